This design comes from an exercise in tuning for small area, a short achievable clock period and few clock cycles per item on the open sky130 flow, not from production work. Only simulation tests tie the RTL to the original design; equivalence was not proved. Runs are listed by start time; runs that overlapped did not see each other's results, and the first one shown may already differ from the original design. The series may have gaps, and a smaller design here may also do less where the tests do not look.

==> flow/run.sh <==
#!/bin/bash
# synth_recipe.tcl (not shown) runs the flow's synth.tcl, then flattens the netlist and writes it again
# the make line also repeats each setting of config.mk as NAME=value (left out here)
make -C /OpenROAD-flow-scripts/flow DESIGN_CONFIG=/design/flow/config.mk WORK_HOME=/design/flow/orfs CLKGATE_MAP_FILE= SYNTH_SCRIPT=/design/flow/synth_recipe.tcl finish
==> flow/config.mk <==
export PLATFORM = sky130hd
export DESIGN_NAME = linear
export DESIGN_NICKNAME = linear
export VERILOG_FILES = /design/flow/design.v
export SDC_FILE = /design/flow/constraint.sdc
export NUM_CORES = 4
export LEC_CHECK = 0
export CAP_MARGIN = 30
export CORE_AREA = 5 5 615 615
export DIE_AREA = 0 0 620 620
export PLACE_DENSITY = 0.5
export SLEW_MARGIN = 30
==> flow/constraint.sdc <==
create_clock -name core_clock -period 8.0 [get_ports {clk}]
set_input_delay 1.6000 -clock core_clock [delete_from_list [all_inputs] [get_ports {clk}]]
set_output_delay 1.6000 -clock core_clock [all_outputs]
set_load 0.01 [all_outputs]
==> flow/design.v <==
module intadder_11_f300_uid1333
  (input wire clk,
   input wire [10:0] x,
   input wire [10:0] y,
   input wire cin,
   output wire [10:0] r);
  wire [10:0] rtmp;
  wire [10:0] y_d1;
  wire [10:0] y_d2;
  wire [10:0] n443_o;
  wire [10:0] n444_o;
  wire [10:0] n445_o;
  reg [10:0] n446_q;
  reg [10:0] n447_q;
  assign r = rtmp;
  assign rtmp = n445_o;  
  assign y_d1 = n446_q;  
  assign y_d2 = n447_q;  
  assign n443_o = x + y_d2;
  assign n444_o = {10'b0, cin};   
  assign n445_o = n443_o + n444_o;
  always @(posedge clk)
    n446_q <= y;
  always @(posedge clk)
    n447_q <= y_d1;
endmodule
module intadder_8_f300_uid10
  (input wire clk,
   input wire [7:0] x,
   input wire [7:0] y,
   input wire cin,
   output wire [7:0] r);
  wire [7:0] rtmp;
  wire [7:0] x_d1;
  wire [7:0] x_d2;
  wire [7:0] y_d1;
  wire [7:0] y_d2;
  wire [7:0] n429_o;
  wire [7:0] n430_o;
  wire [7:0] n431_o;
  reg [7:0] n432_q;
  reg [7:0] n433_q;
  reg [7:0] n434_q;
  reg [7:0] n435_q;
  assign r = rtmp;
  assign rtmp = n431_o;  
  assign x_d1 = n432_q;  
  assign x_d2 = n433_q;  
  assign y_d1 = n434_q;  
  assign y_d2 = n435_q;  
  assign n429_o = x_d2 + y_d2;
  assign n430_o = {7'b0, cin};   
  assign n431_o = n429_o + n430_o;
  always @(posedge clk)
    n432_q <= x;
  always @(posedge clk)
    n433_q <= x_d1;
  always @(posedge clk)
    n434_q <= y;
  always @(posedge clk)
    n435_q <= y_d1;
endmodule
module rightshiftersticky5_by_max_7_f300_uid8
  (input wire clk,
   input wire [4:0] x,
   input wire [2:0] s,
   output wire [6:0] r,
   output wire sticky);
  wire [2:0] ps;
  wire [2:0] ps_d1;
  wire [2:0] ps_d2;
  wire [6:0] xpadded;
  wire [6:0] level3;
  wire [6:0] level3_d1;
  wire stk2;
  wire [6:0] level2;
  wire [6:0] level2_d1;
  wire stk1;
  wire stk1_d1;
  wire [6:0] level1;
  wire [6:0] level1_d1;
  wire [6:0] level1_d2;
  wire stk0;
  wire [6:0] level0;
  wire [6:0] n368_o;
  wire [3:0] n370_o;
  wire n372_o;
  wire n373_o;
  wire n374_o;
  wire n375_o;
  wire n377_o;
  wire n378_o;
  wire [6:0] n379_o;
  wire [2:0] n380_o;
  wire [6:0] n382_o;
  wire [1:0] n384_o;
  wire n386_o;
  wire n387_o;
  wire n388_o;
  wire n389_o;
  wire n390_o;
  wire n392_o;
  wire n393_o;
  wire [6:0] n394_o;
  wire [4:0] n395_o;
  wire [6:0] n397_o;
  wire n399_o;
  wire n401_o;
  wire n402_o;
  wire n403_o;
  wire n404_o;
  wire n405_o;
  wire n407_o;
  wire n408_o;
  wire [6:0] n409_o;
  wire [5:0] n410_o;
  wire [6:0] n412_o;
  reg [2:0] n413_q;
  reg [2:0] n414_q;
  reg [6:0] n415_q;
  reg [6:0] n416_q;
  reg n417_q;
  reg [6:0] n418_q;
  reg [6:0] n419_q;
  assign r = level0;
  assign sticky = stk0;
  assign ps = s;  
  assign ps_d1 = n413_q;  
  assign ps_d2 = n414_q;  
  assign xpadded = n368_o;  
  assign level3 = xpadded;  
  assign level3_d1 = n415_q;  
  assign stk2 = n375_o;  
  assign level2 = n379_o;  
  assign level2_d1 = n416_q;  
  assign stk1 = n390_o;  
  assign stk1_d1 = n417_q;  
  assign level1 = n394_o;  
  assign level1_d1 = n418_q;  
  assign level1_d2 = n419_q;  
  assign stk0 = n405_o;  
  assign level0 = n409_o;  
  assign n368_o = {x, 2'b00};
  assign n370_o = level3_d1[3:0];
  assign n372_o = n370_o != 4'b0000;
  assign n373_o = ps_d1[2];
  assign n374_o = n372_o & n373_o;
  assign n375_o = n374_o ? 1'b1 : 1'b0;
  assign n377_o = ps[2];
  assign n378_o = ~n377_o;
  assign n379_o = n378_o ? level3 : n382_o;
  assign n380_o = level3[6:4];
  assign n382_o = {4'b0000, n380_o};
  assign n384_o = level2_d1[1:0];
  assign n386_o = n384_o != 2'b00;
  assign n387_o = ps_d1[1];
  assign n388_o = n386_o & n387_o;
  assign n389_o = n388_o | stk2;
  assign n390_o = n389_o ? 1'b1 : 1'b0;
  assign n392_o = ps[1];
  assign n393_o = ~n392_o;
  assign n394_o = n393_o ? level2 : n397_o;
  assign n395_o = level2[6:2];
  assign n397_o = {2'b00, n395_o};
  assign n399_o = level1_d2[0];
  assign n401_o = n399_o != 1'b0;
  assign n402_o = ps_d2[0];
  assign n403_o = n401_o & n402_o;
  assign n404_o = n403_o | stk1_d1;
  assign n405_o = n404_o ? 1'b1 : 1'b0;
  assign n407_o = ps[0];
  assign n408_o = ~n407_o;
  assign n409_o = n408_o ? level1 : n412_o;
  assign n410_o = level1[6:1];
  assign n412_o = {1'b0, n410_o};
  always @(posedge clk)
    n413_q <= ps;
  always @(posedge clk)
    n414_q <= ps_d1;
  always @(posedge clk)
    n415_q <= level3;
  always @(posedge clk)
    n416_q <= level2;
  always @(posedge clk)
    n417_q <= stk1;
  always @(posedge clk)
    n418_q <= level1;
  always @(posedge clk)
    n419_q <= level1_d1;
endmodule
module normalizer_z_6_6_6_f300_uid6
  (input wire clk,
   input wire [5:0] x,
   output wire [2:0] count,
   output wire [5:0] r);
  wire [5:0] level3;
  wire [5:0] level3_d1;
  wire count2;
  wire [5:0] level2;
  wire count1;
  wire [5:0] level1;
  wire [5:0] level1_d1;
  wire count0;
  wire count0_d1;
  wire [5:0] level0;
  wire [2:0] scount;
  wire [3:0] n317_o;
  wire n319_o;
  wire n320_o;
  wire n322_o;
  wire [5:0] n323_o;
  wire [1:0] n324_o;
  wire [5:0] n326_o;
  wire [1:0] n328_o;
  wire n330_o;
  wire n331_o;
  wire n333_o;
  wire [5:0] n334_o;
  wire [3:0] n335_o;
  wire [5:0] n337_o;
  wire n339_o;
  wire n341_o;
  wire n342_o;
  wire n344_o;
  wire [5:0] n345_o;
  wire [4:0] n346_o;
  wire [5:0] n348_o;
  wire [1:0] n349_o;
  wire [2:0] n350_o;
  reg [5:0] n351_q;
  reg [5:0] n352_q;
  reg n353_q;
  assign count = scount;
  assign r = level0;
  assign level3 = x;  
  assign level3_d1 = n351_q;  
  assign count2 = n320_o;  
  assign level2 = n323_o;  
  assign count1 = n331_o;  
  assign level1 = n334_o;  
  assign level1_d1 = n352_q;  
  assign count0 = n342_o;  
  assign count0_d1 = n353_q;  
  assign level0 = n345_o;  
  assign scount = n350_o;  
  assign n317_o = level3_d1[5:2];
  assign n319_o = n317_o == 4'b0000;
  assign n320_o = n319_o ? 1'b1 : 1'b0;
  assign n322_o = ~count2;
  assign n323_o = n322_o ? level3_d1 : n326_o;
  assign n324_o = level3_d1[1:0];
  assign n326_o = {n324_o, 4'b0000};
  assign n328_o = level2[5:4];
  assign n330_o = n328_o == 2'b00;
  assign n331_o = n330_o ? 1'b1 : 1'b0;
  assign n333_o = ~count1;
  assign n334_o = n333_o ? level2 : n337_o;
  assign n335_o = level2[3:0];
  assign n337_o = {n335_o, 2'b00};
  assign n339_o = level1[5];
  assign n341_o = n339_o == 1'b0;
  assign n342_o = n341_o ? 1'b1 : 1'b0;
  assign n344_o = ~count0_d1;
  assign n345_o = n344_o ? level1_d1 : n348_o;
  assign n346_o = level1_d1[4:0];
  assign n348_o = {n346_o, 1'b0};
  assign n349_o = {count2, count1};
  assign n350_o = {n349_o, count0};
  always @(posedge clk)
    n351_q <= level3;
  always @(posedge clk)
    n352_q <= level1;
  always @(posedge clk)
    n353_q <= count0;
endmodule
module intdualsub_7_f300_uid4
  (input wire clk,
   input wire [6:0] x,
   input wire [6:0] y,
   output wire [6:0] xmy,
   output wire [6:0] ymx);
  wire [6:0] temprxmy;
  wire [6:0] temprymx;
  wire [6:0] n297_o;
  wire [6:0] n298_o;
  wire [6:0] n301_o;
  wire [6:0] n302_o;
  wire [6:0] n303_o;
  wire [6:0] n306_o;
  assign xmy = temprxmy;
  assign ymx = temprymx;
  assign temprxmy = n301_o;  
  assign temprymx = n306_o;  
  assign n297_o = ~y;
  assign n298_o = x + n297_o;
  assign n301_o = n298_o + 7'b0000001;
  assign n302_o = ~x;
  assign n303_o = y + n302_o;
  assign n306_o = n303_o + 7'b0000001;
endmodule
module fadd #(parameter ID=1)
  (input wire clk,
   input wire [11:0] X,
   input wire [11:0] Y,
   output wire [11:0] R);
  wire [11:0] inx;
  wire [11:0] iny;
  wire exceptionxsuperiory;
  wire exceptionxequaly;
  wire [5:0] signedexponentx;
  wire [5:0] signedexponenty;
  wire [5:0] exponentdifferencexy;
  wire [4:0] exponentdifferenceyx;
  wire swap;
  wire [11:0] newx;
  wire [11:0] newx_d1;
  wire [11:0] newy;
  wire [4:0] exponentdifference;
  wire shiftedout;
  wire [2:0] shiftval;
  wire effsub;
  wire effsub_d1;
  wire effsub_d2;
  wire selectclosepath;
  wire selectclosepath_d1;
  wire selectclosepath_d2;
  wire [3:0] sdexnxy;
  wire pipesigny;
  wire [6:0] fracxclose1;
  wire [6:0] fracyclose1;
  wire [6:0] fracrclosexmy;
  wire [6:0] fracrcloseymx;
  wire fracsignclose;
  wire [5:0] fracrclose1;
  wire ressign;
  wire [2:0] nzerosnew;
  wire [5:0] shiftedfrac;
  wire roundclose0;
  wire resultcloseiszero0;
  wire [6:0] exponentresultclose;
  wire [6:0] exponentresultclose_d1;
  wire [10:0] resultbeforeroundclose;
  wire roundclose;
  wire resultcloseiszero;
  wire [4:0] fracnewy;
  wire [6:0] shiftedfracy;
  wire sticky;
  wire [7:0] fracyfar;
  wire [7:0] effsubvector;
  wire [7:0] fracyfarxorop;
  wire [7:0] fracxfar;
  wire cinaddfar;
  wire [7:0] fracresultfar0;
  wire [7:0] fracresultfarnormstage;
  wire [1:0] fracleadingbits;
  wire [3:0] fracresultfar1;
  wire fracresultroundbit;
  wire fracresultstickybit;
  wire roundfar1;
  wire [1:0] expoperationsel;
  wire [6:0] exponentupdate;
  wire [6:0] exponentresultfar0;
  wire [6:0] exponentresultfar0_d1;
  wire [6:0] exponentresultfar0_d2;
  wire [6:0] exponentresultfar1;
  wire [10:0] resultbeforeroundfar;
  wire roundfar;
  wire [10:0] resultbeforeround;
  wire round;
  wire zerofromclose;
  wire zerofromclose_d1;
  wire [10:0] resultrounded;
  wire synceffsub;
  wire synceffsub_d1;
  wire synceffsub_d2;
  wire [11:0] syncx;
  wire [11:0] syncx_d1;
  wire [11:0] syncx_d2;
  wire syncsigny;
  wire syncsigny_d1;
  wire syncsigny_d2;
  wire syncressign;
  wire syncressign_d1;
  wire syncressign_d2;
  wire [1:0] underflowoverflow;
  wire [11:0] resultnoexn;
  wire [3:0] syncexnxy;
  wire [3:0] syncexnxy_d1;
  wire [3:0] syncexnxy_d2;
  wire [1:0] exnr;
  wire sgnr;
  wire [8:0] expsigr;
  wire [1:0] n25_o;
  wire [1:0] n26_o;
  wire n27_o;
  wire n28_o;
  wire [1:0] n31_o;
  wire [1:0] n32_o;
  wire n33_o;
  wire n34_o;
  wire [4:0] n36_o;
  wire [5:0] n38_o;
  wire [4:0] n39_o;
  wire [5:0] n41_o;
  wire [5:0] n42_o;
  wire [4:0] n43_o;
  wire [4:0] n44_o;
  wire [4:0] n45_o;
  wire n46_o;
  wire n47_o;
  wire n48_o;
  wire n49_o;
  wire [11:0] n50_o;
  wire [11:0] n51_o;
  wire [4:0] n52_o;
  wire [4:0] n53_o;
  wire n54_o;
  wire n55_o;
  wire n56_o;
  wire [2:0] n57_o;
  wire n58_o;
  wire [2:0] n59_o;
  wire n61_o;
  wire n62_o;
  wire n63_o;
  wire [3:0] n64_o;
  wire n66_o;
  wire n67_o;
  wire [1:0] n69_o;
  wire [1:0] n70_o;
  wire [3:0] n71_o;
  wire n72_o;
  wire [3:0] n73_o;
  wire [5:0] n75_o;
  wire [6:0] n77_o;
  wire n78_o;
  wire [3:0] n79_o;
  wire [5:0] n81_o;
  wire [6:0] n83_o;
  wire n85_o;
  wire [3:0] n86_o;
  wire [6:0] n88_o;
  reg [6:0] n89_o;
  wire [6:0] fpadd_5_4_f300_uid2_dualsubclose_n90;
  wire [6:0] fpadd_5_4_f300_uid2_dualsubclose_n91;
  wire [6:0] fpadd_5_4_f300_uid2_dualsubclose_xmy;
  wire [6:0] fpadd_5_4_f300_uid2_dualsubclose_ymx;
  wire n96_o;
  wire [5:0] n97_o;
  wire n98_o;
  wire [5:0] n99_o;
  wire [5:0] n100_o;
  wire n103_o;
  wire n104_o;
  wire n105_o;
  wire n106_o;
  wire n107_o;
  wire n108_o;
  wire [2:0] norm_n109;
  wire [5:0] norm_n110;
  wire [2:0] norm_count;
  wire [5:0] norm_r;
  wire n115_o;
  wire n116_o;
  wire n117_o;
  wire n120_o;
  wire n121_o;
  wire [4:0] n123_o;
  wire [6:0] n125_o;
  wire [6:0] n127_o;
  wire [6:0] n128_o;
  wire [3:0] n129_o;
  wire [10:0] n130_o;
  wire [3:0] n131_o;
  wire [4:0] n133_o;
  wire [6:0] rightshiftercomponent_n134;
  wire rightshiftercomponent_n135;
  wire [6:0] rightshiftercomponent_r;
  wire rightshiftercomponent_sticky;
  wire [7:0] n141_o;
  wire [3:0] n142_o;
  wire [3:0] n143_o;
  wire [7:0] n144_o;
  wire [7:0] n145_o;
  wire [3:0] n146_o;
  wire [5:0] n148_o;
  wire [7:0] n150_o;
  wire n151_o;
  wire n152_o;
  wire [7:0] fpadd_5_4_f300_uid2_fracaddfar_n153;
  wire [7:0] fpadd_5_4_f300_uid2_fracaddfar_r;
  wire [1:0] n156_o;
  wire [3:0] n157_o;
  wire n159_o;
  wire [3:0] n160_o;
  wire [3:0] n161_o;
  wire n163_o;
  wire [3:0] n164_o;
  wire [3:0] n165_o;
  wire n166_o;
  wire n168_o;
  wire n169_o;
  wire n170_o;
  wire n172_o;
  wire n173_o;
  wire n174_o;
  wire n176_o;
  wire n177_o;
  wire n178_o;
  wire n179_o;
  wire n181_o;
  wire n182_o;
  wire n183_o;
  wire n184_o;
  wire n185_o;
  wire n186_o;
  wire n187_o;
  wire n188_o;
  wire n189_o;
  wire n192_o;
  wire [1:0] n193_o;
  wire n196_o;
  wire [1:0] n197_o;
  wire n199_o;
  wire n200_o;
  wire n201_o;
  wire n202_o;
  wire n203_o;
  wire n204_o;
  wire [3:0] n205_o;
  wire [1:0] n206_o;
  wire [5:0] n207_o;
  wire n208_o;
  wire [6:0] n209_o;
  wire [4:0] n210_o;
  wire [6:0] n212_o;
  wire [6:0] n213_o;
  wire [10:0] n214_o;
  wire n216_o;
  reg [10:0] n217_o;
  wire n219_o;
  reg n220_o;
  wire n221_o;
  localparam [10:0] n222_o = 11'b00000000000;
  wire [10:0] fpadd_5_4_f300_uid2_finalroundadd_n223;
  wire [10:0] fpadd_5_4_f300_uid2_finalroundadd_r;
  wire [1:0] n226_o;
  wire n227_o;
  wire [1:0] n229_o;
  wire n231_o;
  wire n234_o;
  wire n236_o;
  wire n237_o;
  wire n238_o;
  wire [1:0] n240_o;
  wire [1:0] n241_o;
  reg [1:0] n242_o;
  wire [8:0] n243_o;
  wire [9:0] n244_o;
  wire [1:0] n245_o;
  wire n247_o;
  wire [1:0] n249_o;
  wire n251_o;
  wire n254_o;
  wire [1:0] n255_o;
  wire [2:0] n256_o;
  reg [1:0] n257_o;
  wire n258_o;
  wire n260_o;
  wire n261_o;
  wire n262_o;
  wire n264_o;
  wire n265_o;
  wire [1:0] n266_o;
  reg n267_o;
  wire [8:0] n268_o;
  wire n270_o;
  wire [8:0] n271_o;
  reg [8:0] n272_o;
  wire [2:0] n273_o;
  wire [11:0] n274_o;
  reg [11:0] n275_q;
  reg n276_q;
  reg n277_q;
  reg n278_q;
  reg n279_q;
  reg [6:0] n280_q;
  reg [6:0] n281_q;
  reg [6:0] n282_q;
  reg n283_q;
  reg n284_q;
  reg n285_q;
  reg [11:0] n286_q;
  reg [11:0] n287_q;
  reg n288_q;
  reg n289_q;
  reg n290_q;
  reg n291_q;
  wire [11:0] n292_o;
  reg [3:0] n293_q;
  reg [3:0] n294_q;
  assign R = n274_o;
  assign inx = X;  
  assign iny = Y;  
  assign exceptionxsuperiory = n28_o;  
  assign exceptionxequaly = n34_o;  
  assign signedexponentx = n38_o;  
  assign signedexponenty = n41_o;  
  assign exponentdifferencexy = n42_o;  
  assign exponentdifferenceyx = n45_o;  
  assign swap = n49_o;  
  assign newx = n50_o;  
  assign newx_d1 = n275_q;  
  assign newy = n51_o;  
  assign exponentdifference = n52_o;  
  assign shiftedout = n56_o;  
  assign shiftval = n59_o;  
  assign effsub = n63_o;  
  assign effsub_d1 = n276_q;  
  assign effsub_d2 = n277_q;  
  assign selectclosepath = n67_o;  
  assign selectclosepath_d1 = n278_q;  
  assign selectclosepath_d2 = n279_q;  
  assign sdexnxy = n71_o;  
  assign pipesigny = n72_o;  
  assign fracxclose1 = n77_o;  
  assign fracyclose1 = n89_o;  
  assign fracrclosexmy = fpadd_5_4_f300_uid2_dualsubclose_n90;  
  assign fracrcloseymx = fpadd_5_4_f300_uid2_dualsubclose_n91;  
  assign fracsignclose = n96_o;  
  assign fracrclose1 = n99_o;  
  assign ressign = n105_o;  
  assign nzerosnew = norm_n109;  
  assign shiftedfrac = norm_n110;  
  assign roundclose0 = n117_o;  
  assign resultcloseiszero0 = n121_o;  
  assign exponentresultclose = n128_o;  
  assign exponentresultclose_d1 = n280_q;  
  assign resultbeforeroundclose = n130_o;  
  assign roundclose = roundclose0;  
  assign resultcloseiszero = resultcloseiszero0;  
  assign fracnewy = n133_o;  
  assign shiftedfracy = rightshiftercomponent_n134;  
  assign sticky = rightshiftercomponent_n135;  
  assign fracyfar = n141_o;  
  assign effsubvector = n144_o;  
  assign fracyfarxorop = n145_o;  
  assign fracxfar = n150_o;  
  assign cinaddfar = n152_o;  
  assign fracresultfar0 = fpadd_5_4_f300_uid2_fracaddfar_n153;  
  assign fracresultfarnormstage = fracresultfar0;  
  assign fracleadingbits = n156_o;  
  assign fracresultfar1 = n160_o;  
  assign fracresultroundbit = n169_o;  
  assign fracresultstickybit = n177_o;  
  assign roundfar1 = n189_o;  
  assign expoperationsel = n193_o;  
  assign exponentupdate = n209_o;  
  assign exponentresultfar0 = n212_o;  
  assign exponentresultfar0_d1 = n281_q;  
  assign exponentresultfar0_d2 = n282_q;  
  assign exponentresultfar1 = n213_o;  
  assign resultbeforeroundfar = n214_o;  
  assign roundfar = roundfar1;  
  assign resultbeforeround = n217_o;  
  assign round = n220_o;  
  assign zerofromclose = n221_o;  
  assign zerofromclose_d1 = n283_q;  
  assign resultrounded = fpadd_5_4_f300_uid2_finalroundadd_n223;  
  assign synceffsub = effsub;  
  assign synceffsub_d1 = n284_q;  
  assign synceffsub_d2 = n285_q;  
  assign syncx = newx;  
  assign syncx_d1 = n286_q;  
  assign syncx_d2 = n287_q;  
  assign syncsigny = pipesigny;  
  assign syncsigny_d1 = n288_q;  
  assign syncsigny_d2 = n289_q;  
  assign syncressign = ressign;  
  assign syncressign_d1 = n290_q;  
  assign syncressign_d2 = n291_q;  
  assign underflowoverflow = n226_o;  
  assign resultnoexn = n292_o;  
  assign syncexnxy = sdexnxy;  
  assign syncexnxy_d1 = n293_q;  
  assign syncexnxy_d2 = n294_q;  
  assign exnr = n257_o;  
  assign sgnr = n267_o;  
  assign expsigr = n272_o;  
  assign n25_o = inx[11:10];
  assign n26_o = iny[11:10];
  assign n27_o = $unsigned(n25_o) >= $unsigned(n26_o);
  assign n28_o = n27_o ? 1'b1 : 1'b0;
  assign n31_o = inx[11:10];
  assign n32_o = iny[11:10];
  assign n33_o = n31_o == n32_o;
  assign n34_o = n33_o ? 1'b1 : 1'b0;
  assign n36_o = inx[8:4];
  assign n38_o = {1'b0, n36_o};
  assign n39_o = iny[8:4];
  assign n41_o = {1'b0, n39_o};
  assign n42_o = signedexponentx - signedexponenty;
  assign n43_o = signedexponenty[4:0];
  assign n44_o = signedexponentx[4:0];
  assign n45_o = n43_o - n44_o;
  assign n46_o = exponentdifferencexy[5];
  assign n47_o = exceptionxequaly & n46_o;
  assign n48_o = ~exceptionxsuperiory;
  assign n49_o = n47_o | n48_o;
  assign n50_o = swap ? iny : inx;
  assign n51_o = swap ? inx : iny;
  assign n52_o = swap ? exponentdifferenceyx : n53_o;
  assign n53_o = exponentdifferencexy[4:0];
  assign n54_o = exponentdifference[4];
  assign n55_o = exponentdifference[3];
  assign n56_o = n54_o | n55_o;
  assign n57_o = exponentdifference[2:0];
  assign n58_o = ~shiftedout;
  assign n59_o = n58_o ? n57_o : 3'b111;
  assign n61_o = newx[9];
  assign n62_o = newy[9];
  assign n63_o = n61_o ^ n62_o;
  assign n64_o = exponentdifference[4:1];
  assign n66_o = n64_o == 4'b0000;
  assign n67_o = n66_o ? effsub : 1'b0;
  assign n69_o = newx[11:10];
  assign n70_o = newy[11:10];
  assign n71_o = {n69_o, n70_o};
  assign n72_o = newy[9];
  assign n73_o = newx[3:0];
  assign n75_o = {2'b01, n73_o};
  assign n77_o = {n75_o, 1'b0};
  assign n78_o = exponentdifference[0];
  assign n79_o = newy[3:0];
  assign n81_o = {2'b01, n79_o};
  assign n83_o = {n81_o, 1'b0};
  assign n85_o = n78_o == 1'b0;
  assign n86_o = newy[3:0];
  assign n88_o = {3'b001, n86_o};
  always @*
    case (n85_o)
      1'b1: n89_o = n83_o;
      default: n89_o = n88_o;
    endcase
  assign fpadd_5_4_f300_uid2_dualsubclose_n90 = fpadd_5_4_f300_uid2_dualsubclose_xmy;  
  assign fpadd_5_4_f300_uid2_dualsubclose_n91 = fpadd_5_4_f300_uid2_dualsubclose_ymx;  
  intdualsub_7_f300_uid4 fpadd_5_4_f300_uid2_dualsubclose (
    .clk(clk),
    .x(fracxclose1),
    .y(fracyclose1),
    .xmy(fpadd_5_4_f300_uid2_dualsubclose_xmy),
    .ymx(fpadd_5_4_f300_uid2_dualsubclose_ymx));
  assign n96_o = fracrclosexmy[6];
  assign n97_o = fracrclosexmy[5:0];
  assign n98_o = ~fracsignclose;
  assign n99_o = n98_o ? n97_o : n100_o;
  assign n100_o = fracrcloseymx[5:0];
  assign n103_o = fracrclose1 == 6'b000000;
  assign n104_o = selectclosepath & n103_o;
  assign n105_o = n104_o ? 1'b0 : n108_o;
  assign n106_o = newx[9];
  assign n107_o = selectclosepath & fracsignclose;
  assign n108_o = n106_o ^ n107_o;
  assign norm_n109 = norm_count;  
  assign norm_n110 = norm_r;  
  normalizer_z_6_6_6_f300_uid6 norm (
    .clk(clk),
    .x(fracrclose1),
    .count(norm_count),
    .r(norm_r));
  assign n115_o = shiftedfrac[0];
  assign n116_o = shiftedfrac[1];
  assign n117_o = n115_o & n116_o;
  assign n120_o = nzerosnew == 3'b111;
  assign n121_o = n120_o ? 1'b1 : 1'b0;
  assign n123_o = newx_d1[8:4];
  assign n125_o = {2'b00, n123_o};
  assign n127_o = {4'b0000, nzerosnew};
  assign n128_o = n125_o - n127_o;
  assign n129_o = shiftedfrac[4:1];
  assign n130_o = {exponentresultclose_d1, n129_o};
  assign n131_o = newy[3:0];
  assign n133_o = {1'b1, n131_o};
  assign rightshiftercomponent_n134 = rightshiftercomponent_r;  
  assign rightshiftercomponent_n135 = rightshiftercomponent_sticky;  
  rightshiftersticky5_by_max_7_f300_uid8 rightshiftercomponent (
    .clk(clk),
    .x(fracnewy),
    .s(shiftval),
    .r(rightshiftercomponent_r),
    .sticky(rightshiftercomponent_sticky));
  assign n141_o = {1'b0, shiftedfracy};
  assign n142_o = {effsub, effsub, effsub, effsub};
  assign n143_o = {effsub, effsub, effsub, effsub};
  assign n144_o = {n142_o, n143_o};
  assign n145_o = fracyfar ^ effsubvector;
  assign n146_o = newx[3:0];
  assign n148_o = {2'b01, n146_o};
  assign n150_o = {n148_o, 2'b00};
  assign n151_o = ~sticky;
  assign n152_o = effsub_d2 & n151_o;
  assign fpadd_5_4_f300_uid2_fracaddfar_n153 = fpadd_5_4_f300_uid2_fracaddfar_r;  
  intadder_8_f300_uid10 fpadd_5_4_f300_uid2_fracaddfar (
    .clk(clk),
    .x(fracxfar),
    .y(fracyfarxorop),
    .cin(cinaddfar),
    .r(fpadd_5_4_f300_uid2_fracaddfar_r));
  assign n156_o = fracresultfarnormstage[7:6];
  assign n157_o = fracresultfarnormstage[4:1];
  assign n159_o = fracleadingbits == 2'b00;
  assign n160_o = n159_o ? n157_o : n164_o;
  assign n161_o = fracresultfarnormstage[5:2];
  assign n163_o = fracleadingbits == 2'b01;
  assign n164_o = n163_o ? n161_o : n165_o;
  assign n165_o = fracresultfarnormstage[6:3];
  assign n166_o = fracresultfarnormstage[0];
  assign n168_o = fracleadingbits == 2'b00;
  assign n169_o = n168_o ? n166_o : n173_o;
  assign n170_o = fracresultfarnormstage[1];
  assign n172_o = fracleadingbits == 2'b01;
  assign n173_o = n172_o ? n170_o : n174_o;
  assign n174_o = fracresultfarnormstage[2];
  assign n176_o = fracleadingbits == 2'b00;
  assign n177_o = n176_o ? sticky : n182_o;
  assign n178_o = fracresultfarnormstage[0];
  assign n179_o = n178_o | sticky;
  assign n181_o = fracleadingbits == 2'b01;
  assign n182_o = n181_o ? n179_o : n186_o;
  assign n183_o = fracresultfarnormstage[1];
  assign n184_o = fracresultfarnormstage[0];
  assign n185_o = n183_o | n184_o;
  assign n186_o = n185_o | sticky;
  assign n187_o = fracresultfar1[0];
  assign n188_o = fracresultstickybit | n187_o;
  assign n189_o = fracresultroundbit & n188_o;
  assign n192_o = fracleadingbits == 2'b00;
  assign n193_o = n192_o ? 2'b11 : n197_o;
  assign n196_o = fracleadingbits == 2'b01;
  assign n197_o = n196_o ? 2'b00 : 2'b01;
  assign n199_o = expoperationsel[1];
  assign n200_o = expoperationsel[1];
  assign n201_o = expoperationsel[1];
  assign n202_o = expoperationsel[1];
  assign n203_o = expoperationsel[1];
  assign n204_o = expoperationsel[1];
  assign n205_o = {n204_o, n203_o, n202_o, n201_o};
  assign n206_o = {n200_o, n199_o};
  assign n207_o = {n205_o, n206_o};
  assign n208_o = expoperationsel[0];
  assign n209_o = {n207_o, n208_o};
  assign n210_o = newx[8:4];
  assign n212_o = {2'b00, n210_o};
  assign n213_o = exponentresultfar0_d2 + exponentupdate;
  assign n214_o = {exponentresultfar1, fracresultfar1};
  assign n216_o = selectclosepath_d2 == 1'b1;
  always @*
    case (n216_o)
      1'b1: n217_o = resultbeforeroundclose;
      default: n217_o = resultbeforeroundfar;
    endcase
  assign n219_o = selectclosepath_d2 == 1'b1;
  always @*
    case (n219_o)
      1'b1: n220_o = roundclose;
      default: n220_o = roundfar;
    endcase
  assign n221_o = selectclosepath_d1 & resultcloseiszero;
  assign fpadd_5_4_f300_uid2_finalroundadd_n223 = fpadd_5_4_f300_uid2_finalroundadd_r;  
  intadder_11_f300_uid1333 fpadd_5_4_f300_uid2_finalroundadd (
    .clk(clk),
    .x(resultbeforeround),
    .y(n222_o),
    .cin(round),
    .r(fpadd_5_4_f300_uid2_finalroundadd_r));
  assign n226_o = resultrounded[10:9];
  assign n227_o = ~zerofromclose_d1;
  assign n229_o = {n227_o, 1'b0};
  assign n231_o = underflowoverflow == 2'b01;
  assign n234_o = underflowoverflow == 2'b10;
  assign n236_o = underflowoverflow == 2'b11;
  assign n237_o = n234_o | n236_o;
  assign n238_o = ~zerofromclose_d1;
  assign n240_o = {1'b0, n238_o};
  assign n241_o = {n237_o, n231_o};
  always @*
    case (n241_o)
      2'b10: n242_o = 2'b00;
      2'b01: n242_o = n229_o;
      default: n242_o = n240_o;
    endcase
  assign n243_o = resultrounded[8:0];
  assign n244_o = {syncressign_d2, n243_o};
  assign n245_o = resultnoexn[11:10];
  assign n247_o = syncexnxy_d2 == 4'b0101;
  assign n249_o = {1'b1, synceffsub_d2};
  assign n251_o = syncexnxy_d2 == 4'b1010;
  assign n254_o = syncexnxy_d2 == 4'b1110;
  assign n255_o = syncexnxy_d2[3:2];
  assign n256_o = {n254_o, n251_o, n247_o};
  always @*
    case (n256_o)
      3'b100: n257_o = 2'b11;
      3'b010: n257_o = n249_o;
      3'b001: n257_o = n245_o;
      default: n257_o = n255_o;
    endcase
  assign n258_o = resultnoexn[9];
  assign n260_o = syncexnxy_d2 == 4'b0101;
  assign n261_o = syncx_d2[9];
  assign n262_o = n261_o & syncsigny_d2;
  assign n264_o = syncexnxy_d2 == 4'b0000;
  assign n265_o = syncx_d2[9];
  assign n266_o = {n264_o, n260_o};
  always @*
    case (n266_o)
      2'b10: n267_o = n262_o;
      2'b01: n267_o = n258_o;
      default: n267_o = n265_o;
    endcase
  assign n268_o = resultnoexn[8:0];
  assign n270_o = syncexnxy_d2 == 4'b0101;
  assign n271_o = syncx_d2[8:0];
  always @*
    case (n270_o)
      1'b1: n272_o = n268_o;
      default: n272_o = n271_o;
    endcase
  assign n273_o = {exnr, sgnr};
  assign n274_o = {n273_o, expsigr};
  always @(posedge clk)
    n275_q <= newx;
  always @(posedge clk)
    n276_q <= effsub;
  always @(posedge clk)
    n277_q <= effsub_d1;
  always @(posedge clk)
    n278_q <= selectclosepath;
  always @(posedge clk)
    n279_q <= selectclosepath_d1;
  always @(posedge clk)
    n280_q <= exponentresultclose;
  always @(posedge clk)
    n281_q <= exponentresultfar0;
  always @(posedge clk)
    n282_q <= exponentresultfar0_d1;
  always @(posedge clk)
    n283_q <= zerofromclose;
  always @(posedge clk)
    n284_q <= synceffsub;
  always @(posedge clk)
    n285_q <= synceffsub_d1;
  always @(posedge clk)
    n286_q <= syncx;
  always @(posedge clk)
    n287_q <= syncx_d1;
  always @(posedge clk)
    n288_q <= syncsigny;
  always @(posedge clk)
    n289_q <= syncsigny_d1;
  always @(posedge clk)
    n290_q <= syncressign;
  always @(posedge clk)
    n291_q <= syncressign_d1;
  assign n292_o = {n242_o, n244_o};
  always @(posedge clk)
    n293_q <= syncexnxy;
  always @(posedge clk)
    n294_q <= syncexnxy_d1;
endmodule
module dspblock_5x5_f300_uid9
  (input wire clk,
   input wire [4:0] x,
   input wire [4:0] y,
   output wire [9:0] r);
  wire [9:0] mint;
  wire [9:0] m;
  wire [9:0] rtmp;
  wire [9:0] n158_o;
  wire [9:0] n159_o;
  wire [9:0] n160_o;
  assign r = rtmp;
  assign mint = n160_o;  
  assign m = mint;  
  assign rtmp = m;  
  assign n158_o = {5'b0, x};   
  assign n159_o = {5'b0, y};   
  assign n160_o = n158_o * n159_o;  
endmodule
module intadder_11_f300_uid13
  (input wire clk,
   input wire [10:0] x,
   input wire [10:0] y,
   input wire cin,
   output wire [10:0] r);
  wire cin_1;
  wire cin_1_d1;
  wire [11:0] x_1;
  wire [11:0] x_1_d1;
  wire [11:0] y_1;
  wire [11:0] y_1_d1;
  wire [11:0] s_1;
  wire [10:0] r_1;
  wire [11:0] n147_o;
  wire [11:0] n149_o;
  wire [11:0] n150_o;
  wire [11:0] n151_o;
  wire [11:0] n152_o;
  wire [10:0] n153_o;
  reg n154_q;
  reg [11:0] n155_q;
  reg [11:0] n156_q;
  assign r = r_1;
  assign cin_1 = cin;  
  assign cin_1_d1 = n154_q;  
  assign x_1 = n147_o;  
  assign x_1_d1 = n155_q;  
  assign y_1 = n149_o;  
  assign y_1_d1 = n156_q;  
  assign s_1 = n152_o;  
  assign r_1 = n153_o;  
  assign n147_o = {1'b0, x};
  assign n149_o = {1'b0, y};
  assign n150_o = x_1_d1 + y_1_d1;
  assign n151_o = {11'b0, cin_1_d1};   
  assign n152_o = n150_o + n151_o;
  assign n153_o = s_1[10:0];
  always @(posedge clk)
    n154_q <= cin_1;
  always @(posedge clk)
    n155_q <= x_1;
  always @(posedge clk)
    n156_q <= y_1;
endmodule
module intmultiplier_f300_uid5
  (input wire clk,
   input wire [4:0] x,
   input wire [4:0] y,
   output wire [9:0] r);
  wire [4:0] tile_0_x;
  wire [4:0] tile_0_y;
  wire [9:0] tile_0_output;
  wire [9:0] tile_0_filtered_output;
  wire bh7_w0_0;
  wire bh7_w1_0;
  wire bh7_w2_0;
  wire bh7_w3_0;
  wire bh7_w4_0;
  wire bh7_w5_0;
  wire bh7_w6_0;
  wire bh7_w7_0;
  wire bh7_w8_0;
  wire bh7_w9_0;
  wire [9:0] tmp_bitheapresult_bh7_9;
  wire [9:0] bitheapresult_bh7;
  wire [9:0] tile_0_mult_n116;
  wire [9:0] tile_0_mult_r;
  wire n119_o;
  wire n120_o;
  wire n121_o;
  wire n122_o;
  wire n123_o;
  wire n124_o;
  wire n125_o;
  wire n126_o;
  wire n127_o;
  wire n128_o;
  wire [1:0] n129_o;
  wire [2:0] n130_o;
  wire [3:0] n131_o;
  wire [4:0] n132_o;
  wire [5:0] n133_o;
  wire [6:0] n134_o;
  wire [7:0] n135_o;
  wire [8:0] n136_o;
  wire [9:0] n137_o;
  assign r = bitheapresult_bh7;
  assign tile_0_x = x;  
  assign tile_0_y = y;  
  assign tile_0_output = tile_0_mult_n116;  
  assign tile_0_filtered_output = tile_0_output;  
  assign bh7_w0_0 = n119_o;  
  assign bh7_w1_0 = n120_o;  
  assign bh7_w2_0 = n121_o;  
  assign bh7_w3_0 = n122_o;  
  assign bh7_w4_0 = n123_o;  
  assign bh7_w5_0 = n124_o;  
  assign bh7_w6_0 = n125_o;  
  assign bh7_w7_0 = n126_o;  
  assign bh7_w8_0 = n127_o;  
  assign bh7_w9_0 = n128_o;  
  assign tmp_bitheapresult_bh7_9 = n137_o;  
  assign bitheapresult_bh7 = tmp_bitheapresult_bh7_9;  
  assign tile_0_mult_n116 = tile_0_mult_r;  
  dspblock_5x5_f300_uid9 tile_0_mult (
    .clk(clk),
    .x(tile_0_x),
    .y(tile_0_y),
    .r(tile_0_mult_r));
  assign n119_o = tile_0_filtered_output[0];
  assign n120_o = tile_0_filtered_output[1];
  assign n121_o = tile_0_filtered_output[2];
  assign n122_o = tile_0_filtered_output[3];
  assign n123_o = tile_0_filtered_output[4];
  assign n124_o = tile_0_filtered_output[5];
  assign n125_o = tile_0_filtered_output[6];
  assign n126_o = tile_0_filtered_output[7];
  assign n127_o = tile_0_filtered_output[8];
  assign n128_o = tile_0_filtered_output[9];
  assign n129_o = {bh7_w9_0, bh7_w8_0};
  assign n130_o = {n129_o, bh7_w7_0};
  assign n131_o = {n130_o, bh7_w6_0};
  assign n132_o = {n131_o, bh7_w5_0};
  assign n133_o = {n132_o, bh7_w4_0};
  assign n134_o = {n133_o, bh7_w3_0};
  assign n135_o = {n134_o, bh7_w2_0};
  assign n136_o = {n135_o, bh7_w1_0};
  assign n137_o = {n136_o, bh7_w0_0};
endmodule
module fmul #(parameter ID=1)
  (input wire clk,
   input wire [11:0] X,
   input wire [11:0] Y,
   output wire [11:0] R);
  wire sign;
  wire sign_d1;
  wire [4:0] expx;
  wire [4:0] expy;
  wire [6:0] expsumpresub;
  wire [6:0] bias;
  wire [6:0] expsum;
  wire [4:0] sigx;
  wire [4:0] sigy;
  wire [9:0] sigprod;
  wire [3:0] excsel;
  wire [1:0] exc;
  wire [1:0] exc_d1;
  wire norm;
  wire [6:0] exppostnorm;
  wire [9:0] sigprodext;
  wire [10:0] expsig;
  wire sticky;
  wire guard;
  wire round;
  wire [10:0] expsigpostround;
  wire [1:0] excpostnorm;
  wire [1:0] finalexc;
  wire n7_o;
  wire n8_o;
  wire n9_o;
  wire [4:0] n10_o;
  wire [4:0] n11_o;
  wire [6:0] n13_o;
  wire [6:0] n15_o;
  wire [6:0] n16_o;
  wire [6:0] n18_o;
  wire [3:0] n19_o;
  wire [4:0] n21_o;
  wire [3:0] n22_o;
  wire [4:0] n24_o;
  wire [9:0] significandmultiplication_n25;
  wire [9:0] significandmultiplication_r;
  wire [1:0] n28_o;
  wire [1:0] n29_o;
  wire [3:0] n30_o;
  wire n33_o;
  wire n35_o;
  wire n36_o;
  wire n38_o;
  wire n39_o;
  wire n42_o;
  wire n45_o;
  wire n47_o;
  wire n48_o;
  wire n50_o;
  wire n51_o;
  wire [2:0] n53_o;
  reg [1:0] n54_o;
  wire n55_o;
  wire [6:0] n57_o;
  wire [6:0] n58_o;
  wire [8:0] n59_o;
  wire [9:0] n61_o;
  wire [9:0] n62_o;
  wire [7:0] n63_o;
  wire [9:0] n65_o;
  wire [3:0] n66_o;
  wire [10:0] n67_o;
  wire n68_o;
  wire [4:0] n70_o;
  wire n72_o;
  wire n73_o;
  wire n75_o;
  wire n76_o;
  wire n77_o;
  wire n78_o;
  wire n79_o;
  wire n80_o;
  localparam [10:0] n81_o = 11'b00000000000;
  wire [10:0] roundingadder_n82;
  wire [10:0] roundingadder_r;
  wire [1:0] n85_o;
  wire n88_o;
  wire n91_o;
  wire n94_o;
  wire n96_o;
  wire n97_o;
  wire [2:0] n99_o;
  reg [1:0] n100_o;
  wire n102_o;
  wire n104_o;
  wire n105_o;
  wire n107_o;
  wire n108_o;
  reg [1:0] n109_o;
  wire [2:0] n110_o;
  wire [8:0] n111_o;
  wire [11:0] n112_o;
  reg n113_q;
  reg [1:0] n114_q;
  assign R = n112_o;
  assign sign = n9_o;  
  assign sign_d1 = n113_q;  
  assign expx = n10_o;  
  assign expy = n11_o;  
  assign expsumpresub = n16_o;  
  assign bias = 7'b0001111;  
  assign expsum = n18_o;  
  assign sigx = n21_o;  
  assign sigy = n24_o;  
  assign sigprod = significandmultiplication_n25;  
  assign excsel = n30_o;  
  assign exc = n54_o;  
  assign exc_d1 = n114_q;  
  assign norm = n55_o;  
  assign exppostnorm = n58_o;  
  assign sigprodext = n62_o;  
  assign expsig = n67_o;  
  assign sticky = n68_o;  
  assign guard = n73_o;  
  assign round = n80_o;  
  assign expsigpostround = roundingadder_n82;  
  assign excpostnorm = n100_o;  
  assign finalexc = n109_o;  
  assign n7_o = X[9];
  assign n8_o = Y[9];
  assign n9_o = n7_o ^ n8_o;
  assign n10_o = X[8:4];
  assign n11_o = Y[8:4];
  assign n13_o = {2'b00, expx};
  assign n15_o = {2'b00, expy};
  assign n16_o = n13_o + n15_o;
  assign n18_o = expsumpresub - bias;
  assign n19_o = X[3:0];
  assign n21_o = {1'b1, n19_o};
  assign n22_o = Y[3:0];
  assign n24_o = {1'b1, n22_o};
  assign significandmultiplication_n25 = significandmultiplication_r;  
  intmultiplier_f300_uid5 significandmultiplication (
    .clk(clk),
    .x(sigx),
    .y(sigy),
    .r(significandmultiplication_r));
  assign n28_o = X[11:10];
  assign n29_o = Y[11:10];
  assign n30_o = {n28_o, n29_o};
  assign n33_o = excsel == 4'b0000;
  assign n35_o = excsel == 4'b0001;
  assign n36_o = n33_o | n35_o;
  assign n38_o = excsel == 4'b0100;
  assign n39_o = n36_o | n38_o;
  assign n42_o = excsel == 4'b0101;
  assign n45_o = excsel == 4'b0110;
  assign n47_o = excsel == 4'b1001;
  assign n48_o = n45_o | n47_o;
  assign n50_o = excsel == 4'b1010;
  assign n51_o = n48_o | n50_o;
  assign n53_o = {n51_o, n42_o, n39_o};
  always @*
    case (n53_o)
      3'b100: n54_o = 2'b10;
      3'b010: n54_o = 2'b01;
      3'b001: n54_o = 2'b00;
      default: n54_o = 2'b11;
    endcase
  assign n55_o = sigprod[9];
  assign n57_o = {6'b000000, norm};
  assign n58_o = expsum + n57_o;
  assign n59_o = sigprod[8:0];
  assign n61_o = {n59_o, 1'b0};
  assign n62_o = norm ? n61_o : n65_o;
  assign n63_o = sigprod[7:0];
  assign n65_o = {n63_o, 2'b00};
  assign n66_o = sigprodext[9:6];
  assign n67_o = {exppostnorm, n66_o};
  assign n68_o = sigprodext[5];
  assign n70_o = sigprodext[4:0];
  assign n72_o = n70_o == 5'b00000;
  assign n73_o = n72_o ? 1'b0 : 1'b1;
  assign n75_o = sigprodext[6];
  assign n76_o = ~n75_o;
  assign n77_o = guard & n76_o;
  assign n78_o = sigprodext[6];
  assign n79_o = n77_o | n78_o;
  assign n80_o = sticky & n79_o;
  assign roundingadder_n82 = roundingadder_r;  
  intadder_11_f300_uid13 roundingadder (
    .clk(clk),
    .x(expsig),
    .y(n81_o),
    .cin(round),
    .r(roundingadder_r));
  assign n85_o = expsigpostround[10:9];
  assign n88_o = n85_o == 2'b00;
  assign n91_o = n85_o == 2'b01;
  assign n94_o = n85_o == 2'b11;
  assign n96_o = n85_o == 2'b10;
  assign n97_o = n94_o | n96_o;
  assign n99_o = {n97_o, n91_o, n88_o};
  always @*
    case (n99_o)
      3'b100: n100_o = 2'b00;
      3'b010: n100_o = 2'b10;
      3'b001: n100_o = 2'b01;
      default: n100_o = 2'b11;
    endcase
  assign n102_o = exc_d1 == 2'b11;
  assign n104_o = exc_d1 == 2'b10;
  assign n105_o = n102_o | n104_o;
  assign n107_o = exc_d1 == 2'b00;
  assign n108_o = n105_o | n107_o;
  always @*
    case (n108_o)
      1'b1: n109_o = exc_d1;
      default: n109_o = excpostnorm;
    endcase
  assign n110_o = {finalexc, sign_d1};
  assign n111_o = expsigpostround[8:0];
  assign n112_o = {n110_o, n111_o};
  always @(posedge clk)
    n113_q <= sign;
  always @(posedge clk)
    n114_q <= exc;
endmodule
`default_nettype none
module linear (
	clk,
	rst,
	start,
	ready,
	done,
	p__arg0_0_0,
	p__arg0_0_1,
	p__arg0_0_10,
	p__arg0_0_2,
	p__arg0_0_3,
	p__arg0_0_4,
	p__arg0_0_5,
	p__arg0_0_6,
	p__arg0_0_7,
	p__arg0_0_8,
	p__arg0_0_9,
	p___constant_11x11xf32_0_0,
	p___constant_11x11xf32_0_1,
	p___constant_11x11xf32_0_10,
	p___constant_11x11xf32_0_2,
	p___constant_11x11xf32_0_3,
	p___constant_11x11xf32_0_4,
	p___constant_11x11xf32_0_5,
	p___constant_11x11xf32_0_6,
	p___constant_11x11xf32_0_7,
	p___constant_11x11xf32_0_8,
	p___constant_11x11xf32_0_9,
	p___constant_11x11xf32_10_0,
	p___constant_11x11xf32_10_1,
	p___constant_11x11xf32_10_10,
	p___constant_11x11xf32_10_2,
	p___constant_11x11xf32_10_3,
	p___constant_11x11xf32_10_4,
	p___constant_11x11xf32_10_5,
	p___constant_11x11xf32_10_6,
	p___constant_11x11xf32_10_7,
	p___constant_11x11xf32_10_8,
	p___constant_11x11xf32_10_9,
	p___constant_11x11xf32_1_0,
	p___constant_11x11xf32_1_1,
	p___constant_11x11xf32_1_10,
	p___constant_11x11xf32_1_2,
	p___constant_11x11xf32_1_3,
	p___constant_11x11xf32_1_4,
	p___constant_11x11xf32_1_5,
	p___constant_11x11xf32_1_6,
	p___constant_11x11xf32_1_7,
	p___constant_11x11xf32_1_8,
	p___constant_11x11xf32_1_9,
	p___constant_11x11xf32_2_0,
	p___constant_11x11xf32_2_1,
	p___constant_11x11xf32_2_10,
	p___constant_11x11xf32_2_2,
	p___constant_11x11xf32_2_3,
	p___constant_11x11xf32_2_4,
	p___constant_11x11xf32_2_5,
	p___constant_11x11xf32_2_6,
	p___constant_11x11xf32_2_7,
	p___constant_11x11xf32_2_8,
	p___constant_11x11xf32_2_9,
	p___constant_11x11xf32_3_0,
	p___constant_11x11xf32_3_1,
	p___constant_11x11xf32_3_10,
	p___constant_11x11xf32_3_2,
	p___constant_11x11xf32_3_3,
	p___constant_11x11xf32_3_4,
	p___constant_11x11xf32_3_5,
	p___constant_11x11xf32_3_6,
	p___constant_11x11xf32_3_7,
	p___constant_11x11xf32_3_8,
	p___constant_11x11xf32_3_9,
	p___constant_11x11xf32_4_0,
	p___constant_11x11xf32_4_1,
	p___constant_11x11xf32_4_10,
	p___constant_11x11xf32_4_2,
	p___constant_11x11xf32_4_3,
	p___constant_11x11xf32_4_4,
	p___constant_11x11xf32_4_5,
	p___constant_11x11xf32_4_6,
	p___constant_11x11xf32_4_7,
	p___constant_11x11xf32_4_8,
	p___constant_11x11xf32_4_9,
	p___constant_11x11xf32_5_0,
	p___constant_11x11xf32_5_1,
	p___constant_11x11xf32_5_10,
	p___constant_11x11xf32_5_2,
	p___constant_11x11xf32_5_3,
	p___constant_11x11xf32_5_4,
	p___constant_11x11xf32_5_5,
	p___constant_11x11xf32_5_6,
	p___constant_11x11xf32_5_7,
	p___constant_11x11xf32_5_8,
	p___constant_11x11xf32_5_9,
	p___constant_11x11xf32_6_0,
	p___constant_11x11xf32_6_1,
	p___constant_11x11xf32_6_10,
	p___constant_11x11xf32_6_2,
	p___constant_11x11xf32_6_3,
	p___constant_11x11xf32_6_4,
	p___constant_11x11xf32_6_5,
	p___constant_11x11xf32_6_6,
	p___constant_11x11xf32_6_7,
	p___constant_11x11xf32_6_8,
	p___constant_11x11xf32_6_9,
	p___constant_11x11xf32_7_0,
	p___constant_11x11xf32_7_1,
	p___constant_11x11xf32_7_10,
	p___constant_11x11xf32_7_2,
	p___constant_11x11xf32_7_3,
	p___constant_11x11xf32_7_4,
	p___constant_11x11xf32_7_5,
	p___constant_11x11xf32_7_6,
	p___constant_11x11xf32_7_7,
	p___constant_11x11xf32_7_8,
	p___constant_11x11xf32_7_9,
	p___constant_11x11xf32_8_0,
	p___constant_11x11xf32_8_1,
	p___constant_11x11xf32_8_10,
	p___constant_11x11xf32_8_2,
	p___constant_11x11xf32_8_3,
	p___constant_11x11xf32_8_4,
	p___constant_11x11xf32_8_5,
	p___constant_11x11xf32_8_6,
	p___constant_11x11xf32_8_7,
	p___constant_11x11xf32_8_8,
	p___constant_11x11xf32_8_9,
	p___constant_11x11xf32_9_0,
	p___constant_11x11xf32_9_1,
	p___constant_11x11xf32_9_10,
	p___constant_11x11xf32_9_2,
	p___constant_11x11xf32_9_3,
	p___constant_11x11xf32_9_4,
	p___constant_11x11xf32_9_5,
	p___constant_11x11xf32_9_6,
	p___constant_11x11xf32_9_7,
	p___constant_11x11xf32_9_8,
	p___constant_11x11xf32_9_9,
	p___constant_11xf32_0,
	p___constant_11xf32_1,
	p___constant_11xf32_10,
	p___constant_11xf32_2,
	p___constant_11xf32_3,
	p___constant_11xf32_4,
	p___constant_11xf32_5,
	p___constant_11xf32_6,
	p___constant_11xf32_7,
	p___constant_11xf32_8,
	p___constant_11xf32_9,
	output_p_val_313
);
	input wire clk;
	input wire rst;
	input wire start;
	output wire ready;
	output wire done;
	input wire [11:0] p__arg0_0_0;
	input wire [11:0] p__arg0_0_1;
	input wire [11:0] p__arg0_0_10;
	input wire [11:0] p__arg0_0_2;
	input wire [11:0] p__arg0_0_3;
	input wire [11:0] p__arg0_0_4;
	input wire [11:0] p__arg0_0_5;
	input wire [11:0] p__arg0_0_6;
	input wire [11:0] p__arg0_0_7;
	input wire [11:0] p__arg0_0_8;
	input wire [11:0] p__arg0_0_9;
	input wire [11:0] p___constant_11x11xf32_0_0;
	input wire [11:0] p___constant_11x11xf32_0_1;
	input wire [11:0] p___constant_11x11xf32_0_10;
	input wire [11:0] p___constant_11x11xf32_0_2;
	input wire [11:0] p___constant_11x11xf32_0_3;
	input wire [11:0] p___constant_11x11xf32_0_4;
	input wire [11:0] p___constant_11x11xf32_0_5;
	input wire [11:0] p___constant_11x11xf32_0_6;
	input wire [11:0] p___constant_11x11xf32_0_7;
	input wire [11:0] p___constant_11x11xf32_0_8;
	input wire [11:0] p___constant_11x11xf32_0_9;
	input wire [11:0] p___constant_11x11xf32_10_0;
	input wire [11:0] p___constant_11x11xf32_10_1;
	input wire [11:0] p___constant_11x11xf32_10_10;
	input wire [11:0] p___constant_11x11xf32_10_2;
	input wire [11:0] p___constant_11x11xf32_10_3;
	input wire [11:0] p___constant_11x11xf32_10_4;
	input wire [11:0] p___constant_11x11xf32_10_5;
	input wire [11:0] p___constant_11x11xf32_10_6;
	input wire [11:0] p___constant_11x11xf32_10_7;
	input wire [11:0] p___constant_11x11xf32_10_8;
	input wire [11:0] p___constant_11x11xf32_10_9;
	input wire [11:0] p___constant_11x11xf32_1_0;
	input wire [11:0] p___constant_11x11xf32_1_1;
	input wire [11:0] p___constant_11x11xf32_1_10;
	input wire [11:0] p___constant_11x11xf32_1_2;
	input wire [11:0] p___constant_11x11xf32_1_3;
	input wire [11:0] p___constant_11x11xf32_1_4;
	input wire [11:0] p___constant_11x11xf32_1_5;
	input wire [11:0] p___constant_11x11xf32_1_6;
	input wire [11:0] p___constant_11x11xf32_1_7;
	input wire [11:0] p___constant_11x11xf32_1_8;
	input wire [11:0] p___constant_11x11xf32_1_9;
	input wire [11:0] p___constant_11x11xf32_2_0;
	input wire [11:0] p___constant_11x11xf32_2_1;
	input wire [11:0] p___constant_11x11xf32_2_10;
	input wire [11:0] p___constant_11x11xf32_2_2;
	input wire [11:0] p___constant_11x11xf32_2_3;
	input wire [11:0] p___constant_11x11xf32_2_4;
	input wire [11:0] p___constant_11x11xf32_2_5;
	input wire [11:0] p___constant_11x11xf32_2_6;
	input wire [11:0] p___constant_11x11xf32_2_7;
	input wire [11:0] p___constant_11x11xf32_2_8;
	input wire [11:0] p___constant_11x11xf32_2_9;
	input wire [11:0] p___constant_11x11xf32_3_0;
	input wire [11:0] p___constant_11x11xf32_3_1;
	input wire [11:0] p___constant_11x11xf32_3_10;
	input wire [11:0] p___constant_11x11xf32_3_2;
	input wire [11:0] p___constant_11x11xf32_3_3;
	input wire [11:0] p___constant_11x11xf32_3_4;
	input wire [11:0] p___constant_11x11xf32_3_5;
	input wire [11:0] p___constant_11x11xf32_3_6;
	input wire [11:0] p___constant_11x11xf32_3_7;
	input wire [11:0] p___constant_11x11xf32_3_8;
	input wire [11:0] p___constant_11x11xf32_3_9;
	input wire [11:0] p___constant_11x11xf32_4_0;
	input wire [11:0] p___constant_11x11xf32_4_1;
	input wire [11:0] p___constant_11x11xf32_4_10;
	input wire [11:0] p___constant_11x11xf32_4_2;
	input wire [11:0] p___constant_11x11xf32_4_3;
	input wire [11:0] p___constant_11x11xf32_4_4;
	input wire [11:0] p___constant_11x11xf32_4_5;
	input wire [11:0] p___constant_11x11xf32_4_6;
	input wire [11:0] p___constant_11x11xf32_4_7;
	input wire [11:0] p___constant_11x11xf32_4_8;
	input wire [11:0] p___constant_11x11xf32_4_9;
	input wire [11:0] p___constant_11x11xf32_5_0;
	input wire [11:0] p___constant_11x11xf32_5_1;
	input wire [11:0] p___constant_11x11xf32_5_10;
	input wire [11:0] p___constant_11x11xf32_5_2;
	input wire [11:0] p___constant_11x11xf32_5_3;
	input wire [11:0] p___constant_11x11xf32_5_4;
	input wire [11:0] p___constant_11x11xf32_5_5;
	input wire [11:0] p___constant_11x11xf32_5_6;
	input wire [11:0] p___constant_11x11xf32_5_7;
	input wire [11:0] p___constant_11x11xf32_5_8;
	input wire [11:0] p___constant_11x11xf32_5_9;
	input wire [11:0] p___constant_11x11xf32_6_0;
	input wire [11:0] p___constant_11x11xf32_6_1;
	input wire [11:0] p___constant_11x11xf32_6_10;
	input wire [11:0] p___constant_11x11xf32_6_2;
	input wire [11:0] p___constant_11x11xf32_6_3;
	input wire [11:0] p___constant_11x11xf32_6_4;
	input wire [11:0] p___constant_11x11xf32_6_5;
	input wire [11:0] p___constant_11x11xf32_6_6;
	input wire [11:0] p___constant_11x11xf32_6_7;
	input wire [11:0] p___constant_11x11xf32_6_8;
	input wire [11:0] p___constant_11x11xf32_6_9;
	input wire [11:0] p___constant_11x11xf32_7_0;
	input wire [11:0] p___constant_11x11xf32_7_1;
	input wire [11:0] p___constant_11x11xf32_7_10;
	input wire [11:0] p___constant_11x11xf32_7_2;
	input wire [11:0] p___constant_11x11xf32_7_3;
	input wire [11:0] p___constant_11x11xf32_7_4;
	input wire [11:0] p___constant_11x11xf32_7_5;
	input wire [11:0] p___constant_11x11xf32_7_6;
	input wire [11:0] p___constant_11x11xf32_7_7;
	input wire [11:0] p___constant_11x11xf32_7_8;
	input wire [11:0] p___constant_11x11xf32_7_9;
	input wire [11:0] p___constant_11x11xf32_8_0;
	input wire [11:0] p___constant_11x11xf32_8_1;
	input wire [11:0] p___constant_11x11xf32_8_10;
	input wire [11:0] p___constant_11x11xf32_8_2;
	input wire [11:0] p___constant_11x11xf32_8_3;
	input wire [11:0] p___constant_11x11xf32_8_4;
	input wire [11:0] p___constant_11x11xf32_8_5;
	input wire [11:0] p___constant_11x11xf32_8_6;
	input wire [11:0] p___constant_11x11xf32_8_7;
	input wire [11:0] p___constant_11x11xf32_8_8;
	input wire [11:0] p___constant_11x11xf32_8_9;
	input wire [11:0] p___constant_11x11xf32_9_0;
	input wire [11:0] p___constant_11x11xf32_9_1;
	input wire [11:0] p___constant_11x11xf32_9_10;
	input wire [11:0] p___constant_11x11xf32_9_2;
	input wire [11:0] p___constant_11x11xf32_9_3;
	input wire [11:0] p___constant_11x11xf32_9_4;
	input wire [11:0] p___constant_11x11xf32_9_5;
	input wire [11:0] p___constant_11x11xf32_9_6;
	input wire [11:0] p___constant_11x11xf32_9_7;
	input wire [11:0] p___constant_11x11xf32_9_8;
	input wire [11:0] p___constant_11x11xf32_9_9;
	input wire [11:0] p___constant_11xf32_0;
	input wire [11:0] p___constant_11xf32_1;
	input wire [11:0] p___constant_11xf32_10;
	input wire [11:0] p___constant_11xf32_2;
	input wire [11:0] p___constant_11xf32_3;
	input wire [11:0] p___constant_11xf32_4;
	input wire [11:0] p___constant_11xf32_5;
	input wire [11:0] p___constant_11xf32_6;
	input wire [11:0] p___constant_11xf32_7;
	input wire [11:0] p___constant_11xf32_8;
	input wire [11:0] p___constant_11xf32_9;
	output wire [11:0] output_p_val_313;
reg [11:0] p_val_106;
reg [11:0] p_val_107;
reg [11:0] p_val_130;
reg [11:0] p_val_131;
reg [11:0] p_val_154;
reg [11:0] p_val_155;
reg [11:0] p_val_178;
reg [11:0] p_val_179;
reg [11:0] p_val_202;
reg [11:0] p_val_203;
reg [11:0] p_val_226;
reg [11:0] p_val_227;
reg [11:0] p_val_250;
reg [11:0] p_val_251;
reg [11:0] p_val_274;
reg [11:0] p_val_275;
reg [11:0] p_val_276;
reg [11:0] p_val_277;
reg [11:0] p_val_278;
reg [11:0] p_val_279;
reg [11:0] p_val_280;
reg [11:0] p_val_281;
reg [11:0] p_val_282;
reg [11:0] p_val_283;
reg [11:0] p_val_284;
reg [11:0] p_val_285;
reg [11:0] p_val_286;
reg [11:0] p_val_287;
reg [11:0] p_val_288;
reg [11:0] p_val_289;
reg [11:0] p_val_290;
reg [11:0] p_val_291;
reg [11:0] p_val_292;
reg [11:0] p_val_293;
reg [11:0] p_val_294;
reg [11:0] p_val_295;
reg [11:0] p_val_296;
reg [11:0] p_val_297;
reg [11:0] p_val_299;
reg [11:0] p_val_300;
reg [11:0] p_val_301;
reg [11:0] p_val_302;
reg [11:0] p_val_303;
reg [11:0] p_val_304;
reg [11:0] p_val_305;
reg [11:0] p_val_306;
reg [11:0] p_val_307;
reg [11:0] p_val_308;
reg [11:0] p_val_309;
reg [11:0] p_val_310;
reg [11:0] p_val_311;
reg [11:0] p_val_312;
reg [11:0] p_val_313;
reg [11:0] p_val_34;
reg [11:0] p_val_35;
reg [11:0] p_val_58;
reg [11:0] p_val_59;
reg [11:0] p_val_82;
reg [11:0] p_val_83;
wire [11:0] p_val_cst_0_point_0000000000000000000000000 = 12'b000000000000;  
parameter fsm_state01 = 56'd1;
parameter fsm_state02 = 56'd2;
parameter fsm_state03 = 56'd4;
parameter fsm_state04 = 56'd8;
parameter fsm_state05 = 56'd16;
parameter fsm_state06 = 56'd32;
parameter fsm_state07 = 56'd64;
parameter fsm_state08 = 56'd128;
parameter fsm_state09 = 56'd256;
parameter fsm_state10 = 56'd512;
parameter fsm_state11 = 56'd1024;
parameter fsm_state12 = 56'd2048;
parameter fsm_state13 = 56'd4096;
parameter fsm_state14 = 56'd8192;
parameter fsm_state15 = 56'd16384;
parameter fsm_state16 = 56'd32768;
parameter fsm_state17 = 56'd65536;
parameter fsm_state18 = 56'd131072;
parameter fsm_state19 = 56'd262144;
parameter fsm_state20 = 56'd524288;
parameter fsm_state21 = 56'd1048576;
parameter fsm_state22 = 56'd2097152;
parameter fsm_state23 = 56'd4194304;
parameter fsm_state24 = 56'd8388608;
parameter fsm_state25 = 56'd16777216;
parameter fsm_state26 = 56'd33554432;
parameter fsm_state27 = 56'd67108864;
parameter fsm_state28 = 56'd134217728;
parameter fsm_state29 = 56'd268435456;
parameter fsm_state30 = 56'd536870912;
parameter fsm_state31 = 56'd1073741824;
parameter fsm_state32 = 56'd2147483648;
parameter fsm_state33 = 56'd4294967296;
parameter fsm_state34 = 56'd8589934592;
parameter fsm_state35 = 56'd17179869184;
parameter fsm_state36 = 56'd34359738368;
parameter fsm_state37 = 56'd68719476736;
parameter fsm_state38 = 56'd137438953472;
parameter fsm_state39 = 56'd274877906944;
parameter fsm_state40 = 56'd549755813888;
parameter fsm_state41 = 56'd1099511627776;
parameter fsm_state42 = 56'd2199023255552;
parameter fsm_state43 = 56'd4398046511104;
parameter fsm_state44 = 56'd8796093022208;
parameter fsm_state45 = 56'd17592186044416;
parameter fsm_state46 = 56'd35184372088832;
parameter fsm_state47 = 56'd70368744177664;
parameter fsm_state48 = 56'd140737488355328;
parameter fsm_state49 = 56'd281474976710656;
parameter fsm_state50 = 56'd562949953421312;
parameter fsm_state51 = 56'd1125899906842624;
parameter fsm_state52 = 56'd2251799813685248;
parameter fsm_state53 = 56'd4503599627370496;
parameter fsm_state54 = 56'd9007199254740992;
parameter fsm_state55 = 56'd18014398509481984;
(* max_fanout = 50, fsm_encoding = "none" *) reg [55:0] current_fsm;
reg [55:0] next_state_fsm;
wire current_fsm_state01;
wire current_fsm_state02;
wire current_fsm_state03;
wire current_fsm_state04;
wire current_fsm_state05;
wire current_fsm_state06;
wire current_fsm_state07;
wire current_fsm_state08;
wire current_fsm_state09;
wire current_fsm_state10;
wire current_fsm_state11;
wire current_fsm_state12;
wire current_fsm_state13;
wire current_fsm_state14;
wire current_fsm_state15;
wire current_fsm_state16;
wire current_fsm_state17;
wire current_fsm_state18;
wire current_fsm_state19;
wire current_fsm_state20;
wire current_fsm_state21;
wire current_fsm_state22;
wire current_fsm_state23;
wire current_fsm_state24;
wire current_fsm_state25;
wire current_fsm_state26;
wire current_fsm_state27;
wire current_fsm_state28;
wire current_fsm_state29;
wire current_fsm_state30;
wire current_fsm_state31;
wire current_fsm_state32;
wire current_fsm_state33;
wire current_fsm_state34;
wire current_fsm_state35;
wire current_fsm_state36;
wire current_fsm_state37;
wire current_fsm_state38;
wire current_fsm_state39;
wire current_fsm_state40;
wire current_fsm_state41;
wire current_fsm_state42;
wire current_fsm_state43;
wire current_fsm_state44;
wire current_fsm_state45;
wire current_fsm_state46;
wire current_fsm_state47;
wire current_fsm_state48;
wire current_fsm_state49;
wire current_fsm_state50;
wire current_fsm_state51;
wire current_fsm_state52;
wire current_fsm_state53;
wire current_fsm_state54;
wire current_fsm_state55;
reg [11:0] fadd_0_0_0_0_0_x;
reg [11:0] fadd_0_0_0_0_0_y;
wire [11:0] fadd_0_0_0_0_0_r;
fadd #(1) fadd_0_0_0_0_0(
    .clk(clk),
    .X(fadd_0_0_0_0_0_x),
    .Y(fadd_0_0_0_0_0_y),
    .R(fadd_0_0_0_0_0_r)
);
reg [11:0] fmul_0_0_0_0_0_x;
reg [11:0] fmul_0_0_0_0_0_y;
wire [11:0] fmul_0_0_0_0_0_r;
fmul #(1) fmul_0_0_0_0_0(
    .clk(clk),
    .X(fmul_0_0_0_0_0_x),
    .Y(fmul_0_0_0_0_0_y),
    .R(fmul_0_0_0_0_0_r)
);
reg [11:0] fadd_0_0_0_0_1_x;
reg [11:0] fadd_0_0_0_0_1_y;
wire [11:0] fadd_0_0_0_0_1_r;
fadd #(1) fadd_0_0_0_0_1(
    .clk(clk),
    .X(fadd_0_0_0_0_1_x),
    .Y(fadd_0_0_0_0_1_y),
    .R(fadd_0_0_0_0_1_r)
);
reg [11:0] fmul_0_0_0_0_1_x;
reg [11:0] fmul_0_0_0_0_1_y;
wire [11:0] fmul_0_0_0_0_1_r;
fmul #(1) fmul_0_0_0_0_1(
    .clk(clk),
    .X(fmul_0_0_0_0_1_x),
    .Y(fmul_0_0_0_0_1_y),
    .R(fmul_0_0_0_0_1_r)
);
reg [11:0] fadd_0_0_0_0_2_x;
reg [11:0] fadd_0_0_0_0_2_y;
wire [11:0] fadd_0_0_0_0_2_r;
fadd #(1) fadd_0_0_0_0_2(
    .clk(clk),
    .X(fadd_0_0_0_0_2_x),
    .Y(fadd_0_0_0_0_2_y),
    .R(fadd_0_0_0_0_2_r)
);
reg [11:0] fmul_0_0_0_0_2_x;
reg [11:0] fmul_0_0_0_0_2_y;
wire [11:0] fmul_0_0_0_0_2_r;
fmul #(1) fmul_0_0_0_0_2(
    .clk(clk),
    .X(fmul_0_0_0_0_2_x),
    .Y(fmul_0_0_0_0_2_y),
    .R(fmul_0_0_0_0_2_r)
);
reg [11:0] fadd_0_0_0_0_3_x;
reg [11:0] fadd_0_0_0_0_3_y;
wire [11:0] fadd_0_0_0_0_3_r;
fadd #(1) fadd_0_0_0_0_3(
    .clk(clk),
    .X(fadd_0_0_0_0_3_x),
    .Y(fadd_0_0_0_0_3_y),
    .R(fadd_0_0_0_0_3_r)
);
reg [11:0] fmul_0_0_0_0_3_x;
reg [11:0] fmul_0_0_0_0_3_y;
wire [11:0] fmul_0_0_0_0_3_r;
fmul #(1) fmul_0_0_0_0_3(
    .clk(clk),
    .X(fmul_0_0_0_0_3_x),
    .Y(fmul_0_0_0_0_3_y),
    .R(fmul_0_0_0_0_3_r)
);
reg [11:0] fadd_0_0_0_0_4_x;
reg [11:0] fadd_0_0_0_0_4_y;
wire [11:0] fadd_0_0_0_0_4_r;
fadd #(1) fadd_0_0_0_0_4(
    .clk(clk),
    .X(fadd_0_0_0_0_4_x),
    .Y(fadd_0_0_0_0_4_y),
    .R(fadd_0_0_0_0_4_r)
);
reg [11:0] fmul_0_0_0_0_4_x;
reg [11:0] fmul_0_0_0_0_4_y;
wire [11:0] fmul_0_0_0_0_4_r;
fmul #(1) fmul_0_0_0_0_4(
    .clk(clk),
    .X(fmul_0_0_0_0_4_x),
    .Y(fmul_0_0_0_0_4_y),
    .R(fmul_0_0_0_0_4_r)
);
reg [11:0] fadd_0_0_0_0_5_x;
reg [11:0] fadd_0_0_0_0_5_y;
wire [11:0] fadd_0_0_0_0_5_r;
fadd #(1) fadd_0_0_0_0_5(
    .clk(clk),
    .X(fadd_0_0_0_0_5_x),
    .Y(fadd_0_0_0_0_5_y),
    .R(fadd_0_0_0_0_5_r)
);
reg [11:0] fmul_0_0_0_0_5_x;
reg [11:0] fmul_0_0_0_0_5_y;
wire [11:0] fmul_0_0_0_0_5_r;
fmul #(1) fmul_0_0_0_0_5(
    .clk(clk),
    .X(fmul_0_0_0_0_5_x),
    .Y(fmul_0_0_0_0_5_y),
    .R(fmul_0_0_0_0_5_r)
);
reg [11:0] fadd_0_0_0_0_6_x;
reg [11:0] fadd_0_0_0_0_6_y;
wire [11:0] fadd_0_0_0_0_6_r;
fadd #(1) fadd_0_0_0_0_6(
    .clk(clk),
    .X(fadd_0_0_0_0_6_x),
    .Y(fadd_0_0_0_0_6_y),
    .R(fadd_0_0_0_0_6_r)
);
reg [11:0] fmul_0_0_0_0_6_x;
reg [11:0] fmul_0_0_0_0_6_y;
wire [11:0] fmul_0_0_0_0_6_r;
fmul #(1) fmul_0_0_0_0_6(
    .clk(clk),
    .X(fmul_0_0_0_0_6_x),
    .Y(fmul_0_0_0_0_6_y),
    .R(fmul_0_0_0_0_6_r)
);
reg [11:0] fadd_0_0_0_0_7_x;
reg [11:0] fadd_0_0_0_0_7_y;
wire [11:0] fadd_0_0_0_0_7_r;
fadd #(1) fadd_0_0_0_0_7(
    .clk(clk),
    .X(fadd_0_0_0_0_7_x),
    .Y(fadd_0_0_0_0_7_y),
    .R(fadd_0_0_0_0_7_r)
);
reg [11:0] fmul_0_0_0_0_7_x;
reg [11:0] fmul_0_0_0_0_7_y;
wire [11:0] fmul_0_0_0_0_7_r;
fmul #(1) fmul_0_0_0_0_7(
    .clk(clk),
    .X(fmul_0_0_0_0_7_x),
    .Y(fmul_0_0_0_0_7_y),
    .R(fmul_0_0_0_0_7_r)
);
reg [11:0] fadd_0_0_0_0_8_x;
reg [11:0] fadd_0_0_0_0_8_y;
wire [11:0] fadd_0_0_0_0_8_r;
fadd #(1) fadd_0_0_0_0_8(
    .clk(clk),
    .X(fadd_0_0_0_0_8_x),
    .Y(fadd_0_0_0_0_8_y),
    .R(fadd_0_0_0_0_8_r)
);
reg [11:0] fmul_0_0_0_0_8_x;
reg [11:0] fmul_0_0_0_0_8_y;
wire [11:0] fmul_0_0_0_0_8_r;
fmul #(1) fmul_0_0_0_0_8(
    .clk(clk),
    .X(fmul_0_0_0_0_8_x),
    .Y(fmul_0_0_0_0_8_y),
    .R(fmul_0_0_0_0_8_r)
);
reg [11:0] fadd_0_0_0_0_9_x;
reg [11:0] fadd_0_0_0_0_9_y;
wire [11:0] fadd_0_0_0_0_9_r;
fadd #(1) fadd_0_0_0_0_9(
    .clk(clk),
    .X(fadd_0_0_0_0_9_x),
    .Y(fadd_0_0_0_0_9_y),
    .R(fadd_0_0_0_0_9_r)
);
reg [11:0] fmul_0_0_0_0_9_x;
reg [11:0] fmul_0_0_0_0_9_y;
wire [11:0] fmul_0_0_0_0_9_r;
fmul #(1) fmul_0_0_0_0_9(
    .clk(clk),
    .X(fmul_0_0_0_0_9_x),
    .Y(fmul_0_0_0_0_9_y),
    .R(fmul_0_0_0_0_9_r)
);
reg [11:0] fadd_0_0_0_0_10_x;
reg [11:0] fadd_0_0_0_0_10_y;
wire [11:0] fadd_0_0_0_0_10_r;
fadd #(1) fadd_0_0_0_0_10(
    .clk(clk),
    .X(fadd_0_0_0_0_10_x),
    .Y(fadd_0_0_0_0_10_y),
    .R(fadd_0_0_0_0_10_r)
);
reg [11:0] fmul_0_0_0_0_10_x;
reg [11:0] fmul_0_0_0_0_10_y;
wire [11:0] fmul_0_0_0_0_10_r;
fmul #(1) fmul_0_0_0_0_10(
    .clk(clk),
    .X(fmul_0_0_0_0_10_x),
    .Y(fmul_0_0_0_0_10_y),
    .R(fmul_0_0_0_0_10_r)
);
always @ (posedge clk) begin
	if (1'b1 == current_fsm_state01) begin
	    fmul_0_0_0_0_0_x <= p__arg0_0_0;
	    fmul_0_0_0_0_0_y <= p___constant_11x11xf32_0_0;
	end
	if (1'b1 == current_fsm_state03) begin
	    fadd_0_0_0_0_0_x <= p_val_cst_0_point_0000000000000000000000000;
	    fadd_0_0_0_0_0_y <= fmul_0_0_0_0_0_r;
	end
	if (1'b1 == current_fsm_state04) begin
	    fmul_0_0_0_0_0_x <= p__arg0_0_1;
	    fmul_0_0_0_0_0_y <= p___constant_11x11xf32_0_1;
	end
	if (1'b1 == current_fsm_state06) begin
	    fadd_0_0_0_0_0_x <= fadd_0_0_0_0_0_r;
	    fadd_0_0_0_0_0_y <= fmul_0_0_0_0_0_r;
	end
	if (1'b1 == current_fsm_state07) begin
	    fmul_0_0_0_0_0_x <= p__arg0_0_2;
	    fmul_0_0_0_0_0_y <= p___constant_11x11xf32_0_2;
	end
	if (1'b1 == current_fsm_state09) begin
	    fadd_0_0_0_0_0_x <= fadd_0_0_0_0_0_r;
	    fadd_0_0_0_0_0_y <= fmul_0_0_0_0_0_r;
	end
	if (1'b1 == current_fsm_state10) begin
	    fmul_0_0_0_0_0_x <= p__arg0_0_3;
	    fmul_0_0_0_0_0_y <= p___constant_11x11xf32_0_3;
	end
	if (1'b1 == current_fsm_state12) begin
	    fadd_0_0_0_0_0_x <= fadd_0_0_0_0_0_r;
	    fadd_0_0_0_0_0_y <= fmul_0_0_0_0_0_r;
	end
	if (1'b1 == current_fsm_state13) begin
	    fmul_0_0_0_0_0_x <= p__arg0_0_4;
	    fmul_0_0_0_0_0_y <= p___constant_11x11xf32_0_4;
	end
	if (1'b1 == current_fsm_state15) begin
	    fadd_0_0_0_0_0_x <= fadd_0_0_0_0_0_r;
	    fadd_0_0_0_0_0_y <= fmul_0_0_0_0_0_r;
	end
	if (1'b1 == current_fsm_state16) begin
	    fmul_0_0_0_0_0_x <= p__arg0_0_5;
	    fmul_0_0_0_0_0_y <= p___constant_11x11xf32_0_5;
	end
	if (1'b1 == current_fsm_state18) begin
	    fadd_0_0_0_0_0_x <= fadd_0_0_0_0_0_r;
	    fadd_0_0_0_0_0_y <= fmul_0_0_0_0_0_r;
	end
	if (1'b1 == current_fsm_state19) begin
	    fmul_0_0_0_0_0_x <= p__arg0_0_6;
	    fmul_0_0_0_0_0_y <= p___constant_11x11xf32_0_6;
	end
	if (1'b1 == current_fsm_state21) begin
	    fadd_0_0_0_0_0_x <= fadd_0_0_0_0_0_r;
	    fadd_0_0_0_0_0_y <= fmul_0_0_0_0_0_r;
	end
	if (1'b1 == current_fsm_state22) begin
	    fmul_0_0_0_0_0_x <= p__arg0_0_7;
	    fmul_0_0_0_0_0_y <= p___constant_11x11xf32_0_7;
	end
	if (1'b1 == current_fsm_state24) begin
	    fadd_0_0_0_0_0_x <= fadd_0_0_0_0_0_r;
	    fadd_0_0_0_0_0_y <= fmul_0_0_0_0_0_r;
	end
	if (1'b1 == current_fsm_state25) begin
	    fmul_0_0_0_0_0_x <= p__arg0_0_8;
	    fmul_0_0_0_0_0_y <= p___constant_11x11xf32_0_8;
	end
	if (1'b1 == current_fsm_state27) begin
	    fadd_0_0_0_0_0_x <= fadd_0_0_0_0_0_r;
	    fadd_0_0_0_0_0_y <= fmul_0_0_0_0_0_r;
	end
	if (1'b1 == current_fsm_state28) begin
	    fmul_0_0_0_0_0_x <= p__arg0_0_9;
	    fmul_0_0_0_0_0_y <= p___constant_11x11xf32_0_9;
	end
	if (1'b1 == current_fsm_state30) begin
	    fadd_0_0_0_0_0_x <= fadd_0_0_0_0_0_r;
	    fadd_0_0_0_0_0_y <= fmul_0_0_0_0_0_r;
	end
	if (1'b1 == current_fsm_state31) begin
	    fmul_0_0_0_0_0_x <= p__arg0_0_10;
	    fmul_0_0_0_0_0_y <= p___constant_11x11xf32_0_10;
	end
	if (1'b1 == current_fsm_state33) begin
	    fadd_0_0_0_0_0_x <= fadd_0_0_0_0_0_r;
	    fadd_0_0_0_0_0_y <= fmul_0_0_0_0_0_r;
	end
	if (1'b1 == current_fsm_state36) begin
	    p_val_35 <= fadd_0_0_0_0_0_r;
	end
	if (1'b1 == current_fsm_state37) begin
	    fadd_0_0_0_0_0_x <= p_val_35;
	    fadd_0_0_0_0_0_y <= p___constant_11xf32_0;
	end
	if (1'b1 == current_fsm_state40) begin
	    p_val_287 <= fadd_0_0_0_0_0_r;
	end
	if (1'b1 == current_fsm_state41) begin
	    fadd_0_0_0_0_0_x <= p_val_287;
	    fadd_0_0_0_0_0_y <= p_val_288;
	end
	if (1'b1 == current_fsm_state44) begin
	    fadd_0_0_0_0_0_x <= fadd_0_0_0_0_0_r;
	    fadd_0_0_0_0_0_y <= fadd_0_0_0_0_2_r;
	end
	if (1'b1 == current_fsm_state47) begin
	    fadd_0_0_0_0_0_x <= fadd_0_0_0_0_0_r;
	    fadd_0_0_0_0_0_y <= fadd_0_0_0_0_4_r;
	end
end
always @ (posedge clk) begin
	if (1'b1 == current_fsm_state01) begin
	    fmul_0_0_0_0_1_x <= p__arg0_0_0;
	    fmul_0_0_0_0_1_y <= p___constant_11x11xf32_1_0;
	end
	if (1'b1 == current_fsm_state03) begin
	    fadd_0_0_0_0_1_x <= p_val_cst_0_point_0000000000000000000000000;
	    fadd_0_0_0_0_1_y <= fmul_0_0_0_0_1_r;
	end
	if (1'b1 == current_fsm_state04) begin
	    fmul_0_0_0_0_1_x <= p__arg0_0_1;
	    fmul_0_0_0_0_1_y <= p___constant_11x11xf32_1_1;
	end
	if (1'b1 == current_fsm_state06) begin
	    fadd_0_0_0_0_1_x <= fadd_0_0_0_0_1_r;
	    fadd_0_0_0_0_1_y <= fmul_0_0_0_0_1_r;
	end
	if (1'b1 == current_fsm_state07) begin
	    fmul_0_0_0_0_1_x <= p__arg0_0_2;
	    fmul_0_0_0_0_1_y <= p___constant_11x11xf32_1_2;
	end
	if (1'b1 == current_fsm_state09) begin
	    fadd_0_0_0_0_1_x <= fadd_0_0_0_0_1_r;
	    fadd_0_0_0_0_1_y <= fmul_0_0_0_0_1_r;
	end
	if (1'b1 == current_fsm_state10) begin
	    fmul_0_0_0_0_1_x <= p__arg0_0_3;
	    fmul_0_0_0_0_1_y <= p___constant_11x11xf32_1_3;
	end
	if (1'b1 == current_fsm_state12) begin
	    fadd_0_0_0_0_1_x <= fadd_0_0_0_0_1_r;
	    fadd_0_0_0_0_1_y <= fmul_0_0_0_0_1_r;
	end
	if (1'b1 == current_fsm_state13) begin
	    fmul_0_0_0_0_1_x <= p__arg0_0_4;
	    fmul_0_0_0_0_1_y <= p___constant_11x11xf32_1_4;
	end
	if (1'b1 == current_fsm_state15) begin
	    fadd_0_0_0_0_1_x <= fadd_0_0_0_0_1_r;
	    fadd_0_0_0_0_1_y <= fmul_0_0_0_0_1_r;
	end
	if (1'b1 == current_fsm_state16) begin
	    fmul_0_0_0_0_1_x <= p__arg0_0_5;
	    fmul_0_0_0_0_1_y <= p___constant_11x11xf32_1_5;
	end
	if (1'b1 == current_fsm_state18) begin
	    fadd_0_0_0_0_1_x <= fadd_0_0_0_0_1_r;
	    fadd_0_0_0_0_1_y <= fmul_0_0_0_0_1_r;
	end
	if (1'b1 == current_fsm_state19) begin
	    fmul_0_0_0_0_1_x <= p__arg0_0_6;
	    fmul_0_0_0_0_1_y <= p___constant_11x11xf32_1_6;
	end
	if (1'b1 == current_fsm_state21) begin
	    fadd_0_0_0_0_1_x <= fadd_0_0_0_0_1_r;
	    fadd_0_0_0_0_1_y <= fmul_0_0_0_0_1_r;
	end
	if (1'b1 == current_fsm_state22) begin
	    fmul_0_0_0_0_1_x <= p__arg0_0_7;
	    fmul_0_0_0_0_1_y <= p___constant_11x11xf32_1_7;
	end
	if (1'b1 == current_fsm_state24) begin
	    fadd_0_0_0_0_1_x <= fadd_0_0_0_0_1_r;
	    fadd_0_0_0_0_1_y <= fmul_0_0_0_0_1_r;
	end
	if (1'b1 == current_fsm_state25) begin
	    fmul_0_0_0_0_1_x <= p__arg0_0_8;
	    fmul_0_0_0_0_1_y <= p___constant_11x11xf32_1_8;
	end
	if (1'b1 == current_fsm_state27) begin
	    fadd_0_0_0_0_1_x <= fadd_0_0_0_0_1_r;
	    fadd_0_0_0_0_1_y <= fmul_0_0_0_0_1_r;
	end
	if (1'b1 == current_fsm_state28) begin
	    fmul_0_0_0_0_1_x <= p__arg0_0_9;
	    fmul_0_0_0_0_1_y <= p___constant_11x11xf32_1_9;
	end
	if (1'b1 == current_fsm_state30) begin
	    fadd_0_0_0_0_1_x <= fadd_0_0_0_0_1_r;
	    fadd_0_0_0_0_1_y <= fmul_0_0_0_0_1_r;
	end
	if (1'b1 == current_fsm_state31) begin
	    fmul_0_0_0_0_1_x <= p__arg0_0_10;
	    fmul_0_0_0_0_1_y <= p___constant_11x11xf32_1_10;
	end
	if (1'b1 == current_fsm_state33) begin
	    fadd_0_0_0_0_1_x <= fadd_0_0_0_0_1_r;
	    fadd_0_0_0_0_1_y <= fmul_0_0_0_0_1_r;
	end
	if (1'b1 == current_fsm_state36) begin
	    p_val_59 <= fadd_0_0_0_0_1_r;
	end
	if (1'b1 == current_fsm_state37) begin
	    fadd_0_0_0_0_1_x <= p_val_59;
	    fadd_0_0_0_0_1_y <= p___constant_11xf32_1;
	end
	if (1'b1 == current_fsm_state40) begin
	    p_val_288 <= fadd_0_0_0_0_1_r;
	end
end
always @ (posedge clk) begin
	if (1'b1 == current_fsm_state01) begin
	    fmul_0_0_0_0_2_x <= p__arg0_0_0;
	    fmul_0_0_0_0_2_y <= p___constant_11x11xf32_2_0;
	end
	if (1'b1 == current_fsm_state03) begin
	    fadd_0_0_0_0_2_x <= p_val_cst_0_point_0000000000000000000000000;
	    fadd_0_0_0_0_2_y <= fmul_0_0_0_0_2_r;
	end
	if (1'b1 == current_fsm_state04) begin
	    fmul_0_0_0_0_2_x <= p__arg0_0_1;
	    fmul_0_0_0_0_2_y <= p___constant_11x11xf32_2_1;
	end
	if (1'b1 == current_fsm_state06) begin
	    fadd_0_0_0_0_2_x <= fadd_0_0_0_0_2_r;
	    fadd_0_0_0_0_2_y <= fmul_0_0_0_0_2_r;
	end
	if (1'b1 == current_fsm_state07) begin
	    fmul_0_0_0_0_2_x <= p__arg0_0_2;
	    fmul_0_0_0_0_2_y <= p___constant_11x11xf32_2_2;
	end
	if (1'b1 == current_fsm_state09) begin
	    fadd_0_0_0_0_2_x <= fadd_0_0_0_0_2_r;
	    fadd_0_0_0_0_2_y <= fmul_0_0_0_0_2_r;
	end
	if (1'b1 == current_fsm_state10) begin
	    fmul_0_0_0_0_2_x <= p__arg0_0_3;
	    fmul_0_0_0_0_2_y <= p___constant_11x11xf32_2_3;
	end
	if (1'b1 == current_fsm_state12) begin
	    fadd_0_0_0_0_2_x <= fadd_0_0_0_0_2_r;
	    fadd_0_0_0_0_2_y <= fmul_0_0_0_0_2_r;
	end
	if (1'b1 == current_fsm_state13) begin
	    fmul_0_0_0_0_2_x <= p__arg0_0_4;
	    fmul_0_0_0_0_2_y <= p___constant_11x11xf32_2_4;
	end
	if (1'b1 == current_fsm_state15) begin
	    fadd_0_0_0_0_2_x <= fadd_0_0_0_0_2_r;
	    fadd_0_0_0_0_2_y <= fmul_0_0_0_0_2_r;
	end
	if (1'b1 == current_fsm_state16) begin
	    fmul_0_0_0_0_2_x <= p__arg0_0_5;
	    fmul_0_0_0_0_2_y <= p___constant_11x11xf32_2_5;
	end
	if (1'b1 == current_fsm_state18) begin
	    fadd_0_0_0_0_2_x <= fadd_0_0_0_0_2_r;
	    fadd_0_0_0_0_2_y <= fmul_0_0_0_0_2_r;
	end
	if (1'b1 == current_fsm_state19) begin
	    fmul_0_0_0_0_2_x <= p__arg0_0_6;
	    fmul_0_0_0_0_2_y <= p___constant_11x11xf32_2_6;
	end
	if (1'b1 == current_fsm_state21) begin
	    fadd_0_0_0_0_2_x <= fadd_0_0_0_0_2_r;
	    fadd_0_0_0_0_2_y <= fmul_0_0_0_0_2_r;
	end
	if (1'b1 == current_fsm_state22) begin
	    fmul_0_0_0_0_2_x <= p__arg0_0_7;
	    fmul_0_0_0_0_2_y <= p___constant_11x11xf32_2_7;
	end
	if (1'b1 == current_fsm_state24) begin
	    fadd_0_0_0_0_2_x <= fadd_0_0_0_0_2_r;
	    fadd_0_0_0_0_2_y <= fmul_0_0_0_0_2_r;
	end
	if (1'b1 == current_fsm_state25) begin
	    fmul_0_0_0_0_2_x <= p__arg0_0_8;
	    fmul_0_0_0_0_2_y <= p___constant_11x11xf32_2_8;
	end
	if (1'b1 == current_fsm_state27) begin
	    fadd_0_0_0_0_2_x <= fadd_0_0_0_0_2_r;
	    fadd_0_0_0_0_2_y <= fmul_0_0_0_0_2_r;
	end
	if (1'b1 == current_fsm_state28) begin
	    fmul_0_0_0_0_2_x <= p__arg0_0_9;
	    fmul_0_0_0_0_2_y <= p___constant_11x11xf32_2_9;
	end
	if (1'b1 == current_fsm_state30) begin
	    fadd_0_0_0_0_2_x <= fadd_0_0_0_0_2_r;
	    fadd_0_0_0_0_2_y <= fmul_0_0_0_0_2_r;
	end
	if (1'b1 == current_fsm_state31) begin
	    fmul_0_0_0_0_2_x <= p__arg0_0_10;
	    fmul_0_0_0_0_2_y <= p___constant_11x11xf32_2_10;
	end
	if (1'b1 == current_fsm_state33) begin
	    fadd_0_0_0_0_2_x <= fadd_0_0_0_0_2_r;
	    fadd_0_0_0_0_2_y <= fmul_0_0_0_0_2_r;
	end
	if (1'b1 == current_fsm_state36) begin
	    p_val_83 <= fadd_0_0_0_0_2_r;
	end
	if (1'b1 == current_fsm_state37) begin
	    fadd_0_0_0_0_2_x <= p_val_83;
	    fadd_0_0_0_0_2_y <= p___constant_11xf32_2;
	end
	if (1'b1 == current_fsm_state40) begin
	    p_val_289 <= fadd_0_0_0_0_2_r;
	end
	if (1'b1 == current_fsm_state41) begin
	    fadd_0_0_0_0_2_x <= p_val_289;
	    fadd_0_0_0_0_2_y <= p_val_290;
	end
end
always @ (posedge clk) begin
	if (1'b1 == current_fsm_state01) begin
	    fmul_0_0_0_0_3_x <= p__arg0_0_0;
	    fmul_0_0_0_0_3_y <= p___constant_11x11xf32_3_0;
	end
	if (1'b1 == current_fsm_state03) begin
	    fadd_0_0_0_0_3_x <= p_val_cst_0_point_0000000000000000000000000;
	    fadd_0_0_0_0_3_y <= fmul_0_0_0_0_3_r;
	end
	if (1'b1 == current_fsm_state04) begin
	    fmul_0_0_0_0_3_x <= p__arg0_0_1;
	    fmul_0_0_0_0_3_y <= p___constant_11x11xf32_3_1;
	end
	if (1'b1 == current_fsm_state06) begin
	    fadd_0_0_0_0_3_x <= fadd_0_0_0_0_3_r;
	    fadd_0_0_0_0_3_y <= fmul_0_0_0_0_3_r;
	end
	if (1'b1 == current_fsm_state07) begin
	    fmul_0_0_0_0_3_x <= p__arg0_0_2;
	    fmul_0_0_0_0_3_y <= p___constant_11x11xf32_3_2;
	end
	if (1'b1 == current_fsm_state09) begin
	    fadd_0_0_0_0_3_x <= fadd_0_0_0_0_3_r;
	    fadd_0_0_0_0_3_y <= fmul_0_0_0_0_3_r;
	end
	if (1'b1 == current_fsm_state10) begin
	    fmul_0_0_0_0_3_x <= p__arg0_0_3;
	    fmul_0_0_0_0_3_y <= p___constant_11x11xf32_3_3;
	end
	if (1'b1 == current_fsm_state12) begin
	    fadd_0_0_0_0_3_x <= fadd_0_0_0_0_3_r;
	    fadd_0_0_0_0_3_y <= fmul_0_0_0_0_3_r;
	end
	if (1'b1 == current_fsm_state13) begin
	    fmul_0_0_0_0_3_x <= p__arg0_0_4;
	    fmul_0_0_0_0_3_y <= p___constant_11x11xf32_3_4;
	end
	if (1'b1 == current_fsm_state15) begin
	    fadd_0_0_0_0_3_x <= fadd_0_0_0_0_3_r;
	    fadd_0_0_0_0_3_y <= fmul_0_0_0_0_3_r;
	end
	if (1'b1 == current_fsm_state16) begin
	    fmul_0_0_0_0_3_x <= p__arg0_0_5;
	    fmul_0_0_0_0_3_y <= p___constant_11x11xf32_3_5;
	end
	if (1'b1 == current_fsm_state18) begin
	    fadd_0_0_0_0_3_x <= fadd_0_0_0_0_3_r;
	    fadd_0_0_0_0_3_y <= fmul_0_0_0_0_3_r;
	end
	if (1'b1 == current_fsm_state19) begin
	    fmul_0_0_0_0_3_x <= p__arg0_0_6;
	    fmul_0_0_0_0_3_y <= p___constant_11x11xf32_3_6;
	end
	if (1'b1 == current_fsm_state21) begin
	    fadd_0_0_0_0_3_x <= fadd_0_0_0_0_3_r;
	    fadd_0_0_0_0_3_y <= fmul_0_0_0_0_3_r;
	end
	if (1'b1 == current_fsm_state22) begin
	    fmul_0_0_0_0_3_x <= p__arg0_0_7;
	    fmul_0_0_0_0_3_y <= p___constant_11x11xf32_3_7;
	end
	if (1'b1 == current_fsm_state24) begin
	    fadd_0_0_0_0_3_x <= fadd_0_0_0_0_3_r;
	    fadd_0_0_0_0_3_y <= fmul_0_0_0_0_3_r;
	end
	if (1'b1 == current_fsm_state25) begin
	    fmul_0_0_0_0_3_x <= p__arg0_0_8;
	    fmul_0_0_0_0_3_y <= p___constant_11x11xf32_3_8;
	end
	if (1'b1 == current_fsm_state27) begin
	    fadd_0_0_0_0_3_x <= fadd_0_0_0_0_3_r;
	    fadd_0_0_0_0_3_y <= fmul_0_0_0_0_3_r;
	end
	if (1'b1 == current_fsm_state28) begin
	    fmul_0_0_0_0_3_x <= p__arg0_0_9;
	    fmul_0_0_0_0_3_y <= p___constant_11x11xf32_3_9;
	end
	if (1'b1 == current_fsm_state30) begin
	    fadd_0_0_0_0_3_x <= fadd_0_0_0_0_3_r;
	    fadd_0_0_0_0_3_y <= fmul_0_0_0_0_3_r;
	end
	if (1'b1 == current_fsm_state31) begin
	    fmul_0_0_0_0_3_x <= p__arg0_0_10;
	    fmul_0_0_0_0_3_y <= p___constant_11x11xf32_3_10;
	end
	if (1'b1 == current_fsm_state33) begin
	    fadd_0_0_0_0_3_x <= fadd_0_0_0_0_3_r;
	    fadd_0_0_0_0_3_y <= fmul_0_0_0_0_3_r;
	end
	if (1'b1 == current_fsm_state36) begin
	    p_val_107 <= fadd_0_0_0_0_3_r;
	end
	if (1'b1 == current_fsm_state37) begin
	    fadd_0_0_0_0_3_x <= p_val_107;
	    fadd_0_0_0_0_3_y <= p___constant_11xf32_3;
	end
	if (1'b1 == current_fsm_state40) begin
	    p_val_290 <= fadd_0_0_0_0_3_r;
	end
end
always @ (posedge clk) begin
	if (1'b1 == current_fsm_state01) begin
	    fmul_0_0_0_0_4_x <= p__arg0_0_0;
	    fmul_0_0_0_0_4_y <= p___constant_11x11xf32_4_0;
	end
	if (1'b1 == current_fsm_state03) begin
	    fadd_0_0_0_0_4_x <= p_val_cst_0_point_0000000000000000000000000;
	    fadd_0_0_0_0_4_y <= fmul_0_0_0_0_4_r;
	end
	if (1'b1 == current_fsm_state04) begin
	    fmul_0_0_0_0_4_x <= p__arg0_0_1;
	    fmul_0_0_0_0_4_y <= p___constant_11x11xf32_4_1;
	end
	if (1'b1 == current_fsm_state06) begin
	    fadd_0_0_0_0_4_x <= fadd_0_0_0_0_4_r;
	    fadd_0_0_0_0_4_y <= fmul_0_0_0_0_4_r;
	end
	if (1'b1 == current_fsm_state07) begin
	    fmul_0_0_0_0_4_x <= p__arg0_0_2;
	    fmul_0_0_0_0_4_y <= p___constant_11x11xf32_4_2;
	end
	if (1'b1 == current_fsm_state09) begin
	    fadd_0_0_0_0_4_x <= fadd_0_0_0_0_4_r;
	    fadd_0_0_0_0_4_y <= fmul_0_0_0_0_4_r;
	end
	if (1'b1 == current_fsm_state10) begin
	    fmul_0_0_0_0_4_x <= p__arg0_0_3;
	    fmul_0_0_0_0_4_y <= p___constant_11x11xf32_4_3;
	end
	if (1'b1 == current_fsm_state12) begin
	    fadd_0_0_0_0_4_x <= fadd_0_0_0_0_4_r;
	    fadd_0_0_0_0_4_y <= fmul_0_0_0_0_4_r;
	end
	if (1'b1 == current_fsm_state13) begin
	    fmul_0_0_0_0_4_x <= p__arg0_0_4;
	    fmul_0_0_0_0_4_y <= p___constant_11x11xf32_4_4;
	end
	if (1'b1 == current_fsm_state15) begin
	    fadd_0_0_0_0_4_x <= fadd_0_0_0_0_4_r;
	    fadd_0_0_0_0_4_y <= fmul_0_0_0_0_4_r;
	end
	if (1'b1 == current_fsm_state16) begin
	    fmul_0_0_0_0_4_x <= p__arg0_0_5;
	    fmul_0_0_0_0_4_y <= p___constant_11x11xf32_4_5;
	end
	if (1'b1 == current_fsm_state18) begin
	    fadd_0_0_0_0_4_x <= fadd_0_0_0_0_4_r;
	    fadd_0_0_0_0_4_y <= fmul_0_0_0_0_4_r;
	end
	if (1'b1 == current_fsm_state19) begin
	    fmul_0_0_0_0_4_x <= p__arg0_0_6;
	    fmul_0_0_0_0_4_y <= p___constant_11x11xf32_4_6;
	end
	if (1'b1 == current_fsm_state21) begin
	    fadd_0_0_0_0_4_x <= fadd_0_0_0_0_4_r;
	    fadd_0_0_0_0_4_y <= fmul_0_0_0_0_4_r;
	end
	if (1'b1 == current_fsm_state22) begin
	    fmul_0_0_0_0_4_x <= p__arg0_0_7;
	    fmul_0_0_0_0_4_y <= p___constant_11x11xf32_4_7;
	end
	if (1'b1 == current_fsm_state24) begin
	    fadd_0_0_0_0_4_x <= fadd_0_0_0_0_4_r;
	    fadd_0_0_0_0_4_y <= fmul_0_0_0_0_4_r;
	end
	if (1'b1 == current_fsm_state25) begin
	    fmul_0_0_0_0_4_x <= p__arg0_0_8;
	    fmul_0_0_0_0_4_y <= p___constant_11x11xf32_4_8;
	end
	if (1'b1 == current_fsm_state27) begin
	    fadd_0_0_0_0_4_x <= fadd_0_0_0_0_4_r;
	    fadd_0_0_0_0_4_y <= fmul_0_0_0_0_4_r;
	end
	if (1'b1 == current_fsm_state28) begin
	    fmul_0_0_0_0_4_x <= p__arg0_0_9;
	    fmul_0_0_0_0_4_y <= p___constant_11x11xf32_4_9;
	end
	if (1'b1 == current_fsm_state30) begin
	    fadd_0_0_0_0_4_x <= fadd_0_0_0_0_4_r;
	    fadd_0_0_0_0_4_y <= fmul_0_0_0_0_4_r;
	end
	if (1'b1 == current_fsm_state31) begin
	    fmul_0_0_0_0_4_x <= p__arg0_0_10;
	    fmul_0_0_0_0_4_y <= p___constant_11x11xf32_4_10;
	end
	if (1'b1 == current_fsm_state33) begin
	    fadd_0_0_0_0_4_x <= fadd_0_0_0_0_4_r;
	    fadd_0_0_0_0_4_y <= fmul_0_0_0_0_4_r;
	end
	if (1'b1 == current_fsm_state36) begin
	    p_val_131 <= fadd_0_0_0_0_4_r;
	end
	if (1'b1 == current_fsm_state37) begin
	    fadd_0_0_0_0_4_x <= p_val_131;
	    fadd_0_0_0_0_4_y <= p___constant_11xf32_4;
	end
	if (1'b1 == current_fsm_state40) begin
	    p_val_291 <= fadd_0_0_0_0_4_r;
	end
	if (1'b1 == current_fsm_state41) begin
	    fadd_0_0_0_0_4_x <= p_val_291;
	    fadd_0_0_0_0_4_y <= p_val_292;
	end
	if (1'b1 == current_fsm_state44) begin
	    fadd_0_0_0_0_4_x <= fadd_0_0_0_0_4_r;
	    fadd_0_0_0_0_4_y <= fadd_0_0_0_0_6_r;
	end
end
always @ (posedge clk) begin
	if (1'b1 == current_fsm_state01) begin
	    fmul_0_0_0_0_5_x <= p__arg0_0_0;
	    fmul_0_0_0_0_5_y <= p___constant_11x11xf32_5_0;
	end
	if (1'b1 == current_fsm_state03) begin
	    fadd_0_0_0_0_5_x <= p_val_cst_0_point_0000000000000000000000000;
	    fadd_0_0_0_0_5_y <= fmul_0_0_0_0_5_r;
	end
	if (1'b1 == current_fsm_state04) begin
	    fmul_0_0_0_0_5_x <= p__arg0_0_1;
	    fmul_0_0_0_0_5_y <= p___constant_11x11xf32_5_1;
	end
	if (1'b1 == current_fsm_state06) begin
	    fadd_0_0_0_0_5_x <= fadd_0_0_0_0_5_r;
	    fadd_0_0_0_0_5_y <= fmul_0_0_0_0_5_r;
	end
	if (1'b1 == current_fsm_state07) begin
	    fmul_0_0_0_0_5_x <= p__arg0_0_2;
	    fmul_0_0_0_0_5_y <= p___constant_11x11xf32_5_2;
	end
	if (1'b1 == current_fsm_state09) begin
	    fadd_0_0_0_0_5_x <= fadd_0_0_0_0_5_r;
	    fadd_0_0_0_0_5_y <= fmul_0_0_0_0_5_r;
	end
	if (1'b1 == current_fsm_state10) begin
	    fmul_0_0_0_0_5_x <= p__arg0_0_3;
	    fmul_0_0_0_0_5_y <= p___constant_11x11xf32_5_3;
	end
	if (1'b1 == current_fsm_state12) begin
	    fadd_0_0_0_0_5_x <= fadd_0_0_0_0_5_r;
	    fadd_0_0_0_0_5_y <= fmul_0_0_0_0_5_r;
	end
	if (1'b1 == current_fsm_state13) begin
	    fmul_0_0_0_0_5_x <= p__arg0_0_4;
	    fmul_0_0_0_0_5_y <= p___constant_11x11xf32_5_4;
	end
	if (1'b1 == current_fsm_state15) begin
	    fadd_0_0_0_0_5_x <= fadd_0_0_0_0_5_r;
	    fadd_0_0_0_0_5_y <= fmul_0_0_0_0_5_r;
	end
	if (1'b1 == current_fsm_state16) begin
	    fmul_0_0_0_0_5_x <= p__arg0_0_5;
	    fmul_0_0_0_0_5_y <= p___constant_11x11xf32_5_5;
	end
	if (1'b1 == current_fsm_state18) begin
	    fadd_0_0_0_0_5_x <= fadd_0_0_0_0_5_r;
	    fadd_0_0_0_0_5_y <= fmul_0_0_0_0_5_r;
	end
	if (1'b1 == current_fsm_state19) begin
	    fmul_0_0_0_0_5_x <= p__arg0_0_6;
	    fmul_0_0_0_0_5_y <= p___constant_11x11xf32_5_6;
	end
	if (1'b1 == current_fsm_state21) begin
	    fadd_0_0_0_0_5_x <= fadd_0_0_0_0_5_r;
	    fadd_0_0_0_0_5_y <= fmul_0_0_0_0_5_r;
	end
	if (1'b1 == current_fsm_state22) begin
	    fmul_0_0_0_0_5_x <= p__arg0_0_7;
	    fmul_0_0_0_0_5_y <= p___constant_11x11xf32_5_7;
	end
	if (1'b1 == current_fsm_state24) begin
	    fadd_0_0_0_0_5_x <= fadd_0_0_0_0_5_r;
	    fadd_0_0_0_0_5_y <= fmul_0_0_0_0_5_r;
	end
	if (1'b1 == current_fsm_state25) begin
	    fmul_0_0_0_0_5_x <= p__arg0_0_8;
	    fmul_0_0_0_0_5_y <= p___constant_11x11xf32_5_8;
	end
	if (1'b1 == current_fsm_state27) begin
	    fadd_0_0_0_0_5_x <= fadd_0_0_0_0_5_r;
	    fadd_0_0_0_0_5_y <= fmul_0_0_0_0_5_r;
	end
	if (1'b1 == current_fsm_state28) begin
	    fmul_0_0_0_0_5_x <= p__arg0_0_9;
	    fmul_0_0_0_0_5_y <= p___constant_11x11xf32_5_9;
	end
	if (1'b1 == current_fsm_state30) begin
	    fadd_0_0_0_0_5_x <= fadd_0_0_0_0_5_r;
	    fadd_0_0_0_0_5_y <= fmul_0_0_0_0_5_r;
	end
	if (1'b1 == current_fsm_state31) begin
	    fmul_0_0_0_0_5_x <= p__arg0_0_10;
	    fmul_0_0_0_0_5_y <= p___constant_11x11xf32_5_10;
	end
	if (1'b1 == current_fsm_state33) begin
	    fadd_0_0_0_0_5_x <= fadd_0_0_0_0_5_r;
	    fadd_0_0_0_0_5_y <= fmul_0_0_0_0_5_r;
	end
	if (1'b1 == current_fsm_state36) begin
	    p_val_155 <= fadd_0_0_0_0_5_r;
	end
	if (1'b1 == current_fsm_state37) begin
	    fadd_0_0_0_0_5_x <= p_val_155;
	    fadd_0_0_0_0_5_y <= p___constant_11xf32_5;
	end
	if (1'b1 == current_fsm_state40) begin
	    p_val_292 <= fadd_0_0_0_0_5_r;
	end
end
always @ (posedge clk) begin
	if (1'b1 == current_fsm_state01) begin
	    fmul_0_0_0_0_6_x <= p__arg0_0_0;
	    fmul_0_0_0_0_6_y <= p___constant_11x11xf32_6_0;
	end
	if (1'b1 == current_fsm_state03) begin
	    fadd_0_0_0_0_6_x <= p_val_cst_0_point_0000000000000000000000000;
	    fadd_0_0_0_0_6_y <= fmul_0_0_0_0_6_r;
	end
	if (1'b1 == current_fsm_state04) begin
	    fmul_0_0_0_0_6_x <= p__arg0_0_1;
	    fmul_0_0_0_0_6_y <= p___constant_11x11xf32_6_1;
	end
	if (1'b1 == current_fsm_state06) begin
	    fadd_0_0_0_0_6_x <= fadd_0_0_0_0_6_r;
	    fadd_0_0_0_0_6_y <= fmul_0_0_0_0_6_r;
	end
	if (1'b1 == current_fsm_state07) begin
	    fmul_0_0_0_0_6_x <= p__arg0_0_2;
	    fmul_0_0_0_0_6_y <= p___constant_11x11xf32_6_2;
	end
	if (1'b1 == current_fsm_state09) begin
	    fadd_0_0_0_0_6_x <= fadd_0_0_0_0_6_r;
	    fadd_0_0_0_0_6_y <= fmul_0_0_0_0_6_r;
	end
	if (1'b1 == current_fsm_state10) begin
	    fmul_0_0_0_0_6_x <= p__arg0_0_3;
	    fmul_0_0_0_0_6_y <= p___constant_11x11xf32_6_3;
	end
	if (1'b1 == current_fsm_state12) begin
	    fadd_0_0_0_0_6_x <= fadd_0_0_0_0_6_r;
	    fadd_0_0_0_0_6_y <= fmul_0_0_0_0_6_r;
	end
	if (1'b1 == current_fsm_state13) begin
	    fmul_0_0_0_0_6_x <= p__arg0_0_4;
	    fmul_0_0_0_0_6_y <= p___constant_11x11xf32_6_4;
	end
	if (1'b1 == current_fsm_state15) begin
	    fadd_0_0_0_0_6_x <= fadd_0_0_0_0_6_r;
	    fadd_0_0_0_0_6_y <= fmul_0_0_0_0_6_r;
	end
	if (1'b1 == current_fsm_state16) begin
	    fmul_0_0_0_0_6_x <= p__arg0_0_5;
	    fmul_0_0_0_0_6_y <= p___constant_11x11xf32_6_5;
	end
	if (1'b1 == current_fsm_state18) begin
	    fadd_0_0_0_0_6_x <= fadd_0_0_0_0_6_r;
	    fadd_0_0_0_0_6_y <= fmul_0_0_0_0_6_r;
	end
	if (1'b1 == current_fsm_state19) begin
	    fmul_0_0_0_0_6_x <= p__arg0_0_6;
	    fmul_0_0_0_0_6_y <= p___constant_11x11xf32_6_6;
	end
	if (1'b1 == current_fsm_state21) begin
	    fadd_0_0_0_0_6_x <= fadd_0_0_0_0_6_r;
	    fadd_0_0_0_0_6_y <= fmul_0_0_0_0_6_r;
	end
	if (1'b1 == current_fsm_state22) begin
	    fmul_0_0_0_0_6_x <= p__arg0_0_7;
	    fmul_0_0_0_0_6_y <= p___constant_11x11xf32_6_7;
	end
	if (1'b1 == current_fsm_state24) begin
	    fadd_0_0_0_0_6_x <= fadd_0_0_0_0_6_r;
	    fadd_0_0_0_0_6_y <= fmul_0_0_0_0_6_r;
	end
	if (1'b1 == current_fsm_state25) begin
	    fmul_0_0_0_0_6_x <= p__arg0_0_8;
	    fmul_0_0_0_0_6_y <= p___constant_11x11xf32_6_8;
	end
	if (1'b1 == current_fsm_state27) begin
	    fadd_0_0_0_0_6_x <= fadd_0_0_0_0_6_r;
	    fadd_0_0_0_0_6_y <= fmul_0_0_0_0_6_r;
	end
	if (1'b1 == current_fsm_state28) begin
	    fmul_0_0_0_0_6_x <= p__arg0_0_9;
	    fmul_0_0_0_0_6_y <= p___constant_11x11xf32_6_9;
	end
	if (1'b1 == current_fsm_state30) begin
	    fadd_0_0_0_0_6_x <= fadd_0_0_0_0_6_r;
	    fadd_0_0_0_0_6_y <= fmul_0_0_0_0_6_r;
	end
	if (1'b1 == current_fsm_state31) begin
	    fmul_0_0_0_0_6_x <= p__arg0_0_10;
	    fmul_0_0_0_0_6_y <= p___constant_11x11xf32_6_10;
	end
	if (1'b1 == current_fsm_state33) begin
	    fadd_0_0_0_0_6_x <= fadd_0_0_0_0_6_r;
	    fadd_0_0_0_0_6_y <= fmul_0_0_0_0_6_r;
	end
	if (1'b1 == current_fsm_state36) begin
	    p_val_179 <= fadd_0_0_0_0_6_r;
	end
	if (1'b1 == current_fsm_state37) begin
	    fadd_0_0_0_0_6_x <= p_val_179;
	    fadd_0_0_0_0_6_y <= p___constant_11xf32_6;
	end
	if (1'b1 == current_fsm_state40) begin
	    p_val_293 <= fadd_0_0_0_0_6_r;
	end
	if (1'b1 == current_fsm_state41) begin
	    fadd_0_0_0_0_6_x <= p_val_293;
	    fadd_0_0_0_0_6_y <= p_val_294;
	end
end
always @ (posedge clk) begin
	if (1'b1 == current_fsm_state01) begin
	    fmul_0_0_0_0_7_x <= p__arg0_0_0;
	    fmul_0_0_0_0_7_y <= p___constant_11x11xf32_7_0;
	end
	if (1'b1 == current_fsm_state03) begin
	    fadd_0_0_0_0_7_x <= p_val_cst_0_point_0000000000000000000000000;
	    fadd_0_0_0_0_7_y <= fmul_0_0_0_0_7_r;
	end
	if (1'b1 == current_fsm_state04) begin
	    fmul_0_0_0_0_7_x <= p__arg0_0_1;
	    fmul_0_0_0_0_7_y <= p___constant_11x11xf32_7_1;
	end
	if (1'b1 == current_fsm_state06) begin
	    fadd_0_0_0_0_7_x <= fadd_0_0_0_0_7_r;
	    fadd_0_0_0_0_7_y <= fmul_0_0_0_0_7_r;
	end
	if (1'b1 == current_fsm_state07) begin
	    fmul_0_0_0_0_7_x <= p__arg0_0_2;
	    fmul_0_0_0_0_7_y <= p___constant_11x11xf32_7_2;
	end
	if (1'b1 == current_fsm_state09) begin
	    fadd_0_0_0_0_7_x <= fadd_0_0_0_0_7_r;
	    fadd_0_0_0_0_7_y <= fmul_0_0_0_0_7_r;
	end
	if (1'b1 == current_fsm_state10) begin
	    fmul_0_0_0_0_7_x <= p__arg0_0_3;
	    fmul_0_0_0_0_7_y <= p___constant_11x11xf32_7_3;
	end
	if (1'b1 == current_fsm_state12) begin
	    fadd_0_0_0_0_7_x <= fadd_0_0_0_0_7_r;
	    fadd_0_0_0_0_7_y <= fmul_0_0_0_0_7_r;
	end
	if (1'b1 == current_fsm_state13) begin
	    fmul_0_0_0_0_7_x <= p__arg0_0_4;
	    fmul_0_0_0_0_7_y <= p___constant_11x11xf32_7_4;
	end
	if (1'b1 == current_fsm_state15) begin
	    fadd_0_0_0_0_7_x <= fadd_0_0_0_0_7_r;
	    fadd_0_0_0_0_7_y <= fmul_0_0_0_0_7_r;
	end
	if (1'b1 == current_fsm_state16) begin
	    fmul_0_0_0_0_7_x <= p__arg0_0_5;
	    fmul_0_0_0_0_7_y <= p___constant_11x11xf32_7_5;
	end
	if (1'b1 == current_fsm_state18) begin
	    fadd_0_0_0_0_7_x <= fadd_0_0_0_0_7_r;
	    fadd_0_0_0_0_7_y <= fmul_0_0_0_0_7_r;
	end
	if (1'b1 == current_fsm_state19) begin
	    fmul_0_0_0_0_7_x <= p__arg0_0_6;
	    fmul_0_0_0_0_7_y <= p___constant_11x11xf32_7_6;
	end
	if (1'b1 == current_fsm_state21) begin
	    fadd_0_0_0_0_7_x <= fadd_0_0_0_0_7_r;
	    fadd_0_0_0_0_7_y <= fmul_0_0_0_0_7_r;
	end
	if (1'b1 == current_fsm_state22) begin
	    fmul_0_0_0_0_7_x <= p__arg0_0_7;
	    fmul_0_0_0_0_7_y <= p___constant_11x11xf32_7_7;
	end
	if (1'b1 == current_fsm_state24) begin
	    fadd_0_0_0_0_7_x <= fadd_0_0_0_0_7_r;
	    fadd_0_0_0_0_7_y <= fmul_0_0_0_0_7_r;
	end
	if (1'b1 == current_fsm_state25) begin
	    fmul_0_0_0_0_7_x <= p__arg0_0_8;
	    fmul_0_0_0_0_7_y <= p___constant_11x11xf32_7_8;
	end
	if (1'b1 == current_fsm_state27) begin
	    fadd_0_0_0_0_7_x <= fadd_0_0_0_0_7_r;
	    fadd_0_0_0_0_7_y <= fmul_0_0_0_0_7_r;
	end
	if (1'b1 == current_fsm_state28) begin
	    fmul_0_0_0_0_7_x <= p__arg0_0_9;
	    fmul_0_0_0_0_7_y <= p___constant_11x11xf32_7_9;
	end
	if (1'b1 == current_fsm_state30) begin
	    fadd_0_0_0_0_7_x <= fadd_0_0_0_0_7_r;
	    fadd_0_0_0_0_7_y <= fmul_0_0_0_0_7_r;
	end
	if (1'b1 == current_fsm_state31) begin
	    fmul_0_0_0_0_7_x <= p__arg0_0_10;
	    fmul_0_0_0_0_7_y <= p___constant_11x11xf32_7_10;
	end
	if (1'b1 == current_fsm_state33) begin
	    fadd_0_0_0_0_7_x <= fadd_0_0_0_0_7_r;
	    fadd_0_0_0_0_7_y <= fmul_0_0_0_0_7_r;
	end
	if (1'b1 == current_fsm_state36) begin
	    p_val_203 <= fadd_0_0_0_0_7_r;
	end
	if (1'b1 == current_fsm_state37) begin
	    fadd_0_0_0_0_7_x <= p_val_203;
	    fadd_0_0_0_0_7_y <= p___constant_11xf32_7;
	end
	if (1'b1 == current_fsm_state40) begin
	    p_val_294 <= fadd_0_0_0_0_7_r;
	end
end
always @ (posedge clk) begin
	if (1'b1 == current_fsm_state01) begin
	    fmul_0_0_0_0_8_x <= p__arg0_0_0;
	    fmul_0_0_0_0_8_y <= p___constant_11x11xf32_8_0;
	end
	if (1'b1 == current_fsm_state03) begin
	    fadd_0_0_0_0_8_x <= p_val_cst_0_point_0000000000000000000000000;
	    fadd_0_0_0_0_8_y <= fmul_0_0_0_0_8_r;
	end
	if (1'b1 == current_fsm_state04) begin
	    fmul_0_0_0_0_8_x <= p__arg0_0_1;
	    fmul_0_0_0_0_8_y <= p___constant_11x11xf32_8_1;
	end
	if (1'b1 == current_fsm_state06) begin
	    fadd_0_0_0_0_8_x <= fadd_0_0_0_0_8_r;
	    fadd_0_0_0_0_8_y <= fmul_0_0_0_0_8_r;
	end
	if (1'b1 == current_fsm_state07) begin
	    fmul_0_0_0_0_8_x <= p__arg0_0_2;
	    fmul_0_0_0_0_8_y <= p___constant_11x11xf32_8_2;
	end
	if (1'b1 == current_fsm_state09) begin
	    fadd_0_0_0_0_8_x <= fadd_0_0_0_0_8_r;
	    fadd_0_0_0_0_8_y <= fmul_0_0_0_0_8_r;
	end
	if (1'b1 == current_fsm_state10) begin
	    fmul_0_0_0_0_8_x <= p__arg0_0_3;
	    fmul_0_0_0_0_8_y <= p___constant_11x11xf32_8_3;
	end
	if (1'b1 == current_fsm_state12) begin
	    fadd_0_0_0_0_8_x <= fadd_0_0_0_0_8_r;
	    fadd_0_0_0_0_8_y <= fmul_0_0_0_0_8_r;
	end
	if (1'b1 == current_fsm_state13) begin
	    fmul_0_0_0_0_8_x <= p__arg0_0_4;
	    fmul_0_0_0_0_8_y <= p___constant_11x11xf32_8_4;
	end
	if (1'b1 == current_fsm_state15) begin
	    fadd_0_0_0_0_8_x <= fadd_0_0_0_0_8_r;
	    fadd_0_0_0_0_8_y <= fmul_0_0_0_0_8_r;
	end
	if (1'b1 == current_fsm_state16) begin
	    fmul_0_0_0_0_8_x <= p__arg0_0_5;
	    fmul_0_0_0_0_8_y <= p___constant_11x11xf32_8_5;
	end
	if (1'b1 == current_fsm_state18) begin
	    fadd_0_0_0_0_8_x <= fadd_0_0_0_0_8_r;
	    fadd_0_0_0_0_8_y <= fmul_0_0_0_0_8_r;
	end
	if (1'b1 == current_fsm_state19) begin
	    fmul_0_0_0_0_8_x <= p__arg0_0_6;
	    fmul_0_0_0_0_8_y <= p___constant_11x11xf32_8_6;
	end
	if (1'b1 == current_fsm_state21) begin
	    fadd_0_0_0_0_8_x <= fadd_0_0_0_0_8_r;
	    fadd_0_0_0_0_8_y <= fmul_0_0_0_0_8_r;
	end
	if (1'b1 == current_fsm_state22) begin
	    fmul_0_0_0_0_8_x <= p__arg0_0_7;
	    fmul_0_0_0_0_8_y <= p___constant_11x11xf32_8_7;
	end
	if (1'b1 == current_fsm_state24) begin
	    fadd_0_0_0_0_8_x <= fadd_0_0_0_0_8_r;
	    fadd_0_0_0_0_8_y <= fmul_0_0_0_0_8_r;
	end
	if (1'b1 == current_fsm_state25) begin
	    fmul_0_0_0_0_8_x <= p__arg0_0_8;
	    fmul_0_0_0_0_8_y <= p___constant_11x11xf32_8_8;
	end
	if (1'b1 == current_fsm_state27) begin
	    fadd_0_0_0_0_8_x <= fadd_0_0_0_0_8_r;
	    fadd_0_0_0_0_8_y <= fmul_0_0_0_0_8_r;
	end
	if (1'b1 == current_fsm_state28) begin
	    fmul_0_0_0_0_8_x <= p__arg0_0_9;
	    fmul_0_0_0_0_8_y <= p___constant_11x11xf32_8_9;
	end
	if (1'b1 == current_fsm_state30) begin
	    fadd_0_0_0_0_8_x <= fadd_0_0_0_0_8_r;
	    fadd_0_0_0_0_8_y <= fmul_0_0_0_0_8_r;
	end
	if (1'b1 == current_fsm_state31) begin
	    fmul_0_0_0_0_8_x <= p__arg0_0_10;
	    fmul_0_0_0_0_8_y <= p___constant_11x11xf32_8_10;
	end
	if (1'b1 == current_fsm_state33) begin
	    fadd_0_0_0_0_8_x <= fadd_0_0_0_0_8_r;
	    fadd_0_0_0_0_8_y <= fmul_0_0_0_0_8_r;
	end
	if (1'b1 == current_fsm_state36) begin
	    p_val_227 <= fadd_0_0_0_0_8_r;
	end
	if (1'b1 == current_fsm_state37) begin
	    fadd_0_0_0_0_8_x <= p_val_227;
	    fadd_0_0_0_0_8_y <= p___constant_11xf32_8;
	end
	if (1'b1 == current_fsm_state40) begin
	    p_val_295 <= fadd_0_0_0_0_8_r;
	end
	if (1'b1 == current_fsm_state41) begin
	    fadd_0_0_0_0_8_x <= p_val_295;
	    fadd_0_0_0_0_8_y <= p_val_296;
	end
	if (1'b1 == current_fsm_state41) begin
	    p_val_307 <= p_val_297;
	end
	if (1'b1 == current_fsm_state44) begin
	    p_val_308 <= fadd_0_0_0_0_8_r;
	end
	if (1'b1 == current_fsm_state46) begin
	    fadd_0_0_0_0_8_x <= p_val_308;
	    fadd_0_0_0_0_8_y <= p_val_307;
	end
	if (1'b1 == current_fsm_state49) begin
	    p_val_310 <= fadd_0_0_0_0_8_r;
	end
	if (1'b1 == current_fsm_state50) begin
	    p_val_311 <= fadd_0_0_0_0_0_r;
	end
	if (1'b1 == current_fsm_state51) begin
	    fadd_0_0_0_0_8_x <= p_val_311;
	    fadd_0_0_0_0_8_y <= p_val_310;
	end
	if (1'b1 == current_fsm_state54) begin
	    p_val_313 <= fadd_0_0_0_0_8_r;
	end
end
always @ (posedge clk) begin
	if (1'b1 == current_fsm_state01) begin
	    fmul_0_0_0_0_9_x <= p__arg0_0_0;
	    fmul_0_0_0_0_9_y <= p___constant_11x11xf32_9_0;
	end
	if (1'b1 == current_fsm_state03) begin
	    fadd_0_0_0_0_9_x <= p_val_cst_0_point_0000000000000000000000000;
	    fadd_0_0_0_0_9_y <= fmul_0_0_0_0_9_r;
	end
	if (1'b1 == current_fsm_state04) begin
	    fmul_0_0_0_0_9_x <= p__arg0_0_1;
	    fmul_0_0_0_0_9_y <= p___constant_11x11xf32_9_1;
	end
	if (1'b1 == current_fsm_state06) begin
	    fadd_0_0_0_0_9_x <= fadd_0_0_0_0_9_r;
	    fadd_0_0_0_0_9_y <= fmul_0_0_0_0_9_r;
	end
	if (1'b1 == current_fsm_state07) begin
	    fmul_0_0_0_0_9_x <= p__arg0_0_2;
	    fmul_0_0_0_0_9_y <= p___constant_11x11xf32_9_2;
	end
	if (1'b1 == current_fsm_state09) begin
	    fadd_0_0_0_0_9_x <= fadd_0_0_0_0_9_r;
	    fadd_0_0_0_0_9_y <= fmul_0_0_0_0_9_r;
	end
	if (1'b1 == current_fsm_state10) begin
	    fmul_0_0_0_0_9_x <= p__arg0_0_3;
	    fmul_0_0_0_0_9_y <= p___constant_11x11xf32_9_3;
	end
	if (1'b1 == current_fsm_state12) begin
	    fadd_0_0_0_0_9_x <= fadd_0_0_0_0_9_r;
	    fadd_0_0_0_0_9_y <= fmul_0_0_0_0_9_r;
	end
	if (1'b1 == current_fsm_state13) begin
	    fmul_0_0_0_0_9_x <= p__arg0_0_4;
	    fmul_0_0_0_0_9_y <= p___constant_11x11xf32_9_4;
	end
	if (1'b1 == current_fsm_state15) begin
	    fadd_0_0_0_0_9_x <= fadd_0_0_0_0_9_r;
	    fadd_0_0_0_0_9_y <= fmul_0_0_0_0_9_r;
	end
	if (1'b1 == current_fsm_state16) begin
	    fmul_0_0_0_0_9_x <= p__arg0_0_5;
	    fmul_0_0_0_0_9_y <= p___constant_11x11xf32_9_5;
	end
	if (1'b1 == current_fsm_state18) begin
	    fadd_0_0_0_0_9_x <= fadd_0_0_0_0_9_r;
	    fadd_0_0_0_0_9_y <= fmul_0_0_0_0_9_r;
	end
	if (1'b1 == current_fsm_state19) begin
	    fmul_0_0_0_0_9_x <= p__arg0_0_6;
	    fmul_0_0_0_0_9_y <= p___constant_11x11xf32_9_6;
	end
	if (1'b1 == current_fsm_state21) begin
	    fadd_0_0_0_0_9_x <= fadd_0_0_0_0_9_r;
	    fadd_0_0_0_0_9_y <= fmul_0_0_0_0_9_r;
	end
	if (1'b1 == current_fsm_state22) begin
	    fmul_0_0_0_0_9_x <= p__arg0_0_7;
	    fmul_0_0_0_0_9_y <= p___constant_11x11xf32_9_7;
	end
	if (1'b1 == current_fsm_state24) begin
	    fadd_0_0_0_0_9_x <= fadd_0_0_0_0_9_r;
	    fadd_0_0_0_0_9_y <= fmul_0_0_0_0_9_r;
	end
	if (1'b1 == current_fsm_state25) begin
	    fmul_0_0_0_0_9_x <= p__arg0_0_8;
	    fmul_0_0_0_0_9_y <= p___constant_11x11xf32_9_8;
	end
	if (1'b1 == current_fsm_state27) begin
	    fadd_0_0_0_0_9_x <= fadd_0_0_0_0_9_r;
	    fadd_0_0_0_0_9_y <= fmul_0_0_0_0_9_r;
	end
	if (1'b1 == current_fsm_state28) begin
	    fmul_0_0_0_0_9_x <= p__arg0_0_9;
	    fmul_0_0_0_0_9_y <= p___constant_11x11xf32_9_9;
	end
	if (1'b1 == current_fsm_state30) begin
	    fadd_0_0_0_0_9_x <= fadd_0_0_0_0_9_r;
	    fadd_0_0_0_0_9_y <= fmul_0_0_0_0_9_r;
	end
	if (1'b1 == current_fsm_state31) begin
	    fmul_0_0_0_0_9_x <= p__arg0_0_10;
	    fmul_0_0_0_0_9_y <= p___constant_11x11xf32_9_10;
	end
	if (1'b1 == current_fsm_state33) begin
	    fadd_0_0_0_0_9_x <= fadd_0_0_0_0_9_r;
	    fadd_0_0_0_0_9_y <= fmul_0_0_0_0_9_r;
	end
	if (1'b1 == current_fsm_state36) begin
	    p_val_251 <= fadd_0_0_0_0_9_r;
	end
	if (1'b1 == current_fsm_state37) begin
	    fadd_0_0_0_0_9_x <= p_val_251;
	    fadd_0_0_0_0_9_y <= p___constant_11xf32_9;
	end
	if (1'b1 == current_fsm_state40) begin
	    p_val_296 <= fadd_0_0_0_0_9_r;
	end
end
always @ (posedge clk) begin
	if (1'b1 == current_fsm_state01) begin
	    fmul_0_0_0_0_10_x <= p__arg0_0_0;
	    fmul_0_0_0_0_10_y <= p___constant_11x11xf32_10_0;
	end
	if (1'b1 == current_fsm_state03) begin
	    fadd_0_0_0_0_10_x <= p_val_cst_0_point_0000000000000000000000000;
	    fadd_0_0_0_0_10_y <= fmul_0_0_0_0_10_r;
	end
	if (1'b1 == current_fsm_state04) begin
	    fmul_0_0_0_0_10_x <= p__arg0_0_1;
	    fmul_0_0_0_0_10_y <= p___constant_11x11xf32_10_1;
	end
	if (1'b1 == current_fsm_state06) begin
	    fadd_0_0_0_0_10_x <= fadd_0_0_0_0_10_r;
	    fadd_0_0_0_0_10_y <= fmul_0_0_0_0_10_r;
	end
	if (1'b1 == current_fsm_state07) begin
	    fmul_0_0_0_0_10_x <= p__arg0_0_2;
	    fmul_0_0_0_0_10_y <= p___constant_11x11xf32_10_2;
	end
	if (1'b1 == current_fsm_state09) begin
	    fadd_0_0_0_0_10_x <= fadd_0_0_0_0_10_r;
	    fadd_0_0_0_0_10_y <= fmul_0_0_0_0_10_r;
	end
	if (1'b1 == current_fsm_state10) begin
	    fmul_0_0_0_0_10_x <= p__arg0_0_3;
	    fmul_0_0_0_0_10_y <= p___constant_11x11xf32_10_3;
	end
	if (1'b1 == current_fsm_state12) begin
	    fadd_0_0_0_0_10_x <= fadd_0_0_0_0_10_r;
	    fadd_0_0_0_0_10_y <= fmul_0_0_0_0_10_r;
	end
	if (1'b1 == current_fsm_state13) begin
	    fmul_0_0_0_0_10_x <= p__arg0_0_4;
	    fmul_0_0_0_0_10_y <= p___constant_11x11xf32_10_4;
	end
	if (1'b1 == current_fsm_state15) begin
	    fadd_0_0_0_0_10_x <= fadd_0_0_0_0_10_r;
	    fadd_0_0_0_0_10_y <= fmul_0_0_0_0_10_r;
	end
	if (1'b1 == current_fsm_state16) begin
	    fmul_0_0_0_0_10_x <= p__arg0_0_5;
	    fmul_0_0_0_0_10_y <= p___constant_11x11xf32_10_5;
	end
	if (1'b1 == current_fsm_state18) begin
	    fadd_0_0_0_0_10_x <= fadd_0_0_0_0_10_r;
	    fadd_0_0_0_0_10_y <= fmul_0_0_0_0_10_r;
	end
	if (1'b1 == current_fsm_state19) begin
	    fmul_0_0_0_0_10_x <= p__arg0_0_6;
	    fmul_0_0_0_0_10_y <= p___constant_11x11xf32_10_6;
	end
	if (1'b1 == current_fsm_state21) begin
	    fadd_0_0_0_0_10_x <= fadd_0_0_0_0_10_r;
	    fadd_0_0_0_0_10_y <= fmul_0_0_0_0_10_r;
	end
	if (1'b1 == current_fsm_state22) begin
	    fmul_0_0_0_0_10_x <= p__arg0_0_7;
	    fmul_0_0_0_0_10_y <= p___constant_11x11xf32_10_7;
	end
	if (1'b1 == current_fsm_state24) begin
	    fadd_0_0_0_0_10_x <= fadd_0_0_0_0_10_r;
	    fadd_0_0_0_0_10_y <= fmul_0_0_0_0_10_r;
	end
	if (1'b1 == current_fsm_state25) begin
	    fmul_0_0_0_0_10_x <= p__arg0_0_8;
	    fmul_0_0_0_0_10_y <= p___constant_11x11xf32_10_8;
	end
	if (1'b1 == current_fsm_state27) begin
	    fadd_0_0_0_0_10_x <= fadd_0_0_0_0_10_r;
	    fadd_0_0_0_0_10_y <= fmul_0_0_0_0_10_r;
	end
	if (1'b1 == current_fsm_state28) begin
	    fmul_0_0_0_0_10_x <= p__arg0_0_9;
	    fmul_0_0_0_0_10_y <= p___constant_11x11xf32_10_9;
	end
	if (1'b1 == current_fsm_state30) begin
	    fadd_0_0_0_0_10_x <= fadd_0_0_0_0_10_r;
	    fadd_0_0_0_0_10_y <= fmul_0_0_0_0_10_r;
	end
	if (1'b1 == current_fsm_state31) begin
	    fmul_0_0_0_0_10_x <= p__arg0_0_10;
	    fmul_0_0_0_0_10_y <= p___constant_11x11xf32_10_10;
	end
	if (1'b1 == current_fsm_state33) begin
	    fadd_0_0_0_0_10_x <= fadd_0_0_0_0_10_r;
	    fadd_0_0_0_0_10_y <= fmul_0_0_0_0_10_r;
	end
	if (1'b1 == current_fsm_state36) begin
	    p_val_275 <= fadd_0_0_0_0_10_r;
	end
	if (1'b1 == current_fsm_state37) begin
	    fadd_0_0_0_0_10_x <= p_val_275;
	    fadd_0_0_0_0_10_y <= p___constant_11xf32_10;
	end
	if (1'b1 == current_fsm_state40) begin
	    p_val_297 <= fadd_0_0_0_0_10_r;
	end
end
always @ (posedge clk) begin
    if (rst == 1'b1) begin
        current_fsm <= fsm_state01;
    end else begin
        current_fsm <= next_state_fsm;
    end
end
always @ (*) begin
    case (current_fsm)
		fsm_state01 : begin
		    if (start == 1'b1)
		        next_state_fsm = fsm_state02;
		    else
		        next_state_fsm = fsm_state01;
		end
		fsm_state02 : begin
		    next_state_fsm = fsm_state03;
		end
		fsm_state03 : begin
		    next_state_fsm = fsm_state04;
		end
		fsm_state04 : begin
		    next_state_fsm = fsm_state05;
		end
		fsm_state05 : begin
		    next_state_fsm = fsm_state06;
		end
		fsm_state06 : begin
		    next_state_fsm = fsm_state07;
		end
		fsm_state07 : begin
		    next_state_fsm = fsm_state08;
		end
		fsm_state08 : begin
		    next_state_fsm = fsm_state09;
		end
		fsm_state09 : begin
		    next_state_fsm = fsm_state10;
		end
		fsm_state10 : begin
		    next_state_fsm = fsm_state11;
		end
		fsm_state11 : begin
		    next_state_fsm = fsm_state12;
		end
		fsm_state12 : begin
		    next_state_fsm = fsm_state13;
		end
		fsm_state13 : begin
		    next_state_fsm = fsm_state14;
		end
		fsm_state14 : begin
		    next_state_fsm = fsm_state15;
		end
		fsm_state15 : begin
		    next_state_fsm = fsm_state16;
		end
		fsm_state16 : begin
		    next_state_fsm = fsm_state17;
		end
		fsm_state17 : begin
		    next_state_fsm = fsm_state18;
		end
		fsm_state18 : begin
		    next_state_fsm = fsm_state19;
		end
		fsm_state19 : begin
		    next_state_fsm = fsm_state20;
		end
		fsm_state20 : begin
		    next_state_fsm = fsm_state21;
		end
		fsm_state21 : begin
		    next_state_fsm = fsm_state22;
		end
		fsm_state22 : begin
		    next_state_fsm = fsm_state23;
		end
		fsm_state23 : begin
		    next_state_fsm = fsm_state24;
		end
		fsm_state24 : begin
		    next_state_fsm = fsm_state25;
		end
		fsm_state25 : begin
		    next_state_fsm = fsm_state26;
		end
		fsm_state26 : begin
		    next_state_fsm = fsm_state27;
		end
		fsm_state27 : begin
		    next_state_fsm = fsm_state28;
		end
		fsm_state28 : begin
		    next_state_fsm = fsm_state29;
		end
		fsm_state29 : begin
		    next_state_fsm = fsm_state30;
		end
		fsm_state30 : begin
		    next_state_fsm = fsm_state31;
		end
		fsm_state31 : begin
		    next_state_fsm = fsm_state32;
		end
		fsm_state32 : begin
		    next_state_fsm = fsm_state33;
		end
		fsm_state33 : begin
		    next_state_fsm = fsm_state34;
		end
		fsm_state34 : begin
		    next_state_fsm = fsm_state35;
		end
		fsm_state35 : begin
		    next_state_fsm = fsm_state36;
		end
		fsm_state36 : begin
		    next_state_fsm = fsm_state37;
		end
		fsm_state37 : begin
		    next_state_fsm = fsm_state38;
		end
		fsm_state38 : begin
		    next_state_fsm = fsm_state39;
		end
		fsm_state39 : begin
		    next_state_fsm = fsm_state40;
		end
		fsm_state40 : begin
		    next_state_fsm = fsm_state41;
		end
		fsm_state41 : begin
		    next_state_fsm = fsm_state42;
		end
		fsm_state42 : begin
		    next_state_fsm = fsm_state43;
		end
		fsm_state43 : begin
		    next_state_fsm = fsm_state44;
		end
		fsm_state44 : begin
		    next_state_fsm = fsm_state45;
		end
		fsm_state45 : begin
		    next_state_fsm = fsm_state46;
		end
		fsm_state46 : begin
		    next_state_fsm = fsm_state47;
		end
		fsm_state47 : begin
		    next_state_fsm = fsm_state48;
		end
		fsm_state48 : begin
		    next_state_fsm = fsm_state49;
		end
		fsm_state49 : begin
		    next_state_fsm = fsm_state50;
		end
		fsm_state50 : begin
		    next_state_fsm = fsm_state51;
		end
		fsm_state51 : begin
		    next_state_fsm = fsm_state52;
		end
		fsm_state52 : begin
		    next_state_fsm = fsm_state53;
		end
		fsm_state53 : begin
		    next_state_fsm = fsm_state54;
		end
		fsm_state54 : begin
		    next_state_fsm = fsm_state55;
		end
		fsm_state55 : begin
		    next_state_fsm = fsm_state01;
		end
		default : begin
		    next_state_fsm = 'bx;
		end
    endcase
end
assign current_fsm_state01 = current_fsm[6'd0];
assign current_fsm_state02 = current_fsm[6'd1];
assign current_fsm_state03 = current_fsm[6'd2];
assign current_fsm_state04 = current_fsm[6'd3];
assign current_fsm_state05 = current_fsm[6'd4];
assign current_fsm_state06 = current_fsm[6'd5];
assign current_fsm_state07 = current_fsm[6'd6];
assign current_fsm_state08 = current_fsm[6'd7];
assign current_fsm_state09 = current_fsm[6'd8];
assign current_fsm_state10 = current_fsm[6'd9];
assign current_fsm_state11 = current_fsm[6'd10];
assign current_fsm_state12 = current_fsm[6'd11];
assign current_fsm_state13 = current_fsm[6'd12];
assign current_fsm_state14 = current_fsm[6'd13];
assign current_fsm_state15 = current_fsm[6'd14];
assign current_fsm_state16 = current_fsm[6'd15];
assign current_fsm_state17 = current_fsm[6'd16];
assign current_fsm_state18 = current_fsm[6'd17];
assign current_fsm_state19 = current_fsm[6'd18];
assign current_fsm_state20 = current_fsm[6'd19];
assign current_fsm_state21 = current_fsm[6'd20];
assign current_fsm_state22 = current_fsm[6'd21];
assign current_fsm_state23 = current_fsm[6'd22];
assign current_fsm_state24 = current_fsm[6'd23];
assign current_fsm_state25 = current_fsm[6'd24];
assign current_fsm_state26 = current_fsm[6'd25];
assign current_fsm_state27 = current_fsm[6'd26];
assign current_fsm_state28 = current_fsm[6'd27];
assign current_fsm_state29 = current_fsm[6'd28];
assign current_fsm_state30 = current_fsm[6'd29];
assign current_fsm_state31 = current_fsm[6'd30];
assign current_fsm_state32 = current_fsm[6'd31];
assign current_fsm_state33 = current_fsm[6'd32];
assign current_fsm_state34 = current_fsm[6'd33];
assign current_fsm_state35 = current_fsm[6'd34];
assign current_fsm_state36 = current_fsm[6'd35];
assign current_fsm_state37 = current_fsm[6'd36];
assign current_fsm_state38 = current_fsm[6'd37];
assign current_fsm_state39 = current_fsm[6'd38];
assign current_fsm_state40 = current_fsm[6'd39];
assign current_fsm_state41 = current_fsm[6'd40];
assign current_fsm_state42 = current_fsm[6'd41];
assign current_fsm_state43 = current_fsm[6'd42];
assign current_fsm_state44 = current_fsm[6'd43];
assign current_fsm_state45 = current_fsm[6'd44];
assign current_fsm_state46 = current_fsm[6'd45];
assign current_fsm_state47 = current_fsm[6'd46];
assign current_fsm_state48 = current_fsm[6'd47];
assign current_fsm_state49 = current_fsm[6'd48];
assign current_fsm_state50 = current_fsm[6'd49];
assign current_fsm_state51 = current_fsm[6'd50];
assign current_fsm_state52 = current_fsm[6'd51];
assign current_fsm_state53 = current_fsm[6'd52];
assign current_fsm_state54 = current_fsm[6'd53];
assign current_fsm_state55 = current_fsm[6'd54];
assign output_p_val_313 = p_val_313;
assign ready = current_fsm_state01;
assign done = current_fsm_state55;
endmodule
==> results of run 1 <==
## routing by layer
| layer | vias to the layer above | share of wire | global-route usage |
|---|---|---|---|
| met1 | 44404 | 0.43 | 0.323 |
| met4 | 54 | 0.041 | 0.0936 |
| met3 | 581 | 0.064 | 0.0438 |
| met2 | 3061 | 0.46 | 0.396 |
| li1 | 45025 | - | - |
| met5 | - | 0.00070 | 0 |
## worst min-delay path by stage
stage                                                 start                                 to
after floorplan                                        flop                               flop
after global placement    fadd_0_0_0_0_10.n293_q[3]$_DFF_P_  fadd_0_0_0_0_10.n294_q[3]$_DFF_P_
after detailed placement                               flop                               flop
after CTS                                              flop                               flop
after global routing                                   flop                               flop
final                                                  flop                               flop
## synth_stat cells, types with 186 or more instances
| cell type | instances |
|---|---|
| sky130_fd_sc_hd__a21oi_1 | 716 |
| sky130_fd_sc_hd__and2_1 | 186 |
| sky130_fd_sc_hd__clkbuf_1 | 434 |
| sky130_fd_sc_hd__dfxtp_1 | 1100 |
| sky130_fd_sc_hd__edfxtp_1 | 732 |
| sky130_fd_sc_hd__ha_1 | 715 |
| sky130_fd_sc_hd__inv_1 | 776 |
| sky130_fd_sc_hd__mux2i_1 | 807 |
| sky130_fd_sc_hd__nand2_1 | 1258 |
| sky130_fd_sc_hd__nand3_1 | 187 |
| sky130_fd_sc_hd__nor2_1 | 712 |
| sky130_fd_sc_hd__nor3_1 | 186 |
| sky130_fd_sc_hd__o21ai_0 | 1161 |
| sky130_fd_sc_hd__xnor2_1 | 379 |
| sky130_fd_sc_hd__xor2_1 | 230 |
## through the flow
step,instance area (um^2),utilization
after floorplan,110000,-
after global placement,133000,0.358
after detailed placement,133000,0.358
after CTS,140000,0.377
after global routing,140000,0.377
final,140000,0.378
## area by class of cell
| cell class | count | area [um^2] |
|---|---|---|
| Sequential cell | 1832 | 44100 |
| Inverter | 788 | 2960 |
| Clock inverter | 92 | 801 |
| Tap cell | 4972 | 6220 |
| Clock buffer | 284 | 6050 |
| Timing Repair Buffer | 1889 | 18800 |
| Fill cell | 37554 | 231000 |
| Multi-Input combinational cell | 8670 | 61100 |
| Antenna cell | 115 | 288 |
## cells by family (layout without fill, tap and decap cells)
family,count (synthesis),count (layout),synth area share
simple gates,3295,3295,0.142
compound gates,2896,2896,0.158
flops,1832,1832,0.401
buf+inv,1330,3053,0.0455
mux,979,979,0.0912
fa+ha+maj,891,891,0.114
xor+xnor,609,609,0.0486
other cells,0,115,0
## critical path: cells and delay by family, from the launching register on
kind | cells | cell delay (ns)
muxes | 2 | 0.55
DFF | 1 | 0.43
and+or+nand+nor | 6 | 1.61
xor gates and xnor gates | 1 | 0.13
adders and majority gates | 3 | 0.65
buffers and inverters | 1 | 0.05
AOI/OAI and AO/OA | 7 | 2.20
==> flow_summary.html, run 1 <==
<table>
<tr><th>Metric</th><th>Value</th></tr>
<tr><th colspan="2">Synth</th></tr>
<tr><td>Total standard cell area after synthesis</td><td>110000 um^2</td></tr>
<tr><td>Share of the yosys chip area belonging to registers</td><td>0.401</td></tr>
<tr><td>Most used flip-flop cell after synthesis</td><td>sky130_fd_sc_hd__dfxtp_1</td></tr>
<tr><td>Number of synthesized flops with an enable pin</td><td>732</td></tr>
<tr><td>Post-synthesis async set-or-reset flop share</td><td>0</td></tr>
<tr><td>Area leader, netlist</td><td>sky130_fd_sc_hd__dfxtp_1</td></tr>
<tr><td>Cell count after synthesis</td><td>11.8k</td></tr>
<tr><td>Synth top area share</td><td>0.201</td></tr>
<tr><td>Distinct cells, synth</td><td>94</td></tr>
<tr><td>Flops &amp; latches, synth</td><td>about 1.8k</td></tr>
<tr><td>Number of nets in the synthesized netlist</td><td>14.4k</td></tr>
<tr><td>Biggest area contributors in the synthesized netlist</td><td>sky130_fd_sc_hd__dfxtp_1 (20%), sky130_fd_sc_hd__edfxtp_1 (20%), sky130_fd_sc_hd__ha_1 (8.2%)</td></tr>
<tr><td>Warning count from the yosys run</td><td>8</td></tr>
<tr><td>Avg Inst Size Synth</td><td>9.28 um^2</td></tr>
<tr><th colspan="2">Min path</th></tr>
<tr><td>Number of instances on the worst hold path</td><td>0</td></tr>
<tr><td>Hold WC Path Type</td><td>flop to flop</td></tr>
<tr><th colspan="2">Final layout</th></tr>
<tr><td>Most common library cell in the layout ignoring fill and taps</td><td>sky130_fd_sc_hd__clkdlybuf4s50_1</td></tr>
<tr><td>Biggest register</td><td>current_fsm</td></tr>
<tr><td>Final nets</td><td>16.0k</td></tr>
<tr><td>Flip-flop count of the largest register, all copies and words added</td><td>55</td></tr>
<tr><td>Area growth syn-to-layout</td><td>27.7%</td></tr>
<tr><td>Final instance count without filler cells</td><td>approximately 19k</td></tr>
<tr><td>Most frequent cells in the layout</td><td>sky130_fd_sc_hd__clkdlybuf4s50_1 (1731), sky130_fd_sc_hd__nand2_1 (1257), sky130_fd_sc_hd__o21ai_0 (1128)</td></tr>
<tr><td>Share of final-layout standard cells stronger than drive strength 1</td><td>0.0601</td></tr>
<tr><th colspan="2">Route</th></tr>
<tr><td>Vias/cell</td><td>5.00</td></tr>
<tr><td>ANT nets after route</td><td>0</td></tr>
<tr><td>Total wire length after detailed routing</td><td>493 mm</td></tr>
<tr><td>Vias post-DR</td><td>a little over 90k</td></tr>
<tr><td>Drt first-iter violations</td><td>7602</td></tr>
<tr><td>Detailed-routing iteration count for the pre-antenna-repair pass</td><td>8</td></tr>
<tr><td>Number of DRC violations after detailed routing</td><td>0</td></tr>
<tr><td>Routed length per instance</td><td>about 26 um</td></tr>
<tr><th colspan="2">Floorplanning</th></tr>
<tr><td>DIE WIDTH</td><td>620 um</td></tr>
<tr><td>Boundary Pins</td><td>1733</td></tr>
<tr><td>Chip height</td><td>620 um</td></tr>
<tr><td>Area enclosed by the die boundary</td><td>384000 um^2</td></tr>
<tr><td>Initial core utilization</td><td>0.296</td></tr>
<tr><td>Core region area</td><td>371000 um^2</td></tr>
<tr><td>Std-Cell Rows</td><td>224</td></tr>
<tr><th colspan="2">Place</th></tr>
<tr><td>Final estimated routing congestion in global placement</td><td>0.927</td></tr>
<tr><td>Dpl hpwl</td><td>402 mm</td></tr>
<tr><td>Placed Cells</td><td>around 18k</td></tr>
<tr><td>Count of buffers inserted at the top-level ports</td><td>~1.7k</td></tr>
<tr><td>Pre-CTS setup slack</td><td>2.14 ns</td></tr>
<tr><th colspan="2">Timing</th></tr>
<tr><td>Relative slew margins</td><td>0.216</td></tr>
<tr><td>Count of endpoints failing hold in the final timing report</td><td>0</td></tr>
<tr><td>Final worst hold slack</td><td>0.309 ns</td></tr>
<tr><td>Final critical path time including I/O delays and setup</td><td>5.87 ns</td></tr>
<tr><td>Setup slack of the critical path after layout</td><td>~2.1 ns</td></tr>
<tr><td>Period Utilization, post-route</td><td>0.734</td></tr>
<tr><td>Clock Skew</td><td>0.0494 ns</td></tr>
<tr><td>Achievable clock frequency</td><td>about 170 MHz</td></tr>
<tr><td>Final Max Tran Viols</td><td>0</td></tr>
<tr><td>Unrepaired setup endpoints after global routing</td><td>false</td></tr>
<tr><td>Setup tns final</td><td>0 ns</td></tr>
<tr><td>Worst slew pin tran</td><td>1.14 ns</td></tr>
<tr><td>Final setup vio count</td><td>0</td></tr>
<tr><th colspan="2">Worst setup path</th></tr>
<tr><td>Type of element capturing the critical path</td><td>flop</td></tr>
<tr><td>Start of the worst register-to-register path</td><td>fadd_0_0_0_0_2.n285_q$_DFF_P_</td></tr>
<tr><td>Reg2Reg Capture Point</td><td>fadd_0_0_0_0_0_y[5]$_DFFE_PP_</td></tr>
<tr><td>Critical path startpoint category</td><td>flop</td></tr>
<tr><td>Startpoint-to-endpoint class of the critical path</td><td>flop to flop</td></tr>
<tr><td>Critical Path Source</td><td>fadd_0_0_0_0_2.n285_q$_DFF_P_</td></tr>
<tr><td>Crit path to</td><td>fadd_0_0_0_0_0_y[5]$_DFFE_PP_</td></tr>
<tr><td>Worst R2R Path Depth</td><td>20</td></tr>
<tr><td>Arrival time worst endpoint</td><td>6.48 ns</td></tr>
<tr><td>Flop-to-flop setup slack</td><td>2.13 ns</td></tr>
<tr><td>Cell with the largest stage delay on the worst path</td><td>sky130_fd_sc_hd__o32ai_1</td></tr>
<tr><td>Maximum net fanout on the critical path</td><td>12</td></tr>
<tr><td>Most numerous cell on the critical path</td><td>sky130_fd_sc_hd__ha_1</td></tr>
<tr><td>Required arrival time at the worst endpoint</td><td>~8.6 ns</td></tr>
<tr><td>List of cells traversed by the critical path</td><td>and2_1, ha_1, ha_1, a21o_1, and4_1, o32ai_1, nor2_1, o211ai_1, o21ai_0, o21ai_0, ha_1, inv_1, or3_1, o22ai_1, and3_1, nand2_1, xnor2_1, a221o_1, mux2_2, mux2_2</td></tr>
<tr><td>Largest stage delay, worst path</td><td>0.72 ns</td></tr>
<tr><th colspan="2">Clocking</th></tr>
<tr><td>Clock edge transition at the registers on the reported setup and hold paths</td><td>around 0.08 ns</td></tr>
<tr><td>Cells resized by post-CTS repair</td><td>0</td></tr>
<tr><td>Clock insertion delay at the later pin of the skew report</td><td>0.87 ns</td></tr>
<tr><td>Quantity of hold-fixing buffers added after cts</td><td>0</td></tr>
<tr><td>Post-CTS setup-driven buffer insertion count</td><td>0</td></tr>
<tr><td>CTS H-Tree Depth</td><td>4</td></tr>
<tr><td>Buffer cell driving the clock tree root</td><td>sky130_fd_sc_hd__clkbuf_16</td></tr>
<tr><td>TritonCTS sink count</td><td>1832</td></tr>
<tr><td>Buffers from clock root to sink, at most</td><td>4</td></tr>
<tr><td>CTS Buf Count</td><td>205</td></tr>
<tr><td>TritonCTS clock tree</td><td>done</td></tr>
<tr><th colspan="2">Flow run</th></tr>
<tr><td>Max Cap Viol</td><td>0</td></tr>
<tr><th colspan="2">GRT</th></tr>
<tr><td>Pin count of the biggest net entering global routing</td><td>~130</td></tr>
<tr><td>Congestion Overflow GR</td><td>0</td></tr>
<tr><td>Via count of the first global-routing pass</td><td>approximately 89k</td></tr>
<tr><td>Overall fraction of global-route tracks in use</td><td>0.244</td></tr>
<tr><td>Global-route wire length before repair</td><td>about 670 mm</td></tr>
<tr><td>Initial antenna violation count</td><td>113</td></tr>
<tr><th colspan="2">Run status</th></tr>
<tr><td>Run status</td><td>no timing/DRC/antenna violations</td></tr>
</table>
Testbench counts, summed over its fixed seeds: cycles 44,000, items 800.
Power of run 1 is not shown: the default activity estimate is doubtful for this run.
==> inputs of run 2 (changes only) <==
==> flow/design.v (replaced) <==
module fadd_s1 (
  input  wire [11:0] X,
  input  wire [11:0] Y,
  output wire [31:0] M);
  wire [1:0] exnX = X[11:10], exnY = Y[11:10];
  wire [5:0] dXY = {1'b0, X[8:4]} - {1'b0, Y[8:4]};
  wire [4:0] dYX = Y[8:4] - X[8:4];
  wire swap = ((exnX == exnY) & dXY[5]) | (exnX < exnY);
  wire [11:0] nX = swap ? Y : X;
  wire [11:0] nY = swap ? X : Y;
  wire [4:0] ed = swap ? dYX : dXY[4:0];
  wire [2:0] sv = (ed[4] | ed[3]) ? 3'b111 : ed[2:0];
  wire effSub = nX[9] ^ nY[9];
  wire selClose = (ed[4:1] == 4'b0000) & effSub;
  wire [6:0] fxc = {2'b01, nX[3:0], 1'b0};
  wire [6:0] fyc = ed[0] ? {3'b001, nY[3:0]} : {2'b01, nY[3:0], 1'b0};
  wire [6:0] xmy = fxc - fyc;
  wire [6:0] ymx = fyc - fxc;
  wire fsc = xmy[6];
  wire [5:0] frc1 = fsc ? ymx[5:0] : xmy[5:0];
  wire resSign = (selClose & (frc1 == 6'd0)) ? 1'b0 : (nX[9] ^ (selClose & fsc));
  wire [6:0] l3 = {1'b1, nY[3:0], 2'b00};
  wire stk2 = (l3[3:0] != 4'd0) & sv[2];
  wire [6:0] l2 = sv[2] ? {4'b0000, l3[6:4]} : l3;
  wire stk1 = ((l2[1:0] != 2'd0) & sv[1]) | stk2;
  wire [6:0] l1 = sv[1] ? {2'b00, l2[6:2]} : l2;
  wire sticky = (l1[0] & sv[0]) | stk1;
  wire [6:0] sfy = sv[0] ? {1'b0, l1[6:1]} : l1;
  assign M = {nX[11:10], nY[11:10], nX[9:0], nY[9], effSub, selClose, resSign, frc1, sfy, sticky};
endmodule
module fadd_s2 (
  input  wire [31:0] M,
  output wire [11:0] R);
  wire [3:0] exnXY = M[31:28];
  wire [9:0] nX = M[27:18];
  wire nYs = M[17];
  wire effSub = M[16];
  wire selClose = M[15];
  wire resSign = M[14];
  wire [5:0] frc1 = M[13:8];
  wire [6:0] sfy = M[7:1];
  wire sticky = M[0];
  wire c2 = (frc1[5:2] == 4'd0);
  wire [5:0] n2 = c2 ? {frc1[1:0], 4'b0000} : frc1;
  wire c1 = (n2[5:4] == 2'd0);
  wire [5:0] n1 = c1 ? {n2[3:0], 2'b00} : n2;
  wire c0 = ~n1[5];
  wire [5:0] n0 = c0 ? {n1[4:0], 1'b0} : n1;
  wire [2:0] nz = {c2, c1, c0};
  wire roundClose = n0[0] & n0[1];
  wire closeZero = (nz == 3'b111);
  wire [6:0] expClose = {2'b00, nX[8:4]} - {4'b0000, nz};
  wire [10:0] rbrClose = {expClose, n0[4:1]};
  wire [7:0] fyf = {1'b0, sfy} ^ {8{effSub}};
  wire [7:0] fxf = {2'b01, nX[3:0], 2'b00};
  wire [7:0] r0 = fxf + fyf + {7'd0, effSub & ~sticky};
  wire [1:0] lb = r0[7:6];
  wire [3:0] f1 = (lb == 2'b00) ? r0[4:1] : (lb == 2'b01) ? r0[5:2] : r0[6:3];
  wire rb = (lb == 2'b00) ? r0[0] : (lb == 2'b01) ? r0[1] : r0[2];
  wire sb = (lb == 2'b00) ? sticky : (lb == 2'b01) ? (r0[0] | sticky) : (r0[1] | r0[0] | sticky);
  wire roundFar = rb & (sb | f1[0]);
  wire [6:0] upd = (lb == 2'b00) ? 7'b1111111 : (lb == 2'b01) ? 7'd0 : 7'd1;
  wire [6:0] expFar = {2'b00, nX[8:4]} + upd;
  wire [10:0] rbrFar = {expFar, f1};
  wire [10:0] rbr = selClose ? rbrClose : rbrFar;
  wire rnd = selClose ? roundClose : roundFar;
  wire zfc = selClose & closeZero;
  wire [10:0] rr = rbr + {10'd0, rnd};
  wire [1:0] uo = rr[10:9];
  wire [1:0] exn2 = uo[1] ? 2'b00 : uo[0] ? {~zfc, 1'b0} : {1'b0, ~zfc};
  wire n0101 = (exnXY == 4'b0101);
  wire [1:0] exnR = (exnXY == 4'b1110) ? 2'b11 :
                    (exnXY == 4'b1010) ? {1'b1, effSub} :
                    n0101 ? exn2 : exnXY[3:2];
  wire sgnR = (exnXY == 4'b0000) ? (nX[9] & nYs) : n0101 ? resSign : nX[9];
  wire [8:0] es = n0101 ? rr[8:0] : nX[8:0];
  assign R = {exnR, sgnR, es};
endmodule
module fmul_s1 (
  input  wire [11:0] X,
  input  wire [11:0] Y,
  output wire [19:0] M);
  wire sign = X[9] ^ Y[9];
  wire [6:0] expSum = {2'b00, X[8:4]} + {2'b00, Y[8:4]} - 7'd15;
  wire [9:0] sigProd = {1'b1, X[3:0]} * {1'b1, Y[3:0]};
  wire [3:0] es = {X[11:10], Y[11:10]};
  wire [1:0] exc = (es == 4'b0000 || es == 4'b0001 || es == 4'b0100) ? 2'b00 :
                   (es == 4'b0101) ? 2'b01 :
                   (es == 4'b0110 || es == 4'b1001 || es == 4'b1010) ? 2'b10 : 2'b11;
  assign M = {exc, sign, expSum, sigProd};
endmodule
module fmul_s2 (
  input  wire [19:0] M,
  output wire [11:0] R);
  wire [1:0] exc = M[19:18];
  wire sign = M[17];
  wire [6:0] expSum = M[16:10];
  wire [9:0] sigProd = M[9:0];
  wire norm = sigProd[9];
  wire [6:0] expPost = expSum + {6'd0, norm};
  wire [9:0] spe = norm ? {sigProd[8:0], 1'b0} : {sigProd[7:0], 2'b00};
  wire guard = (spe[4:0] != 5'd0);
  wire rnd = spe[5] & (guard | spe[6]);
  wire [10:0] esr = {expPost, spe[9:6]} + {10'd0, rnd};
  wire [1:0] excPost = (esr[10:9] == 2'b00) ? 2'b01 : (esr[10:9] == 2'b01) ? 2'b10 : 2'b00;
  wire [1:0] fexc = (exc == 2'b01) ? excPost : exc;
  assign R = {fexc, sign, esr[8:0]};
endmodule
`default_nettype none
module linear (
	clk,
	rst,
	start,
	ready,
	done,
	p__arg0_0_0,
	p__arg0_0_1,
	p__arg0_0_10,
	p__arg0_0_2,
	p__arg0_0_3,
	p__arg0_0_4,
	p__arg0_0_5,
	p__arg0_0_6,
	p__arg0_0_7,
	p__arg0_0_8,
	p__arg0_0_9,
	p___constant_11x11xf32_0_0,
	p___constant_11x11xf32_0_1,
	p___constant_11x11xf32_0_10,
	p___constant_11x11xf32_0_2,
	p___constant_11x11xf32_0_3,
	p___constant_11x11xf32_0_4,
	p___constant_11x11xf32_0_5,
	p___constant_11x11xf32_0_6,
	p___constant_11x11xf32_0_7,
	p___constant_11x11xf32_0_8,
	p___constant_11x11xf32_0_9,
	p___constant_11x11xf32_10_0,
	p___constant_11x11xf32_10_1,
	p___constant_11x11xf32_10_10,
	p___constant_11x11xf32_10_2,
	p___constant_11x11xf32_10_3,
	p___constant_11x11xf32_10_4,
	p___constant_11x11xf32_10_5,
	p___constant_11x11xf32_10_6,
	p___constant_11x11xf32_10_7,
	p___constant_11x11xf32_10_8,
	p___constant_11x11xf32_10_9,
	p___constant_11x11xf32_1_0,
	p___constant_11x11xf32_1_1,
	p___constant_11x11xf32_1_10,
	p___constant_11x11xf32_1_2,
	p___constant_11x11xf32_1_3,
	p___constant_11x11xf32_1_4,
	p___constant_11x11xf32_1_5,
	p___constant_11x11xf32_1_6,
	p___constant_11x11xf32_1_7,
	p___constant_11x11xf32_1_8,
	p___constant_11x11xf32_1_9,
	p___constant_11x11xf32_2_0,
	p___constant_11x11xf32_2_1,
	p___constant_11x11xf32_2_10,
	p___constant_11x11xf32_2_2,
	p___constant_11x11xf32_2_3,
	p___constant_11x11xf32_2_4,
	p___constant_11x11xf32_2_5,
	p___constant_11x11xf32_2_6,
	p___constant_11x11xf32_2_7,
	p___constant_11x11xf32_2_8,
	p___constant_11x11xf32_2_9,
	p___constant_11x11xf32_3_0,
	p___constant_11x11xf32_3_1,
	p___constant_11x11xf32_3_10,
	p___constant_11x11xf32_3_2,
	p___constant_11x11xf32_3_3,
	p___constant_11x11xf32_3_4,
	p___constant_11x11xf32_3_5,
	p___constant_11x11xf32_3_6,
	p___constant_11x11xf32_3_7,
	p___constant_11x11xf32_3_8,
	p___constant_11x11xf32_3_9,
	p___constant_11x11xf32_4_0,
	p___constant_11x11xf32_4_1,
	p___constant_11x11xf32_4_10,
	p___constant_11x11xf32_4_2,
	p___constant_11x11xf32_4_3,
	p___constant_11x11xf32_4_4,
	p___constant_11x11xf32_4_5,
	p___constant_11x11xf32_4_6,
	p___constant_11x11xf32_4_7,
	p___constant_11x11xf32_4_8,
	p___constant_11x11xf32_4_9,
	p___constant_11x11xf32_5_0,
	p___constant_11x11xf32_5_1,
	p___constant_11x11xf32_5_10,
	p___constant_11x11xf32_5_2,
	p___constant_11x11xf32_5_3,
	p___constant_11x11xf32_5_4,
	p___constant_11x11xf32_5_5,
	p___constant_11x11xf32_5_6,
	p___constant_11x11xf32_5_7,
	p___constant_11x11xf32_5_8,
	p___constant_11x11xf32_5_9,
	p___constant_11x11xf32_6_0,
	p___constant_11x11xf32_6_1,
	p___constant_11x11xf32_6_10,
	p___constant_11x11xf32_6_2,
	p___constant_11x11xf32_6_3,
	p___constant_11x11xf32_6_4,
	p___constant_11x11xf32_6_5,
	p___constant_11x11xf32_6_6,
	p___constant_11x11xf32_6_7,
	p___constant_11x11xf32_6_8,
	p___constant_11x11xf32_6_9,
	p___constant_11x11xf32_7_0,
	p___constant_11x11xf32_7_1,
	p___constant_11x11xf32_7_10,
	p___constant_11x11xf32_7_2,
	p___constant_11x11xf32_7_3,
	p___constant_11x11xf32_7_4,
	p___constant_11x11xf32_7_5,
	p___constant_11x11xf32_7_6,
	p___constant_11x11xf32_7_7,
	p___constant_11x11xf32_7_8,
	p___constant_11x11xf32_7_9,
	p___constant_11x11xf32_8_0,
	p___constant_11x11xf32_8_1,
	p___constant_11x11xf32_8_10,
	p___constant_11x11xf32_8_2,
	p___constant_11x11xf32_8_3,
	p___constant_11x11xf32_8_4,
	p___constant_11x11xf32_8_5,
	p___constant_11x11xf32_8_6,
	p___constant_11x11xf32_8_7,
	p___constant_11x11xf32_8_8,
	p___constant_11x11xf32_8_9,
	p___constant_11x11xf32_9_0,
	p___constant_11x11xf32_9_1,
	p___constant_11x11xf32_9_10,
	p___constant_11x11xf32_9_2,
	p___constant_11x11xf32_9_3,
	p___constant_11x11xf32_9_4,
	p___constant_11x11xf32_9_5,
	p___constant_11x11xf32_9_6,
	p___constant_11x11xf32_9_7,
	p___constant_11x11xf32_9_8,
	p___constant_11x11xf32_9_9,
	p___constant_11xf32_0,
	p___constant_11xf32_1,
	p___constant_11xf32_10,
	p___constant_11xf32_2,
	p___constant_11xf32_3,
	p___constant_11xf32_4,
	p___constant_11xf32_5,
	p___constant_11xf32_6,
	p___constant_11xf32_7,
	p___constant_11xf32_8,
	p___constant_11xf32_9,
	output_p_val_313
);
	input wire clk;
	input wire rst;
	input wire start;
	output wire ready;
	output wire done;
	input wire [11:0] p__arg0_0_0;
	input wire [11:0] p__arg0_0_1;
	input wire [11:0] p__arg0_0_10;
	input wire [11:0] p__arg0_0_2;
	input wire [11:0] p__arg0_0_3;
	input wire [11:0] p__arg0_0_4;
	input wire [11:0] p__arg0_0_5;
	input wire [11:0] p__arg0_0_6;
	input wire [11:0] p__arg0_0_7;
	input wire [11:0] p__arg0_0_8;
	input wire [11:0] p__arg0_0_9;
	input wire [11:0] p___constant_11x11xf32_0_0;
	input wire [11:0] p___constant_11x11xf32_0_1;
	input wire [11:0] p___constant_11x11xf32_0_10;
	input wire [11:0] p___constant_11x11xf32_0_2;
	input wire [11:0] p___constant_11x11xf32_0_3;
	input wire [11:0] p___constant_11x11xf32_0_4;
	input wire [11:0] p___constant_11x11xf32_0_5;
	input wire [11:0] p___constant_11x11xf32_0_6;
	input wire [11:0] p___constant_11x11xf32_0_7;
	input wire [11:0] p___constant_11x11xf32_0_8;
	input wire [11:0] p___constant_11x11xf32_0_9;
	input wire [11:0] p___constant_11x11xf32_10_0;
	input wire [11:0] p___constant_11x11xf32_10_1;
	input wire [11:0] p___constant_11x11xf32_10_10;
	input wire [11:0] p___constant_11x11xf32_10_2;
	input wire [11:0] p___constant_11x11xf32_10_3;
	input wire [11:0] p___constant_11x11xf32_10_4;
	input wire [11:0] p___constant_11x11xf32_10_5;
	input wire [11:0] p___constant_11x11xf32_10_6;
	input wire [11:0] p___constant_11x11xf32_10_7;
	input wire [11:0] p___constant_11x11xf32_10_8;
	input wire [11:0] p___constant_11x11xf32_10_9;
	input wire [11:0] p___constant_11x11xf32_1_0;
	input wire [11:0] p___constant_11x11xf32_1_1;
	input wire [11:0] p___constant_11x11xf32_1_10;
	input wire [11:0] p___constant_11x11xf32_1_2;
	input wire [11:0] p___constant_11x11xf32_1_3;
	input wire [11:0] p___constant_11x11xf32_1_4;
	input wire [11:0] p___constant_11x11xf32_1_5;
	input wire [11:0] p___constant_11x11xf32_1_6;
	input wire [11:0] p___constant_11x11xf32_1_7;
	input wire [11:0] p___constant_11x11xf32_1_8;
	input wire [11:0] p___constant_11x11xf32_1_9;
	input wire [11:0] p___constant_11x11xf32_2_0;
	input wire [11:0] p___constant_11x11xf32_2_1;
	input wire [11:0] p___constant_11x11xf32_2_10;
	input wire [11:0] p___constant_11x11xf32_2_2;
	input wire [11:0] p___constant_11x11xf32_2_3;
	input wire [11:0] p___constant_11x11xf32_2_4;
	input wire [11:0] p___constant_11x11xf32_2_5;
	input wire [11:0] p___constant_11x11xf32_2_6;
	input wire [11:0] p___constant_11x11xf32_2_7;
	input wire [11:0] p___constant_11x11xf32_2_8;
	input wire [11:0] p___constant_11x11xf32_2_9;
	input wire [11:0] p___constant_11x11xf32_3_0;
	input wire [11:0] p___constant_11x11xf32_3_1;
	input wire [11:0] p___constant_11x11xf32_3_10;
	input wire [11:0] p___constant_11x11xf32_3_2;
	input wire [11:0] p___constant_11x11xf32_3_3;
	input wire [11:0] p___constant_11x11xf32_3_4;
	input wire [11:0] p___constant_11x11xf32_3_5;
	input wire [11:0] p___constant_11x11xf32_3_6;
	input wire [11:0] p___constant_11x11xf32_3_7;
	input wire [11:0] p___constant_11x11xf32_3_8;
	input wire [11:0] p___constant_11x11xf32_3_9;
	input wire [11:0] p___constant_11x11xf32_4_0;
	input wire [11:0] p___constant_11x11xf32_4_1;
	input wire [11:0] p___constant_11x11xf32_4_10;
	input wire [11:0] p___constant_11x11xf32_4_2;
	input wire [11:0] p___constant_11x11xf32_4_3;
	input wire [11:0] p___constant_11x11xf32_4_4;
	input wire [11:0] p___constant_11x11xf32_4_5;
	input wire [11:0] p___constant_11x11xf32_4_6;
	input wire [11:0] p___constant_11x11xf32_4_7;
	input wire [11:0] p___constant_11x11xf32_4_8;
	input wire [11:0] p___constant_11x11xf32_4_9;
	input wire [11:0] p___constant_11x11xf32_5_0;
	input wire [11:0] p___constant_11x11xf32_5_1;
	input wire [11:0] p___constant_11x11xf32_5_10;
	input wire [11:0] p___constant_11x11xf32_5_2;
	input wire [11:0] p___constant_11x11xf32_5_3;
	input wire [11:0] p___constant_11x11xf32_5_4;
	input wire [11:0] p___constant_11x11xf32_5_5;
	input wire [11:0] p___constant_11x11xf32_5_6;
	input wire [11:0] p___constant_11x11xf32_5_7;
	input wire [11:0] p___constant_11x11xf32_5_8;
	input wire [11:0] p___constant_11x11xf32_5_9;
	input wire [11:0] p___constant_11x11xf32_6_0;
	input wire [11:0] p___constant_11x11xf32_6_1;
	input wire [11:0] p___constant_11x11xf32_6_10;
	input wire [11:0] p___constant_11x11xf32_6_2;
	input wire [11:0] p___constant_11x11xf32_6_3;
	input wire [11:0] p___constant_11x11xf32_6_4;
	input wire [11:0] p___constant_11x11xf32_6_5;
	input wire [11:0] p___constant_11x11xf32_6_6;
	input wire [11:0] p___constant_11x11xf32_6_7;
	input wire [11:0] p___constant_11x11xf32_6_8;
	input wire [11:0] p___constant_11x11xf32_6_9;
	input wire [11:0] p___constant_11x11xf32_7_0;
	input wire [11:0] p___constant_11x11xf32_7_1;
	input wire [11:0] p___constant_11x11xf32_7_10;
	input wire [11:0] p___constant_11x11xf32_7_2;
	input wire [11:0] p___constant_11x11xf32_7_3;
	input wire [11:0] p___constant_11x11xf32_7_4;
	input wire [11:0] p___constant_11x11xf32_7_5;
	input wire [11:0] p___constant_11x11xf32_7_6;
	input wire [11:0] p___constant_11x11xf32_7_7;
	input wire [11:0] p___constant_11x11xf32_7_8;
	input wire [11:0] p___constant_11x11xf32_7_9;
	input wire [11:0] p___constant_11x11xf32_8_0;
	input wire [11:0] p___constant_11x11xf32_8_1;
	input wire [11:0] p___constant_11x11xf32_8_10;
	input wire [11:0] p___constant_11x11xf32_8_2;
	input wire [11:0] p___constant_11x11xf32_8_3;
	input wire [11:0] p___constant_11x11xf32_8_4;
	input wire [11:0] p___constant_11x11xf32_8_5;
	input wire [11:0] p___constant_11x11xf32_8_6;
	input wire [11:0] p___constant_11x11xf32_8_7;
	input wire [11:0] p___constant_11x11xf32_8_8;
	input wire [11:0] p___constant_11x11xf32_8_9;
	input wire [11:0] p___constant_11x11xf32_9_0;
	input wire [11:0] p___constant_11x11xf32_9_1;
	input wire [11:0] p___constant_11x11xf32_9_10;
	input wire [11:0] p___constant_11x11xf32_9_2;
	input wire [11:0] p___constant_11x11xf32_9_3;
	input wire [11:0] p___constant_11x11xf32_9_4;
	input wire [11:0] p___constant_11x11xf32_9_5;
	input wire [11:0] p___constant_11x11xf32_9_6;
	input wire [11:0] p___constant_11x11xf32_9_7;
	input wire [11:0] p___constant_11x11xf32_9_8;
	input wire [11:0] p___constant_11x11xf32_9_9;
	input wire [11:0] p___constant_11xf32_0;
	input wire [11:0] p___constant_11xf32_1;
	input wire [11:0] p___constant_11xf32_10;
	input wire [11:0] p___constant_11xf32_2;
	input wire [11:0] p___constant_11xf32_3;
	input wire [11:0] p___constant_11xf32_4;
	input wire [11:0] p___constant_11xf32_5;
	input wire [11:0] p___constant_11xf32_6;
	input wire [11:0] p___constant_11xf32_7;
	input wire [11:0] p___constant_11xf32_8;
	input wire [11:0] p___constant_11xf32_9;
	output wire [11:0] output_p_val_313;
reg busy;
reg [5:0] cnt;
always @(posedge clk) begin
  if (rst) begin
    busy <= 1'b0;
    cnt <= 6'd0;
  end else if (!busy) begin
    if (start) begin
      busy <= 1'b1;
      cnt <= 6'd1;
    end
  end else if (cnt == 6'd36) begin
    busy <= 1'b0;
    cnt <= 6'd0;
  end else begin
    cnt <= cnt + 6'd1;
  end
end
assign ready = ~busy;
assign done = busy & (cnt == 6'd36);
reg [11:0] xr;
always @(posedge clk) begin
  case (cnt[4:1])
    4'd0: xr <= p__arg0_0_0;
    4'd1: xr <= p__arg0_0_1;
    4'd2: xr <= p__arg0_0_2;
    4'd3: xr <= p__arg0_0_3;
    4'd4: xr <= p__arg0_0_4;
    4'd5: xr <= p__arg0_0_5;
    4'd6: xr <= p__arg0_0_6;
    4'd7: xr <= p__arg0_0_7;
    4'd8: xr <= p__arg0_0_8;
    4'd9: xr <= p__arg0_0_9;
    4'd10: xr <= p__arg0_0_10;
    default: xr <= p__arg0_0_0;
  endcase
end
wire zx = (cnt == 6'd2) | (cnt == 6'd3);    
wire yb0 = (cnt == 6'd24);                   
wire yb1 = (cnt == 6'd25);                   
wire t1 = (cnt == 6'd27);                    
wire t2 = (cnt == 6'd29);
wire t3 = (cnt == 6'd31);
wire t4 = (cnt == 6'd33);
reg [11:0] wr0;
always @(posedge clk) begin
  case (cnt[4:0])
    5'd0: wr0 <= p___constant_11x11xf32_0_0;
    5'd1: wr0 <= p___constant_11x11xf32_1_0;
    5'd2: wr0 <= p___constant_11x11xf32_0_1;
    5'd3: wr0 <= p___constant_11x11xf32_1_1;
    5'd4: wr0 <= p___constant_11x11xf32_0_2;
    5'd5: wr0 <= p___constant_11x11xf32_1_2;
    5'd6: wr0 <= p___constant_11x11xf32_0_3;
    5'd7: wr0 <= p___constant_11x11xf32_1_3;
    5'd8: wr0 <= p___constant_11x11xf32_0_4;
    5'd9: wr0 <= p___constant_11x11xf32_1_4;
    5'd10: wr0 <= p___constant_11x11xf32_0_5;
    5'd11: wr0 <= p___constant_11x11xf32_1_5;
    5'd12: wr0 <= p___constant_11x11xf32_0_6;
    5'd13: wr0 <= p___constant_11x11xf32_1_6;
    5'd14: wr0 <= p___constant_11x11xf32_0_7;
    5'd15: wr0 <= p___constant_11x11xf32_1_7;
    5'd16: wr0 <= p___constant_11x11xf32_0_8;
    5'd17: wr0 <= p___constant_11x11xf32_1_8;
    5'd18: wr0 <= p___constant_11x11xf32_0_9;
    5'd19: wr0 <= p___constant_11x11xf32_1_9;
    5'd20: wr0 <= p___constant_11x11xf32_0_10;
    5'd21: wr0 <= p___constant_11x11xf32_1_10;
    default: wr0 <= p___constant_11x11xf32_0_0;
  endcase
end
reg [19:0] mm0;
wire [19:0] mmd0;
wire [11:0] m0;
fmul_s1 mul1_0 (.X(xr), .Y(wr0), .M(mmd0));
always @(posedge clk) mm0 <= mmd0;
fmul_s2 mul2_0 (.M(mm0), .R(m0));
reg [11:0] ax0, ay0;
reg [31:0] am0;
wire [31:0] amd0;
wire [11:0] s0;
fadd_s1 add1_0 (.X(ax0), .Y(ay0), .M(amd0));
always @(posedge clk) am0 <= amd0;
fadd_s2 add2_0 (.M(am0), .R(s0));
reg [11:0] wr1;
always @(posedge clk) begin
  case (cnt[4:0])
    5'd0: wr1 <= p___constant_11x11xf32_2_0;
    5'd1: wr1 <= p___constant_11x11xf32_3_0;
    5'd2: wr1 <= p___constant_11x11xf32_2_1;
    5'd3: wr1 <= p___constant_11x11xf32_3_1;
    5'd4: wr1 <= p___constant_11x11xf32_2_2;
    5'd5: wr1 <= p___constant_11x11xf32_3_2;
    5'd6: wr1 <= p___constant_11x11xf32_2_3;
    5'd7: wr1 <= p___constant_11x11xf32_3_3;
    5'd8: wr1 <= p___constant_11x11xf32_2_4;
    5'd9: wr1 <= p___constant_11x11xf32_3_4;
    5'd10: wr1 <= p___constant_11x11xf32_2_5;
    5'd11: wr1 <= p___constant_11x11xf32_3_5;
    5'd12: wr1 <= p___constant_11x11xf32_2_6;
    5'd13: wr1 <= p___constant_11x11xf32_3_6;
    5'd14: wr1 <= p___constant_11x11xf32_2_7;
    5'd15: wr1 <= p___constant_11x11xf32_3_7;
    5'd16: wr1 <= p___constant_11x11xf32_2_8;
    5'd17: wr1 <= p___constant_11x11xf32_3_8;
    5'd18: wr1 <= p___constant_11x11xf32_2_9;
    5'd19: wr1 <= p___constant_11x11xf32_3_9;
    5'd20: wr1 <= p___constant_11x11xf32_2_10;
    5'd21: wr1 <= p___constant_11x11xf32_3_10;
    default: wr1 <= p___constant_11x11xf32_2_0;
  endcase
end
reg [19:0] mm1;
wire [19:0] mmd1;
wire [11:0] m1;
fmul_s1 mul1_1 (.X(xr), .Y(wr1), .M(mmd1));
always @(posedge clk) mm1 <= mmd1;
fmul_s2 mul2_1 (.M(mm1), .R(m1));
reg [11:0] ax1, ay1;
reg [31:0] am1;
wire [31:0] amd1;
wire [11:0] s1;
fadd_s1 add1_1 (.X(ax1), .Y(ay1), .M(amd1));
always @(posedge clk) am1 <= amd1;
fadd_s2 add2_1 (.M(am1), .R(s1));
reg [11:0] wr2;
always @(posedge clk) begin
  case (cnt[4:0])
    5'd0: wr2 <= p___constant_11x11xf32_4_0;
    5'd1: wr2 <= p___constant_11x11xf32_5_0;
    5'd2: wr2 <= p___constant_11x11xf32_4_1;
    5'd3: wr2 <= p___constant_11x11xf32_5_1;
    5'd4: wr2 <= p___constant_11x11xf32_4_2;
    5'd5: wr2 <= p___constant_11x11xf32_5_2;
    5'd6: wr2 <= p___constant_11x11xf32_4_3;
    5'd7: wr2 <= p___constant_11x11xf32_5_3;
    5'd8: wr2 <= p___constant_11x11xf32_4_4;
    5'd9: wr2 <= p___constant_11x11xf32_5_4;
    5'd10: wr2 <= p___constant_11x11xf32_4_5;
    5'd11: wr2 <= p___constant_11x11xf32_5_5;
    5'd12: wr2 <= p___constant_11x11xf32_4_6;
    5'd13: wr2 <= p___constant_11x11xf32_5_6;
    5'd14: wr2 <= p___constant_11x11xf32_4_7;
    5'd15: wr2 <= p___constant_11x11xf32_5_7;
    5'd16: wr2 <= p___constant_11x11xf32_4_8;
    5'd17: wr2 <= p___constant_11x11xf32_5_8;
    5'd18: wr2 <= p___constant_11x11xf32_4_9;
    5'd19: wr2 <= p___constant_11x11xf32_5_9;
    5'd20: wr2 <= p___constant_11x11xf32_4_10;
    5'd21: wr2 <= p___constant_11x11xf32_5_10;
    default: wr2 <= p___constant_11x11xf32_4_0;
  endcase
end
reg [19:0] mm2;
wire [19:0] mmd2;
wire [11:0] m2;
fmul_s1 mul1_2 (.X(xr), .Y(wr2), .M(mmd2));
always @(posedge clk) mm2 <= mmd2;
fmul_s2 mul2_2 (.M(mm2), .R(m2));
reg [11:0] ax2, ay2;
reg [31:0] am2;
wire [31:0] amd2;
wire [11:0] s2;
fadd_s1 add1_2 (.X(ax2), .Y(ay2), .M(amd2));
always @(posedge clk) am2 <= amd2;
fadd_s2 add2_2 (.M(am2), .R(s2));
reg [11:0] wr3;
always @(posedge clk) begin
  case (cnt[4:0])
    5'd0: wr3 <= p___constant_11x11xf32_6_0;
    5'd1: wr3 <= p___constant_11x11xf32_7_0;
    5'd2: wr3 <= p___constant_11x11xf32_6_1;
    5'd3: wr3 <= p___constant_11x11xf32_7_1;
    5'd4: wr3 <= p___constant_11x11xf32_6_2;
    5'd5: wr3 <= p___constant_11x11xf32_7_2;
    5'd6: wr3 <= p___constant_11x11xf32_6_3;
    5'd7: wr3 <= p___constant_11x11xf32_7_3;
    5'd8: wr3 <= p___constant_11x11xf32_6_4;
    5'd9: wr3 <= p___constant_11x11xf32_7_4;
    5'd10: wr3 <= p___constant_11x11xf32_6_5;
    5'd11: wr3 <= p___constant_11x11xf32_7_5;
    5'd12: wr3 <= p___constant_11x11xf32_6_6;
    5'd13: wr3 <= p___constant_11x11xf32_7_6;
    5'd14: wr3 <= p___constant_11x11xf32_6_7;
    5'd15: wr3 <= p___constant_11x11xf32_7_7;
    5'd16: wr3 <= p___constant_11x11xf32_6_8;
    5'd17: wr3 <= p___constant_11x11xf32_7_8;
    5'd18: wr3 <= p___constant_11x11xf32_6_9;
    5'd19: wr3 <= p___constant_11x11xf32_7_9;
    5'd20: wr3 <= p___constant_11x11xf32_6_10;
    5'd21: wr3 <= p___constant_11x11xf32_7_10;
    default: wr3 <= p___constant_11x11xf32_6_0;
  endcase
end
reg [19:0] mm3;
wire [19:0] mmd3;
wire [11:0] m3;
fmul_s1 mul1_3 (.X(xr), .Y(wr3), .M(mmd3));
always @(posedge clk) mm3 <= mmd3;
fmul_s2 mul2_3 (.M(mm3), .R(m3));
reg [11:0] ax3, ay3;
reg [31:0] am3;
wire [31:0] amd3;
wire [11:0] s3;
fadd_s1 add1_3 (.X(ax3), .Y(ay3), .M(amd3));
always @(posedge clk) am3 <= amd3;
fadd_s2 add2_3 (.M(am3), .R(s3));
reg [11:0] wr4;
always @(posedge clk) begin
  case (cnt[4:0])
    5'd0: wr4 <= p___constant_11x11xf32_8_0;
    5'd1: wr4 <= p___constant_11x11xf32_9_0;
    5'd2: wr4 <= p___constant_11x11xf32_8_1;
    5'd3: wr4 <= p___constant_11x11xf32_9_1;
    5'd4: wr4 <= p___constant_11x11xf32_8_2;
    5'd5: wr4 <= p___constant_11x11xf32_9_2;
    5'd6: wr4 <= p___constant_11x11xf32_8_3;
    5'd7: wr4 <= p___constant_11x11xf32_9_3;
    5'd8: wr4 <= p___constant_11x11xf32_8_4;
    5'd9: wr4 <= p___constant_11x11xf32_9_4;
    5'd10: wr4 <= p___constant_11x11xf32_8_5;
    5'd11: wr4 <= p___constant_11x11xf32_9_5;
    5'd12: wr4 <= p___constant_11x11xf32_8_6;
    5'd13: wr4 <= p___constant_11x11xf32_9_6;
    5'd14: wr4 <= p___constant_11x11xf32_8_7;
    5'd15: wr4 <= p___constant_11x11xf32_9_7;
    5'd16: wr4 <= p___constant_11x11xf32_8_8;
    5'd17: wr4 <= p___constant_11x11xf32_9_8;
    5'd18: wr4 <= p___constant_11x11xf32_8_9;
    5'd19: wr4 <= p___constant_11x11xf32_9_9;
    5'd20: wr4 <= p___constant_11x11xf32_8_10;
    5'd21: wr4 <= p___constant_11x11xf32_9_10;
    default: wr4 <= p___constant_11x11xf32_8_0;
  endcase
end
reg [19:0] mm4;
wire [19:0] mmd4;
wire [11:0] m4;
fmul_s1 mul1_4 (.X(xr), .Y(wr4), .M(mmd4));
always @(posedge clk) mm4 <= mmd4;
fmul_s2 mul2_4 (.M(mm4), .R(m4));
reg [11:0] ax4, ay4;
reg [31:0] am4;
wire [31:0] amd4;
wire [11:0] s4;
fadd_s1 add1_4 (.X(ax4), .Y(ay4), .M(amd4));
always @(posedge clk) am4 <= amd4;
fadd_s2 add2_4 (.M(am4), .R(s4));
reg [11:0] wr5;
always @(posedge clk) begin
  case (cnt[4:0])
    5'd0: wr5 <= p___constant_11x11xf32_10_0;
    5'd1: wr5 <= p___constant_11x11xf32_10_0;
    5'd2: wr5 <= p___constant_11x11xf32_10_1;
    5'd3: wr5 <= p___constant_11x11xf32_10_1;
    5'd4: wr5 <= p___constant_11x11xf32_10_2;
    5'd5: wr5 <= p___constant_11x11xf32_10_2;
    5'd6: wr5 <= p___constant_11x11xf32_10_3;
    5'd7: wr5 <= p___constant_11x11xf32_10_3;
    5'd8: wr5 <= p___constant_11x11xf32_10_4;
    5'd9: wr5 <= p___constant_11x11xf32_10_4;
    5'd10: wr5 <= p___constant_11x11xf32_10_5;
    5'd11: wr5 <= p___constant_11x11xf32_10_5;
    5'd12: wr5 <= p___constant_11x11xf32_10_6;
    5'd13: wr5 <= p___constant_11x11xf32_10_6;
    5'd14: wr5 <= p___constant_11x11xf32_10_7;
    5'd15: wr5 <= p___constant_11x11xf32_10_7;
    5'd16: wr5 <= p___constant_11x11xf32_10_8;
    5'd17: wr5 <= p___constant_11x11xf32_10_8;
    5'd18: wr5 <= p___constant_11x11xf32_10_9;
    5'd19: wr5 <= p___constant_11x11xf32_10_9;
    5'd20: wr5 <= p___constant_11x11xf32_10_10;
    5'd21: wr5 <= p___constant_11x11xf32_10_10;
    default: wr5 <= p___constant_11x11xf32_10_0;
  endcase
end
reg [19:0] mm5;
wire [19:0] mmd5;
wire [11:0] m5;
fmul_s1 mul1_5 (.X(xr), .Y(wr5), .M(mmd5));
always @(posedge clk) mm5 <= mmd5;
fmul_s2 mul2_5 (.M(mm5), .R(m5));
reg [11:0] ax5, ay5;
reg [31:0] am5;
wire [31:0] amd5;
wire [11:0] s5;
fadd_s1 add1_5 (.X(ax5), .Y(ay5), .M(amd5));
always @(posedge clk) am5 <= amd5;
fadd_s2 add2_5 (.M(am5), .R(s5));
always @(posedge clk) begin
  if (zx) ax0 <= 12'd0;
  else if (!(t1)) ax0 <= s0;
end
always @(posedge clk) begin
  if (yb0) ay0 <= p___constant_11xf32_0;
  else if (yb1) ay0 <= p___constant_11xf32_1;
  else if (t1) ay0 <= s0;
  else if (t2) ay0 <= s1;
  else if (t3) ay0 <= s2;
  else if (t4) ay0 <= ax4;
  else ay0 <= m0;
end
always @(posedge clk) begin
  if (zx) ax1 <= 12'd0;
  else if (!(t1)) ax1 <= s1;
end
always @(posedge clk) begin
  if (yb0) ay1 <= p___constant_11xf32_2;
  else if (yb1) ay1 <= p___constant_11xf32_3;
  else if (t1) ay1 <= s1;
  else ay1 <= m1;
end
always @(posedge clk) begin
  if (zx) ax2 <= 12'd0;
  else if (!(t1)) ax2 <= s2;
end
always @(posedge clk) begin
  if (yb0) ay2 <= p___constant_11xf32_4;
  else if (yb1) ay2 <= p___constant_11xf32_5;
  else if (t1) ay2 <= s2;
  else if (t2) ay2 <= s3;
  else ay2 <= m2;
end
always @(posedge clk) begin
  if (zx) ax3 <= 12'd0;
  else if (!(t1)) ax3 <= s3;
end
always @(posedge clk) begin
  if (yb0) ay3 <= p___constant_11xf32_6;
  else if (yb1) ay3 <= p___constant_11xf32_7;
  else if (t1) ay3 <= s3;
  else ay3 <= m3;
end
always @(posedge clk) begin
  if (zx) ax4 <= 12'd0;
  else if (!(t1 | (cnt == 6'd32))) ax4 <= s4;
end
always @(posedge clk) begin
  if (yb0) ay4 <= p___constant_11xf32_8;
  else if (yb1) ay4 <= p___constant_11xf32_9;
  else if (t1) ay4 <= s4;
  else if (t2) ay4 <= ax5;
  else ay4 <= m4;
end
always @(posedge clk) begin
  if (zx) ax5 <= 12'd0;
  else if (!((cnt == 6'd27) | (cnt == 6'd28))) ax5 <= s5;
end
always @(posedge clk) begin
  if (yb0) ay5 <= p___constant_11xf32_10;
  else if (yb1) ay5 <= p___constant_11xf32_10;
  else if (t1) ay5 <= s5;
  else ay5 <= m5;
end
assign output_p_val_313 = ax0;
endmodule
==> run 2 against run 1 <==
Against the previous run: global-route usage fell by 0.82 points; core utilization fell by 17 points; still clean; clock-buffer cell count fell by 180; highest routed layer unchanged; hold slack improved by 0.14 ns; cell area fell by 46%; register-to-register slack got worse by 0.23 ns.
==> flow_summary.html, run 2 <==
<table>
<tr><th>Metric</th><th>Value</th></tr>
<tr><th colspan="2">GRT</th></tr>
<tr><td>Pin count of the biggest net entering global routing</td><td>121 (was 134)</td></tr>
<tr><td>Initial antenna violation count</td><td>358 (was 113)</td></tr>
<tr><td>Via count of the first global-routing pass</td><td>55.7k (was 88.5k)</td></tr>
<tr><td>Congestion Overflow GR</td><td>0 (unchanged)</td></tr>
<tr><td>Global-route wire length before repair</td><td>593 mm (was 674 mm)</td></tr>
<tr><td>Overall fraction of global-route tracks in use</td><td>0.236 (was 0.244)</td></tr>
<tr><th colspan="2">Timing</th></tr>
<tr><td>Final Max Tran Viols</td><td>0 (unchanged)</td></tr>
<tr><td>Clock Skew</td><td>0.0561 ns (was 0.0494 ns)</td></tr>
<tr><td>Setup tns final</td><td>0 ns (unchanged)</td></tr>
<tr><td>Unrepaired setup endpoints after global routing</td><td>false (unchanged)</td></tr>
<tr><td>Relative slew margins</td><td>0.243 (was 0.216)</td></tr>
<tr><td>Final critical path time including I/O delays and setup</td><td>6.09 ns (was 5.87 ns)</td></tr>
<tr><td>Final setup vio count</td><td>0 (unchanged)</td></tr>
<tr><td>Period Utilization, post-route</td><td>0.762 (was 0.734)</td></tr>
<tr><td>Count of endpoints failing hold in the final timing report</td><td>0 (unchanged)</td></tr>
<tr><td>Worst slew pin tran</td><td>1.14 ns (about the same)</td></tr>
<tr><td>Achievable clock frequency</td><td>164 MHz (was 170 MHz)</td></tr>
<tr><th colspan="2">Final layout</th></tr>
<tr><td>Area growth syn-to-layout</td><td>56.2% (was 27.7%)</td></tr>
<tr><td>Post-layout utilization of the core</td><td>0.205 (was 0.378)</td></tr>
<tr><td>Final nets</td><td>10.0k (was 16.0k)</td></tr>
<tr><td>Most common library cell in the layout ignoring fill and taps</td><td>sky130_fd_sc_hd__clkdlybuf4s50_1 (unchanged)</td></tr>
<tr><td>Share of final-layout standard cells stronger than drive strength 1</td><td>0.0600 (was 0.0601)</td></tr>
<tr><td>Most frequent cells in the layout</td><td>sky130_fd_sc_hd__clkdlybuf4s50_1 (1732), sky130_fd_sc_hd__dfxtp_1 (543), sky130_fd_sc_hd__nor2_1 (501) (was sky130_fd_sc_hd__clkdlybuf4s50_1 (1731), sky130_fd_sc_hd__nand2_1 (1257), sky130_fd_sc_hd__o21ai_0 (1128))</td></tr>
<tr><th colspan="2">Floorplanning</th></tr>
<tr><td>Chip height</td><td>620 um (unchanged)</td></tr>
<tr><td>Boundary Pins</td><td>1733 (unchanged)</td></tr>
<tr><td>DIE WIDTH</td><td>620 um (unchanged)</td></tr>
<tr><td>Initial core utilization</td><td>0.131 (was 0.296)</td></tr>
<tr><td>Area enclosed by the die boundary</td><td>384000 um^2 (unchanged)</td></tr>
<tr><td>Std-Cell Rows</td><td>224 (unchanged)</td></tr>
<tr><td>Core region area</td><td>371000 um^2 (unchanged)</td></tr>
<tr><th colspan="2">Clocking</th></tr>
<tr><td>Quantity of hold-fixing buffers added after cts</td><td>0 (unchanged)</td></tr>
<tr><td>CTS H-Tree Depth</td><td>3 (was 4)</td></tr>
<tr><td>Buffers from clock root to sink, at most</td><td>3 (was 4)</td></tr>
<tr><td>Post-CTS setup-driven buffer insertion count</td><td>0 (unchanged)</td></tr>
<tr><td>Cells resized by post-CTS repair</td><td>0 (unchanged)</td></tr>
<tr><td>CTS Buf Count</td><td>77 (was 205)</td></tr>
<tr><td>Buffer cell driving the clock tree root</td><td>sky130_fd_sc_hd__clkbuf_16 (unchanged)</td></tr>
<tr><td>TritonCTS clock tree</td><td>done (unchanged)</td></tr>
<tr><td>Clock edge transition at the registers on the reported setup and hold paths</td><td>0.06 ns (was 0.08 ns)</td></tr>
<tr><td>TritonCTS sink count</td><td>547 (was 1832)</td></tr>
<tr><td>Clock insertion delay at the later pin of the skew report</td><td>0.72 ns (was 0.87 ns)</td></tr>
<tr><th colspan="2">Synth</th></tr>
<tr><td>Number of nets in the synthesized netlist</td><td>8404 (was 14.4k)</td></tr>
<tr><td>Compound-Gate Fraction of Synth Area</td><td>0.296 (was 0.158)</td></tr>
<tr><td>Post-Synth XOR/XNOR Area</td><td>0.0590 (was 0.0486)</td></tr>
<tr><td>Share of synthesized cell area in full adder, half adder and majority cells</td><td>0.139 (was 0.114)</td></tr>
<tr><td>Biggest area contributors in the synthesized netlist</td><td>sky130_fd_sc_hd__dfxtp_1 (22%), sky130_fd_sc_hd__ha_1 (10%), sky130_fd_sc_hd__a22oi_1 (5.1%) (was sky130_fd_sc_hd__dfxtp_1 (20%), sky130_fd_sc_hd__edfxtp_1 (20%), sky130_fd_sc_hd__ha_1 (8.2%))</td></tr>
<tr><td>Total standard cell area after synthesis</td><td>48800 um^2 (was 110000 um^2)</td></tr>
<tr><td>Synth top area share</td><td>0.224 (was 0.201)</td></tr>
<tr><td>Multiplexer area fraction after synthesis</td><td>0.0453 (was 0.0912)</td></tr>
<tr><td>Leading cell type by number of instances after synthesis</td><td>sky130_fd_sc_hd__dfxtp_1 (was sky130_fd_sc_hd__nand2_1)</td></tr>
<tr><td>Area leader, netlist</td><td>sky130_fd_sc_hd__dfxtp_1 (unchanged)</td></tr>
<tr><td>Cell count after synthesis</td><td>6199 (was 11.8k)</td></tr>
<tr><td>Number of synthesized flops with an enable pin</td><td>0 (was 732)</td></tr>
<tr><td>Avg Inst Size Synth</td><td>7.88 um^2 (was 9.28 um^2)</td></tr>
<tr><td>Most used flip-flop cell after synthesis</td><td>sky130_fd_sc_hd__dfxtp_1 (unchanged)</td></tr>
<tr><td>Basic-gate share of the synthesized area counting and, or, nand and nor cells</td><td>0.178 (was 0.142)</td></tr>
<tr><td>Warning count from the yosys run</td><td>1 (was 8)</td></tr>
<tr><td>Flops &amp; latches, synth</td><td>547 (was 1832)</td></tr>
<tr><td>Ranking of synthesized cells by instance count</td><td>sky130_fd_sc_hd__dfxtp_1 (547), sky130_fd_sc_hd__nor2_1 (517), sky130_fd_sc_hd__nand2_1 (498) (was sky130_fd_sc_hd__nand2_1 (1258), sky130_fd_sc_hd__o21ai_0 (1161), sky130_fd_sc_hd__dfxtp_1 (1100))</td></tr>
<tr><td>Combinational family with the most area after synthesis</td><td>compound AO/OA/AOI/OAI gates (unchanged)</td></tr>
<tr><td>Post-synthesis async set-or-reset flop share</td><td>0 (unchanged)</td></tr>
<tr><td>Distinct cells, synth</td><td>93 (was 94)</td></tr>
<tr><td>Share of the yosys chip area belonging to registers</td><td>0.224 (was 0.401)</td></tr>
<tr><th colspan="2">Worst setup path</th></tr>
<tr><td>Maximum net fanout on the critical path</td><td>10 (was 12)</td></tr>
<tr><td>Arrival time worst endpoint</td><td>6.67 ns (was 6.48 ns)</td></tr>
<tr><td>Critical path startpoint category</td><td>flop (unchanged)</td></tr>
<tr><td>Required arrival time at the worst endpoint</td><td>8.58 ns (was 8.61 ns)</td></tr>
<tr><td>Startpoint-to-endpoint class of the critical path</td><td>flop to flop (unchanged)</td></tr>
<tr><td>Type of element capturing the critical path</td><td>flop (unchanged)</td></tr>
<tr><th colspan="2">Route</th></tr>
<tr><td>Number of DRC violations after detailed routing</td><td>0 (unchanged)</td></tr>
<tr><td>Detailed route wirelength on metal2</td><td>228 mm (was 227 mm)</td></tr>
<tr><td>Routed metal-1 wirelength</td><td>175 mm (was 214 mm)</td></tr>
<tr><td>Total wire length after detailed routing</td><td>480 mm (was 493 mm)</td></tr>
<tr><td>Vias/cell</td><td>4.57 (was 5.00)</td></tr>
<tr><td>ANT nets after route</td><td>0 (unchanged)</td></tr>
<tr><td>Drt first-iter violations</td><td>6668 (was 7602)</td></tr>
<tr><td>Detailed-routing iteration count for the pre-antenna-repair pass</td><td>8 (unchanged)</td></tr>
<tr><td>Vias post-DR</td><td>60.2k (was 93.1k)</td></tr>
<tr><td>Metal3 WL</td><td>38.9 mm (was 31.8 mm)</td></tr>
<tr><td>Highest metal layer with signal wires</td><td>met5 (unchanged)</td></tr>
<tr><td>Routed length per instance</td><td>36.4 um (was 26.5 um)</td></tr>
<tr><th colspan="2">Min path</th></tr>
<tr><td>Hold WC Path Type</td><td>flop to flop (unchanged)</td></tr>
<tr><th colspan="2">Place</th></tr>
<tr><td>Final estimated routing congestion in global placement</td><td>1.01 (was 0.927)</td></tr>
<tr><td>Dpl hpwl</td><td>415 mm (was 402 mm)</td></tr>
<tr><td>Count of buffers inserted at the top-level ports</td><td>1732 (unchanged)</td></tr>
<tr><th colspan="2">Run status</th></tr>
<tr><td>Run status</td><td>no timing/DRC/antenna violations (unchanged)</td></tr>
<tr><th colspan="2">Flow run</th></tr>
<tr><td>Max Cap Viol</td><td>0 (unchanged)</td></tr>
</table>
run 2: cell count changes after synthesis, sizes merged, moves of 213 or more:
cell / change
a21oi: -268
dfxtp: -553
edfxtp: -732
ha: -325
inv: -389
mux2i: -665
nand2: -760
o21ai: -872
xnor2: -213
run 2: cell families after synthesis:
family | Yosys count
and+or+nand+nor | 1807
adders and majority gates | 487
AOI/OAI and AO/OA | 2071
DFF | 547
buffers and inverters | 746
xor gates and xnor gates | 329
muxes | 212
run 2: worst max-delay path: stages, from the launching register on:
cell	delay (ns)
sky130_fd_sc_hd__dfxtp_1	0.43
sky130_fd_sc_hd__inv_1	0.13
sky130_fd_sc_hd__ha_1	0.31
sky130_fd_sc_hd__nor2b_1	0.13
sky130_fd_sc_hd__o21ai_0	0.32
sky130_fd_sc_hd__a211oi_1	0.19
sky130_fd_sc_hd__nor2_2	0.45
sky130_fd_sc_hd__mux2i_1	0.49
sky130_fd_sc_hd__inv_1	0.16
sky130_fd_sc_hd__nor2_1	0.12
sky130_fd_sc_hd__a21oi_1	0.07
sky130_fd_sc_hd__ha_1	0.44
sky130_fd_sc_hd__inv_1	0.15
sky130_fd_sc_hd__o21bai_1	0.15
sky130_fd_sc_hd__a21oi_1	0.65
sky130_fd_sc_hd__nor4_1	0.09
sky130_fd_sc_hd__or3b_2	0.49
sky130_fd_sc_hd__a211o_1	0.26
sky130_fd_sc_hd__or3b_2	0.49
sky130_fd_sc_hd__nand2b_1	0.08
sky130_fd_sc_hd__a41oi_1	0.11
sky130_fd_sc_hd__a41o_1	0.25
run 2: final timing paths:
| check | to | cells past startpoint | startpoint | slack, ns |
|---|---|---|---|---|
| max | am0[14]$_SDFF_PP0_ | 21 | ax0[5]$_SDFFE_PP0N_ | 1.91 |
| min | ay5[9]$_DFF_P_ | 2 | mm5[17]$_DFF_P_ | 0.45 |
| max reg2reg | am0[14]$_SDFF_PP0_ | 21 | ax0[5]$_SDFFE_PP0N_ | 1.91 |
| min reg2reg | ay5[9]$_DFF_P_ | 2 | mm5[17]$_DFF_P_ | 0.45 |
run 2: cell type report:
| type | count | area (um^2) |
|---|---|---|
| clock buffers | 104 | 2210 |
| diodes | 337 | 843 |
| well taps | 4972 | 6220 |
| fillers | 41618 | 295000 |
| repair buffers | 1884 | 18700 |
| clock inverters | 36 | 475 |
| multi-input cells | 4906 | 35400 |
| flip-flops and latches | 547 | 11000 |
| inverters | 392 | 1470 |
run 2: per-stage QoR:
step	hold slack, ns	area (um^2)	setup WS, ns	instances
after floorplan	0.406	48800	2.58	6199
after global placement	0.444	72500	2.13	12684
after detailed placement	0.448	72700	2.04	12699
after CTS	0.456	75400	1.97	12839
after global routing	0.495	76100	1.42	13115
final	0.454	76300	1.91	13178
run 2: layer usage:
metal  vias to the layer above  track usage
li1                      26671            -
met1                     29187        0.259
met2                      3263        0.396
met3                       963       0.0650
met4                       106        0.160
met5                         -      0.00512
Testbench counts for the RTL of run 2, summed over its fixed seeds: cycles 29,600, items 800.
Power of run 2 is not shown: the default activity estimate is doubtful for this run.
==> inputs of run 3 (changes only) <==
--- a/flow/config.mk
+++ b/flow/config.mk
@@ -5,8 +5,11 @@
 export SDC_FILE = /design/flow/constraint.sdc
 export NUM_CORES = 4
 export LEC_CHECK = 0
+export ABC_CLOCK_PERIOD_IN_PS = 3000
 export CAP_MARGIN = 30
 export CORE_AREA = 5 5 615 615
 export DIE_AREA = 0 0 620 620
 export PLACE_DENSITY = 0.5
+export SETUP_SLACK_MARGIN = 4.5
 export SLEW_MARGIN = 30
+export TNS_END_PERCENT = 100
==> run 3 against run 2 <==
Against the previous run: sequential share of layout area decreased by 1.4 points; clock-buffer cell count is 3 lower; synthesized area unchanged; global-route usage up 0.29 points; core utilization is 2.4 points higher; still clean; critical endpoint is now ay0[11]$_DFF_P_; critical path depth decreased by 1.
==> flow_summary.html, run 3 <==
<table>
<tr><th>Metric</th><th>Value</th></tr>
<tr><th colspan="2">Synth</th></tr>
<tr><td>Warning count from the yosys run</td><td>1 (unchanged)</td></tr>
<tr><td>Synth top area share</td><td>0.224 (unchanged)</td></tr>
<tr><td>Post-synthesis async set-or-reset flop share</td><td>0 (unchanged)</td></tr>
<tr><td>Distinct cells, synth</td><td>93 (unchanged)</td></tr>
<tr><td>Area leader, netlist</td><td>sky130_fd_sc_hd__dfxtp_1 (unchanged)</td></tr>
<tr><td>Cell count after synthesis</td><td>6199 (unchanged)</td></tr>
<tr><td>Share of the yosys chip area belonging to registers</td><td>0.224 (unchanged)</td></tr>
<tr><td>Most used flip-flop cell after synthesis</td><td>sky130_fd_sc_hd__dfxtp_1 (unchanged)</td></tr>
<tr><td>Total standard cell area after synthesis</td><td>48800 um^2 (unchanged)</td></tr>
<tr><td>Biggest area contributors in the synthesized netlist</td><td>sky130_fd_sc_hd__dfxtp_1 (22%), sky130_fd_sc_hd__ha_1 (10%), sky130_fd_sc_hd__a22oi_1 (5.1%) (unchanged)</td></tr>
<tr><td>Number of nets in the synthesized netlist</td><td>8404 (unchanged)</td></tr>
<tr><td>Flops &amp; latches, synth</td><td>547 (unchanged)</td></tr>
<tr><td>Avg Inst Size Synth</td><td>7.88 um^2 (unchanged)</td></tr>
<tr><td>Leading cell type by number of instances after synthesis</td><td>sky130_fd_sc_hd__dfxtp_1 (unchanged)</td></tr>
<tr><td>Ranking of synthesized cells by instance count</td><td>sky130_fd_sc_hd__dfxtp_1 (547), sky130_fd_sc_hd__nor2_1 (517), sky130_fd_sc_hd__nand2_1 (498) (unchanged)</td></tr>
<tr><td>Number of synthesized flops with an enable pin</td><td>0 (unchanged)</td></tr>
<tr><th colspan="2">Route</th></tr>
<tr><td>Total wire length after detailed routing</td><td>490 mm (was 480 mm)</td></tr>
<tr><td>Vias/cell</td><td>4.60 (was 4.57)</td></tr>
<tr><td>Routed length per instance</td><td>36.2 um (was 36.4 um)</td></tr>
<tr><td>Number of DRC violations after detailed routing</td><td>0 (unchanged)</td></tr>
<tr><td>Vias post-DR</td><td>62.2k (was 60.2k)</td></tr>
<tr><td>Drt first-iter violations</td><td>6755 (was 6668)</td></tr>
<tr><td>Detailed-routing iteration count for the pre-antenna-repair pass</td><td>7 (was 8)</td></tr>
<tr><td>ANT nets after route</td><td>0 (unchanged)</td></tr>
<tr><th colspan="2">Flow run</th></tr>
<tr><td>Max Cap Viol</td><td>0 (unchanged)</td></tr>
<tr><th colspan="2">Timing</th></tr>
<tr><td>Final critical path time including I/O delays and setup</td><td>4.79 ns (was 6.09 ns)</td></tr>
<tr><td>Achievable clock frequency</td><td>209 MHz (was 164 MHz)</td></tr>
<tr><td>Setup tns final</td><td>0 ns (unchanged)</td></tr>
<tr><td>Clock Skew</td><td>0.0445 ns (was 0.0561 ns)</td></tr>
<tr><td>Final Max Tran Viols</td><td>0 (unchanged)</td></tr>
<tr><td>Unrepaired setup endpoints after global routing</td><td>true (was false)</td></tr>
<tr><td>Final setup vio count</td><td>0 (unchanged)</td></tr>
<tr><td>Count of endpoints failing hold in the final timing report</td><td>0 (unchanged)</td></tr>
<tr><td>Period Utilization, post-route</td><td>0.599 (was 0.762)</td></tr>
<tr><td>Worst slew pin tran</td><td>1.11 ns (was 1.14 ns)</td></tr>
<tr><td>Relative slew margins</td><td>0.256 (was 0.243)</td></tr>
<tr><th colspan="2">Floorplanning</th></tr>
<tr><td>Std-Cell Rows</td><td>224 (unchanged)</td></tr>
<tr><td>Boundary Pins</td><td>1733 (unchanged)</td></tr>
<tr><td>DIE WIDTH</td><td>620 um (unchanged)</td></tr>
<tr><td>Initial core utilization</td><td>0.131 (unchanged)</td></tr>
<tr><td>Area enclosed by the die boundary</td><td>384000 um^2 (unchanged)</td></tr>
<tr><td>Core region area</td><td>371000 um^2 (unchanged)</td></tr>
<tr><td>Chip height</td><td>620 um (unchanged)</td></tr>
<tr><th colspan="2">GRT</th></tr>
<tr><td>Congestion Overflow GR</td><td>0 (unchanged)</td></tr>
<tr><td>GR Layer Usage met2</td><td>0.408 (was 0.396)</td></tr>
<tr><td>GR Util met3</td><td>0.0609 (was 0.0650)</td></tr>
<tr><td>Pin count of the biggest net entering global routing</td><td>64 (was 121)</td></tr>
<tr><td>Overall fraction of global-route tracks in use</td><td>0.239 (was 0.236)</td></tr>
<tr><td>Initial antenna violation count</td><td>330 (was 358)</td></tr>
<tr><td>Via count of the first global-routing pass</td><td>58.1k (was 55.7k)</td></tr>
<tr><td>Peak-usage layer in the global routing report</td><td>met2 (unchanged)</td></tr>
<tr><td>Global-route wire length before repair</td><td>604 mm (was 593 mm)</td></tr>
<tr><td>Met1 usage in global routing</td><td>0.268 (was 0.259)</td></tr>
<tr><th colspan="2">Min path</th></tr>
<tr><td>Worst Min Path Start</td><td>wr4[9]$_DFF_P_ (was mm5[17]$_DFF_P_)</td></tr>
<tr><td>Hold WC Path Type</td><td>flop to flop (unchanged)</td></tr>
<tr><th colspan="2">Worst setup path</th></tr>
<tr><td>Startpoint-to-endpoint class of the critical path</td><td>flop to flop (unchanged)</td></tr>
<tr><td>Required arrival time at the worst endpoint</td><td>8.60 ns (was 8.58 ns)</td></tr>
<tr><td>Arrival time worst endpoint</td><td>5.39 ns (was 6.67 ns)</td></tr>
<tr><td>Critical path startpoint category</td><td>flop (unchanged)</td></tr>
<tr><td>Maximum net fanout on the critical path</td><td>7 (was 10)</td></tr>
<tr><td>Flop-to-flop setup slack</td><td>3.21 ns (was 1.91 ns)</td></tr>
<tr><td>Start of the worst register-to-register path</td><td>am1[16]$_DFF_P_ (was ax0[5]$_SDFFE_PP0N_)</td></tr>
<tr><td>Type of element capturing the critical path</td><td>flop (unchanged)</td></tr>
<tr><td>Critical Path Source</td><td>am1[16]$_DFF_P_ (was ax0[5]$_SDFFE_PP0N_)</td></tr>
<tr><th colspan="2">Final layout</th></tr>
<tr><td>Post-layout utilization of the core</td><td>0.230 (was 0.205)</td></tr>
<tr><td>Final nets</td><td>10.4k (was 10.0k)</td></tr>
<tr><td>Total non-filler cell area in the finished layout</td><td>85400 um^2 (was 76300 um^2)</td></tr>
<tr><td>Most common library cell in the layout ignoring fill and taps</td><td>sky130_fd_sc_hd__clkdlybuf4s50_1 (unchanged)</td></tr>
<tr><td>Area growth syn-to-layout</td><td>74.8% (was 56.2%)</td></tr>
<tr><td>Share of final-layout standard cells stronger than drive strength 1</td><td>0.197 (was 0.0600)</td></tr>
<tr><td>Most frequent cells in the layout</td><td>sky130_fd_sc_hd__clkdlybuf4s50_1 (1722), sky130_fd_sc_hd__dfxtp_1 (502), sky130_fd_sc_hd__nand2_1 (466) (was sky130_fd_sc_hd__clkdlybuf4s50_1 (1732), sky130_fd_sc_hd__dfxtp_1 (543), sky130_fd_sc_hd__nor2_1 (501))</td></tr>
<tr><th colspan="2">Clocking</th></tr>
<tr><td>Clock insertion delay at the later pin of the skew report</td><td>0.70 ns (was 0.72 ns)</td></tr>
<tr><td>CTS H-Tree Depth</td><td>3 (unchanged)</td></tr>
<tr><td>Buffer cell driving the clock tree root</td><td>sky130_fd_sc_hd__clkbuf_16 (unchanged)</td></tr>
<tr><td>TritonCTS sink count</td><td>547 (unchanged)</td></tr>
<tr><td>CTS Buf Count</td><td>78 (was 77)</td></tr>
<tr><td>Buffers from clock root to sink, at most</td><td>3 (unchanged)</td></tr>
<tr><td>Clock edge transition at the registers on the reported setup and hold paths</td><td>0.06 ns (about the same)</td></tr>
<tr><td>TritonCTS clock tree</td><td>done (unchanged)</td></tr>
<tr><th colspan="2">Place</th></tr>
<tr><td>Dpl hpwl</td><td>414 mm (was 415 mm)</td></tr>
<tr><td>Area after detailed placement</td><td>73900 um^2 (was 72700 um^2)</td></tr>
<tr><td>Count of buffers inserted at the top-level ports</td><td>1732 (unchanged)</td></tr>
<tr><td>Final estimated routing congestion in global placement</td><td>1.00 (was 1.01)</td></tr>
<tr><th colspan="2">Run status</th></tr>
<tr><td>Run status</td><td>no timing/DRC/antenna violations (unchanged)</td></tr>
</table>
-- run 3: area by class of cell --
cell class | instances | area, um^2
antenna | 257 | 643
clock buffer | 101 | 2190
clock inverter | 38 | 445
fill | 40879 | 286000
inverter | 392 | 1530
multi-input combinational | 4910 | 40400
sequential | 547 | 11100
tap | 4972 | 6220
timing repair buffer | 2305 | 22900
timing repair inverter | 1 | 5.00
-- run 3: layer usage --
layer,vias up,part of all wire
met5,-,0.0011
met2,3463,0.48
met3,907,0.080
met1,30339,0.37
met4,84,0.068
li1,27415,-
-- run 3: repair_timing --
| item | 4_1_cts | 5_1_grt |
|---|---|---|
| resized for setup | 666 | 330 |
| hold buffers | 0 | 0 |
| setup buffers | 315 | 102 |
| gates cloned | 12 | 3 |
| setup endpoints to repair | 313 | 249 |
| pin swaps | 300 | 213 |
-- run 3: path summary, 6_finish.rpt --
| path | endpoint | cells after the start |
|---|---|---|
| min reg2reg | mm4[17]$_DFF_P_ | 1 |
| max | ay0[11]$_DFF_P_ | 20 |
| min | mm4[17]$_DFF_P_ | 1 |
| max reg2reg | ay0[11]$_DFF_P_ | 20 |
-- run 3: per-stage QoR --
stage	hold slack (ns)	cells	setup slack [ns]
final	0.473	13523	3.21
after global routing	0.481	13438	2.99
after CTS	0.480	13160	3.29
after detailed placement	0.430	12694	2.54
after global placement	0.427	12687	2.50
after floorplan	0.406	6199	3.39
-- run 3: cells by family after synthesis --
group	count (synthesis)	share of synthesized area
fa+ha+maj	487	0.139
buf+inv	746	0.0577
xor+xnor	329	0.0590
mux	212	0.0453
simple gates	1807	0.178
compound gates	2071	0.296
flops	547	0.224
-- run 3: critical path, stage by stage (launching register included) --
cell                      delay (ns)
sky130_fd_sc_hd__dfxtp_4        0.44
sky130_fd_sc_hd__buf_8          0.17
sky130_fd_sc_hd__xor2_4         0.17
sky130_fd_sc_hd__ha_4           0.24
sky130_fd_sc_hd__a21oi_4        0.19
sky130_fd_sc_hd__nor2_1         0.08
sky130_fd_sc_hd__or4b_4         0.62
sky130_fd_sc_hd__nor3_4         0.19
sky130_fd_sc_hd__buf_6          0.15
sky130_fd_sc_hd__ha_4           0.20
sky130_fd_sc_hd__nor2b_4        0.12
sky130_fd_sc_hd__o21a_1         0.19
sky130_fd_sc_hd__or3_4          0.33
sky130_fd_sc_hd__a31o_4         0.26
sky130_fd_sc_hd__nor3_4         0.19
sky130_fd_sc_hd__nand3_1        0.09
sky130_fd_sc_hd__nor2_1         0.15
sky130_fd_sc_hd__xor2_1         0.25
sky130_fd_sc_hd__a31oi_2        0.19
sky130_fd_sc_hd__a211o_1        0.32
sky130_fd_sc_hd__o22ai_1        0.18
Power of run 3 is not shown: the default activity estimate is doubtful for this run.
==> inputs of run 4 (changes only) <==
--- a/flow/design.v
+++ b/flow/design.v
@@ -1,7 +1,91 @@
+module fadd_rsh (
+  input  wire [3:0] f,
+  input  wire [2:0] s,
+  output wire [6:0] r,
+  output wire sticky);
+  wire [6:0] l3 = {1'b1, f, 2'b00};
+  wire stk2 = (l3[3:0] != 4'd0) & s[2];
+  wire [6:0] l2 = s[2] ? {4'b0000, l3[6:4]} : l3;
+  wire stk1 = ((l2[1:0] != 2'd0) & s[1]) | stk2;
+  wire [6:0] l1 = s[1] ? {2'b00, l2[6:2]} : l2;
+  assign sticky = (l1[0] & s[0]) | stk1;
+  assign r = s[0] ? {1'b0, l1[6:1]} : l1;
+endmodule
 module fadd_s1 (
   input  wire [11:0] X,
   input  wire [11:0] Y,
-  output wire [31:0] M);
+  output wire [32:0] M);
+  function [2:0] sub3(input [2:0] a, input [2:0] b);
+    begin
+      case ({a, b})
+        6'd0: sub3 = 3'd0;
+        6'd1: sub3 = 3'd7;
+        6'd2: sub3 = 3'd6;
+        6'd3: sub3 = 3'd5;
+        6'd4: sub3 = 3'd4;
+        6'd5: sub3 = 3'd3;
+        6'd6: sub3 = 3'd2;
+        6'd7: sub3 = 3'd1;
+        6'd8: sub3 = 3'd1;
+        6'd9: sub3 = 3'd0;
+        6'd10: sub3 = 3'd7;
+        6'd11: sub3 = 3'd6;
+        6'd12: sub3 = 3'd5;
+        6'd13: sub3 = 3'd4;
+        6'd14: sub3 = 3'd3;
+        6'd15: sub3 = 3'd2;
+        6'd16: sub3 = 3'd2;
+        6'd17: sub3 = 3'd1;
+        6'd18: sub3 = 3'd0;
+        6'd19: sub3 = 3'd7;
+        6'd20: sub3 = 3'd6;
+        6'd21: sub3 = 3'd5;
+        6'd22: sub3 = 3'd4;
+        6'd23: sub3 = 3'd3;
+        6'd24: sub3 = 3'd3;
+        6'd25: sub3 = 3'd2;
+        6'd26: sub3 = 3'd1;
+        6'd27: sub3 = 3'd0;
+        6'd28: sub3 = 3'd7;
+        6'd29: sub3 = 3'd6;
+        6'd30: sub3 = 3'd5;
+        6'd31: sub3 = 3'd4;
+        6'd32: sub3 = 3'd4;
+        6'd33: sub3 = 3'd3;
+        6'd34: sub3 = 3'd2;
+        6'd35: sub3 = 3'd1;
+        6'd36: sub3 = 3'd0;
+        6'd37: sub3 = 3'd7;
+        6'd38: sub3 = 3'd6;
+        6'd39: sub3 = 3'd5;
+        6'd40: sub3 = 3'd5;
+        6'd41: sub3 = 3'd4;
+        6'd42: sub3 = 3'd3;
+        6'd43: sub3 = 3'd2;
+        6'd44: sub3 = 3'd1;
+        6'd45: sub3 = 3'd0;
+        6'd46: sub3 = 3'd7;
+        6'd47: sub3 = 3'd6;
+        6'd48: sub3 = 3'd6;
+        6'd49: sub3 = 3'd5;
+        6'd50: sub3 = 3'd4;
+        6'd51: sub3 = 3'd3;
+        6'd52: sub3 = 3'd2;
+        6'd53: sub3 = 3'd1;
+        6'd54: sub3 = 3'd0;
+        6'd55: sub3 = 3'd7;
+        6'd56: sub3 = 3'd7;
+        6'd57: sub3 = 3'd6;
+        6'd58: sub3 = 3'd5;
+        6'd59: sub3 = 3'd4;
+        6'd60: sub3 = 3'd3;
+        6'd61: sub3 = 3'd2;
+        6'd62: sub3 = 3'd1;
+        6'd63: sub3 = 3'd0;
+        default: sub3 = 3'd0;
+      endcase
+    end
+  endfunction
   wire [1:0] exnX = X[11:10], exnY = Y[11:10];
   wire [5:0] dXY = {1'b0, X[8:4]} - {1'b0, Y[8:4]};
   wire [4:0] dYX = Y[8:4] - X[8:4];
@@ -9,37 +93,55 @@
   wire [11:0] nX = swap ? Y : X;
   wire [11:0] nY = swap ? X : Y;
   wire [4:0] ed = swap ? dYX : dXY[4:0];
-  wire [2:0] sv = (ed[4] | ed[3]) ? 3'b111 : ed[2:0];
-  wire effSub = nX[9] ^ nY[9];
+  wire ed0 = X[4] ^ Y[4];
+  wire effSub = X[9] ^ Y[9];
   wire selClose = (ed[4:1] == 4'b0000) & effSub;
-  wire [6:0] fxc = {2'b01, nX[3:0], 1'b0};
-  wire [6:0] fyc = ed[0] ? {3'b001, nY[3:0]} : {2'b01, nY[3:0], 1'b0};
-  wire [6:0] xmy = fxc - fyc;
-  wire [6:0] ymx = fyc - fxc;
-  wire fsc = xmy[6];
-  wire [5:0] frc1 = fsc ? ymx[5:0] : xmy[5:0];
-  wire resSign = (selClose & (frc1 == 6'd0)) ? 1'b0 : (nX[9] ^ (selClose & fsc));
-  wire [6:0] l3 = {1'b1, nY[3:0], 2'b00};
-  wire stk2 = (l3[3:0] != 4'd0) & sv[2];
-  wire [6:0] l2 = sv[2] ? {4'b0000, l3[6:4]} : l3;
-  wire stk1 = ((l2[1:0] != 2'd0) & sv[1]) | stk2;
-  wire [6:0] l1 = sv[1] ? {2'b00, l2[6:2]} : l2;
-  wire sticky = (l1[0] & sv[0]) | stk1;
-  wire [6:0] sfy = sv[0] ? {1'b0, l1[6:1]} : l1;
-  assign M = {nX[11:10], nY[11:10], nX[9:0], nY[9], effSub, selClose, resSign, frc1, sfy, sticky};
+  wire [6:0] A  = {2'b01, X[3:0], 1'b0};
+  wire [6:0] Bv = {2'b01, Y[3:0], 1'b0};
+  wire [6:0] A1 = {3'b001, X[3:0]};
+  wire [6:0] B1 = {3'b001, Y[3:0]};
+  wire [6:0] amb = A - Bv;
+  wire [6:0] bma = Bv - A;
+  wire [6:0] amb1 = A - B1;
+  wire [6:0] bma1 = Bv - A1;
+  wire [5:0] frcE = amb[6] ? bma[5:0] : amb[5:0];
+  wire fscE = swap ? bma[6] : amb[6];
+  wire [6:0] dO = swap ? bma1 : amb1;
+  wire [5:0] frc1 = ed0 ? dO[5:0] : frcE;
+  wire fsc = ed0 ? dO[6] : fscE;
+  wire [2:0] lXY = sub3(X[6:4], Y[6:4]);
+  wire [2:0] lYX = sub3(Y[6:4], X[6:4]);
+  wire oXY = dXY[4] | dXY[3];
+  wire oYX = dYX[4] | dYX[3];
+  wire [6:0] shY, shX;
+  wire stY, stX;
+  fadd_rsh rY (.f(Y[3:0]), .s(lXY), .r(shY), .sticky(stY));
+  fadd_rsh rX (.f(X[3:0]), .s(lYX), .r(shX), .sticky(stX));
+  wire [7:0] fX = {2'b01, X[3:0], 2'b00};
+  wire [7:0] fY = {2'b01, Y[3:0], 2'b00};
+  wire [7:0] aN = fX + ({1'b0, shY} ^ {8{effSub}}) + {7'd0, effSub & ~stY};
+  wire [7:0] aS = fY + ({1'b0, shX} ^ {8{effSub}}) + {7'd0, effSub & ~stX};
+  wire [7:0] oN = fX - {7'd0, effSub};
+  wire [7:0] oS = fY - {7'd0, effSub};
+  wire [7:0] rN = oXY ? oN : aN;
+  wire [7:0] rS = oYX ? oS : aS;
+  wire [7:0] r0 = swap ? rS : rN;
+  wire sticky = swap ? (oYX | stX) : (oXY | stY);
+  assign M = {nX[11:10], nY[11:10], nX[9:0], nY[9], effSub, selClose, fsc, frc1, r0, sticky};
 endmodule
 module fadd_s2 (
-  input  wire [31:0] M,
+  input  wire [32:0] M,
   output wire [11:0] R);
-  wire [3:0] exnXY = M[31:28];
-  wire [9:0] nX = M[27:18];
-  wire nYs = M[17];
-  wire effSub = M[16];
-  wire selClose = M[15];
-  wire resSign = M[14];
-  wire [5:0] frc1 = M[13:8];
-  wire [6:0] sfy = M[7:1];
+  wire [3:0] exnXY = M[32:29];
+  wire [9:0] nX = M[28:19];
+  wire nYs = M[18];
+  wire effSub = M[17];
+  wire selClose = M[16];
+  wire fsc = M[15];
+  wire [5:0] frc1 = M[14:9];
+  wire [7:0] r0 = M[8:1];
   wire sticky = M[0];
+  wire [6:0] E = {2'b00, nX[8:4]};
   wire c2 = (frc1[5:2] == 4'd0);
   wire [5:0] n2 = c2 ? {frc1[1:0], 4'b0000} : frc1;
   wire c1 = (n2[5:4] == 2'd0);
@@ -48,24 +150,23 @@
   wire [5:0] n0 = c0 ? {n1[4:0], 1'b0} : n1;
   wire [2:0] nz = {c2, c1, c0};
   wire roundClose = n0[0] & n0[1];
-  wire closeZero = (nz == 3'b111);
-  wire [6:0] expClose = {2'b00, nX[8:4]} - {4'b0000, nz};
-  wire [10:0] rbrClose = {expClose, n0[4:1]};
-  wire [7:0] fyf = {1'b0, sfy} ^ {8{effSub}};
-  wire [7:0] fxf = {2'b01, nX[3:0], 2'b00};
-  wire [7:0] r0 = fxf + fyf + {7'd0, effSub & ~sticky};
+  wire closeZero = (frc1 == 6'd0);
+  wire [6:0] expClose = E - {4'b0000, nz};
+  wire [4:0] fracC = {1'b0, n0[4:1]} + {4'd0, roundClose};
+  wire [6:0] expC = expClose + {6'd0, fracC[4]};
   wire [1:0] lb = r0[7:6];
   wire [3:0] f1 = (lb == 2'b00) ? r0[4:1] : (lb == 2'b01) ? r0[5:2] : r0[6:3];
   wire rb = (lb == 2'b00) ? r0[0] : (lb == 2'b01) ? r0[1] : r0[2];
   wire sb = (lb == 2'b00) ? sticky : (lb == 2'b01) ? (r0[0] | sticky) : (r0[1] | r0[0] | sticky);
   wire roundFar = rb & (sb | f1[0]);
-  wire [6:0] upd = (lb == 2'b00) ? 7'b1111111 : (lb == 2'b01) ? 7'd0 : 7'd1;
-  wire [6:0] expFar = {2'b00, nX[8:4]} + upd;
-  wire [10:0] rbrFar = {expFar, f1};
-  wire [10:0] rbr = selClose ? rbrClose : rbrFar;
-  wire rnd = selClose ? roundClose : roundFar;
+  wire [4:0] fracF = {1'b0, f1} + {4'd0, roundFar};
+  wire [6:0] Em1 = E - 7'd1, Ep1 = E + 7'd1, Ep2 = E + 7'd2;
+  wire cf = fracF[4];
+  wire [6:0] expF = (lb == 2'b00) ? (cf ? E : Em1) :
+                    (lb == 2'b01) ? (cf ? Ep1 : E) : (cf ? Ep2 : Ep1);
+  wire [10:0] rr = selClose ? {expC, fracC[3:0]} : {expF, fracF[3:0]};
   wire zfc = selClose & closeZero;
-  wire [10:0] rr = rbr + {10'd0, rnd};
+  wire resSign = (selClose & closeZero) ? 1'b0 : (nX[9] ^ (selClose & fsc));
   wire [1:0] uo = rr[10:9];
   wire [1:0] exn2 = uo[1] ? 2'b00 : uo[0] ? {~zfc, 1'b0} : {1'b0, ~zfc};
   wire n0101 = (exnXY == 4'b0101);
@@ -486,8 +587,8 @@
 always @(posedge clk) mm0 <= mmd0;
 fmul_s2 mul2_0 (.M(mm0), .R(m0));
 reg [11:0] ax0, ay0;
-reg [31:0] am0;
-wire [31:0] amd0;
+reg [32:0] am0;
+wire [32:0] amd0;
 wire [11:0] s0;
 fadd_s1 add1_0 (.X(ax0), .Y(ay0), .M(amd0));
 always @(posedge clk) am0 <= amd0;
@@ -527,8 +628,8 @@
 always @(posedge clk) mm1 <= mmd1;
 fmul_s2 mul2_1 (.M(mm1), .R(m1));
 reg [11:0] ax1, ay1;
-reg [31:0] am1;
-wire [31:0] amd1;
+reg [32:0] am1;
+wire [32:0] amd1;
 wire [11:0] s1;
 fadd_s1 add1_1 (.X(ax1), .Y(ay1), .M(amd1));
 always @(posedge clk) am1 <= amd1;
@@ -568,8 +669,8 @@
 always @(posedge clk) mm2 <= mmd2;
 fmul_s2 mul2_2 (.M(mm2), .R(m2));
 reg [11:0] ax2, ay2;
-reg [31:0] am2;
-wire [31:0] amd2;
+reg [32:0] am2;
+wire [32:0] amd2;
 wire [11:0] s2;
 fadd_s1 add1_2 (.X(ax2), .Y(ay2), .M(amd2));
 always @(posedge clk) am2 <= amd2;
@@ -609,8 +710,8 @@
 always @(posedge clk) mm3 <= mmd3;
 fmul_s2 mul2_3 (.M(mm3), .R(m3));
 reg [11:0] ax3, ay3;
-reg [31:0] am3;
-wire [31:0] amd3;
+reg [32:0] am3;
+wire [32:0] amd3;
 wire [11:0] s3;
 fadd_s1 add1_3 (.X(ax3), .Y(ay3), .M(amd3));
 always @(posedge clk) am3 <= amd3;
@@ -650,8 +751,8 @@
 always @(posedge clk) mm4 <= mmd4;
 fmul_s2 mul2_4 (.M(mm4), .R(m4));
 reg [11:0] ax4, ay4;
-reg [31:0] am4;
-wire [31:0] amd4;
+reg [32:0] am4;
+wire [32:0] amd4;
 wire [11:0] s4;
 fadd_s1 add1_4 (.X(ax4), .Y(ay4), .M(amd4));
 always @(posedge clk) am4 <= amd4;
@@ -691,8 +792,8 @@
 always @(posedge clk) mm5 <= mmd5;
 fmul_s2 mul2_5 (.M(mm5), .R(m5));
 reg [11:0] ax5, ay5;
-reg [31:0] am5;
-wire [31:0] amd5;
+reg [32:0] am5;
+wire [32:0] amd5;
 wire [11:0] s5;
 fadd_s1 add1_5 (.X(ax5), .Y(ay5), .M(amd5));
 always @(posedge clk) am5 <= amd5;
==> run 4 against run 3 <==
Against the previous run: worst setup slack gained 1.1 ns; synthesized cell count rose by 18%; wire length is 3.7% higher; via count up 12%; register-to-register slack better by 1.1 ns; largest cell class unchanged; hold slack improved by 0.0039 ns.
==> flow_summary.html, run 4 <==
<table>
<tr><th>Metric</th><th>Value</th></tr>
<tr><th colspan="2">GRT</th></tr>
<tr><td>Via count of the first global-routing pass</td><td>64.4k (was 58.1k)</td></tr>
<tr><td>Pin count of the biggest net entering global routing</td><td>59 (was 64)</td></tr>
<tr><td>Congestion Overflow GR</td><td>0 (unchanged)</td></tr>
<tr><td>Initial antenna violation count</td><td>266 (was 330)</td></tr>
<tr><td>Overall fraction of global-route tracks in use</td><td>0.248 (was 0.239)</td></tr>
<tr><td>Global-route wire length before repair</td><td>636 mm (was 604 mm)</td></tr>
<tr><th colspan="2">Route</th></tr>
<tr><td>Vias post-DR</td><td>69.9k (was 62.2k)</td></tr>
<tr><td>Number of DRC violations after detailed routing</td><td>0 (unchanged)</td></tr>
<tr><td>Vias/cell</td><td>4.85 (was 4.60)</td></tr>
<tr><td>Detailed-routing iteration count for the pre-antenna-repair pass</td><td>8 (was 7)</td></tr>
<tr><td>Total wire length after detailed routing</td><td>508 mm (was 490 mm)</td></tr>
<tr><td>Drt first-iter violations</td><td>8162 (was 6755)</td></tr>
<tr><td>Routed length per instance</td><td>35.2 um (was 36.2 um)</td></tr>
<tr><td>ANT nets after route</td><td>0 (unchanged)</td></tr>
<tr><th colspan="2">Clocking</th></tr>
<tr><td>Clock edge transition at the registers on the reported setup and hold paths</td><td>0.06 ns (about the same)</td></tr>
<tr><td>CTS H-Tree Depth</td><td>3 (unchanged)</td></tr>
<tr><td>Clock insertion delay at the later pin of the skew report</td><td>0.73 ns (was 0.70 ns)</td></tr>
<tr><td>Quantity of hold-fixing buffers added after cts</td><td>0 (unchanged)</td></tr>
<tr><td>Buffer cell driving the clock tree root</td><td>sky130_fd_sc_hd__clkbuf_16 (unchanged)</td></tr>
<tr><td>Buffers from clock root to sink, at most</td><td>3 (unchanged)</td></tr>
<tr><td>TritonCTS sink count</td><td>553 (was 547)</td></tr>
<tr><td>TritonCTS clock tree</td><td>done (unchanged)</td></tr>
<tr><td>CTS Buf Count</td><td>81 (was 78)</td></tr>
<tr><th colspan="2">Synth</th></tr>
<tr><td>Post-synthesis async set-or-reset flop share</td><td>0 (unchanged)</td></tr>
<tr><td>Synth top area share</td><td>0.196 (was 0.224)</td></tr>
<tr><td>Number of nets in the synthesized netlist</td><td>9624 (was 8404)</td></tr>
<tr><td>Share of the yosys chip area belonging to registers</td><td>0.196 (was 0.224)</td></tr>
<tr><td>Flops &amp; latches, synth</td><td>553 (was 547)</td></tr>
<tr><td>Number of synthesized flops with an enable pin</td><td>0 (unchanged)</td></tr>
<tr><td>Most used flip-flop cell after synthesis</td><td>sky130_fd_sc_hd__dfxtp_1 (unchanged)</td></tr>
<tr><td>Cell count after synthesis</td><td>7300 (was 6199)</td></tr>
<tr><td>Biggest area contributors in the synthesized netlist</td><td>sky130_fd_sc_hd__dfxtp_1 (20%), sky130_fd_sc_hd__ha_1 (11%), sky130_fd_sc_hd__xnor2_1 (5.4%) (was sky130_fd_sc_hd__dfxtp_1 (22%), sky130_fd_sc_hd__ha_1 (10%), sky130_fd_sc_hd__a22oi_1 (5.1%))</td></tr>
<tr><td>Total standard cell area after synthesis</td><td>56600 um^2 (was 48800 um^2)</td></tr>
<tr><td>Warning count from the yosys run</td><td>2 (was 1)</td></tr>
<tr><td>Area leader, netlist</td><td>sky130_fd_sc_hd__dfxtp_1 (unchanged)</td></tr>
<tr><td>Distinct cells, synth</td><td>120 (was 93)</td></tr>
<tr><td>Ranking of synthesized cells by instance count</td><td>sky130_fd_sc_hd__nor2_1 (675), sky130_fd_sc_hd__a21oi_1 (587), sky130_fd_sc_hd__dfxtp_1 (553) (was sky130_fd_sc_hd__dfxtp_1 (547), sky130_fd_sc_hd__nor2_1 (517), sky130_fd_sc_hd__nand2_1 (498))</td></tr>
<tr><td>Leading cell type by number of instances after synthesis</td><td>sky130_fd_sc_hd__nor2_1 (was sky130_fd_sc_hd__dfxtp_1)</td></tr>
<tr><td>Avg Inst Size Synth</td><td>7.75 um^2 (was 7.88 um^2)</td></tr>
<tr><th colspan="2">Floorplanning</th></tr>
<tr><td>Initial core utilization</td><td>0.152 (was 0.131)</td></tr>
<tr><td>Chip height</td><td>620 um (unchanged)</td></tr>
<tr><td>Area enclosed by the die boundary</td><td>384000 um^2 (unchanged)</td></tr>
<tr><td>Core region area</td><td>371000 um^2 (unchanged)</td></tr>
<tr><td>DIE WIDTH</td><td>620 um (unchanged)</td></tr>
<tr><td>Boundary Pins</td><td>1733 (unchanged)</td></tr>
<tr><td>Std-Cell Rows</td><td>224 (unchanged)</td></tr>
<tr><th colspan="2">Worst setup path</th></tr>
<tr><td>Worst R2R Path Depth</td><td>16 (was 20)</td></tr>
<tr><td>Type of element capturing the critical path</td><td>flop (unchanged)</td></tr>
<tr><td>Maximum net fanout on the critical path</td><td>4 (was 7)</td></tr>
<tr><td>Critical path startpoint category</td><td>flop (unchanged)</td></tr>
<tr><td>Startpoint-to-endpoint class of the critical path</td><td>flop to flop (unchanged)</td></tr>
<tr><td>Required arrival time at the worst endpoint</td><td>8.61 ns (was 8.60 ns)</td></tr>
<tr><td>Arrival time worst endpoint</td><td>4.30 ns (was 5.39 ns)</td></tr>
<tr><th colspan="2">Final layout</th></tr>
<tr><td>Most frequent cells in the layout</td><td>sky130_fd_sc_hd__clkdlybuf4s50_1 (1719), sky130_fd_sc_hd__nor2_1 (626), sky130_fd_sc_hd__a21oi_1 (504) (was sky130_fd_sc_hd__clkdlybuf4s50_1 (1722), sky130_fd_sc_hd__dfxtp_1 (502), sky130_fd_sc_hd__nand2_1 (466))</td></tr>
<tr><td>Area taken by multi-input logic gates</td><td>45700 um^2 (was 40400 um^2)</td></tr>
<tr><td>Fill cell total of the finished layout</td><td>41.0k (was 40.9k)</td></tr>
<tr><td>Area used by sequential logic in the layout</td><td>11300 um^2 (was 11100 um^2)</td></tr>
<tr><td>Most common library cell in the layout ignoring fill and taps</td><td>sky130_fd_sc_hd__clkdlybuf4s50_1 (unchanged)</td></tr>
<tr><td>Final nets</td><td>11.4k (was 10.4k)</td></tr>
<tr><td>Share of final-layout standard cells stronger than drive strength 1</td><td>0.145 (was 0.197)</td></tr>
<tr><td>Area growth syn-to-layout</td><td>58.6% (was 74.8%)</td></tr>
<tr><th colspan="2">Timing</th></tr>
<tr><td>Clock Skew</td><td>0.0544 ns (was 0.0445 ns)</td></tr>
<tr><td>Count of endpoints failing hold in the final timing report</td><td>0 (unchanged)</td></tr>
<tr><td>Final Max Tran Viols</td><td>0 (unchanged)</td></tr>
<tr><td>Final setup vio count</td><td>0 (unchanged)</td></tr>
<tr><td>Relative slew margins</td><td>0.237 (was 0.256)</td></tr>
<tr><td>Unrepaired setup endpoints after global routing</td><td>true (unchanged)</td></tr>
<tr><td>Period Utilization, post-route</td><td>0.460 (was 0.599)</td></tr>
<tr><td>Achievable clock frequency</td><td>271 MHz (was 209 MHz)</td></tr>
<tr><td>Setup tns final</td><td>0 ns (unchanged)</td></tr>
<tr><td>Final critical path time including I/O delays and setup</td><td>3.68 ns (was 4.79 ns)</td></tr>
<tr><td>Worst slew pin tran</td><td>1.15 ns (was 1.11 ns)</td></tr>
<tr><th colspan="2">Min path</th></tr>
<tr><td>Number of instances on the worst hold path</td><td>2 (was 1)</td></tr>
<tr><td>Hold WC Path Type</td><td>flop to flop (unchanged)</td></tr>
<tr><th colspan="2">Run status</th></tr>
<tr><td>Run status</td><td>no timing/DRC/antenna violations (unchanged)</td></tr>
<tr><th colspan="2">Place</th></tr>
<tr><td>Dpl hpwl</td><td>424 mm (was 414 mm)</td></tr>
<tr><td>Final estimated routing congestion in global placement</td><td>1.00 (about the same)</td></tr>
<tr><td>Count of buffers inserted at the top-level ports</td><td>1732 (unchanged)</td></tr>
<tr><th colspan="2">Flow run</th></tr>
<tr><td>Max Cap Viol</td><td>0 (unchanged)</td></tr>
</table>
-- run 4: changes by cell type after synthesis, moves of 46 or more --
cell / change
sky130_fd_sc_hd__a211oi_1: +46
sky130_fd_sc_hd__a21oi_1: +140
sky130_fd_sc_hd__clkbuf_1: +86
sky130_fd_sc_hd__ha_1: +113
sky130_fd_sc_hd__nand3_1: +49
sky130_fd_sc_hd__nor2_1: +158
sky130_fd_sc_hd__o21ai_0: +74
sky130_fd_sc_hd__xnor2_1: +180
sky130_fd_sc_hd__xor2_1: -56
-- run 4: area by class of cell --
cell class | count | area share
multi-input cells | 5891 | 0.510
repair buffers | 2174 | 0.238
flip-flops and latches | 553 | 0.126
well taps | 4972 | 0.0693
clock buffers | 108 | 0.0252
inverters | 402 | 0.0182
diodes | 270 | 0.00753
clock inverters | 38 | 0.00616
-- run 4: kinds of logic after synthesis --
group | after synthesis | share of synthesized area
AO/OA/AOI/OAI | 2512 | 0.307
XOR/XNOR | 462 | 0.0732
adder cells (fa/ha/maj) | 609 | 0.148
buffers and inverters | 860 | 0.0579
flip-flops | 553 | 0.196
multiplexers | 239 | 0.0449
AND/OR/NAND/NOR | 2065 | 0.173
-- run 4: worst max-delay path, cell delays in order, from the launching register on --
cell and delay (ns):
sky130_fd_sc_hd__dfxtp_4 0.39, sky130_fd_sc_hd__clkinvlp_4 0.14, sky130_fd_sc_hd__ha_4 0.17, sky130_fd_sc_hd__or2_4 0.24, sky130_fd_sc_hd__a21oi_4 0.20, sky130_fd_sc_hd__o22a_1 0.23, sky130_fd_sc_hd__mux2_4 0.35, sky130_fd_sc_hd__o21ai_2 0.14
sky130_fd_sc_hd__xnor2_1 0.09, sky130_fd_sc_hd__ha_1 0.24, sky130_fd_sc_hd__nand2_2 0.09, sky130_fd_sc_hd__nor2_2 0.04, sky130_fd_sc_hd__a221oi_2 0.32, sky130_fd_sc_hd__a21oi_2 0.11, sky130_fd_sc_hd__a2111oi_4 0.30, sky130_fd_sc_hd__mux2i_1 0.32
sky130_fd_sc_hd__a22o_1 0.18
-- run 4: metal layers --
| layer | share of wire | GRT usage |
|---|---|---|
| met1 | 0.39 | 0.297 |
| met2 | 0.46 | 0.403 |
| met3 | 0.081 | 0.0571 |
| met4 | 0.069 | 0.148 |
| met5 | 0.0010 | 0 |
-- run 4: through the flow --
stage	worst slack (ns)	utilization	hold WS [ns]	cell area, um^2	cells
after floorplan	4.42	-	0.406	56900	7300
after global placement	2.92	0.216	0.462	80300	13682
after detailed placement	3.14	0.217	0.469	80600	13697
after CTS	4.25	0.233	0.478	86600	14030
after global routing	4.17	0.241	0.500	89700	14371
final	4.32	0.242	0.477	89700	14408
-- run 4: final timing paths --
path,from,end,slack (ns)
hold reg to reg,ax1[8]$_SDFFE_PP0N_,ax1[8]$_SDFFE_PP0N_,0.48
hold / removal,ax1[8]$_SDFFE_PP0N_,ax1[8]$_SDFFE_PP0N_,0.48
setup / recovery,ay1[5]$_DFF_P_,am1[8]$_DFF_P_,4.32
setup reg to reg,ay1[5]$_DFF_P_,am1[8]$_DFF_P_,4.32
-- run 4: what timing repair did --
item	CTS	global route
pin swaps	139	226
cloned	5	4
resized for setup	413	357
buffers inserted	182	103
endpoints found under the setup margin	280	107
Testbench counts for the RTL of run 4, summed over its fixed seeds: cycles 29,600, items 800.
Power of run 4 is not shown: the default activity estimate is doubtful for this run.
==> inputs of run 5 (changes only) <==
==> flow/flow/run.sh (new file) <==
#!/bin/bash
# The standard layout, with the port buffers made of the smallest buffer
# cell (sky130_fd_sc_hd__buf_1) instead of the one buffer_ports picks itself.
set -euo pipefail
export BUFFER_PORTS_ARGS="-buffer_cell sky130_fd_sc_hd__buf_1"
bash standard.sh > standard_flow.log 2>&1
==> flow/standard.sh (new file) <==
#!/bin/bash
# synth_recipe.tcl (not shown) runs the flow's synth.tcl, then flattens the netlist and writes it again
# the make line also repeats each setting of config.mk as NAME=value (left out here)
make -C /OpenROAD-flow-scripts/flow DESIGN_CONFIG=/design/flow/config.mk WORK_HOME=/design/flow/orfs CLKGATE_MAP_FILE= SYNTH_SCRIPT=/design/flow/synth_recipe.tcl "${@:-finish}"
removed: flow/run.sh
==> run 5 against run 4 <==
Against the previous run: via count increased by 1.6%; largest cell class unchanged; clock-buffer cell count shrank 9; worst setup slack worse by 0.28 ns; first-iteration DRC count increased by 1.2%; hold slack worse by 0.064 ns; synthesized cell count did not move; still clean on timing, DRC and antenna; global-route usage grew 0.25 points; wire length up 1.5%; sequential cell count did not move; highest routed layer unchanged; sequential share of layout area increased by 1.5 points; non-clock buffer count rose by 46.
==> flow_summary.html, run 5 <==
<table>
<tr><th>Metric</th><th>Value</th></tr>
<tr><th colspan="2">Clocking</th></tr>
<tr><td>Buffer cell driving the clock tree root</td><td>sky130_fd_sc_hd__clkbuf_16 (unchanged)</td></tr>
<tr><td>CTS H-Tree Depth</td><td>3 (unchanged)</td></tr>
<tr><td>Buffers from clock root to sink, at most</td><td>3 (unchanged)</td></tr>
<tr><td>Clock insertion delay at the later pin of the skew report</td><td>0.74 ns (was 0.73 ns)</td></tr>
<tr><td>TritonCTS clock tree</td><td>done (unchanged)</td></tr>
<tr><td>Clock edge transition at the registers on the reported setup and hold paths</td><td>0.06 ns (about the same)</td></tr>
<tr><td>TritonCTS sink count</td><td>553 (unchanged)</td></tr>
<tr><td>Quantity of hold-fixing buffers added after cts</td><td>0 (unchanged)</td></tr>
<tr><td>CTS Buf Count</td><td>76 (was 81)</td></tr>
<tr><th colspan="2">Floorplanning</th></tr>
<tr><td>Chip height</td><td>620 um (unchanged)</td></tr>
<tr><td>Initial core utilization</td><td>0.152 (unchanged)</td></tr>
<tr><td>Boundary Pins</td><td>1733 (unchanged)</td></tr>
<tr><td>Core region area</td><td>371000 um^2 (unchanged)</td></tr>
<tr><td>Area enclosed by the die boundary</td><td>384000 um^2 (unchanged)</td></tr>
<tr><td>Std-Cell Rows</td><td>224 (unchanged)</td></tr>
<tr><td>DIE WIDTH</td><td>620 um (unchanged)</td></tr>
<tr><th colspan="2">Route</th></tr>
<tr><td>Total wire length after detailed routing</td><td>515 mm (was 508 mm)</td></tr>
<tr><td>Routed length per instance</td><td>35.5 um (was 35.2 um)</td></tr>
<tr><td>Vias/cell</td><td>4.90 (was 4.85)</td></tr>
<tr><td>Vias post-DR</td><td>71.1k (was 69.9k)</td></tr>
<tr><td>Detailed-routing iteration count for the pre-antenna-repair pass</td><td>10 (was 8)</td></tr>
<tr><td>ANT nets after route</td><td>0 (unchanged)</td></tr>
<tr><td>Drt first-iter violations</td><td>8263 (was 8162)</td></tr>
<tr><td>Number of DRC violations after detailed routing</td><td>0 (unchanged)</td></tr>
<tr><th colspan="2">Flow run</th></tr>
<tr><td>Max Cap Viol</td><td>0 (unchanged)</td></tr>
<tr><th colspan="2">Worst setup path</th></tr>
<tr><td>Cell with the largest stage delay on the worst path</td><td>sky130_fd_sc_hd__dfxtp_4 (unchanged)</td></tr>
<tr><td>Crit path to</td><td>done (was am1[8]$_DFF_P_)</td></tr>
<tr><td>Largest delay share family, worst path</td><td>buffers and inverters (was compound AO/OA/AOI/OAI gates)</td></tr>
<tr><td>List of cells traversed by the critical path</td><td>buf_12, clkinvlp_4, ha_4, nand2_4, buf_6, nor2_4, buf_12, nand2_4, nor2_4, buf_12, buf_8 (was clkinvlp_4, ha_4, or2_4, a21oi_4, o22a_1, mux2_4, o21ai_2, xnor2_1, ha_1, nand2_2, nor2_2, a221oi_2, a21oi_2, a2111oi_4, mux2i_1, a22o_1)</td></tr>
<tr><td>Flop-to-flop setup slack</td><td>4.26 ns (was 4.32 ns)</td></tr>
<tr><td>Reg2Reg Capture Point</td><td>am0[8]$_DFF_P_ (was am1[8]$_DFF_P_)</td></tr>
<tr><td>Start of the worst register-to-register path</td><td>ax0[4]$_SDFFE_PP0N_ (was ay1[5]$_DFF_P_)</td></tr>
<tr><td>Largest stage delay, worst path</td><td>0.35 ns (was 0.39 ns)</td></tr>
<tr><td>Critical Path Source</td><td>cnt[1]$_SDFFE_PP0P_ (was ay1[5]$_DFF_P_)</td></tr>
<tr><td>Critical path startpoint category</td><td>flop (unchanged)</td></tr>
<tr><td>Most numerous cell on the critical path</td><td>sky130_fd_sc_hd__buf_12</td></tr>
<tr><td>Maximum net fanout on the critical path</td><td>4 (unchanged)</td></tr>
<tr><td>Required arrival time at the worst endpoint</td><td>6.40 ns (was 8.61 ns)</td></tr>
<tr><td>Instance count on the critical path</td><td>11 (was 16)</td></tr>
<tr><td>Worst R2R Path Depth</td><td>18 (was 16)</td></tr>
<tr><td>Arrival time worst endpoint</td><td>2.36 ns (was 4.30 ns)</td></tr>
<tr><td>Startpoint-to-endpoint class of the critical path</td><td>flop to output pin (was flop to flop)</td></tr>
<tr><td>Buf/Inv on CP</td><td>6 (was 1)</td></tr>
<tr><td>Type of element capturing the critical path</td><td>output pin (was flop)</td></tr>
<tr><th colspan="2">Timing</th></tr>
<tr><td>Unrepaired setup endpoints after global routing</td><td>true (unchanged)</td></tr>
<tr><td>Final worst hold slack</td><td>0.413 ns (was 0.477 ns)</td></tr>
<tr><td>Period Utilization, post-route</td><td>0.495 (was 0.460)</td></tr>
<tr><td>Final Max Tran Viols</td><td>0 (unchanged)</td></tr>
<tr><td>Final critical path time including I/O delays and setup</td><td>3.96 ns (was 3.68 ns)</td></tr>
<tr><td>Count of endpoints failing hold in the final timing report</td><td>0 (unchanged)</td></tr>
<tr><td>Clock Skew</td><td>0.0560 ns (was 0.0544 ns)</td></tr>
<tr><td>Final setup vio count</td><td>0 (unchanged)</td></tr>
<tr><td>Achievable clock frequency</td><td>252 MHz (was 271 MHz)</td></tr>
<tr><td>Worst slew pin tran</td><td>1.05 ns (was 1.15 ns)</td></tr>
<tr><td>Setup slack of the critical path after layout</td><td>4.04 ns (was 4.32 ns)</td></tr>
<tr><td>Relative slew margins</td><td>0.300 (was 0.237)</td></tr>
<tr><td>Setup tns final</td><td>0 ns (unchanged)</td></tr>
<tr><th colspan="2">Synth</th></tr>
<tr><td>Post-synthesis async set-or-reset flop share</td><td>0 (unchanged)</td></tr>
<tr><td>Area leader, netlist</td><td>sky130_fd_sc_hd__dfxtp_1 (unchanged)</td></tr>
<tr><td>Number of synthesized flops with an enable pin</td><td>0 (unchanged)</td></tr>
<tr><td>Share of the yosys chip area belonging to registers</td><td>0.196 (unchanged)</td></tr>
<tr><td>Flops &amp; latches, synth</td><td>553 (unchanged)</td></tr>
<tr><td>Synth top area share</td><td>0.196 (unchanged)</td></tr>
<tr><td>Warning count from the yosys run</td><td>2 (unchanged)</td></tr>
<tr><td>Ranking of synthesized cells by instance count</td><td>sky130_fd_sc_hd__nor2_1 (675), sky130_fd_sc_hd__a21oi_1 (587), sky130_fd_sc_hd__dfxtp_1 (553) (unchanged)</td></tr>
<tr><td>Biggest area contributors in the synthesized netlist</td><td>sky130_fd_sc_hd__dfxtp_1 (20%), sky130_fd_sc_hd__ha_1 (11%), sky130_fd_sc_hd__xnor2_1 (5.4%) (unchanged)</td></tr>
<tr><td>Most used flip-flop cell after synthesis</td><td>sky130_fd_sc_hd__dfxtp_1 (unchanged)</td></tr>
<tr><td>Number of nets in the synthesized netlist</td><td>9624 (unchanged)</td></tr>
<tr><td>Cell count after synthesis</td><td>7300 (unchanged)</td></tr>
<tr><td>Total standard cell area after synthesis</td><td>56600 um^2 (unchanged)</td></tr>
<tr><td>Distinct cells, synth</td><td>120 (unchanged)</td></tr>
<tr><td>Avg Inst Size Synth</td><td>7.75 um^2 (unchanged)</td></tr>
<tr><td>Leading cell type by number of instances after synthesis</td><td>sky130_fd_sc_hd__nor2_1 (unchanged)</td></tr>
<tr><th colspan="2">Final layout</th></tr>
<tr><td>Post-layout utilization of the core</td><td>0.216 (was 0.242)</td></tr>
<tr><td>Share of final-layout standard cells stronger than drive strength 1</td><td>0.156 (was 0.145)</td></tr>
<tr><td>Most common library cell in the layout ignoring fill and taps</td><td>sky130_fd_sc_hd__buf_1 (was sky130_fd_sc_hd__clkdlybuf4s50_1)</td></tr>
<tr><td>Fill cell total of the finished layout</td><td>42.0k (was 41.0k)</td></tr>
<tr><td>Area growth syn-to-layout</td><td>41.6% (was 58.6%)</td></tr>
<tr><td>Final nets</td><td>11.5k (was 11.4k)</td></tr>
<tr><td>Most frequent cells in the layout</td><td>sky130_fd_sc_hd__buf_1 (1731), sky130_fd_sc_hd__nor2_1 (613), sky130_fd_sc_hd__a21oi_1 (499) (was sky130_fd_sc_hd__clkdlybuf4s50_1 (1719), sky130_fd_sc_hd__nor2_1 (626), sky130_fd_sc_hd__a21oi_1 (504))</td></tr>
<tr><th colspan="2">GRT</th></tr>
<tr><td>Initial antenna violation count</td><td>236 (was 266)</td></tr>
<tr><td>Congestion Overflow GR</td><td>0 (unchanged)</td></tr>
<tr><td>Overall fraction of global-route tracks in use</td><td>0.250 (was 0.248)</td></tr>
<tr><td>Via count of the first global-routing pass</td><td>64.4k (about the same)</td></tr>
<tr><td>Pin count of the biggest net entering global routing</td><td>127 (was 59)</td></tr>
<tr><td>Global-route wire length before repair</td><td>641 mm (was 636 mm)</td></tr>
<tr><th colspan="2">Place</th></tr>
<tr><td>Final estimated routing congestion in global placement</td><td>1.05 (was 1.00)</td></tr>
<tr><td>Count of buffers inserted at the top-level ports</td><td>1732 (unchanged)</td></tr>
<tr><td>Pre-CTS setup slack</td><td>2.40 ns (was 3.14 ns)</td></tr>
<tr><td>Dpl hpwl</td><td>424 mm (about the same)</td></tr>
<tr><th colspan="2">Min path</th></tr>
<tr><td>Hold WC Path Type</td><td>flop to flop (unchanged)</td></tr>
<tr><th colspan="2">Run status</th></tr>
<tr><td>Run status</td><td>no timing/DRC/antenna violations (unchanged)</td></tr>
</table>
## run 5: area by class of cell
cell class	instances	area, um^2	share of cell area
Antenna cell	315	788	0.00984
Clock buffer	99	2190	0.0273
Clock inverter	42	587	0.00733
Inverter	402	1630	0.0204
Multi-Input combinational cell	5895	46200	0.577
Sequential cell	553	11300	0.141
Tap cell	4972	6220	0.0777
Timing Repair Buffer	2220	11200	0.140
## run 5: worst min-delay path by stage
stage                    from         endpoint  cells after the start
6_report       wr4[9]$_DFF_P_  mm4[17]$_DFF_P_                      1
5_1_grt        wr4[9]$_DFF_P_  mm4[17]$_DFF_P_                      1
4_1_cts        wr4[9]$_DFF_P_  mm4[17]$_DFF_P_                      1
3_5_place_dp   wr4[9]$_DFF_P_  mm4[17]$_DFF_P_                      1
3_3_place_gp   wr4[9]$_DFF_P_  mm4[17]$_DFF_P_                      1
2_1_floorplan  wr1[9]$_DFF_P_  mm1[17]$_DFF_P_                      1
## run 5: repair_timing
item / in CTS / in global routing
cloned: 10 / 9
gates resized for setup: 553 / 346
setup endpoints to repair: 270 / 142
setup buffers: 220 / 106
pin swaps: 213 / 237
## run 5: logic make-up (layout without fill, tap and decap cells)
kind of cell / Yosys count / after routing / synth area share
buf+inv: 860 / 2763 / 0.0579
other cells: 0 / 315 / 0
fa+ha+maj: 609 / 609 / 0.148
compound gates: 2512 / 2513 / 0.307
simple gates: 2065 / 2069 / 0.173
mux: 239 / 239 / 0.0449
xor+xnor: 462 / 465 / 0.0732
flops: 553 / 553 / 0.196
## run 5: routing by layer
metal	vias to the layer above	wire, um	global-route usage
li1	31182	-	-
met1	34918	198000	0.299
met2	3922	233000	0.397
met3	944	42800	0.0618
met4	110	40800	0.166
met5	-	724	0
## run 5: through the flow
step	cells	cell area [um^2]
5_1_grt	14446	80000
2_1_floorplan	7300	56900
4_1_cts	14067	76800
6_report	14498	80100
3_3_place_gp	13684	69400
3_5_place_dp	13696	69600
Power of run 5 is not shown: the default activity estimate is doubtful for this run.
==> inputs of run 6 (changes only) <==
--- a/flow/design.v
+++ b/flow/design.v
@@ -510,24 +510,33 @@
 	output wire [11:0] output_p_val_313;
 reg busy;
 reg [5:0] cnt;
+reg ready_r, done_r;
+wire last = (cnt == 6'd36);
 always @(posedge clk) begin
   if (rst) begin
     busy <= 1'b0;
     cnt <= 6'd0;
-  end else if (!busy) begin
-    if (start) begin
-      busy <= 1'b1;
-      cnt <= 6'd1;
-    end
-  end else if (cnt == 6'd36) begin
-    busy <= 1'b0;
-    cnt <= 6'd0;
+    ready_r <= 1'b1;
+    done_r <= 1'b0;
   end else begin
-    cnt <= cnt + 6'd1;
+    done_r <= busy & (cnt == 6'd35);
+    if (!busy) begin
+      if (start) begin
+        busy <= 1'b1;
+        cnt <= 6'd1;
+        ready_r <= 1'b0;
+      end
+    end else if (last) begin
+      busy <= 1'b0;
+      cnt <= 6'd0;
+      ready_r <= 1'b1;
+    end else begin
+      cnt <= cnt + 6'd1;
+    end
   end
 end
-assign ready = ~busy;
-assign done = busy & (cnt == 6'd36);
+assign ready = ready_r;
+assign done = done_r;
 reg [11:0] xr;
 always @(posedge clk) begin
   case (cnt[4:1])
@@ -863,5 +872,7 @@
   else if (t1) ay5 <= s5;
   else ay5 <= m5;
 end
-assign output_p_val_313 = ax0;
+reg [11:0] out_r;
+always @(posedge clk) out_r <= s0;
+assign output_p_val_313 = out_r;
 endmodule
==> run 6 against run 5 <==
Against the previous run: first-iteration DRC count down 1.1%; core utilization decreased by 0.26 points; register-to-register slack got worse by 0.03 ns; critical path depth is 7 higher; die area stayed put; sequential share of layout area rose by 0.53 points; non-clock buffer count fell by 46; global-route usage fell by 2.1 points; highest routed layer unchanged; clock skew is 0.068 ns higher; final cell count down 0.58%; worst setup slack better by 0.20 ns; still clean on timing, DRC and antenna.
==> flow_summary.html, run 6 <==
<table>
<tr><th>Metric</th><th>Value</th></tr>
<tr><th colspan="2">Run status</th></tr>
<tr><td>Run status</td><td>no timing/DRC/antenna violations (unchanged)</td></tr>
<tr><th colspan="2">Floorplanning</th></tr>
<tr><td>Std-Cell Rows</td><td>224 (unchanged)</td></tr>
<tr><td>Chip height</td><td>620 um (unchanged)</td></tr>
<tr><td>DIE WIDTH</td><td>620 um (unchanged)</td></tr>
<tr><td>Initial core utilization</td><td>0.154 (was 0.152)</td></tr>
<tr><td>Area enclosed by the die boundary</td><td>384000 um^2 (unchanged)</td></tr>
<tr><td>Boundary Pins</td><td>1733 (unchanged)</td></tr>
<tr><td>Core region area</td><td>371000 um^2 (unchanged)</td></tr>
<tr><th colspan="2">Worst setup path</th></tr>
<tr><td>Largest delay share family, worst path</td><td>compound AO/OA/AOI/OAI gates (was buffers and inverters)</td></tr>
<tr><td>Buf/Inv on CP</td><td>2 (was 6)</td></tr>
<tr><td>Required arrival time at the worst endpoint</td><td>8.72 ns (was 6.40 ns)</td></tr>
<tr><td>Critical path startpoint category</td><td>flop (unchanged)</td></tr>
<tr><td>Maximum net fanout on the critical path</td><td>3 (was 4)</td></tr>
<tr><td>Worst R2R Path Depth</td><td>18 (unchanged)</td></tr>
<tr><td>Largest stage delay, worst path</td><td>0.37 ns (was 0.35 ns)</td></tr>
<tr><td>Cell with the largest stage delay on the worst path</td><td>sky130_fd_sc_hd__dfxtp_4 (unchanged)</td></tr>
<tr><td>List of cells traversed by the critical path</td><td>clkinvlp_4, ha_4, or2_4, and3_4, buf_4, o221a_4, a221oi_4, a21oi_1, xnor2_2, ha_4, a21o_1, a21oi_2, o21bai_1, a21oi_2, xnor2_1, xnor2_1, mux2i_1, mux2_4 (was buf_12, clkinvlp_4, ha_4, nand2_4, buf_6, nor2_4, buf_12, nand2_4, nor2_4, buf_12, buf_8)</td></tr>
<tr><td>Startpoint-to-endpoint class of the critical path</td><td>flop to flop (was flop to output pin)</td></tr>
<tr><td>Type of element capturing the critical path</td><td>flop (was output pin)</td></tr>
<tr><td>Arrival time worst endpoint</td><td>4.49 ns (was 2.36 ns)</td></tr>
<tr><td>Instance count on the critical path</td><td>18 (was 11)</td></tr>
<tr><th colspan="2">Timing</th></tr>
<tr><td>Setup slack of the critical path after layout</td><td>4.23 ns (was 4.04 ns)</td></tr>
<tr><td>Final worst hold slack</td><td>0.452 ns (was 0.413 ns)</td></tr>
<tr><td>Worst slew pin tran</td><td>1.13 ns (was 1.05 ns)</td></tr>
<tr><td>Achievable clock frequency</td><td>265 MHz (was 252 MHz)</td></tr>
<tr><td>Relative slew margins</td><td>0.247 (was 0.300)</td></tr>
<tr><td>Period Utilization, post-route</td><td>0.471 (was 0.495)</td></tr>
<tr><td>Clock Skew</td><td>0.124 ns (was 0.0560 ns)</td></tr>
<tr><td>Final critical path time including I/O delays and setup</td><td>3.77 ns (was 3.96 ns)</td></tr>
<tr><td>Final setup vio count</td><td>0 (unchanged)</td></tr>
<tr><td>Unrepaired setup endpoints after global routing</td><td>true (unchanged)</td></tr>
<tr><td>Setup tns final</td><td>0 ns (unchanged)</td></tr>
<tr><td>Final Max Tran Viols</td><td>0 (unchanged)</td></tr>
<tr><td>Count of endpoints failing hold in the final timing report</td><td>0 (unchanged)</td></tr>
<tr><th colspan="2">Final layout</th></tr>
<tr><td>Share of final-layout standard cells stronger than drive strength 1</td><td>0.148 (was 0.156)</td></tr>
<tr><td>Most common library cell in the layout ignoring fill and taps</td><td>sky130_fd_sc_hd__buf_1 (unchanged)</td></tr>
<tr><td>Area growth syn-to-layout</td><td>38.6% (was 41.6%)</td></tr>
<tr><td>Fill cell total of the finished layout</td><td>42.0k (unchanged)</td></tr>
<tr><td>Final instance count without filler cells</td><td>14.4k (was 14.5k)</td></tr>
<tr><td>Final nets</td><td>11.5k (about the same)</td></tr>
<tr><td>Most frequent cells in the layout</td><td>sky130_fd_sc_hd__buf_1 (1732), sky130_fd_sc_hd__nor2_1 (632), sky130_fd_sc_hd__nand2_1 (514), sky130_fd_sc_hd__a21oi_1 (514), sky130_fd_sc_hd__dfxtp_1 (487) (was sky130_fd_sc_hd__buf_1 (1731), sky130_fd_sc_hd__nor2_1 (613), sky130_fd_sc_hd__a21oi_1 (499))</td></tr>
<tr><th colspan="2">Route</th></tr>
<tr><td>Routed length per instance</td><td>32.8 um (was 35.5 um)</td></tr>
<tr><td>ANT nets after route</td><td>0 (unchanged)</td></tr>
<tr><td>Drt first-iter violations</td><td>8168 (was 8263)</td></tr>
<tr><td>Vias post-DR</td><td>70.0k (was 71.1k)</td></tr>
<tr><td>Number of DRC violations after detailed routing</td><td>0 (unchanged)</td></tr>
<tr><td>Total wire length after detailed routing</td><td>472 mm (was 515 mm)</td></tr>
<tr><td>Detailed-routing iteration count for the pre-antenna-repair pass</td><td>9 (was 10)</td></tr>
<tr><td>Vias/cell</td><td>4.86 (was 4.90)</td></tr>
<tr><th colspan="2">Synth</th></tr>
<tr><td>Number of synthesized flops with an enable pin</td><td>0 (unchanged)</td></tr>
<tr><td>Flops &amp; latches, synth</td><td>567 (was 553)</td></tr>
<tr><td>Leading cell type by number of instances after synthesis</td><td>sky130_fd_sc_hd__nor2_1 (unchanged)</td></tr>
<tr><td>Warning count from the yosys run</td><td>2 (unchanged)</td></tr>
<tr><td>Total standard cell area after synthesis</td><td>57100 um^2 (was 56600 um^2)</td></tr>
<tr><td>Synth top area share</td><td>0.199 (was 0.196)</td></tr>
<tr><td>Cell count after synthesis</td><td>7410 (was 7300)</td></tr>
<tr><td>Avg Inst Size Synth</td><td>7.70 um^2 (was 7.75 um^2)</td></tr>
<tr><td>Post-synthesis async set-or-reset flop share</td><td>0 (unchanged)</td></tr>
<tr><td>Biggest area contributors in the synthesized netlist</td><td>sky130_fd_sc_hd__dfxtp_1 (20%), sky130_fd_sc_hd__ha_1 (11%), sky130_fd_sc_hd__a21oi_1 (5.4%) (was sky130_fd_sc_hd__dfxtp_1 (20%), sky130_fd_sc_hd__ha_1 (11%), sky130_fd_sc_hd__xnor2_1 (5.4%))</td></tr>
<tr><td>Share of the yosys chip area belonging to registers</td><td>0.199 (was 0.196)</td></tr>
<tr><td>Distinct cells, synth</td><td>107 (was 120)</td></tr>
<tr><td>Ranking of synthesized cells by instance count</td><td>sky130_fd_sc_hd__nor2_1 (680), sky130_fd_sc_hd__a21oi_1 (613), sky130_fd_sc_hd__dfxtp_1 (567) (was sky130_fd_sc_hd__nor2_1 (675), sky130_fd_sc_hd__a21oi_1 (587), sky130_fd_sc_hd__dfxtp_1 (553))</td></tr>
<tr><td>Number of nets in the synthesized netlist</td><td>9734 (was 9624)</td></tr>
<tr><td>Most used flip-flop cell after synthesis</td><td>sky130_fd_sc_hd__dfxtp_1 (unchanged)</td></tr>
<tr><td>Area leader, netlist</td><td>sky130_fd_sc_hd__dfxtp_1 (unchanged)</td></tr>
<tr><th colspan="2">GRT</th></tr>
<tr><td>Initial antenna violation count</td><td>250 (was 236)</td></tr>
<tr><td>Overall fraction of global-route tracks in use</td><td>0.229 (was 0.250)</td></tr>
<tr><td>Via count of the first global-routing pass</td><td>64.5k (was 64.4k)</td></tr>
<tr><td>Global-route wire length before repair</td><td>598 mm (was 641 mm)</td></tr>
<tr><td>Congestion Overflow GR</td><td>0 (unchanged)</td></tr>
<tr><td>Pin count of the biggest net entering global routing</td><td>99 (was 127)</td></tr>
<tr><th colspan="2">Place</th></tr>
<tr><td>Count of buffers inserted at the top-level ports</td><td>1732 (unchanged)</td></tr>
<tr><td>Final estimated routing congestion in global placement</td><td>0.990 (was 1.05)</td></tr>
<tr><td>Dpl hpwl</td><td>391 mm (was 424 mm)</td></tr>
<tr><td>Pre-CTS setup slack</td><td>3.24 ns (was 2.40 ns)</td></tr>
<tr><td>Placed Cells</td><td>13.8k (was 13.7k)</td></tr>
<tr><th colspan="2">Clocking</th></tr>
<tr><td>Clock insertion delay at the later pin of the skew report</td><td>0.84 ns (was 0.74 ns)</td></tr>
<tr><td>Clock edge transition at the registers on the reported setup and hold paths</td><td>0.07 ns (was 0.06 ns)</td></tr>
<tr><td>TritonCTS clock tree</td><td>done (unchanged)</td></tr>
<tr><td>Buffer cell driving the clock tree root</td><td>sky130_fd_sc_hd__clkbuf_16 (unchanged)</td></tr>
<tr><td>CTS Buf Count</td><td>84 (was 76)</td></tr>
<tr><td>Buffers from clock root to sink, at most</td><td>4 (was 3)</td></tr>
<tr><td>CTS H-Tree Depth</td><td>3 (unchanged)</td></tr>
<tr><td>TritonCTS sink count</td><td>567 (was 553)</td></tr>
<tr><th colspan="2">Min path</th></tr>
<tr><td>Number of instances on the worst hold path</td><td>2 (was 1)</td></tr>
<tr><td>Hold WC Path Type</td><td>flop to flop (unchanged)</td></tr>
<tr><th colspan="2">Flow run</th></tr>
<tr><td>Max Cap Viol</td><td>0 (unchanged)</td></tr>
</table>
run 6: changes by cell type after synthesis, moves of 20 or more:
cell | previous run | this run
sky130_fd_sc_hd__a22o_1 | 147 | 81
sky130_fd_sc_hd__a222oi_1 | 94 | 115
sky130_fd_sc_hd__a21oi_1 | 587 | 613
sky130_fd_sc_hd__a221oi_1 | 141 | 106
sky130_fd_sc_hd__o21ai_0 | 391 | 433
sky130_fd_sc_hd__nand2_1 | 510 | 539
sky130_fd_sc_hd__xnor2_1 | 346 | 324
sky130_fd_sc_hd__mux2i_1 | 163 | 192
sky130_fd_sc_hd__xor2_1 | 107 | 135
sky130_fd_sc_hd__nand4_1 | 139 | 119
run 6: worst paths after layout:
path / endpoint / startpoint / slack (ns)
setup reg to reg: am0[7]$_DFF_P_ / ay0[4]$_DFF_P_ / 4.23
hold / removal: am2[27]$_DFF_P_ / ay2[8]$_DFF_P_ / 0.45
hold reg to reg: am2[27]$_DFF_P_ / ay2[8]$_DFF_P_ / 0.45
setup / recovery: am0[7]$_DFF_P_ / ay0[4]$_DFF_P_ / 4.23
run 6: final cells by class:
| cell class | instances | area, um^2 | area share |
|---|---|---|---|
| Tap cell | 4972 | 6220 | 0.0786 |
| Timing Repair Buffer | 2174 | 10400 | 0.131 |
| Sequential cell | 567 | 11600 | 0.146 |
| Clock buffer | 105 | 2350 | 0.0298 |
| Antenna cell | 181 | 453 | 0.00572 |
| Multi-Input combinational cell | 5968 | 46100 | 0.583 |
| Clock inverter | 44 | 452 | 0.00571 |
| Inverter | 403 | 1600 | 0.0202 |
run 6: metrics by stage:
stage                      util  cell area (um^2)
after floorplan               -             57600
after global placement    0.188             69700
after detailed placement  0.188             69900
after CTS                 0.206             76400
after global routing      0.213             79000
final                     0.213             79100
run 6: tightest hold or removal path: stages (launching register included):
cell	delay, ns
sky130_fd_sc_hd__dfxtp_1	0.30
sky130_fd_sc_hd__inv_1	0.06
sky130_fd_sc_hd__o21ai_0	0.08
run 6: kinds of logic after synthesis:
family	Yosys count	share of synthesized area
fa+ha+maj	609	0.147
mux	266	0.0488
xor+xnor	465	0.0721
flops	567	0.199
simple gates	2130	0.177
compound gates	2490	0.298
buf+inv	883	0.0589
run 6: what timing repair did:
action / in CTS / in global routing
pin swaps: 175 / 226
resized for setup: 457 / 344
setup buffers: 184 / 109
gates cloned: 9 / 3
hold buffers: 0 / 0
setup endpoints to repair: 262 / 167
run 6: per-layer routing:
metal	part of all wire	global-route usage	wire [um]	up-vias
met5	0.0016	0.000749	778	-
met3	0.094	0.0643	44400	847
met2	0.47	0.375	220000	3706
met1	0.38	0.275	180000	34191
met4	0.056	0.112	26600	116
li1	-	-	-	31157
Testbench counts for the RTL of run 6, summed over its fixed seeds: cycles 29,600, items 800.
Power of run 6 is not shown: the default activity estimate is doubtful for this run.
==> inputs of run 7 (changes only) <==
--- a/flow/design.v
+++ b/flow/design.v
@@ -183,7 +183,19 @@
   output wire [19:0] M);
   wire sign = X[9] ^ Y[9];
   wire [6:0] expSum = {2'b00, X[8:4]} + {2'b00, Y[8:4]} - 7'd15;
-  wire [9:0] sigProd = {1'b1, X[3:0]} * {1'b1, Y[3:0]};
+  wire [4:0] a = {1'b1, X[3:0]};
+  wire [9:0] p0 = {5'd0, a & {5{Y[0]}}};
+  wire [9:0] p1 = {4'd0, a & {5{Y[1]}}, 1'd0};
+  wire [9:0] p2 = {3'd0, a & {5{Y[2]}}, 2'd0};
+  wire [9:0] p3 = {2'd0, a & {5{Y[3]}}, 3'd0};
+  wire [9:0] p4 = {1'd0, a, 4'd0};
+  wire [9:0] s1 = p0 ^ p1 ^ p2;
+  wire [9:0] c1 = {(p0[8:0] & p1[8:0]) | (p0[8:0] & p2[8:0]) | (p1[8:0] & p2[8:0]), 1'b0};
+  wire [9:0] s2 = s1 ^ c1 ^ p3;
+  wire [9:0] c2 = {(s1[8:0] & c1[8:0]) | (s1[8:0] & p3[8:0]) | (c1[8:0] & p3[8:0]), 1'b0};
+  wire [9:0] s3 = s2 ^ c2 ^ p4;
+  wire [9:0] c3 = {(s2[8:0] & c2[8:0]) | (s2[8:0] & p4[8:0]) | (c2[8:0] & p4[8:0]), 1'b0};
+  wire [9:0] sigProd = s3 + c3;
   wire [3:0] es = {X[11:10], Y[11:10]};
   wire [1:0] exc = (es == 4'b0000 || es == 4'b0001 || es == 4'b0100) ? 2'b00 :
                    (es == 4'b0101) ? 2'b01 :
@@ -537,58 +549,72 @@
 end
 assign ready = ready_r;
 assign done = done_r;
-reg [11:0] xr;
+reg [21:0] oh;
 always @(posedge clk) begin
-  case (cnt[4:1])
-    4'd0: xr <= p__arg0_0_0;
-    4'd1: xr <= p__arg0_0_1;
-    4'd2: xr <= p__arg0_0_2;
-    4'd3: xr <= p__arg0_0_3;
-    4'd4: xr <= p__arg0_0_4;
-    4'd5: xr <= p__arg0_0_5;
-    4'd6: xr <= p__arg0_0_6;
-    4'd7: xr <= p__arg0_0_7;
-    4'd8: xr <= p__arg0_0_8;
-    4'd9: xr <= p__arg0_0_9;
-    4'd10: xr <= p__arg0_0_10;
-    default: xr <= p__arg0_0_0;
-  endcase
+  if (rst | (busy & last)) oh <= 22'd1;
+  else if (busy | start) oh <= {oh[20:0], 1'b0};
 end
-wire zx = (cnt == 6'd2) | (cnt == 6'd3);    
-wire yb0 = (cnt == 6'd24);                   
-wire yb1 = (cnt == 6'd25);                   
-wire t1 = (cnt == 6'd27);                    
-wire t2 = (cnt == 6'd29);
-wire t3 = (cnt == 6'd31);
-wire t4 = (cnt == 6'd33);
-reg [11:0] wr0;
-always @(posedge clk) begin
-  case (cnt[4:0])
-    5'd0: wr0 <= p___constant_11x11xf32_0_0;
-    5'd1: wr0 <= p___constant_11x11xf32_1_0;
-    5'd2: wr0 <= p___constant_11x11xf32_0_1;
-    5'd3: wr0 <= p___constant_11x11xf32_1_1;
-    5'd4: wr0 <= p___constant_11x11xf32_0_2;
-    5'd5: wr0 <= p___constant_11x11xf32_1_2;
-    5'd6: wr0 <= p___constant_11x11xf32_0_3;
-    5'd7: wr0 <= p___constant_11x11xf32_1_3;
-    5'd8: wr0 <= p___constant_11x11xf32_0_4;
-    5'd9: wr0 <= p___constant_11x11xf32_1_4;
-    5'd10: wr0 <= p___constant_11x11xf32_0_5;
-    5'd11: wr0 <= p___constant_11x11xf32_1_5;
-    5'd12: wr0 <= p___constant_11x11xf32_0_6;
-    5'd13: wr0 <= p___constant_11x11xf32_1_6;
-    5'd14: wr0 <= p___constant_11x11xf32_0_7;
-    5'd15: wr0 <= p___constant_11x11xf32_1_7;
-    5'd16: wr0 <= p___constant_11x11xf32_0_8;
-    5'd17: wr0 <= p___constant_11x11xf32_1_8;
-    5'd18: wr0 <= p___constant_11x11xf32_0_9;
-    5'd19: wr0 <= p___constant_11x11xf32_1_9;
-    5'd20: wr0 <= p___constant_11x11xf32_0_10;
-    5'd21: wr0 <= p___constant_11x11xf32_1_10;
-    default: wr0 <= p___constant_11x11xf32_0_0;
-  endcase
+reg [11:0] xr;
+always @(posedge clk)
+  xr <=
+    ({12{(oh[0] | oh[1])}} & p__arg0_0_0) |
+    ({12{(oh[2] | oh[3])}} & p__arg0_0_1) |
+    ({12{(oh[4] | oh[5])}} & p__arg0_0_2) |
+    ({12{(oh[6] | oh[7])}} & p__arg0_0_3) |
+    ({12{(oh[8] | oh[9])}} & p__arg0_0_4) |
+    ({12{(oh[10] | oh[11])}} & p__arg0_0_5) |
+    ({12{(oh[12] | oh[13])}} & p__arg0_0_6) |
+    ({12{(oh[14] | oh[15])}} & p__arg0_0_7) |
+    ({12{(oh[16] | oh[17])}} & p__arg0_0_8) |
+    ({12{(oh[18] | oh[19])}} & p__arg0_0_9) |
+    ({12{(oh[20] | oh[21])}} & p__arg0_0_10);
+reg q_zx;                 
+reg q_yb0, q_yb1;         
+reg q_t1, q_t2, q_t3, q_t4;   
+reg q_ym;                 
+reg q_xs, q_xs4, q_xs5;   
+reg q_xh, q_xh4, q_xh5;   
+always @(posedge clk) begin
+  q_zx <= (cnt == 6'd1) | (cnt == 6'd2);
+  q_yb0 <= (cnt == 6'd23);
+  q_yb1 <= (cnt == 6'd24);
+  q_t1 <= (cnt == 6'd26);
+  q_t2 <= (cnt == 6'd28);
+  q_t3 <= (cnt == 6'd30);
+  q_t4 <= (cnt == 6'd32);
+  q_ym <= ~((cnt == 6'd23) | (cnt == 6'd24) | (cnt == 6'd26) | (cnt == 6'd28) | (cnt == 6'd30) | (cnt == 6'd32));
+  q_xh <= (cnt == 6'd26);
+  q_xh4 <= (cnt == 6'd26) | (cnt == 6'd31);
+  q_xh5 <= (cnt == 6'd26) | (cnt == 6'd27);
+  q_xs <= ~((cnt == 6'd1) | (cnt == 6'd2) | (cnt == 6'd26));
+  q_xs4 <= ~((cnt == 6'd1) | (cnt == 6'd2) | (cnt == 6'd26) | (cnt == 6'd31));
+  q_xs5 <= ~((cnt == 6'd1) | (cnt == 6'd2) | (cnt == 6'd26) | (cnt == 6'd27));
 end
+reg [11:0] wr0;
+always @(posedge clk)
+  wr0 <=
+    ({12{oh[0]}} & p___constant_11x11xf32_0_0) |
+    ({12{oh[1]}} & p___constant_11x11xf32_1_0) |
+    ({12{oh[2]}} & p___constant_11x11xf32_0_1) |
+    ({12{oh[3]}} & p___constant_11x11xf32_1_1) |
+    ({12{oh[4]}} & p___constant_11x11xf32_0_2) |
+    ({12{oh[5]}} & p___constant_11x11xf32_1_2) |
+    ({12{oh[6]}} & p___constant_11x11xf32_0_3) |
+    ({12{oh[7]}} & p___constant_11x11xf32_1_3) |
+    ({12{oh[8]}} & p___constant_11x11xf32_0_4) |
+    ({12{oh[9]}} & p___constant_11x11xf32_1_4) |
+    ({12{oh[10]}} & p___constant_11x11xf32_0_5) |
+    ({12{oh[11]}} & p___constant_11x11xf32_1_5) |
+    ({12{oh[12]}} & p___constant_11x11xf32_0_6) |
+    ({12{oh[13]}} & p___constant_11x11xf32_1_6) |
+    ({12{oh[14]}} & p___constant_11x11xf32_0_7) |
+    ({12{oh[15]}} & p___constant_11x11xf32_1_7) |
+    ({12{oh[16]}} & p___constant_11x11xf32_0_8) |
+    ({12{oh[17]}} & p___constant_11x11xf32_1_8) |
+    ({12{oh[18]}} & p___constant_11x11xf32_0_9) |
+    ({12{oh[19]}} & p___constant_11x11xf32_1_9) |
+    ({12{oh[20]}} & p___constant_11x11xf32_0_10) |
+    ({12{oh[21]}} & p___constant_11x11xf32_1_10);
 reg [19:0] mm0;
 wire [19:0] mmd0;
 wire [11:0] m0;
@@ -603,33 +629,30 @@
 always @(posedge clk) am0 <= amd0;
 fadd_s2 add2_0 (.M(am0), .R(s0));
 reg [11:0] wr1;
-always @(posedge clk) begin
-  case (cnt[4:0])
-    5'd0: wr1 <= p___constant_11x11xf32_2_0;
-    5'd1: wr1 <= p___constant_11x11xf32_3_0;
-    5'd2: wr1 <= p___constant_11x11xf32_2_1;
-    5'd3: wr1 <= p___constant_11x11xf32_3_1;
-    5'd4: wr1 <= p___constant_11x11xf32_2_2;
-    5'd5: wr1 <= p___constant_11x11xf32_3_2;
-    5'd6: wr1 <= p___constant_11x11xf32_2_3;
-    5'd7: wr1 <= p___constant_11x11xf32_3_3;
-    5'd8: wr1 <= p___constant_11x11xf32_2_4;
-    5'd9: wr1 <= p___constant_11x11xf32_3_4;
-    5'd10: wr1 <= p___constant_11x11xf32_2_5;
-    5'd11: wr1 <= p___constant_11x11xf32_3_5;
-    5'd12: wr1 <= p___constant_11x11xf32_2_6;
-    5'd13: wr1 <= p___constant_11x11xf32_3_6;
-    5'd14: wr1 <= p___constant_11x11xf32_2_7;
-    5'd15: wr1 <= p___constant_11x11xf32_3_7;
-    5'd16: wr1 <= p___constant_11x11xf32_2_8;
-    5'd17: wr1 <= p___constant_11x11xf32_3_8;
-    5'd18: wr1 <= p___constant_11x11xf32_2_9;
-    5'd19: wr1 <= p___constant_11x11xf32_3_9;
-    5'd20: wr1 <= p___constant_11x11xf32_2_10;
-    5'd21: wr1 <= p___constant_11x11xf32_3_10;
-    default: wr1 <= p___constant_11x11xf32_2_0;
-  endcase
-end
+always @(posedge clk)
+  wr1 <=
+    ({12{oh[0]}} & p___constant_11x11xf32_2_0) |
+    ({12{oh[1]}} & p___constant_11x11xf32_3_0) |
+    ({12{oh[2]}} & p___constant_11x11xf32_2_1) |
+    ({12{oh[3]}} & p___constant_11x11xf32_3_1) |
+    ({12{oh[4]}} & p___constant_11x11xf32_2_2) |
+    ({12{oh[5]}} & p___constant_11x11xf32_3_2) |
+    ({12{oh[6]}} & p___constant_11x11xf32_2_3) |
+    ({12{oh[7]}} & p___constant_11x11xf32_3_3) |
+    ({12{oh[8]}} & p___constant_11x11xf32_2_4) |
+    ({12{oh[9]}} & p___constant_11x11xf32_3_4) |
+    ({12{oh[10]}} & p___constant_11x11xf32_2_5) |
+    ({12{oh[11]}} & p___constant_11x11xf32_3_5) |
+    ({12{oh[12]}} & p___constant_11x11xf32_2_6) |
+    ({12{oh[13]}} & p___constant_11x11xf32_3_6) |
+    ({12{oh[14]}} & p___constant_11x11xf32_2_7) |
+    ({12{oh[15]}} & p___constant_11x11xf32_3_7) |
+    ({12{oh[16]}} & p___constant_11x11xf32_2_8) |
+    ({12{oh[17]}} & p___constant_11x11xf32_3_8) |
+    ({12{oh[18]}} & p___constant_11x11xf32_2_9) |
+    ({12{oh[19]}} & p___constant_11x11xf32_3_9) |
+    ({12{oh[20]}} & p___constant_11x11xf32_2_10) |
+    ({12{oh[21]}} & p___constant_11x11xf32_3_10);
 reg [19:0] mm1;
 wire [19:0] mmd1;
 wire [11:0] m1;
@@ -644,33 +667,30 @@
 always @(posedge clk) am1 <= amd1;
 fadd_s2 add2_1 (.M(am1), .R(s1));
 reg [11:0] wr2;
-always @(posedge clk) begin
-  case (cnt[4:0])
-    5'd0: wr2 <= p___constant_11x11xf32_4_0;
-    5'd1: wr2 <= p___constant_11x11xf32_5_0;
-    5'd2: wr2 <= p___constant_11x11xf32_4_1;
-    5'd3: wr2 <= p___constant_11x11xf32_5_1;
-    5'd4: wr2 <= p___constant_11x11xf32_4_2;
-    5'd5: wr2 <= p___constant_11x11xf32_5_2;
-    5'd6: wr2 <= p___constant_11x11xf32_4_3;
-    5'd7: wr2 <= p___constant_11x11xf32_5_3;
-    5'd8: wr2 <= p___constant_11x11xf32_4_4;
-    5'd9: wr2 <= p___constant_11x11xf32_5_4;
-    5'd10: wr2 <= p___constant_11x11xf32_4_5;
-    5'd11: wr2 <= p___constant_11x11xf32_5_5;
-    5'd12: wr2 <= p___constant_11x11xf32_4_6;
-    5'd13: wr2 <= p___constant_11x11xf32_5_6;
-    5'd14: wr2 <= p___constant_11x11xf32_4_7;
-    5'd15: wr2 <= p___constant_11x11xf32_5_7;
-    5'd16: wr2 <= p___constant_11x11xf32_4_8;
-    5'd17: wr2 <= p___constant_11x11xf32_5_8;
-    5'd18: wr2 <= p___constant_11x11xf32_4_9;
-    5'd19: wr2 <= p___constant_11x11xf32_5_9;
-    5'd20: wr2 <= p___constant_11x11xf32_4_10;
-    5'd21: wr2 <= p___constant_11x11xf32_5_10;
-    default: wr2 <= p___constant_11x11xf32_4_0;
-  endcase
-end
+always @(posedge clk)
+  wr2 <=
+    ({12{oh[0]}} & p___constant_11x11xf32_4_0) |
+    ({12{oh[1]}} & p___constant_11x11xf32_5_0) |
+    ({12{oh[2]}} & p___constant_11x11xf32_4_1) |
+    ({12{oh[3]}} & p___constant_11x11xf32_5_1) |
+    ({12{oh[4]}} & p___constant_11x11xf32_4_2) |
+    ({12{oh[5]}} & p___constant_11x11xf32_5_2) |
+    ({12{oh[6]}} & p___constant_11x11xf32_4_3) |
+    ({12{oh[7]}} & p___constant_11x11xf32_5_3) |
+    ({12{oh[8]}} & p___constant_11x11xf32_4_4) |
+    ({12{oh[9]}} & p___constant_11x11xf32_5_4) |
+    ({12{oh[10]}} & p___constant_11x11xf32_4_5) |
+    ({12{oh[11]}} & p___constant_11x11xf32_5_5) |
+    ({12{oh[12]}} & p___constant_11x11xf32_4_6) |
+    ({12{oh[13]}} & p___constant_11x11xf32_5_6) |
+    ({12{oh[14]}} & p___constant_11x11xf32_4_7) |
+    ({12{oh[15]}} & p___constant_11x11xf32_5_7) |
+    ({12{oh[16]}} & p___constant_11x11xf32_4_8) |
+    ({12{oh[17]}} & p___constant_11x11xf32_5_8) |
+    ({12{oh[18]}} & p___constant_11x11xf32_4_9) |
+    ({12{oh[19]}} & p___constant_11x11xf32_5_9) |
+    ({12{oh[20]}} & p___constant_11x11xf32_4_10) |
+    ({12{oh[21]}} & p___constant_11x11xf32_5_10);
 reg [19:0] mm2;
 wire [19:0] mmd2;
 wire [11:0] m2;
@@ -685,33 +705,30 @@
 always @(posedge clk) am2 <= amd2;
 fadd_s2 add2_2 (.M(am2), .R(s2));
 reg [11:0] wr3;
-always @(posedge clk) begin
-  case (cnt[4:0])
-    5'd0: wr3 <= p___constant_11x11xf32_6_0;
-    5'd1: wr3 <= p___constant_11x11xf32_7_0;
-    5'd2: wr3 <= p___constant_11x11xf32_6_1;
-    5'd3: wr3 <= p___constant_11x11xf32_7_1;
-    5'd4: wr3 <= p___constant_11x11xf32_6_2;
-    5'd5: wr3 <= p___constant_11x11xf32_7_2;
-    5'd6: wr3 <= p___constant_11x11xf32_6_3;
-    5'd7: wr3 <= p___constant_11x11xf32_7_3;
-    5'd8: wr3 <= p___constant_11x11xf32_6_4;
-    5'd9: wr3 <= p___constant_11x11xf32_7_4;
-    5'd10: wr3 <= p___constant_11x11xf32_6_5;
-    5'd11: wr3 <= p___constant_11x11xf32_7_5;
-    5'd12: wr3 <= p___constant_11x11xf32_6_6;
-    5'd13: wr3 <= p___constant_11x11xf32_7_6;
-    5'd14: wr3 <= p___constant_11x11xf32_6_7;
-    5'd15: wr3 <= p___constant_11x11xf32_7_7;
-    5'd16: wr3 <= p___constant_11x11xf32_6_8;
-    5'd17: wr3 <= p___constant_11x11xf32_7_8;
-    5'd18: wr3 <= p___constant_11x11xf32_6_9;
-    5'd19: wr3 <= p___constant_11x11xf32_7_9;
-    5'd20: wr3 <= p___constant_11x11xf32_6_10;
-    5'd21: wr3 <= p___constant_11x11xf32_7_10;
-    default: wr3 <= p___constant_11x11xf32_6_0;
-  endcase
-end
+always @(posedge clk)
+  wr3 <=
+    ({12{oh[0]}} & p___constant_11x11xf32_6_0) |
+    ({12{oh[1]}} & p___constant_11x11xf32_7_0) |
+    ({12{oh[2]}} & p___constant_11x11xf32_6_1) |
+    ({12{oh[3]}} & p___constant_11x11xf32_7_1) |
+    ({12{oh[4]}} & p___constant_11x11xf32_6_2) |
+    ({12{oh[5]}} & p___constant_11x11xf32_7_2) |
+    ({12{oh[6]}} & p___constant_11x11xf32_6_3) |
+    ({12{oh[7]}} & p___constant_11x11xf32_7_3) |
+    ({12{oh[8]}} & p___constant_11x11xf32_6_4) |
+    ({12{oh[9]}} & p___constant_11x11xf32_7_4) |
+    ({12{oh[10]}} & p___constant_11x11xf32_6_5) |
+    ({12{oh[11]}} & p___constant_11x11xf32_7_5) |
+    ({12{oh[12]}} & p___constant_11x11xf32_6_6) |
+    ({12{oh[13]}} & p___constant_11x11xf32_7_6) |
+    ({12{oh[14]}} & p___constant_11x11xf32_6_7) |
+    ({12{oh[15]}} & p___constant_11x11xf32_7_7) |
+    ({12{oh[16]}} & p___constant_11x11xf32_6_8) |
+    ({12{oh[17]}} & p___constant_11x11xf32_7_8) |
+    ({12{oh[18]}} & p___constant_11x11xf32_6_9) |
+    ({12{oh[19]}} & p___constant_11x11xf32_7_9) |
+    ({12{oh[20]}} & p___constant_11x11xf32_6_10) |
+    ({12{oh[21]}} & p___constant_11x11xf32_7_10);
 reg [19:0] mm3;
 wire [19:0] mmd3;
 wire [11:0] m3;
@@ -726,33 +743,30 @@
 always @(posedge clk) am3 <= amd3;
 fadd_s2 add2_3 (.M(am3), .R(s3));
 reg [11:0] wr4;
-always @(posedge clk) begin
-  case (cnt[4:0])
-    5'd0: wr4 <= p___constant_11x11xf32_8_0;
-    5'd1: wr4 <= p___constant_11x11xf32_9_0;
-    5'd2: wr4 <= p___constant_11x11xf32_8_1;
-    5'd3: wr4 <= p___constant_11x11xf32_9_1;
-    5'd4: wr4 <= p___constant_11x11xf32_8_2;
-    5'd5: wr4 <= p___constant_11x11xf32_9_2;
-    5'd6: wr4 <= p___constant_11x11xf32_8_3;
-    5'd7: wr4 <= p___constant_11x11xf32_9_3;
-    5'd8: wr4 <= p___constant_11x11xf32_8_4;
-    5'd9: wr4 <= p___constant_11x11xf32_9_4;
-    5'd10: wr4 <= p___constant_11x11xf32_8_5;
-    5'd11: wr4 <= p___constant_11x11xf32_9_5;
-    5'd12: wr4 <= p___constant_11x11xf32_8_6;
-    5'd13: wr4 <= p___constant_11x11xf32_9_6;
-    5'd14: wr4 <= p___constant_11x11xf32_8_7;
-    5'd15: wr4 <= p___constant_11x11xf32_9_7;
-    5'd16: wr4 <= p___constant_11x11xf32_8_8;
-    5'd17: wr4 <= p___constant_11x11xf32_9_8;
-    5'd18: wr4 <= p___constant_11x11xf32_8_9;
-    5'd19: wr4 <= p___constant_11x11xf32_9_9;
-    5'd20: wr4 <= p___constant_11x11xf32_8_10;
-    5'd21: wr4 <= p___constant_11x11xf32_9_10;
-    default: wr4 <= p___constant_11x11xf32_8_0;
-  endcase
-end
+always @(posedge clk)
+  wr4 <=
+    ({12{oh[0]}} & p___constant_11x11xf32_8_0) |
+    ({12{oh[1]}} & p___constant_11x11xf32_9_0) |
+    ({12{oh[2]}} & p___constant_11x11xf32_8_1) |
+    ({12{oh[3]}} & p___constant_11x11xf32_9_1) |
+    ({12{oh[4]}} & p___constant_11x11xf32_8_2) |
+    ({12{oh[5]}} & p___constant_11x11xf32_9_2) |
+    ({12{oh[6]}} & p___constant_11x11xf32_8_3) |
+    ({12{oh[7]}} & p___constant_11x11xf32_9_3) |
+    ({12{oh[8]}} & p___constant_11x11xf32_8_4) |
+    ({12{oh[9]}} & p___constant_11x11xf32_9_4) |
+    ({12{oh[10]}} & p___constant_11x11xf32_8_5) |
+    ({12{oh[11]}} & p___constant_11x11xf32_9_5) |
+    ({12{oh[12]}} & p___constant_11x11xf32_8_6) |
+    ({12{oh[13]}} & p___constant_11x11xf32_9_6) |
+    ({12{oh[14]}} & p___constant_11x11xf32_8_7) |
+    ({12{oh[15]}} & p___constant_11x11xf32_9_7) |
+    ({12{oh[16]}} & p___constant_11x11xf32_8_8) |
+    ({12{oh[17]}} & p___constant_11x11xf32_9_8) |
+    ({12{oh[18]}} & p___constant_11x11xf32_8_9) |
+    ({12{oh[19]}} & p___constant_11x11xf32_9_9) |
+    ({12{oh[20]}} & p___constant_11x11xf32_8_10) |
+    ({12{oh[21]}} & p___constant_11x11xf32_9_10);
 reg [19:0] mm4;
 wire [19:0] mmd4;
 wire [11:0] m4;
@@ -767,33 +781,30 @@
 always @(posedge clk) am4 <= amd4;
 fadd_s2 add2_4 (.M(am4), .R(s4));
 reg [11:0] wr5;
-always @(posedge clk) begin
-  case (cnt[4:0])
-    5'd0: wr5 <= p___constant_11x11xf32_10_0;
-    5'd1: wr5 <= p___constant_11x11xf32_10_0;
-    5'd2: wr5 <= p___constant_11x11xf32_10_1;
-    5'd3: wr5 <= p___constant_11x11xf32_10_1;
-    5'd4: wr5 <= p___constant_11x11xf32_10_2;
-    5'd5: wr5 <= p___constant_11x11xf32_10_2;
-    5'd6: wr5 <= p___constant_11x11xf32_10_3;
-    5'd7: wr5 <= p___constant_11x11xf32_10_3;
-    5'd8: wr5 <= p___constant_11x11xf32_10_4;
-    5'd9: wr5 <= p___constant_11x11xf32_10_4;
-    5'd10: wr5 <= p___constant_11x11xf32_10_5;
-    5'd11: wr5 <= p___constant_11x11xf32_10_5;
-    5'd12: wr5 <= p___constant_11x11xf32_10_6;
-    5'd13: wr5 <= p___constant_11x11xf32_10_6;
-    5'd14: wr5 <= p___constant_11x11xf32_10_7;
-    5'd15: wr5 <= p___constant_11x11xf32_10_7;
-    5'd16: wr5 <= p___constant_11x11xf32_10_8;
-    5'd17: wr5 <= p___constant_11x11xf32_10_8;
-    5'd18: wr5 <= p___constant_11x11xf32_10_9;
-    5'd19: wr5 <= p___constant_11x11xf32_10_9;
-    5'd20: wr5 <= p___constant_11x11xf32_10_10;
-    5'd21: wr5 <= p___constant_11x11xf32_10_10;
-    default: wr5 <= p___constant_11x11xf32_10_0;
-  endcase
-end
+always @(posedge clk)
+  wr5 <=
+    ({12{oh[0]}} & p___constant_11x11xf32_10_0) |
+    ({12{oh[1]}} & p___constant_11x11xf32_10_0) |
+    ({12{oh[2]}} & p___constant_11x11xf32_10_1) |
+    ({12{oh[3]}} & p___constant_11x11xf32_10_1) |
+    ({12{oh[4]}} & p___constant_11x11xf32_10_2) |
+    ({12{oh[5]}} & p___constant_11x11xf32_10_2) |
+    ({12{oh[6]}} & p___constant_11x11xf32_10_3) |
+    ({12{oh[7]}} & p___constant_11x11xf32_10_3) |
+    ({12{oh[8]}} & p___constant_11x11xf32_10_4) |
+    ({12{oh[9]}} & p___constant_11x11xf32_10_4) |
+    ({12{oh[10]}} & p___constant_11x11xf32_10_5) |
+    ({12{oh[11]}} & p___constant_11x11xf32_10_5) |
+    ({12{oh[12]}} & p___constant_11x11xf32_10_6) |
+    ({12{oh[13]}} & p___constant_11x11xf32_10_6) |
+    ({12{oh[14]}} & p___constant_11x11xf32_10_7) |
+    ({12{oh[15]}} & p___constant_11x11xf32_10_7) |
+    ({12{oh[16]}} & p___constant_11x11xf32_10_8) |
+    ({12{oh[17]}} & p___constant_11x11xf32_10_8) |
+    ({12{oh[18]}} & p___constant_11x11xf32_10_9) |
+    ({12{oh[19]}} & p___constant_11x11xf32_10_9) |
+    ({12{oh[20]}} & p___constant_11x11xf32_10_10) |
+    ({12{oh[21]}} & p___constant_11x11xf32_10_10);
 reg [19:0] mm5;
 wire [19:0] mmd5;
 wire [11:0] m5;
@@ -808,70 +819,70 @@
 always @(posedge clk) am5 <= amd5;
 fadd_s2 add2_5 (.M(am5), .R(s5));
 always @(posedge clk) begin
-  if (zx) ax0 <= 12'd0;
-  else if (!(t1)) ax0 <= s0;
-end
-always @(posedge clk) begin
-  if (yb0) ay0 <= p___constant_11xf32_0;
-  else if (yb1) ay0 <= p___constant_11xf32_1;
-  else if (t1) ay0 <= s0;
-  else if (t2) ay0 <= s1;
-  else if (t3) ay0 <= s2;
-  else if (t4) ay0 <= ax4;
-  else ay0 <= m0;
-end
-always @(posedge clk) begin
-  if (zx) ax1 <= 12'd0;
-  else if (!(t1)) ax1 <= s1;
-end
-always @(posedge clk) begin
-  if (yb0) ay1 <= p___constant_11xf32_2;
-  else if (yb1) ay1 <= p___constant_11xf32_3;
-  else if (t1) ay1 <= s1;
-  else ay1 <= m1;
-end
-always @(posedge clk) begin
-  if (zx) ax2 <= 12'd0;
-  else if (!(t1)) ax2 <= s2;
-end
-always @(posedge clk) begin
-  if (yb0) ay2 <= p___constant_11xf32_4;
-  else if (yb1) ay2 <= p___constant_11xf32_5;
-  else if (t1) ay2 <= s2;
-  else if (t2) ay2 <= s3;
-  else ay2 <= m2;
-end
-always @(posedge clk) begin
-  if (zx) ax3 <= 12'd0;
-  else if (!(t1)) ax3 <= s3;
-end
-always @(posedge clk) begin
-  if (yb0) ay3 <= p___constant_11xf32_6;
-  else if (yb1) ay3 <= p___constant_11xf32_7;
-  else if (t1) ay3 <= s3;
-  else ay3 <= m3;
-end
-always @(posedge clk) begin
-  if (zx) ax4 <= 12'd0;
-  else if (!(t1 | (cnt == 6'd32))) ax4 <= s4;
-end
-always @(posedge clk) begin
-  if (yb0) ay4 <= p___constant_11xf32_8;
-  else if (yb1) ay4 <= p___constant_11xf32_9;
-  else if (t1) ay4 <= s4;
-  else if (t2) ay4 <= ax5;
-  else ay4 <= m4;
-end
-always @(posedge clk) begin
-  if (zx) ax5 <= 12'd0;
-  else if (!((cnt == 6'd27) | (cnt == 6'd28))) ax5 <= s5;
-end
-always @(posedge clk) begin
-  if (yb0) ay5 <= p___constant_11xf32_10;
-  else if (yb1) ay5 <= p___constant_11xf32_10;
-  else if (t1) ay5 <= s5;
-  else ay5 <= m5;
+  if (q_zx) ax0 <= 12'd0;
+  else if (!q_xh) ax0 <= s0;
 end
+always @(posedge clk)
+  ay0 <=
+    ({12{q_ym}} & m0) |
+    ({12{q_yb0}} & p___constant_11xf32_0) |
+    ({12{q_yb1}} & p___constant_11xf32_1) |
+    ({12{q_t1}} & s0) |
+    ({12{q_t2}} & s1) |
+    ({12{q_t3}} & s2) |
+    ({12{q_t4}} & ax4);
+always @(posedge clk) begin
+  if (q_zx) ax1 <= 12'd0;
+  else if (!q_xh) ax1 <= s1;
+end
+always @(posedge clk)
+  ay1 <=
+    ({12{q_ym}} & m1) |
+    ({12{q_yb0}} & p___constant_11xf32_2) |
+    ({12{q_yb1}} & p___constant_11xf32_3) |
+    ({12{q_t1}} & s1);
+always @(posedge clk) begin
+  if (q_zx) ax2 <= 12'd0;
+  else if (!q_xh) ax2 <= s2;
+end
+always @(posedge clk)
+  ay2 <=
+    ({12{q_ym}} & m2) |
+    ({12{q_yb0}} & p___constant_11xf32_4) |
+    ({12{q_yb1}} & p___constant_11xf32_5) |
+    ({12{q_t1}} & s2) |
+    ({12{q_t2}} & s3);
+always @(posedge clk) begin
+  if (q_zx) ax3 <= 12'd0;
+  else if (!q_xh) ax3 <= s3;
+end
+always @(posedge clk)
+  ay3 <=
+    ({12{q_ym}} & m3) |
+    ({12{q_yb0}} & p___constant_11xf32_6) |
+    ({12{q_yb1}} & p___constant_11xf32_7) |
+    ({12{q_t1}} & s3);
+always @(posedge clk) begin
+  if (q_zx) ax4 <= 12'd0;
+  else if (!q_xh4) ax4 <= s4;
+end
+always @(posedge clk)
+  ay4 <=
+    ({12{q_ym}} & m4) |
+    ({12{q_yb0}} & p___constant_11xf32_8) |
+    ({12{q_yb1}} & p___constant_11xf32_9) |
+    ({12{q_t1}} & s4) |
+    ({12{q_t2}} & ax5);
+always @(posedge clk) begin
+  if (q_zx) ax5 <= 12'd0;
+  else if (!q_xh5) ax5 <= s5;
+end
+always @(posedge clk)
+  ay5 <=
+    ({12{q_ym}} & m5) |
+    ({12{q_yb0}} & p___constant_11xf32_10) |
+    ({12{q_yb1}} & p___constant_11xf32_10) |
+    ({12{q_t1}} & s5);
 reg [11:0] out_r;
 always @(posedge clk) out_r <= s0;
 assign output_p_val_313 = out_r;
==> flow/config.mk (replaced) <==
export PLATFORM = sky130hd
export DESIGN_NAME = linear
export DESIGN_NICKNAME = linear
export VERILOG_FILES = /design/flow/design.v
export SDC_FILE = /design/flow/constraint.sdc
export NUM_CORES = 4
export LEC_CHECK = 0
export CAP_MARGIN = 30
export CORE_AREA = 5 5 555 555
export DIE_AREA = 0 0 560 560
export PLACE_DENSITY = 0.7
export SETUP_SLACK_MARGIN = 4.5
export SLEW_MARGIN = 30
export TNS_END_PERCENT = 100
==> run 7 against run 6 <==
Against the previous run: synthesized area decreased by 2.5%; final cell count decreased by 8.5%; via count decreased by 2.7%; synthesized cell count decreased by 5.3%; sequential share of layout area increased by 1.6 points; die area decreased by 18%; critical path type unchanged; highest routed layer unchanged.
==> flow_summary.html, run 7 <==
<table>
<tr><th>Metric</th><th>Value</th></tr>
<tr><th colspan="2">Clocking</th></tr>
<tr><td>Quantity of hold-fixing buffers added after cts</td><td>0 (unchanged)</td></tr>
<tr><td>TritonCTS clock tree</td><td>done (unchanged)</td></tr>
<tr><td>Buffers from clock root to sink, at most</td><td>4 (unchanged)</td></tr>
<tr><td>Buffer cell driving the clock tree root</td><td>sky130_fd_sc_hd__clkbuf_16 (unchanged)</td></tr>
<tr><td>Clock insertion delay at the later pin of the skew report</td><td>0.84 ns (about the same)</td></tr>
<tr><td>Clock edge transition at the registers on the reported setup and hold paths</td><td>0.06 ns (was 0.07 ns)</td></tr>
<tr><td>CTS Buf Count</td><td>89 (was 84)</td></tr>
<tr><td>TritonCTS sink count</td><td>599 (was 567)</td></tr>
<tr><td>CTS H-Tree Depth</td><td>3 (unchanged)</td></tr>
<tr><th colspan="2">Final layout</th></tr>
<tr><td>Share of final-layout standard cells stronger than drive strength 1</td><td>0.132 (was 0.148)</td></tr>
<tr><td>Post-layout utilization of the core</td><td>0.250 (was 0.213)</td></tr>
<tr><td>Fill cell total of the finished layout</td><td>33.4k (was 42.0k)</td></tr>
<tr><td>Final instance count without filler cells</td><td>13.2k (was 14.4k)</td></tr>
<tr><td>Area growth syn-to-layout</td><td>35.4% (was 38.6%)</td></tr>
<tr><td>Most frequent cells in the layout</td><td>sky130_fd_sc_hd__buf_1 (1732), sky130_fd_sc_hd__nor2_1 (518), sky130_fd_sc_hd__dfxtp_1 (512) (was sky130_fd_sc_hd__buf_1 (1732), sky130_fd_sc_hd__nor2_1 (632), sky130_fd_sc_hd__nand2_1 (514), sky130_fd_sc_hd__a21oi_1 (514), sky130_fd_sc_hd__dfxtp_1 (487))</td></tr>
<tr><td>Final nets</td><td>11.0k (was 11.5k)</td></tr>
<tr><td>Most common library cell in the layout ignoring fill and taps</td><td>sky130_fd_sc_hd__buf_1 (unchanged)</td></tr>
<tr><th colspan="2">Place</th></tr>
<tr><td>Placed Cells</td><td>12.4k (was 13.8k)</td></tr>
<tr><td>Dpl hpwl</td><td>383 mm (was 391 mm)</td></tr>
<tr><td>Count of buffers inserted at the top-level ports</td><td>1732 (unchanged)</td></tr>
<tr><td>Final estimated routing congestion in global placement</td><td>1.01 (was 0.990)</td></tr>
<tr><td>Pre-CTS setup slack</td><td>3.18 ns (was 3.24 ns)</td></tr>
<tr><th colspan="2">Timing</th></tr>
<tr><td>Clock Skew</td><td>0.0739 ns (was 0.124 ns)</td></tr>
<tr><td>Achievable clock frequency</td><td>257 MHz (was 265 MHz)</td></tr>
<tr><td>Setup slack of the critical path after layout</td><td>4.11 ns (was 4.23 ns)</td></tr>
<tr><td>Relative slew margins</td><td>0.218 (was 0.247)</td></tr>
<tr><td>Setup tns final</td><td>0 ns (unchanged)</td></tr>
<tr><td>Period Utilization, post-route</td><td>0.486 (was 0.471)</td></tr>
<tr><td>Final Max Tran Viols</td><td>0 (unchanged)</td></tr>
<tr><td>Final setup vio count</td><td>0 (unchanged)</td></tr>
<tr><td>Unrepaired setup endpoints after global routing</td><td>true (unchanged)</td></tr>
<tr><td>Final critical path time including I/O delays and setup</td><td>3.89 ns (was 3.77 ns)</td></tr>
<tr><td>Worst slew pin tran</td><td>1.16 ns (was 1.13 ns)</td></tr>
<tr><td>Count of endpoints failing hold in the final timing report</td><td>0 (unchanged)</td></tr>
<tr><th colspan="2">Route</th></tr>
<tr><td>Drt first-iter violations</td><td>8278 (was 8168)</td></tr>
<tr><td>Vias/cell</td><td>5.17 (was 4.86)</td></tr>
<tr><td>Number of DRC violations after detailed routing</td><td>0 (unchanged)</td></tr>
<tr><td>Total wire length after detailed routing</td><td>466 mm (was 472 mm)</td></tr>
<tr><td>Detailed-routing iteration count for the pre-antenna-repair pass</td><td>11 (was 9)</td></tr>
<tr><td>ANT nets after route</td><td>0 (unchanged)</td></tr>
<tr><td>Vias post-DR</td><td>68.1k (was 70.0k)</td></tr>
<tr><td>Routed length per instance</td><td>35.4 um (was 32.8 um)</td></tr>
<tr><th colspan="2">Worst setup path</th></tr>
<tr><td>Type of element capturing the critical path</td><td>flop (unchanged)</td></tr>
<tr><td>Start of the worst register-to-register path</td><td>ax4[3]$_SDFFE_PP0N_ (was ay0[4]$_DFF_P_)</td></tr>
<tr><td>Maximum net fanout on the critical path</td><td>10 (was 3)</td></tr>
<tr><td>Worst R2R Path Depth</td><td>14 (was 18)</td></tr>
<tr><td>Startpoint-to-endpoint class of the critical path</td><td>flop to flop (unchanged)</td></tr>
<tr><td>Flop-to-flop setup slack</td><td>4.11 ns (was 4.23 ns)</td></tr>
<tr><td>Reg2Reg Capture Point</td><td>am4[8]$_DFF_P_ (was am0[7]$_DFF_P_)</td></tr>
<tr><td>Crit path to</td><td>am4[8]$_DFF_P_ (was am0[7]$_DFF_P_)</td></tr>
<tr><td>Required arrival time at the worst endpoint</td><td>8.72 ns (about the same)</td></tr>
<tr><td>Critical path startpoint category</td><td>flop (unchanged)</td></tr>
<tr><td>Arrival time worst endpoint</td><td>4.61 ns (was 4.49 ns)</td></tr>
<tr><td>Critical Path Source</td><td>ax4[3]$_SDFFE_PP0N_ (was ay0[4]$_DFF_P_)</td></tr>
<tr><th colspan="2">Synth</th></tr>
<tr><td>Distinct cells, synth</td><td>109 (was 107)</td></tr>
<tr><td>Biggest area contributors in the synthesized netlist</td><td>sky130_fd_sc_hd__dfxtp_1 (22%), sky130_fd_sc_hd__ha_1 (10%), sky130_fd_sc_hd__a22oi_1 (7.0%) (was sky130_fd_sc_hd__dfxtp_1 (20%), sky130_fd_sc_hd__ha_1 (11%), sky130_fd_sc_hd__a21oi_1 (5.4%))</td></tr>
<tr><td>Warning count from the yosys run</td><td>2 (unchanged)</td></tr>
<tr><td>Synth top area share</td><td>0.216 (was 0.199)</td></tr>
<tr><td>Area leader, netlist</td><td>sky130_fd_sc_hd__dfxtp_1 (unchanged)</td></tr>
<tr><td>Total standard cell area after synthesis</td><td>55600 um^2 (was 57100 um^2)</td></tr>
<tr><td>Leading cell type by number of instances after synthesis</td><td>sky130_fd_sc_hd__dfxtp_1 (was sky130_fd_sc_hd__nor2_1)</td></tr>
<tr><td>Avg Inst Size Synth</td><td>7.93 um^2 (was 7.70 um^2)</td></tr>
<tr><td>Flops &amp; latches, synth</td><td>599 (was 567)</td></tr>
<tr><td>Post-synthesis async set-or-reset flop share</td><td>0 (unchanged)</td></tr>
<tr><td>Ranking of synthesized cells by instance count</td><td>sky130_fd_sc_hd__dfxtp_1 (599), sky130_fd_sc_hd__nor2_1 (543), sky130_fd_sc_hd__a22oi_1 (519) (was sky130_fd_sc_hd__nor2_1 (680), sky130_fd_sc_hd__a21oi_1 (613), sky130_fd_sc_hd__dfxtp_1 (567))</td></tr>
<tr><td>Number of synthesized flops with an enable pin</td><td>0 (unchanged)</td></tr>
<tr><td>Share of the yosys chip area belonging to registers</td><td>0.216 (was 0.199)</td></tr>
<tr><td>Cell count after synthesis</td><td>7017 (was 7410)</td></tr>
<tr><td>Number of nets in the synthesized netlist</td><td>9304 (was 9734)</td></tr>
<tr><td>Most used flip-flop cell after synthesis</td><td>sky130_fd_sc_hd__dfxtp_1 (unchanged)</td></tr>
<tr><th colspan="2">GRT</th></tr>
<tr><td>Via count of the first global-routing pass</td><td>63.0k (was 64.5k)</td></tr>
<tr><td>Global-route wire length before repair</td><td>588 mm (was 598 mm)</td></tr>
<tr><td>Initial antenna violation count</td><td>254 (was 250)</td></tr>
<tr><td>Pin count of the biggest net entering global routing</td><td>87 (was 99)</td></tr>
<tr><td>Congestion Overflow GR</td><td>0 (unchanged)</td></tr>
<tr><td>Overall fraction of global-route tracks in use</td><td>0.277 (was 0.229)</td></tr>
<tr><th colspan="2">Floorplanning</th></tr>
<tr><td>Core region area</td><td>302000 um^2 (was 371000 um^2)</td></tr>
<tr><td>Chip height</td><td>560 um (was 620 um)</td></tr>
<tr><td>Boundary Pins</td><td>1733 (unchanged)</td></tr>
<tr><td>Std-Cell Rows</td><td>202 (was 224)</td></tr>
<tr><td>Area enclosed by the die boundary</td><td>314000 um^2 (was 384000 um^2)</td></tr>
<tr><td>DIE WIDTH</td><td>560 um (was 620 um)</td></tr>
<tr><td>Initial core utilization</td><td>0.184 (was 0.154)</td></tr>
<tr><th colspan="2">Min path</th></tr>
<tr><td>Hold WC Path Type</td><td>flop to flop (unchanged)</td></tr>
<tr><th colspan="2">Flow run</th></tr>
<tr><td>Max Cap Viol</td><td>0 (unchanged)</td></tr>
<tr><th colspan="2">Run status</th></tr>
<tr><td>Run status</td><td>no timing/DRC/antenna violations (unchanged)</td></tr>
</table>
run 7: cell count changes after synthesis, moves of 39 or more:
cell / previous run / this run
sky130_fd_sc_hd__a211oi_1: 152 / 113
sky130_fd_sc_hd__a21oi_1: 613 / 453
sky130_fd_sc_hd__a221oi_1: 106 / 158
sky130_fd_sc_hd__a22o_1: 81 / 159
sky130_fd_sc_hd__a22oi_1: 363 / 519
sky130_fd_sc_hd__ha_1: 503 / 448
sky130_fd_sc_hd__inv_1: 395 / 343
sky130_fd_sc_hd__mux2i_1: 192 / 139
sky130_fd_sc_hd__nand3_1: 130 / 241
sky130_fd_sc_hd__nor2_1: 680 / 543
sky130_fd_sc_hd__o21ai_0: 433 / 346
run 7: cell type report:
| type | instances | area, um^2 | area share |
|---|---|---|---|
| antenna | 389 | 973 | 0.0129 |
| sequential | 599 | 12200 | 0.162 |
| clock inverter | 44 | 438 | 0.00581 |
| tap | 3978 | 4980 | 0.0660 |
| inverter | 355 | 1430 | 0.0190 |
| timing repair buffer | 2108 | 9690 | 0.129 |
| clock buffer | 112 | 2480 | 0.0329 |
| multi-input combinational | 5603 | 43100 | 0.572 |
run 7: logic make-up after synthesis:
family	synth area share
AND/OR/NAND/NOR	0.175
flip-flops	0.216
AO/OA/AOI/OAI	0.298
multiplexers	0.0392
buffers and inverters	0.0555
adder cells (fa/ha/maj)	0.145
XOR/XNOR	0.0719
run 7: how the worst min path moves through the flow:
stage,cells after the start,start,to
floorplan,1,wr1[9]$_DFF_P_,mm1[17]$_DFF_P_
global placement,1,wr4[9]$_DFF_P_,mm4[17]$_DFF_P_
detailed placement,1,wr4[9]$_DFF_P_,mm4[17]$_DFF_P_
CTS,1,wr4[9]$_DFF_P_,mm4[17]$_DFF_P_
global route,1,wr4[9]$_DFF_P_,mm4[17]$_DFF_P_
finish,1,wr4[9]$_DFF_P_,mm4[17]$_DFF_P_
run 7: through the flow:
stage,hold WS (ns),area (um^2)
floorplan,0.406,56000
global placement,0.418,67100
detailed placement,0.421,67100
CTS,0.440,72100
global route,0.445,75200
finish,0.438,75400
run 7: timing repair:
item,CTS,global route
pin swaps,123,172
cloned,2,4
setup buffers,116,102
resized for setup,256,338
setup endpoints to repair,110,98
hold endpoints to repair,0,0
run 7: worst max-delay path: stages (launching register included):
cell                        delay, ns
sky130_fd_sc_hd__dfxtp_1         0.74
sky130_fd_sc_hd__clkinv_2        0.39
sky130_fd_sc_hd__nor2_1          0.25
sky130_fd_sc_hd__a21oi_2         0.07
sky130_fd_sc_hd__nor2_1          0.19
sky130_fd_sc_hd__a31oi_1         0.08
sky130_fd_sc_hd__o22ai_1         0.25
sky130_fd_sc_hd__xnor2_1         0.10
sky130_fd_sc_hd__ha_1            0.36
sky130_fd_sc_hd__nand4_1         0.18
sky130_fd_sc_hd__a2111oi_4       0.42
sky130_fd_sc_hd__a2111oi_4       0.10
sky130_fd_sc_hd__a21oi_2         0.15
sky130_fd_sc_hd__mux2_4          0.30
sky130_fd_sc_hd__a22o_1          0.17
run 7: routing by layer:
| layer | global-route usage | vias up | share of wire |
|---|---|---|---|
| met5 | 0 | - | 0.00080 |
| met4 | 0.225 | 54 | 0.10 |
| met3 | 0.0637 | 1111 | 0.081 |
| met2 | 0.478 | 4278 | 0.48 |
| met1 | 0.287 | 32721 | 0.34 |
| li1 | - | 29975 | - |
Testbench counts for the RTL of run 7, summed over its fixed seeds: cycles 29,600, items 800.
Power of run 7 is not shown: the default activity estimate is doubtful for this run.
==> inputs of run 8 (changes only) <==
--- a/flow/config.mk
+++ b/flow/config.mk
@@ -9,6 +9,6 @@
 export CORE_AREA = 5 5 555 555
 export DIE_AREA = 0 0 560 560
 export PLACE_DENSITY = 0.7
-export SETUP_SLACK_MARGIN = 4.5
+export SETUP_SLACK_MARGIN = 5
 export SLEW_MARGIN = 30
 export TNS_END_PERCENT = 100
==> run 8 against run 7 <==
Against the previous run: largest cell class unchanged; first-iteration DRC count grew 1.9%; worst setup slack better by 0.25 ns; critical endpoint unchanged; hold slack better by 0.010 ns; fmax up 6.8%; core utilization up 0.96 points.
==> flow_summary.html, run 8 <==
<table>
<tr><th>Metric</th><th>Value</th></tr>
<tr><th colspan="2">Synth</th></tr>
<tr><td>Cell count after synthesis</td><td>7017 (unchanged)</td></tr>
<tr><td>Most used flip-flop cell after synthesis</td><td>sky130_fd_sc_hd__dfxtp_1 (unchanged)</td></tr>
<tr><td>Basic-gate share of the synthesized area counting and, or, nand and nor cells</td><td>0.175 (unchanged)</td></tr>
<tr><td>Multiplexer area fraction after synthesis</td><td>0.0392 (unchanged)</td></tr>
<tr><td>Distinct cells, synth</td><td>109 (unchanged)</td></tr>
<tr><td>Combinational family with the most area after synthesis</td><td>compound AO/OA/AOI/OAI gates (unchanged)</td></tr>
<tr><td>Number of synthesized flops with an enable pin</td><td>0 (unchanged)</td></tr>
<tr><td>Leading cell type by number of instances after synthesis</td><td>sky130_fd_sc_hd__dfxtp_1 (unchanged)</td></tr>
<tr><td>Warning count from the yosys run</td><td>2 (unchanged)</td></tr>
<tr><td>Post-Synth XOR/XNOR Area</td><td>0.0719 (unchanged)</td></tr>
<tr><td>Total standard cell area after synthesis</td><td>55600 um^2 (unchanged)</td></tr>
<tr><td>Flops &amp; latches, synth</td><td>599 (unchanged)</td></tr>
<tr><td>Number of nets in the synthesized netlist</td><td>9304 (unchanged)</td></tr>
<tr><td>Post-synthesis async set-or-reset flop share</td><td>0 (unchanged)</td></tr>
<tr><td>Biggest area contributors in the synthesized netlist</td><td>sky130_fd_sc_hd__dfxtp_1 (22%), sky130_fd_sc_hd__ha_1 (10%), sky130_fd_sc_hd__a22oi_1 (7.0%) (unchanged)</td></tr>
<tr><td>Ranking of synthesized cells by instance count</td><td>sky130_fd_sc_hd__dfxtp_1 (599), sky130_fd_sc_hd__nor2_1 (543), sky130_fd_sc_hd__a22oi_1 (519) (unchanged)</td></tr>
<tr><td>Synth top area share</td><td>0.216 (unchanged)</td></tr>
<tr><td>Avg Inst Size Synth</td><td>7.93 um^2 (unchanged)</td></tr>
<tr><td>Area leader, netlist</td><td>sky130_fd_sc_hd__dfxtp_1 (unchanged)</td></tr>
<tr><td>Share of the yosys chip area belonging to registers</td><td>0.216 (unchanged)</td></tr>
<tr><td>Share of synthesized cell area in full adder, half adder and majority cells</td><td>0.145 (unchanged)</td></tr>
<tr><td>Compound-Gate Fraction of Synth Area</td><td>0.298 (unchanged)</td></tr>
<tr><th colspan="2">Run status</th></tr>
<tr><td>Run status</td><td>no timing/DRC/antenna violations (unchanged)</td></tr>
<tr><th colspan="2">Clocking</th></tr>
<tr><td>Buffers from clock root to sink, at most</td><td>4 (unchanged)</td></tr>
<tr><td>TritonCTS sink count</td><td>599 (unchanged)</td></tr>
<tr><td>Clock insertion delay at the later pin of the skew report</td><td>0.83 ns (was 0.84 ns)</td></tr>
<tr><td>CTS H-Tree Depth</td><td>3 (unchanged)</td></tr>
<tr><td>CTS Buf Count</td><td>86 (was 89)</td></tr>
<tr><td>TritonCTS clock tree</td><td>done (unchanged)</td></tr>
<tr><td>Buffer cell driving the clock tree root</td><td>sky130_fd_sc_hd__clkbuf_16 (unchanged)</td></tr>
<tr><td>Clock edge transition at the registers on the reported setup and hold paths</td><td>0.06 ns (about the same)</td></tr>
<tr><th colspan="2">Worst setup path</th></tr>
<tr><td>Start of the worst register-to-register path</td><td>ax4[5]$_SDFFE_PP0N_ (was ax4[3]$_SDFFE_PP0N_)</td></tr>
<tr><td>Type of element capturing the critical path</td><td>flop (unchanged)</td></tr>
<tr><td>Required arrival time at the worst endpoint</td><td>8.71 ns (was 8.72 ns)</td></tr>
<tr><td>Flop-to-flop setup slack</td><td>4.36 ns (was 4.11 ns)</td></tr>
<tr><td>Reg2Reg Capture Point</td><td>am4[8]$_DFF_P_ (unchanged)</td></tr>
<tr><td>Critical path startpoint category</td><td>flop (unchanged)</td></tr>
<tr><td>Worst R2R Path Depth</td><td>17 (was 14)</td></tr>
<tr><td>Startpoint-to-endpoint class of the critical path</td><td>flop to flop (unchanged)</td></tr>
<tr><td>Maximum net fanout on the critical path</td><td>10 (unchanged)</td></tr>
<tr><td>Arrival time worst endpoint</td><td>4.35 ns (was 4.61 ns)</td></tr>
<tr><th colspan="2">Timing</th></tr>
<tr><td>Clock Skew</td><td>0.0555 ns (was 0.0739 ns)</td></tr>
<tr><td>Final Max Tran Viols</td><td>0 (unchanged)</td></tr>
<tr><td>Worst slew pin tran</td><td>1.05 ns (was 1.16 ns)</td></tr>
<tr><td>Final critical path time including I/O delays and setup</td><td>3.64 ns (was 3.89 ns)</td></tr>
<tr><td>Final worst hold slack</td><td>0.448 ns (was 0.438 ns)</td></tr>
<tr><td>Count of endpoints failing hold in the final timing report</td><td>0 (unchanged)</td></tr>
<tr><td>Final setup vio count</td><td>0 (unchanged)</td></tr>
<tr><td>Period Utilization, post-route</td><td>0.455 (was 0.486)</td></tr>
<tr><td>Unrepaired setup endpoints after global routing</td><td>true (unchanged)</td></tr>
<tr><td>Achievable clock frequency</td><td>275 MHz (was 257 MHz)</td></tr>
<tr><td>Relative slew margins</td><td>0.301 (was 0.218)</td></tr>
<tr><td>Setup tns final</td><td>0 ns (unchanged)</td></tr>
<tr><th colspan="2">Route</th></tr>
<tr><td>Number of DRC violations after detailed routing</td><td>0 (unchanged)</td></tr>
<tr><td>Detailed-routing iteration count for the pre-antenna-repair pass</td><td>9 (was 11)</td></tr>
<tr><td>Vias/cell</td><td>5.22 (was 5.17)</td></tr>
<tr><td>ANT nets after route</td><td>0 (unchanged)</td></tr>
<tr><td>Routed length per instance</td><td>35.2 um (was 35.4 um)</td></tr>
<tr><td>Drt first-iter violations</td><td>8437 (was 8278)</td></tr>
<tr><td>Total wire length after detailed routing</td><td>470 mm (was 466 mm)</td></tr>
<tr><td>Vias post-DR</td><td>69.6k (was 68.1k)</td></tr>
<tr><th colspan="2">GRT</th></tr>
<tr><td>Congestion Overflow GR</td><td>0 (unchanged)</td></tr>
<tr><td>Global-route wire length before repair</td><td>596 mm (was 588 mm)</td></tr>
<tr><td>Initial antenna violation count</td><td>262 (was 254)</td></tr>
<tr><td>Pin count of the biggest net entering global routing</td><td>76 (was 87)</td></tr>
<tr><td>Via count of the first global-routing pass</td><td>64.3k (was 63.0k)</td></tr>
<tr><td>Overall fraction of global-route tracks in use</td><td>0.280 (was 0.277)</td></tr>
<tr><th colspan="2">Final layout</th></tr>
<tr><td>Post-layout utilization of the core</td><td>0.259 (was 0.250)</td></tr>
<tr><td>Most frequent cells in the layout</td><td>sky130_fd_sc_hd__buf_1 (1725), sky130_fd_sc_hd__a22oi_1 (513), sky130_fd_sc_hd__nor2_1 (509) (was sky130_fd_sc_hd__buf_1 (1732), sky130_fd_sc_hd__nor2_1 (518), sky130_fd_sc_hd__dfxtp_1 (512))</td></tr>
<tr><td>Area growth syn-to-layout</td><td>40.7% (was 35.4%)</td></tr>
<tr><td>Final nets</td><td>11.2k (was 11.0k)</td></tr>
<tr><td>Most common library cell in the layout ignoring fill and taps</td><td>sky130_fd_sc_hd__buf_1 (unchanged)</td></tr>
<tr><td>Share of final-layout standard cells stronger than drive strength 1</td><td>0.177 (was 0.132)</td></tr>
<tr><th colspan="2">Place</th></tr>
<tr><td>Dpl hpwl</td><td>379 mm (was 383 mm)</td></tr>
<tr><td>Final estimated routing congestion in global placement</td><td>1.03 (was 1.01)</td></tr>
<tr><td>Count of buffers inserted at the top-level ports</td><td>1732 (unchanged)</td></tr>
<tr><th colspan="2">Floorplanning</th></tr>
<tr><td>Boundary Pins</td><td>1733 (unchanged)</td></tr>
<tr><td>Chip height</td><td>560 um (unchanged)</td></tr>
<tr><td>Std-Cell Rows</td><td>202 (unchanged)</td></tr>
<tr><td>Core region area</td><td>302000 um^2 (unchanged)</td></tr>
<tr><td>DIE WIDTH</td><td>560 um (unchanged)</td></tr>
<tr><td>Initial core utilization</td><td>0.184 (unchanged)</td></tr>
<tr><td>Area enclosed by the die boundary</td><td>314000 um^2 (unchanged)</td></tr>
<tr><th colspan="2">Min path</th></tr>
<tr><td>Worst Min Path Start</td><td>wr4[9]$_DFF_P_ (unchanged)</td></tr>
<tr><td>Number of instances on the worst hold path</td><td>1 (unchanged)</td></tr>
<tr><td>Hold endpoint</td><td>mm4[17]$_DFF_P_ (unchanged)</td></tr>
<tr><td>Hold WC Path Type</td><td>flop to flop (unchanged)</td></tr>
<tr><th colspan="2">Flow run</th></tr>
<tr><td>Max Cap Viol</td><td>0 (unchanged)</td></tr>
</table>
run 8: cell counts after synthesis:
Identical to the previous run, type by type.
run 8: how the worst max path moves through the flow:
| stage | from | end | slack [ns] | depth (start not counted) |
|---|---|---|---|---|
| 2_1_floorplan | ax3[5]$_SDFFE_PP0N_ | am3[8]$_DFF_P_ | 4.47 | 19 |
| 3_3_place_gp | p___constant_11x11xf32_2_1[7] | wr1[7]$_DFF_P_ | 2.75 | 6 |
| 3_5_place_dp | p___constant_11x11xf32_2_1[7] | wr1[7]$_DFF_P_ | 2.86 | 6 |
| 4_1_cts | ax3[5]$_SDFFE_PP0N_ | am3[7]$_DFF_P_ | 4.48 | 19 |
| 5_1_grt | ax3[5]$_SDFFE_PP0N_ | am3[7]$_DFF_P_ | 4.24 | 18 |
| 6_report | ax4[5]$_SDFFE_PP0N_ | am4[8]$_DFF_P_ | 4.36 | 17 |
run 8: metal layers:
metal,vias up,routed length (um),GRT usage
met5,-,316,0
met4,50,49200,0.243
met3,1175,41400,0.0713
met2,4458,221000,0.471
met1,33612,158000,0.291
li1,30311,-,-
run 8: final cells by class:
| type | instances | area [um^2] |
|---|---|---|
| fill | 33101 | 224000 |
| multi-input combinational | 5604 | 44500 |
| antenna | 412 | 1030 |
| tap | 3978 | 4980 |
| sequential | 599 | 12400 |
| clock buffer | 106 | 2340 |
| clock inverter | 49 | 527 |
| inverter | 355 | 1450 |
| timing repair buffer | 2242 | 11100 |
run 8: kinds of logic (layout without fill, tap and decap cells):
family / after synthesis / count (layout)
AND/OR/NAND/NOR: 2023 / 2023
adder cells (fa/ha/maj): 572 / 572
AO/OA/AOI/OAI: 2346 / 2349
multiplexers: 208 / 208
other: 0 / 412
XOR/XNOR: 451 / 452
flip-flops: 599 / 599
buffers and inverters: 818 / 2752
run 8: critical path, stage by stage (launching register included):
cell	delay, ns
sky130_fd_sc_hd__dfxtp_4	0.37
sky130_fd_sc_hd__clkinvlp_4	0.11
sky130_fd_sc_hd__ha_4	0.15
sky130_fd_sc_hd__or2_0	0.21
sky130_fd_sc_hd__a21oi_2	0.30
sky130_fd_sc_hd__o21ai_4	0.16
sky130_fd_sc_hd__nand2_8	0.17
sky130_fd_sc_hd__a22oi_2	0.08
sky130_fd_sc_hd__nor2_1	0.23
sky130_fd_sc_hd__a21oi_2	0.07
sky130_fd_sc_hd__and2_1	0.19
sky130_fd_sc_hd__ha_4	0.18
sky130_fd_sc_hd__nand4_1	0.11
sky130_fd_sc_hd__o21ba_4	0.17
sky130_fd_sc_hd__a2111oi_4	0.42
sky130_fd_sc_hd__a21oi_2	0.11
sky130_fd_sc_hd__mux2_4	0.31
sky130_fd_sc_hd__a22o_1	0.18
run 8: repair_timing:
| action | CTS | global route |
|---|---|---|
| setup buffers | 269 | 97 |
| pin swaps | 306 | 238 |
| hold buffers | 0 | 0 |
| endpoints found under the setup margin | 230 | 188 |
| gates cloned | 5 | 3 |
| resized for setup | 593 | 340 |
run 8: stage by stage:
stage                     instance area, um^2  worst slack, ns  std cells
after floorplan                         56700             4.47       7017
after global placement                  67400             2.75      12396
after detailed placement                67500             2.86      12403
after CTS                               75000             4.48      12832
after global routing                    78100             4.24      13286
final                                   78300             4.36      13345
Power of run 8 is not shown: the default activity estimate is doubtful for this run.
==> inputs of run 9 (changes only) <==
--- a/flow/design.v
+++ b/flow/design.v
@@ -1,15 +1,18 @@
 module fadd_rsh (
   input  wire [3:0] f,
   input  wire [2:0] s,
+  input  wire e,
   output wire [6:0] r,
   output wire sticky);
-  wire [6:0] l3 = {1'b1, f, 2'b00};
-  wire stk2 = (l3[3:0] != 4'd0) & s[2];
-  wire [6:0] l2 = s[2] ? {4'b0000, l3[6:4]} : l3;
-  wire stk1 = ((l2[1:0] != 2'd0) & s[1]) | stk2;
-  wire [6:0] l1 = s[1] ? {2'b00, l2[6:2]} : l2;
-  assign sticky = (l1[0] & s[0]) | stk1;
-  assign r = s[0] ? {1'b0, l1[6:1]} : l1;
+  wire [6:0] l3 = {1'b1, f, 2'b00} ^ {7{e}};
+  wire [6:0] l2 = s[2] ? {{4{e}}, l3[6:4]} : l3;
+  wire [6:0] l1 = s[1] ? {{2{e}}, l2[6:2]} : l2;
+  assign r = s[0] ? {e, l1[6:1]} : l1;
+  assign sticky = (s == 3'd3) ? f[0] :
+                  (s == 3'd4) ? (f[1:0] != 2'd0) :
+                  (s == 3'd5) ? (f[2:0] != 3'd0) :
+                  (s == 3'd6) ? (f != 4'd0) :
+                  (s == 3'd7);
 endmodule
 module fadd_s1 (
   input  wire [11:0] X,
@@ -115,18 +118,16 @@
   wire oYX = dYX[4] | dYX[3];
   wire [6:0] shY, shX;
   wire stY, stX;
-  fadd_rsh rY (.f(Y[3:0]), .s(lXY), .r(shY), .sticky(stY));
-  fadd_rsh rX (.f(X[3:0]), .s(lYX), .r(shX), .sticky(stX));
-  wire [7:0] fX = {2'b01, X[3:0], 2'b00};
-  wire [7:0] fY = {2'b01, Y[3:0], 2'b00};
-  wire [7:0] aN = fX + ({1'b0, shY} ^ {8{effSub}}) + {7'd0, effSub & ~stY};
-  wire [7:0] aS = fY + ({1'b0, shX} ^ {8{effSub}}) + {7'd0, effSub & ~stX};
-  wire [7:0] oN = fX - {7'd0, effSub};
-  wire [7:0] oS = fY - {7'd0, effSub};
-  wire [7:0] rN = oXY ? oN : aN;
-  wire [7:0] rS = oYX ? oS : aS;
+  fadd_rsh rY (.f(Y[3:0]), .s(lXY), .e(effSub), .r(shY), .sticky(stY));
+  fadd_rsh rX (.f(X[3:0]), .s(lYX), .e(effSub), .r(shX), .sticky(stX));
+  wire [7:0] opY = oXY ? {8{effSub}} : {effSub, shY};
+  wire [7:0] opX = oYX ? {8{effSub}} : {effSub, shX};
+  wire sN = oXY | stY;
+  wire sS = oYX | stX;
+  wire [7:0] rN = {2'b01, X[3:0], 2'b00} + opY + {7'd0, effSub & ~sN};
+  wire [7:0] rS = {2'b01, Y[3:0], 2'b00} + opX + {7'd0, effSub & ~sS};
   wire [7:0] r0 = swap ? rS : rN;
-  wire sticky = swap ? (oYX | stX) : (oXY | stY);
+  wire sticky = swap ? sS : sN;
   assign M = {nX[11:10], nY[11:10], nX[9:0], nY[9], effSub, selClose, fsc, frc1, r0, sticky};
 endmodule
 module fadd_s2 (
--- a/flow/config.mk
+++ b/flow/config.mk
@@ -9,6 +9,6 @@
 export CORE_AREA = 5 5 555 555
 export DIE_AREA = 0 0 560 560
 export PLACE_DENSITY = 0.7
-export SETUP_SLACK_MARGIN = 5
+export SETUP_SLACK_MARGIN = 4.5
 export SLEW_MARGIN = 30
 export TNS_END_PERCENT = 100
==> run 9 against run 8 <==
Against the previous run: first-iteration DRC count decreased by 7.5%; synthesized area decreased by 3.0%; register-to-register slack got worse by 0.23 ns; critical path depth increased by 2; sequential share of layout area increased by 0.80 points; final cell count decreased by 4.1%; fmax decreased by 5.8%; die area unchanged; hold slack got worse by 0.0079 ns; synthesized cell count decreased by 3.8%; worst setup slack got worse by 0.23 ns; non-clock buffer count decreased by 95.
==> flow_summary.html, run 9 <==
<table>
<tr><th>Metric</th><th>Value</th></tr>
<tr><th colspan="2">Worst setup path</th></tr>
<tr><td>Startpoint-to-endpoint class of the critical path</td><td>flop to flop (unchanged)</td></tr>
<tr><td>Flop-to-flop setup slack</td><td>4.13 ns (was 4.36 ns)</td></tr>
<tr><td>Largest stage delay, worst path</td><td>0.38 ns (was 0.42 ns)</td></tr>
<tr><td>Required arrival time at the worst endpoint</td><td>8.63 ns (was 8.71 ns)</td></tr>
<tr><td>Buf/Inv on CP</td><td>2 (was 1)</td></tr>
<tr><td>Critical path startpoint category</td><td>flop (unchanged)</td></tr>
<tr><td>Most numerous cell on the critical path</td><td>sky130_fd_sc_hd__nor2_1 (was sky130_fd_sc_hd__a21oi_2)</td></tr>
<tr><td>Start of the worst register-to-register path</td><td>ay5[4]$_DFF_P_ (was ax4[5]$_SDFFE_PP0N_)</td></tr>
<tr><td>Largest delay share family, worst path</td><td>compound AO/OA/AOI/OAI gates (unchanged)</td></tr>
<tr><td>Maximum net fanout on the critical path</td><td>3 (was 10)</td></tr>
<tr><td>Type of element capturing the critical path</td><td>flop (unchanged)</td></tr>
<tr><td>Reg2Reg Capture Point</td><td>am5[8]$_DFF_P_ (was am4[8]$_DFF_P_)</td></tr>
<tr><td>Arrival time worst endpoint</td><td>4.49 ns (was 4.35 ns)</td></tr>
<tr><td>Worst R2R Path Depth</td><td>19 (was 17)</td></tr>
<tr><td>List of cells traversed by the critical path</td><td>inv_4, ha_4, fa_2, inv_2, a21oi_2, nor2_1, nor2_1, o22a_2, or2_4, a211oi_2, xnor2_1, ha_1, nand3_2, nor2_2, and2_4, o41ai_2, nand2b_1, a2111oi_4, mux2i_1 (was clkinvlp_4, ha_4, or2_0, a21oi_2, o21ai_4, nand2_8, a22oi_2, nor2_1, a21oi_2, and2_1, ha_4, nand4_1, o21ba_4, a2111oi_4, a21oi_2, mux2_4, a22o_1)</td></tr>
<tr><td>Cell with the largest stage delay on the worst path</td><td>sky130_fd_sc_hd__fa_2 (was sky130_fd_sc_hd__a2111oi_4)</td></tr>
<tr><th colspan="2">Floorplanning</th></tr>
<tr><td>Area enclosed by the die boundary</td><td>314000 um^2 (unchanged)</td></tr>
<tr><td>DIE WIDTH</td><td>560 um (unchanged)</td></tr>
<tr><td>Initial core utilization</td><td>0.179 (was 0.184)</td></tr>
<tr><td>Chip height</td><td>560 um (unchanged)</td></tr>
<tr><td>Core region area</td><td>302000 um^2 (unchanged)</td></tr>
<tr><td>Boundary Pins</td><td>1733 (unchanged)</td></tr>
<tr><td>Std-Cell Rows</td><td>202 (unchanged)</td></tr>
<tr><th colspan="2">Final layout</th></tr>
<tr><td>Fill cell total of the finished layout</td><td>33.1k (about the same)</td></tr>
<tr><td>Most common library cell in the layout ignoring fill and taps</td><td>sky130_fd_sc_hd__buf_1 (unchanged)</td></tr>
<tr><td>Final instance count without filler cells</td><td>12.8k (was 13.3k)</td></tr>
<tr><td>Most frequent cells in the layout</td><td>sky130_fd_sc_hd__buf_1 (1732), sky130_fd_sc_hd__nand2_1 (518), sky130_fd_sc_hd__dfxtp_1 (508) (was sky130_fd_sc_hd__buf_1 (1725), sky130_fd_sc_hd__a22oi_1 (513), sky130_fd_sc_hd__nor2_1 (509))</td></tr>
<tr><td>Share of final-layout standard cells stronger than drive strength 1</td><td>0.145 (was 0.177)</td></tr>
<tr><td>Area taken by multi-input logic gates</td><td>41900 um^2 (was 44500 um^2)</td></tr>
<tr><td>Area used by sequential logic in the layout</td><td>12300 um^2 (was 12400 um^2)</td></tr>
<tr><td>Final nets</td><td>10.8k (was 11.2k)</td></tr>
<tr><td>Area growth syn-to-layout</td><td>36.8% (was 40.7%)</td></tr>
<tr><td>Total non-filler cell area in the finished layout</td><td>73800 um^2 (was 78300 um^2)</td></tr>
<tr><th colspan="2">Route</th></tr>
<tr><td>Drt first-iter violations</td><td>7802 (was 8437)</td></tr>
<tr><td>ANT nets after route</td><td>0 (unchanged)</td></tr>
<tr><td>Total wire length after detailed routing</td><td>437 mm (was 470 mm)</td></tr>
<tr><td>Detailed-routing iteration count for the pre-antenna-repair pass</td><td>10 (was 9)</td></tr>
<tr><td>Vias/cell</td><td>5.12 (was 5.22)</td></tr>
<tr><td>Routed length per instance</td><td>34.1 um (was 35.2 um)</td></tr>
<tr><td>Number of DRC violations after detailed routing</td><td>0 (unchanged)</td></tr>
<tr><td>Vias post-DR</td><td>65.5k (was 69.6k)</td></tr>
<tr><th colspan="2">Clocking</th></tr>
<tr><td>Buffers from clock root to sink, at most</td><td>3 (was 4)</td></tr>
<tr><td>Buffer cell driving the clock tree root</td><td>sky130_fd_sc_hd__clkbuf_16 (unchanged)</td></tr>
<tr><td>TritonCTS sink count</td><td>599 (unchanged)</td></tr>
<tr><td>TritonCTS clock tree</td><td>done (unchanged)</td></tr>
<tr><td>Clock insertion delay at the later pin of the skew report</td><td>0.73 ns (was 0.83 ns)</td></tr>
<tr><td>Clock edge transition at the registers on the reported setup and hold paths</td><td>0.06 ns (about the same)</td></tr>
<tr><td>CTS H-Tree Depth</td><td>3 (unchanged)</td></tr>
<tr><td>CTS Buf Count</td><td>78 (was 86)</td></tr>
<tr><th colspan="2">Min path</th></tr>
<tr><td>Hold WC Path Type</td><td>flop to flop (unchanged)</td></tr>
<tr><td>Worst Min Path Start</td><td>wr4[9]$_DFF_P_ (unchanged)</td></tr>
<tr><td>Number of instances on the worst hold path</td><td>1 (unchanged)</td></tr>
<tr><td>Hold endpoint</td><td>mm4[17]$_DFF_P_ (unchanged)</td></tr>
<tr><th colspan="2">Timing</th></tr>
<tr><td>Relative slew margins</td><td>0.292 (was 0.301)</td></tr>
<tr><td>Setup tns final</td><td>0 ns (unchanged)</td></tr>
<tr><td>Final setup vio count</td><td>0 (unchanged)</td></tr>
<tr><td>Unrepaired setup endpoints after global routing</td><td>true (unchanged)</td></tr>
<tr><td>Achievable clock frequency</td><td>259 MHz (was 275 MHz)</td></tr>
<tr><td>Period Utilization, post-route</td><td>0.483 (was 0.455)</td></tr>
<tr><td>Count of endpoints failing hold in the final timing report</td><td>0 (unchanged)</td></tr>
<tr><td>Final worst hold slack</td><td>0.440 ns (was 0.448 ns)</td></tr>
<tr><td>Worst slew pin tran</td><td>1.06 ns (was 1.05 ns)</td></tr>
<tr><td>Final Max Tran Viols</td><td>0 (unchanged)</td></tr>
<tr><td>Clock Skew</td><td>0.0458 ns (was 0.0555 ns)</td></tr>
<tr><td>Final critical path time including I/O delays and setup</td><td>3.87 ns (was 3.64 ns)</td></tr>
<tr><th colspan="2">GRT</th></tr>
<tr><td>GR Util met3</td><td>0.0639 (was 0.0713)</td></tr>
<tr><td>Peak-usage layer in the global routing report</td><td>met2 (unchanged)</td></tr>
<tr><td>Congestion Overflow GR</td><td>0 (unchanged)</td></tr>
<tr><td>Overall fraction of global-route tracks in use</td><td>0.260 (was 0.280)</td></tr>
<tr><td>Pin count of the biggest net entering global routing</td><td>65 (was 76)</td></tr>
<tr><td>Via count of the first global-routing pass</td><td>60.6k (was 64.3k)</td></tr>
<tr><td>Met1 usage in global routing</td><td>0.274 (was 0.291)</td></tr>
<tr><td>Global-route wire length before repair</td><td>554 mm (was 596 mm)</td></tr>
<tr><td>Initial antenna violation count</td><td>213 (was 262)</td></tr>
<tr><td>GR Layer Usage met2</td><td>0.452 (was 0.471)</td></tr>
<tr><th colspan="2">Synth</th></tr>
<tr><td>Area leader, netlist</td><td>sky130_fd_sc_hd__dfxtp_1 (unchanged)</td></tr>
<tr><td>Share of the yosys chip area belonging to registers</td><td>0.222 (was 0.216)</td></tr>
<tr><td>Ranking of synthesized cells by instance count</td><td>sky130_fd_sc_hd__dfxtp_1 (599), sky130_fd_sc_hd__nand2_1 (531), sky130_fd_sc_hd__nor2_1 (493) (was sky130_fd_sc_hd__dfxtp_1 (599), sky130_fd_sc_hd__nor2_1 (543), sky130_fd_sc_hd__a22oi_1 (519))</td></tr>
<tr><td>Cell count after synthesis</td><td>6753 (was 7017)</td></tr>
<tr><td>Leading cell type by number of instances after synthesis</td><td>sky130_fd_sc_hd__dfxtp_1 (unchanged)</td></tr>
<tr><td>Number of synthesized flops with an enable pin</td><td>0 (unchanged)</td></tr>
<tr><td>Distinct cells, synth</td><td>110 (was 109)</td></tr>
<tr><td>Avg Inst Size Synth</td><td>7.99 um^2 (was 7.93 um^2)</td></tr>
<tr><td>Number of nets in the synthesized netlist</td><td>9028 (was 9304)</td></tr>
<tr><td>Total standard cell area after synthesis</td><td>53900 um^2 (was 55600 um^2)</td></tr>
<tr><td>Biggest area contributors in the synthesized netlist</td><td>sky130_fd_sc_hd__dfxtp_1 (22%), sky130_fd_sc_hd__ha_1 (10%), sky130_fd_sc_hd__a22oi_1 (6.8%) (was sky130_fd_sc_hd__dfxtp_1 (22%), sky130_fd_sc_hd__ha_1 (10%), sky130_fd_sc_hd__a22oi_1 (7.0%))</td></tr>
<tr><td>Synth top area share</td><td>0.222 (was 0.216)</td></tr>
<tr><td>Flops &amp; latches, synth</td><td>599 (unchanged)</td></tr>
<tr><td>Most used flip-flop cell after synthesis</td><td>sky130_fd_sc_hd__dfxtp_1 (unchanged)</td></tr>
<tr><td>Warning count from the yosys run</td><td>2 (unchanged)</td></tr>
<tr><td>Post-synthesis async set-or-reset flop share</td><td>0 (unchanged)</td></tr>
<tr><th colspan="2">Place</th></tr>
<tr><td>Final estimated routing congestion in global placement</td><td>1.04 (was 1.03)</td></tr>
<tr><td>Count of buffers inserted at the top-level ports</td><td>1732 (unchanged)</td></tr>
<tr><td>Dpl hpwl</td><td>362 mm (was 379 mm)</td></tr>
<tr><td>Placed Cells</td><td>12.2k (was 12.4k)</td></tr>
<tr><td>Area after detailed placement</td><td>65800 um^2 (was 67500 um^2)</td></tr>
<tr><th colspan="2">Flow run</th></tr>
<tr><td>Max Cap Viol</td><td>0 (unchanged)</td></tr>
<tr><th colspan="2">Run status</th></tr>
<tr><td>Run status</td><td>no timing/DRC/antenna violations (unchanged)</td></tr>
</table>
==> run 9: worst reg2reg max path, stage by stage, from the launching register on <==
cell                        delay (ns)
sky130_fd_sc_hd__dfxtp_4          0.37
sky130_fd_sc_hd__inv_4            0.05
sky130_fd_sc_hd__ha_4             0.16
sky130_fd_sc_hd__fa_2             0.38
sky130_fd_sc_hd__inv_2            0.07
sky130_fd_sc_hd__a21oi_2          0.05
sky130_fd_sc_hd__nor2_1           0.13
sky130_fd_sc_hd__nor2_1           0.07
sky130_fd_sc_hd__o22a_2           0.29
sky130_fd_sc_hd__or2_4            0.27
sky130_fd_sc_hd__a211oi_2         0.17
sky130_fd_sc_hd__xnor2_1          0.09
sky130_fd_sc_hd__ha_1             0.34
sky130_fd_sc_hd__nand3_2          0.09
sky130_fd_sc_hd__nor2_2           0.05
sky130_fd_sc_hd__and2_4           0.16
sky130_fd_sc_hd__o41ai_2          0.30
sky130_fd_sc_hd__nand2b_1         0.15
sky130_fd_sc_hd__a2111oi_4        0.34
sky130_fd_sc_hd__mux2i_1          0.26
==> run 9: per-layer routing <==
metal | wire length, um | up-vias
met5 | 588 | -
met4 | 38100 | 88
met3 | 37600 | 988
met2 | 212000 | 4157
met1 | 148000 | 31410
li1 | - | 28864
==> run 9: stage by stage <==
stage / utilization / setup slack [ns]
CTS: 0.235 / 4.22
detailed placement: 0.218 / 3.28
floorplan: - / 4.19
global placement: 0.217 / 3.22
finish: 0.244 / 4.13
global route: 0.244 / 4.01
==> run 9: repair_timing <==
action,in CTS,in global routing
hold buffers,0,0
resized for setup,314,306
pin swaps,163,207
endpoints found under the setup margin,110,92
buffers inserted,151,96
gates cloned,0,2
==> run 9: final cells by class <==
| cell class | count | share of cell area |
|---|---|---|
| multi-input combinational | 5357 | 0.567 |
| timing repair inverter | 1 | 0.0000678 |
| tap | 3978 | 0.0674 |
| clock inverter | 45 | 0.00846 |
| timing repair buffer | 2147 | 0.135 |
| clock buffer | 96 | 0.0287 |
| antenna | 225 | 0.00763 |
| inverter | 351 | 0.0190 |
| sequential | 599 | 0.166 |
==> run 9: logic make-up after synthesis <==
kind of cell / count (synthesis) / synth area share
muxes: 209 / 0.0408
AOI/OAI and AO/OA: 2213 / 0.289
adders and majority gates: 561 / 0.147
buffers and inverters: 797 / 0.0561
and+or+nand+nor: 1931 / 0.172
DFF: 599 / 0.222
xor gates and xnor gates: 443 / 0.0729
==> run 9: worst max-delay path by stage <==
stage / slack [ns] / start / end / cells past startpoint
6_report: 4.13 / ay5[4]$_DFF_P_ / am5[8]$_DFF_P_ / 19
5_1_grt: 4.01 / ay5[4]$_DFF_P_ / am5[8]$_DFF_P_ / 19
4_1_cts: 4.22 / ay5[4]$_DFF_P_ / am5[8]$_DFF_P_ / 19
3_5_place_dp: 3.28 / p___constant_11x11xf32_2_10[10] / wr1[10]$_DFF_P_ / 6
3_3_place_gp: 3.22 / p___constant_11x11xf32_2_10[10] / wr1[10]$_DFF_P_ / 6
2_1_floorplan: 4.19 / ay5[5]$_DFF_P_ / am5[8]$_DFF_P_ / 19
Testbench counts for the RTL of run 9, summed over its fixed seeds: cycles 29,600, items 800.
Power of run 9 is not shown: the default activity estimate is doubtful for this run.
==> inputs of run 10 (changes only) <==
--- a/flow/config.mk
+++ b/flow/config.mk
@@ -9,6 +9,6 @@
 export CORE_AREA = 5 5 555 555
 export DIE_AREA = 0 0 560 560
 export PLACE_DENSITY = 0.7
-export SETUP_SLACK_MARGIN = 4.5
+export SETUP_SLACK_MARGIN = 5
 export SLEW_MARGIN = 30
 export TNS_END_PERCENT = 100
==> run 10 against run 9 <==
Against the previous run: critical path type unchanged; die area unchanged; register-to-register slack improved by 0.06 ns; clock-buffer cell count increased by 20; worst setup slack improved by 0.056 ns; cell area increased by 4.2%; wire length increased by 1.5%; global-route usage increased by 0.44 points; sequential cell count unchanged.
==> flow_summary.html, run 10 <==
<table>
<tr><th>Metric</th><th>Value</th></tr>
<tr><th colspan="2">Place</th></tr>
<tr><td>Final estimated routing congestion in global placement</td><td>1.03 (was 1.04)</td></tr>
<tr><td>Count of buffers inserted at the top-level ports</td><td>1732 (unchanged)</td></tr>
<tr><td>Dpl hpwl</td><td>361 mm (was 362 mm)</td></tr>
<tr><th colspan="2">Timing</th></tr>
<tr><td>Final Max Tran Viols</td><td>0 (unchanged)</td></tr>
<tr><td>Final critical path time including I/O delays and setup</td><td>3.81 ns (was 3.87 ns)</td></tr>
<tr><td>Count of endpoints failing hold in the final timing report</td><td>0 (unchanged)</td></tr>
<tr><td>Achievable clock frequency</td><td>262 MHz (was 259 MHz)</td></tr>
<tr><td>Final worst hold slack</td><td>0.464 ns (was 0.440 ns)</td></tr>
<tr><td>Period Utilization, post-route</td><td>0.477 (was 0.483)</td></tr>
<tr><td>Final setup vio count</td><td>0 (unchanged)</td></tr>
<tr><td>Relative slew margins</td><td>0.267 (was 0.292)</td></tr>
<tr><td>Clock Skew</td><td>0.0493 ns (was 0.0458 ns)</td></tr>
<tr><td>Worst slew pin tran</td><td>1.10 ns (was 1.06 ns)</td></tr>
<tr><td>Setup tns final</td><td>0 ns (unchanged)</td></tr>
<tr><td>Unrepaired setup endpoints after global routing</td><td>true (unchanged)</td></tr>
<tr><th colspan="2">Synth</th></tr>
<tr><td>Ranking of synthesized cells by instance count</td><td>sky130_fd_sc_hd__dfxtp_1 (599), sky130_fd_sc_hd__nand2_1 (531), sky130_fd_sc_hd__nor2_1 (493) (unchanged)</td></tr>
<tr><td>Warning count from the yosys run</td><td>2 (unchanged)</td></tr>
<tr><td>Share of the yosys chip area belonging to registers</td><td>0.222 (unchanged)</td></tr>
<tr><td>Number of nets in the synthesized netlist</td><td>9028 (unchanged)</td></tr>
<tr><td>Leading cell type by number of instances after synthesis</td><td>sky130_fd_sc_hd__dfxtp_1 (unchanged)</td></tr>
<tr><td>Area leader, netlist</td><td>sky130_fd_sc_hd__dfxtp_1 (unchanged)</td></tr>
<tr><td>Distinct cells, synth</td><td>110 (unchanged)</td></tr>
<tr><td>Biggest area contributors in the synthesized netlist</td><td>sky130_fd_sc_hd__dfxtp_1 (22%), sky130_fd_sc_hd__ha_1 (10%), sky130_fd_sc_hd__a22oi_1 (6.8%) (unchanged)</td></tr>
<tr><td>Number of synthesized flops with an enable pin</td><td>0 (unchanged)</td></tr>
<tr><td>Cell count after synthesis</td><td>6753 (unchanged)</td></tr>
<tr><td>Post-synthesis async set-or-reset flop share</td><td>0 (unchanged)</td></tr>
<tr><td>Synth top area share</td><td>0.222 (unchanged)</td></tr>
<tr><td>Most used flip-flop cell after synthesis</td><td>sky130_fd_sc_hd__dfxtp_1 (unchanged)</td></tr>
<tr><td>Total standard cell area after synthesis</td><td>53900 um^2 (unchanged)</td></tr>
<tr><td>Avg Inst Size Synth</td><td>7.99 um^2 (unchanged)</td></tr>
<tr><td>Flops &amp; latches, synth</td><td>599 (unchanged)</td></tr>
<tr><th colspan="2">Clocking</th></tr>
<tr><td>CTS H-Tree Depth</td><td>3 (unchanged)</td></tr>
<tr><td>TritonCTS clock tree</td><td>done (unchanged)</td></tr>
<tr><td>Buffers from clock root to sink, at most</td><td>3 (unchanged)</td></tr>
<tr><td>Quantity of hold-fixing buffers added after cts</td><td>0 (unchanged)</td></tr>
<tr><td>CTS Buf Count</td><td>85 (was 78)</td></tr>
<tr><td>Clock edge transition at the registers on the reported setup and hold paths</td><td>0.06 ns (about the same)</td></tr>
<tr><td>TritonCTS sink count</td><td>599 (unchanged)</td></tr>
<tr><td>Clock insertion delay at the later pin of the skew report</td><td>0.72 ns (was 0.73 ns)</td></tr>
<tr><td>Buffer cell driving the clock tree root</td><td>sky130_fd_sc_hd__clkbuf_16 (unchanged)</td></tr>
<tr><th colspan="2">Worst setup path</th></tr>
<tr><td>Largest stage delay, worst path</td><td>0.39 ns (was 0.38 ns)</td></tr>
<tr><td>Maximum net fanout on the critical path</td><td>6 (was 3)</td></tr>
<tr><td>Type of element capturing the critical path</td><td>flop (unchanged)</td></tr>
<tr><td>Critical path startpoint category</td><td>flop (unchanged)</td></tr>
<tr><td>Cell with the largest stage delay on the worst path</td><td>sky130_fd_sc_hd__dfxtp_4 (was sky130_fd_sc_hd__fa_2)</td></tr>
<tr><td>Required arrival time at the worst endpoint</td><td>8.63 ns (about the same)</td></tr>
<tr><td>Buf/Inv on CP</td><td>3 (was 2)</td></tr>
<tr><td>Arrival time worst endpoint</td><td>4.44 ns (was 4.49 ns)</td></tr>
<tr><td>Startpoint-to-endpoint class of the critical path</td><td>flop to flop (unchanged)</td></tr>
<tr><td>List of cells traversed by the critical path</td><td>buf_4, fa_2, o21ai_0, mux2i_1, a21oi_1, o22a_2, buf_4, buf_6, a21oi_2, xnor2_1, ha_1, nand3_2, nor2_2, and2_4, o41ai_2, nand2b_1, a2111oi_4, mux2i_1 (was inv_4, ha_4, fa_2, inv_2, a21oi_2, nor2_1, nor2_1, o22a_2, or2_4, a211oi_2, xnor2_1, ha_1, nand3_2, nor2_2, and2_4, o41ai_2, nand2b_1, a2111oi_4, mux2i_1)</td></tr>
<tr><td>Largest delay share family, worst path</td><td>compound AO/OA/AOI/OAI gates (unchanged)</td></tr>
<tr><th colspan="2">GRT</th></tr>
<tr><td>Initial antenna violation count</td><td>208 (was 213)</td></tr>
<tr><td>Congestion Overflow GR</td><td>0 (unchanged)</td></tr>
<tr><td>Pin count of the biggest net entering global routing</td><td>81 (was 65)</td></tr>
<tr><td>Via count of the first global-routing pass</td><td>62.4k (was 60.6k)</td></tr>
<tr><td>Global-route wire length before repair</td><td>565 mm (was 554 mm)</td></tr>
<tr><td>Overall fraction of global-route tracks in use</td><td>0.264 (was 0.260)</td></tr>
<tr><th colspan="2">Floorplanning</th></tr>
<tr><td>Chip height</td><td>560 um (unchanged)</td></tr>
<tr><td>Std-Cell Rows</td><td>202 (unchanged)</td></tr>
<tr><td>Boundary Pins</td><td>1733 (unchanged)</td></tr>
<tr><td>Initial core utilization</td><td>0.179 (unchanged)</td></tr>
<tr><td>Area enclosed by the die boundary</td><td>314000 um^2 (unchanged)</td></tr>
<tr><td>DIE WIDTH</td><td>560 um (unchanged)</td></tr>
<tr><td>Core region area</td><td>302000 um^2 (unchanged)</td></tr>
<tr><th colspan="2">Route</th></tr>
<tr><td>ANT nets after route</td><td>0 (unchanged)</td></tr>
<tr><td>Vias/cell</td><td>5.17 (was 5.12)</td></tr>
<tr><td>Detailed-routing iteration count for the pre-antenna-repair pass</td><td>9 (was 10)</td></tr>
<tr><td>Number of DRC violations after detailed routing</td><td>0 (unchanged)</td></tr>
<tr><td>Routed length per instance</td><td>34.3 um (was 34.1 um)</td></tr>
<tr><td>Vias post-DR</td><td>66.9k (was 65.5k)</td></tr>
<tr><td>Total wire length after detailed routing</td><td>444 mm (was 437 mm)</td></tr>
<tr><td>Drt first-iter violations</td><td>7831 (was 7802)</td></tr>
<tr><th colspan="2">Min path</th></tr>
<tr><td>Hold WC Path Type</td><td>flop to flop (unchanged)</td></tr>
<tr><th colspan="2">Final layout</th></tr>
<tr><td>Most common library cell in the layout ignoring fill and taps</td><td>sky130_fd_sc_hd__buf_1 (unchanged)</td></tr>
<tr><td>Area growth syn-to-layout</td><td>42.6% (was 36.8%)</td></tr>
<tr><td>Share of final-layout standard cells stronger than drive strength 1</td><td>0.190 (was 0.145)</td></tr>
<tr><td>Most frequent cells in the layout</td><td>sky130_fd_sc_hd__buf_1 (1725), sky130_fd_sc_hd__nand2_1 (514), sky130_fd_sc_hd__a22oi_1 (483) (was sky130_fd_sc_hd__buf_1 (1732), sky130_fd_sc_hd__nand2_1 (518), sky130_fd_sc_hd__dfxtp_1 (508))</td></tr>
<tr><td>Final nets</td><td>10.9k (was 10.8k)</td></tr>
<tr><th colspan="2">Run status</th></tr>
<tr><td>Run status</td><td>no timing/DRC/antenna violations (unchanged)</td></tr>
<tr><th colspan="2">Flow run</th></tr>
<tr><td>Max Cap Viol</td><td>0 (unchanged)</td></tr>
</table>
run 10: through the flow:
step	worst slack, ns	area [um^2]	std cells	utilization
after floorplan	4.19	55000	6753	-
after global placement	3.32	65800	12143	0.218
after detailed placement	3.33	65900	12152	0.218
after CTS	4.25	73700	12585	0.244
after global routing	4.02	76800	12911	0.254
final	4.19	76900	12946	0.255
run 10: logic make-up after synthesis:
kind of cell | Yosys count | share of synthesized area
AO/OA/AOI/OAI | 2213 | 0.289
AND/OR/NAND/NOR | 1931 | 0.172
buffers and inverters | 797 | 0.0561
flip-flops | 599 | 0.222
adder cells (fa/ha/maj) | 561 | 0.147
XOR/XNOR | 443 | 0.0729
multiplexers | 209 | 0.0408
run 10: cell type report:
class	count	area (um^2)
Antenna cell	237	593
Clock inverter	43	594
Fill cell	32917	225000
Multi-Input combinational cell	5360	43300
Tap cell	3978	4980
Clock buffer	116	2460
Timing Repair Buffer	2262	11200
Inverter	351	1440
Sequential cell	599	12300
run 10: what timing repair did:
| item | 4_1_cts | 5_1_grt |
|---|---|---|
| setup endpoints to repair | 212 | 180 |
| cloned | 2 | 2 |
| setup buffers | 272 | 122 |
| pin swaps | 329 | 298 |
| resized for setup | 570 | 403 |
run 10: final timing paths:
check	startpoint	to	slack, ns	cells after the start
hold / removal	ready_r$_SDFFE_PP1P_	ready_r$_SDFFE_PP1P_	0.46	1
setup reg to reg	ax5[5]$_SDFFE_PP0N_	am5[8]$_DFF_P_	4.19	18
setup / recovery	ax5[5]$_SDFFE_PP0N_	am5[8]$_DFF_P_	4.19	18
hold reg to reg	ready_r$_SDFFE_PP1P_	ready_r$_SDFFE_PP1P_	0.46	1
run 10: metal layers:
layer | track usage | routed length, um | part of all wire
met1 | 0.283 | 152000 | 0.34
met2 | 0.451 | 211000 | 0.47
met3 | 0.0640 | 38900 | 0.088
met4 | 0.195 | 41500 | 0.094
met5 | 0 | 543 | 0.0012
Power of run 10 is not shown: the default activity estimate is doubtful for this run.
==> inputs of run 11 (changes only) <==
--- a/flow/design.v
+++ b/flow/design.v
@@ -18,6 +18,77 @@
   input  wire [11:0] X,
   input  wire [11:0] Y,
   output wire [32:0] M);
+  function ge3(input [2:0] b, input [2:0] a);
+    begin
+      case ({b, a})
+        6'd0: ge3 = 1'b1;
+        6'd1: ge3 = 1'b0;
+        6'd2: ge3 = 1'b0;
+        6'd3: ge3 = 1'b0;
+        6'd4: ge3 = 1'b0;
+        6'd5: ge3 = 1'b0;
+        6'd6: ge3 = 1'b0;
+        6'd7: ge3 = 1'b0;
+        6'd8: ge3 = 1'b1;
+        6'd9: ge3 = 1'b1;
+        6'd10: ge3 = 1'b0;
+        6'd11: ge3 = 1'b0;
+        6'd12: ge3 = 1'b0;
+        6'd13: ge3 = 1'b0;
+        6'd14: ge3 = 1'b0;
+        6'd15: ge3 = 1'b0;
+        6'd16: ge3 = 1'b1;
+        6'd17: ge3 = 1'b1;
+        6'd18: ge3 = 1'b1;
+        6'd19: ge3 = 1'b0;
+        6'd20: ge3 = 1'b0;
+        6'd21: ge3 = 1'b0;
+        6'd22: ge3 = 1'b0;
+        6'd23: ge3 = 1'b0;
+        6'd24: ge3 = 1'b1;
+        6'd25: ge3 = 1'b1;
+        6'd26: ge3 = 1'b1;
+        6'd27: ge3 = 1'b1;
+        6'd28: ge3 = 1'b0;
+        6'd29: ge3 = 1'b0;
+        6'd30: ge3 = 1'b0;
+        6'd31: ge3 = 1'b0;
+        6'd32: ge3 = 1'b1;
+        6'd33: ge3 = 1'b1;
+        6'd34: ge3 = 1'b1;
+        6'd35: ge3 = 1'b1;
+        6'd36: ge3 = 1'b1;
+        6'd37: ge3 = 1'b0;
+        6'd38: ge3 = 1'b0;
+        6'd39: ge3 = 1'b0;
+        6'd40: ge3 = 1'b1;
+        6'd41: ge3 = 1'b1;
+        6'd42: ge3 = 1'b1;
+        6'd43: ge3 = 1'b1;
+        6'd44: ge3 = 1'b1;
+        6'd45: ge3 = 1'b1;
+        6'd46: ge3 = 1'b0;
+        6'd47: ge3 = 1'b0;
+        6'd48: ge3 = 1'b1;
+        6'd49: ge3 = 1'b1;
+        6'd50: ge3 = 1'b1;
+        6'd51: ge3 = 1'b1;
+        6'd52: ge3 = 1'b1;
+        6'd53: ge3 = 1'b1;
+        6'd54: ge3 = 1'b1;
+        6'd55: ge3 = 1'b0;
+        6'd56: ge3 = 1'b1;
+        6'd57: ge3 = 1'b1;
+        6'd58: ge3 = 1'b1;
+        6'd59: ge3 = 1'b1;
+        6'd60: ge3 = 1'b1;
+        6'd61: ge3 = 1'b1;
+        6'd62: ge3 = 1'b1;
+        6'd63: ge3 = 1'b1;
+        default: ge3 = 1'b0;
+      endcase
+    end
+  endfunction
   function [2:0] sub3(input [2:0] a, input [2:0] b);
     begin
       case ({a, b})
@@ -92,7 +163,17 @@
   wire [1:0] exnX = X[11:10], exnY = Y[11:10];
   wire [5:0] dXY = {1'b0, X[8:4]} - {1'b0, Y[8:4]};
   wire [4:0] dYX = Y[8:4] - X[8:4];
-  wire swap = ((exnX == exnY) & dXY[5]) | (exnX < exnY);
+  wire [1:0] hX = X[8:7], hY = Y[8:7];
+  wire [2:0] lX = X[6:4], lY = Y[6:4];
+  wire geXY = ge3(lX, lY);
+  wire geYX = ge3(lY, lX);
+  wire hEq = (hX == hY);
+  wire hX1 = (hX == hY + 2'd1);
+  wire hY1 = (hY == hX + 2'd1);
+  wire xLtY = (hX < hY) | (hEq & ~geXY);
+  wire oXY = ~(geXY ? hEq : hX1);
+  wire oYX = ~(geYX ? hEq : hY1);
+  wire swap = ((exnX == exnY) & xLtY) | (exnX < exnY);
   wire [11:0] nX = swap ? Y : X;
   wire [11:0] nY = swap ? X : Y;
   wire [4:0] ed = swap ? dYX : dXY[4:0];
@@ -114,8 +195,6 @@
   wire fsc = ed0 ? dO[6] : fscE;
   wire [2:0] lXY = sub3(X[6:4], Y[6:4]);
   wire [2:0] lYX = sub3(Y[6:4], X[6:4]);
-  wire oXY = dXY[4] | dXY[3];
-  wire oYX = dYX[4] | dYX[3];
   wire [6:0] shY, shX;
   wire stY, stX;
   fadd_rsh rY (.f(Y[3:0]), .s(lXY), .e(effSub), .r(shY), .sticky(stY));
==> run 11 against run 10 <==
Against the previous run: still clean on timing, DRC and antenna; first-iteration DRC count grew 3.5%; non-clock buffer count grew 61; worst setup slack lost 0.58 ns; clock skew shrank 0.0037 ns; synthesized cell count grew 1.9%; synthesized area grew 2.1%; sequential cell count is the same; wire length grew 1.5%; critical path depth grew 1; largest cell class unchanged.
==> flow_summary.html, run 11 <==
<table>
<tr><th>Metric</th><th>Value</th></tr>
<tr><th colspan="2">Run status</th></tr>
<tr><td>Run status</td><td>no timing/DRC/antenna violations (unchanged)</td></tr>
<tr><th colspan="2">Worst setup path</th></tr>
<tr><td>Arrival time worst endpoint</td><td>4.96 ns (was 4.44 ns)</td></tr>
<tr><td>Startpoint-to-endpoint class of the critical path</td><td>flop to flop (unchanged)</td></tr>
<tr><td>Critical path startpoint category</td><td>flop (unchanged)</td></tr>
<tr><td>Maximum net fanout on the critical path</td><td>15 (was 6)</td></tr>
<tr><td>Type of element capturing the critical path</td><td>flop (unchanged)</td></tr>
<tr><td>Required arrival time at the worst endpoint</td><td>8.57 ns (was 8.63 ns)</td></tr>
<tr><th colspan="2">Synth</th></tr>
<tr><td>Total standard cell area after synthesis</td><td>55100 um^2 (was 53900 um^2)</td></tr>
<tr><td>Distinct cells, synth</td><td>97 (was 110)</td></tr>
<tr><td>Cell count after synthesis</td><td>6882 (was 6753)</td></tr>
<tr><td>Share of the yosys chip area belonging to registers</td><td>0.218 (was 0.222)</td></tr>
<tr><td>Number of nets in the synthesized netlist</td><td>9181 (was 9028)</td></tr>
<tr><td>Avg Inst Size Synth</td><td>8.00 um^2 (was 7.99 um^2)</td></tr>
<tr><td>Leading cell type by number of instances after synthesis</td><td>sky130_fd_sc_hd__dfxtp_1 (unchanged)</td></tr>
<tr><td>Ranking of synthesized cells by instance count</td><td>sky130_fd_sc_hd__dfxtp_1 (599), sky130_fd_sc_hd__nand2_1 (543), sky130_fd_sc_hd__nor2_1 (509) (was sky130_fd_sc_hd__dfxtp_1 (599), sky130_fd_sc_hd__nand2_1 (531), sky130_fd_sc_hd__nor2_1 (493))</td></tr>
<tr><td>Biggest area contributors in the synthesized netlist</td><td>sky130_fd_sc_hd__dfxtp_1 (22%), sky130_fd_sc_hd__ha_1 (10%), sky130_fd_sc_hd__a22oi_1 (6.7%) (was sky130_fd_sc_hd__dfxtp_1 (22%), sky130_fd_sc_hd__ha_1 (10%), sky130_fd_sc_hd__a22oi_1 (6.8%))</td></tr>
<tr><td>Synth top area share</td><td>0.218 (was 0.222)</td></tr>
<tr><td>Most used flip-flop cell after synthesis</td><td>sky130_fd_sc_hd__dfxtp_1 (unchanged)</td></tr>
<tr><td>Number of synthesized flops with an enable pin</td><td>0 (unchanged)</td></tr>
<tr><td>Flops &amp; latches, synth</td><td>599 (unchanged)</td></tr>
<tr><td>Post-synthesis async set-or-reset flop share</td><td>0 (unchanged)</td></tr>
<tr><td>Area leader, netlist</td><td>sky130_fd_sc_hd__dfxtp_1 (unchanged)</td></tr>
<tr><td>Warning count from the yosys run</td><td>2 (unchanged)</td></tr>
<tr><th colspan="2">Floorplanning</th></tr>
<tr><td>Area enclosed by the die boundary</td><td>314000 um^2 (unchanged)</td></tr>
<tr><td>Boundary Pins</td><td>1733 (unchanged)</td></tr>
<tr><td>Std-Cell Rows</td><td>202 (unchanged)</td></tr>
<tr><td>DIE WIDTH</td><td>560 um (unchanged)</td></tr>
<tr><td>Initial core utilization</td><td>0.182 (was 0.179)</td></tr>
<tr><td>Core region area</td><td>302000 um^2 (unchanged)</td></tr>
<tr><td>Chip height</td><td>560 um (unchanged)</td></tr>
<tr><th colspan="2">Route</th></tr>
<tr><td>Detailed route wirelength on metal2</td><td>214 mm (was 211 mm)</td></tr>
<tr><td>Detailed-routing iteration count for the pre-antenna-repair pass</td><td>12 (was 9)</td></tr>
<tr><td>Vias/cell</td><td>5.24 (was 5.17)</td></tr>
<tr><td>Number of DRC violations after detailed routing</td><td>0 (unchanged)</td></tr>
<tr><td>ANT nets after route</td><td>0 (unchanged)</td></tr>
<tr><td>Metal3 WL</td><td>40.6 mm (was 38.9 mm)</td></tr>
<tr><td>Drt first-iter violations</td><td>8108 (was 7831)</td></tr>
<tr><td>Routed length per instance</td><td>34.6 um (was 34.3 um)</td></tr>
<tr><td>Routed metal-1 wirelength</td><td>161 mm (was 152 mm)</td></tr>
<tr><td>Total wire length after detailed routing</td><td>450 mm (was 444 mm)</td></tr>
<tr><td>Highest metal layer with signal wires</td><td>met5 (unchanged)</td></tr>
<tr><td>Vias post-DR</td><td>68.2k (was 66.9k)</td></tr>
<tr><th colspan="2">Final layout</th></tr>
<tr><td>Final nets</td><td>11.1k (was 10.9k)</td></tr>
<tr><td>Most common library cell in the layout ignoring fill and taps</td><td>sky130_fd_sc_hd__buf_1 (unchanged)</td></tr>
<tr><td>Area growth syn-to-layout</td><td>42.2% (was 42.6%)</td></tr>
<tr><td>Fill cell total of the finished layout</td><td>32.8k (was 32.9k)</td></tr>
<tr><td>Share of final-layout standard cells stronger than drive strength 1</td><td>0.191 (was 0.190)</td></tr>
<tr><td>Most frequent cells in the layout</td><td>sky130_fd_sc_hd__buf_1 (1727), sky130_fd_sc_hd__nand2_1 (536), sky130_fd_sc_hd__dfxtp_1 (483) (was sky130_fd_sc_hd__buf_1 (1725), sky130_fd_sc_hd__nand2_1 (514), sky130_fd_sc_hd__a22oi_1 (483))</td></tr>
<tr><th colspan="2">Place</th></tr>
<tr><td>Dpl hpwl</td><td>358 mm (was 361 mm)</td></tr>
<tr><td>Final estimated routing congestion in global placement</td><td>1.07 (was 1.03)</td></tr>
<tr><td>Count of buffers inserted at the top-level ports</td><td>1732 (unchanged)</td></tr>
<tr><th colspan="2">Clocking</th></tr>
<tr><td>TritonCTS clock tree</td><td>done (unchanged)</td></tr>
<tr><td>Buffer cell driving the clock tree root</td><td>sky130_fd_sc_hd__clkbuf_16 (unchanged)</td></tr>
<tr><td>Buffers from clock root to sink, at most</td><td>3 (unchanged)</td></tr>
<tr><td>Clock insertion delay at the later pin of the skew report</td><td>0.74 ns (was 0.72 ns)</td></tr>
<tr><td>CTS H-Tree Depth</td><td>3 (unchanged)</td></tr>
<tr><td>Clock edge transition at the registers on the reported setup and hold paths</td><td>0.06 ns (about the same)</td></tr>
<tr><td>CTS Buf Count</td><td>85 (unchanged)</td></tr>
<tr><td>TritonCTS sink count</td><td>599 (unchanged)</td></tr>
<tr><th colspan="2">Min path</th></tr>
<tr><td>Hold WC Path Type</td><td>flop to flop (unchanged)</td></tr>
<tr><th colspan="2">Timing</th></tr>
<tr><td>Final critical path time including I/O delays and setup</td><td>4.39 ns (was 3.81 ns)</td></tr>
<tr><td>Final setup vio count</td><td>0 (unchanged)</td></tr>
<tr><td>Clock Skew</td><td>0.0455 ns (was 0.0493 ns)</td></tr>
<tr><td>Final Max Tran Viols</td><td>0 (unchanged)</td></tr>
<tr><td>Count of endpoints failing hold in the final timing report</td><td>0 (unchanged)</td></tr>
<tr><td>Worst slew pin tran</td><td>1.07 ns (was 1.10 ns)</td></tr>
<tr><td>Setup tns final</td><td>0 ns (unchanged)</td></tr>
<tr><td>Achievable clock frequency</td><td>228 MHz (was 262 MHz)</td></tr>
<tr><td>Relative slew margins</td><td>0.285 (was 0.267)</td></tr>
<tr><td>Period Utilization, post-route</td><td>0.549 (was 0.477)</td></tr>
<tr><td>Unrepaired setup endpoints after global routing</td><td>true (unchanged)</td></tr>
<tr><th colspan="2">GRT</th></tr>
<tr><td>Global-route wire length before repair</td><td>573 mm (was 565 mm)</td></tr>
<tr><td>Via count of the first global-routing pass</td><td>63.0k (was 62.4k)</td></tr>
<tr><td>Initial antenna violation count</td><td>239 (was 208)</td></tr>
<tr><td>Congestion Overflow GR</td><td>0 (unchanged)</td></tr>
<tr><td>Pin count of the biggest net entering global routing</td><td>65 (was 81)</td></tr>
<tr><td>Overall fraction of global-route tracks in use</td><td>0.267 (was 0.264)</td></tr>
<tr><th colspan="2">Flow run</th></tr>
<tr><td>Max Cap Viol</td><td>0 (unchanged)</td></tr>
</table>
run 11: changes by cell type in the layout (fill, tap and decap cells not counted), moves of 18 or more:
cell and delta:
sky130_fd_sc_hd__a21oi_2 -19, sky130_fd_sc_hd__nor3_1 -18, sky130_fd_sc_hd__a21oi_1 +30, sky130_fd_sc_hd__nand2_1 +22, sky130_fd_sc_hd__xnor2_1 +33, sky130_fd_sc_hd__buf_4 +52
sky130_fd_sc_hd__a221oi_2 +22, sky130_fd_sc_hd__inv_1 -27, sky130_fd_sc_hd__nor2_1 +21, sky130_fd_sc_hd__diode_2 -118, sky130_fd_sc_hd__clkinvlp_4 +23, sky130_fd_sc_hd__ha_1 +41
sky130_fd_sc_hd__and2_1 +18, sky130_fd_sc_hd__nand3_1 +20
run 11: cell type report:
class / count / area, um^2 / area share
Clock buffer: 111 / 2430 / 0.0311
Inverter: 338 / 1420 / 0.0181
Timing Repair Buffer: 2323 / 11900 / 0.152
Multi-Input combinational cell: 5502 / 44300 / 0.566
Clock inverter: 47 / 547 / 0.00698
Antenna cell: 119 / 298 / 0.00380
Tap cell: 3978 / 4980 / 0.0636
Sequential cell: 599 / 12400 / 0.158
Timing Repair inverter: 1 / 5.00 / 0.0000639
run 11: timing repair:
item,in CTS,in global routing
cloned,8,8
resized for setup,573,381
setup endpoints to repair,278,174
hold buffers,0,0
buffers inserted,282,153
endpoints found under the hold margin,0,0
pin swaps,211,256
run 11: path summary, 6_finish.rpt:
path	slack (ns)	start	cells past startpoint	to
min	0.44	wr4[9]$_DFF_P_	1	mm4[17]$_DFF_P_
max	3.61	ax2[5]$_SDFFE_PP0N_	19	am2[6]$_DFF_P_
min reg2reg	0.44	wr4[9]$_DFF_P_	1	mm4[17]$_DFF_P_
max reg2reg	3.61	ax2[5]$_SDFFE_PP0N_	19	am2[6]$_DFF_P_
run 11: logic make-up after synthesis:
logic type | after synthesis | synth area share
flip-flops | 599 | 0.218
multiplexers | 220 | 0.0415
adder cells (fa/ha/maj) | 588 | 0.150
buffers and inverters | 784 | 0.0546
XOR/XNOR | 468 | 0.0746
AND/OR/NAND/NOR | 1987 | 0.174
AO/OA/AOI/OAI | 2236 | 0.288
run 11: worst max-delay path: stages, from the launching register on:
cell and delay [ns]:
sky130_fd_sc_hd__dfxtp_4 0.38, sky130_fd_sc_hd__buf_8 0.16, sky130_fd_sc_hd__ha_2 0.21, sky130_fd_sc_hd__nand2b_1 0.09
sky130_fd_sc_hd__a31o_2 0.28, sky130_fd_sc_hd__o31a_1 0.31, sky130_fd_sc_hd__or2_4 0.29, sky130_fd_sc_hd__o21ai_4 0.14
sky130_fd_sc_hd__o31ai_2 0.08, sky130_fd_sc_hd__a21oi_1 0.19, sky130_fd_sc_hd__nor2_1 0.08, sky130_fd_sc_hd__xnor2_1 0.13
sky130_fd_sc_hd__ha_1 0.33, sky130_fd_sc_hd__and3_4 0.16, sky130_fd_sc_hd__and2_4 0.15, sky130_fd_sc_hd__a311o_1 0.30
sky130_fd_sc_hd__o31a_1 0.32, sky130_fd_sc_hd__or3_4 0.38, sky130_fd_sc_hd__a21oi_2 0.17, sky130_fd_sc_hd__o32ai_2 0.10
run 11: per-layer routing:
metal | global-route usage | vias to the layer above
li1 | - | 29639
met1 | 0.300 | 32804
met2 | 0.453 | 4465
met5 | 0 | -
met4 | 0.168 | 82
met3 | 0.0649 | 1181
run 11: metrics by stage:
step | setup slack (ns) | hold WS (ns) | instances | area [um^2] | util
2_1_floorplan | 3.83 | 0.406 | 6882 | 56200 | -
3_3_place_gp | 3.36 | 0.420 | 12282 | 67000 | 0.222
3_5_place_dp | 3.34 | 0.423 | 12289 | 67100 | 0.222
4_1_cts | 3.71 | 0.443 | 12737 | 74900 | 0.248
5_1_grt | 3.48 | 0.461 | 12996 | 78200 | 0.259
6_report | 3.61 | 0.439 | 13018 | 78300 | 0.259
Testbench counts for the RTL of run 11, summed over its fixed seeds: cycles 29,600, items 800.
Power of run 11 is not shown: the default activity estimate is doubtful for this run.
==> inputs of run 12 (changes only) <==
--- a/flow/config.mk
+++ b/flow/config.mk
@@ -5,6 +5,7 @@
 export SDC_FILE = /design/flow/constraint.sdc
 export NUM_CORES = 4
 export LEC_CHECK = 0
+export ABC_AREA = 1
 export CAP_MARGIN = 30
 export CORE_AREA = 5 5 555 555
 export DIE_AREA = 0 0 560 560
==> run 12 against run 11 <==
Against the previous run: via count increased by 13%; final cell count is 17% higher; clock-buffer cell count fell by 3; fmax is 33% higher; critical path depth down 7; core utilization rose by 1.8 points; hold slack better by 0.0081 ns; still clean on timing, DRC and antenna; cell area is 6.9% higher; synthesized area is 5.4% higher; worst setup slack improved by 1.1 ns; non-clock buffer count up 80; sequential share of layout area is 1.0 points lower.
==> flow_summary.html, run 12 <==
<table>
<tr><th>Metric</th><th>Value</th></tr>
<tr><th colspan="2">Timing</th></tr>
<tr><td>Worst slew pin tran</td><td>1.12 ns (was 1.07 ns)</td></tr>
<tr><td>Setup tns final</td><td>0 ns (unchanged)</td></tr>
<tr><td>Relative slew margins</td><td>0.253 (was 0.285)</td></tr>
<tr><td>Final critical path time including I/O delays and setup</td><td>3.31 ns (was 4.39 ns)</td></tr>
<tr><td>Unrepaired setup endpoints after global routing</td><td>true (unchanged)</td></tr>
<tr><td>Final Max Tran Viols</td><td>0 (unchanged)</td></tr>
<tr><td>Achievable clock frequency</td><td>302 MHz (was 228 MHz)</td></tr>
<tr><td>Final setup vio count</td><td>0 (unchanged)</td></tr>
<tr><td>Count of endpoints failing hold in the final timing report</td><td>0 (unchanged)</td></tr>
<tr><td>Final worst hold slack</td><td>0.447 ns (was 0.439 ns)</td></tr>
<tr><td>Period Utilization, post-route</td><td>0.414 (was 0.549)</td></tr>
<tr><td>Clock Skew</td><td>0.0596 ns (was 0.0455 ns)</td></tr>
<tr><th colspan="2">Synth</th></tr>
<tr><td>Post-synthesis async set-or-reset flop share</td><td>0 (unchanged)</td></tr>
<tr><td>Ranking of synthesized cells by instance count</td><td>sky130_fd_sc_hd__nand2_1 (2649), sky130_fd_sc_hd__inv_1 (917), sky130_fd_sc_hd__dfxtp_1 (599) (was sky130_fd_sc_hd__dfxtp_1 (599), sky130_fd_sc_hd__nand2_1 (543), sky130_fd_sc_hd__nor2_1 (509))</td></tr>
<tr><td>Total standard cell area after synthesis</td><td>58100 um^2 (was 55100 um^2)</td></tr>
<tr><td>Number of nets in the synthesized netlist</td><td>11.2k (was 9181)</td></tr>
<tr><td>Share of the yosys chip area belonging to registers</td><td>0.207 (was 0.218)</td></tr>
<tr><td>Most used flip-flop cell after synthesis</td><td>sky130_fd_sc_hd__dfxtp_1 (unchanged)</td></tr>
<tr><td>Flops &amp; latches, synth</td><td>599 (unchanged)</td></tr>
<tr><td>Avg Inst Size Synth</td><td>6.50 um^2 (was 8.00 um^2)</td></tr>
<tr><td>Synth top area share</td><td>0.207 (was 0.218)</td></tr>
<tr><td>Number of synthesized flops with an enable pin</td><td>0 (unchanged)</td></tr>
<tr><td>Warning count from the yosys run</td><td>2 (unchanged)</td></tr>
<tr><td>Distinct cells, synth</td><td>81 (was 97)</td></tr>
<tr><td>Area leader, netlist</td><td>sky130_fd_sc_hd__dfxtp_1 (unchanged)</td></tr>
<tr><td>Biggest area contributors in the synthesized netlist</td><td>sky130_fd_sc_hd__dfxtp_1 (21%), sky130_fd_sc_hd__nand2_1 (17%), sky130_fd_sc_hd__ha_1 (9.9%) (was sky130_fd_sc_hd__dfxtp_1 (22%), sky130_fd_sc_hd__ha_1 (10%), sky130_fd_sc_hd__a22oi_1 (6.7%))</td></tr>
<tr><td>Cell count after synthesis</td><td>8937 (was 6882)</td></tr>
<tr><td>Leading cell type by number of instances after synthesis</td><td>sky130_fd_sc_hd__nand2_1 (was sky130_fd_sc_hd__dfxtp_1)</td></tr>
<tr><th colspan="2">Clocking</th></tr>
<tr><td>CTS Buf Count</td><td>82 (was 85)</td></tr>
<tr><td>TritonCTS sink count</td><td>599 (unchanged)</td></tr>
<tr><td>Buffer cell driving the clock tree root</td><td>sky130_fd_sc_hd__clkbuf_16 (unchanged)</td></tr>
<tr><td>Clock edge transition at the registers on the reported setup and hold paths</td><td>0.06 ns (about the same)</td></tr>
<tr><td>CTS H-Tree Depth</td><td>3 (unchanged)</td></tr>
<tr><td>Buffers from clock root to sink, at most</td><td>3 (unchanged)</td></tr>
<tr><td>Quantity of hold-fixing buffers added after cts</td><td>0 (unchanged)</td></tr>
<tr><td>Clock insertion delay at the later pin of the skew report</td><td>0.77 ns (was 0.74 ns)</td></tr>
<tr><td>TritonCTS clock tree</td><td>done (unchanged)</td></tr>
<tr><th colspan="2">Route</th></tr>
<tr><td>Routed length per instance</td><td>31.6 um (was 34.6 um)</td></tr>
<tr><td>Highest metal layer with signal wires</td><td>met5 (unchanged)</td></tr>
<tr><td>Routed metal-1 wirelength</td><td>173 mm (was 161 mm)</td></tr>
<tr><td>Number of DRC violations after detailed routing</td><td>0 (unchanged)</td></tr>
<tr><td>Vias/cell</td><td>5.06 (was 5.24)</td></tr>
<tr><td>Detailed route wirelength on metal2</td><td>225 mm (was 214 mm)</td></tr>
<tr><td>Drt first-iter violations</td><td>8611 (was 8108)</td></tr>
<tr><td>ANT nets after route</td><td>0 (unchanged)</td></tr>
<tr><td>Total wire length after detailed routing</td><td>482 mm (was 450 mm)</td></tr>
<tr><td>Detailed-routing iteration count for the pre-antenna-repair pass</td><td>8 (was 12)</td></tr>
<tr><td>Metal3 WL</td><td>48.2 mm (was 40.6 mm)</td></tr>
<tr><td>Vias post-DR</td><td>77.4k (was 68.2k)</td></tr>
<tr><th colspan="2">Worst setup path</th></tr>
<tr><td>Required arrival time at the worst endpoint</td><td>8.61 ns (was 8.57 ns)</td></tr>
<tr><td>Critical path startpoint category</td><td>flop (unchanged)</td></tr>
<tr><td>Startpoint-to-endpoint class of the critical path</td><td>flop to flop (unchanged)</td></tr>
<tr><td>List of cells traversed by the critical path</td><td>buf_12, buf_6, nand2_4, inv_2, fa_2, fa_2, fa_2, ha_2, inv_2, fa_2, o21a_1, xor2_1 (was buf_8, ha_2, nand2b_1, a31o_2, o31a_1, or2_4, o21ai_4, o31ai_2, a21oi_1, nor2_1, xnor2_1, ha_1, and3_4, and2_4, a311o_1, o31a_1, or3_4, a21oi_2, o32ai_2)</td></tr>
<tr><td>Most numerous cell on the critical path</td><td>sky130_fd_sc_hd__fa_2 (was sky130_fd_sc_hd__o31a_1)</td></tr>
<tr><td>Arrival time worst endpoint</td><td>3.93 ns (was 4.96 ns)</td></tr>
<tr><td>Maximum net fanout on the critical path</td><td>5 (was 15)</td></tr>
<tr><td>Cell with the largest stage delay on the worst path</td><td>sky130_fd_sc_hd__fa_2 (was sky130_fd_sc_hd__dfxtp_4)</td></tr>
<tr><td>Type of element capturing the critical path</td><td>flop (unchanged)</td></tr>
<tr><td>Largest stage delay, worst path</td><td>0.54 ns (was 0.38 ns)</td></tr>
<tr><th colspan="2">Floorplanning</th></tr>
<tr><td>Area enclosed by the die boundary</td><td>314000 um^2 (unchanged)</td></tr>
<tr><td>DIE WIDTH</td><td>560 um (unchanged)</td></tr>
<tr><td>Boundary Pins</td><td>1733 (unchanged)</td></tr>
<tr><td>Std-Cell Rows</td><td>202 (unchanged)</td></tr>
<tr><td>Initial core utilization</td><td>0.192 (was 0.182)</td></tr>
<tr><td>Chip height</td><td>560 um (unchanged)</td></tr>
<tr><td>Core region area</td><td>302000 um^2 (unchanged)</td></tr>
<tr><th colspan="2">Min path</th></tr>
<tr><td>Hold WC Path Type</td><td>flop to flop (unchanged)</td></tr>
<tr><th colspan="2">Run status</th></tr>
<tr><td>Run status</td><td>no timing/DRC/antenna violations (unchanged)</td></tr>
<tr><th colspan="2">Final layout</th></tr>
<tr><td>Fill cell total of the finished layout</td><td>33.1k (was 32.8k)</td></tr>
<tr><td>Final nets</td><td>13.4k (was 11.1k)</td></tr>
<tr><td>Share of final-layout standard cells stronger than drive strength 1</td><td>0.200 (was 0.191)</td></tr>
<tr><td>Most common library cell in the layout ignoring fill and taps</td><td>sky130_fd_sc_hd__nand2_1 (was sky130_fd_sc_hd__buf_1)</td></tr>
<tr><td>Area growth syn-to-layout</td><td>44.1% (was 42.2%)</td></tr>
<tr><td>Most frequent cells in the layout</td><td>sky130_fd_sc_hd__nand2_1 (2439), sky130_fd_sc_hd__buf_1 (1723), sky130_fd_sc_hd__inv_1 (789) (was sky130_fd_sc_hd__buf_1 (1727), sky130_fd_sc_hd__nand2_1 (536), sky130_fd_sc_hd__dfxtp_1 (483))</td></tr>
<tr><th colspan="2">GRT</th></tr>
<tr><td>Overall fraction of global-route tracks in use</td><td>0.286 (was 0.267)</td></tr>
<tr><td>Global-route wire length before repair</td><td>614 mm (was 573 mm)</td></tr>
<tr><td>Via count of the first global-routing pass</td><td>70.2k (was 63.0k)</td></tr>
<tr><td>Initial antenna violation count</td><td>218 (was 239)</td></tr>
<tr><td>Congestion Overflow GR</td><td>0 (unchanged)</td></tr>
<tr><td>Pin count of the biggest net entering global routing</td><td>84 (was 65)</td></tr>
<tr><th colspan="2">Flow run</th></tr>
<tr><td>Max Cap Viol</td><td>0 (unchanged)</td></tr>
<tr><th colspan="2">Place</th></tr>
<tr><td>Dpl hpwl</td><td>377 mm (was 358 mm)</td></tr>
<tr><td>Count of buffers inserted at the top-level ports</td><td>1732 (unchanged)</td></tr>
<tr><td>Final estimated routing congestion in global placement</td><td>1.09 (was 1.07)</td></tr>
</table>
-- run 12: logic make-up (layout without fill, tap and decap cells) --
logic type	Yosys count	in the layout	share of synthesized area
flip-flops	599	599	0.207
multiplexers	6	6	0.00103
adder cells (fa/ha/maj)	580	580	0.141
other	0	176	0
buffers and inverters	1363	3542	0.0915
XOR/XNOR	276	276	0.0425
AO/OA/AOI/OAI	1816	1816	0.196
AND/OR/NAND/NOR	4297	4301	0.322
-- run 12: worst paths after layout --
check | start | end | slack (ns) | cells after the start
max | xr[2]$_DFF_P_ | mm5[8]$_DFF_P_ | 4.69 | 12
min | mm1[17]$_DFF_P_ | ay1[9]$_DFF_P_ | 0.45 | 2
min reg2reg | mm1[17]$_DFF_P_ | ay1[9]$_DFF_P_ | 0.45 | 2
max reg2reg | xr[2]$_DFF_P_ | mm5[8]$_DFF_P_ | 4.69 | 12
-- run 12: area by class of cell --
type                       count  area (um^2)  area share
clock buffer                 108         2400      0.0286
timing repair buffer        2403        12500       0.149
sequential                   599        12400       0.148
inverter                     986         4060      0.0485
multi-input combinational   6979        46400       0.554
timing repair inverter         2         15.0    0.000179
antenna                      176          440     0.00526
clock inverter                43          581     0.00694
tap                         3978         4980      0.0595
-- run 12: critical path, delay by kind of cell, from the launching register on --
kind	cells	cell delay (ns)
AO/OA/AOI/OAI	1	0.19
flip-flops	1	0.40
adder cells (fa/ha/maj)	5	2.03
XOR/XNOR	1	0.13
AND/OR/NAND/NOR	1	0.04
buffers and inverters	4	0.37
-- run 12: per-stage QoR --
step	cells	setup WS (ns)	area [um^2]	util
final	15274	4.69	83700	0.277
after detailed placement	14375	3.09	69500	0.230
after CTS	14873	4.74	78200	0.259
after floorplan	8937	4.82	58500	-
after global placement	14365	3.09	69300	0.229
after global routing	15230	4.55	83600	0.277
-- run 12: timing repair --
action                                  CTS  global route
gates resized for setup                 814           864
pin swaps                               326           524
setup buffers                           340           221
cloned                                    7             4
endpoints found under the setup margin  197           171
-- run 12: layer usage --
layer / global-route usage / up-vias
met5: 0 / -
met4: 0.164 / 54
met3: 0.0824 / 1173
met2: 0.480 / 4965
met1: 0.323 / 36438
li1: - / 34725
Power of run 12 is not shown: the default activity estimate is doubtful for this run.
==> inputs of run 13 (changes only) <==
--- a/flow/design.v
+++ b/flow/design.v
@@ -17,7 +17,31 @@
 module fadd_s1 (
   input  wire [11:0] X,
   input  wire [11:0] Y,
-  output wire [32:0] M);
+  output wire [24:0] M);
+  function [7:0] ks8(input [7:0] a, input [7:0] b, input cin);
+    reg [8:0] g0, p0, g1, p1, g2, p2, g3;
+    integer i;
+    begin
+      g0[0] = cin;
+      p0[0] = 1'b0;
+      for (i = 0; i < 8; i = i + 1) begin
+        g0[i+1] = a[i] & b[i];
+        p0[i+1] = a[i] ^ b[i];
+      end
+      for (i = 0; i < 9; i = i + 1) begin
+        g1[i] = (i >= 1) ? (g0[i] | (p0[i] & g0[i-1])) : g0[i];
+        p1[i] = (i >= 1) ? (p0[i] & p0[i-1]) : p0[i];
+      end
+      for (i = 0; i < 9; i = i + 1) begin
+        g2[i] = (i >= 2) ? (g1[i] | (p1[i] & g1[i-2])) : g1[i];
+        p2[i] = (i >= 2) ? (p1[i] & p1[i-2]) : p1[i];
+      end
+      for (i = 0; i < 9; i = i + 1)
+        g3[i] = (i >= 4) ? (g2[i] | (p2[i] & g2[i-4])) : g2[i];
+      for (i = 0; i < 8; i = i + 1)
+        ks8[i] = p0[i+1] ^ g3[i];
+    end
+  endfunction
   function ge3(input [2:0] b, input [2:0] a);
     begin
       case ({b, a})
@@ -203,25 +227,31 @@
   wire [7:0] opX = oYX ? {8{effSub}} : {effSub, shX};
   wire sN = oXY | stY;
   wire sS = oYX | stX;
-  wire [7:0] rN = {2'b01, X[3:0], 2'b00} + opY + {7'd0, effSub & ~sN};
-  wire [7:0] rS = {2'b01, Y[3:0], 2'b00} + opX + {7'd0, effSub & ~sS};
+  wire [7:0] rN = ks8({2'b01, X[3:0], 2'b00}, opY, effSub & ~sN);
+  wire [7:0] rS = ks8({2'b01, Y[3:0], 2'b00}, opX, effSub & ~sS);
   wire [7:0] r0 = swap ? rS : rN;
   wire sticky = swap ? sS : sN;
-  assign M = {nX[11:10], nY[11:10], nX[9:0], nY[9], effSub, selClose, fsc, frc1, r0, sticky};
+  wire [3:0] exnXY = {nX[11:10], nY[11:10]};
+  wire n0101 = (exnX == 2'b01) & (exnY == 2'b01);
+  wire [1:0] exnS = (exnXY == 4'b1110) ? 2'b11 :
+                    (exnXY == 4'b1010) ? {1'b1, effSub} : exnXY[3:2];
+  wire resSign = (selClose & (frc1 == 6'd0)) ? 1'b0 : (nX[9] ^ (selClose & fsc));
+  wire sgnR = (exnXY == 4'b0000) ? (nX[9] & nY[9]) : n0101 ? resSign : nX[9];
+  wire [5:0] frcM = n0101 ? frc1 : {2'b00, nX[3:0]};
+  assign M = {n0101, exnS, sgnR, nX[8:4], selClose, frcM, r0, sticky};
 endmodule
 module fadd_s2 (
-  input  wire [32:0] M,
+  input  wire [24:0] M,
   output wire [11:0] R);
-  wire [3:0] exnXY = M[32:29];
-  wire [9:0] nX = M[28:19];
-  wire nYs = M[18];
-  wire effSub = M[17];
-  wire selClose = M[16];
-  wire fsc = M[15];
+  wire n0101 = M[24];
+  wire [1:0] exnS = M[23:22];
+  wire sgnR = M[21];
+  wire [4:0] eN = M[20:16];
+  wire selClose = M[15];
   wire [5:0] frc1 = M[14:9];
   wire [7:0] r0 = M[8:1];
   wire sticky = M[0];
-  wire [6:0] E = {2'b00, nX[8:4]};
+  wire [6:0] E = {2'b00, eN};
   wire c2 = (frc1[5:2] == 4'd0);
   wire [5:0] n2 = c2 ? {frc1[1:0], 4'b0000} : frc1;
   wire c1 = (n2[5:4] == 2'd0);
@@ -233,7 +263,7 @@
   wire closeZero = (frc1 == 6'd0);
   wire [6:0] expClose = E - {4'b0000, nz};
   wire [4:0] fracC = {1'b0, n0[4:1]} + {4'd0, roundClose};
-  wire [6:0] expC = expClose + {6'd0, fracC[4]};
+  wire [6:0] expC = expClose;
   wire [1:0] lb = r0[7:6];
   wire [3:0] f1 = (lb == 2'b00) ? r0[4:1] : (lb == 2'b01) ? r0[5:2] : r0[6:3];
   wire rb = (lb == 2'b00) ? r0[0] : (lb == 2'b01) ? r0[1] : r0[2];
@@ -246,15 +276,10 @@
                     (lb == 2'b01) ? (cf ? Ep1 : E) : (cf ? Ep2 : Ep1);
   wire [10:0] rr = selClose ? {expC, fracC[3:0]} : {expF, fracF[3:0]};
   wire zfc = selClose & closeZero;
-  wire resSign = (selClose & closeZero) ? 1'b0 : (nX[9] ^ (selClose & fsc));
   wire [1:0] uo = rr[10:9];
   wire [1:0] exn2 = uo[1] ? 2'b00 : uo[0] ? {~zfc, 1'b0} : {1'b0, ~zfc};
-  wire n0101 = (exnXY == 4'b0101);
-  wire [1:0] exnR = (exnXY == 4'b1110) ? 2'b11 :
-                    (exnXY == 4'b1010) ? {1'b1, effSub} :
-                    n0101 ? exn2 : exnXY[3:2];
-  wire sgnR = (exnXY == 4'b0000) ? (nX[9] & nYs) : n0101 ? resSign : nX[9];
-  wire [8:0] es = n0101 ? rr[8:0] : nX[8:0];
+  wire [1:0] exnR = n0101 ? exn2 : exnS;
+  wire [8:0] es = n0101 ? rr[8:0] : {eN, frc1[3:0]};
   assign R = {exnR, sgnR, es};
 endmodule
 module fmul_s1 (
@@ -702,8 +727,8 @@
 always @(posedge clk) mm0 <= mmd0;
 fmul_s2 mul2_0 (.M(mm0), .R(m0));
 reg [11:0] ax0, ay0;
-reg [32:0] am0;
-wire [32:0] amd0;
+reg [24:0] am0;
+wire [24:0] amd0;
 wire [11:0] s0;
 fadd_s1 add1_0 (.X(ax0), .Y(ay0), .M(amd0));
 always @(posedge clk) am0 <= amd0;
@@ -740,8 +765,8 @@
 always @(posedge clk) mm1 <= mmd1;
 fmul_s2 mul2_1 (.M(mm1), .R(m1));
 reg [11:0] ax1, ay1;
-reg [32:0] am1;
-wire [32:0] amd1;
+reg [24:0] am1;
+wire [24:0] amd1;
 wire [11:0] s1;
 fadd_s1 add1_1 (.X(ax1), .Y(ay1), .M(amd1));
 always @(posedge clk) am1 <= amd1;
@@ -778,8 +803,8 @@
 always @(posedge clk) mm2 <= mmd2;
 fmul_s2 mul2_2 (.M(mm2), .R(m2));
 reg [11:0] ax2, ay2;
-reg [32:0] am2;
-wire [32:0] amd2;
+reg [24:0] am2;
+wire [24:0] amd2;
 wire [11:0] s2;
 fadd_s1 add1_2 (.X(ax2), .Y(ay2), .M(amd2));
 always @(posedge clk) am2 <= amd2;
@@ -816,8 +841,8 @@
 always @(posedge clk) mm3 <= mmd3;
 fmul_s2 mul2_3 (.M(mm3), .R(m3));
 reg [11:0] ax3, ay3;
-reg [32:0] am3;
-wire [32:0] amd3;
+reg [24:0] am3;
+wire [24:0] amd3;
 wire [11:0] s3;
 fadd_s1 add1_3 (.X(ax3), .Y(ay3), .M(amd3));
 always @(posedge clk) am3 <= amd3;
@@ -854,8 +879,8 @@
 always @(posedge clk) mm4 <= mmd4;
 fmul_s2 mul2_4 (.M(mm4), .R(m4));
 reg [11:0] ax4, ay4;
-reg [32:0] am4;
-wire [32:0] amd4;
+reg [24:0] am4;
+wire [24:0] amd4;
 wire [11:0] s4;
 fadd_s1 add1_4 (.X(ax4), .Y(ay4), .M(amd4));
 always @(posedge clk) am4 <= amd4;
@@ -892,8 +917,8 @@
 always @(posedge clk) mm5 <= mmd5;
 fmul_s2 mul2_5 (.M(mm5), .R(m5));
 reg [11:0] ax5, ay5;
-reg [32:0] am5;
-wire [32:0] amd5;
+reg [24:0] am5;
+wire [24:0] amd5;
 wire [11:0] s5;
 fadd_s1 add1_5 (.X(ax5), .Y(ay5), .M(amd5));
 always @(posedge clk) am5 <= amd5;
--- a/flow/config.mk
+++ b/flow/config.mk
@@ -5,7 +5,6 @@
 export SDC_FILE = /design/flow/constraint.sdc
 export NUM_CORES = 4
 export LEC_CHECK = 0
-export ABC_AREA = 1
 export CAP_MARGIN = 30
 export CORE_AREA = 5 5 555 555
 export DIE_AREA = 0 0 560 560
==> run 13 against run 12 <==
Against the previous run: hold slack got worse by 0.0046 ns; largest cell class unchanged; critical path depth is 7 higher; wire length shrank 6.0%; die area stayed put; cell area decreased by 4.2%; final cell count fell by 12%; critical endpoint is now am0[8]$_DFF_P_; via count is 8.2% lower; clock skew increased by 0.0042 ns; sequential share of layout area decreased by 0.50 points.
==> flow_summary.html, run 13 <==
<table>
<tr><th>Metric</th><th>Value</th></tr>
<tr><th colspan="2">Timing</th></tr>
<tr><td>Achievable clock frequency</td><td>268 MHz (was 302 MHz)</td></tr>
<tr><td>Clock Skew</td><td>0.0639 ns (was 0.0596 ns)</td></tr>
<tr><td>Worst slew pin tran</td><td>1.07 ns (was 1.12 ns)</td></tr>
<tr><td>Final critical path time including I/O delays and setup</td><td>3.73 ns (was 3.31 ns)</td></tr>
<tr><td>Final Max Tran Viols</td><td>0 (unchanged)</td></tr>
<tr><td>Setup tns final</td><td>0 ns (unchanged)</td></tr>
<tr><td>Count of endpoints failing hold in the final timing report</td><td>0 (unchanged)</td></tr>
<tr><td>Relative slew margins</td><td>0.285 (was 0.253)</td></tr>
<tr><td>Period Utilization, post-route</td><td>0.466 (was 0.414)</td></tr>
<tr><td>Final setup vio count</td><td>0 (unchanged)</td></tr>
<tr><td>Unrepaired setup endpoints after global routing</td><td>true (unchanged)</td></tr>
<tr><th colspan="2">Final layout</th></tr>
<tr><td>Fill cell total of the finished layout</td><td>32.7k (was 33.1k)</td></tr>
<tr><td>Most frequent cells in the layout</td><td>sky130_fd_sc_hd__buf_1 (1726), sky130_fd_sc_hd__nand2_1 (546), sky130_fd_sc_hd__buf_4 (533) (was sky130_fd_sc_hd__nand2_1 (2439), sky130_fd_sc_hd__buf_1 (1723), sky130_fd_sc_hd__inv_1 (789))</td></tr>
<tr><td>Most common library cell in the layout ignoring fill and taps</td><td>sky130_fd_sc_hd__buf_1 (was sky130_fd_sc_hd__nand2_1)</td></tr>
<tr><td>Total non-filler cell area in the finished layout</td><td>80200 um^2 (was 83700 um^2)</td></tr>
<tr><td>Post-layout utilization of the core</td><td>0.265 (was 0.277)</td></tr>
<tr><td>Final nets</td><td>11.4k (was 13.4k)</td></tr>
<tr><td>Share of final-layout standard cells stronger than drive strength 1</td><td>0.197 (was 0.200)</td></tr>
<tr><td>Area growth syn-to-layout</td><td>43.9% (was 44.1%)</td></tr>
<tr><th colspan="2">Route</th></tr>
<tr><td>Routed length per instance</td><td>33.8 um (was 31.6 um)</td></tr>
<tr><td>Detailed-routing iteration count for the pre-antenna-repair pass</td><td>10 (was 8)</td></tr>
<tr><td>Vias/cell</td><td>5.29 (was 5.06)</td></tr>
<tr><td>Vias post-DR</td><td>71.0k (was 77.4k)</td></tr>
<tr><td>Drt first-iter violations</td><td>9494 (was 8611)</td></tr>
<tr><td>ANT nets after route</td><td>0 (unchanged)</td></tr>
<tr><td>Total wire length after detailed routing</td><td>453 mm (was 482 mm)</td></tr>
<tr><td>Number of DRC violations after detailed routing</td><td>0 (unchanged)</td></tr>
<tr><th colspan="2">Worst setup path</th></tr>
<tr><td>Start of the worst register-to-register path</td><td>ay0[5]$_DFF_P_ (was xr[2]$_DFF_P_)</td></tr>
<tr><td>Most numerous cell on the critical path</td><td>sky130_fd_sc_hd__buf_4 (was sky130_fd_sc_hd__fa_2)</td></tr>
<tr><td>Type of element capturing the critical path</td><td>flop (unchanged)</td></tr>
<tr><td>List of cells traversed by the critical path</td><td>clkinvlp_4, ha_4, or3b_4, a21oi_4, a211oi_4, o211ai_1, buf_4, buf_4, nand2_2, o311ai_2, nor2_1, ha_2, nand2_1, or3_1, a211o_1, a41oi_2, o21ai_2, a31oi_1, xnor2_1 (was buf_12, buf_6, nand2_4, inv_2, fa_2, fa_2, fa_2, ha_2, inv_2, fa_2, o21a_1, xor2_1)</td></tr>
<tr><td>Worst R2R Path Depth</td><td>19 (was 12)</td></tr>
<tr><td>Flop-to-flop setup slack</td><td>4.27 ns (was 4.69 ns)</td></tr>
<tr><td>Largest stage delay, worst path</td><td>0.37 ns (was 0.54 ns)</td></tr>
<tr><td>Startpoint-to-endpoint class of the critical path</td><td>flop to flop (unchanged)</td></tr>
<tr><td>Reg2Reg Capture Point</td><td>am0[8]$_DFF_P_ (was mm5[8]$_DFF_P_)</td></tr>
<tr><td>Maximum net fanout on the critical path</td><td>4 (was 5)</td></tr>
<tr><td>Arrival time worst endpoint</td><td>4.32 ns (was 3.93 ns)</td></tr>
<tr><td>Required arrival time at the worst endpoint</td><td>8.59 ns (was 8.61 ns)</td></tr>
<tr><td>Cell with the largest stage delay on the worst path</td><td>sky130_fd_sc_hd__dfxtp_4 (was sky130_fd_sc_hd__fa_2)</td></tr>
<tr><td>Critical path startpoint category</td><td>flop (unchanged)</td></tr>
<tr><th colspan="2">Min path</th></tr>
<tr><td>Worst Min Path Start</td><td>am0[21]$_DFF_P_ (was mm1[17]$_DFF_P_)</td></tr>
<tr><td>Hold endpoint</td><td>out_r[9]$_DFF_P_ (was ay1[9]$_DFF_P_)</td></tr>
<tr><td>Number of instances on the worst hold path</td><td>0 (was 2)</td></tr>
<tr><td>Hold WC Path Type</td><td>flop to flop (unchanged)</td></tr>
<tr><th colspan="2">Clocking</th></tr>
<tr><td>CTS Buf Count</td><td>79 (was 82)</td></tr>
<tr><td>Clock insertion delay at the later pin of the skew report</td><td>0.73 ns (was 0.77 ns)</td></tr>
<tr><td>CTS H-Tree Depth</td><td>3 (unchanged)</td></tr>
<tr><td>TritonCTS sink count</td><td>551 (was 599)</td></tr>
<tr><td>Quantity of hold-fixing buffers added after cts</td><td>0 (unchanged)</td></tr>
<tr><td>Buffer cell driving the clock tree root</td><td>sky130_fd_sc_hd__clkbuf_16 (unchanged)</td></tr>
<tr><td>Clock edge transition at the registers on the reported setup and hold paths</td><td>0.06 ns (about the same)</td></tr>
<tr><td>TritonCTS clock tree</td><td>done (unchanged)</td></tr>
<tr><td>Buffers from clock root to sink, at most</td><td>3 (unchanged)</td></tr>
<tr><th colspan="2">Synth</th></tr>
<tr><td>Total standard cell area after synthesis</td><td>55700 um^2 (was 58100 um^2)</td></tr>
<tr><td>Ranking of synthesized cells by instance count</td><td>sky130_fd_sc_hd__nand2_1 (571), sky130_fd_sc_hd__dfxtp_1 (551), sky130_fd_sc_hd__nor2_1 (517) (was sky130_fd_sc_hd__nand2_1 (2649), sky130_fd_sc_hd__inv_1 (917), sky130_fd_sc_hd__dfxtp_1 (599))</td></tr>
<tr><td>Number of synthesized flops with an enable pin</td><td>0 (unchanged)</td></tr>
<tr><td>Post-synthesis async set-or-reset flop share</td><td>0 (unchanged)</td></tr>
<tr><td>Synth top area share</td><td>0.198 (was 0.207)</td></tr>
<tr><td>Flops &amp; latches, synth</td><td>551 (was 599)</td></tr>
<tr><td>Area leader, netlist</td><td>sky130_fd_sc_hd__dfxtp_1 (unchanged)</td></tr>
<tr><td>Share of the yosys chip area belonging to registers</td><td>0.198 (was 0.207)</td></tr>
<tr><td>Leading cell type by number of instances after synthesis</td><td>sky130_fd_sc_hd__nand2_1 (unchanged)</td></tr>
<tr><td>Number of nets in the synthesized netlist</td><td>9417 (was 11.2k)</td></tr>
<tr><td>Avg Inst Size Synth</td><td>7.83 um^2 (was 6.50 um^2)</td></tr>
<tr><td>Biggest area contributors in the synthesized netlist</td><td>sky130_fd_sc_hd__dfxtp_1 (20%), sky130_fd_sc_hd__ha_1 (10%), sky130_fd_sc_hd__a22oi_1 (6.8%) (was sky130_fd_sc_hd__dfxtp_1 (21%), sky130_fd_sc_hd__nand2_1 (17%), sky130_fd_sc_hd__ha_1 (9.9%))</td></tr>
<tr><td>Distinct cells, synth</td><td>113 (was 81)</td></tr>
<tr><td>Cell count after synthesis</td><td>7118 (was 8937)</td></tr>
<tr><td>Warning count from the yosys run</td><td>2 (unchanged)</td></tr>
<tr><td>Most used flip-flop cell after synthesis</td><td>sky130_fd_sc_hd__dfxtp_1 (unchanged)</td></tr>
<tr><th colspan="2">GRT</th></tr>
<tr><td>Pin count of the biggest net entering global routing</td><td>80 (was 84)</td></tr>
<tr><td>Initial antenna violation count</td><td>221 (was 218)</td></tr>
<tr><td>Global-route wire length before repair</td><td>582 mm (was 614 mm)</td></tr>
<tr><td>Via count of the first global-routing pass</td><td>66.3k (was 70.2k)</td></tr>
<tr><td>Overall fraction of global-route tracks in use</td><td>0.269 (was 0.286)</td></tr>
<tr><td>Peak-usage layer in the global routing report</td><td>met2 (unchanged)</td></tr>
<tr><td>GR Util met3</td><td>0.0797 (was 0.0824)</td></tr>
<tr><td>GR Layer Usage met2</td><td>0.447 (was 0.480)</td></tr>
<tr><td>Met1 usage in global routing</td><td>0.288 (was 0.323)</td></tr>
<tr><td>Congestion Overflow GR</td><td>0 (unchanged)</td></tr>
<tr><th colspan="2">Run status</th></tr>
<tr><td>Run status</td><td>no timing/DRC/antenna violations (unchanged)</td></tr>
<tr><th colspan="2">Place</th></tr>
<tr><td>Final estimated routing congestion in global placement</td><td>1.07 (was 1.09)</td></tr>
<tr><td>Area after detailed placement</td><td>67600 um^2 (was 69500 um^2)</td></tr>
<tr><td>Count of buffers inserted at the top-level ports</td><td>1732 (unchanged)</td></tr>
<tr><td>Dpl hpwl</td><td>355 mm (was 377 mm)</td></tr>
<tr><th colspan="2">Floorplanning</th></tr>
<tr><td>Initial core utilization</td><td>0.184 (was 0.192)</td></tr>
<tr><td>Boundary Pins</td><td>1733 (unchanged)</td></tr>
<tr><td>DIE WIDTH</td><td>560 um (unchanged)</td></tr>
<tr><td>Std-Cell Rows</td><td>202 (unchanged)</td></tr>
<tr><td>Core region area</td><td>302000 um^2 (unchanged)</td></tr>
<tr><td>Area enclosed by the die boundary</td><td>314000 um^2 (unchanged)</td></tr>
<tr><td>Chip height</td><td>560 um (unchanged)</td></tr>
<tr><th colspan="2">Flow run</th></tr>
<tr><td>Max Cap Viol</td><td>0 (unchanged)</td></tr>
</table>
==> run 13: changes by cell type after synthesis, moves of 79 or more <==
cell	change
sky130_fd_sc_hd__o21ai_0	-117
sky130_fd_sc_hd__nand3_1	-282
sky130_fd_sc_hd__a22oi_1	+457
sky130_fd_sc_hd__mux2i_1	+146
sky130_fd_sc_hd__nor2b_1	+90
sky130_fd_sc_hd__nand2_1	-2078
sky130_fd_sc_hd__clkbuf_1	+112
sky130_fd_sc_hd__a21oi_1	-134
sky130_fd_sc_hd__and2_1	+134
sky130_fd_sc_hd__nor2_1	+79
sky130_fd_sc_hd__inv_1	-570
sky130_fd_sc_hd__nand4_1	-179
sky130_fd_sc_hd__xnor2_1	+203
==> run 13: stage by stage <==
| stage | instances | hold WS, ns | setup slack [ns] |
|---|---|---|---|
| after floorplan | 7118 | 0.351 | 4.21 |
| after global placement | 12482 | 0.419 | 2.74 |
| after detailed placement | 12488 | 0.421 | 2.69 |
| after CTS | 13014 | 0.429 | 4.34 |
| after global routing | 13384 | 0.447 | 4.09 |
| final | 13425 | 0.442 | 4.27 |
==> run 13: worst max-delay path: cells and delay by family (launching register included) <==
family	cells	cell delay, ns
compound gates	8	1.31
simple gates	5	0.94
xor+xnor	1	0.09
flops	1	0.37
buf+inv	3	0.50
fa+ha+maj	2	0.44
==> run 13: kinds of logic (layout without fill, tap and decap cells) <==
| family | after synthesis | in the layout | share of synthesized area |
|---|---|---|---|
| and+or+nand+nor | 2152 | 2154 | 0.188 |
| DFF | 551 | 551 | 0.198 |
| buffers and inverters | 827 | 2892 | 0.0569 |
| muxes | 211 | 211 | 0.0395 |
| AOI/OAI and AO/OA | 2357 | 2361 | 0.301 |
| other | 0 | 258 | 0 |
| adders and majority gates | 585 | 585 | 0.147 |
| xor gates and xnor gates | 435 | 435 | 0.0693 |
==> run 13: what timing repair did <==
item | 4_1_cts | 5_1_grt
endpoints found under the setup margin | 245 | 159
resized for setup | 658 | 471
buffers inserted | 372 | 148
gates cloned | 9 | 4
pin swaps | 249 | 279
==> run 13: layout make-up <==
| cell class | count | area, um^2 | area share |
|---|---|---|---|
| timing repair buffer | 2390 | 12400 | 0.155 |
| timing repair inverter | 1 | 5.00 | 0.0000624 |
| clock buffer | 96 | 2160 | 0.0270 |
| tap | 3978 | 4980 | 0.0621 |
| antenna | 258 | 646 | 0.00805 |
| sequential | 551 | 11400 | 0.143 |
| inverter | 356 | 1500 | 0.0187 |
| clock inverter | 49 | 639 | 0.00797 |
| multi-input combinational | 5746 | 46400 | 0.579 |
==> run 13: worst max path at each step <==
stage | slack, ns | end | startpoint | cells past startpoint
after floorplan | 4.21 | am2[8]$_DFF_P_ | ax2[5]$_SDFFE_PP0N_ | 18
after global placement | 2.74 | wr1[4]$_DFF_P_ | p___constant_11x11xf32_2_2[4] | 6
after detailed placement | 2.69 | wr1[4]$_DFF_P_ | p___constant_11x11xf32_2_2[4] | 6
after CTS | 4.34 | am2[6]$_DFF_P_ | ax2[5]$_SDFFE_PP0N_ | 17
after global routing | 4.09 | am0[8]$_DFF_P_ | ay0[5]$_DFF_P_ | 19
final | 4.27 | am0[8]$_DFF_P_ | ay0[5]$_DFF_P_ | 19
==> run 13: layer usage <==
metal	share of wire	vias up
met3	0.099	1130
met5	0.00086	-
met1	0.34	34134
met2	0.47	4776
met4	0.086	60
li1	-	30938
Testbench counts for the RTL of run 13, summed over its fixed seeds: cycles 29,600, items 800.
Power of run 13 is not shown: the default activity estimate is doubtful for this run.
==> inputs of run 14 (changes only) <==
==> flow/config.mk (replaced) <==
export PLATFORM = sky130hd
export DESIGN_NAME = linear
export DESIGN_NICKNAME = linear
export VERILOG_FILES = /design/flow/design.v
export SDC_FILE = /design/flow/constraint.sdc
export NUM_CORES = 4
export LEC_CHECK = 0
export CAP_MARGIN = 10
export CORE_AREA = 5 5 555 555
export DIE_AREA = 0 0 560 560
export PLACE_DENSITY = 0.8
export SETUP_SLACK_MARGIN = 5
export SLEW_MARGIN = 10
export TNS_END_PERCENT = 100
==> run 14 against run 13 <==
Against the previous run: still clean; via count is 1.6% higher; first-iteration DRC count is 2.9% lower; die area stayed put; sequential share of layout area is 0.070 points higher; clock skew is 0.018 ns lower; critical path type unchanged; highest routed layer unchanged.
==> flow_summary.html, run 14 <==
<table>
<tr><th>Metric</th><th>Value</th></tr>
<tr><th colspan="2">Run status</th></tr>
<tr><td>Run status</td><td>no timing/DRC/antenna violations (unchanged)</td></tr>
<tr><th colspan="2">Synth</th></tr>
<tr><td>Warning count from the yosys run</td><td>2 (unchanged)</td></tr>
<tr><td>Number of nets in the synthesized netlist</td><td>9417 (unchanged)</td></tr>
<tr><td>Biggest area contributors in the synthesized netlist</td><td>sky130_fd_sc_hd__dfxtp_1 (20%), sky130_fd_sc_hd__ha_1 (10%), sky130_fd_sc_hd__a22oi_1 (6.8%) (unchanged)</td></tr>
<tr><td>Most used flip-flop cell after synthesis</td><td>sky130_fd_sc_hd__dfxtp_1 (unchanged)</td></tr>
<tr><td>Ranking of synthesized cells by instance count</td><td>sky130_fd_sc_hd__nand2_1 (571), sky130_fd_sc_hd__dfxtp_1 (551), sky130_fd_sc_hd__nor2_1 (517) (unchanged)</td></tr>
<tr><td>Distinct cells, synth</td><td>113 (unchanged)</td></tr>
<tr><td>Avg Inst Size Synth</td><td>7.83 um^2 (unchanged)</td></tr>
<tr><td>Number of synthesized flops with an enable pin</td><td>0 (unchanged)</td></tr>
<tr><td>Post-synthesis async set-or-reset flop share</td><td>0 (unchanged)</td></tr>
<tr><td>Synth top area share</td><td>0.198 (unchanged)</td></tr>
<tr><td>Leading cell type by number of instances after synthesis</td><td>sky130_fd_sc_hd__nand2_1 (unchanged)</td></tr>
<tr><td>Area leader, netlist</td><td>sky130_fd_sc_hd__dfxtp_1 (unchanged)</td></tr>
<tr><td>Cell count after synthesis</td><td>7118 (unchanged)</td></tr>
<tr><td>Share of the yosys chip area belonging to registers</td><td>0.198 (unchanged)</td></tr>
<tr><td>Flops &amp; latches, synth</td><td>551 (unchanged)</td></tr>
<tr><td>Total standard cell area after synthesis</td><td>55700 um^2 (unchanged)</td></tr>
<tr><th colspan="2">Route</th></tr>
<tr><td>ANT nets after route</td><td>0 (unchanged)</td></tr>
<tr><td>Detailed-routing iteration count for the pre-antenna-repair pass</td><td>9 (was 10)</td></tr>
<tr><td>Drt first-iter violations</td><td>9217 (was 9494)</td></tr>
<tr><td>Number of DRC violations after detailed routing</td><td>0 (unchanged)</td></tr>
<tr><td>Vias/cell</td><td>5.39 (was 5.29)</td></tr>
<tr><td>Vias post-DR</td><td>72.2k (was 71.0k)</td></tr>
<tr><td>Routed length per instance</td><td>35.2 um (was 33.8 um)</td></tr>
<tr><td>Total wire length after detailed routing</td><td>471 mm (was 453 mm)</td></tr>
<tr><th colspan="2">Clocking</th></tr>
<tr><td>Clock edge transition at the registers on the reported setup and hold paths</td><td>0.06 ns (about the same)</td></tr>
<tr><td>Clock insertion delay at the later pin of the skew report</td><td>0.69 ns (was 0.73 ns)</td></tr>
<tr><td>CTS H-Tree Depth</td><td>3 (unchanged)</td></tr>
<tr><td>TritonCTS sink count</td><td>551 (unchanged)</td></tr>
<tr><td>Buffer cell driving the clock tree root</td><td>sky130_fd_sc_hd__clkbuf_16 (unchanged)</td></tr>
<tr><td>CTS Buf Count</td><td>76 (was 79)</td></tr>
<tr><td>TritonCTS clock tree</td><td>done (unchanged)</td></tr>
<tr><td>Buffers from clock root to sink, at most</td><td>3 (unchanged)</td></tr>
<tr><th colspan="2">Timing</th></tr>
<tr><td>Setup slack of the critical path after layout</td><td>4.10 ns (was 4.27 ns)</td></tr>
<tr><td>Achievable clock frequency</td><td>256 MHz (was 268 MHz)</td></tr>
<tr><td>Relative slew margins</td><td>0.0975 (was 0.285)</td></tr>
<tr><td>Clock Skew</td><td>0.0460 ns (was 0.0639 ns)</td></tr>
<tr><td>Final setup vio count</td><td>0 (unchanged)</td></tr>
<tr><td>Worst slew pin tran</td><td>1.35 ns (was 1.07 ns)</td></tr>
<tr><td>Period Utilization, post-route</td><td>0.488 (was 0.466)</td></tr>
<tr><td>Final critical path time including I/O delays and setup</td><td>3.90 ns (was 3.73 ns)</td></tr>
<tr><td>Unrepaired setup endpoints after global routing</td><td>true (unchanged)</td></tr>
<tr><td>Setup tns final</td><td>0 ns (unchanged)</td></tr>
<tr><td>Count of endpoints failing hold in the final timing report</td><td>0 (unchanged)</td></tr>
<tr><td>Final Max Tran Viols</td><td>0 (unchanged)</td></tr>
<tr><th colspan="2">Worst setup path</th></tr>
<tr><td>Required arrival time at the worst endpoint</td><td>8.54 ns (was 8.59 ns)</td></tr>
<tr><td>Largest stage delay, worst path</td><td>0.44 ns (was 0.37 ns)</td></tr>
<tr><td>Critical path startpoint category</td><td>flop (unchanged)</td></tr>
<tr><td>Maximum net fanout on the critical path</td><td>5 (was 4)</td></tr>
<tr><td>Type of element capturing the critical path</td><td>flop (unchanged)</td></tr>
<tr><td>List of cells traversed by the critical path</td><td>clkinv_8, ha_1, a31oi_1, a211oi_1, mux2_2, inv_4, nor2_2, o211ai_1, xnor2_1, ha_1, buf_4, nand4_1, nor3_1, o41a_1, or3_1, a211oi_2 (was clkinvlp_4, ha_4, or3b_4, a21oi_4, a211oi_4, o211ai_1, buf_4, buf_4, nand2_2, o311ai_2, nor2_1, ha_2, nand2_1, or3_1, a211o_1, a41oi_2, o21ai_2, a31oi_1, xnor2_1)</td></tr>
<tr><td>Most numerous cell on the critical path</td><td>sky130_fd_sc_hd__ha_1 (was sky130_fd_sc_hd__buf_4)</td></tr>
<tr><td>Startpoint-to-endpoint class of the critical path</td><td>flop to flop (unchanged)</td></tr>
<tr><td>Arrival time worst endpoint</td><td>4.44 ns (was 4.32 ns)</td></tr>
<tr><td>Cell with the largest stage delay on the worst path</td><td>sky130_fd_sc_hd__mux2_2 (was sky130_fd_sc_hd__dfxtp_4)</td></tr>
<tr><th colspan="2">GRT</th></tr>
<tr><td>Overall fraction of global-route tracks in use</td><td>0.279 (was 0.269)</td></tr>
<tr><td>Initial antenna violation count</td><td>211 (was 221)</td></tr>
<tr><td>Global-route wire length before repair</td><td>600 mm (was 582 mm)</td></tr>
<tr><td>Congestion Overflow GR</td><td>0 (unchanged)</td></tr>
<tr><td>Via count of the first global-routing pass</td><td>67.1k (was 66.3k)</td></tr>
<tr><td>Pin count of the biggest net entering global routing</td><td>54 (was 80)</td></tr>
<tr><th colspan="2">Floorplanning</th></tr>
<tr><td>Boundary Pins</td><td>1733 (unchanged)</td></tr>
<tr><td>Area enclosed by the die boundary</td><td>314000 um^2 (unchanged)</td></tr>
<tr><td>Std-Cell Rows</td><td>202 (unchanged)</td></tr>
<tr><td>Core region area</td><td>302000 um^2 (unchanged)</td></tr>
<tr><td>Chip height</td><td>560 um (unchanged)</td></tr>
<tr><td>Initial core utilization</td><td>0.184 (unchanged)</td></tr>
<tr><td>DIE WIDTH</td><td>560 um (unchanged)</td></tr>
<tr><th colspan="2">Final layout</th></tr>
<tr><td>Total non-filler cell area in the finished layout</td><td>79700 um^2 (was 80200 um^2)</td></tr>
<tr><td>Fill cell total of the finished layout</td><td>32.6k (was 32.7k)</td></tr>
<tr><td>Share of final-layout standard cells stronger than drive strength 1</td><td>0.191 (was 0.197)</td></tr>
<tr><td>Most frequent cells in the layout</td><td>sky130_fd_sc_hd__buf_1 (1727), sky130_fd_sc_hd__nand2_1 (546), sky130_fd_sc_hd__buf_4 (520) (was sky130_fd_sc_hd__buf_1 (1726), sky130_fd_sc_hd__nand2_1 (546), sky130_fd_sc_hd__buf_4 (533))</td></tr>
<tr><td>Most common library cell in the layout ignoring fill and taps</td><td>sky130_fd_sc_hd__buf_1 (unchanged)</td></tr>
<tr><td>Final nets</td><td>11.4k (about the same)</td></tr>
<tr><td>Area growth syn-to-layout</td><td>43.1% (was 43.9%)</td></tr>
<tr><th colspan="2">Min path</th></tr>
<tr><td>Hold WC Path Type</td><td>flop to flop (unchanged)</td></tr>
<tr><th colspan="2">Place</th></tr>
<tr><td>Final estimated routing congestion in global placement</td><td>1.07 (about the same)</td></tr>
<tr><td>Count of buffers inserted at the top-level ports</td><td>1732 (unchanged)</td></tr>
<tr><td>Area after detailed placement</td><td>67700 um^2 (was 67600 um^2)</td></tr>
<tr><td>Pre-CTS setup slack</td><td>2.90 ns (was 2.69 ns)</td></tr>
<tr><td>Dpl hpwl</td><td>368 mm (was 355 mm)</td></tr>
<tr><th colspan="2">Flow run</th></tr>
<tr><td>Max Cap Viol</td><td>0 (unchanged)</td></tr>
</table>
==> run 14: cell types whose count changed in the layout (fill, tap and decap cells not counted), sizes merged, moves of 2 or more <==
cell	delta
buf	-16
bufbuf	+5
bufinv	-8
diode	-25
o21a	-2
==> run 14: logic make-up after synthesis <==
group                      share of synthesized area
AOI/OAI and AO/OA                              0.301
and+or+nand+nor                                0.188
buffers and inverters                         0.0569
adders and majority gates                      0.147
DFF                                            0.198
xor gates and xnor gates                      0.0693
muxes                                         0.0395
==> run 14: area by class of cell <==
class                           instances  area [um^2]  area share
Antenna cell                          233          583     0.00732
Timing Repair Buffer                 2378        12400       0.156
Inverter                              356         1520      0.0191
Timing Repair inverter                  1         5.00   0.0000628
Multi-Input combinational cell       5743        46300       0.581
Clock buffer                           97         2110      0.0265
Sequential cell                       551        11400       0.144
Clock inverter                         40          380     0.00477
Tap cell                             3978         4980      0.0624
==> run 14: final timing paths <==
| check | slack (ns) | startpoint | to | cells past startpoint |
|---|---|---|---|---|
| max reg2reg | 4.10 | ax1[6]$_SDFFE_PP0N_ | am1[8]$_DFF_P_ | 16 |
| max | 4.10 | ax1[6]$_SDFFE_PP0N_ | am1[8]$_DFF_P_ | 16 |
| min reg2reg | 0.42 | am0[21]$_DFF_P_ | out_r[9]$_DFF_P_ | 0 |
| min | 0.42 | am0[21]$_DFF_P_ | out_r[9]$_DFF_P_ | 0 |
==> run 14: metrics by stage <==
step	utilization	cells	hold slack, ns
finish	0.264	13377	0.419
global route	0.264	13339	0.419
CTS	0.253	13012	0.408
detailed placement	0.224	12496	0.405
global placement	0.224	12493	0.412
floorplan	-	7118	0.351
==> run 14: layer usage <==
layer | GRT usage | vias to the layer above | wire (um)
li1 | - | 30832 | -
met1 | 0.300 | 34686 | 160000
met2 | 0.464 | 5246 | 219000
met3 | 0.0826 | 1315 | 47300
met4 | 0.211 | 72 | 43700
met5 | 0 | - | 457
==> run 14: repair_timing <==
action / 4_1_cts / 5_1_grt
buffers inserted: 368 / 127
pin swaps: 276 / 247
hold buffers: 0 / 0
gates cloned: 11 / 3
resized for setup: 699 / 371
setup endpoints to repair: 239 / 163
==> run 14: critical path: cells and delay by family (launching register included) <==
| kind | cells | cell delay (ns) |
|---|---|---|
| xor gates and xnor gates | 1 | 0.16 |
| AOI/OAI and AO/OA | 5 | 1.32 |
| muxes | 1 | 0.44 |
| adders and majority gates | 2 | 0.56 |
| DFF | 1 | 0.40 |
| buffers and inverters | 3 | 0.32 |
| and+or+nand+nor | 4 | 0.57 |
Power of run 14 is not shown: the default activity estimate is doubtful for this run.
==> inputs of run 15 (changes only) <==
==> flow/config.mk (replaced) <==
export PLATFORM = sky130hd
export DESIGN_NAME = linear
export DESIGN_NICKNAME = linear
export VERILOG_FILES = /design/flow/design.v
export SDC_FILE = /design/flow/constraint.sdc
export NUM_CORES = 4
export LEC_CHECK = 0
export ABC_AREA = 1
export CAP_MARGIN = 30
export CORE_AREA = 5 5 555 555
export DIE_AREA = 0 0 560 560
export PLACE_DENSITY = 0.7
export SETUP_SLACK_MARGIN = 5
export SLEW_MARGIN = 30
export TNS_END_PERCENT = 100
==> run 15 against run 14 <==
Against the previous run: still clean on timing, DRC and antenna; global-route usage rose by 2.5 points; hold slack better by 0.015 ns; worst setup slack better by 0.63 ns; fmax rose by 19%; clock skew up 0.014 ns; die area stayed put; largest cell class unchanged.
==> flow_summary.html, run 15 <==
<table>
<tr><th>Metric</th><th>Value</th></tr>
<tr><th colspan="2">Run status</th></tr>
<tr><td>Run status</td><td>no timing/DRC/antenna violations (unchanged)</td></tr>
<tr><th colspan="2">Final layout</th></tr>
<tr><td>Most common library cell in the layout ignoring fill and taps</td><td>sky130_fd_sc_hd__nand2_1 (was sky130_fd_sc_hd__buf_1)</td></tr>
<tr><td>Area growth syn-to-layout</td><td>40.0% (was 43.1%)</td></tr>
<tr><td>Most frequent cells in the layout</td><td>sky130_fd_sc_hd__nand2_1 (2687), sky130_fd_sc_hd__buf_1 (1730), sky130_fd_sc_hd__inv_1 (806) (was sky130_fd_sc_hd__buf_1 (1727), sky130_fd_sc_hd__nand2_1 (546), sky130_fd_sc_hd__buf_4 (520))</td></tr>
<tr><td>Area used by sequential logic in the layout</td><td>11400 um^2 (about the same)</td></tr>
<tr><td>Final nets</td><td>13.4k (was 11.4k)</td></tr>
<tr><td>Fill cell total of the finished layout</td><td>33.8k (was 32.6k)</td></tr>
<tr><td>Area taken by multi-input logic gates</td><td>46100 um^2 (was 46300 um^2)</td></tr>
<tr><td>Share of final-layout standard cells stronger than drive strength 1</td><td>0.159 (was 0.191)</td></tr>
<tr><th colspan="2">GRT</th></tr>
<tr><td>Pin count of the biggest net entering global routing</td><td>63 (was 54)</td></tr>
<tr><td>Global-route wire length before repair</td><td>647 mm (was 600 mm)</td></tr>
<tr><td>Overall fraction of global-route tracks in use</td><td>0.305 (was 0.279)</td></tr>
<tr><td>Congestion Overflow GR</td><td>0 (unchanged)</td></tr>
<tr><td>Initial antenna violation count</td><td>272 (was 211)</td></tr>
<tr><td>Via count of the first global-routing pass</td><td>71.0k (was 67.1k)</td></tr>
<tr><th colspan="2">Route</th></tr>
<tr><td>Detailed-routing iteration count for the pre-antenna-repair pass</td><td>6 (was 9)</td></tr>
<tr><td>Routed length per instance</td><td>33.0 um (was 35.2 um)</td></tr>
<tr><td>Number of DRC violations after detailed routing</td><td>0 (unchanged)</td></tr>
<tr><td>Drt first-iter violations</td><td>7738 (was 9217)</td></tr>
<tr><td>ANT nets after route</td><td>0 (unchanged)</td></tr>
<tr><td>Vias/cell</td><td>5.03 (was 5.39)</td></tr>
<tr><td>Total wire length after detailed routing</td><td>513 mm (was 471 mm)</td></tr>
<tr><td>Vias post-DR</td><td>78.2k (was 72.2k)</td></tr>
<tr><th colspan="2">Clocking</th></tr>
<tr><td>CTS H-Tree Depth</td><td>3 (unchanged)</td></tr>
<tr><td>Buffers from clock root to sink, at most</td><td>3 (unchanged)</td></tr>
<tr><td>TritonCTS sink count</td><td>551 (unchanged)</td></tr>
<tr><td>CTS Buf Count</td><td>80 (was 76)</td></tr>
<tr><td>Buffer cell driving the clock tree root</td><td>sky130_fd_sc_hd__clkbuf_16 (unchanged)</td></tr>
<tr><td>Clock edge transition at the registers on the reported setup and hold paths</td><td>0.06 ns (about the same)</td></tr>
<tr><td>TritonCTS clock tree</td><td>done (unchanged)</td></tr>
<tr><td>Clock insertion delay at the later pin of the skew report</td><td>0.76 ns (was 0.69 ns)</td></tr>
<tr><th colspan="2">Floorplanning</th></tr>
<tr><td>Chip height</td><td>560 um (unchanged)</td></tr>
<tr><td>DIE WIDTH</td><td>560 um (unchanged)</td></tr>
<tr><td>Core region area</td><td>302000 um^2 (unchanged)</td></tr>
<tr><td>Area enclosed by the die boundary</td><td>314000 um^2 (unchanged)</td></tr>
<tr><td>Std-Cell Rows</td><td>202 (unchanged)</td></tr>
<tr><td>Initial core utilization</td><td>0.192 (was 0.184)</td></tr>
<tr><td>Boundary Pins</td><td>1733 (unchanged)</td></tr>
<tr><th colspan="2">Worst setup path</th></tr>
<tr><td>Buf/Inv on CP</td><td>2 (was 3)</td></tr>
<tr><td>Cell with the largest stage delay on the worst path</td><td>sky130_fd_sc_hd__a221oi_4 (was sky130_fd_sc_hd__mux2_2)</td></tr>
<tr><td>Maximum net fanout on the critical path</td><td>30 (was 5)</td></tr>
<tr><td>List of cells traversed by the critical path</td><td>buf_4, buf_4, a22o_2, a221oi_4, nand3_4, a221oi_4, nand4_1 (was clkinv_8, ha_1, a31oi_1, a211oi_1, mux2_2, inv_4, nor2_2, o211ai_1, xnor2_1, ha_1, buf_4, nand4_1, nor3_1, o41a_1, or3_1, a211oi_2)</td></tr>
<tr><td>Type of element capturing the critical path</td><td>flop (unchanged)</td></tr>
<tr><td>Largest delay share family, worst path</td><td>compound AO/OA/AOI/OAI gates (unchanged)</td></tr>
<tr><td>Largest stage delay, worst path</td><td>0.56 ns (was 0.44 ns)</td></tr>
<tr><td>Startpoint-to-endpoint class of the critical path</td><td>flop to flop (unchanged)</td></tr>
<tr><td>Required arrival time at the worst endpoint</td><td>8.56 ns (was 8.54 ns)</td></tr>
<tr><td>Arrival time worst endpoint</td><td>3.83 ns (was 4.44 ns)</td></tr>
<tr><td>Critical path startpoint category</td><td>flop (unchanged)</td></tr>
<tr><th colspan="2">Synth</th></tr>
<tr><td>Synth top area share</td><td>0.190 (was 0.198)</td></tr>
<tr><td>Leading cell type by number of instances after synthesis</td><td>sky130_fd_sc_hd__nand2_1 (unchanged)</td></tr>
<tr><td>Biggest area contributors in the synthesized netlist</td><td>sky130_fd_sc_hd__dfxtp_1 (19%), sky130_fd_sc_hd__nand2_1 (18%), sky130_fd_sc_hd__ha_1 (9.9%) (was sky130_fd_sc_hd__dfxtp_1 (20%), sky130_fd_sc_hd__ha_1 (10%), sky130_fd_sc_hd__a22oi_1 (6.8%))</td></tr>
<tr><td>Total standard cell area after synthesis</td><td>58100 um^2 (was 55700 um^2)</td></tr>
<tr><td>Number of synthesized flops with an enable pin</td><td>0 (unchanged)</td></tr>
<tr><td>Warning count from the yosys run</td><td>2 (unchanged)</td></tr>
<tr><td>Number of nets in the synthesized netlist</td><td>11.5k (was 9417)</td></tr>
<tr><td>Area leader, netlist</td><td>sky130_fd_sc_hd__dfxtp_1 (unchanged)</td></tr>
<tr><td>Avg Inst Size Synth</td><td>6.34 um^2 (was 7.83 um^2)</td></tr>
<tr><td>Cell count after synthesis</td><td>9163 (was 7118)</td></tr>
<tr><td>Post-synthesis async set-or-reset flop share</td><td>0 (unchanged)</td></tr>
<tr><td>Share of the yosys chip area belonging to registers</td><td>0.190 (was 0.198)</td></tr>
<tr><td>Distinct cells, synth</td><td>81 (was 113)</td></tr>
<tr><td>Most used flip-flop cell after synthesis</td><td>sky130_fd_sc_hd__dfxtp_1 (unchanged)</td></tr>
<tr><td>Flops &amp; latches, synth</td><td>551 (unchanged)</td></tr>
<tr><td>Ranking of synthesized cells by instance count</td><td>sky130_fd_sc_hd__nand2_1 (2863), sky130_fd_sc_hd__inv_1 (894), sky130_fd_sc_hd__nand3_1 (673) (was sky130_fd_sc_hd__nand2_1 (571), sky130_fd_sc_hd__dfxtp_1 (551), sky130_fd_sc_hd__nor2_1 (517))</td></tr>
<tr><th colspan="2">Timing</th></tr>
<tr><td>Relative slew margins</td><td>0.201 (was 0.0975)</td></tr>
<tr><td>Unrepaired setup endpoints after global routing</td><td>true (unchanged)</td></tr>
<tr><td>Final Max Tran Viols</td><td>0 (unchanged)</td></tr>
<tr><td>Final setup vio count</td><td>0 (unchanged)</td></tr>
<tr><td>Achievable clock frequency</td><td>306 MHz (was 256 MHz)</td></tr>
<tr><td>Final critical path time including I/O delays and setup</td><td>3.27 ns (was 3.90 ns)</td></tr>
<tr><td>Period Utilization, post-route</td><td>0.409 (was 0.488)</td></tr>
<tr><td>Count of endpoints failing hold in the final timing report</td><td>0 (unchanged)</td></tr>
<tr><td>Worst slew pin tran</td><td>1.19 ns (was 1.35 ns)</td></tr>
<tr><td>Clock Skew</td><td>0.0602 ns (was 0.0460 ns)</td></tr>
<tr><td>Setup tns final</td><td>0 ns (unchanged)</td></tr>
<tr><th colspan="2">Place</th></tr>
<tr><td>Count of buffers inserted at the top-level ports</td><td>1732 (unchanged)</td></tr>
<tr><td>Final estimated routing congestion in global placement</td><td>1.06 (was 1.07)</td></tr>
<tr><td>Dpl hpwl</td><td>416 mm (was 368 mm)</td></tr>
<tr><th colspan="2">Min path</th></tr>
<tr><td>Hold WC Path Type</td><td>flop to flop (unchanged)</td></tr>
<tr><th colspan="2">Flow run</th></tr>
<tr><td>Max Cap Viol</td><td>0 (unchanged)</td></tr>
</table>
-- run 15: kinds of logic after synthesis --
family / synth area share
xor gates and xnor gates: 0.0430
muxes: 0.000861
DFF: 0.190
buffers and inverters: 0.0900
adders and majority gates: 0.140
and+or+nand+nor: 0.350
AOI/OAI and AO/OA: 0.186
-- run 15: layout make-up --
cell class                      instances  share of cell area
Inverter                              952              0.0474
Timing Repair inverter                  1           0.0000615
Tap cell                             3978              0.0612
Antenna cell                          367              0.0113
Timing Repair Buffer                 2255               0.137
Sequential cell                       551               0.140
Multi-Input combinational cell       7292               0.567
Clock buffer                          102              0.0278
Clock inverter                         47             0.00858
-- run 15: worst paths after layout --
kind / startpoint / to / slack, ns / cells after the start
worst max register to register: oh[2]$_SDFFE_PP0P_ / wr1[4]$_DFF_P_ / 4.73 / 7
worst max-delay path: oh[2]$_SDFFE_PP0P_ / wr1[4]$_DFF_P_ / 4.73 / 7
worst min register to register: am0[21]$_DFF_P_ / out_r[9]$_DFF_P_ / 0.43 / 0
worst min-delay path: am0[21]$_DFF_P_ / out_r[9]$_DFF_P_ / 0.43 / 0
-- run 15: repair_timing --
action | in CTS | in global routing
resized for setup | 443 | 797
hold buffers | 0 | 0
pin swaps | 128 | 378
gates cloned | 6 | 8
endpoints found under the setup margin | 206 | 164
buffers inserted | 197 | 219
-- run 15: stage by stage --
stage	utilization	std cells	setup WS, ns	cell area [um^2]	hold WS, ns
floorplan	-	9163	4.83	58400	0.346
global placement	0.229	14593	3.46	69100	0.418
detailed placement	0.229	14598	3.43	69100	0.411
CTS	0.250	14950	4.80	75400	0.418
global route	0.269	15490	4.73	81200	0.447
finish	0.269	15545	4.73	81300	0.433
-- run 15: per-layer routing --
metal / track usage / wire (um)
met1: 0.336 / 183000
met3: 0.0673 / 40600
met2: 0.508 / 238000
met4: 0.238 / 50300
met5: 0 / 512
Power of run 15 is not shown: the default activity estimate is doubtful for this run.
==> inputs of run 16 (changes only) <==
==> flow/design.v: back to that of run 9 <==
==> run 16 against run 15 <==
Against the previous run: sequential share of layout area grew 1.6 points; highest routed layer unchanged; global-route usage shrank 3.9 points; critical path depth grew 14; die area is the same; synthesized cell count shrank 5.1%; core utilization shrank 0.68 points; clock skew shrank 0.0052 ns; sequential cell count grew 48; largest cell class unchanged; cell area shrank 2.5%.
==> flow_summary.html, run 16 <==
<table>
<tr><th>Metric</th><th>Value</th></tr>
<tr><th colspan="2">Floorplanning</th></tr>
<tr><td>Boundary Pins</td><td>1733 (unchanged)</td></tr>
<tr><td>Area enclosed by the die boundary</td><td>314000 um^2 (unchanged)</td></tr>
<tr><td>Chip height</td><td>560 um (unchanged)</td></tr>
<tr><td>Initial core utilization</td><td>0.187 (was 0.192)</td></tr>
<tr><td>Std-Cell Rows</td><td>202 (unchanged)</td></tr>
<tr><td>Core region area</td><td>302000 um^2 (unchanged)</td></tr>
<tr><td>DIE WIDTH</td><td>560 um (unchanged)</td></tr>
<tr><th colspan="2">Min path</th></tr>
<tr><td>Number of instances on the worst hold path</td><td>2 (was 0)</td></tr>
<tr><td>Hold WC Path Type</td><td>flop to flop (unchanged)</td></tr>
<tr><td>Hold endpoint</td><td>am3[32]$_DFF_P_ (was out_r[9]$_DFF_P_)</td></tr>
<tr><td>Worst Min Path Start</td><td>ay3[11]$_DFF_P_ (was am0[21]$_DFF_P_)</td></tr>
<tr><th colspan="2">Route</th></tr>
<tr><td>Total wire length after detailed routing</td><td>447 mm (was 513 mm)</td></tr>
<tr><td>Routed length per instance</td><td>29.9 um (was 33.0 um)</td></tr>
<tr><td>Vias post-DR</td><td>74.2k (was 78.2k)</td></tr>
<tr><td>Drt first-iter violations</td><td>8039 (was 7738)</td></tr>
<tr><td>ANT nets after route</td><td>0 (unchanged)</td></tr>
<tr><td>Vias/cell</td><td>4.97 (was 5.03)</td></tr>
<tr><td>Detailed-routing iteration count for the pre-antenna-repair pass</td><td>7 (was 6)</td></tr>
<tr><td>Number of DRC violations after detailed routing</td><td>0 (unchanged)</td></tr>
<tr><th colspan="2">Place</th></tr>
<tr><td>Placed Cells</td><td>14.2k (was 14.6k)</td></tr>
<tr><td>Dpl hpwl</td><td>359 mm (was 416 mm)</td></tr>
<tr><td>Count of buffers inserted at the top-level ports</td><td>1732 (unchanged)</td></tr>
<tr><td>Final estimated routing congestion in global placement</td><td>1.05 (was 1.06)</td></tr>
<tr><th colspan="2">Timing</th></tr>
<tr><td>Period Utilization, post-route</td><td>0.411 (was 0.409)</td></tr>
<tr><td>Final setup vio count</td><td>0 (unchanged)</td></tr>
<tr><td>Final critical path time including I/O delays and setup</td><td>3.29 ns (was 3.27 ns)</td></tr>
<tr><td>Achievable clock frequency</td><td>304 MHz (was 306 MHz)</td></tr>
<tr><td>Worst slew pin tran</td><td>1.04 ns (was 1.19 ns)</td></tr>
<tr><td>Count of endpoints failing hold in the final timing report</td><td>0 (unchanged)</td></tr>
<tr><td>Setup tns final</td><td>0 ns (unchanged)</td></tr>
<tr><td>Final Max Tran Viols</td><td>0 (unchanged)</td></tr>
<tr><td>Clock Skew</td><td>0.0550 ns (was 0.0602 ns)</td></tr>
<tr><td>Unrepaired setup endpoints after global routing</td><td>true (unchanged)</td></tr>
<tr><td>Relative slew margins</td><td>0.301 (was 0.201)</td></tr>
<tr><th colspan="2">GRT</th></tr>
<tr><td>Congestion Overflow GR</td><td>0 (unchanged)</td></tr>
<tr><td>Global-route wire length before repair</td><td>578 mm (was 647 mm)</td></tr>
<tr><td>Pin count of the biggest net entering global routing</td><td>58 (was 63)</td></tr>
<tr><td>Initial antenna violation count</td><td>203 (was 272)</td></tr>
<tr><td>Overall fraction of global-route tracks in use</td><td>0.266 (was 0.305)</td></tr>
<tr><td>Via count of the first global-routing pass</td><td>68.4k (was 71.0k)</td></tr>
<tr><th colspan="2">Synth</th></tr>
<tr><td>Biggest area contributors in the synthesized netlist</td><td>sky130_fd_sc_hd__dfxtp_1 (21%), sky130_fd_sc_hd__nand2_1 (17%), sky130_fd_sc_hd__ha_1 (9.7%) (was sky130_fd_sc_hd__dfxtp_1 (19%), sky130_fd_sc_hd__nand2_1 (18%), sky130_fd_sc_hd__ha_1 (9.9%))</td></tr>
<tr><td>Synth top area share</td><td>0.213 (was 0.190)</td></tr>
<tr><td>Flops &amp; latches, synth</td><td>599 (was 551)</td></tr>
<tr><td>Total standard cell area after synthesis</td><td>56400 um^2 (was 58100 um^2)</td></tr>
<tr><td>Ranking of synthesized cells by instance count</td><td>sky130_fd_sc_hd__nand2_1 (2612), sky130_fd_sc_hd__inv_1 (946), sky130_fd_sc_hd__dfxtp_1 (599) (was sky130_fd_sc_hd__nand2_1 (2863), sky130_fd_sc_hd__inv_1 (894), sky130_fd_sc_hd__nand3_1 (673))</td></tr>
<tr><td>Post-synthesis async set-or-reset flop share</td><td>0 (unchanged)</td></tr>
<tr><td>Warning count from the yosys run</td><td>2 (unchanged)</td></tr>
<tr><td>Cell count after synthesis</td><td>8699 (was 9163)</td></tr>
<tr><td>Number of synthesized flops with an enable pin</td><td>0 (unchanged)</td></tr>
<tr><td>Avg Inst Size Synth</td><td>6.48 um^2 (was 6.34 um^2)</td></tr>
<tr><td>Number of nets in the synthesized netlist</td><td>11.0k (was 11.5k)</td></tr>
<tr><td>Share of the yosys chip area belonging to registers</td><td>0.213 (was 0.190)</td></tr>
<tr><td>Distinct cells, synth</td><td>71 (was 81)</td></tr>
<tr><td>Most used flip-flop cell after synthesis</td><td>sky130_fd_sc_hd__dfxtp_1 (unchanged)</td></tr>
<tr><td>Leading cell type by number of instances after synthesis</td><td>sky130_fd_sc_hd__nand2_1 (unchanged)</td></tr>
<tr><td>Area leader, netlist</td><td>sky130_fd_sc_hd__dfxtp_1 (unchanged)</td></tr>
<tr><th colspan="2">Clocking</th></tr>
<tr><td>Clock insertion delay at the later pin of the skew report</td><td>0.74 ns (was 0.76 ns)</td></tr>
<tr><td>Quantity of hold-fixing buffers added after cts</td><td>0 (unchanged)</td></tr>
<tr><td>TritonCTS sink count</td><td>599 (was 551)</td></tr>
<tr><td>TritonCTS clock tree</td><td>done (unchanged)</td></tr>
<tr><td>CTS H-Tree Depth</td><td>3 (unchanged)</td></tr>
<tr><td>Clock edge transition at the registers on the reported setup and hold paths</td><td>0.06 ns (about the same)</td></tr>
<tr><td>Buffer cell driving the clock tree root</td><td>sky130_fd_sc_hd__clkbuf_16 (unchanged)</td></tr>
<tr><td>Buffers from clock root to sink, at most</td><td>3 (unchanged)</td></tr>
<tr><td>CTS Buf Count</td><td>82 (was 80)</td></tr>
<tr><th colspan="2">Flow run</th></tr>
<tr><td>Max Cap Viol</td><td>0 (unchanged)</td></tr>
<tr><th colspan="2">Final layout</th></tr>
<tr><td>Share of final-layout standard cells stronger than drive strength 1</td><td>0.171 (was 0.159)</td></tr>
<tr><td>Most common library cell in the layout ignoring fill and taps</td><td>sky130_fd_sc_hd__nand2_1 (unchanged)</td></tr>
<tr><td>Area used by sequential logic in the layout</td><td>12300 um^2 (was 11400 um^2)</td></tr>
<tr><td>Final nets</td><td>13.0k (was 13.4k)</td></tr>
<tr><td>Area growth syn-to-layout</td><td>40.6% (was 40.0%)</td></tr>
<tr><td>Most frequent cells in the layout</td><td>sky130_fd_sc_hd__nand2_1 (2463), sky130_fd_sc_hd__buf_1 (1729), sky130_fd_sc_hd__inv_1 (798) (was sky130_fd_sc_hd__nand2_1 (2687), sky130_fd_sc_hd__buf_1 (1730), sky130_fd_sc_hd__inv_1 (806))</td></tr>
<tr><td>Fill cell total of the finished layout</td><td>33.6k (was 33.8k)</td></tr>
<tr><td>Final instance count without filler cells</td><td>14.9k (was 15.5k)</td></tr>
<tr><td>Area taken by multi-input logic gates</td><td>43300 um^2 (was 46100 um^2)</td></tr>
<tr><th colspan="2">Run status</th></tr>
<tr><td>Run status</td><td>no timing/DRC/antenna violations (unchanged)</td></tr>
<tr><th colspan="2">Worst setup path</th></tr>
<tr><td>Flop-to-flop setup slack</td><td>4.71 ns (was 4.73 ns)</td></tr>
<tr><td>Start of the worst register-to-register path</td><td>ay4[4]$_DFF_P_ (was oh[2]$_SDFFE_PP0P_)</td></tr>
<tr><td>Arrival time worst endpoint</td><td>3.93 ns (was 3.83 ns)</td></tr>
<tr><td>Required arrival time at the worst endpoint</td><td>8.63 ns (was 8.56 ns)</td></tr>
<tr><td>Reg2Reg Capture Point</td><td>am4[7]$_DFF_P_ (was wr1[4]$_DFF_P_)</td></tr>
<tr><td>Worst R2R Path Depth</td><td>21 (was 7)</td></tr>
<tr><td>Type of element capturing the critical path</td><td>flop (unchanged)</td></tr>
<tr><td>Maximum net fanout on the critical path</td><td>5 (was 30)</td></tr>
<tr><td>Startpoint-to-endpoint class of the critical path</td><td>flop to flop (unchanged)</td></tr>
<tr><td>Critical path startpoint category</td><td>flop (unchanged)</td></tr>
</table>
==> run 16: cell families after synthesis <==
kind of cell,after synthesis,synth area share
simple gates,4144,0.315
compound gates,1748,0.194
fa+ha+maj,556,0.139
xor+xnor,278,0.0440
buf+inv,1360,0.0926
mux,14,0.00249
flops,599,0.213
==> run 16: how the worst max path moves through the flow <==
stage / startpoint / endpoint / slack (ns) / cells past startpoint
2_1_floorplan: xr[3]$_DFF_P_ / mm3[8]$_DFF_P_ / 4.83 / 12
3_3_place_gp: p___constant_11x11xf32_2_5[1] / wr1[1]$_DFF_P_ / 3.73 / 6
3_5_place_dp: p___constant_11x11xf32_2_5[1] / wr1[1]$_DFF_P_ / 3.79 / 6
4_1_cts: ax1[4]$_SDFFE_PP0N_ / am1[7]$_DFF_P_ / 4.77 / 21
5_1_grt: ay2[5]$_DFF_P_ / am2[7]$_DFF_P_ / 4.52 / 26
6_report: ay4[4]$_DFF_P_ / am4[7]$_DFF_P_ / 4.71 / 21
==> run 16: stage by stage <==
stage               utilization  instance area [um^2]  hold slack [ns]  setup WS [ns]
finish                    0.262                 79300            0.464           4.71
detailed placement        0.225                 67800            0.447           3.79
global route              0.262                 79200            0.478           4.52
floorplan                     -                 56800            0.391           4.83
global placement          0.225                 67800            0.440           3.73
CTS                       0.247                 74700            0.459           4.77
==> run 16: worst max-delay path, cell delays in order, from the launching register on <==
cell                       delay, ns
sky130_fd_sc_hd__dfxtp_4        0.37
sky130_fd_sc_hd__inv_4          0.05
sky130_fd_sc_hd__ha_4           0.16
sky130_fd_sc_hd__fa_2           0.35
sky130_fd_sc_hd__nand3b_1       0.19
sky130_fd_sc_hd__nand2_1        0.07
sky130_fd_sc_hd__nand2_1        0.06
sky130_fd_sc_hd__nand2_2        0.08
sky130_fd_sc_hd__nand3_4        0.11
sky130_fd_sc_hd__nor2_4         0.20
sky130_fd_sc_hd__inv_2          0.08
sky130_fd_sc_hd__o21ai_2        0.13
sky130_fd_sc_hd__a31oi_1        0.06
sky130_fd_sc_hd__ha_1           0.35
sky130_fd_sc_hd__nand2_2        0.09
sky130_fd_sc_hd__nand2_1        0.07
sky130_fd_sc_hd__a21o_1         0.18
sky130_fd_sc_hd__a21o_1         0.17
sky130_fd_sc_hd__a21oi_2        0.12
sky130_fd_sc_hd__xor2_1         0.16
sky130_fd_sc_hd__nand2_1        0.07
sky130_fd_sc_hd__o21ai_1        0.08
==> run 16: cell type report <==
type / count / area share
tap: 3978 / 0.0628
sequential: 599 / 0.155
antenna: 169 / 0.00533
clock inverter: 54 / 0.0103
inverter: 1001 / 0.0495
multi-input combinational: 6742 / 0.546
timing repair buffer: 2297 / 0.144
clock buffer: 99 / 0.0274
==> run 16: per-layer routing <==
metal	wire, um	vias to the layer above	global-route usage	share of wire
met5	556	-	0	0.0012
li1	-	33572	-	-
met3	41300	962	0.0666	0.093
met2	205000	4450	0.429	0.46
met1	167000	35132	0.313	0.37
met4	32400	88	0.169	0.073
==> run 16: what timing repair did <==
action | 4_1_cts | 5_1_grt
buffers inserted | 251 | 211
pin swaps | 243 | 446
endpoints found under the hold margin | 0 | 0
gates resized for setup | 553 | 700
gates cloned | 0 | 3
endpoints found under the setup margin | 200 | 175
Testbench counts for the RTL of run 16, summed over its fixed seeds: cycles 29,600, items 800.
Power of run 16 is not shown: the default activity estimate is doubtful for this run.
==> inputs of run 17 (changes only) <==
==> flow/design.v: back to that of run 13 <==
--- a/flow/config.mk
+++ b/flow/config.mk
@@ -6,10 +6,10 @@
 export NUM_CORES = 4
 export LEC_CHECK = 0
 export ABC_AREA = 1
-export CAP_MARGIN = 30
+export CAP_MARGIN = 10
 export CORE_AREA = 5 5 555 555
 export DIE_AREA = 0 0 560 560
-export PLACE_DENSITY = 0.7
+export PLACE_DENSITY = 0.8
 export SETUP_SLACK_MARGIN = 5
-export SLEW_MARGIN = 30
+export SLEW_MARGIN = 10
 export TNS_END_PERCENT = 100
==> run 17 against run 16 <==
Against the previous run: synthesized cell count increased by 5.3%; fmax increased by 1.6%; synthesized area increased by 3.1%; critical path depth decreased by 2; clock skew decreased by 0.016 ns; critical path type unchanged; global-route usage increased by 2.7 points; sequential share of layout area decreased by 1.5 points; largest cell class unchanged.
==> flow_summary.html, run 17 <==
<table>
<tr><th>Metric</th><th>Value</th></tr>
<tr><th colspan="2">Run status</th></tr>
<tr><td>Run status</td><td>no timing/DRC/antenna violations (unchanged)</td></tr>
<tr><th colspan="2">Route</th></tr>
<tr><td>Detailed-routing iteration count for the pre-antenna-repair pass</td><td>10 (was 7)</td></tr>
<tr><td>ANT nets after route</td><td>0 (unchanged)</td></tr>
<tr><td>Routed length per instance</td><td>32.1 um (was 29.9 um)</td></tr>
<tr><td>Drt first-iter violations</td><td>9260 (was 8039)</td></tr>
<tr><td>Vias post-DR</td><td>79.2k (was 74.2k)</td></tr>
<tr><td>Number of DRC violations after detailed routing</td><td>0 (unchanged)</td></tr>
<tr><td>Vias/cell</td><td>5.11 (was 4.97)</td></tr>
<tr><td>Total wire length after detailed routing</td><td>497 mm (was 447 mm)</td></tr>
<tr><th colspan="2">Final layout</th></tr>
<tr><td>Most frequent cells in the layout</td><td>sky130_fd_sc_hd__nand2_1 (2681), sky130_fd_sc_hd__buf_1 (1729), sky130_fd_sc_hd__inv_1 (808) (was sky130_fd_sc_hd__nand2_1 (2463), sky130_fd_sc_hd__buf_1 (1729), sky130_fd_sc_hd__inv_1 (798))</td></tr>
<tr><td>Most common library cell in the layout ignoring fill and taps</td><td>sky130_fd_sc_hd__nand2_1 (unchanged)</td></tr>
<tr><td>Area used by sequential logic in the layout</td><td>11300 um^2 (was 12300 um^2)</td></tr>
<tr><td>Final nets</td><td>13.4k (was 13.0k)</td></tr>
<tr><td>Share of final-layout standard cells stronger than drive strength 1</td><td>0.159 (was 0.171)</td></tr>
<tr><td>Fill cell total of the finished layout</td><td>33.6k (about the same)</td></tr>
<tr><td>Final instance count without filler cells</td><td>15.5k (was 14.9k)</td></tr>
<tr><td>Area growth syn-to-layout</td><td>38.8% (was 40.6%)</td></tr>
<tr><td>Area taken by multi-input logic gates</td><td>45900 um^2 (was 43300 um^2)</td></tr>
<tr><th colspan="2">Synth</th></tr>
<tr><td>Distinct cells, synth</td><td>81 (was 71)</td></tr>
<tr><td>Post-synthesis async set-or-reset flop share</td><td>0 (unchanged)</td></tr>
<tr><td>Avg Inst Size Synth</td><td>6.34 um^2 (was 6.48 um^2)</td></tr>
<tr><td>Biggest area contributors in the synthesized netlist</td><td>sky130_fd_sc_hd__dfxtp_1 (19%), sky130_fd_sc_hd__nand2_1 (18%), sky130_fd_sc_hd__ha_1 (9.9%) (was sky130_fd_sc_hd__dfxtp_1 (21%), sky130_fd_sc_hd__nand2_1 (17%), sky130_fd_sc_hd__ha_1 (9.7%))</td></tr>
<tr><td>Warning count from the yosys run</td><td>2 (unchanged)</td></tr>
<tr><td>Most used flip-flop cell after synthesis</td><td>sky130_fd_sc_hd__dfxtp_1 (unchanged)</td></tr>
<tr><td>Share of the yosys chip area belonging to registers</td><td>0.190 (was 0.213)</td></tr>
<tr><td>Flops &amp; latches, synth</td><td>551 (was 599)</td></tr>
<tr><td>Total standard cell area after synthesis</td><td>58100 um^2 (was 56400 um^2)</td></tr>
<tr><td>Number of nets in the synthesized netlist</td><td>11.5k (was 11.0k)</td></tr>
<tr><td>Leading cell type by number of instances after synthesis</td><td>sky130_fd_sc_hd__nand2_1 (unchanged)</td></tr>
<tr><td>Cell count after synthesis</td><td>9163 (was 8699)</td></tr>
<tr><td>Number of synthesized flops with an enable pin</td><td>0 (unchanged)</td></tr>
<tr><td>Synth top area share</td><td>0.190 (was 0.213)</td></tr>
<tr><td>Area leader, netlist</td><td>sky130_fd_sc_hd__dfxtp_1 (unchanged)</td></tr>
<tr><td>Ranking of synthesized cells by instance count</td><td>sky130_fd_sc_hd__nand2_1 (2863), sky130_fd_sc_hd__inv_1 (894), sky130_fd_sc_hd__nand3_1 (673) (was sky130_fd_sc_hd__nand2_1 (2612), sky130_fd_sc_hd__inv_1 (946), sky130_fd_sc_hd__dfxtp_1 (599))</td></tr>
<tr><th colspan="2">Clocking</th></tr>
<tr><td>CTS H-Tree Depth</td><td>3 (unchanged)</td></tr>
<tr><td>Buffers from clock root to sink, at most</td><td>3 (unchanged)</td></tr>
<tr><td>TritonCTS sink count</td><td>551 (was 599)</td></tr>
<tr><td>Clock insertion delay at the later pin of the skew report</td><td>0.74 ns (about the same)</td></tr>
<tr><td>Clock edge transition at the registers on the reported setup and hold paths</td><td>0.06 ns (about the same)</td></tr>
<tr><td>Buffer cell driving the clock tree root</td><td>sky130_fd_sc_hd__clkbuf_16 (unchanged)</td></tr>
<tr><td>Quantity of hold-fixing buffers added after cts</td><td>0 (unchanged)</td></tr>
<tr><td>TritonCTS clock tree</td><td>done (unchanged)</td></tr>
<tr><td>CTS Buf Count</td><td>79 (was 82)</td></tr>
<tr><th colspan="2">GRT</th></tr>
<tr><td>Overall fraction of global-route tracks in use</td><td>0.293 (was 0.266)</td></tr>
<tr><td>Initial antenna violation count</td><td>269 (was 203)</td></tr>
<tr><td>Congestion Overflow GR</td><td>0 (unchanged)</td></tr>
<tr><td>Pin count of the biggest net entering global routing</td><td>72 (was 58)</td></tr>
<tr><td>Global-route wire length before repair</td><td>627 mm (was 578 mm)</td></tr>
<tr><td>Via count of the first global-routing pass</td><td>70.8k (was 68.4k)</td></tr>
<tr><th colspan="2">Worst setup path</th></tr>
<tr><td>Type of element capturing the critical path</td><td>flop (unchanged)</td></tr>
<tr><td>Critical path startpoint category</td><td>flop (unchanged)</td></tr>
<tr><td>Required arrival time at the worst endpoint</td><td>8.60 ns (was 8.63 ns)</td></tr>
<tr><td>Largest stage delay, worst path</td><td>0.41 ns (was 0.37 ns)</td></tr>
<tr><td>Flop-to-flop setup slack</td><td>4.76 ns (was 4.71 ns)</td></tr>
<tr><td>Startpoint-to-endpoint class of the critical path</td><td>flop to flop (unchanged)</td></tr>
<tr><td>Largest delay share family, worst path</td><td>simple AND/OR/NAND/NOR gates (unchanged)</td></tr>
<tr><td>Maximum net fanout on the critical path</td><td>6 (was 5)</td></tr>
<tr><td>Arrival time worst endpoint</td><td>3.84 ns (was 3.93 ns)</td></tr>
<tr><td>Cell with the largest stage delay on the worst path</td><td>sky130_fd_sc_hd__dfxtp_4 (unchanged)</td></tr>
<tr><td>Most numerous cell on the critical path</td><td>sky130_fd_sc_hd__nand2_1 (unchanged)</td></tr>
<tr><td>Buf/Inv on CP</td><td>3 (was 2)</td></tr>
<tr><td>List of cells traversed by the critical path</td><td>buf_12, ha_4, nand4_1, buf_4, nand3_1, nand2_1, nand2_1, nand2_2, nor2_4, inv_1, nor2_1, a211oi_2, ha_1, a21oi_2, nor2_1, a211oi_2, nand3_1, nand2_1, o21ai_1 (was inv_4, ha_4, fa_2, nand3b_1, nand2_1, nand2_1, nand2_2, nand3_4, nor2_4, inv_2, o21ai_2, a31oi_1, ha_1, nand2_2, nand2_1, a21o_1, a21o_1, a21oi_2, xor2_1, nand2_1, o21ai_1)</td></tr>
<tr><th colspan="2">Timing</th></tr>
<tr><td>Period Utilization, post-route</td><td>0.405 (was 0.411)</td></tr>
<tr><td>Unrepaired setup endpoints after global routing</td><td>true (unchanged)</td></tr>
<tr><td>Final critical path time including I/O delays and setup</td><td>3.24 ns (was 3.29 ns)</td></tr>
<tr><td>Final Max Tran Viols</td><td>0 (unchanged)</td></tr>
<tr><td>Final setup vio count</td><td>0 (unchanged)</td></tr>
<tr><td>Achievable clock frequency</td><td>309 MHz (was 304 MHz)</td></tr>
<tr><td>Clock Skew</td><td>0.0389 ns (was 0.0550 ns)</td></tr>
<tr><td>Worst slew pin tran</td><td>1.19 ns (was 1.04 ns)</td></tr>
<tr><td>Count of endpoints failing hold in the final timing report</td><td>0 (unchanged)</td></tr>
<tr><td>Setup slack of the critical path after layout</td><td>4.76 ns (was 4.71 ns)</td></tr>
<tr><td>Relative slew margins</td><td>0.208 (was 0.301)</td></tr>
<tr><td>Setup tns final</td><td>0 ns (unchanged)</td></tr>
<tr><th colspan="2">Floorplanning</th></tr>
<tr><td>DIE WIDTH</td><td>560 um (unchanged)</td></tr>
<tr><td>Initial core utilization</td><td>0.192 (was 0.187)</td></tr>
<tr><td>Std-Cell Rows</td><td>202 (unchanged)</td></tr>
<tr><td>Chip height</td><td>560 um (unchanged)</td></tr>
<tr><td>Boundary Pins</td><td>1733 (unchanged)</td></tr>
<tr><td>Core region area</td><td>302000 um^2 (unchanged)</td></tr>
<tr><td>Area enclosed by the die boundary</td><td>314000 um^2 (unchanged)</td></tr>
<tr><th colspan="2">Min path</th></tr>
<tr><td>Hold WC Path Type</td><td>flop to flop (unchanged)</td></tr>
<tr><th colspan="2">Place</th></tr>
<tr><td>Dpl hpwl</td><td>404 mm (was 359 mm)</td></tr>
<tr><td>Count of buffers inserted at the top-level ports</td><td>1732 (unchanged)</td></tr>
<tr><td>Placed Cells</td><td>14.6k (was 14.2k)</td></tr>
<tr><td>Final estimated routing congestion in global placement</td><td>1.07 (was 1.05)</td></tr>
<tr><td>Pre-CTS setup slack</td><td>3.69 ns (was 3.79 ns)</td></tr>
<tr><th colspan="2">Flow run</th></tr>
<tr><td>Max Cap Viol</td><td>0 (unchanged)</td></tr>
</table>
[run 17: cell count changes in the layout (fill, tap and decap cells not counted), sizes merged, moves of 34 or more]
cell / delta
xnor2: +44
a31oi: -40
dfxtp: -48
a21oi: +57
xor2: -43
nand2: +289
inv: -50
nor2: +56
nand4: +34
buf: -56
diode: +169
nand3: +148
[run 17: final timing paths]
path / startpoint / endpoint / cells after the start
max: ay4[5]$_DFF_P_ / am4[7]$_DFF_P_ / 19
min: wr4[9]$_DFF_P_ / mm4[17]$_DFF_P_ / 1
max reg2reg: ay4[5]$_DFF_P_ / am4[7]$_DFF_P_ / 19
min reg2reg: wr4[9]$_DFF_P_ / mm4[17]$_DFF_P_ / 1
[run 17: final cells by class]
| type | count | share of cell area |
|---|---|---|
| antenna | 338 | 0.0105 |
| clock buffer | 91 | 0.0263 |
| clock inverter | 55 | 0.00893 |
| inverter | 952 | 0.0477 |
| multi-input combinational | 7293 | 0.569 |
| sequential | 551 | 0.141 |
| tap | 3978 | 0.0617 |
| timing repair buffer | 2242 | 0.135 |
| timing repair inverter | 2 | 0.000140 |
[run 17: metrics by stage]
| stage | hold slack (ns) | util | area [um^2] |
|---|---|---|---|
| 6_report | 0.439 | 0.267 | 80700 |
| 4_1_cts | 0.440 | 0.249 | 75100 |
| 2_1_floorplan | 0.346 | - | 58400 |
| 5_1_grt | 0.459 | 0.267 | 80600 |
| 3_3_place_gp | 0.425 | 0.229 | 69200 |
| 3_5_place_dp | 0.421 | 0.229 | 69200 |
[run 17: cells by family (layout without fill, tap and decap cells)]
| kind of cell | after synthesis | in the layout | synth area share |
|---|---|---|---|
| and+or+nand+nor | 4687 | 4696 | 0.350 |
| AOI/OAI and AO/OA | 1733 | 1733 | 0.186 |
| buffers and inverters | 1330 | 3342 | 0.0900 |
| adders and majority gates | 580 | 580 | 0.140 |
| DFF | 551 | 551 | 0.190 |
| xor gates and xnor gates | 277 | 279 | 0.0430 |
| muxes | 5 | 5 | 0.000861 |
| other | 0 | 338 | 0 |
[run 17: repair_timing]
item	4_1_cts	5_1_grt
endpoints found under the setup margin	198	155
pin swaps	135	397
buffers inserted	179	219
cloned	4	11
resized for setup	444	767
[run 17: routing by layer]
layer	vias up	routed length, um	GRT usage	share of wire
met1	37150	167000	0.313	0.34
met3	1371	47400	0.0741	0.095
li1	35242	-	-	-
met4	74	44900	0.216	0.090
met5	-	740	0	0.0015
met2	5329	237000	0.500	0.48
Testbench counts for the RTL of run 17, summed over its fixed seeds: cycles 29,600, items 800.
Power of run 17 is not shown: the default activity estimate is doubtful for this run.
==> inputs of run 18 (changes only) <==
==> flow/config.mk (replaced) <==
export PLATFORM = sky130hd
export DESIGN_NAME = linear
export DESIGN_NICKNAME = linear
export VERILOG_FILES = /design/flow/design.v
export SDC_FILE = /design/flow/constraint.sdc
export NUM_CORES = 4
export LEC_CHECK = 0
export ABC_AREA = 1
export CAP_MARGIN = 30
export CORE_AREA = 5 5 535 535
export DIE_AREA = 0 0 540 540
export PLACE_DENSITY = 0.8
export SETUP_SLACK_MARGIN = 5
export SLEW_MARGIN = 30
export TNS_END_PERCENT = 100
==> run 18 against run 17 <==
Against the previous run: synthesized cell count unchanged; clock-buffer cell count rose by 1; sequential share of layout area rose by 0.083 points; hold slack lost 0.0056 ns; critical path type unchanged; global-route usage is 0.86 points higher; sequential cell count unchanged; core utilization is 2.0 points higher; critical endpoint is now mm2[6]$_DFF_P_; clock skew increased by 0.014 ns; wire length fell by 4.1%; fmax rose by 0.50%; critical path depth shrank 7; register-to-register slack improved by 0.02 ns.
==> flow_summary.html, run 18 <==
<table>
<tr><th>Metric</th><th>Value</th></tr>
<tr><th colspan="2">Worst setup path</th></tr>
<tr><td>Type of element capturing the critical path</td><td>flop (unchanged)</td></tr>
<tr><td>Critical path startpoint category</td><td>flop (unchanged)</td></tr>
<tr><td>Maximum net fanout on the critical path</td><td>7 (was 6)</td></tr>
<tr><td>Required arrival time at the worst endpoint</td><td>8.63 ns (was 8.60 ns)</td></tr>
<tr><td>Startpoint-to-endpoint class of the critical path</td><td>flop to flop (unchanged)</td></tr>
<tr><td>Arrival time worst endpoint</td><td>3.85 ns (was 3.84 ns)</td></tr>
<tr><th colspan="2">Synth</th></tr>
<tr><td>Ranking of synthesized cells by instance count</td><td>sky130_fd_sc_hd__nand2_1 (2863), sky130_fd_sc_hd__inv_1 (894), sky130_fd_sc_hd__nand3_1 (673) (unchanged)</td></tr>
<tr><td>Flops &amp; latches, synth</td><td>551 (unchanged)</td></tr>
<tr><td>Area leader, netlist</td><td>sky130_fd_sc_hd__dfxtp_1 (unchanged)</td></tr>
<tr><td>Leading cell type by number of instances after synthesis</td><td>sky130_fd_sc_hd__nand2_1 (unchanged)</td></tr>
<tr><td>Most used flip-flop cell after synthesis</td><td>sky130_fd_sc_hd__dfxtp_1 (unchanged)</td></tr>
<tr><td>Cell count after synthesis</td><td>9163 (unchanged)</td></tr>
<tr><td>Distinct cells, synth</td><td>81 (unchanged)</td></tr>
<tr><td>Avg Inst Size Synth</td><td>6.34 um^2 (unchanged)</td></tr>
<tr><td>Synth top area share</td><td>0.190 (unchanged)</td></tr>
<tr><td>Post-synthesis async set-or-reset flop share</td><td>0 (unchanged)</td></tr>
<tr><td>Total standard cell area after synthesis</td><td>58100 um^2 (unchanged)</td></tr>
<tr><td>Warning count from the yosys run</td><td>2 (unchanged)</td></tr>
<tr><td>Number of nets in the synthesized netlist</td><td>11.5k (unchanged)</td></tr>
<tr><td>Share of the yosys chip area belonging to registers</td><td>0.190 (unchanged)</td></tr>
<tr><td>Number of synthesized flops with an enable pin</td><td>0 (unchanged)</td></tr>
<tr><td>Biggest area contributors in the synthesized netlist</td><td>sky130_fd_sc_hd__dfxtp_1 (19%), sky130_fd_sc_hd__nand2_1 (18%), sky130_fd_sc_hd__ha_1 (9.9%) (unchanged)</td></tr>
<tr><th colspan="2">Timing</th></tr>
<tr><td>Worst slew pin tran</td><td>1.04 ns (was 1.19 ns)</td></tr>
<tr><td>Count of endpoints failing hold in the final timing report</td><td>0 (unchanged)</td></tr>
<tr><td>Final setup vio count</td><td>0 (unchanged)</td></tr>
<tr><td>Final Max Tran Viols</td><td>0 (unchanged)</td></tr>
<tr><td>Final critical path time including I/O delays and setup</td><td>3.22 ns (was 3.24 ns)</td></tr>
<tr><td>Setup tns final</td><td>0 ns (unchanged)</td></tr>
<tr><td>Relative slew margins</td><td>0.304 (was 0.208)</td></tr>
<tr><td>Achievable clock frequency</td><td>310 MHz (was 309 MHz)</td></tr>
<tr><td>Clock Skew</td><td>0.0529 ns (was 0.0389 ns)</td></tr>
<tr><td>Unrepaired setup endpoints after global routing</td><td>true (unchanged)</td></tr>
<tr><td>Period Utilization, post-route</td><td>0.403 (was 0.405)</td></tr>
<tr><th colspan="2">Final layout</th></tr>
<tr><td>Area growth syn-to-layout</td><td>38.1% (was 38.8%)</td></tr>
<tr><td>Share of final-layout standard cells stronger than drive strength 1</td><td>0.157 (was 0.159)</td></tr>
<tr><td>Fill cell total of the finished layout</td><td>30.6k (was 33.6k)</td></tr>
<tr><td>Final nets</td><td>13.4k (about the same)</td></tr>
<tr><td>Post-layout utilization of the core</td><td>0.287 (was 0.267)</td></tr>
<tr><td>Final instance count without filler cells</td><td>15.2k (was 15.5k)</td></tr>
<tr><td>Most frequent cells in the layout</td><td>sky130_fd_sc_hd__nand2_1 (2699), sky130_fd_sc_hd__buf_1 (1729), sky130_fd_sc_hd__inv_1 (818) (was sky130_fd_sc_hd__nand2_1 (2681), sky130_fd_sc_hd__buf_1 (1729), sky130_fd_sc_hd__inv_1 (808))</td></tr>
<tr><td>Most common library cell in the layout ignoring fill and taps</td><td>sky130_fd_sc_hd__nand2_1 (unchanged)</td></tr>
<tr><th colspan="2">Route</th></tr>
<tr><td>Drt first-iter violations</td><td>9479 (was 9260)</td></tr>
<tr><td>Vias/cell</td><td>5.18 (was 5.11)</td></tr>
<tr><td>ANT nets after route</td><td>0 (unchanged)</td></tr>
<tr><td>Vias post-DR</td><td>78.8k (was 79.2k)</td></tr>
<tr><td>Routed length per instance</td><td>31.3 um (was 32.1 um)</td></tr>
<tr><td>Detailed-routing iteration count for the pre-antenna-repair pass</td><td>9 (was 10)</td></tr>
<tr><td>Total wire length after detailed routing</td><td>477 mm (was 497 mm)</td></tr>
<tr><td>Number of DRC violations after detailed routing</td><td>0 (unchanged)</td></tr>
<tr><th colspan="2">Min path</th></tr>
<tr><td>Hold WC Path Type</td><td>flop to flop (unchanged)</td></tr>
<tr><th colspan="2">GRT</th></tr>
<tr><td>Initial antenna violation count</td><td>250 (was 269)</td></tr>
<tr><td>Global-route wire length before repair</td><td>604 mm (was 627 mm)</td></tr>
<tr><td>Via count of the first global-routing pass</td><td>70.6k (was 70.8k)</td></tr>
<tr><td>Congestion Overflow GR</td><td>0 (unchanged)</td></tr>
<tr><td>Overall fraction of global-route tracks in use</td><td>0.302 (was 0.293)</td></tr>
<tr><td>Pin count of the biggest net entering global routing</td><td>77 (was 72)</td></tr>
<tr><th colspan="2">Place</th></tr>
<tr><td>Final estimated routing congestion in global placement</td><td>1.06 (was 1.07)</td></tr>
<tr><td>Dpl hpwl</td><td>377 mm (was 404 mm)</td></tr>
<tr><td>Placed Cells</td><td>14.3k (was 14.6k)</td></tr>
<tr><td>Count of buffers inserted at the top-level ports</td><td>1732 (unchanged)</td></tr>
<tr><th colspan="2">Floorplanning</th></tr>
<tr><td>Initial core utilization</td><td>0.208 (was 0.192)</td></tr>
<tr><td>DIE WIDTH</td><td>540 um (was 560 um)</td></tr>
<tr><td>Chip height</td><td>540 um (was 560 um)</td></tr>
<tr><td>Core region area</td><td>280000 um^2 (was 302000 um^2)</td></tr>
<tr><td>Boundary Pins</td><td>1733 (unchanged)</td></tr>
<tr><td>Area enclosed by the die boundary</td><td>292000 um^2 (was 314000 um^2)</td></tr>
<tr><td>Std-Cell Rows</td><td>194 (was 202)</td></tr>
<tr><th colspan="2">Clocking</th></tr>
<tr><td>CTS H-Tree Depth</td><td>3 (unchanged)</td></tr>
<tr><td>TritonCTS sink count</td><td>551 (unchanged)</td></tr>
<tr><td>Clock edge transition at the registers on the reported setup and hold paths</td><td>0.07 ns (was 0.06 ns)</td></tr>
<tr><td>TritonCTS clock tree</td><td>done (unchanged)</td></tr>
<tr><td>CTS Buf Count</td><td>78 (was 79)</td></tr>
<tr><td>Buffer cell driving the clock tree root</td><td>sky130_fd_sc_hd__clkbuf_16 (unchanged)</td></tr>
<tr><td>Clock insertion delay at the later pin of the skew report</td><td>0.75 ns (was 0.74 ns)</td></tr>
<tr><td>Buffers from clock root to sink, at most</td><td>3 (unchanged)</td></tr>
<tr><th colspan="2">Flow run</th></tr>
<tr><td>Max Cap Viol</td><td>0 (unchanged)</td></tr>
<tr><th colspan="2">Run status</th></tr>
<tr><td>Run status</td><td>no timing/DRC/antenna violations (unchanged)</td></tr>
</table>
[run 18: cell counts after synthesis]
No cell type changed its count.
[run 18: layout make-up]
cell class              instances  area (um^2)  share of cell area
repair buffers               2239        11000               0.137
multi-input cells            7287        45900               0.573
diodes                        314          786             0.00979
clock inverters                51          574             0.00716
repair inverters                1         5.00           0.0000624
flip-flops and latches        551        11400               0.142
well taps                    3724         4660              0.0581
clock buffers                  92         2060              0.0257
inverters                     952         3870              0.0483
[run 18: metrics by stage]
stage	instance area (um^2)	setup WS, ns	hold slack [ns]
after floorplan	58400	4.83	0.346
after global placement	68800	2.58	0.455
after detailed placement	68900	3.98	0.463
after CTS	74200	4.83	0.448
after global routing	80200	4.63	0.410
final	80200	4.78	0.433
[run 18: repair_timing]
action                     in CTS  in global routing
buffers inserted              163                234
gates cloned                    1                  6
hold buffers                    0                  0
setup endpoints to repair     190                161
resized for setup             372                864
pin swaps                     114                425
[run 18: worst max-delay path, stage by stage (launching register included)]
cell and delay, ns:
sky130_fd_sc_hd__dfxtp_4 0.35, sky130_fd_sc_hd__buf_12 0.15, sky130_fd_sc_hd__buf_12 0.14, sky130_fd_sc_hd__nand2_4 0.05
sky130_fd_sc_hd__inv_2 0.04, sky130_fd_sc_hd__fa_2 0.55, sky130_fd_sc_hd__fa_2 0.45, sky130_fd_sc_hd__fa_2 0.54
sky130_fd_sc_hd__ha_2 0.17, sky130_fd_sc_hd__inv_2 0.04, sky130_fd_sc_hd__fa_2 0.35, sky130_fd_sc_hd__buf_4 0.15
sky130_fd_sc_hd__xnor2_1 0.12
[run 18: cells by family (layout without fill, tap and decap cells)]
logic type               Yosys count  in the layout  share of synthesized area
AO/OA/AOI/OAI                   1733           1733                      0.186
XOR/XNOR                         277            277                     0.0430
adder cells (fa/ha/maj)          580            580                      0.140
buffers and inverters           1330           3335                     0.0900
flip-flops                       551            551                      0.190
multiplexers                       5              5                   0.000861
other                              0            314                          0
AND/OR/NAND/NOR                 4687           4692                      0.350
[run 18: final timing paths]
| check | from | end | slack, ns | cells past startpoint |
|---|---|---|---|---|
| worst max-delay path | xr[2]$_DFF_P_ | mm2[6]$_DFF_P_ | 4.78 | 12 |
| worst min-delay path | am0[21]$_DFF_P_ | out_r[9]$_DFF_P_ | 0.43 | 0 |
| worst max register to register | xr[2]$_DFF_P_ | mm2[6]$_DFF_P_ | 4.78 | 12 |
| worst min register to register | am0[21]$_DFF_P_ | out_r[9]$_DFF_P_ | 0.43 | 0 |
[run 18: layer usage]
metal	share of wire	wire [um]	global-route usage	up-vias
li1	-	-	-	35218
met2	0.47	222000	0.503	5271
met3	0.088	41900	0.0676	1605
met1	0.33	159000	0.320	36621
met4	0.11	53500	0.268	56
met5	0.00076	362	0	-
Power of run 18 is not shown: the default activity estimate is doubtful for this run.
==> inputs of run 19 (changes only) <==
==> flow/design.v: back to that of run 9 <==
==> run 19 against run 18 <==
Against the previous run: still clean on timing, DRC and antenna; fmax is 3.8% lower; sequential share of layout area is 1.5 points higher; clock skew is 0.013 ns higher; wire length is 3.5% lower; largest cell class unchanged.
==> flow_summary.html, run 19 <==
<table>
<tr><th>Metric</th><th>Value</th></tr>
<tr><th colspan="2">GRT</th></tr>
<tr><td>Global-route wire length before repair</td><td>588 mm (was 604 mm)</td></tr>
<tr><td>Pin count of the biggest net entering global routing</td><td>77 (unchanged)</td></tr>
<tr><td>Overall fraction of global-route tracks in use</td><td>0.294 (was 0.302)</td></tr>
<tr><td>Congestion Overflow GR</td><td>0 (unchanged)</td></tr>
<tr><td>Initial antenna violation count</td><td>251 (was 250)</td></tr>
<tr><td>Via count of the first global-routing pass</td><td>68.5k (was 70.6k)</td></tr>
<tr><th colspan="2">Synth</th></tr>
<tr><td>Number of synthesized flops with an enable pin</td><td>0 (unchanged)</td></tr>
<tr><td>Most used flip-flop cell after synthesis</td><td>sky130_fd_sc_hd__dfxtp_1 (unchanged)</td></tr>
<tr><td>Basic-gate share of the synthesized area counting and, or, nand and nor cells</td><td>0.315 (was 0.350)</td></tr>
<tr><td>Ranking of synthesized cells by instance count</td><td>sky130_fd_sc_hd__nand2_1 (2612), sky130_fd_sc_hd__inv_1 (946), sky130_fd_sc_hd__dfxtp_1 (599) (was sky130_fd_sc_hd__nand2_1 (2863), sky130_fd_sc_hd__inv_1 (894), sky130_fd_sc_hd__nand3_1 (673))</td></tr>
<tr><td>Share of the yosys chip area belonging to registers</td><td>0.213 (was 0.190)</td></tr>
<tr><td>Flops &amp; latches, synth</td><td>599 (was 551)</td></tr>
<tr><td>Post-Synth XOR/XNOR Area</td><td>0.0440 (was 0.0430)</td></tr>
<tr><td>Compound-Gate Fraction of Synth Area</td><td>0.194 (was 0.186)</td></tr>
<tr><td>Share of synthesized cell area in full adder, half adder and majority cells</td><td>0.139 (was 0.140)</td></tr>
<tr><td>Total standard cell area after synthesis</td><td>56400 um^2 (was 58100 um^2)</td></tr>
<tr><td>Multiplexer area fraction after synthesis</td><td>0.00249 (was 0.000861)</td></tr>
<tr><td>Synth top area share</td><td>0.213 (was 0.190)</td></tr>
<tr><td>Cell count after synthesis</td><td>8699 (was 9163)</td></tr>
<tr><td>Area leader, netlist</td><td>sky130_fd_sc_hd__dfxtp_1 (unchanged)</td></tr>
<tr><td>Avg Inst Size Synth</td><td>6.48 um^2 (was 6.34 um^2)</td></tr>
<tr><td>Leading cell type by number of instances after synthesis</td><td>sky130_fd_sc_hd__nand2_1 (unchanged)</td></tr>
<tr><td>Number of nets in the synthesized netlist</td><td>11.0k (was 11.5k)</td></tr>
<tr><td>Post-synthesis async set-or-reset flop share</td><td>0 (unchanged)</td></tr>
<tr><td>Warning count from the yosys run</td><td>2 (unchanged)</td></tr>
<tr><td>Biggest area contributors in the synthesized netlist</td><td>sky130_fd_sc_hd__dfxtp_1 (21%), sky130_fd_sc_hd__nand2_1 (17%), sky130_fd_sc_hd__ha_1 (9.7%) (was sky130_fd_sc_hd__dfxtp_1 (19%), sky130_fd_sc_hd__nand2_1 (18%), sky130_fd_sc_hd__ha_1 (9.9%))</td></tr>
<tr><td>Distinct cells, synth</td><td>71 (was 81)</td></tr>
<tr><td>Combinational family with the most area after synthesis</td><td>simple AND/OR/NAND/NOR gates (unchanged)</td></tr>
<tr><th colspan="2">Clocking</th></tr>
<tr><td>CTS H-Tree Depth</td><td>3 (unchanged)</td></tr>
<tr><td>TritonCTS sink count</td><td>599 (was 551)</td></tr>
<tr><td>CTS Buf Count</td><td>81 (was 78)</td></tr>
<tr><td>TritonCTS clock tree</td><td>done (unchanged)</td></tr>
<tr><td>Buffer cell driving the clock tree root</td><td>sky130_fd_sc_hd__clkbuf_16 (unchanged)</td></tr>
<tr><td>Clock edge transition at the registers on the reported setup and hold paths</td><td>0.06 ns (was 0.07 ns)</td></tr>
<tr><td>Quantity of hold-fixing buffers added after cts</td><td>0 (unchanged)</td></tr>
<tr><td>Buffers from clock root to sink, at most</td><td>3 (unchanged)</td></tr>
<tr><td>Clock insertion delay at the later pin of the skew report</td><td>0.76 ns (was 0.75 ns)</td></tr>
<tr><th colspan="2">Floorplanning</th></tr>
<tr><td>Initial core utilization</td><td>0.202 (was 0.208)</td></tr>
<tr><td>Std-Cell Rows</td><td>194 (unchanged)</td></tr>
<tr><td>Area enclosed by the die boundary</td><td>292000 um^2 (unchanged)</td></tr>
<tr><td>Chip height</td><td>540 um (unchanged)</td></tr>
<tr><td>DIE WIDTH</td><td>540 um (unchanged)</td></tr>
<tr><td>Boundary Pins</td><td>1733 (unchanged)</td></tr>
<tr><td>Core region area</td><td>280000 um^2 (unchanged)</td></tr>
<tr><th colspan="2">Final layout</th></tr>
<tr><td>Fill cell total of the finished layout</td><td>30.6k (about the same)</td></tr>
<tr><td>Most common library cell in the layout ignoring fill and taps</td><td>sky130_fd_sc_hd__nand2_1 (unchanged)</td></tr>
<tr><td>Share of final-layout standard cells stronger than drive strength 1</td><td>0.163 (was 0.157)</td></tr>
<tr><td>Most frequent cells in the layout</td><td>sky130_fd_sc_hd__nand2_1 (2457), sky130_fd_sc_hd__buf_1 (1729), sky130_fd_sc_hd__inv_1 (812) (was sky130_fd_sc_hd__nand2_1 (2699), sky130_fd_sc_hd__buf_1 (1729), sky130_fd_sc_hd__inv_1 (818))</td></tr>
<tr><td>Final instance count without filler cells</td><td>14.7k (was 15.2k)</td></tr>
<tr><td>Area growth syn-to-layout</td><td>39.3% (was 38.1%)</td></tr>
<tr><td>Final nets</td><td>13.0k (was 13.4k)</td></tr>
<tr><th colspan="2">Route</th></tr>
<tr><td>Number of DRC violations after detailed routing</td><td>0 (unchanged)</td></tr>
<tr><td>Vias post-DR</td><td>75.7k (was 78.8k)</td></tr>
<tr><td>Routed length per instance</td><td>31.3 um (about the same)</td></tr>
<tr><td>Total wire length after detailed routing</td><td>460 mm (was 477 mm)</td></tr>
<tr><td>Vias/cell</td><td>5.15 (was 5.18)</td></tr>
<tr><td>ANT nets after route</td><td>0 (unchanged)</td></tr>
<tr><td>Drt first-iter violations</td><td>9291 (was 9479)</td></tr>
<tr><td>Detailed-routing iteration count for the pre-antenna-repair pass</td><td>11 (was 9)</td></tr>
<tr><th colspan="2">Timing</th></tr>
<tr><td>Final setup vio count</td><td>0 (unchanged)</td></tr>
<tr><td>Period Utilization, post-route</td><td>0.419 (was 0.403)</td></tr>
<tr><td>Setup tns final</td><td>0 ns (unchanged)</td></tr>
<tr><td>Unrepaired setup endpoints after global routing</td><td>true (unchanged)</td></tr>
<tr><td>Count of endpoints failing hold in the final timing report</td><td>0 (unchanged)</td></tr>
<tr><td>Clock Skew</td><td>0.0662 ns (was 0.0529 ns)</td></tr>
<tr><td>Worst slew pin tran</td><td>1.10 ns (was 1.04 ns)</td></tr>
<tr><td>Final critical path time including I/O delays and setup</td><td>3.35 ns (was 3.22 ns)</td></tr>
<tr><td>Relative slew margins</td><td>0.262 (was 0.304)</td></tr>
<tr><td>Final Max Tran Viols</td><td>0 (unchanged)</td></tr>
<tr><td>Achievable clock frequency</td><td>298 MHz (was 310 MHz)</td></tr>
<tr><td>Final worst hold slack</td><td>0.449 ns (was 0.433 ns)</td></tr>
<tr><th colspan="2">Worst setup path</th></tr>
<tr><td>Type of element capturing the critical path</td><td>flop (unchanged)</td></tr>
<tr><td>Maximum net fanout on the critical path</td><td>5 (was 7)</td></tr>
<tr><td>Arrival time worst endpoint</td><td>3.98 ns (was 3.85 ns)</td></tr>
<tr><td>Critical path startpoint category</td><td>flop (unchanged)</td></tr>
<tr><td>Buf/Inv on CP</td><td>2 (was 5)</td></tr>
<tr><td>Startpoint-to-endpoint class of the critical path</td><td>flop to flop (unchanged)</td></tr>
<tr><td>Largest delay share family, worst path</td><td>simple AND/OR/NAND/NOR gates (was adder cells)</td></tr>
<tr><td>Required arrival time at the worst endpoint</td><td>8.62 ns (was 8.63 ns)</td></tr>
<tr><td>Cell with the largest stage delay on the worst path</td><td>sky130_fd_sc_hd__ha_1 (was sky130_fd_sc_hd__fa_2)</td></tr>
<tr><td>Largest stage delay, worst path</td><td>0.41 ns (was 0.55 ns)</td></tr>
<tr><td>List of cells traversed by the critical path</td><td>buf_4, ha_1, nand3_1, nand3_1, nand2_2, inv_4, nand2_2, o21ai_1, nand2_1, nand2_2, nor3_4, a211oi_2, ha_1, a21oi_2, and2_4, nor2_4, nor2_1, nor2_1, nor2_1, xnor2_1, o21ai_1 (was buf_12, buf_12, nand2_4, inv_2, fa_2, fa_2, fa_2, ha_2, inv_2, fa_2, buf_4, xnor2_1)</td></tr>
<tr><th colspan="2">Run status</th></tr>
<tr><td>Run status</td><td>no timing/DRC/antenna violations (unchanged)</td></tr>
<tr><th colspan="2">Min path</th></tr>
<tr><td>Hold WC Path Type</td><td>flop to flop (unchanged)</td></tr>
<tr><th colspan="2">Flow run</th></tr>
<tr><td>Max Cap Viol</td><td>0 (unchanged)</td></tr>
<tr><th colspan="2">Place</th></tr>
<tr><td>Final estimated routing congestion in global placement</td><td>1.05 (was 1.06)</td></tr>
<tr><td>Placed Cells</td><td>13.9k (was 14.3k)</td></tr>
<tr><td>Count of buffers inserted at the top-level ports</td><td>1732 (unchanged)</td></tr>
<tr><td>Dpl hpwl</td><td>367 mm (was 377 mm)</td></tr>
</table>
-- run 19: repair_timing --
item,in CTS,in global routing
cloned,0,2
hold endpoints to repair,0,0
pin swaps,263,390
gates resized for setup,577,621
setup buffers,253,189
endpoints found under the setup margin,187,176
-- run 19: path summary, 6_finish.rpt --
path	startpoint	to	slack, ns	cells after the start
max	ay3[4]$_DFF_P_	am3[7]$_DFF_P_	4.65	21
min	wr4[9]$_DFF_P_	mm4[17]$_DFF_P_	0.45	1
max reg2reg	ay3[4]$_DFF_P_	am3[7]$_DFF_P_	4.65	21
min reg2reg	wr4[9]$_DFF_P_	mm4[17]$_DFF_P_	0.45	1
-- run 19: metal layers --
layer / share of wire / GRT usage / vias up
li1: - / - / 33563
met1: 0.33 / 0.310 / 35444
met2: 0.47 / 0.497 / 5196
met3: 0.099 / 0.0855 / 1400
met4: 0.092 / 0.222 / 80
met5: 0.0011 / 0 / -
-- run 19: cells by family (layout without fill, tap and decap cells) --
group | Yosys count | count (layout)
and+or+nand+nor | 4144 | 4146
AOI/OAI and AO/OA | 1748 | 1748
buffers and inverters | 1360 | 3427
DFF | 599 | 599
adders and majority gates | 556 | 556
xor gates and xnor gates | 278 | 278
muxes | 14 | 14
other | 0 | 208
-- run 19: layout make-up --
type	instances	area, um^2	share of cell area
Antenna cell	208	520	0.00663
Clock buffer	109	2250	0.0287
Clock inverter	39	569	0.00725
Inverter	1001	3910	0.0498
Multi-Input combinational cell	6742	43100	0.549
Sequential cell	599	12300	0.157
Tap cell	3724	4660	0.0593
Timing Repair Buffer	2278	11200	0.143
-- run 19: per-stage QoR --
stage	worst slack [ns]	area, um^2	util
2_1_floorplan	4.83	56800	-
3_3_place_gp	3.40	67400	0.241
3_5_place_dp	3.82	67500	0.241
4_1_cts	4.73	74300	0.266
5_1_grt	4.47	78400	0.280
6_report	4.65	78500	0.281
Testbench counts for the RTL of run 19, summed over its fixed seeds: cycles 29,600, items 800.
Power of run 19 is not shown: the default activity estimate is doubtful for this run.
==> inputs of run 20 (changes only) <==
==> flow/design.v: back to that of run 13 <==
--- a/flow/config.mk
+++ b/flow/config.mk
@@ -6,10 +6,10 @@
 export NUM_CORES = 4
 export LEC_CHECK = 0
 export ABC_AREA = 1
-export CAP_MARGIN = 30
+export CAP_MARGIN = 10
 export CORE_AREA = 5 5 535 535
 export DIE_AREA = 0 0 540 540
 export PLACE_DENSITY = 0.8
 export SETUP_SLACK_MARGIN = 5
-export SLEW_MARGIN = 30
+export SLEW_MARGIN = 10
 export TNS_END_PERCENT = 100
==> run 20 against run 19 <==
Against the previous run: sequential cell count is 48 lower; highest routed layer unchanged; clock-buffer cell count is 18 lower; final cell count is 3.3% higher; via count is 4.2% higher; still clean on timing, DRC and antenna.
==> flow_summary.html, run 20 <==
<table>
<tr><th>Metric</th><th>Value</th></tr>
<tr><th colspan="2">Clocking</th></tr>
<tr><td>Buffers from clock root to sink, at most</td><td>3 (unchanged)</td></tr>
<tr><td>Clock insertion delay at the later pin of the skew report</td><td>0.77 ns (was 0.76 ns)</td></tr>
<tr><td>TritonCTS sink count</td><td>551 (was 599)</td></tr>
<tr><td>CTS H-Tree Depth</td><td>3 (unchanged)</td></tr>
<tr><td>CTS Buf Count</td><td>79 (was 81)</td></tr>
<tr><td>Clock edge transition at the registers on the reported setup and hold paths</td><td>0.06 ns (about the same)</td></tr>
<tr><td>Buffer cell driving the clock tree root</td><td>sky130_fd_sc_hd__clkbuf_16 (unchanged)</td></tr>
<tr><td>TritonCTS clock tree</td><td>done (unchanged)</td></tr>
<tr><th colspan="2">Floorplanning</th></tr>
<tr><td>Chip height</td><td>540 um (unchanged)</td></tr>
<tr><td>Initial core utilization</td><td>0.208 (was 0.202)</td></tr>
<tr><td>Boundary Pins</td><td>1733 (unchanged)</td></tr>
<tr><td>Core region area</td><td>280000 um^2 (unchanged)</td></tr>
<tr><td>Std-Cell Rows</td><td>194 (unchanged)</td></tr>
<tr><td>DIE WIDTH</td><td>540 um (unchanged)</td></tr>
<tr><td>Area enclosed by the die boundary</td><td>292000 um^2 (unchanged)</td></tr>
<tr><th colspan="2">Route</th></tr>
<tr><td>Drt first-iter violations</td><td>9070 (was 9291)</td></tr>
<tr><td>Routed length per instance</td><td>31.4 um (was 31.3 um)</td></tr>
<tr><td>Vias/cell</td><td>5.19 (was 5.15)</td></tr>
<tr><td>Total wire length after detailed routing</td><td>477 mm (was 460 mm)</td></tr>
<tr><td>Vias post-DR</td><td>78.9k (was 75.7k)</td></tr>
<tr><td>ANT nets after route</td><td>0 (unchanged)</td></tr>
<tr><td>Detailed-routing iteration count for the pre-antenna-repair pass</td><td>8 (was 11)</td></tr>
<tr><td>Number of DRC violations after detailed routing</td><td>0 (unchanged)</td></tr>
<tr><th colspan="2">Synth</th></tr>
<tr><td>Biggest area contributors in the synthesized netlist</td><td>sky130_fd_sc_hd__dfxtp_1 (19%), sky130_fd_sc_hd__nand2_1 (18%), sky130_fd_sc_hd__ha_1 (9.9%) (was sky130_fd_sc_hd__dfxtp_1 (21%), sky130_fd_sc_hd__nand2_1 (17%), sky130_fd_sc_hd__ha_1 (9.7%))</td></tr>
<tr><td>Flops &amp; latches, synth</td><td>551 (was 599)</td></tr>
<tr><td>Compound-Gate Fraction of Synth Area</td><td>0.186 (was 0.194)</td></tr>
<tr><td>Cell count after synthesis</td><td>9163 (was 8699)</td></tr>
<tr><td>Post-Synth XOR/XNOR Area</td><td>0.0430 (was 0.0440)</td></tr>
<tr><td>Avg Inst Size Synth</td><td>6.34 um^2 (was 6.48 um^2)</td></tr>
<tr><td>Share of the yosys chip area belonging to registers</td><td>0.190 (was 0.213)</td></tr>
<tr><td>Area leader, netlist</td><td>sky130_fd_sc_hd__dfxtp_1 (unchanged)</td></tr>
<tr><td>Ranking of synthesized cells by instance count</td><td>sky130_fd_sc_hd__nand2_1 (2863), sky130_fd_sc_hd__inv_1 (894), sky130_fd_sc_hd__nand3_1 (673) (was sky130_fd_sc_hd__nand2_1 (2612), sky130_fd_sc_hd__inv_1 (946), sky130_fd_sc_hd__dfxtp_1 (599))</td></tr>
<tr><td>Share of synthesized cell area in full adder, half adder and majority cells</td><td>0.140 (was 0.139)</td></tr>
<tr><td>Multiplexer area fraction after synthesis</td><td>0.000861 (was 0.00249)</td></tr>
<tr><td>Most used flip-flop cell after synthesis</td><td>sky130_fd_sc_hd__dfxtp_1 (unchanged)</td></tr>
<tr><td>Basic-gate share of the synthesized area counting and, or, nand and nor cells</td><td>0.350 (was 0.315)</td></tr>
<tr><td>Combinational family with the most area after synthesis</td><td>simple AND/OR/NAND/NOR gates (unchanged)</td></tr>
<tr><td>Warning count from the yosys run</td><td>2 (unchanged)</td></tr>
<tr><td>Leading cell type by number of instances after synthesis</td><td>sky130_fd_sc_hd__nand2_1 (unchanged)</td></tr>
<tr><td>Synth top area share</td><td>0.190 (was 0.213)</td></tr>
<tr><td>Number of synthesized flops with an enable pin</td><td>0 (unchanged)</td></tr>
<tr><td>Distinct cells, synth</td><td>81 (was 71)</td></tr>
<tr><td>Number of nets in the synthesized netlist</td><td>11.5k (was 11.0k)</td></tr>
<tr><td>Post-synthesis async set-or-reset flop share</td><td>0 (unchanged)</td></tr>
<tr><td>Total standard cell area after synthesis</td><td>58100 um^2 (was 56400 um^2)</td></tr>
<tr><th colspan="2">GRT</th></tr>
<tr><td>GR Util met3</td><td>0.0683 (was 0.0855)</td></tr>
<tr><td>GR Layer Usage met2</td><td>0.508 (was 0.497)</td></tr>
<tr><td>Via count of the first global-routing pass</td><td>70.6k (was 68.5k)</td></tr>
<tr><td>Peak-usage layer in the global routing report</td><td>met2 (unchanged)</td></tr>
<tr><td>Congestion Overflow GR</td><td>0 (unchanged)</td></tr>
<tr><td>Overall fraction of global-route tracks in use</td><td>0.303 (was 0.294)</td></tr>
<tr><td>Initial antenna violation count</td><td>247 (was 251)</td></tr>
<tr><td>Met1 usage in global routing</td><td>0.321 (was 0.310)</td></tr>
<tr><td>Global-route wire length before repair</td><td>605 mm (was 588 mm)</td></tr>
<tr><td>Pin count of the biggest net entering global routing</td><td>77 (unchanged)</td></tr>
<tr><th colspan="2">Min path</th></tr>
<tr><td>Number of instances on the worst hold path</td><td>2 (was 1)</td></tr>
<tr><td>Hold WC Path Type</td><td>flop to flop (unchanged)</td></tr>
<tr><td>Hold endpoint</td><td>ready_r$_SDFFE_PP1P_ (was mm4[17]$_DFF_P_)</td></tr>
<tr><td>Worst Min Path Start</td><td>ready_r$_SDFFE_PP1P_ (was wr4[9]$_DFF_P_)</td></tr>
<tr><th colspan="2">Timing</th></tr>
<tr><td>Worst slew pin tran</td><td>1.25 ns (was 1.10 ns)</td></tr>
<tr><td>Setup tns final</td><td>0 ns (unchanged)</td></tr>
<tr><td>Count of endpoints failing hold in the final timing report</td><td>0 (unchanged)</td></tr>
<tr><td>Period Utilization, post-route</td><td>0.405 (was 0.419)</td></tr>
<tr><td>Final setup vio count</td><td>0 (unchanged)</td></tr>
<tr><td>Final critical path time including I/O delays and setup</td><td>3.24 ns (was 3.35 ns)</td></tr>
<tr><td>Clock Skew</td><td>0.0574 ns (was 0.0662 ns)</td></tr>
<tr><td>Unrepaired setup endpoints after global routing</td><td>true (unchanged)</td></tr>
<tr><td>Achievable clock frequency</td><td>308 MHz (was 298 MHz)</td></tr>
<tr><td>Relative slew margins</td><td>0.167 (was 0.262)</td></tr>
<tr><td>Final Max Tran Viols</td><td>0 (unchanged)</td></tr>
<tr><th colspan="2">Place</th></tr>
<tr><td>Count of buffers inserted at the top-level ports</td><td>1732 (unchanged)</td></tr>
<tr><td>Dpl hpwl</td><td>377 mm (was 367 mm)</td></tr>
<tr><td>Final estimated routing congestion in global placement</td><td>1.06 (was 1.05)</td></tr>
<tr><th colspan="2">Worst setup path</th></tr>
<tr><td>Reg2Reg Capture Point</td><td>mm4[7]$_DFF_P_ (was am3[7]$_DFF_P_)</td></tr>
<tr><td>Maximum net fanout on the critical path</td><td>5 (unchanged)</td></tr>
<tr><td>Required arrival time at the worst endpoint</td><td>8.67 ns (was 8.62 ns)</td></tr>
<tr><td>Arrival time worst endpoint</td><td>3.91 ns (was 3.98 ns)</td></tr>
<tr><td>Largest stage delay, worst path</td><td>0.53 ns (was 0.41 ns)</td></tr>
<tr><td>Flop-to-flop setup slack</td><td>4.76 ns (was 4.65 ns)</td></tr>
<tr><td>Worst R2R Path Depth</td><td>14 (was 21)</td></tr>
<tr><td>Critical path startpoint category</td><td>flop (unchanged)</td></tr>
<tr><td>Buf/Inv on CP</td><td>5 (was 2)</td></tr>
<tr><td>Start of the worst register-to-register path</td><td>xr[3]$_DFF_P_ (was ay3[4]$_DFF_P_)</td></tr>
<tr><td>Largest delay share family, worst path</td><td>adder cells (was simple AND/OR/NAND/NOR gates)</td></tr>
<tr><td>Type of element capturing the critical path</td><td>flop (unchanged)</td></tr>
<tr><td>Cell with the largest stage delay on the worst path</td><td>sky130_fd_sc_hd__fa_1 (was sky130_fd_sc_hd__ha_1)</td></tr>
<tr><td>List of cells traversed by the critical path</td><td>buf_4, buf_8, buf_12, buf_4, nand2_1, inv_1, ha_1, fa_1, fa_1, ha_1, nand2_2, nor2_2, a211oi_2, xor2_1 (was buf_4, ha_1, nand3_1, nand3_1, nand2_2, inv_4, nand2_2, o21ai_1, nand2_1, nand2_2, nor3_4, a211oi_2, ha_1, a21oi_2, and2_4, nor2_4, nor2_1, nor2_1, nor2_1, xnor2_1, o21ai_1)</td></tr>
<tr><td>Startpoint-to-endpoint class of the critical path</td><td>flop to flop (unchanged)</td></tr>
<tr><th colspan="2">Final layout</th></tr>
<tr><td>Area taken by multi-input logic gates</td><td>45800 um^2 (was 43100 um^2)</td></tr>
<tr><td>Most common library cell in the layout ignoring fill and taps</td><td>sky130_fd_sc_hd__nand2_1 (unchanged)</td></tr>
<tr><td>Final nets</td><td>13.4k (was 13.0k)</td></tr>
<tr><td>Share of final-layout standard cells stronger than drive strength 1</td><td>0.156 (was 0.163)</td></tr>
<tr><td>Area growth syn-to-layout</td><td>37.9% (was 39.3%)</td></tr>
<tr><td>Fill cell total of the finished layout</td><td>30.5k (was 30.6k)</td></tr>
<tr><td>Most frequent cells in the layout</td><td>sky130_fd_sc_hd__nand2_1 (2692), sky130_fd_sc_hd__buf_1 (1728), sky130_fd_sc_hd__inv_1 (809) (was sky130_fd_sc_hd__nand2_1 (2457), sky130_fd_sc_hd__buf_1 (1729), sky130_fd_sc_hd__inv_1 (812))</td></tr>
<tr><td>Area used by sequential logic in the layout</td><td>11400 um^2 (was 12300 um^2)</td></tr>
<tr><th colspan="2">Run status</th></tr>
<tr><td>Run status</td><td>no timing/DRC/antenna violations (unchanged)</td></tr>
<tr><th colspan="2">Flow run</th></tr>
<tr><td>Max Cap Viol</td><td>0 (unchanged)</td></tr>
</table>
[run 20: how the worst max path moves through the flow]
stage	start	slack, ns	cells after the start	end
2_1_floorplan	xr[3]$_DFF_P_	4.83	12	mm5[8]$_DFF_P_
3_3_place_gp	p___constant_11x11xf32_2_1[4]	2.58	7	wr1[4]$_DFF_P_
5_1_grt	ax4[4]$_SDFFE_PP0N_	4.60	20	am4[8]$_DFF_P_
4_1_cts	xr[3]$_DFF_P_	4.78	12	mm2[8]$_DFF_P_
6_report	xr[3]$_DFF_P_	4.76	14	mm4[7]$_DFF_P_
3_5_place_dp	p___constant_11x11xf32_5_0[7]	3.71	5	wr2[7]$_DFF_P_
[run 20: stage by stage]
step / utilization / setup WS (ns) / hold slack [ns] / instance area (um^2) / cells
2_1_floorplan: - / 4.83 / 0.346 / 58400 / 9163
3_3_place_gp: 0.246 / 2.58 / 0.455 / 68800 / 14342
3_5_place_dp: 0.246 / 3.71 / 0.463 / 68800 / 14343
4_1_cts: 0.266 / 4.78 / 0.477 / 74300 / 14650
5_1_grt: 0.286 / 4.60 / 0.470 / 80000 / 15160
6_report: 0.286 / 4.76 / 0.476 / 80100 / 15189
[run 20: cell type report]
type	instances	area share
antenna	294	0.00918
clock buffer	91	0.0268
clock inverter	55	0.00804
inverter	952	0.0480
multi-input combinational	7289	0.572
sequential	551	0.142
tap	3724	0.0582
timing repair buffer	2232	0.136
timing repair inverter	1	0.0000625
[run 20: cells by family after synthesis]
group,count (synthesis)
AO/OA/AOI/OAI,1733
buffers and inverters,1330
adder cells (fa/ha/maj),580
flip-flops,551
AND/OR/NAND/NOR,4687
multiplexers,5
XOR/XNOR,277
[run 20: layer usage]
layer  share of wire  vias to the layer above
li1                -                    35138
met1            0.33                    36665
met2            0.47                     5487
met3           0.088                     1536
met4            0.11                       48
met5         0.00066                        -
[run 20: worst register-to-register path, cell delays in order (launching register included)]
cell and delay (ns):
sky130_fd_sc_hd__dfxtp_4 0.36, sky130_fd_sc_hd__buf_4 0.14, sky130_fd_sc_hd__buf_8 0.14, sky130_fd_sc_hd__buf_12 0.15
sky130_fd_sc_hd__buf_4 0.19, sky130_fd_sc_hd__nand2_1 0.07, sky130_fd_sc_hd__inv_1 0.04, sky130_fd_sc_hd__ha_1 0.28
sky130_fd_sc_hd__fa_1 0.53, sky130_fd_sc_hd__fa_1 0.44, sky130_fd_sc_hd__ha_1 0.30, sky130_fd_sc_hd__nand2_2 0.08
sky130_fd_sc_hd__nor2_2 0.04, sky130_fd_sc_hd__a211oi_2 0.23, sky130_fd_sc_hd__xor2_1 0.19
[run 20: what timing repair did]
| item | 4_1_cts | 5_1_grt |
|---|---|---|
| cloned | 2 | 9 |
| endpoints found under the hold margin | 0 | 0 |
| setup endpoints to repair | 185 | 162 |
| hold buffers | 0 | 0 |
| pin swaps | 117 | 426 |
| buffers inserted | 159 | 236 |
| resized for setup | 395 | 824 |
Testbench counts for the RTL of run 20, summed over its fixed seeds: cycles 29,600, items 800.
Power of run 20 is not shown: the default activity estimate is doubtful for this run.

afterwards: timing with drivers on the ports:
How much do the figures lean on ideal ports? The routed layouts below were timed once more, with nothing changed but the port constraints.
Step 1 (the two cells are an assumption about what drives the block):
set clk [get_ports {clk}]
set_driving_cell -lib_cell sky130_fd_sc_hd__clkbuf_16 $clk
set_driving_cell -lib_cell sky130_fd_sc_hd__buf_2 [delete_from_list [all_inputs] $clk]
Step 2 adds t to the input delays and takes it off the output delays; t is the mean of the earliest and latest rising clock arrival at the registers after step 1. Input paths then give back, and output paths get back, about the clock's delay inside the block.
a / b / c = no drivers / after step 1 / after step 2; a / b = the first two.
| run | t, ns | setup slack, ns | worst setup path at the end | latest minus earliest clock arrival (ns) | cell pins on the clock port's net |
|---|---|---|---|---|---|
| run 1 | 0.930 | 2.131 / 2.131 / 2.131 | register to register | 0.054 / 0.054 | 1 |
| run 2 | 0.768 | 1.905 / 1.905 / 1.905 | register to register | 0.060 / 0.060 | 1 |
| run 3 | 0.759 | 3.212 / 3.212 / 3.212 | register to register | 0.046 / 0.046 | 1 |
| run 4 | 0.814 | 4.316 / 4.303 / 3.866 | input to register | 0.056 / 0.056 | 1 |
| run 5 | 0.805 | 4.038 / 3.942 / 4.154 | input to register | 0.057 / 0.057 | 1 |
| run 6 | 0.882 | 4.233 / 4.233 / 4.209 | input to register | 0.134 / 0.133 | 1 |
| run 7 | 0.881 | 4.112 / 4.112 / 3.655 | input to register | 0.085 / 0.085 | 1 |
| run 8 | 0.874 | 4.358 / 4.358 / 4.104 | input to register | 0.068 / 0.068 | 1 |
| run 9 | 0.782 | 4.132 / 4.132 / 4.052 | input to register | 0.061 / 0.061 | 1 |
| run 10 | 0.776 | 4.188 / 4.188 / 4.185 | input to register | 0.052 / 0.051 | 1 |
| run 11 | 0.791 | 3.609 / 3.609 / 3.609 | register to register | 0.047 / 0.047 | 1 |
| run 12 | 0.839 | 4.689 / 4.689 / 4.193 | input to register | 0.067 / 0.067 | 1 |
| run 13 | 0.804 | 4.272 / 4.272 / 4.023 | input to register | 0.064 / 0.064 | 1 |
| run 14 | 0.770 | 4.098 / 4.098 / 4.098 | register to register | 0.048 / 0.049 | 1 |
| run 15 | 0.842 | 4.730 / 4.730 / 3.981 | input to register | 0.061 / 0.060 | 1 |
| run 16 | 0.827 | 4.708 / 4.708 / 4.444 | input to register | 0.069 / 0.069 | 1 |
| run 17 | 0.825 | 4.760 / 4.760 / 4.070 | input to register | 0.040 / 0.040 | 1 |
| run 18 | 0.820 | 4.776 / 4.776 / 4.277 | input to register | 0.060 / 0.060 | 1 |
| run 19 | 0.832 | 4.647 / 4.647 / 4.228 | input to register | 0.070 / 0.070 | 1 |
| run 20 | 0.845 | 4.756 / 4.756 / 4.371 | input to register | 0.061 / 0.061 | 1 |
After both steps every run listed still meets setup and hold. The setup slack of run 15, which loses most, moves by 0.000 ns with the drivers and by -0.749 ns with both steps.
